What follows belongs to an exercise in optimizing a design on an open flow for a short achievable clock period and few clock cycles; a production flow would make more cautious choices. At most, simulation tests tie the RTL to the original design; equivalence was not proved. Runs are listed by start time; runs that overlapped did not see each other's results, and the first one shown may already differ from the original design. Not every run is shown, and edits may drop behaviour that the tests do not exercise. Only the layout flow was run in runs 1 to 3, 5, 7, 14 to 17, 19 to 23, 29, 31, 32, 34 to 36, 38 and 40 to 46; the RTL was not checked for function there. No activity file was given, so power comes from the tool's default toggle rates.

==> design.v <==
module mul_pipe (
    input clk,
    input [31:0] a, b,
    output [31:0] p
);
wire pp0_0 = b[0] & a[0];
wire pp0_1 = b[0] & a[1];
wire pp0_2 = b[0] & a[2];
wire pp0_3 = b[0] & a[3];
wire pp0_4 = b[0] & a[4];
wire pp0_5 = b[0] & a[5];
wire pp0_6 = b[0] & a[6];
wire pp0_7 = b[0] & a[7];
wire pp0_8 = b[0] & a[8];
wire pp0_9 = b[0] & a[9];
wire pp0_10 = b[0] & a[10];
wire pp0_11 = b[0] & a[11];
wire pp0_12 = b[0] & a[12];
wire pp0_13 = b[0] & a[13];
wire pp0_14 = b[0] & a[14];
wire pp0_15 = b[0] & a[15];
wire pp0_16 = b[0] & a[16];
wire pp0_17 = b[0] & a[17];
wire pp0_18 = b[0] & a[18];
wire pp0_19 = b[0] & a[19];
wire pp0_20 = b[0] & a[20];
wire pp0_21 = b[0] & a[21];
wire pp0_22 = b[0] & a[22];
wire pp0_23 = b[0] & a[23];
wire pp0_24 = b[0] & a[24];
wire pp0_25 = b[0] & a[25];
wire pp0_26 = b[0] & a[26];
wire pp0_27 = b[0] & a[27];
wire pp0_28 = b[0] & a[28];
wire pp0_29 = b[0] & a[29];
wire pp0_30 = b[0] & a[30];
wire pp0_31 = b[0] & a[31];
wire pp1_0 = b[1] & a[0];
wire pp1_1 = b[1] & a[1];
wire pp1_2 = b[1] & a[2];
wire pp1_3 = b[1] & a[3];
wire pp1_4 = b[1] & a[4];
wire pp1_5 = b[1] & a[5];
wire pp1_6 = b[1] & a[6];
wire pp1_7 = b[1] & a[7];
wire pp1_8 = b[1] & a[8];
wire pp1_9 = b[1] & a[9];
wire pp1_10 = b[1] & a[10];
wire pp1_11 = b[1] & a[11];
wire pp1_12 = b[1] & a[12];
wire pp1_13 = b[1] & a[13];
wire pp1_14 = b[1] & a[14];
wire pp1_15 = b[1] & a[15];
wire pp1_16 = b[1] & a[16];
wire pp1_17 = b[1] & a[17];
wire pp1_18 = b[1] & a[18];
wire pp1_19 = b[1] & a[19];
wire pp1_20 = b[1] & a[20];
wire pp1_21 = b[1] & a[21];
wire pp1_22 = b[1] & a[22];
wire pp1_23 = b[1] & a[23];
wire pp1_24 = b[1] & a[24];
wire pp1_25 = b[1] & a[25];
wire pp1_26 = b[1] & a[26];
wire pp1_27 = b[1] & a[27];
wire pp1_28 = b[1] & a[28];
wire pp1_29 = b[1] & a[29];
wire pp1_30 = b[1] & a[30];
wire pp2_0 = b[2] & a[0];
wire pp2_1 = b[2] & a[1];
wire pp2_2 = b[2] & a[2];
wire pp2_3 = b[2] & a[3];
wire pp2_4 = b[2] & a[4];
wire pp2_5 = b[2] & a[5];
wire pp2_6 = b[2] & a[6];
wire pp2_7 = b[2] & a[7];
wire pp2_8 = b[2] & a[8];
wire pp2_9 = b[2] & a[9];
wire pp2_10 = b[2] & a[10];
wire pp2_11 = b[2] & a[11];
wire pp2_12 = b[2] & a[12];
wire pp2_13 = b[2] & a[13];
wire pp2_14 = b[2] & a[14];
wire pp2_15 = b[2] & a[15];
wire pp2_16 = b[2] & a[16];
wire pp2_17 = b[2] & a[17];
wire pp2_18 = b[2] & a[18];
wire pp2_19 = b[2] & a[19];
wire pp2_20 = b[2] & a[20];
wire pp2_21 = b[2] & a[21];
wire pp2_22 = b[2] & a[22];
wire pp2_23 = b[2] & a[23];
wire pp2_24 = b[2] & a[24];
wire pp2_25 = b[2] & a[25];
wire pp2_26 = b[2] & a[26];
wire pp2_27 = b[2] & a[27];
wire pp2_28 = b[2] & a[28];
wire pp2_29 = b[2] & a[29];
wire pp3_0 = b[3] & a[0];
wire pp3_1 = b[3] & a[1];
wire pp3_2 = b[3] & a[2];
wire pp3_3 = b[3] & a[3];
wire pp3_4 = b[3] & a[4];
wire pp3_5 = b[3] & a[5];
wire pp3_6 = b[3] & a[6];
wire pp3_7 = b[3] & a[7];
wire pp3_8 = b[3] & a[8];
wire pp3_9 = b[3] & a[9];
wire pp3_10 = b[3] & a[10];
wire pp3_11 = b[3] & a[11];
wire pp3_12 = b[3] & a[12];
wire pp3_13 = b[3] & a[13];
wire pp3_14 = b[3] & a[14];
wire pp3_15 = b[3] & a[15];
wire pp3_16 = b[3] & a[16];
wire pp3_17 = b[3] & a[17];
wire pp3_18 = b[3] & a[18];
wire pp3_19 = b[3] & a[19];
wire pp3_20 = b[3] & a[20];
wire pp3_21 = b[3] & a[21];
wire pp3_22 = b[3] & a[22];
wire pp3_23 = b[3] & a[23];
wire pp3_24 = b[3] & a[24];
wire pp3_25 = b[3] & a[25];
wire pp3_26 = b[3] & a[26];
wire pp3_27 = b[3] & a[27];
wire pp3_28 = b[3] & a[28];
wire pp4_0 = b[4] & a[0];
wire pp4_1 = b[4] & a[1];
wire pp4_2 = b[4] & a[2];
wire pp4_3 = b[4] & a[3];
wire pp4_4 = b[4] & a[4];
wire pp4_5 = b[4] & a[5];
wire pp4_6 = b[4] & a[6];
wire pp4_7 = b[4] & a[7];
wire pp4_8 = b[4] & a[8];
wire pp4_9 = b[4] & a[9];
wire pp4_10 = b[4] & a[10];
wire pp4_11 = b[4] & a[11];
wire pp4_12 = b[4] & a[12];
wire pp4_13 = b[4] & a[13];
wire pp4_14 = b[4] & a[14];
wire pp4_15 = b[4] & a[15];
wire pp4_16 = b[4] & a[16];
wire pp4_17 = b[4] & a[17];
wire pp4_18 = b[4] & a[18];
wire pp4_19 = b[4] & a[19];
wire pp4_20 = b[4] & a[20];
wire pp4_21 = b[4] & a[21];
wire pp4_22 = b[4] & a[22];
wire pp4_23 = b[4] & a[23];
wire pp4_24 = b[4] & a[24];
wire pp4_25 = b[4] & a[25];
wire pp4_26 = b[4] & a[26];
wire pp4_27 = b[4] & a[27];
wire pp5_0 = b[5] & a[0];
wire pp5_1 = b[5] & a[1];
wire pp5_2 = b[5] & a[2];
wire pp5_3 = b[5] & a[3];
wire pp5_4 = b[5] & a[4];
wire pp5_5 = b[5] & a[5];
wire pp5_6 = b[5] & a[6];
wire pp5_7 = b[5] & a[7];
wire pp5_8 = b[5] & a[8];
wire pp5_9 = b[5] & a[9];
wire pp5_10 = b[5] & a[10];
wire pp5_11 = b[5] & a[11];
wire pp5_12 = b[5] & a[12];
wire pp5_13 = b[5] & a[13];
wire pp5_14 = b[5] & a[14];
wire pp5_15 = b[5] & a[15];
wire pp5_16 = b[5] & a[16];
wire pp5_17 = b[5] & a[17];
wire pp5_18 = b[5] & a[18];
wire pp5_19 = b[5] & a[19];
wire pp5_20 = b[5] & a[20];
wire pp5_21 = b[5] & a[21];
wire pp5_22 = b[5] & a[22];
wire pp5_23 = b[5] & a[23];
wire pp5_24 = b[5] & a[24];
wire pp5_25 = b[5] & a[25];
wire pp5_26 = b[5] & a[26];
wire pp6_0 = b[6] & a[0];
wire pp6_1 = b[6] & a[1];
wire pp6_2 = b[6] & a[2];
wire pp6_3 = b[6] & a[3];
wire pp6_4 = b[6] & a[4];
wire pp6_5 = b[6] & a[5];
wire pp6_6 = b[6] & a[6];
wire pp6_7 = b[6] & a[7];
wire pp6_8 = b[6] & a[8];
wire pp6_9 = b[6] & a[9];
wire pp6_10 = b[6] & a[10];
wire pp6_11 = b[6] & a[11];
wire pp6_12 = b[6] & a[12];
wire pp6_13 = b[6] & a[13];
wire pp6_14 = b[6] & a[14];
wire pp6_15 = b[6] & a[15];
wire pp6_16 = b[6] & a[16];
wire pp6_17 = b[6] & a[17];
wire pp6_18 = b[6] & a[18];
wire pp6_19 = b[6] & a[19];
wire pp6_20 = b[6] & a[20];
wire pp6_21 = b[6] & a[21];
wire pp6_22 = b[6] & a[22];
wire pp6_23 = b[6] & a[23];
wire pp6_24 = b[6] & a[24];
wire pp6_25 = b[6] & a[25];
wire pp7_0 = b[7] & a[0];
wire pp7_1 = b[7] & a[1];
wire pp7_2 = b[7] & a[2];
wire pp7_3 = b[7] & a[3];
wire pp7_4 = b[7] & a[4];
wire pp7_5 = b[7] & a[5];
wire pp7_6 = b[7] & a[6];
wire pp7_7 = b[7] & a[7];
wire pp7_8 = b[7] & a[8];
wire pp7_9 = b[7] & a[9];
wire pp7_10 = b[7] & a[10];
wire pp7_11 = b[7] & a[11];
wire pp7_12 = b[7] & a[12];
wire pp7_13 = b[7] & a[13];
wire pp7_14 = b[7] & a[14];
wire pp7_15 = b[7] & a[15];
wire pp7_16 = b[7] & a[16];
wire pp7_17 = b[7] & a[17];
wire pp7_18 = b[7] & a[18];
wire pp7_19 = b[7] & a[19];
wire pp7_20 = b[7] & a[20];
wire pp7_21 = b[7] & a[21];
wire pp7_22 = b[7] & a[22];
wire pp7_23 = b[7] & a[23];
wire pp7_24 = b[7] & a[24];
wire pp8_0 = b[8] & a[0];
wire pp8_1 = b[8] & a[1];
wire pp8_2 = b[8] & a[2];
wire pp8_3 = b[8] & a[3];
wire pp8_4 = b[8] & a[4];
wire pp8_5 = b[8] & a[5];
wire pp8_6 = b[8] & a[6];
wire pp8_7 = b[8] & a[7];
wire pp8_8 = b[8] & a[8];
wire pp8_9 = b[8] & a[9];
wire pp8_10 = b[8] & a[10];
wire pp8_11 = b[8] & a[11];
wire pp8_12 = b[8] & a[12];
wire pp8_13 = b[8] & a[13];
wire pp8_14 = b[8] & a[14];
wire pp8_15 = b[8] & a[15];
wire pp8_16 = b[8] & a[16];
wire pp8_17 = b[8] & a[17];
wire pp8_18 = b[8] & a[18];
wire pp8_19 = b[8] & a[19];
wire pp8_20 = b[8] & a[20];
wire pp8_21 = b[8] & a[21];
wire pp8_22 = b[8] & a[22];
wire pp8_23 = b[8] & a[23];
wire pp9_0 = b[9] & a[0];
wire pp9_1 = b[9] & a[1];
wire pp9_2 = b[9] & a[2];
wire pp9_3 = b[9] & a[3];
wire pp9_4 = b[9] & a[4];
wire pp9_5 = b[9] & a[5];
wire pp9_6 = b[9] & a[6];
wire pp9_7 = b[9] & a[7];
wire pp9_8 = b[9] & a[8];
wire pp9_9 = b[9] & a[9];
wire pp9_10 = b[9] & a[10];
wire pp9_11 = b[9] & a[11];
wire pp9_12 = b[9] & a[12];
wire pp9_13 = b[9] & a[13];
wire pp9_14 = b[9] & a[14];
wire pp9_15 = b[9] & a[15];
wire pp9_16 = b[9] & a[16];
wire pp9_17 = b[9] & a[17];
wire pp9_18 = b[9] & a[18];
wire pp9_19 = b[9] & a[19];
wire pp9_20 = b[9] & a[20];
wire pp9_21 = b[9] & a[21];
wire pp9_22 = b[9] & a[22];
wire pp10_0 = b[10] & a[0];
wire pp10_1 = b[10] & a[1];
wire pp10_2 = b[10] & a[2];
wire pp10_3 = b[10] & a[3];
wire pp10_4 = b[10] & a[4];
wire pp10_5 = b[10] & a[5];
wire pp10_6 = b[10] & a[6];
wire pp10_7 = b[10] & a[7];
wire pp10_8 = b[10] & a[8];
wire pp10_9 = b[10] & a[9];
wire pp10_10 = b[10] & a[10];
wire pp10_11 = b[10] & a[11];
wire pp10_12 = b[10] & a[12];
wire pp10_13 = b[10] & a[13];
wire pp10_14 = b[10] & a[14];
wire pp10_15 = b[10] & a[15];
wire pp10_16 = b[10] & a[16];
wire pp10_17 = b[10] & a[17];
wire pp10_18 = b[10] & a[18];
wire pp10_19 = b[10] & a[19];
wire pp10_20 = b[10] & a[20];
wire pp10_21 = b[10] & a[21];
wire pp11_0 = b[11] & a[0];
wire pp11_1 = b[11] & a[1];
wire pp11_2 = b[11] & a[2];
wire pp11_3 = b[11] & a[3];
wire pp11_4 = b[11] & a[4];
wire pp11_5 = b[11] & a[5];
wire pp11_6 = b[11] & a[6];
wire pp11_7 = b[11] & a[7];
wire pp11_8 = b[11] & a[8];
wire pp11_9 = b[11] & a[9];
wire pp11_10 = b[11] & a[10];
wire pp11_11 = b[11] & a[11];
wire pp11_12 = b[11] & a[12];
wire pp11_13 = b[11] & a[13];
wire pp11_14 = b[11] & a[14];
wire pp11_15 = b[11] & a[15];
wire pp11_16 = b[11] & a[16];
wire pp11_17 = b[11] & a[17];
wire pp11_18 = b[11] & a[18];
wire pp11_19 = b[11] & a[19];
wire pp11_20 = b[11] & a[20];
wire pp12_0 = b[12] & a[0];
wire pp12_1 = b[12] & a[1];
wire pp12_2 = b[12] & a[2];
wire pp12_3 = b[12] & a[3];
wire pp12_4 = b[12] & a[4];
wire pp12_5 = b[12] & a[5];
wire pp12_6 = b[12] & a[6];
wire pp12_7 = b[12] & a[7];
wire pp12_8 = b[12] & a[8];
wire pp12_9 = b[12] & a[9];
wire pp12_10 = b[12] & a[10];
wire pp12_11 = b[12] & a[11];
wire pp12_12 = b[12] & a[12];
wire pp12_13 = b[12] & a[13];
wire pp12_14 = b[12] & a[14];
wire pp12_15 = b[12] & a[15];
wire pp12_16 = b[12] & a[16];
wire pp12_17 = b[12] & a[17];
wire pp12_18 = b[12] & a[18];
wire pp12_19 = b[12] & a[19];
wire pp13_0 = b[13] & a[0];
wire pp13_1 = b[13] & a[1];
wire pp13_2 = b[13] & a[2];
wire pp13_3 = b[13] & a[3];
wire pp13_4 = b[13] & a[4];
wire pp13_5 = b[13] & a[5];
wire pp13_6 = b[13] & a[6];
wire pp13_7 = b[13] & a[7];
wire pp13_8 = b[13] & a[8];
wire pp13_9 = b[13] & a[9];
wire pp13_10 = b[13] & a[10];
wire pp13_11 = b[13] & a[11];
wire pp13_12 = b[13] & a[12];
wire pp13_13 = b[13] & a[13];
wire pp13_14 = b[13] & a[14];
wire pp13_15 = b[13] & a[15];
wire pp13_16 = b[13] & a[16];
wire pp13_17 = b[13] & a[17];
wire pp13_18 = b[13] & a[18];
wire pp14_0 = b[14] & a[0];
wire pp14_1 = b[14] & a[1];
wire pp14_2 = b[14] & a[2];
wire pp14_3 = b[14] & a[3];
wire pp14_4 = b[14] & a[4];
wire pp14_5 = b[14] & a[5];
wire pp14_6 = b[14] & a[6];
wire pp14_7 = b[14] & a[7];
wire pp14_8 = b[14] & a[8];
wire pp14_9 = b[14] & a[9];
wire pp14_10 = b[14] & a[10];
wire pp14_11 = b[14] & a[11];
wire pp14_12 = b[14] & a[12];
wire pp14_13 = b[14] & a[13];
wire pp14_14 = b[14] & a[14];
wire pp14_15 = b[14] & a[15];
wire pp14_16 = b[14] & a[16];
wire pp14_17 = b[14] & a[17];
wire pp15_0 = b[15] & a[0];
wire pp15_1 = b[15] & a[1];
wire pp15_2 = b[15] & a[2];
wire pp15_3 = b[15] & a[3];
wire pp15_4 = b[15] & a[4];
wire pp15_5 = b[15] & a[5];
wire pp15_6 = b[15] & a[6];
wire pp15_7 = b[15] & a[7];
wire pp15_8 = b[15] & a[8];
wire pp15_9 = b[15] & a[9];
wire pp15_10 = b[15] & a[10];
wire pp15_11 = b[15] & a[11];
wire pp15_12 = b[15] & a[12];
wire pp15_13 = b[15] & a[13];
wire pp15_14 = b[15] & a[14];
wire pp15_15 = b[15] & a[15];
wire pp15_16 = b[15] & a[16];
wire pp16_0 = b[16] & a[0];
wire pp16_1 = b[16] & a[1];
wire pp16_2 = b[16] & a[2];
wire pp16_3 = b[16] & a[3];
wire pp16_4 = b[16] & a[4];
wire pp16_5 = b[16] & a[5];
wire pp16_6 = b[16] & a[6];
wire pp16_7 = b[16] & a[7];
wire pp16_8 = b[16] & a[8];
wire pp16_9 = b[16] & a[9];
wire pp16_10 = b[16] & a[10];
wire pp16_11 = b[16] & a[11];
wire pp16_12 = b[16] & a[12];
wire pp16_13 = b[16] & a[13];
wire pp16_14 = b[16] & a[14];
wire pp16_15 = b[16] & a[15];
wire pp17_0 = b[17] & a[0];
wire pp17_1 = b[17] & a[1];
wire pp17_2 = b[17] & a[2];
wire pp17_3 = b[17] & a[3];
wire pp17_4 = b[17] & a[4];
wire pp17_5 = b[17] & a[5];
wire pp17_6 = b[17] & a[6];
wire pp17_7 = b[17] & a[7];
wire pp17_8 = b[17] & a[8];
wire pp17_9 = b[17] & a[9];
wire pp17_10 = b[17] & a[10];
wire pp17_11 = b[17] & a[11];
wire pp17_12 = b[17] & a[12];
wire pp17_13 = b[17] & a[13];
wire pp17_14 = b[17] & a[14];
wire pp18_0 = b[18] & a[0];
wire pp18_1 = b[18] & a[1];
wire pp18_2 = b[18] & a[2];
wire pp18_3 = b[18] & a[3];
wire pp18_4 = b[18] & a[4];
wire pp18_5 = b[18] & a[5];
wire pp18_6 = b[18] & a[6];
wire pp18_7 = b[18] & a[7];
wire pp18_8 = b[18] & a[8];
wire pp18_9 = b[18] & a[9];
wire pp18_10 = b[18] & a[10];
wire pp18_11 = b[18] & a[11];
wire pp18_12 = b[18] & a[12];
wire pp18_13 = b[18] & a[13];
wire pp19_0 = b[19] & a[0];
wire pp19_1 = b[19] & a[1];
wire pp19_2 = b[19] & a[2];
wire pp19_3 = b[19] & a[3];
wire pp19_4 = b[19] & a[4];
wire pp19_5 = b[19] & a[5];
wire pp19_6 = b[19] & a[6];
wire pp19_7 = b[19] & a[7];
wire pp19_8 = b[19] & a[8];
wire pp19_9 = b[19] & a[9];
wire pp19_10 = b[19] & a[10];
wire pp19_11 = b[19] & a[11];
wire pp19_12 = b[19] & a[12];
wire pp20_0 = b[20] & a[0];
wire pp20_1 = b[20] & a[1];
wire pp20_2 = b[20] & a[2];
wire pp20_3 = b[20] & a[3];
wire pp20_4 = b[20] & a[4];
wire pp20_5 = b[20] & a[5];
wire pp20_6 = b[20] & a[6];
wire pp20_7 = b[20] & a[7];
wire pp20_8 = b[20] & a[8];
wire pp20_9 = b[20] & a[9];
wire pp20_10 = b[20] & a[10];
wire pp20_11 = b[20] & a[11];
wire pp21_0 = b[21] & a[0];
wire pp21_1 = b[21] & a[1];
wire pp21_2 = b[21] & a[2];
wire pp21_3 = b[21] & a[3];
wire pp21_4 = b[21] & a[4];
wire pp21_5 = b[21] & a[5];
wire pp21_6 = b[21] & a[6];
wire pp21_7 = b[21] & a[7];
wire pp21_8 = b[21] & a[8];
wire pp21_9 = b[21] & a[9];
wire pp21_10 = b[21] & a[10];
wire pp22_0 = b[22] & a[0];
wire pp22_1 = b[22] & a[1];
wire pp22_2 = b[22] & a[2];
wire pp22_3 = b[22] & a[3];
wire pp22_4 = b[22] & a[4];
wire pp22_5 = b[22] & a[5];
wire pp22_6 = b[22] & a[6];
wire pp22_7 = b[22] & a[7];
wire pp22_8 = b[22] & a[8];
wire pp22_9 = b[22] & a[9];
wire pp23_0 = b[23] & a[0];
wire pp23_1 = b[23] & a[1];
wire pp23_2 = b[23] & a[2];
wire pp23_3 = b[23] & a[3];
wire pp23_4 = b[23] & a[4];
wire pp23_5 = b[23] & a[5];
wire pp23_6 = b[23] & a[6];
wire pp23_7 = b[23] & a[7];
wire pp23_8 = b[23] & a[8];
wire pp24_0 = b[24] & a[0];
wire pp24_1 = b[24] & a[1];
wire pp24_2 = b[24] & a[2];
wire pp24_3 = b[24] & a[3];
wire pp24_4 = b[24] & a[4];
wire pp24_5 = b[24] & a[5];
wire pp24_6 = b[24] & a[6];
wire pp24_7 = b[24] & a[7];
wire pp25_0 = b[25] & a[0];
wire pp25_1 = b[25] & a[1];
wire pp25_2 = b[25] & a[2];
wire pp25_3 = b[25] & a[3];
wire pp25_4 = b[25] & a[4];
wire pp25_5 = b[25] & a[5];
wire pp25_6 = b[25] & a[6];
wire pp26_0 = b[26] & a[0];
wire pp26_1 = b[26] & a[1];
wire pp26_2 = b[26] & a[2];
wire pp26_3 = b[26] & a[3];
wire pp26_4 = b[26] & a[4];
wire pp26_5 = b[26] & a[5];
wire pp27_0 = b[27] & a[0];
wire pp27_1 = b[27] & a[1];
wire pp27_2 = b[27] & a[2];
wire pp27_3 = b[27] & a[3];
wire pp27_4 = b[27] & a[4];
wire pp28_0 = b[28] & a[0];
wire pp28_1 = b[28] & a[1];
wire pp28_2 = b[28] & a[2];
wire pp28_3 = b[28] & a[3];
wire pp29_0 = b[29] & a[0];
wire pp29_1 = b[29] & a[1];
wire pp29_2 = b[29] & a[2];
wire pp30_0 = b[30] & a[0];
wire pp30_1 = b[30] & a[1];
wire pp31_0 = b[31] & a[0];
wire s1;
wire c2;
wire s3;
wire c4;
wire s5;
wire c6;
wire s7;
wire c8;
wire s9;
wire c10;
wire s11;
wire c12;
wire s13;
wire c14;
wire s15;
wire c16;
wire s17;
wire c18;
wire s19;
wire c20;
wire s21;
wire c22;
wire s23;
wire c24;
wire s25;
wire c26;
wire s27;
wire c28;
wire s29;
wire c30;
wire s31;
wire c32;
wire s33;
wire c34;
wire s35;
wire c36;
wire s37;
wire c38;
wire s39;
wire c40;
wire s41;
wire c42;
wire s43;
wire c44;
wire s45;
wire c46;
wire s47;
wire c48;
wire s49;
wire c50;
wire s51;
wire c52;
wire s53;
wire c54;
wire s55;
wire c56;
wire s57;
wire c58;
wire s59;
wire c60;
wire s61;
wire c62;
wire s63;
wire c64;
wire s65;
wire c66;
wire s67;
wire c68;
wire s69;
wire c70;
wire s71;
wire c72;
wire s73;
wire c74;
wire s75;
wire c76;
wire s77;
wire c78;
wire s79;
wire c80;
wire s81;
wire c82;
wire s83;
wire c84;
wire s85;
wire c86;
wire s87;
wire c88;
wire s89;
wire c90;
wire s91;
wire c92;
wire s93;
wire c94;
wire s95;
wire c96;
wire s97;
wire c98;
wire s99;
wire c100;
wire s101;
wire c102;
wire s103;
wire c104;
wire s105;
wire c106;
wire s107;
wire c108;
wire s109;
wire c110;
wire s111;
wire c112;
wire s113;
wire c114;
wire s115;
wire c116;
wire s117;
wire c118;
wire s119;
wire c120;
wire s121;
wire c122;
wire s123;
wire c124;
wire s125;
wire c126;
wire s127;
wire c128;
wire s129;
wire c130;
wire s131;
wire c132;
wire s133;
wire c134;
wire s135;
wire c136;
wire s137;
wire c138;
wire s139;
wire c140;
wire s141;
wire c142;
wire s143;
wire c144;
wire s145;
wire c146;
wire s147;
wire c148;
wire s149;
wire c150;
wire s151;
wire c152;
wire s153;
wire c154;
wire s155;
wire c156;
wire s157;
wire c158;
wire s159;
wire c160;
wire s161;
wire c162;
wire s163;
wire c164;
wire s165;
wire c166;
wire s167;
wire c168;
wire s169;
wire c170;
wire s171;
wire c172;
wire s173;
wire c174;
wire s175;
wire c176;
wire s177;
wire c178;
wire s179;
wire c180;
wire s181;
wire c182;
wire s183;
wire c184;
wire s185;
wire c186;
wire s187;
wire c188;
wire s189;
wire c190;
wire s191;
wire c192;
wire s193;
wire c194;
wire s195;
wire c196;
wire s197;
wire c198;
wire s199;
wire c200;
wire s201;
wire c202;
wire s203;
wire c204;
wire s205;
wire c206;
wire s207;
wire c208;
wire s209;
wire c210;
wire s211;
wire c212;
wire s213;
wire c214;
wire s215;
wire c216;
wire s217;
wire c218;
wire s219;
wire c220;
wire s221;
wire c222;
wire s223;
wire c224;
wire s225;
wire c226;
wire s227;
wire c228;
wire s229;
wire c230;
wire s231;
wire c232;
wire s233;
wire c234;
wire s235;
wire c236;
wire s237;
wire c238;
wire s239;
wire c240;
wire s241;
wire c242;
wire s243;
wire c244;
wire s245;
wire c246;
wire s247;
wire c248;
wire s249;
wire c250;
wire s251;
wire c252;
wire s253;
wire c254;
wire s255;
wire c256;
wire s257;
wire c258;
wire s259;
wire c260;
wire s261;
wire c262;
wire s263;
wire c264;
wire s265;
wire c266;
wire s267;
wire c268;
wire s269;
wire c270;
wire s271;
wire c272;
wire s273;
wire c274;
wire s275;
wire c276;
wire s277;
wire c278;
wire s279;
wire c280;
wire s281;
wire c282;
wire s283;
wire c284;
wire s285;
wire c286;
wire s287;
wire c288;
wire s289;
wire c290;
wire s291;
wire c292;
wire s293;
wire c294;
wire s295;
wire c296;
wire s297;
wire c298;
wire s299;
wire c300;
wire s301;
wire c302;
wire s303;
wire c304;
wire s305;
wire c306;
wire s307;
wire c308;
wire s309;
wire c310;
wire s311;
wire c312;
wire s313;
wire c314;
wire s315;
wire c316;
wire s317;
wire c318;
wire s319;
wire c320;
wire s321;
wire c322;
wire s323;
wire c324;
wire s325;
wire c326;
wire s327;
wire c328;
wire s329;
wire c330;
wire s331;
wire c332;
wire s333;
wire c334;
wire s335;
wire c336;
wire s337;
wire c338;
wire s339;
wire c340;
wire s341;
wire c342;
wire s343;
wire c344;
wire s345;
wire c346;
wire s347;
wire c348;
wire s349;
wire c350;
wire s351;
wire c352;
wire s353;
wire c354;
wire s355;
wire c356;
wire s357;
wire c358;
wire s359;
wire c360;
wire s361;
wire c362;
wire s363;
wire c364;
wire s365;
wire c366;
wire s367;
wire c368;
wire s369;
wire c370;
wire s371;
wire c372;
wire s373;
wire c374;
wire s375;
wire c376;
wire s377;
wire c378;
wire s379;
wire c380;
wire s381;
wire c382;
wire s383;
wire c384;
wire s385;
wire c386;
wire s387;
wire c388;
wire s389;
wire c390;
wire s391;
wire c392;
wire s393;
wire c394;
wire s395;
wire c396;
wire s397;
wire c398;
wire s399;
wire c400;
wire s401;
wire c402;
wire s403;
wire c404;
wire s405;
wire c406;
wire s407;
wire c408;
wire s409;
wire c410;
wire s411;
wire c412;
wire s413;
wire c414;
wire s415;
wire c416;
wire s417;
wire c418;
wire s419;
wire c420;
wire s421;
wire c422;
wire s423;
wire c424;
wire s425;
wire c426;
wire s427;
wire c428;
wire s429;
wire c430;
wire s431;
wire c432;
wire s433;
wire c434;
wire s435;
wire c436;
wire s437;
wire c438;
wire s439;
wire c440;
wire s441;
wire c442;
wire s443;
wire c444;
wire s445;
wire c446;
wire s447;
wire c448;
wire s449;
wire c450;
wire s451;
wire c452;
wire s453;
wire c454;
wire s455;
wire c456;
wire s457;
wire c458;
wire s459;
wire c460;
wire s461;
wire c462;
wire s463;
wire c464;
wire s465;
wire c466;
wire s467;
wire c468;
wire s469;
wire c470;
wire s471;
wire c472;
wire s473;
wire c474;
wire s475;
wire c476;
wire s477;
wire c478;
wire s479;
wire c480;
wire s481;
wire c482;
wire s483;
wire c484;
wire s485;
wire c486;
wire s487;
wire c488;
wire s489;
wire c490;
wire s491;
wire c492;
wire s493;
wire c494;
wire s495;
wire c496;
wire s497;
wire c498;
wire s499;
wire c500;
wire s501;
wire c502;
wire s503;
wire c504;
wire s505;
wire c506;
wire s507;
wire c508;
wire s509;
wire c510;
wire s511;
wire c512;
wire s513;
wire c514;
wire s515;
wire c516;
wire s517;
wire c518;
wire s519;
wire c520;
wire s521;
wire c522;
wire s523;
wire c524;
wire s525;
wire c526;
wire s527;
wire c528;
wire s529;
wire c530;
wire s531;
wire c532;
wire s533;
wire c534;
wire s535;
wire c536;
wire s537;
wire c538;
wire s539;
wire c540;
wire s541;
wire c542;
wire s543;
wire c544;
wire s545;
wire c546;
wire s547;
wire c548;
wire s549;
wire c550;
wire s551;
wire c552;
wire s553;
wire c554;
wire s555;
wire c556;
wire s557;
wire c558;
wire s559;
wire c560;
wire s561;
wire c562;
wire s563;
wire c564;
wire s565;
wire c566;
wire s567;
wire c568;
wire s569;
wire c570;
wire s571;
wire c572;
wire s573;
wire c574;
wire s575;
wire c576;
wire s577;
wire c578;
wire s579;
wire c580;
wire s581;
wire c582;
wire s583;
wire c584;
wire s585;
wire c586;
wire s587;
wire c588;
wire s589;
wire c590;
wire s591;
wire c592;
wire s593;
wire c594;
wire s595;
wire c596;
wire s597;
wire c598;
wire s599;
wire c600;
wire s601;
wire c602;
wire s603;
wire c604;
wire s605;
wire c606;
wire s607;
wire c608;
wire s609;
wire c610;
wire s611;
wire c612;
wire s613;
wire c614;
wire s615;
wire c616;
wire s617;
wire c618;
wire s619;
wire c620;
wire s621;
wire c622;
wire s623;
wire c624;
wire s625;
wire c626;
wire s627;
wire c628;
wire s629;
wire c630;
wire s631;
wire c632;
wire s633;
wire c634;
wire s635;
wire c636;
wire s637;
wire c638;
wire s639;
wire c640;
wire s641;
wire c642;
wire s643;
wire c644;
wire s645;
wire c646;
wire s647;
wire c648;
wire s649;
wire c650;
wire s651;
wire c652;
wire s653;
wire c654;
wire s655;
wire c656;
wire s657;
wire c658;
wire s659;
wire c660;
wire s661;
wire c662;
wire s663;
wire c664;
wire s665;
wire c666;
wire s667;
wire c668;
wire s669;
wire c670;
wire s671;
wire c672;
wire s673;
wire c674;
wire s675;
wire c676;
wire s677;
wire c678;
wire s679;
wire c680;
wire s681;
wire c682;
wire s683;
wire c684;
wire s685;
wire c686;
wire s687;
wire c688;
wire s689;
wire c690;
wire s691;
wire c692;
wire s693;
wire c694;
wire s695;
wire c696;
wire s697;
wire c698;
wire s699;
wire c700;
wire s701;
wire c702;
wire s703;
wire c704;
wire s705;
wire c706;
wire s707;
wire c708;
wire s709;
wire c710;
wire s711;
wire c712;
wire s713;
wire c714;
wire s715;
wire c716;
wire s717;
wire c718;
wire s719;
wire c720;
wire s721;
wire c722;
wire s723;
wire c724;
wire s725;
wire c726;
wire s727;
wire c728;
wire s729;
wire c730;
wire s731;
wire c732;
wire s733;
wire c734;
wire s735;
wire c736;
wire s737;
wire c738;
wire s739;
wire c740;
wire s741;
wire c742;
wire s743;
wire c744;
wire s745;
wire c746;
wire s747;
wire c748;
wire s749;
wire c750;
wire s751;
wire c752;
wire s753;
wire c754;
wire s755;
wire c756;
wire s757;
wire c758;
wire s759;
wire c760;
wire s761;
wire c762;
wire s763;
wire c764;
wire s765;
wire c766;
wire s767;
wire c768;
wire s769;
wire c770;
wire s771;
wire c772;
wire s773;
wire c774;
wire s775;
wire c776;
wire s777;
wire c778;
wire s779;
wire c780;
wire s781;
wire c782;
wire s783;
wire c784;
wire s785;
wire c786;
wire s787;
wire c788;
wire s789;
wire c790;
wire s791;
wire c792;
wire s793;
wire c794;
wire s795;
wire c796;
wire s797;
wire c798;
wire s799;
wire c800;
wire s801;
wire c802;
wire s803;
wire c804;
wire s805;
wire c806;
wire s807;
wire c808;
wire s809;
wire c810;
wire s811;
wire c812;
wire s813;
wire c814;
wire s815;
wire c816;
wire s817;
wire c818;
wire s819;
wire c820;
wire s821;
wire c822;
wire s823;
wire c824;
wire s825;
wire c826;
wire s827;
wire c828;
wire s829;
wire c830;
wire s831;
wire c832;
wire s833;
wire c834;
wire s835;
wire c836;
wire s837;
wire c838;
wire s839;
wire c840;
wire s841;
wire c842;
wire s843;
wire c844;
wire s845;
wire c846;
wire s847;
wire c848;
wire s849;
wire c850;
wire s851;
wire c852;
wire s853;
wire c854;
wire s855;
wire c856;
wire s857;
wire c858;
wire s859;
wire c860;
wire s861;
wire c862;
wire s863;
wire c864;
wire s865;
wire c866;
wire s867;
wire c868;
wire s869;
wire c870;
wire s871;
wire c872;
wire s873;
wire c874;
wire s875;
wire c876;
wire s877;
wire c878;
wire s879;
wire c880;
wire s881;
wire c882;
wire s883;
wire c884;
wire s885;
wire c886;
wire s887;
wire c888;
wire s889;
wire c890;
wire s891;
wire c892;
wire s893;
wire c894;
wire s895;
wire c896;
wire s897;
wire c898;
wire s899;
wire c900;
wire s901;
wire c902;
wire s903;
wire c904;
wire s905;
wire c906;
wire s907;
wire c908;
wire s909;
wire c910;
wire s911;
wire c912;
wire s913;
wire c914;
wire s915;
wire c916;
wire s917;
wire c918;
wire s919;
wire c920;
wire s921;
wire c922;
wire s923;
wire c924;
wire s925;
wire c926;
wire s927;
wire c928;
wire s929;
wire c930;
reg r1_0_0;
reg r1_1_0;
reg r1_1_1;
reg r1_2_0;
reg r1_2_1;
reg r1_2_2;
reg r1_3_0;
reg r1_3_1;
reg r1_3_2;
reg r1_3_3;
reg r1_4_0;
reg r1_4_1;
reg r1_4_2;
reg r1_4_3;
reg r1_4_4;
reg r1_5_0;
reg r1_5_1;
reg r1_5_2;
reg r1_5_3;
reg r1_5_4;
reg r1_5_5;
reg r1_6_0;
reg r1_6_1;
reg r1_6_2;
reg r1_6_3;
reg r1_6_4;
reg r1_6_5;
reg r1_6_6;
reg r1_7_0;
reg r1_7_1;
reg r1_7_2;
reg r1_7_3;
reg r1_7_4;
reg r1_7_5;
reg r1_7_6;
reg r1_7_7;
reg r1_8_0;
reg r1_8_1;
reg r1_8_2;
reg r1_8_3;
reg r1_8_4;
reg r1_8_5;
reg r1_8_6;
reg r1_8_7;
reg r1_8_8;
reg r1_9_0;
reg r1_9_1;
reg r1_9_2;
reg r1_9_3;
reg r1_9_4;
reg r1_9_5;
reg r1_9_6;
reg r1_9_7;
reg r1_9_8;
reg r1_10_0;
reg r1_10_1;
reg r1_10_2;
reg r1_10_3;
reg r1_10_4;
reg r1_10_5;
reg r1_10_6;
reg r1_10_7;
reg r1_10_8;
reg r1_11_0;
reg r1_11_1;
reg r1_11_2;
reg r1_11_3;
reg r1_11_4;
reg r1_11_5;
reg r1_11_6;
reg r1_11_7;
reg r1_11_8;
reg r1_12_0;
reg r1_12_1;
reg r1_12_2;
reg r1_12_3;
reg r1_12_4;
reg r1_12_5;
reg r1_12_6;
reg r1_12_7;
reg r1_12_8;
reg r1_13_0;
reg r1_13_1;
reg r1_13_2;
reg r1_13_3;
reg r1_13_4;
reg r1_13_5;
reg r1_13_6;
reg r1_13_7;
reg r1_13_8;
reg r1_14_0;
reg r1_14_1;
reg r1_14_2;
reg r1_14_3;
reg r1_14_4;
reg r1_14_5;
reg r1_14_6;
reg r1_14_7;
reg r1_14_8;
reg r1_15_0;
reg r1_15_1;
reg r1_15_2;
reg r1_15_3;
reg r1_15_4;
reg r1_15_5;
reg r1_15_6;
reg r1_15_7;
reg r1_15_8;
reg r1_16_0;
reg r1_16_1;
reg r1_16_2;
reg r1_16_3;
reg r1_16_4;
reg r1_16_5;
reg r1_16_6;
reg r1_16_7;
reg r1_16_8;
reg r1_17_0;
reg r1_17_1;
reg r1_17_2;
reg r1_17_3;
reg r1_17_4;
reg r1_17_5;
reg r1_17_6;
reg r1_17_7;
reg r1_17_8;
reg r1_18_0;
reg r1_18_1;
reg r1_18_2;
reg r1_18_3;
reg r1_18_4;
reg r1_18_5;
reg r1_18_6;
reg r1_18_7;
reg r1_18_8;
reg r1_19_0;
reg r1_19_1;
reg r1_19_2;
reg r1_19_3;
reg r1_19_4;
reg r1_19_5;
reg r1_19_6;
reg r1_19_7;
reg r1_19_8;
reg r1_20_0;
reg r1_20_1;
reg r1_20_2;
reg r1_20_3;
reg r1_20_4;
reg r1_20_5;
reg r1_20_6;
reg r1_20_7;
reg r1_20_8;
reg r1_21_0;
reg r1_21_1;
reg r1_21_2;
reg r1_21_3;
reg r1_21_4;
reg r1_21_5;
reg r1_21_6;
reg r1_21_7;
reg r1_21_8;
reg r1_22_0;
reg r1_22_1;
reg r1_22_2;
reg r1_22_3;
reg r1_22_4;
reg r1_22_5;
reg r1_22_6;
reg r1_22_7;
reg r1_22_8;
reg r1_23_0;
reg r1_23_1;
reg r1_23_2;
reg r1_23_3;
reg r1_23_4;
reg r1_23_5;
reg r1_23_6;
reg r1_23_7;
reg r1_23_8;
reg r1_24_0;
reg r1_24_1;
reg r1_24_2;
reg r1_24_3;
reg r1_24_4;
reg r1_24_5;
reg r1_24_6;
reg r1_24_7;
reg r1_24_8;
reg r1_25_0;
reg r1_25_1;
reg r1_25_2;
reg r1_25_3;
reg r1_25_4;
reg r1_25_5;
reg r1_25_6;
reg r1_25_7;
reg r1_25_8;
reg r1_26_0;
reg r1_26_1;
reg r1_26_2;
reg r1_26_3;
reg r1_26_4;
reg r1_26_5;
reg r1_26_6;
reg r1_26_7;
reg r1_26_8;
reg r1_27_0;
reg r1_27_1;
reg r1_27_2;
reg r1_27_3;
reg r1_27_4;
reg r1_27_5;
reg r1_27_6;
reg r1_27_7;
reg r1_27_8;
reg r1_28_0;
reg r1_28_1;
reg r1_28_2;
reg r1_28_3;
reg r1_28_4;
reg r1_28_5;
reg r1_28_6;
reg r1_28_7;
reg r1_28_8;
reg r1_29_0;
reg r1_29_1;
reg r1_29_2;
reg r1_29_3;
reg r1_29_4;
reg r1_29_5;
reg r1_29_6;
reg r1_29_7;
reg r1_29_8;
reg r1_30_0;
reg r1_30_1;
reg r1_30_2;
reg r1_30_3;
reg r1_30_4;
reg r1_30_5;
reg r1_30_6;
reg r1_30_7;
reg r1_30_8;
reg r1_31_0;
reg r1_31_1;
reg r1_31_2;
reg r1_31_3;
reg r1_31_4;
reg r1_31_5;
reg r1_31_6;
reg r1_31_7;
reg r1_31_8;
reg r2_0_0;
reg r2_1_0;
reg r2_1_1;
reg r2_2_0;
reg r2_2_1;
reg r2_3_0;
reg r2_3_1;
reg r2_4_0;
reg r2_4_1;
reg r2_5_0;
reg r2_5_1;
reg r2_6_0;
reg r2_6_1;
reg r2_7_0;
reg r2_7_1;
reg r2_8_0;
reg r2_8_1;
reg r2_9_0;
reg r2_9_1;
reg r2_10_0;
reg r2_10_1;
reg r2_11_0;
reg r2_11_1;
reg r2_12_0;
reg r2_12_1;
reg r2_13_0;
reg r2_13_1;
reg r2_14_0;
reg r2_14_1;
reg r2_15_0;
reg r2_15_1;
reg r2_16_0;
reg r2_16_1;
reg r2_17_0;
reg r2_17_1;
reg r2_18_0;
reg r2_18_1;
reg r2_19_0;
reg r2_19_1;
reg r2_20_0;
reg r2_20_1;
reg r2_21_0;
reg r2_21_1;
reg r2_22_0;
reg r2_22_1;
reg r2_23_0;
reg r2_23_1;
reg r2_24_0;
reg r2_24_1;
reg r2_25_0;
reg r2_25_1;
reg r2_26_0;
reg r2_26_1;
reg r2_27_0;
reg r2_27_1;
reg r2_28_0;
reg r2_28_1;
reg r2_29_0;
reg r2_29_1;
reg r2_30_0;
reg r2_30_1;
reg r2_31_0;
reg r2_31_1;
assign s1 = pp0_28 ^ pp1_27;
assign c2 = pp0_28 & pp1_27;
assign s3 = pp0_29 ^ pp1_28 ^ pp2_27;
assign c4 = (pp0_29 & pp1_28) | (pp0_29 & pp2_27) | (pp1_28 & pp2_27);
assign s5 = pp3_26 ^ pp4_25;
assign c6 = pp3_26 & pp4_25;
assign s7 = pp0_30 ^ pp1_29 ^ pp2_28;
assign c8 = (pp0_30 & pp1_29) | (pp0_30 & pp2_28) | (pp1_29 & pp2_28);
assign s9 = pp3_27 ^ pp4_26 ^ pp5_25;
assign c10 = (pp3_27 & pp4_26) | (pp3_27 & pp5_25) | (pp4_26 & pp5_25);
assign s11 = pp6_24 ^ pp7_23;
assign c12 = pp6_24 & pp7_23;
assign s13 = pp0_31 ^ pp1_30 ^ pp2_29;
assign c14 = (pp0_31 & pp1_30) | (pp0_31 & pp2_29) | (pp1_30 & pp2_29);
assign s15 = pp3_28 ^ pp4_27 ^ pp5_26;
assign c16 = (pp3_28 & pp4_27) | (pp3_28 & pp5_26) | (pp4_27 & pp5_26);
assign s17 = pp6_25 ^ pp7_24 ^ pp8_23;
assign c18 = (pp6_25 & pp7_24) | (pp6_25 & pp8_23) | (pp7_24 & pp8_23);
assign s19 = pp9_22 ^ pp10_21;
assign c20 = pp9_22 & pp10_21;
assign s21 = pp0_19 ^ pp1_18;
assign c22 = pp0_19 & pp1_18;
assign s23 = pp0_20 ^ pp1_19 ^ pp2_18;
assign c24 = (pp0_20 & pp1_19) | (pp0_20 & pp2_18) | (pp1_19 & pp2_18);
assign s25 = pp3_17 ^ pp4_16;
assign c26 = pp3_17 & pp4_16;
assign s27 = pp0_21 ^ pp1_20 ^ pp2_19;
assign c28 = (pp0_21 & pp1_20) | (pp0_21 & pp2_19) | (pp1_20 & pp2_19);
assign s29 = pp3_18 ^ pp4_17 ^ pp5_16;
assign c30 = (pp3_18 & pp4_17) | (pp3_18 & pp5_16) | (pp4_17 & pp5_16);
assign s31 = pp6_15 ^ pp7_14;
assign c32 = pp6_15 & pp7_14;
assign s33 = pp0_22 ^ pp1_21 ^ pp2_20;
assign c34 = (pp0_22 & pp1_21) | (pp0_22 & pp2_20) | (pp1_21 & pp2_20);
assign s35 = pp3_19 ^ pp4_18 ^ pp5_17;
assign c36 = (pp3_19 & pp4_18) | (pp3_19 & pp5_17) | (pp4_18 & pp5_17);
assign s37 = pp6_16 ^ pp7_15 ^ pp8_14;
assign c38 = (pp6_16 & pp7_15) | (pp6_16 & pp8_14) | (pp7_15 & pp8_14);
assign s39 = pp9_13 ^ pp10_12;
assign c40 = pp9_13 & pp10_12;
assign s41 = pp0_23 ^ pp1_22 ^ pp2_21;
assign c42 = (pp0_23 & pp1_22) | (pp0_23 & pp2_21) | (pp1_22 & pp2_21);
assign s43 = pp3_20 ^ pp4_19 ^ pp5_18;
assign c44 = (pp3_20 & pp4_19) | (pp3_20 & pp5_18) | (pp4_19 & pp5_18);
assign s45 = pp6_17 ^ pp7_16 ^ pp8_15;
assign c46 = (pp6_17 & pp7_16) | (pp6_17 & pp8_15) | (pp7_16 & pp8_15);
assign s47 = pp9_14 ^ pp10_13 ^ pp11_12;
assign c48 = (pp9_14 & pp10_13) | (pp9_14 & pp11_12) | (pp10_13 & pp11_12);
assign s49 = pp12_11 ^ pp13_10;
assign c50 = pp12_11 & pp13_10;
assign s51 = pp0_24 ^ pp1_23 ^ pp2_22;
assign c52 = (pp0_24 & pp1_23) | (pp0_24 & pp2_22) | (pp1_23 & pp2_22);
assign s53 = pp3_21 ^ pp4_20 ^ pp5_19;
assign c54 = (pp3_21 & pp4_20) | (pp3_21 & pp5_19) | (pp4_20 & pp5_19);
assign s55 = pp6_18 ^ pp7_17 ^ pp8_16;
assign c56 = (pp6_18 & pp7_17) | (pp6_18 & pp8_16) | (pp7_17 & pp8_16);
assign s57 = pp9_15 ^ pp10_14 ^ pp11_13;
assign c58 = (pp9_15 & pp10_14) | (pp9_15 & pp11_13) | (pp10_14 & pp11_13);
assign s59 = pp12_12 ^ pp13_11 ^ pp14_10;
assign c60 = (pp12_12 & pp13_11) | (pp12_12 & pp14_10) | (pp13_11 & pp14_10);
assign s61 = pp15_9 ^ pp16_8;
assign c62 = pp15_9 & pp16_8;
assign s63 = pp0_25 ^ pp1_24 ^ pp2_23;
assign c64 = (pp0_25 & pp1_24) | (pp0_25 & pp2_23) | (pp1_24 & pp2_23);
assign s65 = pp3_22 ^ pp4_21 ^ pp5_20;
assign c66 = (pp3_22 & pp4_21) | (pp3_22 & pp5_20) | (pp4_21 & pp5_20);
assign s67 = pp6_19 ^ pp7_18 ^ pp8_17;
assign c68 = (pp6_19 & pp7_18) | (pp6_19 & pp8_17) | (pp7_18 & pp8_17);
assign s69 = pp9_16 ^ pp10_15 ^ pp11_14;
assign c70 = (pp9_16 & pp10_15) | (pp9_16 & pp11_14) | (pp10_15 & pp11_14);
assign s71 = pp12_13 ^ pp13_12 ^ pp14_11;
assign c72 = (pp12_13 & pp13_12) | (pp12_13 & pp14_11) | (pp13_12 & pp14_11);
assign s73 = pp15_10 ^ pp16_9 ^ pp17_8;
assign c74 = (pp15_10 & pp16_9) | (pp15_10 & pp17_8) | (pp16_9 & pp17_8);
assign s75 = pp18_7 ^ pp19_6;
assign c76 = pp18_7 & pp19_6;
assign s77 = pp0_26 ^ pp1_25 ^ pp2_24;
assign c78 = (pp0_26 & pp1_25) | (pp0_26 & pp2_24) | (pp1_25 & pp2_24);
assign s79 = pp3_23 ^ pp4_22 ^ pp5_21;
assign c80 = (pp3_23 & pp4_22) | (pp3_23 & pp5_21) | (pp4_22 & pp5_21);
assign s81 = pp6_20 ^ pp7_19 ^ pp8_18;
assign c82 = (pp6_20 & pp7_19) | (pp6_20 & pp8_18) | (pp7_19 & pp8_18);
assign s83 = pp9_17 ^ pp10_16 ^ pp11_15;
assign c84 = (pp9_17 & pp10_16) | (pp9_17 & pp11_15) | (pp10_16 & pp11_15);
assign s85 = pp12_14 ^ pp13_13 ^ pp14_12;
assign c86 = (pp12_14 & pp13_13) | (pp12_14 & pp14_12) | (pp13_13 & pp14_12);
assign s87 = pp15_11 ^ pp16_10 ^ pp17_9;
assign c88 = (pp15_11 & pp16_10) | (pp15_11 & pp17_9) | (pp16_10 & pp17_9);
assign s89 = pp18_8 ^ pp19_7 ^ pp20_6;
assign c90 = (pp18_8 & pp19_7) | (pp18_8 & pp20_6) | (pp19_7 & pp20_6);
assign s91 = pp21_5 ^ pp22_4;
assign c92 = pp21_5 & pp22_4;
assign s93 = pp0_27 ^ pp1_26 ^ pp2_25;
assign c94 = (pp0_27 & pp1_26) | (pp0_27 & pp2_25) | (pp1_26 & pp2_25);
assign s95 = pp3_24 ^ pp4_23 ^ pp5_22;
assign c96 = (pp3_24 & pp4_23) | (pp3_24 & pp5_22) | (pp4_23 & pp5_22);
assign s97 = pp6_21 ^ pp7_20 ^ pp8_19;
assign c98 = (pp6_21 & pp7_20) | (pp6_21 & pp8_19) | (pp7_20 & pp8_19);
assign s99 = pp9_18 ^ pp10_17 ^ pp11_16;
assign c100 = (pp9_18 & pp10_17) | (pp9_18 & pp11_16) | (pp10_17 & pp11_16);
assign s101 = pp12_15 ^ pp13_14 ^ pp14_13;
assign c102 = (pp12_15 & pp13_14) | (pp12_15 & pp14_13) | (pp13_14 & pp14_13);
assign s103 = pp15_12 ^ pp16_11 ^ pp17_10;
assign c104 = (pp15_12 & pp16_11) | (pp15_12 & pp17_10) | (pp16_11 & pp17_10);
assign s105 = pp18_9 ^ pp19_8 ^ pp20_7;
assign c106 = (pp18_9 & pp19_8) | (pp18_9 & pp20_7) | (pp19_8 & pp20_7);
assign s107 = pp21_6 ^ pp22_5 ^ pp23_4;
assign c108 = (pp21_6 & pp22_5) | (pp21_6 & pp23_4) | (pp22_5 & pp23_4);
assign s109 = pp24_3 ^ pp25_2;
assign c110 = pp24_3 & pp25_2;
assign s111 = s1 ^ pp2_26 ^ pp3_25;
assign c112 = (s1 & pp2_26) | (s1 & pp3_25) | (pp2_26 & pp3_25);
assign s113 = pp4_24 ^ pp5_23 ^ pp6_22;
assign c114 = (pp4_24 & pp5_23) | (pp4_24 & pp6_22) | (pp5_23 & pp6_22);
assign s115 = pp7_21 ^ pp8_20 ^ pp9_19;
assign c116 = (pp7_21 & pp8_20) | (pp7_21 & pp9_19) | (pp8_20 & pp9_19);
assign s117 = pp10_18 ^ pp11_17 ^ pp12_16;
assign c118 = (pp10_18 & pp11_17) | (pp10_18 & pp12_16) | (pp11_17 & pp12_16);
assign s119 = pp13_15 ^ pp14_14 ^ pp15_13;
assign c120 = (pp13_15 & pp14_14) | (pp13_15 & pp15_13) | (pp14_14 & pp15_13);
assign s121 = pp16_12 ^ pp17_11 ^ pp18_10;
assign c122 = (pp16_12 & pp17_11) | (pp16_12 & pp18_10) | (pp17_11 & pp18_10);
assign s123 = pp19_9 ^ pp20_8 ^ pp21_7;
assign c124 = (pp19_9 & pp20_8) | (pp19_9 & pp21_7) | (pp20_8 & pp21_7);
assign s125 = pp22_6 ^ pp23_5 ^ pp24_4;
assign c126 = (pp22_6 & pp23_5) | (pp22_6 & pp24_4) | (pp23_5 & pp24_4);
assign s127 = pp25_3 ^ pp26_2 ^ pp27_1;
assign c128 = (pp25_3 & pp26_2) | (pp25_3 & pp27_1) | (pp26_2 & pp27_1);
assign s129 = s3 ^ s5 ^ pp5_24;
assign c130 = (s3 & s5) | (s3 & pp5_24) | (s5 & pp5_24);
assign s131 = pp6_23 ^ pp7_22 ^ pp8_21;
assign c132 = (pp6_23 & pp7_22) | (pp6_23 & pp8_21) | (pp7_22 & pp8_21);
assign s133 = pp9_20 ^ pp10_19 ^ pp11_18;
assign c134 = (pp9_20 & pp10_19) | (pp9_20 & pp11_18) | (pp10_19 & pp11_18);
assign s135 = pp12_17 ^ pp13_16 ^ pp14_15;
assign c136 = (pp12_17 & pp13_16) | (pp12_17 & pp14_15) | (pp13_16 & pp14_15);
assign s137 = pp15_14 ^ pp16_13 ^ pp17_12;
assign c138 = (pp15_14 & pp16_13) | (pp15_14 & pp17_12) | (pp16_13 & pp17_12);
assign s139 = pp18_11 ^ pp19_10 ^ pp20_9;
assign c140 = (pp18_11 & pp19_10) | (pp18_11 & pp20_9) | (pp19_10 & pp20_9);
assign s141 = pp21_8 ^ pp22_7 ^ pp23_6;
assign c142 = (pp21_8 & pp22_7) | (pp21_8 & pp23_6) | (pp22_7 & pp23_6);
assign s143 = pp24_5 ^ pp25_4 ^ pp26_3;
assign c144 = (pp24_5 & pp25_4) | (pp24_5 & pp26_3) | (pp25_4 & pp26_3);
assign s145 = pp27_2 ^ pp28_1 ^ pp29_0;
assign c146 = (pp27_2 & pp28_1) | (pp27_2 & pp29_0) | (pp28_1 & pp29_0);
assign s147 = s7 ^ s9 ^ s11;
assign c148 = (s7 & s9) | (s7 & s11) | (s9 & s11);
assign s149 = pp8_22 ^ pp9_21 ^ pp10_20;
assign c150 = (pp8_22 & pp9_21) | (pp8_22 & pp10_20) | (pp9_21 & pp10_20);
assign s151 = pp11_19 ^ pp12_18 ^ pp13_17;
assign c152 = (pp11_19 & pp12_18) | (pp11_19 & pp13_17) | (pp12_18 & pp13_17);
assign s153 = pp14_16 ^ pp15_15 ^ pp16_14;
assign c154 = (pp14_16 & pp15_15) | (pp14_16 & pp16_14) | (pp15_15 & pp16_14);
assign s155 = pp17_13 ^ pp18_12 ^ pp19_11;
assign c156 = (pp17_13 & pp18_12) | (pp17_13 & pp19_11) | (pp18_12 & pp19_11);
assign s157 = pp20_10 ^ pp21_9 ^ pp22_8;
assign c158 = (pp20_10 & pp21_9) | (pp20_10 & pp22_8) | (pp21_9 & pp22_8);
assign s159 = pp23_7 ^ pp24_6 ^ pp25_5;
assign c160 = (pp23_7 & pp24_6) | (pp23_7 & pp25_5) | (pp24_6 & pp25_5);
assign s161 = pp26_4 ^ pp27_3 ^ pp28_2;
assign c162 = (pp26_4 & pp27_3) | (pp26_4 & pp28_2) | (pp27_3 & pp28_2);
assign s163 = pp29_1 ^ pp30_0 ^ c4;
assign c164 = (pp29_1 & pp30_0) | (pp29_1 & c4) | (pp30_0 & c4);
assign s165 = s13 ^ s15 ^ s17;
assign c166 = (s13 & s15) | (s13 & s17) | (s15 & s17);
assign s167 = s19 ^ pp11_20 ^ pp12_19;
assign c168 = (s19 & pp11_20) | (s19 & pp12_19) | (pp11_20 & pp12_19);
assign s169 = pp13_18 ^ pp14_17 ^ pp15_16;
assign c170 = (pp13_18 & pp14_17) | (pp13_18 & pp15_16) | (pp14_17 & pp15_16);
assign s171 = pp16_15 ^ pp17_14 ^ pp18_13;
assign c172 = (pp16_15 & pp17_14) | (pp16_15 & pp18_13) | (pp17_14 & pp18_13);
assign s173 = pp19_12 ^ pp20_11 ^ pp21_10;
assign c174 = (pp19_12 & pp20_11) | (pp19_12 & pp21_10) | (pp20_11 & pp21_10);
assign s175 = pp22_9 ^ pp23_8 ^ pp24_7;
assign c176 = (pp22_9 & pp23_8) | (pp22_9 & pp24_7) | (pp23_8 & pp24_7);
assign s177 = pp25_6 ^ pp26_5 ^ pp27_4;
assign c178 = (pp25_6 & pp26_5) | (pp25_6 & pp27_4) | (pp26_5 & pp27_4);
assign s179 = pp28_3 ^ pp29_2 ^ pp30_1;
assign c180 = (pp28_3 & pp29_2) | (pp28_3 & pp30_1) | (pp29_2 & pp30_1);
assign s181 = pp31_0 ^ c8 ^ c10;
assign c182 = (pp31_0 & c8) | (pp31_0 & c10) | (c8 & c10);
assign s183 = pp0_13 ^ pp1_12;
assign c184 = pp0_13 & pp1_12;
assign s185 = pp0_14 ^ pp1_13 ^ pp2_12;
assign c186 = (pp0_14 & pp1_13) | (pp0_14 & pp2_12) | (pp1_13 & pp2_12);
assign s187 = pp3_11 ^ pp4_10;
assign c188 = pp3_11 & pp4_10;
assign s189 = pp0_15 ^ pp1_14 ^ pp2_13;
assign c190 = (pp0_15 & pp1_14) | (pp0_15 & pp2_13) | (pp1_14 & pp2_13);
assign s191 = pp3_12 ^ pp4_11 ^ pp5_10;
assign c192 = (pp3_12 & pp4_11) | (pp3_12 & pp5_10) | (pp4_11 & pp5_10);
assign s193 = pp6_9 ^ pp7_8;
assign c194 = pp6_9 & pp7_8;
assign s195 = pp0_16 ^ pp1_15 ^ pp2_14;
assign c196 = (pp0_16 & pp1_15) | (pp0_16 & pp2_14) | (pp1_15 & pp2_14);
assign s197 = pp3_13 ^ pp4_12 ^ pp5_11;
assign c198 = (pp3_13 & pp4_12) | (pp3_13 & pp5_11) | (pp4_12 & pp5_11);
assign s199 = pp6_10 ^ pp7_9 ^ pp8_8;
assign c200 = (pp6_10 & pp7_9) | (pp6_10 & pp8_8) | (pp7_9 & pp8_8);
assign s201 = pp9_7 ^ pp10_6;
assign c202 = pp9_7 & pp10_6;
assign s203 = pp0_17 ^ pp1_16 ^ pp2_15;
assign c204 = (pp0_17 & pp1_16) | (pp0_17 & pp2_15) | (pp1_16 & pp2_15);
assign s205 = pp3_14 ^ pp4_13 ^ pp5_12;
assign c206 = (pp3_14 & pp4_13) | (pp3_14 & pp5_12) | (pp4_13 & pp5_12);
assign s207 = pp6_11 ^ pp7_10 ^ pp8_9;
assign c208 = (pp6_11 & pp7_10) | (pp6_11 & pp8_9) | (pp7_10 & pp8_9);
assign s209 = pp9_8 ^ pp10_7 ^ pp11_6;
assign c210 = (pp9_8 & pp10_7) | (pp9_8 & pp11_6) | (pp10_7 & pp11_6);
assign s211 = pp12_5 ^ pp13_4;
assign c212 = pp12_5 & pp13_4;
assign s213 = pp0_18 ^ pp1_17 ^ pp2_16;
assign c214 = (pp0_18 & pp1_17) | (pp0_18 & pp2_16) | (pp1_17 & pp2_16);
assign s215 = pp3_15 ^ pp4_14 ^ pp5_13;
assign c216 = (pp3_15 & pp4_14) | (pp3_15 & pp5_13) | (pp4_14 & pp5_13);
assign s217 = pp6_12 ^ pp7_11 ^ pp8_10;
assign c218 = (pp6_12 & pp7_11) | (pp6_12 & pp8_10) | (pp7_11 & pp8_10);
assign s219 = pp9_9 ^ pp10_8 ^ pp11_7;
assign c220 = (pp9_9 & pp10_8) | (pp9_9 & pp11_7) | (pp10_8 & pp11_7);
assign s221 = pp12_6 ^ pp13_5 ^ pp14_4;
assign c222 = (pp12_6 & pp13_5) | (pp12_6 & pp14_4) | (pp13_5 & pp14_4);
assign s223 = pp15_3 ^ pp16_2;
assign c224 = pp15_3 & pp16_2;
assign s225 = s21 ^ pp2_17 ^ pp3_16;
assign c226 = (s21 & pp2_17) | (s21 & pp3_16) | (pp2_17 & pp3_16);
assign s227 = pp4_15 ^ pp5_14 ^ pp6_13;
assign c228 = (pp4_15 & pp5_14) | (pp4_15 & pp6_13) | (pp5_14 & pp6_13);
assign s229 = pp7_12 ^ pp8_11 ^ pp9_10;
assign c230 = (pp7_12 & pp8_11) | (pp7_12 & pp9_10) | (pp8_11 & pp9_10);
assign s231 = pp10_9 ^ pp11_8 ^ pp12_7;
assign c232 = (pp10_9 & pp11_8) | (pp10_9 & pp12_7) | (pp11_8 & pp12_7);
assign s233 = pp13_6 ^ pp14_5 ^ pp15_4;
assign c234 = (pp13_6 & pp14_5) | (pp13_6 & pp15_4) | (pp14_5 & pp15_4);
assign s235 = pp16_3 ^ pp17_2 ^ pp18_1;
assign c236 = (pp16_3 & pp17_2) | (pp16_3 & pp18_1) | (pp17_2 & pp18_1);
assign s237 = s23 ^ s25 ^ pp5_15;
assign c238 = (s23 & s25) | (s23 & pp5_15) | (s25 & pp5_15);
assign s239 = pp6_14 ^ pp7_13 ^ pp8_12;
assign c240 = (pp6_14 & pp7_13) | (pp6_14 & pp8_12) | (pp7_13 & pp8_12);
assign s241 = pp9_11 ^ pp10_10 ^ pp11_9;
assign c242 = (pp9_11 & pp10_10) | (pp9_11 & pp11_9) | (pp10_10 & pp11_9);
assign s243 = pp12_8 ^ pp13_7 ^ pp14_6;
assign c244 = (pp12_8 & pp13_7) | (pp12_8 & pp14_6) | (pp13_7 & pp14_6);
assign s245 = pp15_5 ^ pp16_4 ^ pp17_3;
assign c246 = (pp15_5 & pp16_4) | (pp15_5 & pp17_3) | (pp16_4 & pp17_3);
assign s247 = pp18_2 ^ pp19_1 ^ pp20_0;
assign c248 = (pp18_2 & pp19_1) | (pp18_2 & pp20_0) | (pp19_1 & pp20_0);
assign s249 = s27 ^ s29 ^ s31;
assign c250 = (s27 & s29) | (s27 & s31) | (s29 & s31);
assign s251 = pp8_13 ^ pp9_12 ^ pp10_11;
assign c252 = (pp8_13 & pp9_12) | (pp8_13 & pp10_11) | (pp9_12 & pp10_11);
assign s253 = pp11_10 ^ pp12_9 ^ pp13_8;
assign c254 = (pp11_10 & pp12_9) | (pp11_10 & pp13_8) | (pp12_9 & pp13_8);
assign s255 = pp14_7 ^ pp15_6 ^ pp16_5;
assign c256 = (pp14_7 & pp15_6) | (pp14_7 & pp16_5) | (pp15_6 & pp16_5);
assign s257 = pp17_4 ^ pp18_3 ^ pp19_2;
assign c258 = (pp17_4 & pp18_3) | (pp17_4 & pp19_2) | (pp18_3 & pp19_2);
assign s259 = pp20_1 ^ pp21_0 ^ c24;
assign c260 = (pp20_1 & pp21_0) | (pp20_1 & c24) | (pp21_0 & c24);
assign s261 = s33 ^ s35 ^ s37;
assign c262 = (s33 & s35) | (s33 & s37) | (s35 & s37);
assign s263 = s39 ^ pp11_11 ^ pp12_10;
assign c264 = (s39 & pp11_11) | (s39 & pp12_10) | (pp11_11 & pp12_10);
assign s265 = pp13_9 ^ pp14_8 ^ pp15_7;
assign c266 = (pp13_9 & pp14_8) | (pp13_9 & pp15_7) | (pp14_8 & pp15_7);
assign s267 = pp16_6 ^ pp17_5 ^ pp18_4;
assign c268 = (pp16_6 & pp17_5) | (pp16_6 & pp18_4) | (pp17_5 & pp18_4);
assign s269 = pp19_3 ^ pp20_2 ^ pp21_1;
assign c270 = (pp19_3 & pp20_2) | (pp19_3 & pp21_1) | (pp20_2 & pp21_1);
assign s271 = pp22_0 ^ c28 ^ c30;
assign c272 = (pp22_0 & c28) | (pp22_0 & c30) | (c28 & c30);
assign s273 = s41 ^ s43 ^ s45;
assign c274 = (s41 & s43) | (s41 & s45) | (s43 & s45);
assign s275 = s47 ^ s49 ^ pp14_9;
assign c276 = (s47 & s49) | (s47 & pp14_9) | (s49 & pp14_9);
assign s277 = pp15_8 ^ pp16_7 ^ pp17_6;
assign c278 = (pp15_8 & pp16_7) | (pp15_8 & pp17_6) | (pp16_7 & pp17_6);
assign s279 = pp18_5 ^ pp19_4 ^ pp20_3;
assign c280 = (pp18_5 & pp19_4) | (pp18_5 & pp20_3) | (pp19_4 & pp20_3);
assign s281 = pp21_2 ^ pp22_1 ^ pp23_0;
assign c282 = (pp21_2 & pp22_1) | (pp21_2 & pp23_0) | (pp22_1 & pp23_0);
assign s283 = c34 ^ c36 ^ c38;
assign c284 = (c34 & c36) | (c34 & c38) | (c36 & c38);
assign s285 = s51 ^ s53 ^ s55;
assign c286 = (s51 & s53) | (s51 & s55) | (s53 & s55);
assign s287 = s57 ^ s59 ^ s61;
assign c288 = (s57 & s59) | (s57 & s61) | (s59 & s61);
assign s289 = pp17_7 ^ pp18_6 ^ pp19_5;
assign c290 = (pp17_7 & pp18_6) | (pp17_7 & pp19_5) | (pp18_6 & pp19_5);
assign s291 = pp20_4 ^ pp21_3 ^ pp22_2;
assign c292 = (pp20_4 & pp21_3) | (pp20_4 & pp22_2) | (pp21_3 & pp22_2);
assign s293 = pp23_1 ^ pp24_0 ^ c42;
assign c294 = (pp23_1 & pp24_0) | (pp23_1 & c42) | (pp24_0 & c42);
assign s295 = c44 ^ c46 ^ c48;
assign c296 = (c44 & c46) | (c44 & c48) | (c46 & c48);
assign s297 = s63 ^ s65 ^ s67;
assign c298 = (s63 & s65) | (s63 & s67) | (s65 & s67);
assign s299 = s69 ^ s71 ^ s73;
assign c300 = (s69 & s71) | (s69 & s73) | (s71 & s73);
assign s301 = s75 ^ pp20_5 ^ pp21_4;
assign c302 = (s75 & pp20_5) | (s75 & pp21_4) | (pp20_5 & pp21_4);
assign s303 = pp22_3 ^ pp23_2 ^ pp24_1;
assign c304 = (pp22_3 & pp23_2) | (pp22_3 & pp24_1) | (pp23_2 & pp24_1);
assign s305 = pp25_0 ^ c52 ^ c54;
assign c306 = (pp25_0 & c52) | (pp25_0 & c54) | (c52 & c54);
assign s307 = c56 ^ c58 ^ c60;
assign c308 = (c56 & c58) | (c56 & c60) | (c58 & c60);
assign s309 = s77 ^ s79 ^ s81;
assign c310 = (s77 & s79) | (s77 & s81) | (s79 & s81);
assign s311 = s83 ^ s85 ^ s87;
assign c312 = (s83 & s85) | (s83 & s87) | (s85 & s87);
assign s313 = s89 ^ s91 ^ pp23_3;
assign c314 = (s89 & s91) | (s89 & pp23_3) | (s91 & pp23_3);
assign s315 = pp24_2 ^ pp25_1 ^ pp26_0;
assign c316 = (pp24_2 & pp25_1) | (pp24_2 & pp26_0) | (pp25_1 & pp26_0);
assign s317 = c64 ^ c66 ^ c68;
assign c318 = (c64 & c66) | (c64 & c68) | (c66 & c68);
assign s319 = c70 ^ c72 ^ c74;
assign c320 = (c70 & c72) | (c70 & c74) | (c72 & c74);
assign s321 = s93 ^ s95 ^ s97;
assign c322 = (s93 & s95) | (s93 & s97) | (s95 & s97);
assign s323 = s99 ^ s101 ^ s103;
assign c324 = (s99 & s101) | (s99 & s103) | (s101 & s103);
assign s325 = s105 ^ s107 ^ s109;
assign c326 = (s105 & s107) | (s105 & s109) | (s107 & s109);
assign s327 = pp26_1 ^ pp27_0 ^ c78;
assign c328 = (pp26_1 & pp27_0) | (pp26_1 & c78) | (pp27_0 & c78);
assign s329 = c80 ^ c82 ^ c84;
assign c330 = (c80 & c82) | (c80 & c84) | (c82 & c84);
assign s331 = c86 ^ c88 ^ c90;
assign c332 = (c86 & c88) | (c86 & c90) | (c88 & c90);
assign s333 = s111 ^ s113 ^ s115;
assign c334 = (s111 & s113) | (s111 & s115) | (s113 & s115);
assign s335 = s117 ^ s119 ^ s121;
assign c336 = (s117 & s119) | (s117 & s121) | (s119 & s121);
assign s337 = s123 ^ s125 ^ s127;
assign c338 = (s123 & s125) | (s123 & s127) | (s125 & s127);
assign s339 = pp28_0 ^ c94 ^ c96;
assign c340 = (pp28_0 & c94) | (pp28_0 & c96) | (c94 & c96);
assign s341 = c98 ^ c100 ^ c102;
assign c342 = (c98 & c100) | (c98 & c102) | (c100 & c102);
assign s343 = c104 ^ c106 ^ c108;
assign c344 = (c104 & c106) | (c104 & c108) | (c106 & c108);
assign s345 = s129 ^ s131 ^ s133;
assign c346 = (s129 & s131) | (s129 & s133) | (s131 & s133);
assign s347 = s135 ^ s137 ^ s139;
assign c348 = (s135 & s137) | (s135 & s139) | (s137 & s139);
assign s349 = s141 ^ s143 ^ s145;
assign c350 = (s141 & s143) | (s141 & s145) | (s143 & s145);
assign s351 = c2 ^ c112 ^ c114;
assign c352 = (c2 & c112) | (c2 & c114) | (c112 & c114);
assign s353 = c116 ^ c118 ^ c120;
assign c354 = (c116 & c118) | (c116 & c120) | (c118 & c120);
assign s355 = c122 ^ c124 ^ c126;
assign c356 = (c122 & c124) | (c122 & c126) | (c124 & c126);
assign s357 = s147 ^ s149 ^ s151;
assign c358 = (s147 & s149) | (s147 & s151) | (s149 & s151);
assign s359 = s153 ^ s155 ^ s157;
assign c360 = (s153 & s155) | (s153 & s157) | (s155 & s157);
assign s361 = s159 ^ s161 ^ s163;
assign c362 = (s159 & s161) | (s159 & s163) | (s161 & s163);
assign s363 = c6 ^ c130 ^ c132;
assign c364 = (c6 & c130) | (c6 & c132) | (c130 & c132);
assign s365 = c134 ^ c136 ^ c138;
assign c366 = (c134 & c136) | (c134 & c138) | (c136 & c138);
assign s367 = c140 ^ c142 ^ c144;
assign c368 = (c140 & c142) | (c140 & c144) | (c142 & c144);
assign s369 = s165 ^ s167 ^ s169;
assign c370 = (s165 & s167) | (s165 & s169) | (s167 & s169);
assign s371 = s171 ^ s173 ^ s175;
assign c372 = (s171 & s173) | (s171 & s175) | (s173 & s175);
assign s373 = s177 ^ s179 ^ s181;
assign c374 = (s177 & s179) | (s177 & s181) | (s179 & s181);
assign s375 = c12 ^ c148 ^ c150;
assign c376 = (c12 & c148) | (c12 & c150) | (c148 & c150);
assign s377 = c152 ^ c154 ^ c156;
assign c378 = (c152 & c154) | (c152 & c156) | (c154 & c156);
assign s379 = c158 ^ c160 ^ c162;
assign c380 = (c158 & c160) | (c158 & c162) | (c160 & c162);
assign s381 = pp0_9 ^ pp1_8;
assign c382 = pp0_9 & pp1_8;
assign s383 = pp0_10 ^ pp1_9 ^ pp2_8;
assign c384 = (pp0_10 & pp1_9) | (pp0_10 & pp2_8) | (pp1_9 & pp2_8);
assign s385 = pp3_7 ^ pp4_6;
assign c386 = pp3_7 & pp4_6;
assign s387 = pp0_11 ^ pp1_10 ^ pp2_9;
assign c388 = (pp0_11 & pp1_10) | (pp0_11 & pp2_9) | (pp1_10 & pp2_9);
assign s389 = pp3_8 ^ pp4_7 ^ pp5_6;
assign c390 = (pp3_8 & pp4_7) | (pp3_8 & pp5_6) | (pp4_7 & pp5_6);
assign s391 = pp6_5 ^ pp7_4;
assign c392 = pp6_5 & pp7_4;
assign s393 = pp0_12 ^ pp1_11 ^ pp2_10;
assign c394 = (pp0_12 & pp1_11) | (pp0_12 & pp2_10) | (pp1_11 & pp2_10);
assign s395 = pp3_9 ^ pp4_8 ^ pp5_7;
assign c396 = (pp3_9 & pp4_8) | (pp3_9 & pp5_7) | (pp4_8 & pp5_7);
assign s397 = pp6_6 ^ pp7_5 ^ pp8_4;
assign c398 = (pp6_6 & pp7_5) | (pp6_6 & pp8_4) | (pp7_5 & pp8_4);
assign s399 = pp9_3 ^ pp10_2;
assign c400 = pp9_3 & pp10_2;
assign s401 = s183 ^ pp2_11 ^ pp3_10;
assign c402 = (s183 & pp2_11) | (s183 & pp3_10) | (pp2_11 & pp3_10);
assign s403 = pp4_9 ^ pp5_8 ^ pp6_7;
assign c404 = (pp4_9 & pp5_8) | (pp4_9 & pp6_7) | (pp5_8 & pp6_7);
assign s405 = pp7_6 ^ pp8_5 ^ pp9_4;
assign c406 = (pp7_6 & pp8_5) | (pp7_6 & pp9_4) | (pp8_5 & pp9_4);
assign s407 = pp10_3 ^ pp11_2 ^ pp12_1;
assign c408 = (pp10_3 & pp11_2) | (pp10_3 & pp12_1) | (pp11_2 & pp12_1);
assign s409 = s185 ^ s187 ^ pp5_9;
assign c410 = (s185 & s187) | (s185 & pp5_9) | (s187 & pp5_9);
assign s411 = pp6_8 ^ pp7_7 ^ pp8_6;
assign c412 = (pp6_8 & pp7_7) | (pp6_8 & pp8_6) | (pp7_7 & pp8_6);
assign s413 = pp9_5 ^ pp10_4 ^ pp11_3;
assign c414 = (pp9_5 & pp10_4) | (pp9_5 & pp11_3) | (pp10_4 & pp11_3);
assign s415 = pp12_2 ^ pp13_1 ^ pp14_0;
assign c416 = (pp12_2 & pp13_1) | (pp12_2 & pp14_0) | (pp13_1 & pp14_0);
assign s417 = s189 ^ s191 ^ s193;
assign c418 = (s189 & s191) | (s189 & s193) | (s191 & s193);
assign s419 = pp8_7 ^ pp9_6 ^ pp10_5;
assign c420 = (pp8_7 & pp9_6) | (pp8_7 & pp10_5) | (pp9_6 & pp10_5);
assign s421 = pp11_4 ^ pp12_3 ^ pp13_2;
assign c422 = (pp11_4 & pp12_3) | (pp11_4 & pp13_2) | (pp12_3 & pp13_2);
assign s423 = pp14_1 ^ pp15_0 ^ c186;
assign c424 = (pp14_1 & pp15_0) | (pp14_1 & c186) | (pp15_0 & c186);
assign s425 = s195 ^ s197 ^ s199;
assign c426 = (s195 & s197) | (s195 & s199) | (s197 & s199);
assign s427 = s201 ^ pp11_5 ^ pp12_4;
assign c428 = (s201 & pp11_5) | (s201 & pp12_4) | (pp11_5 & pp12_4);
assign s429 = pp13_3 ^ pp14_2 ^ pp15_1;
assign c430 = (pp13_3 & pp14_2) | (pp13_3 & pp15_1) | (pp14_2 & pp15_1);
assign s431 = pp16_0 ^ c190 ^ c192;
assign c432 = (pp16_0 & c190) | (pp16_0 & c192) | (c190 & c192);
assign s433 = s203 ^ s205 ^ s207;
assign c434 = (s203 & s205) | (s203 & s207) | (s205 & s207);
assign s435 = s209 ^ s211 ^ pp14_3;
assign c436 = (s209 & s211) | (s209 & pp14_3) | (s211 & pp14_3);
assign s437 = pp15_2 ^ pp16_1 ^ pp17_0;
assign c438 = (pp15_2 & pp16_1) | (pp15_2 & pp17_0) | (pp16_1 & pp17_0);
assign s439 = c196 ^ c198 ^ c200;
assign c440 = (c196 & c198) | (c196 & c200) | (c198 & c200);
assign s441 = s213 ^ s215 ^ s217;
assign c442 = (s213 & s215) | (s213 & s217) | (s215 & s217);
assign s443 = s219 ^ s221 ^ s223;
assign c444 = (s219 & s221) | (s219 & s223) | (s221 & s223);
assign s445 = pp17_1 ^ pp18_0 ^ c204;
assign c446 = (pp17_1 & pp18_0) | (pp17_1 & c204) | (pp18_0 & c204);
assign s447 = c206 ^ c208 ^ c210;
assign c448 = (c206 & c208) | (c206 & c210) | (c208 & c210);
assign s449 = s225 ^ s227 ^ s229;
assign c450 = (s225 & s227) | (s225 & s229) | (s227 & s229);
assign s451 = s231 ^ s233 ^ s235;
assign c452 = (s231 & s233) | (s231 & s235) | (s233 & s235);
assign s453 = pp19_0 ^ c214 ^ c216;
assign c454 = (pp19_0 & c214) | (pp19_0 & c216) | (c214 & c216);
assign s455 = c218 ^ c220 ^ c222;
assign c456 = (c218 & c220) | (c218 & c222) | (c220 & c222);
assign s457 = s237 ^ s239 ^ s241;
assign c458 = (s237 & s239) | (s237 & s241) | (s239 & s241);
assign s459 = s243 ^ s245 ^ s247;
assign c460 = (s243 & s245) | (s243 & s247) | (s245 & s247);
assign s461 = c22 ^ c226 ^ c228;
assign c462 = (c22 & c226) | (c22 & c228) | (c226 & c228);
assign s463 = c230 ^ c232 ^ c234;
assign c464 = (c230 & c232) | (c230 & c234) | (c232 & c234);
assign s465 = s249 ^ s251 ^ s253;
assign c466 = (s249 & s251) | (s249 & s253) | (s251 & s253);
assign s467 = s255 ^ s257 ^ s259;
assign c468 = (s255 & s257) | (s255 & s259) | (s257 & s259);
assign s469 = c26 ^ c238 ^ c240;
assign c470 = (c26 & c238) | (c26 & c240) | (c238 & c240);
assign s471 = c242 ^ c244 ^ c246;
assign c472 = (c242 & c244) | (c242 & c246) | (c244 & c246);
assign s473 = s261 ^ s263 ^ s265;
assign c474 = (s261 & s263) | (s261 & s265) | (s263 & s265);
assign s475 = s267 ^ s269 ^ s271;
assign c476 = (s267 & s269) | (s267 & s271) | (s269 & s271);
assign s477 = c32 ^ c250 ^ c252;
assign c478 = (c32 & c250) | (c32 & c252) | (c250 & c252);
assign s479 = c254 ^ c256 ^ c258;
assign c480 = (c254 & c256) | (c254 & c258) | (c256 & c258);
assign s481 = s273 ^ s275 ^ s277;
assign c482 = (s273 & s275) | (s273 & s277) | (s275 & s277);
assign s483 = s279 ^ s281 ^ s283;
assign c484 = (s279 & s281) | (s279 & s283) | (s281 & s283);
assign s485 = c40 ^ c262 ^ c264;
assign c486 = (c40 & c262) | (c40 & c264) | (c262 & c264);
assign s487 = c266 ^ c268 ^ c270;
assign c488 = (c266 & c268) | (c266 & c270) | (c268 & c270);
assign s489 = s285 ^ s287 ^ s289;
assign c490 = (s285 & s287) | (s285 & s289) | (s287 & s289);
assign s491 = s291 ^ s293 ^ s295;
assign c492 = (s291 & s293) | (s291 & s295) | (s293 & s295);
assign s493 = c50 ^ c274 ^ c276;
assign c494 = (c50 & c274) | (c50 & c276) | (c274 & c276);
assign s495 = c278 ^ c280 ^ c282;
assign c496 = (c278 & c280) | (c278 & c282) | (c280 & c282);
assign s497 = s297 ^ s299 ^ s301;
assign c498 = (s297 & s299) | (s297 & s301) | (s299 & s301);
assign s499 = s303 ^ s305 ^ s307;
assign c500 = (s303 & s305) | (s303 & s307) | (s305 & s307);
assign s501 = c62 ^ c286 ^ c288;
assign c502 = (c62 & c286) | (c62 & c288) | (c286 & c288);
assign s503 = c290 ^ c292 ^ c294;
assign c504 = (c290 & c292) | (c290 & c294) | (c292 & c294);
assign s505 = s309 ^ s311 ^ s313;
assign c506 = (s309 & s311) | (s309 & s313) | (s311 & s313);
assign s507 = s315 ^ s317 ^ s319;
assign c508 = (s315 & s317) | (s315 & s319) | (s317 & s319);
assign s509 = c76 ^ c298 ^ c300;
assign c510 = (c76 & c298) | (c76 & c300) | (c298 & c300);
assign s511 = c302 ^ c304 ^ c306;
assign c512 = (c302 & c304) | (c302 & c306) | (c304 & c306);
assign s513 = s321 ^ s323 ^ s325;
assign c514 = (s321 & s323) | (s321 & s325) | (s323 & s325);
assign s515 = s327 ^ s329 ^ s331;
assign c516 = (s327 & s329) | (s327 & s331) | (s329 & s331);
assign s517 = c92 ^ c310 ^ c312;
assign c518 = (c92 & c310) | (c92 & c312) | (c310 & c312);
assign s519 = c314 ^ c316 ^ c318;
assign c520 = (c314 & c316) | (c314 & c318) | (c316 & c318);
assign s521 = s333 ^ s335 ^ s337;
assign c522 = (s333 & s335) | (s333 & s337) | (s335 & s337);
assign s523 = s339 ^ s341 ^ s343;
assign c524 = (s339 & s341) | (s339 & s343) | (s341 & s343);
assign s525 = c110 ^ c322 ^ c324;
assign c526 = (c110 & c322) | (c110 & c324) | (c322 & c324);
assign s527 = c326 ^ c328 ^ c330;
assign c528 = (c326 & c328) | (c326 & c330) | (c328 & c330);
assign s529 = s345 ^ s347 ^ s349;
assign c530 = (s345 & s347) | (s345 & s349) | (s347 & s349);
assign s531 = s351 ^ s353 ^ s355;
assign c532 = (s351 & s353) | (s351 & s355) | (s353 & s355);
assign s533 = c128 ^ c334 ^ c336;
assign c534 = (c128 & c334) | (c128 & c336) | (c334 & c336);
assign s535 = c338 ^ c340 ^ c342;
assign c536 = (c338 & c340) | (c338 & c342) | (c340 & c342);
assign s537 = s357 ^ s359 ^ s361;
assign c538 = (s357 & s359) | (s357 & s361) | (s359 & s361);
assign s539 = s363 ^ s365 ^ s367;
assign c540 = (s363 & s365) | (s363 & s367) | (s365 & s367);
assign s541 = c146 ^ c346 ^ c348;
assign c542 = (c146 & c346) | (c146 & c348) | (c346 & c348);
assign s543 = c350 ^ c352 ^ c354;
assign c544 = (c350 & c352) | (c350 & c354) | (c352 & c354);
assign s545 = s369 ^ s371 ^ s373;
assign c546 = (s369 & s371) | (s369 & s373) | (s371 & s373);
assign s547 = s375 ^ s377 ^ s379;
assign c548 = (s375 & s377) | (s375 & s379) | (s377 & s379);
assign s549 = c164 ^ c358 ^ c360;
assign c550 = (c164 & c358) | (c164 & c360) | (c358 & c360);
assign s551 = c362 ^ c364 ^ c366;
assign c552 = (c362 & c364) | (c362 & c366) | (c364 & c366);
assign s553 = r1_6_0 ^ r1_6_1;
assign c554 = r1_6_0 & r1_6_1;
assign s555 = r1_7_0 ^ r1_7_1 ^ r1_7_2;
assign c556 = (r1_7_0 & r1_7_1) | (r1_7_0 & r1_7_2) | (r1_7_1 & r1_7_2);
assign s557 = r1_7_3 ^ r1_7_4;
assign c558 = r1_7_3 & r1_7_4;
assign s559 = r1_8_0 ^ r1_8_1 ^ r1_8_2;
assign c560 = (r1_8_0 & r1_8_1) | (r1_8_0 & r1_8_2) | (r1_8_1 & r1_8_2);
assign s561 = r1_8_3 ^ r1_8_4 ^ r1_8_5;
assign c562 = (r1_8_3 & r1_8_4) | (r1_8_3 & r1_8_5) | (r1_8_4 & r1_8_5);
assign s563 = r1_8_6 ^ r1_8_7;
assign c564 = r1_8_6 & r1_8_7;
assign s565 = r1_9_0 ^ r1_9_1 ^ r1_9_2;
assign c566 = (r1_9_0 & r1_9_1) | (r1_9_0 & r1_9_2) | (r1_9_1 & r1_9_2);
assign s567 = r1_9_3 ^ r1_9_4 ^ r1_9_5;
assign c568 = (r1_9_3 & r1_9_4) | (r1_9_3 & r1_9_5) | (r1_9_4 & r1_9_5);
assign s569 = r1_9_6 ^ r1_9_7 ^ r1_9_8;
assign c570 = (r1_9_6 & r1_9_7) | (r1_9_6 & r1_9_8) | (r1_9_7 & r1_9_8);
assign s571 = r1_10_0 ^ r1_10_1 ^ r1_10_2;
assign c572 = (r1_10_0 & r1_10_1) | (r1_10_0 & r1_10_2) | (r1_10_1 & r1_10_2);
assign s573 = r1_10_3 ^ r1_10_4 ^ r1_10_5;
assign c574 = (r1_10_3 & r1_10_4) | (r1_10_3 & r1_10_5) | (r1_10_4 & r1_10_5);
assign s575 = r1_10_6 ^ r1_10_7 ^ r1_10_8;
assign c576 = (r1_10_6 & r1_10_7) | (r1_10_6 & r1_10_8) | (r1_10_7 & r1_10_8);
assign s577 = r1_11_0 ^ r1_11_1 ^ r1_11_2;
assign c578 = (r1_11_0 & r1_11_1) | (r1_11_0 & r1_11_2) | (r1_11_1 & r1_11_2);
assign s579 = r1_11_3 ^ r1_11_4 ^ r1_11_5;
assign c580 = (r1_11_3 & r1_11_4) | (r1_11_3 & r1_11_5) | (r1_11_4 & r1_11_5);
assign s581 = r1_11_6 ^ r1_11_7 ^ r1_11_8;
assign c582 = (r1_11_6 & r1_11_7) | (r1_11_6 & r1_11_8) | (r1_11_7 & r1_11_8);
assign s583 = r1_12_0 ^ r1_12_1 ^ r1_12_2;
assign c584 = (r1_12_0 & r1_12_1) | (r1_12_0 & r1_12_2) | (r1_12_1 & r1_12_2);
assign s585 = r1_12_3 ^ r1_12_4 ^ r1_12_5;
assign c586 = (r1_12_3 & r1_12_4) | (r1_12_3 & r1_12_5) | (r1_12_4 & r1_12_5);
assign s587 = r1_12_6 ^ r1_12_7 ^ r1_12_8;
assign c588 = (r1_12_6 & r1_12_7) | (r1_12_6 & r1_12_8) | (r1_12_7 & r1_12_8);
assign s589 = r1_13_0 ^ r1_13_1 ^ r1_13_2;
assign c590 = (r1_13_0 & r1_13_1) | (r1_13_0 & r1_13_2) | (r1_13_1 & r1_13_2);
assign s591 = r1_13_3 ^ r1_13_4 ^ r1_13_5;
assign c592 = (r1_13_3 & r1_13_4) | (r1_13_3 & r1_13_5) | (r1_13_4 & r1_13_5);
assign s593 = r1_13_6 ^ r1_13_7 ^ r1_13_8;
assign c594 = (r1_13_6 & r1_13_7) | (r1_13_6 & r1_13_8) | (r1_13_7 & r1_13_8);
assign s595 = r1_14_0 ^ r1_14_1 ^ r1_14_2;
assign c596 = (r1_14_0 & r1_14_1) | (r1_14_0 & r1_14_2) | (r1_14_1 & r1_14_2);
assign s597 = r1_14_3 ^ r1_14_4 ^ r1_14_5;
assign c598 = (r1_14_3 & r1_14_4) | (r1_14_3 & r1_14_5) | (r1_14_4 & r1_14_5);
assign s599 = r1_14_6 ^ r1_14_7 ^ r1_14_8;
assign c600 = (r1_14_6 & r1_14_7) | (r1_14_6 & r1_14_8) | (r1_14_7 & r1_14_8);
assign s601 = r1_15_0 ^ r1_15_1 ^ r1_15_2;
assign c602 = (r1_15_0 & r1_15_1) | (r1_15_0 & r1_15_2) | (r1_15_1 & r1_15_2);
assign s603 = r1_15_3 ^ r1_15_4 ^ r1_15_5;
assign c604 = (r1_15_3 & r1_15_4) | (r1_15_3 & r1_15_5) | (r1_15_4 & r1_15_5);
assign s605 = r1_15_6 ^ r1_15_7 ^ r1_15_8;
assign c606 = (r1_15_6 & r1_15_7) | (r1_15_6 & r1_15_8) | (r1_15_7 & r1_15_8);
assign s607 = r1_16_0 ^ r1_16_1 ^ r1_16_2;
assign c608 = (r1_16_0 & r1_16_1) | (r1_16_0 & r1_16_2) | (r1_16_1 & r1_16_2);
assign s609 = r1_16_3 ^ r1_16_4 ^ r1_16_5;
assign c610 = (r1_16_3 & r1_16_4) | (r1_16_3 & r1_16_5) | (r1_16_4 & r1_16_5);
assign s611 = r1_16_6 ^ r1_16_7 ^ r1_16_8;
assign c612 = (r1_16_6 & r1_16_7) | (r1_16_6 & r1_16_8) | (r1_16_7 & r1_16_8);
assign s613 = r1_17_0 ^ r1_17_1 ^ r1_17_2;
assign c614 = (r1_17_0 & r1_17_1) | (r1_17_0 & r1_17_2) | (r1_17_1 & r1_17_2);
assign s615 = r1_17_3 ^ r1_17_4 ^ r1_17_5;
assign c616 = (r1_17_3 & r1_17_4) | (r1_17_3 & r1_17_5) | (r1_17_4 & r1_17_5);
assign s617 = r1_17_6 ^ r1_17_7 ^ r1_17_8;
assign c618 = (r1_17_6 & r1_17_7) | (r1_17_6 & r1_17_8) | (r1_17_7 & r1_17_8);
assign s619 = r1_18_0 ^ r1_18_1 ^ r1_18_2;
assign c620 = (r1_18_0 & r1_18_1) | (r1_18_0 & r1_18_2) | (r1_18_1 & r1_18_2);
assign s621 = r1_18_3 ^ r1_18_4 ^ r1_18_5;
assign c622 = (r1_18_3 & r1_18_4) | (r1_18_3 & r1_18_5) | (r1_18_4 & r1_18_5);
assign s623 = r1_18_6 ^ r1_18_7 ^ r1_18_8;
assign c624 = (r1_18_6 & r1_18_7) | (r1_18_6 & r1_18_8) | (r1_18_7 & r1_18_8);
assign s625 = r1_19_0 ^ r1_19_1 ^ r1_19_2;
assign c626 = (r1_19_0 & r1_19_1) | (r1_19_0 & r1_19_2) | (r1_19_1 & r1_19_2);
assign s627 = r1_19_3 ^ r1_19_4 ^ r1_19_5;
assign c628 = (r1_19_3 & r1_19_4) | (r1_19_3 & r1_19_5) | (r1_19_4 & r1_19_5);
assign s629 = r1_19_6 ^ r1_19_7 ^ r1_19_8;
assign c630 = (r1_19_6 & r1_19_7) | (r1_19_6 & r1_19_8) | (r1_19_7 & r1_19_8);
assign s631 = r1_20_0 ^ r1_20_1 ^ r1_20_2;
assign c632 = (r1_20_0 & r1_20_1) | (r1_20_0 & r1_20_2) | (r1_20_1 & r1_20_2);
assign s633 = r1_20_3 ^ r1_20_4 ^ r1_20_5;
assign c634 = (r1_20_3 & r1_20_4) | (r1_20_3 & r1_20_5) | (r1_20_4 & r1_20_5);
assign s635 = r1_20_6 ^ r1_20_7 ^ r1_20_8;
assign c636 = (r1_20_6 & r1_20_7) | (r1_20_6 & r1_20_8) | (r1_20_7 & r1_20_8);
assign s637 = r1_21_0 ^ r1_21_1 ^ r1_21_2;
assign c638 = (r1_21_0 & r1_21_1) | (r1_21_0 & r1_21_2) | (r1_21_1 & r1_21_2);
assign s639 = r1_21_3 ^ r1_21_4 ^ r1_21_5;
assign c640 = (r1_21_3 & r1_21_4) | (r1_21_3 & r1_21_5) | (r1_21_4 & r1_21_5);
assign s641 = r1_21_6 ^ r1_21_7 ^ r1_21_8;
assign c642 = (r1_21_6 & r1_21_7) | (r1_21_6 & r1_21_8) | (r1_21_7 & r1_21_8);
assign s643 = r1_22_0 ^ r1_22_1 ^ r1_22_2;
assign c644 = (r1_22_0 & r1_22_1) | (r1_22_0 & r1_22_2) | (r1_22_1 & r1_22_2);
assign s645 = r1_22_3 ^ r1_22_4 ^ r1_22_5;
assign c646 = (r1_22_3 & r1_22_4) | (r1_22_3 & r1_22_5) | (r1_22_4 & r1_22_5);
assign s647 = r1_22_6 ^ r1_22_7 ^ r1_22_8;
assign c648 = (r1_22_6 & r1_22_7) | (r1_22_6 & r1_22_8) | (r1_22_7 & r1_22_8);
assign s649 = r1_23_0 ^ r1_23_1 ^ r1_23_2;
assign c650 = (r1_23_0 & r1_23_1) | (r1_23_0 & r1_23_2) | (r1_23_1 & r1_23_2);
assign s651 = r1_23_3 ^ r1_23_4 ^ r1_23_5;
assign c652 = (r1_23_3 & r1_23_4) | (r1_23_3 & r1_23_5) | (r1_23_4 & r1_23_5);
assign s653 = r1_23_6 ^ r1_23_7 ^ r1_23_8;
assign c654 = (r1_23_6 & r1_23_7) | (r1_23_6 & r1_23_8) | (r1_23_7 & r1_23_8);
assign s655 = r1_24_0 ^ r1_24_1 ^ r1_24_2;
assign c656 = (r1_24_0 & r1_24_1) | (r1_24_0 & r1_24_2) | (r1_24_1 & r1_24_2);
assign s657 = r1_24_3 ^ r1_24_4 ^ r1_24_5;
assign c658 = (r1_24_3 & r1_24_4) | (r1_24_3 & r1_24_5) | (r1_24_4 & r1_24_5);
assign s659 = r1_24_6 ^ r1_24_7 ^ r1_24_8;
assign c660 = (r1_24_6 & r1_24_7) | (r1_24_6 & r1_24_8) | (r1_24_7 & r1_24_8);
assign s661 = r1_25_0 ^ r1_25_1 ^ r1_25_2;
assign c662 = (r1_25_0 & r1_25_1) | (r1_25_0 & r1_25_2) | (r1_25_1 & r1_25_2);
assign s663 = r1_25_3 ^ r1_25_4 ^ r1_25_5;
assign c664 = (r1_25_3 & r1_25_4) | (r1_25_3 & r1_25_5) | (r1_25_4 & r1_25_5);
assign s665 = r1_25_6 ^ r1_25_7 ^ r1_25_8;
assign c666 = (r1_25_6 & r1_25_7) | (r1_25_6 & r1_25_8) | (r1_25_7 & r1_25_8);
assign s667 = r1_26_0 ^ r1_26_1 ^ r1_26_2;
assign c668 = (r1_26_0 & r1_26_1) | (r1_26_0 & r1_26_2) | (r1_26_1 & r1_26_2);
assign s669 = r1_26_3 ^ r1_26_4 ^ r1_26_5;
assign c670 = (r1_26_3 & r1_26_4) | (r1_26_3 & r1_26_5) | (r1_26_4 & r1_26_5);
assign s671 = r1_26_6 ^ r1_26_7 ^ r1_26_8;
assign c672 = (r1_26_6 & r1_26_7) | (r1_26_6 & r1_26_8) | (r1_26_7 & r1_26_8);
assign s673 = r1_27_0 ^ r1_27_1 ^ r1_27_2;
assign c674 = (r1_27_0 & r1_27_1) | (r1_27_0 & r1_27_2) | (r1_27_1 & r1_27_2);
assign s675 = r1_27_3 ^ r1_27_4 ^ r1_27_5;
assign c676 = (r1_27_3 & r1_27_4) | (r1_27_3 & r1_27_5) | (r1_27_4 & r1_27_5);
assign s677 = r1_27_6 ^ r1_27_7 ^ r1_27_8;
assign c678 = (r1_27_6 & r1_27_7) | (r1_27_6 & r1_27_8) | (r1_27_7 & r1_27_8);
assign s679 = r1_28_0 ^ r1_28_1 ^ r1_28_2;
assign c680 = (r1_28_0 & r1_28_1) | (r1_28_0 & r1_28_2) | (r1_28_1 & r1_28_2);
assign s681 = r1_28_3 ^ r1_28_4 ^ r1_28_5;
assign c682 = (r1_28_3 & r1_28_4) | (r1_28_3 & r1_28_5) | (r1_28_4 & r1_28_5);
assign s683 = r1_28_6 ^ r1_28_7 ^ r1_28_8;
assign c684 = (r1_28_6 & r1_28_7) | (r1_28_6 & r1_28_8) | (r1_28_7 & r1_28_8);
assign s685 = r1_29_0 ^ r1_29_1 ^ r1_29_2;
assign c686 = (r1_29_0 & r1_29_1) | (r1_29_0 & r1_29_2) | (r1_29_1 & r1_29_2);
assign s687 = r1_29_3 ^ r1_29_4 ^ r1_29_5;
assign c688 = (r1_29_3 & r1_29_4) | (r1_29_3 & r1_29_5) | (r1_29_4 & r1_29_5);
assign s689 = r1_29_6 ^ r1_29_7 ^ r1_29_8;
assign c690 = (r1_29_6 & r1_29_7) | (r1_29_6 & r1_29_8) | (r1_29_7 & r1_29_8);
assign s691 = r1_30_0 ^ r1_30_1 ^ r1_30_2;
assign c692 = (r1_30_0 & r1_30_1) | (r1_30_0 & r1_30_2) | (r1_30_1 & r1_30_2);
assign s693 = r1_30_3 ^ r1_30_4 ^ r1_30_5;
assign c694 = (r1_30_3 & r1_30_4) | (r1_30_3 & r1_30_5) | (r1_30_4 & r1_30_5);
assign s695 = r1_30_6 ^ r1_30_7 ^ r1_30_8;
assign c696 = (r1_30_6 & r1_30_7) | (r1_30_6 & r1_30_8) | (r1_30_7 & r1_30_8);
assign s697 = r1_31_0 ^ r1_31_1 ^ r1_31_2;
assign c698 = (r1_31_0 & r1_31_1) | (r1_31_0 & r1_31_2) | (r1_31_1 & r1_31_2);
assign s699 = r1_31_3 ^ r1_31_4 ^ r1_31_5;
assign c700 = (r1_31_3 & r1_31_4) | (r1_31_3 & r1_31_5) | (r1_31_4 & r1_31_5);
assign s701 = r1_31_6 ^ r1_31_7 ^ r1_31_8;
assign c702 = (r1_31_6 & r1_31_7) | (r1_31_6 & r1_31_8) | (r1_31_7 & r1_31_8);
assign s703 = r1_4_0 ^ r1_4_1;
assign c704 = r1_4_0 & r1_4_1;
assign s705 = r1_5_0 ^ r1_5_1 ^ r1_5_2;
assign c706 = (r1_5_0 & r1_5_1) | (r1_5_0 & r1_5_2) | (r1_5_1 & r1_5_2);
assign s707 = r1_5_3 ^ r1_5_4;
assign c708 = r1_5_3 & r1_5_4;
assign s709 = s553 ^ r1_6_2 ^ r1_6_3;
assign c710 = (s553 & r1_6_2) | (s553 & r1_6_3) | (r1_6_2 & r1_6_3);
assign s711 = r1_6_4 ^ r1_6_5 ^ r1_6_6;
assign c712 = (r1_6_4 & r1_6_5) | (r1_6_4 & r1_6_6) | (r1_6_5 & r1_6_6);
assign s713 = s555 ^ s557 ^ r1_7_5;
assign c714 = (s555 & s557) | (s555 & r1_7_5) | (s557 & r1_7_5);
assign s715 = r1_7_6 ^ r1_7_7 ^ c554;
assign c716 = (r1_7_6 & r1_7_7) | (r1_7_6 & c554) | (r1_7_7 & c554);
assign s717 = s559 ^ s561 ^ s563;
assign c718 = (s559 & s561) | (s559 & s563) | (s561 & s563);
assign s719 = r1_8_8 ^ c556 ^ c558;
assign c720 = (r1_8_8 & c556) | (r1_8_8 & c558) | (c556 & c558);
assign s721 = s565 ^ s567 ^ s569;
assign c722 = (s565 & s567) | (s565 & s569) | (s567 & s569);
assign s723 = c560 ^ c562 ^ c564;
assign c724 = (c560 & c562) | (c560 & c564) | (c562 & c564);
assign s725 = s571 ^ s573 ^ s575;
assign c726 = (s571 & s573) | (s571 & s575) | (s573 & s575);
assign s727 = c566 ^ c568 ^ c570;
assign c728 = (c566 & c568) | (c566 & c570) | (c568 & c570);
assign s729 = s577 ^ s579 ^ s581;
assign c730 = (s577 & s579) | (s577 & s581) | (s579 & s581);
assign s731 = c572 ^ c574 ^ c576;
assign c732 = (c572 & c574) | (c572 & c576) | (c574 & c576);
assign s733 = s583 ^ s585 ^ s587;
assign c734 = (s583 & s585) | (s583 & s587) | (s585 & s587);
assign s735 = c578 ^ c580 ^ c582;
assign c736 = (c578 & c580) | (c578 & c582) | (c580 & c582);
assign s737 = s589 ^ s591 ^ s593;
assign c738 = (s589 & s591) | (s589 & s593) | (s591 & s593);
assign s739 = c584 ^ c586 ^ c588;
assign c740 = (c584 & c586) | (c584 & c588) | (c586 & c588);
assign s741 = s595 ^ s597 ^ s599;
assign c742 = (s595 & s597) | (s595 & s599) | (s597 & s599);
assign s743 = c590 ^ c592 ^ c594;
assign c744 = (c590 & c592) | (c590 & c594) | (c592 & c594);
assign s745 = s601 ^ s603 ^ s605;
assign c746 = (s601 & s603) | (s601 & s605) | (s603 & s605);
assign s747 = c596 ^ c598 ^ c600;
assign c748 = (c596 & c598) | (c596 & c600) | (c598 & c600);
assign s749 = s607 ^ s609 ^ s611;
assign c750 = (s607 & s609) | (s607 & s611) | (s609 & s611);
assign s751 = c602 ^ c604 ^ c606;
assign c752 = (c602 & c604) | (c602 & c606) | (c604 & c606);
assign s753 = s613 ^ s615 ^ s617;
assign c754 = (s613 & s615) | (s613 & s617) | (s615 & s617);
assign s755 = c608 ^ c610 ^ c612;
assign c756 = (c608 & c610) | (c608 & c612) | (c610 & c612);
assign s757 = s619 ^ s621 ^ s623;
assign c758 = (s619 & s621) | (s619 & s623) | (s621 & s623);
assign s759 = c614 ^ c616 ^ c618;
assign c760 = (c614 & c616) | (c614 & c618) | (c616 & c618);
assign s761 = s625 ^ s627 ^ s629;
assign c762 = (s625 & s627) | (s625 & s629) | (s627 & s629);
assign s763 = c620 ^ c622 ^ c624;
assign c764 = (c620 & c622) | (c620 & c624) | (c622 & c624);
assign s765 = s631 ^ s633 ^ s635;
assign c766 = (s631 & s633) | (s631 & s635) | (s633 & s635);
assign s767 = c626 ^ c628 ^ c630;
assign c768 = (c626 & c628) | (c626 & c630) | (c628 & c630);
assign s769 = s637 ^ s639 ^ s641;
assign c770 = (s637 & s639) | (s637 & s641) | (s639 & s641);
assign s771 = c632 ^ c634 ^ c636;
assign c772 = (c632 & c634) | (c632 & c636) | (c634 & c636);
assign s773 = s643 ^ s645 ^ s647;
assign c774 = (s643 & s645) | (s643 & s647) | (s645 & s647);
assign s775 = c638 ^ c640 ^ c642;
assign c776 = (c638 & c640) | (c638 & c642) | (c640 & c642);
assign s777 = s649 ^ s651 ^ s653;
assign c778 = (s649 & s651) | (s649 & s653) | (s651 & s653);
assign s779 = c644 ^ c646 ^ c648;
assign c780 = (c644 & c646) | (c644 & c648) | (c646 & c648);
assign s781 = s655 ^ s657 ^ s659;
assign c782 = (s655 & s657) | (s655 & s659) | (s657 & s659);
assign s783 = c650 ^ c652 ^ c654;
assign c784 = (c650 & c652) | (c650 & c654) | (c652 & c654);
assign s785 = s661 ^ s663 ^ s665;
assign c786 = (s661 & s663) | (s661 & s665) | (s663 & s665);
assign s787 = c656 ^ c658 ^ c660;
assign c788 = (c656 & c658) | (c656 & c660) | (c658 & c660);
assign s789 = s667 ^ s669 ^ s671;
assign c790 = (s667 & s669) | (s667 & s671) | (s669 & s671);
assign s791 = c662 ^ c664 ^ c666;
assign c792 = (c662 & c664) | (c662 & c666) | (c664 & c666);
assign s793 = s673 ^ s675 ^ s677;
assign c794 = (s673 & s675) | (s673 & s677) | (s675 & s677);
assign s795 = c668 ^ c670 ^ c672;
assign c796 = (c668 & c670) | (c668 & c672) | (c670 & c672);
assign s797 = s679 ^ s681 ^ s683;
assign c798 = (s679 & s681) | (s679 & s683) | (s681 & s683);
assign s799 = c674 ^ c676 ^ c678;
assign c800 = (c674 & c676) | (c674 & c678) | (c676 & c678);
assign s801 = s685 ^ s687 ^ s689;
assign c802 = (s685 & s687) | (s685 & s689) | (s687 & s689);
assign s803 = c680 ^ c682 ^ c684;
assign c804 = (c680 & c682) | (c680 & c684) | (c682 & c684);
assign s805 = s691 ^ s693 ^ s695;
assign c806 = (s691 & s693) | (s691 & s695) | (s693 & s695);
assign s807 = c686 ^ c688 ^ c690;
assign c808 = (c686 & c688) | (c686 & c690) | (c688 & c690);
assign s809 = s697 ^ s699 ^ s701;
assign c810 = (s697 & s699) | (s697 & s701) | (s699 & s701);
assign s811 = c692 ^ c694 ^ c696;
assign c812 = (c692 & c694) | (c692 & c696) | (c694 & c696);
assign s813 = r1_3_0 ^ r1_3_1;
assign c814 = r1_3_0 & r1_3_1;
assign s815 = s703 ^ r1_4_2 ^ r1_4_3;
assign c816 = (s703 & r1_4_2) | (s703 & r1_4_3) | (r1_4_2 & r1_4_3);
assign s817 = s705 ^ s707 ^ r1_5_5;
assign c818 = (s705 & s707) | (s705 & r1_5_5) | (s707 & r1_5_5);
assign s819 = s709 ^ s711 ^ c706;
assign c820 = (s709 & s711) | (s709 & c706) | (s711 & c706);
assign s821 = s713 ^ s715 ^ c710;
assign c822 = (s713 & s715) | (s713 & c710) | (s715 & c710);
assign s823 = s717 ^ s719 ^ c714;
assign c824 = (s717 & s719) | (s717 & c714) | (s719 & c714);
assign s825 = s721 ^ s723 ^ c718;
assign c826 = (s721 & s723) | (s721 & c718) | (s723 & c718);
assign s827 = s725 ^ s727 ^ c722;
assign c828 = (s725 & s727) | (s725 & c722) | (s727 & c722);
assign s829 = s729 ^ s731 ^ c726;
assign c830 = (s729 & s731) | (s729 & c726) | (s731 & c726);
assign s831 = s733 ^ s735 ^ c730;
assign c832 = (s733 & s735) | (s733 & c730) | (s735 & c730);
assign s833 = s737 ^ s739 ^ c734;
assign c834 = (s737 & s739) | (s737 & c734) | (s739 & c734);
assign s835 = s741 ^ s743 ^ c738;
assign c836 = (s741 & s743) | (s741 & c738) | (s743 & c738);
assign s837 = s745 ^ s747 ^ c742;
assign c838 = (s745 & s747) | (s745 & c742) | (s747 & c742);
assign s839 = s749 ^ s751 ^ c746;
assign c840 = (s749 & s751) | (s749 & c746) | (s751 & c746);
assign s841 = s753 ^ s755 ^ c750;
assign c842 = (s753 & s755) | (s753 & c750) | (s755 & c750);
assign s843 = s757 ^ s759 ^ c754;
assign c844 = (s757 & s759) | (s757 & c754) | (s759 & c754);
assign s845 = s761 ^ s763 ^ c758;
assign c846 = (s761 & s763) | (s761 & c758) | (s763 & c758);
assign s847 = s765 ^ s767 ^ c762;
assign c848 = (s765 & s767) | (s765 & c762) | (s767 & c762);
assign s849 = s769 ^ s771 ^ c766;
assign c850 = (s769 & s771) | (s769 & c766) | (s771 & c766);
assign s851 = s773 ^ s775 ^ c770;
assign c852 = (s773 & s775) | (s773 & c770) | (s775 & c770);
assign s853 = s777 ^ s779 ^ c774;
assign c854 = (s777 & s779) | (s777 & c774) | (s779 & c774);
assign s855 = s781 ^ s783 ^ c778;
assign c856 = (s781 & s783) | (s781 & c778) | (s783 & c778);
assign s857 = s785 ^ s787 ^ c782;
assign c858 = (s785 & s787) | (s785 & c782) | (s787 & c782);
assign s859 = s789 ^ s791 ^ c786;
assign c860 = (s789 & s791) | (s789 & c786) | (s791 & c786);
assign s861 = s793 ^ s795 ^ c790;
assign c862 = (s793 & s795) | (s793 & c790) | (s795 & c790);
assign s863 = s797 ^ s799 ^ c794;
assign c864 = (s797 & s799) | (s797 & c794) | (s799 & c794);
assign s865 = s801 ^ s803 ^ c798;
assign c866 = (s801 & s803) | (s801 & c798) | (s803 & c798);
assign s867 = s805 ^ s807 ^ c802;
assign c868 = (s805 & s807) | (s805 & c802) | (s807 & c802);
assign s869 = s809 ^ s811 ^ c806;
assign c870 = (s809 & s811) | (s809 & c806) | (s811 & c806);
assign s871 = r1_2_0 ^ r1_2_1;
assign c872 = r1_2_0 & r1_2_1;
assign s873 = s813 ^ r1_3_2 ^ r1_3_3;
assign c874 = (s813 & r1_3_2) | (s813 & r1_3_3) | (r1_3_2 & r1_3_3);
assign s875 = s815 ^ r1_4_4 ^ c814;
assign c876 = (s815 & r1_4_4) | (s815 & c814) | (r1_4_4 & c814);
assign s877 = s817 ^ c704 ^ c816;
assign c878 = (s817 & c704) | (s817 & c816) | (c704 & c816);
assign s879 = s819 ^ c708 ^ c818;
assign c880 = (s819 & c708) | (s819 & c818) | (c708 & c818);
assign s881 = s821 ^ c712 ^ c820;
assign c882 = (s821 & c712) | (s821 & c820) | (c712 & c820);
assign s883 = s823 ^ c716 ^ c822;
assign c884 = (s823 & c716) | (s823 & c822) | (c716 & c822);
assign s885 = s825 ^ c720 ^ c824;
assign c886 = (s825 & c720) | (s825 & c824) | (c720 & c824);
assign s887 = s827 ^ c724 ^ c826;
assign c888 = (s827 & c724) | (s827 & c826) | (c724 & c826);
assign s889 = s829 ^ c728 ^ c828;
assign c890 = (s829 & c728) | (s829 & c828) | (c728 & c828);
assign s891 = s831 ^ c732 ^ c830;
assign c892 = (s831 & c732) | (s831 & c830) | (c732 & c830);
assign s893 = s833 ^ c736 ^ c832;
assign c894 = (s833 & c736) | (s833 & c832) | (c736 & c832);
assign s895 = s835 ^ c740 ^ c834;
assign c896 = (s835 & c740) | (s835 & c834) | (c740 & c834);
assign s897 = s837 ^ c744 ^ c836;
assign c898 = (s837 & c744) | (s837 & c836) | (c744 & c836);
assign s899 = s839 ^ c748 ^ c838;
assign c900 = (s839 & c748) | (s839 & c838) | (c748 & c838);
assign s901 = s841 ^ c752 ^ c840;
assign c902 = (s841 & c752) | (s841 & c840) | (c752 & c840);
assign s903 = s843 ^ c756 ^ c842;
assign c904 = (s843 & c756) | (s843 & c842) | (c756 & c842);
assign s905 = s845 ^ c760 ^ c844;
assign c906 = (s845 & c760) | (s845 & c844) | (c760 & c844);
assign s907 = s847 ^ c764 ^ c846;
assign c908 = (s847 & c764) | (s847 & c846) | (c764 & c846);
assign s909 = s849 ^ c768 ^ c848;
assign c910 = (s849 & c768) | (s849 & c848) | (c768 & c848);
assign s911 = s851 ^ c772 ^ c850;
assign c912 = (s851 & c772) | (s851 & c850) | (c772 & c850);
assign s913 = s853 ^ c776 ^ c852;
assign c914 = (s853 & c776) | (s853 & c852) | (c776 & c852);
assign s915 = s855 ^ c780 ^ c854;
assign c916 = (s855 & c780) | (s855 & c854) | (c780 & c854);
assign s917 = s857 ^ c784 ^ c856;
assign c918 = (s857 & c784) | (s857 & c856) | (c784 & c856);
assign s919 = s859 ^ c788 ^ c858;
assign c920 = (s859 & c788) | (s859 & c858) | (c788 & c858);
assign s921 = s861 ^ c792 ^ c860;
assign c922 = (s861 & c792) | (s861 & c860) | (c792 & c860);
assign s923 = s863 ^ c796 ^ c862;
assign c924 = (s863 & c796) | (s863 & c862) | (c796 & c862);
assign s925 = s865 ^ c800 ^ c864;
assign c926 = (s865 & c800) | (s865 & c864) | (c800 & c864);
assign s927 = s867 ^ c804 ^ c866;
assign c928 = (s867 & c804) | (s867 & c866) | (c804 & c866);
assign s929 = s869 ^ c808 ^ c868;
assign c930 = (s869 & c808) | (s869 & c868) | (c808 & c868);
always @(posedge clk) begin
  r1_0_0 <= pp0_0;
  r1_1_0 <= pp0_1;
  r1_1_1 <= pp1_0;
  r1_2_0 <= pp0_2;
  r1_2_1 <= pp1_1;
  r1_2_2 <= pp2_0;
  r1_3_0 <= pp0_3;
  r1_3_1 <= pp1_2;
  r1_3_2 <= pp2_1;
  r1_3_3 <= pp3_0;
  r1_4_0 <= pp0_4;
  r1_4_1 <= pp1_3;
  r1_4_2 <= pp2_2;
  r1_4_3 <= pp3_1;
  r1_4_4 <= pp4_0;
  r1_5_0 <= pp0_5;
  r1_5_1 <= pp1_4;
  r1_5_2 <= pp2_3;
  r1_5_3 <= pp3_2;
  r1_5_4 <= pp4_1;
  r1_5_5 <= pp5_0;
  r1_6_0 <= pp0_6;
  r1_6_1 <= pp1_5;
  r1_6_2 <= pp2_4;
  r1_6_3 <= pp3_3;
  r1_6_4 <= pp4_2;
  r1_6_5 <= pp5_1;
  r1_6_6 <= pp6_0;
  r1_7_0 <= pp0_7;
  r1_7_1 <= pp1_6;
  r1_7_2 <= pp2_5;
  r1_7_3 <= pp3_4;
  r1_7_4 <= pp4_3;
  r1_7_5 <= pp5_2;
  r1_7_6 <= pp6_1;
  r1_7_7 <= pp7_0;
  r1_8_0 <= pp0_8;
  r1_8_1 <= pp1_7;
  r1_8_2 <= pp2_6;
  r1_8_3 <= pp3_5;
  r1_8_4 <= pp4_4;
  r1_8_5 <= pp5_3;
  r1_8_6 <= pp6_2;
  r1_8_7 <= pp7_1;
  r1_8_8 <= pp8_0;
  r1_9_0 <= s381;
  r1_9_1 <= pp2_7;
  r1_9_2 <= pp3_6;
  r1_9_3 <= pp4_5;
  r1_9_4 <= pp5_4;
  r1_9_5 <= pp6_3;
  r1_9_6 <= pp7_2;
  r1_9_7 <= pp8_1;
  r1_9_8 <= pp9_0;
  r1_10_0 <= s383;
  r1_10_1 <= s385;
  r1_10_2 <= pp5_5;
  r1_10_3 <= pp6_4;
  r1_10_4 <= pp7_3;
  r1_10_5 <= pp8_2;
  r1_10_6 <= pp9_1;
  r1_10_7 <= pp10_0;
  r1_10_8 <= c382;
  r1_11_0 <= s387;
  r1_11_1 <= s389;
  r1_11_2 <= s391;
  r1_11_3 <= pp8_3;
  r1_11_4 <= pp9_2;
  r1_11_5 <= pp10_1;
  r1_11_6 <= pp11_0;
  r1_11_7 <= c384;
  r1_11_8 <= c386;
  r1_12_0 <= s393;
  r1_12_1 <= s395;
  r1_12_2 <= s397;
  r1_12_3 <= s399;
  r1_12_4 <= pp11_1;
  r1_12_5 <= pp12_0;
  r1_12_6 <= c388;
  r1_12_7 <= c390;
  r1_12_8 <= c392;
  r1_13_0 <= s401;
  r1_13_1 <= s403;
  r1_13_2 <= s405;
  r1_13_3 <= s407;
  r1_13_4 <= pp13_0;
  r1_13_5 <= c394;
  r1_13_6 <= c396;
  r1_13_7 <= c398;
  r1_13_8 <= c400;
  r1_14_0 <= s409;
  r1_14_1 <= s411;
  r1_14_2 <= s413;
  r1_14_3 <= s415;
  r1_14_4 <= c184;
  r1_14_5 <= c402;
  r1_14_6 <= c404;
  r1_14_7 <= c406;
  r1_14_8 <= c408;
  r1_15_0 <= s417;
  r1_15_1 <= s419;
  r1_15_2 <= s421;
  r1_15_3 <= s423;
  r1_15_4 <= c188;
  r1_15_5 <= c410;
  r1_15_6 <= c412;
  r1_15_7 <= c414;
  r1_15_8 <= c416;
  r1_16_0 <= s425;
  r1_16_1 <= s427;
  r1_16_2 <= s429;
  r1_16_3 <= s431;
  r1_16_4 <= c194;
  r1_16_5 <= c418;
  r1_16_6 <= c420;
  r1_16_7 <= c422;
  r1_16_8 <= c424;
  r1_17_0 <= s433;
  r1_17_1 <= s435;
  r1_17_2 <= s437;
  r1_17_3 <= s439;
  r1_17_4 <= c202;
  r1_17_5 <= c426;
  r1_17_6 <= c428;
  r1_17_7 <= c430;
  r1_17_8 <= c432;
  r1_18_0 <= s441;
  r1_18_1 <= s443;
  r1_18_2 <= s445;
  r1_18_3 <= s447;
  r1_18_4 <= c212;
  r1_18_5 <= c434;
  r1_18_6 <= c436;
  r1_18_7 <= c438;
  r1_18_8 <= c440;
  r1_19_0 <= s449;
  r1_19_1 <= s451;
  r1_19_2 <= s453;
  r1_19_3 <= s455;
  r1_19_4 <= c224;
  r1_19_5 <= c442;
  r1_19_6 <= c444;
  r1_19_7 <= c446;
  r1_19_8 <= c448;
  r1_20_0 <= s457;
  r1_20_1 <= s459;
  r1_20_2 <= s461;
  r1_20_3 <= s463;
  r1_20_4 <= c236;
  r1_20_5 <= c450;
  r1_20_6 <= c452;
  r1_20_7 <= c454;
  r1_20_8 <= c456;
  r1_21_0 <= s465;
  r1_21_1 <= s467;
  r1_21_2 <= s469;
  r1_21_3 <= s471;
  r1_21_4 <= c248;
  r1_21_5 <= c458;
  r1_21_6 <= c460;
  r1_21_7 <= c462;
  r1_21_8 <= c464;
  r1_22_0 <= s473;
  r1_22_1 <= s475;
  r1_22_2 <= s477;
  r1_22_3 <= s479;
  r1_22_4 <= c260;
  r1_22_5 <= c466;
  r1_22_6 <= c468;
  r1_22_7 <= c470;
  r1_22_8 <= c472;
  r1_23_0 <= s481;
  r1_23_1 <= s483;
  r1_23_2 <= s485;
  r1_23_3 <= s487;
  r1_23_4 <= c272;
  r1_23_5 <= c474;
  r1_23_6 <= c476;
  r1_23_7 <= c478;
  r1_23_8 <= c480;
  r1_24_0 <= s489;
  r1_24_1 <= s491;
  r1_24_2 <= s493;
  r1_24_3 <= s495;
  r1_24_4 <= c284;
  r1_24_5 <= c482;
  r1_24_6 <= c484;
  r1_24_7 <= c486;
  r1_24_8 <= c488;
  r1_25_0 <= s497;
  r1_25_1 <= s499;
  r1_25_2 <= s501;
  r1_25_3 <= s503;
  r1_25_4 <= c296;
  r1_25_5 <= c490;
  r1_25_6 <= c492;
  r1_25_7 <= c494;
  r1_25_8 <= c496;
  r1_26_0 <= s505;
  r1_26_1 <= s507;
  r1_26_2 <= s509;
  r1_26_3 <= s511;
  r1_26_4 <= c308;
  r1_26_5 <= c498;
  r1_26_6 <= c500;
  r1_26_7 <= c502;
  r1_26_8 <= c504;
  r1_27_0 <= s513;
  r1_27_1 <= s515;
  r1_27_2 <= s517;
  r1_27_3 <= s519;
  r1_27_4 <= c320;
  r1_27_5 <= c506;
  r1_27_6 <= c508;
  r1_27_7 <= c510;
  r1_27_8 <= c512;
  r1_28_0 <= s521;
  r1_28_1 <= s523;
  r1_28_2 <= s525;
  r1_28_3 <= s527;
  r1_28_4 <= c332;
  r1_28_5 <= c514;
  r1_28_6 <= c516;
  r1_28_7 <= c518;
  r1_28_8 <= c520;
  r1_29_0 <= s529;
  r1_29_1 <= s531;
  r1_29_2 <= s533;
  r1_29_3 <= s535;
  r1_29_4 <= c344;
  r1_29_5 <= c522;
  r1_29_6 <= c524;
  r1_29_7 <= c526;
  r1_29_8 <= c528;
  r1_30_0 <= s537;
  r1_30_1 <= s539;
  r1_30_2 <= s541;
  r1_30_3 <= s543;
  r1_30_4 <= c356;
  r1_30_5 <= c530;
  r1_30_6 <= c532;
  r1_30_7 <= c534;
  r1_30_8 <= c536;
  r1_31_0 <= s545;
  r1_31_1 <= s547;
  r1_31_2 <= s549;
  r1_31_3 <= s551;
  r1_31_4 <= c368;
  r1_31_5 <= c538;
  r1_31_6 <= c540;
  r1_31_7 <= c542;
  r1_31_8 <= c544;
  r2_0_0 <= r1_0_0;
  r2_1_0 <= r1_1_0;
  r2_1_1 <= r1_1_1;
  r2_2_0 <= s871;
  r2_2_1 <= r1_2_2;
  r2_3_0 <= s873;
  r2_3_1 <= c872;
  r2_4_0 <= s875;
  r2_4_1 <= c874;
  r2_5_0 <= s877;
  r2_5_1 <= c876;
  r2_6_0 <= s879;
  r2_6_1 <= c878;
  r2_7_0 <= s881;
  r2_7_1 <= c880;
  r2_8_0 <= s883;
  r2_8_1 <= c882;
  r2_9_0 <= s885;
  r2_9_1 <= c884;
  r2_10_0 <= s887;
  r2_10_1 <= c886;
  r2_11_0 <= s889;
  r2_11_1 <= c888;
  r2_12_0 <= s891;
  r2_12_1 <= c890;
  r2_13_0 <= s893;
  r2_13_1 <= c892;
  r2_14_0 <= s895;
  r2_14_1 <= c894;
  r2_15_0 <= s897;
  r2_15_1 <= c896;
  r2_16_0 <= s899;
  r2_16_1 <= c898;
  r2_17_0 <= s901;
  r2_17_1 <= c900;
  r2_18_0 <= s903;
  r2_18_1 <= c902;
  r2_19_0 <= s905;
  r2_19_1 <= c904;
  r2_20_0 <= s907;
  r2_20_1 <= c906;
  r2_21_0 <= s909;
  r2_21_1 <= c908;
  r2_22_0 <= s911;
  r2_22_1 <= c910;
  r2_23_0 <= s913;
  r2_23_1 <= c912;
  r2_24_0 <= s915;
  r2_24_1 <= c914;
  r2_25_0 <= s917;
  r2_25_1 <= c916;
  r2_26_0 <= s919;
  r2_26_1 <= c918;
  r2_27_0 <= s921;
  r2_27_1 <= c920;
  r2_28_0 <= s923;
  r2_28_1 <= c922;
  r2_29_0 <= s925;
  r2_29_1 <= c924;
  r2_30_0 <= s927;
  r2_30_1 <= c926;
  r2_31_0 <= s929;
  r2_31_1 <= c928;
end
wire [31:0] ra = {r2_31_0, r2_30_0, r2_29_0, r2_28_0, r2_27_0, r2_26_0, r2_25_0, r2_24_0, r2_23_0, r2_22_0, r2_21_0, r2_20_0, r2_19_0, r2_18_0, r2_17_0, r2_16_0, r2_15_0, r2_14_0, r2_13_0, r2_12_0, r2_11_0, r2_10_0, r2_9_0, r2_8_0, r2_7_0, r2_6_0, r2_5_0, r2_4_0, r2_3_0, r2_2_0, r2_1_0, r2_0_0};
wire [31:0] rb = {r2_31_1, r2_30_1, r2_29_1, r2_28_1, r2_27_1, r2_26_1, r2_25_1, r2_24_1, r2_23_1, r2_22_1, r2_21_1, r2_20_1, r2_19_1, r2_18_1, r2_17_1, r2_16_1, r2_15_1, r2_14_1, r2_13_1, r2_12_1, r2_11_1, r2_10_1, r2_9_1, r2_8_1, r2_7_1, r2_6_1, r2_5_1, r2_4_1, r2_3_1, r2_2_1, r2_1_1, 1'b0};
assign p = ra + rb;
endmodule
module MIPS_Pipe (
    input  clk, reset,
    input  [31:0] imem_rdata,
    input  [31:0] dmem_rdata,
    output [31:0] imem_addr,
    output [31:0] dmem_addr,
    output [31:0] dmem_wdata,
    output dmem_we
);
reg  [31:0] pc_f;
assign imem_addr = pc_f;
reg        btb_v   [0:15];
reg  [5:0] btb_tag [0:15];
reg [29:0] btb_tgt [0:15];
reg        btb_t   [0:15];
wire [3:0]  f_idx  = pc_f[5:2];
wire        f_hit  = btb_v[f_idx] & btb_t[f_idx] & (btb_tag[f_idx] == pc_f[11:6]);
wire [31:0] pcp4_f = pc_f + 32'd4;
wire [31:0] pred_f = f_hit ? {btb_tgt[f_idx], 2'b00} : pcp4_f;
reg         valid_d;
reg  [31:0] instr_d, pc_d, pcp4_d, pred_d;
reg         predt_d;
wire [5:0]  op_d  = instr_d[31:26];
wire [5:0]  fn_d  = instr_d[5:0];
wire [4:0]  rs_d  = instr_d[25:21];
wire [4:0]  rt_d  = instr_d[20:16];
wire [4:0]  rd_d  = instr_d[15:11];
wire [31:0] imm_d = {{16{instr_d[15]}}, instr_d[15:0]};
wire is_r_d    = (op_d == 6'b000000);
wire is_addi_d = (op_d == 6'b001000);
wire is_lw_d   = (op_d == 6'b100011);
wire is_sw_d   = (op_d == 6'b101011);
wire is_beq_d  = (op_d == 6'b000100);
wire is_j_d    = (op_d == 6'b000010);
wire f_add_d = (fn_d == 6'b100000);
wire f_sub_d = (fn_d == 6'b100010);
wire f_slt_d = (fn_d == 6'b101010);
wire f_mul_d = (fn_d == 6'b011100);
wire f_and_d = (fn_d == 6'b100100);
wire f_or_d  = (fn_d == 6'b100101);
wire use_imm_d = is_addi_d | is_lw_d | is_sw_d;
wire uses_rs_d = is_r_d | use_imm_d | is_beq_d;
wire uses_rt_d = is_r_d | is_sw_d | is_beq_d;
wire [4:0] dst_d = is_r_d ? rd_d : rt_d;
wire wr_d = (is_r_d | is_addi_d | is_lw_d) & (dst_d != 5'd0);
reg        wr_e, lw_e, mul_e;
reg  [4:0] dst_e;
reg        wr_m, lw_m, mul_m;
reg  [4:0] dst_m;
reg        wr_w, mul_w;
reg  [4:0] dst_w;
reg [31:0] res_m, res_w;
wire [31:0] mul_p;
wire [31:0] wdata_w = mul_w ? mul_p : res_w;
reg [31:0] rf [1:31];
wire [31:0] rf_rs = (rs_d == 5'd0) ? 32'd0 :
                    (wr_w && dst_w == rs_d) ? wdata_w : rf[rs_d];
wire [31:0] rf_rt = (rt_d == 5'd0) ? 32'd0 :
                    (wr_w && dst_w == rt_d) ? wdata_w : rf[rt_d];
wire rs_e_hit = wr_e && dst_e == rs_d;
wire rt_e_hit = wr_e && dst_e == rt_d;
wire rs_m_hit = wr_m && dst_m == rs_d;
wire rt_m_hit = wr_m && dst_m == rt_d;
wire long_e = lw_e | mul_e;
wire stall_d = valid_d & (
      (uses_rs_d & ((rs_e_hit & long_e) | (rs_m_hit & mul_m))) |
      (uses_rt_d & ((rt_e_hit & long_e) | (rt_m_hit & mul_m))));
wire [31:0] jt_d = {pcp4_d[31:28], instr_d[25:0], 2'b00};
wire [31:0] bt_d = pcp4_d + {imm_d[29:0], 2'b00};
wire j_ok_d  = predt_d & (pred_d == jt_d);
wire redir_d = valid_d & ~stall_d &
               ((is_j_d & ~j_ok_d) | (~is_j_d & ~is_beq_d & predt_d));
wire [31:0] redir_d_tgt = is_j_d ? jt_d : pcp4_d;
reg  [31:0] opa_e, opb_e, sd_e, bt_e, pcp4_e, pred_e;
reg         fa_m_e, fa_w_e, fb_m_e, fb_w_e, fs_m_e, fs_w_e;
reg         add_e, sub_e, and_e, or_e, slt_e, sw_e, beq_e, predt_e;
reg   [9:0] bpc_e;
wire [31:0] a_e = fa_m_e ? res_m : fa_w_e ? res_w : opa_e;
wire [31:0] b_e = fb_m_e ? res_m : fb_w_e ? res_w : opb_e;
wire [31:0] s_e = fs_m_e ? res_m : fs_w_e ? res_w : sd_e;
wire [31:0] sum_e  = a_e + b_e;
wire [31:0] diff_e = a_e - b_e;
wire        lt_e   = a_e < b_e;
wire [31:0] alu_e  = ({32{add_e}} & sum_e) | ({32{sub_e}} & diff_e) |
                     ({32{and_e}} & (a_e & b_e)) | ({32{or_e}} & (a_e | b_e)) |
                     {31'd0, slt_e & lt_e};
wire taken_e  = (a_e == b_e);
wire tmatch_e = (pred_e == bt_e);
wire redir_e  = beq_e & (taken_e ? ~(predt_e & tmatch_e) : predt_e);
wire [31:0] redir_e_tgt = taken_e ? bt_e : pcp4_e;
mul_pipe mul_u (.clk(clk), .a(a_e), .b(b_e), .p(mul_p));
reg  [31:0] sd_m;
reg         we_m;
assign dmem_addr  = res_m;
assign dmem_wdata = sd_m;
assign dmem_we    = we_m;
integer i;
always @(posedge clk or negedge reset) begin
    if (!reset) begin
        pc_f <= 32'd0;
        valid_d <= 1'b0;
        predt_d <= 1'b0;
        wr_e <= 1'b0; lw_e <= 1'b0; mul_e <= 1'b0; dst_e <= 5'd0;
        add_e <= 1'b0; sub_e <= 1'b0; and_e <= 1'b0; or_e <= 1'b0; slt_e <= 1'b0;
        sw_e <= 1'b0; beq_e <= 1'b0; predt_e <= 1'b0;
        fa_m_e <= 1'b0; fa_w_e <= 1'b0; fb_m_e <= 1'b0; fb_w_e <= 1'b0;
        fs_m_e <= 1'b0; fs_w_e <= 1'b0;
        wr_m <= 1'b0; lw_m <= 1'b0; mul_m <= 1'b0; dst_m <= 5'd0; we_m <= 1'b0;
        wr_w <= 1'b0; mul_w <= 1'b0; dst_w <= 5'd0;
        for (i = 0; i < 16; i = i + 1) btb_v[i] <= 1'b0;
        for (i = 1; i < 32; i = i + 1) rf[i] <= 32'd0;
    end else begin
        if (redir_e) begin
            pc_f <= redir_e_tgt;
            valid_d <= 1'b0;
            predt_d <= 1'b0;
        end else if (stall_d) begin
        end else if (redir_d) begin
            pc_f <= redir_d_tgt;
            valid_d <= 1'b0;
            predt_d <= 1'b0;
        end else begin
            pc_f <= pred_f;
            valid_d <= 1'b1;
            predt_d <= f_hit;
        end
        if (redir_e || stall_d || !valid_d) begin
            wr_e <= 1'b0; lw_e <= 1'b0; mul_e <= 1'b0;
            add_e <= 1'b0; sub_e <= 1'b0; and_e <= 1'b0; or_e <= 1'b0; slt_e <= 1'b0;
            sw_e <= 1'b0; beq_e <= 1'b0;
            fa_m_e <= 1'b0; fa_w_e <= 1'b0; fb_m_e <= 1'b0; fb_w_e <= 1'b0;
            fs_m_e <= 1'b0; fs_w_e <= 1'b0;
        end else begin
            wr_e  <= wr_d;
            lw_e  <= is_lw_d;
            mul_e <= is_r_d & f_mul_d;
            add_e <= use_imm_d | (is_r_d & f_add_d);
            sub_e <= is_r_d & f_sub_d;
            and_e <= is_r_d & f_and_d;
            or_e  <= is_r_d & f_or_d;
            slt_e <= is_r_d & f_slt_d;
            sw_e  <= is_sw_d;
            beq_e <= is_beq_d;
            fa_m_e <= rs_e_hit;
            fa_w_e <= ~rs_e_hit & rs_m_hit;
            fb_m_e <= ~use_imm_d & rt_e_hit;
            fb_w_e <= ~use_imm_d & ~rt_e_hit & rt_m_hit;
            fs_m_e <= rt_e_hit;
            fs_w_e <= ~rt_e_hit & rt_m_hit;
        end
        dst_e <= dst_d;
        predt_e <= predt_d;
        wr_m  <= wr_e;
        lw_m  <= lw_e;
        mul_m <= mul_e;
        dst_m <= dst_e;
        we_m  <= sw_e;
        wr_w  <= wr_m;
        mul_w <= mul_m;
        dst_w <= dst_m;
        if (wr_w) rf[dst_w] <= wdata_w;
        if (valid_d && !stall_d && is_j_d) begin
            btb_v[pc_d[5:2]] <= 1'b1;
        end
        if (beq_e && (taken_e || predt_e)) begin
            btb_v[bpc_e[3:0]] <= 1'b1;
        end
    end
end
always @(posedge clk) begin
    if (!redir_e && !stall_d && !redir_d) begin
        instr_d <= imem_rdata;
        pc_d    <= pc_f;
        pcp4_d  <= pcp4_f;
        pred_d  <= pred_f;
    end
    opa_e  <= rf_rs;
    opb_e  <= use_imm_d ? imm_d : rf_rt;
    sd_e   <= rf_rt;
    bt_e   <= bt_d;
    pcp4_e <= pcp4_d;
    pred_e <= pred_d;
    bpc_e  <= pc_d[11:2];
    res_m  <= alu_e;
    sd_m   <= s_e;
    res_w  <= lw_m ? dmem_rdata : res_m;
    if (valid_d && !stall_d && is_j_d) begin
        btb_tag[pc_d[5:2]] <= pc_d[11:6];
        btb_tgt[pc_d[5:2]] <= jt_d[31:2];
        btb_t[pc_d[5:2]]   <= 1'b1;
    end
    if (beq_e && (taken_e || predt_e)) begin
        btb_tag[bpc_e[3:0]] <= bpc_e[9:4];
        btb_tgt[bpc_e[3:0]] <= bt_e[31:2];
        btb_t[bpc_e[3:0]]   <= taken_e;
    end
end
endmodule
==> run.sh <==
#!/bin/bash
# synth_recipe.tcl (not shown) runs the flow's synth.tcl, then flattens the netlist and writes it again
# the make line also repeats each setting of config.mk as NAME=value (left out here)
make -C /OpenROAD-flow-scripts/flow DESIGN_CONFIG=/design/flow/config.mk WORK_HOME=/design/flow/orfs CLKGATE_MAP_FILE= SYNTH_SCRIPT=/design/flow/synth_recipe.tcl finish
==> config.mk <==
export PLATFORM = sky130hd
export DESIGN_NAME = MIPS_Pipe
export DESIGN_NICKNAME = MIPS_Pipe
export VERILOG_FILES = /design/flow/design.v
export SDC_FILE = /design/flow/constraint.sdc
export NUM_CORES = 8
export LEC_CHECK = 0
export ABC_CLOCK_PERIOD_IN_PS = 3000
export CAP_MARGIN = 20
export CORE_MARGIN = 2
export CORE_UTILIZATION = 40
export SETUP_SLACK_MARGIN = 5
export SLEW_MARGIN = 20
==> constraint.sdc <==
create_clock -name core_clock -period 12.0 [get_ports {clk}]
set_input_delay 2.4000 -clock core_clock [delete_from_list [all_inputs] [get_ports {clk}]]
set_output_delay 2.4000 -clock core_clock [all_outputs]
set_load 0.01 [all_outputs]
==> results of run 1 <==
==> state kept, by name, indices dropped and copies added (netlist names), 10 cells and up <==
name,count
pred_e,32
btb_tag,96
res_w,32
pc_d,12
pc_f,32
pred_d,32
pcp4_d,30
sd_e,32
bt_e,30
opa_e,32
btb_v,16
rf,992
pcp4_e,32
bpc_e,10
instr_d,32
res_m,32
opb_e,32
btb_t,16
sd_m,32
btb_tgt,480
==> cell usage after synthesis (66+ instances only) <==
cell type                     n  area share [%]
sky130_fd_sc_hd__mux4_2     184             3.4
sky130_fd_sc_hd__inv_1      537             1.6
sky130_fd_sc_hd__a21oi_1    309             1.3
sky130_fd_sc_hd__o21ai_0   1245             5.1
sky130_fd_sc_hd__ha_1       207             2.1
sky130_fd_sc_hd__edfxtp_1   682              17
sky130_fd_sc_hd__dfxtp_1    627              10
sky130_fd_sc_hd__buf_1       92            0.28
sky130_fd_sc_hd__nand2_1   1651             5.1
sky130_fd_sc_hd__fa_1       403             6.6
sky130_fd_sc_hd__dfrtp_1   1080              22
sky130_fd_sc_hd__xnor2_1    208             1.5
sky130_fd_sc_hd__mux2i_1    143             1.2
sky130_fd_sc_hd__a22o_1     101            0.72
sky130_fd_sc_hd__nand3_1    122            0.50
sky130_fd_sc_hd__clkbuf_1   773             2.4
sky130_fd_sc_hd__nor3_1      74            0.30
sky130_fd_sc_hd__xor2_1      72            0.52
sky130_fd_sc_hd__a221oi_1   119            0.85
sky130_fd_sc_hd__o21a_1      66            0.41
sky130_fd_sc_hd__a22oi_1    669             4.1
sky130_fd_sc_hd__nor2_1     655             2.0
sky130_fd_sc_hd__nand4_1    139            0.71
sky130_fd_sc_hd__buf_2       76            0.31
sky130_fd_sc_hd__mux2_2     580             5.3
==> report_power, final <==
part / switching (mW) / internal, mW / total (mW)
Combinational: 2.63 / 1.77 / 4.40
Sequential: 0.934 / 8.94 / 9.87
Clock: 3.65 / 4.95 / 8.60
Total: 7.21 / 15.7 / 22.9
==> logic make-up (layout without fill, tap and decap cells) <==
group / after synthesis / count (layout) / synth area share (%)
XOR/XNOR: 280 / 280 / 2.006
buffers and inverters: 1527 / 1513 / 4.863
AND/OR/NAND/NOR: 2939 / 2940 / 10.33
other: 0 / 38 / 0
adder cells (fa/ha/maj): 612 / 612 / 8.735
multiplexers: 910 / 910 / 9.931
AO/OA/AOI/OAI: 2893 / 2893 / 15.01
flip-flops: 2389 / 2389 / 49.13
==> stage by stage <==
| stage | worst slack [ns] | utilization, % | instance area, um2 |
|---|---|---|---|
| 3_3_place_gp | 4.757 | 42.31 | 128400 |
| 3_5_place_dp | 4.728 | 42.32 | 128500 |
| 4_1_cts | 5.005 | 45.32 | 137600 |
| 2_1_floorplan | 5.559 | - | 122200 |
| 6_report | 5.206 | 45.39 | 137800 |
| 5_1_grt | 5.050 | 45.37 | 137700 |
==> area by class of cell <==
type / instances / area [um2] / area share (%)
Antenna cell: 38 / 95.09 / 0.06901
Clock buffer: 381 / 7830 / 5.682
Clock inverter: 107 / 1252 / 0.9089
Inverter: 554 / 2082 / 1.511
Multi-Input combinational cell: 7635 / 57290 / 41.58
Sequential cell: 2389 / 60080 / 43.60
Tap cell: 4080 / 5105 / 3.705
Timing Repair Buffer: 471 / 4058 / 2.945
==> layer usage <==
metal | routed length [um] | vias up | global-route usage (%)
met4 | 42980 | 22 | 21.83
met2 | 223200 | 7943 | 48.67
met1 | 196700 | 49650 | 42.85
met3 | 71850 | 2176 | 11.78
li1 | - | 40480 | -
met5 | 145 | - | 0.1235
==> path summary, 6_finish.rpt <==
path                               from              to  cells after the start
max                              fa_w_e  btb_tgt[4][25]                     15
min                        mul_u.r1_1_1    mul_u.r2_1_1                      0
max reg2reg                      fa_w_e  btb_tgt[4][25]                     15
min reg2reg                mul_u.r1_1_1    mul_u.r2_1_1                      0
max in group asynchronous         reset      rf[23][13]                      3
min in group asynchronous         reset       rf[25][0]                      1
==> worst register-to-register path: cells and delay by family, from the launching register on <==
family                   cells  cell delay (ns)
buffers and inverters        5             2.48
flip-flops                   1             0.35
AND/OR/NAND/NOR              6             1.76
adder cells (fa/ha/maj)      1             0.48
AO/OA/AOI/OAI                2             0.91
multiplexers                 1             0.33
==> timing repair <==
item,4_1_cts,5_1_grt
endpoints found under the setup margin,60,109
gates resized for setup,4,8
cloned,1,0
hold buffers,0,0
==> impl_table.tex, run 1 <==
\begin{tabular}{lr}
\hline
Metric & Value \\
\hline
\multicolumn{2}{l}{\textbf{Status}} \\
\quad Result of the run & finished clean \\
\multicolumn{2}{l}{\textbf{Worst setup path}} \\
\quad Nature of the critical path startpoint & flip-flop \\
\quad Slowest cell on the critical path & sky130\_fd\_sc\_hd\_\_o21a\_1 \\
\quad Kind of cell adding the most delay to the critical path & buffers and inverters \\
\quad CP required & 12.48 ns \\
\quad Cells along the critical path & buf\_4 > mux2i\_1 > o21a\_1 > ha\_1 > clkinv\_1 > nand4\_1 > nor4\_4 > buf\_4 > o21ai\_1 > nor2\_1 > nand2\_2 > nor3\_4 > buf\_4 > or2\_2 > buf\_4 \\
\quad Biggest fanout along the worst timing path & 46 \\
\quad Delay contributed by the slowest stage of the critical path & 0.69 ns \\
\quad Setup slack of the most critical reg-to-reg path & 5.21 ns \\
\quad Critical path buffers and inverters & 5 \\
\quad Data arrival time of the worst path & 7.28 ns \\
\quad Cell occurring most often along the worst timing path & sky130\_fd\_sc\_hd\_\_buf\_4 \\
\quad Element type at the critical path end & flip-flop \\
\quad Classification of the worst setup path & reg -> reg \\
\multicolumn{2}{l}{\textbf{Clock network}} \\
\quad H-tree depth reported by CTS & 5 \\
\quad Sink Count & 2,389 \\
\quad Number of buffers inserted during clock tree synthesis & 271 \\
\quad Clock slew at reported path FFs & 0.06 ns \\
\quad Clock tree from TritonCTS & built \\
\quad Root buffer selected by CTS & sky130\_fd\_sc\_hd\_\_clkbuf\_16 \\
\quad Source-to-sink clock delay at the later pin of the worst-skew pair & 0.93 ns \\
\quad Maximum clock insertion buffer count & 4 \\
\quad Post-CTS repair timing setup buffer count & 0 \\
\multicolumn{2}{l}{\textbf{Final layout}} \\
\quad Area growth from synthesis to final layout & 12.72\% \\
\quad Commonest cells after routing, fill and taps aside & 1,617 x sky130\_fd\_sc\_hd\_\_nand2\_1, 1,239 x sky130\_fd\_sc\_hd\_\_o21ai\_0, 1,068 x sky130\_fd\_sc\_hd\_\_dfrtp\_1 \\
\quad FILL cells & 27,980 \\
\quad Post-layout instance count excluding filler cells & 15,660 \\
\quad Most common cell after layout, fill and taps aside & sky130\_fd\_sc\_hd\_\_nand2\_1 \\
\quad Layout cells sized above 1 & 15.30\% \\
\quad Final \#Nets & 12,000 \\
\multicolumn{2}{l}{\textbf{Floorplanning}} \\
\quad Horizontal extent of the die & 556.8 um \\
\quad Effective utilization at floorplan & 40.27\% \\
\quad Floorplan die height & 556.8 um \\
\quad Std-Cell Core Area & 303,500 um2 \\
\quad Total number of placement rows & 202 \\
\quad Total I/O pin count & 163 \\
\quad Area of the die & 310,000 um2 \\
\multicolumn{2}{l}{\textbf{Synth}} \\
\quad Flip-flop and latch count after synthesis & 2,389 \\
\quad Synthesized instance count & 11,550 \\
\quad Proportion of synthesized flip-flops having asynchronous set or reset & 45.21\% \\
\quad Synth warn & 4 \\
\quad Distinct cell type count of the synthesized netlist & 99 \\
\quad Syn avg cell area & 10.58 um2 \\
\quad Seq/Total Area, Yosys & 49.13\% \\
\quad Combined area of all synthesized cells & 122,200 um2 \\
\quad Prevailing post-synth register cell & sky130\_fd\_sc\_hd\_\_dfrtp\_1 \\
\quad Number of flops mapped to enable cells by yosys & 682 \\
\multicolumn{2}{l}{\textbf{Timing}} \\
\quad Final TNS setup & 0 ns \\
\quad Slew at the pin closest to its max-slew limit & 1.409 ns \\
\quad Headroom to the max-slew limit & 5.061\% \\
\quad Worst hold slack & 0.3272 ns \\
\quad Final Cycle Share & 56.62\% \\
\quad Time the final worst path needs with I/O delays and setup & 6.794 ns \\
\quad Final Hold Fails & 0 \\
\quad Highest clock rate & 147.2 MHz \\
\quad Total setup violations reported at the end of the flow & 0 \\
\quad Post-route clock skew & 0.08612 ns \\
\quad Setup repair after global routing missed its margin & no \\
\quad Number of pins with negative max-slew slack in the final report & 0 \\
\multicolumn{2}{l}{\textbf{Global routing}} \\
\quad Remaining global-route overflow & 0 \\
\quad Number of antenna violations at the first check in global routing & 48 \\
\quad Wire length of the first global-routing pass & 743.4 mm \\
\quad Largest net degree at the start of global routing & 166 \\
\quad Overall global routing resource usage & 33.73\% \\
\quad Number of global-route vias before repair & 97,630 \\
\multicolumn{2}{l}{\textbf{Detailed routing}} \\
\quad First-pass iteration count of the detailed router & 14 \\
\quad Antenna Nets Post-Route & 0 \\
\quad Detail-routed via count per cell & 6.405 \\
\quad Count of unresolved DRC violations after routing & 0 \\
\quad Total wirelength of the detailed-routed design & 534.9 mm \\
\quad Total via count after detailed routing & 100,300 \\
\quad Drt initial violations & 17,950 \\
\quad Routed wire per std cell & 34.16 um \\
\multicolumn{2}{l}{\textbf{Power}} \\
\quad Leak pwr & 54.92 nW \\
\quad Power consumption & 22.87 mW \\
\quad Largest voltage drop on the vdd net & 0.1680 mV \\
\quad Power Dens Cells & 165.9 nW/um2 \\
\multicolumn{2}{l}{\textbf{Place}} \\
\quad Global placement routability congestion & 1.015 \\
\quad I/O Buffers & 162 \\
\quad Post-DP HPWL & 338.4 mm \\
\quad \# placed instances & 15,120 \\
\multicolumn{2}{l}{\textbf{Job}} \\
\quad Number of max-cap violations & 0 \\
\multicolumn{2}{l}{\textbf{Worst hold path}} \\
\quad Worst hold-check path type & reg -> reg \\
\hline
\end{tabular}
--- run 2: outline of the changes from run 1 ---
design.v: 3227 -> 3236 lines; modules unchanged: 1
  MIPS_Pipe: edited, 198 -> 207 lines, shown in part
==> module MIPS_Pipe, changes in run 2, first 9 of 118 lines <==
@@ -13,6 +13,10 @@
 reg  [5:0] btb_tag [0:15];
 reg [29:0] btb_tgt [0:15];
 reg        btb_t   [0:15];
+reg        upd_v, upd_t, updj_v;
+reg  [3:0] upd_idx, updj_idx;
+reg  [5:0] upd_tag, updj_tag;
+reg [29:0] upd_tgt, updj_tgt;
 wire [3:0]  f_idx  = pc_f[5:2];
removed: run.sh
==> flow/run.sh (new file) <==
#!/bin/bash
set -euo pipefail
MARGIN=$(cat flow/setup_margin)
bash standard.sh SETUP_SLACK_MARGIN="$MARGIN" finish > flow_make.log 2>&1
==> flow/setup_margin (new file) <==
8.5
==> standard.sh (new file) <==
#!/bin/bash
# synth_recipe.tcl (not shown) runs the flow's synth.tcl, then flattens the netlist and writes it again
# the make line also repeats each setting of config.mk as NAME=value (left out here)
make -C /OpenROAD-flow-scripts/flow DESIGN_CONFIG=/design/flow/config.mk WORK_HOME=/design/flow/orfs CLKGATE_MAP_FILE= SYNTH_SCRIPT=/design/flow/synth_recipe.tcl "${@:-finish}"
--- a/config.mk
+++ b/config.mk
@@ -9,5 +9,4 @@
 export CAP_MARGIN = 20
 export CORE_MARGIN = 2
 export CORE_UTILIZATION = 40
-export SETUP_SLACK_MARGIN = 5
 export SLEW_MARGIN = 20
==> run 2 against run 1 <==
Compared with the run above:
- still clean on timing, DRC and antenna
- wire length is 11% higher
- critical endpoint is now imem_addr[5]
- largest power group unchanged
- clock power is 5.6% higher
- core utilization is 4.4 points higher
- largest cell class is now multi-input gates
- sequential cell count is 69 higher
- critical path type is now reg -> out
- critical path depth is 12 lower
- first-iteration DRC count is 12% higher
==> impl_table.tex, run 2 <==
\begin{tabular}{lr}
\hline
Metric & Value \\
\hline
\multicolumn{2}{l}{\textbf{Worst setup path}} \\
\quad Critical path buffers and inverters & 3 (-2) \\
\quad Setup slack of the most critical reg-to-reg path & 7.92 ns (+2.71 ns) \\
\quad Kind of cell adding the most delay to the critical path & flip-flops \\
\quad Crit. path cell count & 3 (-12) \\
\quad Source of the worst register-to-register timing path & fb\_w\_e \\
\quad Slowest cell on the critical path & sky130\_fd\_sc\_hd\_\_dfrtp\_2 \\
\quad Cells along the critical path & buf\_12 > buf\_16 > buf\_6 \\
\quad Data arrival time of the worst path & 1.75 ns (-5.53 ns) \\
\quad Cell depth of the worst flop-to-flop path & 18 (+3) \\
\quad CP required & 9.60 ns (-2.88 ns) \\
\multicolumn{2}{l}{\textbf{Floorplanning}} \\
\quad Std-Cell Core Area & 309,100 um2 (+1.8\%) \\
\quad Total I/O pin count & 163 (unchanged) \\
\multicolumn{2}{l}{\textbf{Synth}} \\
\quad Most repeated cell in the gate-level netlist after synthesis & sky130\_fd\_sc\_hd\_\_nand2\_1 \\
\quad Prevailing post-synth register cell & sky130\_fd\_sc\_hd\_\_dfrtp\_1 \\
\quad Seq/Total Area, Yosys & 49.42\% (+0.29 points) \\
\quad Synthesized instance count & 11,570 (+0.17\%) \\
\quad Xor and xnor area share after synthesis & 2.634\% (+0.63 points) \\
\quad Distinct cell type count of the synthesized netlist & 95 (-4.0\%) \\
\multicolumn{2}{l}{\textbf{Clock network}} \\
\quad Source-to-sink clock delay at the later pin of the worst-skew pair & 0.94 ns (about the same) \\
\quad H-tree depth reported by CTS & 5 (unchanged) \\
\quad Maximum clock insertion buffer count & 4 (unchanged) \\
\quad Clock slew at reported path FFs & 0.06 ns (about the same) \\
\multicolumn{2}{l}{\textbf{Final layout}} \\
\quad Flip-flop count of the largest register, all copies and words added & 992 (unchanged) \\
\quad Final \#Nets & 12,650 (+5.4\%) \\
\quad Area growth from synthesis to final layout & 23.83\% \\
\multicolumn{2}{l}{\textbf{Power}} \\
\quad Leak pwr & 61.95 nW (+13\%) \\
\quad Internal power & 16.87 mW (+7.7\%) \\
\quad Share of power burned in combinational logic & 20.2\% (+1.0 points) \\
\multicolumn{2}{l}{\textbf{Timing}} \\
\quad Headroom to the max-slew limit & 9.860\% (+4.8 points) \\
\quad Highest clock rate & 240.7 MHz (+64\%) \\
\quad Post-route clock skew & 0.09411 ns (+0.007991 ns) \\
\multicolumn{2}{l}{\textbf{Status}} \\
\quad Result of the run & finished clean \\
\multicolumn{2}{l}{\textbf{Place}} \\
\quad \# placed instances & 15,210 (+0.57\%) \\
\quad Post-DP HPWL & 343.6 mm (+1.6\%) \\
\hline
\end{tabular}
run 2: cell types whose count changed after synthesis, moves of 46 or more:
cell,before,now
sky130_fd_sc_hd__dfxtp_1,627,694
sky130_fd_sc_hd__mux2_2,580,658
sky130_fd_sc_hd__mux2i_1,143,189
sky130_fd_sc_hd__nand2_1,1651,1511
sky130_fd_sc_hd__nor2_1,655,704
sky130_fd_sc_hd__o21ai_0,1245,1083
sky130_fd_sc_hd__o21ai_1,6,93
sky130_fd_sc_hd__xnor2_1,208,270
run 2: layout make-up:
cell class,count,area (um2)
Clock buffer,399,8102
Multi-Input combinational cell,7619,62520
Tap cell,4120,5155
Fill cell,27010,155100
Antenna cell,40,100.1
Clock inverter,101,1434
Sequential cell,2458,61640
Timing Repair Buffer,1068,12710
Inverter,558,2328
run 2: stage by stage:
stage          util, %  setup WS, ns  cell area, um2  total power, mW
2_1_floorplan        -         8.009          124700            12.40
3_3_place_gp     42.42         6.508          131100            14.01
3_5_place_dp     42.46         6.479          131300            14.08
4_1_cts          48.28         7.820          149200            23.76
5_1_grt          49.79         7.828          153900            24.64
6_report         49.82         7.845          154000            24.07
run 2: routing by layer:
metal,vias to the layer above,global-route usage [%],wire length (um)
met5,-,0.6325,290
met4,24,26.02,56300
met3,2863,13.49,86180
met2,9365,50.97,240500
met1,53170,46.29,211400
li1,42090,-,-
run 2: how the worst min path moves through the flow:
stage / start / to / cells after the start
6_report: mul_u.r1_2_2 / mul_u.r2_2_1 / 0
5_1_grt: mul_u.r1_2_2 / mul_u.r2_2_1 / 0
4_1_cts: mul_u.r1_2_2 / mul_u.r2_2_1 / 0
3_5_place_dp: mul_u.r1_2_2 / mul_u.r2_2_1 / 0
3_3_place_gp: mul_u.r1_2_2 / mul_u.r2_2_1 / 0
2_1_floorplan: mul_u.r1_0_0 / mul_u.r2_0_0 / 0
run 2: repair_timing:
item | in CTS | in global routing
pin swaps | 268 | 280
resized for setup | 1587 | 701
buffers inserted | 336 | 197
gates cloned | 61 | 14
setup endpoints to repair | 1478 | 897
--- run 3: outline of the changes from run 2 ---
design.v: 3236 -> 3741 lines; modules unchanged: 0
  mul_pipe: edited, 3029 -> 3207 lines, shown in part
  gcell: new, 4 lines
  gcell_g: new, 3 lines
  ks_add32: new, 298 lines, not shown
  MIPS_Pipe: edited, 207 -> 198 lines, not shown
  dff_r: new, 9 lines, not shown
  dff: new, 7 lines, not shown
  beq_cmp: new, 15 lines, not shown
==> module mul_pipe, changes in run 3, first 8 of 1411 lines <==
@@ -1,8 +1,13 @@
 module mul_pipe (
     input clk,
-    input [31:0] a, b,
+    input [31:0] res_m, res_w, opa, opb,
+    input [3:0] sel_d,
     output [31:0] p
 );
==> module gcell as of run 3 <==
module gcell (input gh, ph, gl, pl, output g, p);
assign g = gh | (ph & gl);
assign p = ph & pl;
endmodule
==> module gcell_g as of run 3 <==
module gcell_g (input gh, ph, gl, output g);
assign g = gh | (ph & gl);
endmodule
--- a/config.mk
+++ b/config.mk
@@ -5,8 +5,9 @@
 export SDC_FILE = /design/flow/constraint.sdc
 export NUM_CORES = 8
 export LEC_CHECK = 0
-export ABC_CLOCK_PERIOD_IN_PS = 3000
 export CAP_MARGIN = 20
 export CORE_MARGIN = 2
-export CORE_UTILIZATION = 40
+export CORE_UTILIZATION = 55
+export PLACE_DENSITY = 0.65
 export SLEW_MARGIN = 20
+export SYNTH_HIERARCHICAL = 1
==> run 3 against run 2 <==
Compared with the run above:
- hold slack got worse by 0.0079 ns
- via count decreased by 30%
- combinational power increased by 3%
- clock power shrank 19%
- largest cell class is now flip-flops and latches
- largest power group unchanged
==> impl_table.tex, run 3 <==
\begin{tabular}{lr}
\hline
Metric & Value \\
\hline
\multicolumn{2}{l}{\textbf{Status}} \\
\quad Result of the run & finished clean \\
\multicolumn{2}{l}{\textbf{Worst setup path}} \\
\quad Biggest fanout along the worst timing path & 9 \\
\quad Cell occurring most often along the worst timing path & sky130\_fd\_sc\_hd\_\_buf\_12 \\
\quad CP required & 12.78 ns (+3.18 ns) \\
\quad Setup slack of the most critical reg-to-reg path & 7.65 ns (-0.27 ns) \\
\quad Source of the worst register-to-register timing path & res\_m[24] \\
\quad Slowest cell on the critical path & sky130\_fd\_sc\_hd\_\_dfxtp\_1 \\
\quad Cell depth of the worst flop-to-flop path & 16 (-2) \\
\quad Cells along the critical path & xor2\_1 > nor4\_1 > nand4\_1 > nor4\_1 > a22oi\_1 > a31oi\_4 > buf\_12 > nand4\_1 > nor4\_4 > a21boi\_4 > buf\_12 > nor2\_4 > buf\_12 > buf\_12 > a22oi\_1 > and3\_1 \\
\quad Data arrival time of the worst path & 5.12 ns (+3.37 ns) \\
\quad Worst setup path startpoint & res\_m[24] \\
\multicolumn{2}{l}{\textbf{Power}} \\
\quad Power consumption & 21.99 mW (-8.6\%) \\
\quad Internal power & 15.31 mW (-9.2\%) \\
\quad Fraction of power spent switching nets & 30.36\% \\
\quad Share of power burned in combinational logic & 22.7\% (+2.5 points) \\
\quad Leak pwr & 53.17 nW (-14\%) \\
\multicolumn{2}{l}{\textbf{Clock network}} \\
\quad Clock slew at reported path FFs & 0.06 ns (about the same) \\
\quad Sink Count & 2,271 \\
\quad H-tree depth reported by CTS & 4 (-1) \\
\quad Maximum clock insertion buffer count & 3 (-1) \\
\quad Source-to-sink clock delay at the later pin of the worst-skew pair & 0.94 ns (about the same) \\
\multicolumn{2}{l}{\textbf{Final layout}} \\
\quad Flip-flop count of the largest register, all copies and words added & 992 (unchanged) \\
\quad Post-route core utilization & 64.41\% (+15 points) \\
\quad Final std cell area, no fill & 133,100 um2 (-14\%) \\
\quad Final \#Nets & 9,419 (-26\%) \\
\quad Layout cells sized above 1 & 24.96\% \\
\quad Area growth from synthesis to final layout & 16.57\% \\
\quad Post-layout instance count excluding filler cells & 11,690 \\
\multicolumn{2}{l}{\textbf{Synth}} \\
\quad Synth warn & 11 \\
\quad Synthesized instance count & 8,432 (-27\%) \\
\quad Combined area of all synthesized cells & 114,200 um2 \\
\multicolumn{2}{l}{\textbf{Timing}} \\
\quad Highest clock rate & 230.1 MHz (-4.4\%) \\
\quad Final Hold Fails & 0 \\
\quad Headroom to the max-slew limit & 17.18\% (+7.3 points) \\
\quad Slack of the critical path & 7.654 ns (-0.1910 ns) \\
\multicolumn{2}{l}{\textbf{Place}} \\
\quad Placed cell areas & 119,300 um2 (-9.1\%) \\
\quad Post-DP HPWL & 249.2 mm (-27\%) \\
\quad I/O Buffers & 162 \\
\quad \# placed instances & 11,030 (-27\%) \\
\quad Placement Setup Slack & 5.186 ns (-1.293 ns) \\
\multicolumn{2}{l}{\textbf{Worst hold path}} \\
\quad Worst-case hold path end point & upd\_idx[2] \\
\quad WHS Path Cells & 0 (unchanged) \\
\quad Min-delay src & bpc\_e[2] \\
\multicolumn{2}{l}{\textbf{Detailed routing}} \\
\quad Count of unresolved DRC violations after routing & 0 \\
\quad Antenna Nets Post-Route & 0 \\
\multicolumn{2}{l}{\textbf{Floorplanning}} \\
\quad Std-Cell Core Area & 206,700 um2 (-33\%) \\
\quad Total I/O pin count & 163 (unchanged) \\
\quad Floorplan die height & 459.6 um \\
\multicolumn{2}{l}{\textbf{Global routing}} \\
\quad Overall global routing resource usage & 36.40\% \\
\hline
\end{tabular}
## run 3: cell types whose count changed in the layout (fill, tap and decap cells not counted), moves of 191 or more
cell	delta
sky130_fd_sc_hd__nand2_1	-928
sky130_fd_sc_hd__dfrtp_1	-914
sky130_fd_sc_hd__o21ai_0	-725
sky130_fd_sc_hd__edfxtp_1	+672
sky130_fd_sc_hd__a22oi_1	-655
sky130_fd_sc_hd__mux2_2	-568
sky130_fd_sc_hd__mux4_2	+470
sky130_fd_sc_hd__a21o_1	+365
sky130_fd_sc_hd__and2_1	+290
sky130_fd_sc_hd__buf_4	-281
sky130_fd_sc_hd__mux2i_1	+191
## run 3: power by group through the flow
| stage | sequential, mW | combinational, mW | clock, mW |
|---|---|---|---|
| after detailed placement | 9.79 | 4.25 | 0 |
| after global routing | 9.70 | 5.24 | 7.72 |
| after floorplan | 9.50 | 2.72 | 0 |
| final | 9.65 | 5.00 | 7.34 |
| after CTS | 9.62 | 4.70 | 7.42 |
| after global placement | 9.77 | 4.23 | 0 |
## run 3: timing repair
item / CTS / global route
pin swaps: 146 / 141
cloned: 24 / 12
buffers inserted: 132 / 45
setup endpoints to repair: 1113 / 877
gates resized for setup: 1037 / 264
## run 3: area by class of cell
type                    instances  area [um2]
fillers                     15030       73550
flip-flops and latches       2271       59920
multi-input cells            5105       53760
clock buffers                 313        6424
repair buffers                535        5844
well taps                    2704        3383
inverters                     621        2419
clock inverters               118        1270
repair inverters                8       57.56
diodes                         10       25.02
## run 3: layer usage
| layer | global-route usage, % | vias to the layer above | part of all wire, % |
|---|---|---|---|
| li1 | - | 31280 | - |
| met1 | 49.29 | 38810 | 38 |
| met2 | 55.79 | 4189 | 46 |
| met3 | 7.873 | 982 | 9.9 |
| met4 | 18.61 | 16 | 5.9 |
| met5 | 0 | - | 0.031 |
## run 3: worst max-delay path: cells and delay by family, from the launching register on
family,cells,cell delay [ns]
AND/OR/NAND/NOR,7,1.94
AO/OA/AOI/OAI,4,0.81
flip-flops,1,0.67
buffers and inverters,4,0.65
XOR/XNOR,1,0.14
## Run 4: large edit since run 3, in outline
design.v: 3741 -> 3224 lines; modules unchanged: 0
  mul_pipe: edited, 3207 -> 3029 lines, not shown
  MIPS_Pipe: edited, 198 -> 195 lines, not shown
  removed: gcell, gcell_g, ks_add32, dff_r, dff, beq_cmp
--- a/config.mk
+++ b/config.mk
@@ -7,7 +7,5 @@
 export LEC_CHECK = 0
 export CAP_MARGIN = 20
 export CORE_MARGIN = 2
-export CORE_UTILIZATION = 55
-export PLACE_DENSITY = 0.65
+export CORE_UTILIZATION = 40
 export SLEW_MARGIN = 20
-export SYNTH_HIERARCHICAL = 1
==> run 4 against run 3 <==
Compared with the run above:
- clock power hardly changed
- sequential cell count is 195 lower
- largest cell class is now multi-input gates
- critical path depth is 14 lower
- final area is 3.2% lower
- hold slack worse by 0.039 ns
- critical path type is now reg -> out
- synthesized area is 8.9% lower
==> impl_table.tex, run 4 <==
\begin{tabular}{lr}
\hline
Metric & Value \\
\hline
\multicolumn{2}{l}{\textbf{Worst setup path}} \\
\quad Cells along the critical path & buf\_16 > buf\_6 \\
\quad Kind of cell adding the most delay to the critical path & flip-flops \\
\quad Critical path buffers and inverters & 2 (-2) \\
\quad CP required & 9.60 ns (-3.18 ns) \\
\quad Data arrival time of the worst path & 1.72 ns (-3.40 ns) \\
\quad Slowest cell on the critical path & sky130\_fd\_sc\_hd\_\_dfrtp\_4 \\
\quad Biggest fanout along the worst timing path & 2 (-7) \\
\multicolumn{2}{l}{\textbf{Synth}} \\
\quad Seq/Total Area, Yosys & 48.63\% \\
\quad Proportion of synthesized area in mux cells & 4.124\% \\
\quad Proportion of synthesized flip-flops having asynchronous set or reset & 52.12\% \\
\quad Synth warn & 4 (-7) \\
\quad Synthesized instance count & 10,320 (+22\%) \\
\quad Xor and xnor area share after synthesis & 3.097\% \\
\quad Combined area of all synthesized cells & 104,100 um2 (-8.9\%) \\
\multicolumn{2}{l}{\textbf{Detailed routing}} \\
\quad Antenna Nets Post-Route & 0 (unchanged) \\
\quad Count of unresolved DRC violations after routing & 0 (unchanged) \\
\quad Drt initial violations & 15,550 \\
\multicolumn{2}{l}{\textbf{Final layout}} \\
\quad Post-layout instance count excluding filler cells & 14,350 (+23\%) \\
\quad Area growth from synthesis to final layout & 23.77\% \\
\quad Flip-flop count of the largest register, all copies and words added & 992 (unchanged) \\
\quad FILL cells & 23,100 (+54\%) \\
\quad Final \#Nets & 11,390 (+21\%) \\
\quad Biggest register & rf \\
\quad Layout cells sized above 1 & 20.88\% (-4.1 points) \\
\multicolumn{2}{l}{\textbf{Global routing}} \\
\quad GR Util met3 & 15.38\% (+7.5 points) \\
\quad Number of global-route vias before repair & 89,370 \\
\quad Met1 GRT Util & 46.40\% (-2.9 points) \\
\quad Met2 track demand over resource & 51.97\% (-3.8 points) \\
\quad Most Used Layer, Global Route & met2 \\
\multicolumn{2}{l}{\textbf{Place}} \\
\quad \# placed instances & 13,350 (+21\%) \\
\quad Post-DP HPWL & 297.8 mm (+20\%) \\
\quad I/O Buffers & 162 (unchanged) \\
\quad Placement Setup Slack & 6.157 ns (+0.9712 ns) \\
\multicolumn{2}{l}{\textbf{Floorplanning}} \\
\quad Std-Cell Core Area & 259,200 um2 (+25\%) \\
\quad Floorplan die height & 514.0 um (+12\%) \\
\quad Area of the die & 264,200 um2 \\
\multicolumn{2}{l}{\textbf{Power}} \\
\quad Power Dens Cells & 141.1 nW/um2 \\
\quad Leak pwr & 53.72 nW (+1.0\%) \\
\multicolumn{2}{l}{\textbf{Timing}} \\
\quad Headroom to the max-slew limit & 11.10\% (-6.1 points) \\
\quad Final Hold Fails & 0 (unchanged) \\
\quad Highest clock rate & 242.7 MHz (+5.5\%) \\
\quad Slack of the critical path & 7.880 ns (+0.2253 ns) \\
\quad Time the final worst path needs with I/O delays and setup & 4.120 ns \\
\multicolumn{2}{l}{\textbf{Clock network}} \\
\quad H-tree depth reported by CTS & 4 (unchanged) \\
\quad Maximum clock insertion buffer count & 3 (unchanged) \\
\quad Number of buffers inserted during clock tree synthesis & 217 \\
\quad Sink Count & 2,076 (-8.6\%) \\
\quad Source-to-sink clock delay at the later pin of the worst-skew pair & 0.96 ns (+0.02 ns) \\
\multicolumn{2}{l}{\textbf{Status}} \\
\quad Result of the run & finished clean \\
\hline
\end{tabular}
[run 4: cell type report]
class	instances	area [um2]	area share, %
timing repair buffer	970	10840	8.420
sequential	2076	50790	39.43
antenna	31	77.57	0.06023
clock inverter	108	1540	1.196
tap	3402	4257	3.305
multi-input combinational	6918	52740	40.95
clock buffer	301	6294	4.887
inverter	542	2248	1.746
[run 4: path summary, 6_finish.rpt]
path / start / end / slack [ns] / cells past startpoint
min in group asynchronous: reset / rf[31][12] / 1.46 / 1
worst min-delay path: mul_u.r1_1_0 / mul_u.r2_1_0 / 0.29 / 0
worst max-delay path: pc_f[3] / imem_addr[3] / 7.88 / 2
worst max register to register: fa_w_e / res_m[29] / 7.89 / 15
max in group asynchronous: reset / rf[21][22] / 8.76 / 3
worst min register to register: mul_u.r1_1_0 / mul_u.r2_1_0 / 0.29 / 0
[run 4: per-layer routing]
| metal | routed length (um) | vias up | share of wire, % |
|---|---|---|---|
| met5 | 492 | - | 0.097 |
| met4 | 47870 | 54 | 9.4 |
| met3 | 73530 | 2574 | 14 |
| met2 | 205200 | 7740 | 40 |
| met1 | 181900 | 45630 | 36 |
| li1 | - | 37080 | - |
[run 4: repair_timing]
item	CTS	global route
endpoints found under the hold margin	0	0
gates cloned	34	19
setup buffers	396	110
setup endpoints to repair	1522	535
pin swaps	130	176
resized for setup	1284	458
[run 4: cells by family after synthesis]
family	count (synthesis)
AO/OA/AOI/OAI	2734
XOR/XNOR	368
adder cells (fa/ha/maj)	598
buffers and inverters	1334
flip-flops	2076
multiplexers	333
AND/OR/NAND/NOR	2878
[run 4: per-stage QoR]
stage	utilization (%)	cell area, um2	total power [mW]	hold slack (ns)
finish	49.68	128800	18.18	0.2855
global route	49.65	128700	18.61	0.2902
CTS	48.38	125400	17.91	0.2705
detailed placement	42.50	110200	10.23	0.3128
global placement	42.49	110200	10.19	0.3108
floorplan	-	104800	9.271	0.3096
[run 4: power by group]
part | total, mW | switching [mW] | internal, mW
Sequential | 8.06 | 0.406 | 7.65
Clock | 7.35 | 3.17 | 4.18
Combinational | 2.76 | 1.58 | 1.18
Testbench counts for the RTL of run 4, summed over its fixed seeds: cycles 116,867.
==> run 5: too many edits to list; what changed since run 4 <==
design.v: 3224 -> 3332 lines; modules unchanged: 0
  mul_pipe: edited, 3029 -> 2763 lines, not shown
  gcell: new, 4 lines, not shown
  gcell_g: new, 3 lines
  ks_add32: new, 298 lines, not shown
  MIPS_Pipe: edited, 195 -> 202 lines, not shown
  dff_r: new, 9 lines, not shown
  dff: new, 7 lines, not shown
  beq_cmp: new, 16 lines, not shown
  eq32: new, 3 lines
  late_sel: new, 7 lines, not shown
  fwd3: new, 7 lines, not shown
  fwd_slice: new, 13 lines, not shown
==> module gcell_g as of run 5 <==
module gcell_g (input gh, ph, gl, output g);
assign g = gh | (ph & gl);
endmodule
==> module eq32 as of run 5 <==
module eq32 (input [31:0] a, b, output eq);
assign eq = (a == b);
endmodule
--- a/config.mk
+++ b/config.mk
@@ -7,5 +7,6 @@
 export LEC_CHECK = 0
 export CAP_MARGIN = 20
 export CORE_MARGIN = 2
-export CORE_UTILIZATION = 40
+export CORE_UTILIZATION = 50
 export SLEW_MARGIN = 20
+export SYNTH_HIERARCHICAL = 1
==> run 5 against run 4 <==
Compared with the run above:
- setup slack better by 0.11 ns
- global-route usage down 3.1 points
- clock skew down 0.020 ns
- final area up 3.2%
- non-clock buffer count down 346
- largest power group unchanged
==> impl_table.tex, run 5 <==
\begin{tabular}{lr}
\hline
Metric & Value \\
\hline
\multicolumn{2}{l}{\textbf{Status}} \\
\quad Result of the run & finished clean \\
\multicolumn{2}{l}{\textbf{Global routing}} \\
\quad Remaining global-route overflow & 0 \\
\quad Number of global-route vias before repair & 74,570 (-17\%) \\
\quad Overall global routing resource usage & 34.08\% \\
\multicolumn{2}{l}{\textbf{Floorplanning}} \\
\quad Area of the die & 227,800 um2 (-14\%) \\
\quad Floorplan die height & 477.2 um (-7.2\%) \\
\quad Std-Cell Core Area & 222,500 um2 (-14\%) \\
\multicolumn{2}{l}{\textbf{Synth}} \\
\quad Syn avg cell area & 13.76 um2 \\
\quad Combined area of all synthesized cells & 112,000 um2 (+7.6\%) \\
\quad Synthesized instance count & 8,139 (-21\%) \\
\multicolumn{2}{l}{\textbf{Final layout}} \\
\quad Area growth from synthesis to final layout & 18.73\% \\
\quad Area used by sequential logic in the layout & 57,560 um2 (+13\%) \\
\quad FILL cells & 17,390 (-25\%) \\
\quad Final \#Nets & 9,190 (-19\%) \\
\quad Flip-flop count of the largest register, all copies and words added & 992 (unchanged) \\
\quad Layout cells sized above 1 & 30.28\% (+9.4 points) \\
\quad Post-route core utilization & 59.75\% (+10 points) \\
\quad Biggest register & rf \\
\quad Footprint of the multi-input gates & 56,110 um2 (+6.4\%) \\
\multicolumn{2}{l}{\textbf{Clock network}} \\
\quad H-tree depth reported by CTS & 4 (unchanged) \\
\quad Sink Count & 2,138 (+3.0\%) \\
\quad Maximum clock insertion buffer count & 3 (unchanged) \\
\quad Number of buffers inserted during clock tree synthesis & 222 (+2.3\%) \\
\quad Source-to-sink clock delay at the later pin of the worst-skew pair & 0.92 ns (-0.04 ns) \\
\multicolumn{2}{l}{\textbf{Timing}} \\
\quad Highest clock rate & 249.7 MHz (+2.9\%) \\
\quad Final Hold Fails & 0 (unchanged) \\
\quad Time the final worst path needs with I/O delays and setup & 4.005 ns (-0.1148 ns) \\
\quad Headroom to the max-slew limit & 22.24\% (+11 points) \\
\quad Final TNS setup & 0 ns \\
\multicolumn{2}{l}{\textbf{Detailed routing}} \\
\quad Count of unresolved DRC violations after routing & 0 (unchanged) \\
\quad Antenna Nets Post-Route & 0 (unchanged) \\
\quad First-pass iteration count of the detailed router & 6 \\
\multicolumn{2}{l}{\textbf{Worst setup path}} \\
\quad Biggest fanout along the worst timing path & 8 (+6) \\
\quad Critical path buffers and inverters & 6 (+4) \\
\quad CP required & 12.86 ns (+3.26 ns) \\
\quad Slowest cell on the critical path & sky130\_fd\_sc\_hd\_\_fa\_1 \\
\quad Data arrival time of the worst path & 4.86 ns (+3.14 ns) \\
\quad Source of the worst register-to-register timing path & mul\_u.fwd[0].fb.sw \\
\quad Worst setup path startpoint & mul\_u.fwd[0].fb.sw \\
\quad Cells along the critical path & buf\_6 > mux2i\_4 > o21ai\_4 > buf\_12 > and2\_4 > fa\_1 > inv\_2 > fa\_1 > inv\_1 > fa\_2 > inv\_2 > fa\_2 > inv\_2 > fa\_2 \\
\quad Kind of cell adding the most delay to the critical path & adder cells \\
\multicolumn{2}{l}{\textbf{Power}} \\
\quad Psw & 6.718 mW (+30\%) \\
\quad Clock network fraction of total power & 32.5\% (-8.0 points) \\
\quad Leak pwr & 51.86 nW (-3.5\%) \\
\quad Share of power burned in combinational logic & 24.6\% (+9.4 points) \\
\quad Power Dens Cells & 163.2 nW/um2 (+16\%) \\
\quad Fraction of power spent switching nets & 30.96\% (+2.6 points) \\
\multicolumn{2}{l}{\textbf{Place}} \\
\quad Post-DP HPWL & 247.9 mm (-17\%) \\
\quad I/O Buffers & 162 (unchanged) \\
\hline
\end{tabular}
## run 5: worst paths after layout
kind / slack (ns) / cells past startpoint / to
worst min-delay path: 0.33 / 0 / upd_idx[3]
max in group asynchronous: 8.97 / 2 / rf_ok[14]
worst max register to register: 7.99 / 14 / mul_u.r1_30_0
min in group asynchronous: 1.55 / 1 / pc_out.q[0]
worst max-delay path: 7.99 / 14 / mul_u.r1_30_0
worst min register to register: 0.33 / 0 / upd_idx[3]
## run 5: cell type report
type,instances,share of cell area (%)
flip-flops and latches,2138,43.29
well taps,2975,2.800
inverters,371,1.052
clock buffers,317,4.689
diodes,8,0.01506
clock inverters,102,0.9835
multi-input cells,5185,42.21
repair buffers,624,4.962
## run 5: power groups by stage
| stage | clock network (mW) | logic [mW] | registers, mW |
|---|---|---|---|
| floorplan | 0 | 2.92 | 9.02 |
| global placement | 0 | 4.32 | 9.40 |
| detailed placement | 0 | 4.34 | 9.41 |
| CTS | 7.14 | 4.93 | 9.26 |
| global route | 7.43 | 5.63 | 9.34 |
| finish | 7.06 | 5.34 | 9.29 |
## run 5: stage by stage
step | setup slack, ns | hold slack [ns] | instances | instance area, um2 | power (mW)
global placement | 6.715 | 0.3110 | 11010 | 117400 | 13.73
detailed placement | 6.610 | 0.3121 | 11010 | 117400 | 13.75
finish | 7.995 | 0.3271 | 11720 | 133000 | 21.70
CTS | 8.020 | 0.3258 | 11600 | 129500 | 21.34
floorplan | 7.891 | 0.3096 | 8140 | 112300 | 11.94
global route | 7.933 | 0.3326 | 11710 | 132900 | 22.40
## run 5: routing by layer
metal	global-route usage (%)	wire, um
met2	52.01	178600
met4	13.33	18590
met5	0	39
met3	6.955	36790
met1	48.19	160200
## run 5: repair_timing
| item | 4_1_cts | 5_1_grt |
|---|---|---|
| resized for setup | 1281 | 473 |
| setup endpoints to repair | 588 | 400 |
| pin swaps | 197 | 220 |
| gates cloned | 21 | 4 |
| buffers inserted | 148 | 109 |
==> run 6: too many edits to list; what changed since run 5 <==
design.v: 3332 -> 4215 lines; modules unchanged: 10
  x2: new, 3 lines
  mj3: new, 3 lines
  mul_pipe: edited, 2763 -> 3633 lines, not shown
  kx2: new, 3 lines
  ks_add32: edited, 298 -> 302 lines, not shown
==> module x2 as of run 6 <==
module x2 (input a, b, output y);
assign y = a ^ b;
endmodule
==> module mj3 as of run 6 <==
module mj3 (input a, b, c, output y);
assign y = (a & b) | (a & c) | (b & c);
endmodule
==> module kx2 as of run 6 <==
module kx2 (input a, b, output y);
assign y = a ^ b;
endmodule
==> run 6 against run 5 <==
Compared with the run above:
- first-iteration DRC count down 7.0%
- largest power group unchanged
- register-to-register slack better by 0.19 ns
- setup slack better by 0.051 ns
==> impl_table.tex, run 6 <==
\begin{tabular}{lr}
\hline
Metric & Value \\
\hline
\multicolumn{2}{l}{\textbf{Timing}} \\
\quad Total setup violations reported at the end of the flow & 0 \\
\quad Highest clock rate & 252.9 MHz (+1.3\%) \\
\quad Final TNS setup & 0 ns (unchanged) \\
\quad Headroom to the max-slew limit & 20.77\% (-1.5 points) \\
\quad Final Hold Fails & 0 (unchanged) \\
\quad Worst hold slack & 0.3135 ns (-0.01358 ns) \\
\quad Time the final worst path needs with I/O delays and setup & 3.954 ns (-0.05123 ns) \\
\multicolumn{2}{l}{\textbf{Synth}} \\
\quad Synth warn & 12 \\
\quad Combined area of all synthesized cells & 115,100 um2 (+2.8\%) \\
\multicolumn{2}{l}{\textbf{Detailed routing}} \\
\quad Total wirelength of the detailed-routed design & 394.8 mm \\
\quad Count of unresolved DRC violations after routing & 0 (unchanged) \\
\quad First-pass iteration count of the detailed router & 7 (+1) \\
\quad Antenna Nets Post-Route & 0 (unchanged) \\
\multicolumn{2}{l}{\textbf{Worst setup path}} \\
\quad Cells along the critical path & buf\_6 \\
\quad CP required & 9.60 ns (-3.26 ns) \\
\quad Reg2reg end & pc\_f[28] \\
\quad Classification of the worst setup path & reg -> out \\
\quad Cell depth of the worst flop-to-flop path & 14 (unchanged) \\
\quad Kind of cell adding the most delay to the critical path & flip-flops \\
\quad Crit. path cell count & 1 (-13) \\
\quad Critical path buffers and inverters & 1 (-5) \\
\quad Worst setup path startpoint & pc\_out.q[7] \\
\quad Biggest fanout along the worst timing path & 1 (-7) \\
\quad Setup slack of the most critical reg-to-reg path & 8.18 ns (+0.19 ns) \\
\quad Data arrival time of the worst path & 1.55 ns (-3.31 ns) \\
\multicolumn{2}{l}{\textbf{Clock network}} \\
\quad Maximum clock insertion buffer count & 3 (unchanged) \\
\quad H-tree depth reported by CTS & 4 (unchanged) \\
\quad Sink Count & 2,138 (unchanged) \\
\quad Source-to-sink clock delay at the later pin of the worst-skew pair & 0.92 ns (about the same) \\
\quad Number of buffers inserted during clock tree synthesis & 221 (-0.45\%) \\
\multicolumn{2}{l}{\textbf{Floorplanning}} \\
\quad Area of the die & 234,100 um2 (+2.8\%) \\
\quad Std-Cell Core Area & 229,500 um2 (+3.1\%) \\
\quad Floorplan die height & 483.8 um (+1.4\%) \\
\multicolumn{2}{l}{\textbf{Global routing}} \\
\quad Wire length of the first global-routing pass & 560.1 mm \\
\quad Remaining global-route overflow & 0 (unchanged) \\
\quad Overall global routing resource usage & 33.20\% (-0.88 points) \\
\quad Number of global-route vias before repair & 76,820 (+3.0\%) \\
\multicolumn{2}{l}{\textbf{Worst hold path}} \\
\quad WHS Path Cells & 0 (unchanged) \\
\quad Worst-case hold path end point & upd\_tag[0] \\
\multicolumn{2}{l}{\textbf{Final layout}} \\
\quad Final \#Nets & 9,170 (-0.22\%) \\
\quad Biggest register & rf \\
\quad Footprint of the multi-input gates & 59,040 um2 (+5.2\%) \\
\quad Area used by sequential logic in the layout & 57,470 um2 (-0.15\%) \\
\quad Flip-flop count of the largest register, all copies and words added & 992 (unchanged) \\
\multicolumn{2}{l}{\textbf{Status}} \\
\quad Result of the run & finished clean \\
\multicolumn{2}{l}{\textbf{Power}} \\
\quad Power Dens Cells & 157.5 nW/um2 (-3.5\%) \\
\quad Leak pwr & 56.84 nW (+9.6\%) \\
\multicolumn{2}{l}{\textbf{Place}} \\
\quad Post-DP HPWL & 256.1 mm (+3.3\%) \\
\quad I/O Buffers & 162 (unchanged) \\
\hline
\end{tabular}
## run 6: timing repair
| action | in CTS | in global routing |
|---|---|---|
| endpoints found under the setup margin | 624 | 406 |
| gates cloned | 12 | 0 |
| gates resized for setup | 1075 | 319 |
| buffers inserted | 136 | 100 |
| pin swaps | 194 | 213 |
## run 6: cell type report
cell class	count	area share [%]
multi-input combinational	6045	44.10
sequential	2138	42.93
clock buffer	305	4.670
timing repair buffer	574	4.211
tap	3026	2.828
clock inverter	115	1.041
inverter	71	0.2103
antenna	6	0.01121
## run 6: per-stage QoR
| step | instances | power, mW | util, % | worst slack (ns) | area (um2) |
|---|---|---|---|---|---|
| finish | 12280 | 21.09 | 58.35 | 8.046 | 133900 |
| floorplan | 8706 | 11.63 | - | 7.980 | 115300 |
| global placement | 11600 | 13.10 | 52.41 | 6.722 | 120300 |
| global route | 12280 | 21.77 | 58.34 | 8.018 | 133900 |
| CTS | 12170 | 20.90 | 57.39 | 8.001 | 131700 |
| detailed placement | 11610 | 13.14 | 52.43 | 6.758 | 120300 |
## run 6: routing by layer
| layer | up-vias | track usage (%) | wire length (um) |
|---|---|---|---|
| met1 | 39550 | 43.69 | 155200 |
| met2 | 3684 | 53.03 | 184200 |
| li1 | 32950 | - | - |
| met4 | 2 | 16.33 | 23080 |
| met3 | 870 | 6.117 | 32300 |
| met5 | - | 0 | 9 |
## run 6: power by group
| group | internal [mW] | switching (mW) | total, mW |
|---|---|---|---|
| Clock | 4.12 | 3.06 | 7.18 |
| Sequential | 8.49 | 0.712 | 9.20 |
| Combinational | 2.12 | 2.58 | 4.70 |
## run 6: how the worst max path moves through the flow
stage                    to  slack, ns
3_3_place_gp       pc_f[14]       6.72
6_report       imem_addr[7]       8.05
5_1_grt        imem_addr[7]       8.02
2_1_floorplan      pc_f[12]       7.98
3_5_place_dp       pc_f[24]       6.76
4_1_cts        imem_addr[7]       8.00
Testbench counts for the RTL of run 6, summed over its fixed seeds: cycles 115,533.
--- run 7: outline of the changes from run 6 ---
design.v: 4215 -> 4263 lines; modules unchanged: 14
  MIPS_Pipe: edited, 202 -> 237 lines, not shown
  stall_calc: new, 13 lines
==> module stall_calc as of run 7 <==
module stall_calc (
    input valid, uses_rs, uses_rt, is_sw,
    input [4:0] rs, rt,
    input wr_e, lw_e, mul_e,
    input [4:0] dst_e,
    output stall
);
wire rs_hit = wr_e && dst_e == rs;
wire rt_hit = wr_e && dst_e == rt;
assign stall = valid & ((uses_rs & rs_hit & (lw_e | mul_e)) |
                        (uses_rt & rt_hit & (lw_e | mul_e)) |
                        (is_sw & rt_hit & mul_e));
endmodule
--- a/config.mk
+++ b/config.mk
@@ -8,5 +8,7 @@
 export CAP_MARGIN = 20
 export CORE_MARGIN = 2
 export CORE_UTILIZATION = 50
+export CTS_CLUSTER_DIAMETER = 60
+export CTS_CLUSTER_SIZE = 20
 export SLEW_MARGIN = 20
 export SYNTH_HIERARCHICAL = 1
==> run 7 against run 6 <==
Compared with the run above:
- still clean on timing, DRC and antenna
- clock power down 15%
- synthesized area is 0.30% higher
- combinational power rose by 22%
- setup slack improved by 0.082 ns
- register-to-register slack improved by 0.03 ns
- largest cell class unchanged
- largest power group unchanged
==> impl_table.tex, run 7 <==
\begin{tabular}{lr}
\hline
Metric & Value \\
\hline
\multicolumn{2}{l}{\textbf{Global routing}} \\
\quad Largest net degree at the start of global routing & 105 \\
\quad Overall global routing resource usage & 33.85\% (+0.66 points) \\
\quad Remaining global-route overflow & 0 (unchanged) \\
\quad Number of global-route vias before repair & 77,120 (+0.39\%) \\
\quad Wire length of the first global-routing pass & 569.1 mm (+1.6\%) \\
\multicolumn{2}{l}{\textbf{Worst setup path}} \\
\quad Classification of the worst setup path & reg -> out \\
\quad Data arrival time of the worst path & 1.47 ns (-0.08 ns) \\
\quad Critical path buffers and inverters & 1 (unchanged) \\
\quad Cell depth of the worst flop-to-flop path & 11 (-3) \\
\quad Kind of cell adding the most delay to the critical path & flip-flops \\
\quad Crit. path cell count & 1 (unchanged) \\
\quad Biggest fanout along the worst timing path & 1 (unchanged) \\
\quad CP required & 9.60 ns (about the same) \\
\multicolumn{2}{l}{\textbf{Floorplanning}} \\
\quad Area of the die & 234,800 um2 (+0.29\%) \\
\quad Std-Cell Core Area & 229,700 um2 (about the same) \\
\quad Floorplan die height & 484.5 um (+0.15\%) \\
\multicolumn{2}{l}{\textbf{Detailed routing}} \\
\quad Count of unresolved DRC violations after routing & 0 (unchanged) \\
\quad First-pass iteration count of the detailed router & 7 (unchanged) \\
\quad Total wirelength of the detailed-routed design & 405.0 mm (+2.6\%) \\
\multicolumn{2}{l}{\textbf{Clock network}} \\
\quad Number of buffers inserted during clock tree synthesis & 170 (-23\%) \\
\quad H-tree depth reported by CTS & 4 (unchanged) \\
\quad Maximum clock insertion buffer count & 3 (unchanged) \\
\quad Sink Count & 2,117 (-0.98\%) \\
\multicolumn{2}{l}{\textbf{Final layout}} \\
\quad Final \#Nets & 9,217 (+0.51\%) \\
\quad Footprint of the multi-input gates & 59,830 um2 (+1.3\%) \\
\quad Area used by sequential logic in the layout & 56,820 um2 (-1.1\%) \\
\quad Most common cell after layout, fill and taps aside & sky130\_fd\_sc\_hd\_\_edfxtp\_1 \\
\quad Post-route core utilization & 57.68\% (-0.67 points) \\
\quad Biggest register & rf \\
\quad Flip-flop count of the largest register, all copies and words added & 992 (unchanged) \\
\multicolumn{2}{l}{\textbf{Timing}} \\
\quad Worst hold slack & 0.3457 ns (+0.03216 ns) \\
\quad Headroom to the max-slew limit & 22.62\% (+1.8 points) \\
\quad Final Hold Fails & 0 (unchanged) \\
\quad Highest clock rate & 258.2 MHz (+2.1\%) \\
\quad Slack of the critical path & 8.128 ns (+0.08189 ns) \\
\quad Time the final worst path needs with I/O delays and setup & 3.872 ns (-0.08189 ns) \\
\quad Total setup violations reported at the end of the flow & 0 (unchanged) \\
\quad Final TNS setup & 0 ns (unchanged) \\
\multicolumn{2}{l}{\textbf{Place}} \\
\quad Post-DP HPWL & 255.2 mm (-0.38\%) \\
\quad Global placement routability congestion & 0.9462 \\
\quad I/O Buffers & 162 (unchanged) \\
\quad Placement Setup Slack & 6.992 ns (+0.2345 ns) \\
\multicolumn{2}{l}{\textbf{Power}} \\
\quad Power Dens Cells & 157.7 nW/um2 (+0.11\%) \\
\quad Power consumption & 20.89 mW (-0.94\%) \\
\quad Leak pwr & 56.69 nW (-0.26\%) \\
\multicolumn{2}{l}{\textbf{Status}} \\
\quad Result of the run & finished clean \\
\multicolumn{2}{l}{\textbf{Worst hold path}} \\
\quad WHS Path Cells & 0 (unchanged) \\
\multicolumn{2}{l}{\textbf{Synth}} \\
\quad Synth warn & 12 (unchanged) \\
\quad Combined area of all synthesized cells & 115,500 um2 (+0.30\%) \\
\hline
\end{tabular}
==> run 7: per-stage QoR <==
stage / instances / area, um2
after global routing: 12260 / 132500
after detailed placement: 11700 / 121000
final: 12270 / 132500
after floorplan: 8764 / 115700
after CTS: 12170 / 130100
after global placement: 11690 / 120900
==> run 7: path summary, 6_finish.rpt <==
path / startpoint / endpoint / slack (ns)
setup / recovery: pc_out.q[19] / imem_addr[19] / 8.13
hold / removal: dec_d[14] / sub_e / 0.35
setup reg to reg: pc_f[10] / pc_out.q[30] / 8.21
hold reg to reg: dec_d[14] / sub_e / 0.35
max in group asynchronous: reset / pc_f[2] / 8.88
min in group asynchronous: reset / pc_f[23] / 1.57
==> run 7: power by group <==
part / internal, mW / switching, mW / total (mW)
Sequential: 8.36 / 0.713 / 9.07
Combinational: 2.61 / 3.13 / 5.74
Clock: 3.09 / 2.99 / 6.08
Total: 14.1 / 6.83 / 20.9
==> run 7: per-layer routing <==
metal  GRT usage [%]  wire length [um]
met1           45.83            161200
met2           53.55            186600
met3           5.811             35100
met4           15.31             22010
met5               0                77
==> run 7: cell type report <==
| class | instances | share of cell area (%) |
|---|---|---|
| multi-input combinational | 6130 | 45.16 |
| sequential | 2117 | 42.89 |
| timing repair buffer | 604 | 4.321 |
| clock buffer | 197 | 3.396 |
| tap | 3026 | 2.858 |
| clock inverter | 112 | 1.125 |
| inverter | 74 | 0.2201 |
| antenna | 13 | 0.02456 |
==> run 7: timing repair <==
item                       4_1_cts  5_1_grt
buffers inserted               154       86
pin swaps                      154      176
gates resized for setup        958      359
setup endpoints to repair      478      368
gates cloned                    14        2
## Run 8: large edit since run 7, in outline
design.v: 4263 -> 4187 lines; modules unchanged: 14
  mul_pipe: edited, 3633 -> 3523 lines, not shown
  MIPS_Pipe: edited, 237 -> 252 lines, not shown
  inc4: new, 16 lines, not shown
  and2m: new, 3 lines
==> module and2m as of run 8 <==
module and2m (input a, b, output y);
assign y = a & b;
endmodule
==> run 8 against run 7 <==
Compared with the run above:
- still clean on timing, DRC and antenna
- clock skew increased by 0.018 ns
- synthesized area rose by 1.1%
- register-to-register slack better by 0.02 ns
- sequential power is 2% lower
- wire length is 0.93% higher
- final cell count grew 1.4%
- count of clock-buffer cells in the layout grew 3
- maximum frequency is 1.6% higher
- die area grew 1.1%
- synthesized cell count up 2.2%
- largest power group unchanged
==> impl_table.tex, run 8 <==
\begin{tabular}{lr}
\hline
Metric & Value \\
\hline
\multicolumn{2}{l}{\textbf{Synth}} \\
\quad Synthesized instance count & 8,952 \\
\quad Combined area of all synthesized cells & 116,700 um2 (+1.1\%) \\
\quad Synth warn & 11 (-1) \\
\multicolumn{2}{l}{\textbf{Timing}} \\
\quad Total setup violations reported at the end of the flow & 0 (unchanged) \\
\quad Final Hold Fails & 0 (unchanged) \\
\quad Headroom to the max-slew limit & 16.50\% (-6.1 points) \\
\quad Slack of the critical path & 8.188 ns (+0.06055 ns) \\
\quad Highest clock rate & 262.3 MHz (+1.6\%) \\
\quad Worst hold slack & 0.3357 ns (-0.009926 ns) \\
\quad Time the final worst path needs with I/O delays and setup & 3.812 ns (-0.06055 ns) \\
\quad Final TNS setup & 0 ns (unchanged) \\
\multicolumn{2}{l}{\textbf{Global routing}} \\
\quad Number of global-route vias before repair & 77,410 (+0.38\%) \\
\quad Met2 track demand over resource & 50.15\% (-3.4 points) \\
\quad Wire length of the first global-routing pass & 570.2 mm (+0.20\%) \\
\quad Remaining global-route overflow & 0 (unchanged) \\
\quad Met1 GRT Util & 48.42\% (+2.6 points) \\
\quad Largest net degree at the start of global routing & 126 (+20\%) \\
\quad Overall global routing resource usage & 33.56\% (-0.29 points) \\
\multicolumn{2}{l}{\textbf{Final layout}} \\
\quad Final std cell area, no fill & 134,900 um2 (+1.8\%) \\
\quad Post-route core utilization & 58.08\% (+0.40 points) \\
\quad Biggest register & rf \\
\quad Most common cell after layout, fill and taps aside & sky130\_fd\_sc\_hd\_\_edfxtp\_1 \\
\quad Final \#Nets & 9,345 (+1.4\%) \\
\multicolumn{2}{l}{\textbf{Detailed routing}} \\
\quad Top Layer Used & met5 \\
\quad Detail Route met2 WL & 180.4 mm (-3.3\%) \\
\quad M1 WL & 171.9 mm (+6.6\%) \\
\quad First-pass iteration count of the detailed router & 7 (unchanged) \\
\quad Total wirelength of the detailed-routed design & 408.8 mm (+0.93\%) \\
\quad Count of unresolved DRC violations after routing & 0 (unchanged) \\
\quad Met3 wire len & 38.49 mm (+9.7\%) \\
\multicolumn{2}{l}{\textbf{Worst setup path}} \\
\quad Classification of the worst setup path & in -> reg \\
\quad CP required & 12.68 ns (+3.08 ns) \\
\quad Biggest fanout along the worst timing path & 5 (+4) \\
\quad Data arrival time of the worst path & 4.49 ns (+3.02 ns) \\
\multicolumn{2}{l}{\textbf{Clock network}} \\
\quad Sink Count & 2,083 (-1.6\%) \\
\quad Number of buffers inserted during clock tree synthesis & 169 (-0.59\%) \\
\quad Maximum clock insertion buffer count & 3 (unchanged) \\
\quad H-tree depth reported by CTS & 4 (unchanged) \\
\multicolumn{2}{l}{\textbf{Place}} \\
\quad I/O Buffers & 162 (unchanged) \\
\quad Placement Setup Slack & 6.367 ns (-0.6247 ns) \\
\quad \# placed instances & 11,890 (+1.7\%) \\
\quad Global placement routability congestion & 0.9871 (+4.3\%) \\
\multicolumn{2}{l}{\textbf{Floorplanning}} \\
\quad Floorplan die height & 487.1 um (+0.53\%) \\
\quad Area of the die & 237,200 um2 (+1.1\%) \\
\quad Std-Cell Core Area & 232,300 um2 (+1.1\%) \\
\multicolumn{2}{l}{\textbf{Power}} \\
\quad Power consumption & 19.10 mW (-8.6\%) \\
\quad Power Dens Cells & 141.5 nW/um2 (-10\%) \\
\quad Largest voltage drop on the vdd net & 0.1468 mV \\
\multicolumn{2}{l}{\textbf{Status}} \\
\quad Result of the run & finished clean \\
\hline
\end{tabular}
==> run 8: path summary, 6_finish.rpt <==
check,start,to,slack [ns],cells past startpoint
worst min register to register,bpc_e[2],upd_idx[2],0.34,0
max in group asynchronous,reset,pc_f[3],9.18,2
worst min-delay path,bpc_e[2],upd_idx[2],0.34,0
min in group asynchronous,reset,pc_f[4],1.42,1
worst max register to register,pc_f[4],pc_out.q[27],8.23,11
worst max-delay path,imem_rdata[30],pc_out.q[27],8.19,11
==> run 8: area by class of cell <==
class	instances	area, um2	share of cell area [%]
Timing Repair inverter	2	12.51	0.009274
Inverter	85	330.3	0.2448
Clock buffer	200	4533	3.360
Sequential cell	2083	56360	41.77
Clock inverter	109	1573	1.166
Timing Repair Buffer	559	6050	4.484
Tap cell	3043	3807	2.822
Antenna cell	14	35.03	0.02597
Multi-Input combinational cell	6355	62220	46.11
==> run 8: timing repair <==
action | CTS | global route
gates cloned | 19 | 13
gates resized for setup | 1157 | 463
hold endpoints to repair | 0 | 0
pin swaps | 77 | 153
setup endpoints to repair | 542 | 481
buffers inserted | 103 | 101
==> run 8: report_power, final <==
group | internal [mW] | leakage, nW | switching (mW) | total [mW]
sequential | 8.10 | 19.6 | 0.797 | 8.90
combinational | 1.72 | 35.6 | 2.31 | 4.03
clock | 3.18 | 2.96 | 2.99 | 6.17
==> run 8: worst max-delay path, stage by stage <==
cell                       delay (ns)
sky130_fd_sc_hd__buf_8           0.10
sky130_fd_sc_hd__nor4_4          0.28
sky130_fd_sc_hd__nand3b_1        0.12
sky130_fd_sc_hd__buf_6           0.15
sky130_fd_sc_hd__nand2b_4        0.22
sky130_fd_sc_hd__o221a_4         0.26
sky130_fd_sc_hd__o21ai_0         0.16
sky130_fd_sc_hd__a31oi_4         0.05
sky130_fd_sc_hd__a21o_1          0.20
sky130_fd_sc_hd__mux2_4          0.27
sky130_fd_sc_hd__mux2_4          0.27
Testbench counts for the RTL of run 8, summed over its fixed seeds: cycles 115,533.
==> inputs of run 9 (changes only) <==
--- a/design.v
+++ b/design.v
@@ -3873,7 +3873,7 @@
 inc4 inc_f (.a(pc_f), .y(pcp4_f));
 wire [31:0] jt_f   = {pcp4_f[31:28], imem_rdata[25:0], 2'b00};
 wire [9:0]  btgt_f = btb_tgt[f_idx];
-wire [31:0] pred_f = j_f ? jt_f : f_hit ? {pc_f[31:12], btgt_f, 2'b00} : pcp4_f;
+wire [31:0] pred_f = f_hit ? {pc_f[31:12], btgt_f, 2'b00} : pcp4_f;
 wire        predt_f = f_hit & ~j_f;
 wire [29:0] immp1_f = {{14{imem_rdata[15]}}, imem_rdata[15:0]} + 30'd1;
 wire [31:0] immx_f  = {immp1_f, 2'b00};
@@ -3998,8 +3998,12 @@
 wire tmatch_e = (pch_e == bt_e[31:12]) & (btgt_e == bt_e[11:2]);
 wire redir_t = beq_e & ~(predt_e & tmatch_e);    
 wire redir_n = beq_e & predt_e;                  
-wire [31:0] pc_t = redir_t ? bt_e   : pc_next_f;
-wire [31:0] pc_n = redir_n ? pcp4_e : pc_next_f;
+wire [31:0] pc_t0 = redir_t ? bt_e   : pc_next_f;
+wire [31:0] pc_n0 = redir_n ? pcp4_e : pc_next_f;
+wire j_ok = j_f & ~hold_pc & ~redir_pc;
+wire [31:0] pc_t, pc_n;
+late_sel #(.W(32)) jsel_t (.s(j_ok & ~redir_t), .x1(jt_f), .x0(pc_t0), .y(pc_t));
+late_sel #(.W(32)) jsel_n (.s(j_ok & ~redir_n), .x1(jt_f), .x0(pc_n0), .y(pc_n));
 wire vd = stall_d ? valid_d : ~redir_d;
 wire b0 = stall_d | ~valid_d;
 wire valid_d_next, bubble_d;
--- a/config.mk
+++ b/config.mk
@@ -7,7 +7,7 @@
 export LEC_CHECK = 0
 export CAP_MARGIN = 20
 export CORE_MARGIN = 2
-export CORE_UTILIZATION = 50
+export CORE_UTILIZATION = 35
 export CTS_CLUSTER_DIAMETER = 60
 export CTS_CLUSTER_SIZE = 20
 export SLEW_MARGIN = 20
==> run 9 against run 8 <==
Compared with the run above:
- hold slack got worse by 0.0083 ns
- critical path depth fell by 10
- setup slack got worse by 0.18 ns
- clock power fell by 0.8%
- largest cell class unchanged
- still clean on timing, DRC and antenna
- synthesized cell count rose by 1.8%
==> impl_table.tex, run 9 <==
\begin{tabular}{lr}
\hline
Metric & Value \\
\hline
\multicolumn{2}{l}{\textbf{Floorplanning}} \\
\quad Area of the die & 341,400 um2 (+44\%) \\
\quad Std-Cell Core Area & 335,800 um2 (+45\%) \\
\quad Floorplan die height & 584.3 um (+20\%) \\
\multicolumn{2}{l}{\textbf{Place}} \\
\quad Global placement routability congestion & 0.9314 (-5.6\%) \\
\quad Placement Setup Slack & 6.040 ns (-0.3277 ns) \\
\multicolumn{2}{l}{\textbf{Power}} \\
\quad Power Dens Cells & 138.2 nW/um2 (-2.4\%) \\
\quad Largest voltage drop on the vdd net & 0.1321 mV (-10\%) \\
\quad Power consumption & 19.06 mW (-0.17\%) \\
\multicolumn{2}{l}{\textbf{Clock network}} \\
\quad Clock tree from TritonCTS & built \\
\quad Sink Count & 2,083 (unchanged) \\
\quad H-tree depth reported by CTS & 4 (unchanged) \\
\quad Maximum clock insertion buffer count & 4 (+1) \\
\multicolumn{2}{l}{\textbf{Worst setup path}} \\
\quad Classification of the worst setup path & reg -> out \\
\quad Kind of cell adding the most delay to the critical path & flip-flops \\
\quad Slowest cell on the critical path & sky130\_fd\_sc\_hd\_\_dfrtp\_2 \\
\quad Delay contributed by the slowest stage of the critical path & 0.48 ns (+0.20 ns) \\
\quad Critical path buffers and inverters & 1 (-1) \\
\quad Nature of the critical path startpoint & flip-flop \\
\quad Data arrival time of the worst path & 1.59 ns (-2.90 ns) \\
\quad Biggest fanout along the worst timing path & 1 (-4) \\
\quad CP required & 9.60 ns (-3.08 ns) \\
\multicolumn{2}{l}{\textbf{Global routing}} \\
\quad Remaining global-route overflow & 0 (unchanged) \\
\quad Most Used Layer, Global Route & met2 \\
\quad Wire length of the first global-routing pass & 587.8 mm (+3.1\%) \\
\quad Met1 GRT Util & 30.22\% (-18 points) \\
\quad Largest net degree at the start of global routing & 95 (-25\%) \\
\quad Number of global-route vias before repair & 79,730 (+3.0\%) \\
\quad Met2 track demand over resource & 38.92\% (-11 points) \\
\multicolumn{2}{l}{\textbf{Timing}} \\
\quad Final TNS setup & 0 ns (unchanged) \\
\quad Total setup violations reported at the end of the flow & 0 (unchanged) \\
\quad Highest clock rate & 250.5 MHz (-4.5\%) \\
\quad Worst hold slack & 0.3274 ns (-0.008338 ns) \\
\quad Slack of the critical path & 8.009 ns (-0.1796 ns) \\
\quad Time the final worst path needs with I/O delays and setup & 3.991 ns (+0.1796 ns) \\
\multicolumn{2}{l}{\textbf{Detailed routing}} \\
\quad Count of unresolved DRC violations after routing & 0 (unchanged) \\
\quad Total wirelength of the detailed-routed design & 423.6 mm (+3.6\%) \\
\quad First-pass iteration count of the detailed router & 8 (+1) \\
\quad Met3 wire len & 33.47 mm (-13\%) \\
\quad Detail Route met2 WL & 199.3 mm (+10\%) \\
\quad M1 WL & 164.2 mm (-4.5\%) \\
\quad Top Layer Used & met5 \\
\multicolumn{2}{l}{\textbf{Final layout}} \\
\quad Post-route core utilization & 41.09\% (-17 points) \\
\quad Biggest register & rf \\
\quad Final \#Nets & 9,593 (+2.7\%) \\
\quad Final std cell area, no fill & 138,000 um2 (+2.3\%) \\
\multicolumn{2}{l}{\textbf{Status}} \\
\quad Result of the run & finished clean \\
\multicolumn{2}{l}{\textbf{Synth}} \\
\quad Synthesized instance count & 9,116 (+1.8\%) \\
\quad Combined area of all synthesized cells & 117,800 um2 (+0.99\%) \\
\quad Synth warn & 11 (unchanged) \\
\hline
\end{tabular}
-- run 9: timing repair --
| item | CTS | global route |
|---|---|---|
| hold buffers | 0 | 0 |
| endpoints found under the setup margin | 536 | 452 |
| pin swaps | 94 | 150 |
| gates resized for setup | 1039 | 410 |
| setup buffers | 117 | 150 |
| gates cloned | 27 | 22 |
-- run 9: layout make-up --
cell class	instances	area [um2]	area share (%)
multi-input cells	6523	62570	45.34
flip-flops and latches	2083	56400	40.87
repair inverters	2	12.51	0.009068
well taps	4407	5514	3.996
diodes	41	102.6	0.07435
inverters	75	285.3	0.2067
clock inverters	117	1265	0.9167
clock buffers	207	4726	3.425
repair buffers	641	7113	5.155
-- run 9: power by group --
group,internal (mW),switching (mW)
combinational,1.87,2.26
sequential,8.13,0.675
clock,3.07,3.05
-- run 9: final timing paths --
path                            startpoint   endpoint  depth (start not counted)
max in group asynchronous            reset   dst_w[3]                          3
worst min register to register   btgt_d[4]  btgt_e[4]                          0
worst min-delay path             btgt_d[4]  btgt_e[4]                          0
worst max-delay path                  we_m    dmem_we                          1
worst max register to register     pc_f[3]    pc_f[7]                         15
min in group asynchronous            reset    pc_f[4]                          2
-- run 9: worst register-to-register path: stages (launching register included) --
cell and delay (ns):
sky130_fd_sc_hd__dfrtp_4 0.51, sky130_fd_sc_hd__buf_6 0.15, sky130_fd_sc_hd__buf_16 0.13, sky130_fd_sc_hd__mux4_2 0.40, sky130_fd_sc_hd__mux2i_1 0.19, sky130_fd_sc_hd__xor2_1 0.18, sky130_fd_sc_hd__o211ai_1 0.10, sky130_fd_sc_hd__or4_4 0.51
sky130_fd_sc_hd__buf_8 0.17, sky130_fd_sc_hd__buf_12 0.13, sky130_fd_sc_hd__a21oi_4 0.21, sky130_fd_sc_hd__buf_6 0.17, sky130_fd_sc_hd__mux2_4 0.19, sky130_fd_sc_hd__a31oi_4 0.08, sky130_fd_sc_hd__mux2_4 0.31, sky130_fd_sc_hd__mux2_4 0.26
Testbench counts for the RTL of run 9, summed over its fixed seeds: cycles 115,533.
==> inputs of run 10 (changes only) <==
--- a/config.mk
+++ b/config.mk
@@ -7,7 +7,7 @@
 export LEC_CHECK = 0
 export CAP_MARGIN = 20
 export CORE_MARGIN = 2
-export CORE_UTILIZATION = 35
+export CORE_UTILIZATION = 42
 export CTS_CLUSTER_DIAMETER = 60
 export CTS_CLUSTER_SIZE = 20
 export SLEW_MARGIN = 20
==> run 10 against run 9 <==
Compared with the run above:
- still clean
- first-iteration DRC count shrank 2.2%
- sequential cell count is the same
- critical path depth is the same
- setup slack gained 0.017 ns
- via count shrank 0.84%
- largest power group unchanged
==> impl_table.tex, run 10 <==
\begin{tabular}{lr}
\hline
Metric & Value \\
\hline
\multicolumn{2}{l}{\textbf{Status}} \\
\quad Result of the run & finished clean \\
\multicolumn{2}{l}{\textbf{Worst setup path}} \\
\quad Slowest cell on the critical path & sky130\_fd\_sc\_hd\_\_dfrtp\_2 \\
\quad Source of the worst register-to-register timing path & pc\_f[3] \\
\quad Worst setup path startpoint & we\_m \\
\quad Biggest fanout along the worst timing path & 1 (unchanged) \\
\quad Data arrival time of the worst path & 1.57 ns (-0.02 ns) \\
\quad Reg2reg end & pc\_out.q[26] \\
\quad Nature of the critical path startpoint & flip-flop \\
\quad Kind of cell adding the most delay to the critical path & flip-flops \\
\quad Cell depth of the worst flop-to-flop path & 15 (unchanged) \\
\quad Classification of the worst setup path & reg -> out \\
\quad CP required & 9.60 ns (about the same) \\
\quad Critical path buffers and inverters & 1 (unchanged) \\
\multicolumn{2}{l}{\textbf{Synth}} \\
\quad Synth warn & 11 (unchanged) \\
\quad Combined area of all synthesized cells & 117,800 um2 (unchanged) \\
\quad Synthesized instance count & 9,116 (unchanged) \\
\multicolumn{2}{l}{\textbf{Power}} \\
\quad Seq pwr share & 46.2\% (about the same) \\
\quad Power consumption & 19.04 mW (-0.14\%) \\
\quad Power Dens Cells & 139.6 nW/um2 (+1.0\%) \\
\quad Clock network fraction of total power & 32.1\% (about the same) \\
\quad Internal power & 13.15 mW (+0.53\%) \\
\quad Largest voltage drop on the vdd net & 0.1296 mV (-1.9\%) \\
\quad Share of power burned in combinational logic & 21.6\% (about the same) \\
\quad Fraction of power spent switching nets & 30.93\% (-0.46 points) \\
\quad Psw & 5.888 mW (-1.6\%) \\
\multicolumn{2}{l}{\textbf{Clock network}} \\
\quad Clock tree from TritonCTS & built \\
\quad H-tree depth reported by CTS & 4 (unchanged) \\
\quad Maximum clock insertion buffer count & 4 (unchanged) \\
\quad Sink Count & 2,083 (unchanged) \\
\multicolumn{2}{l}{\textbf{Worst hold path}} \\
\quad Min-delay src & bpc\_e[4] \\
\quad Worst-case hold path end point & upd\_tag[0] \\
\quad WHS Path Cells & 0 (unchanged) \\
\multicolumn{2}{l}{\textbf{Place}} \\
\quad Global placement routability congestion & 0.9402 (+0.94\%) \\
\quad Placement Setup Slack & 6.181 ns (+0.1417 ns) \\
\multicolumn{2}{l}{\textbf{Floorplanning}} \\
\quad Floorplan die height & 533.7 um (-8.7\%) \\
\quad Area of the die & 284,800 um2 (-17\%) \\
\multicolumn{2}{l}{\textbf{Final layout}} \\
\quad Post-route core utilization & 48.87\% (+7.8 points) \\
\quad Final std cell area, no fill & 136,400 um2 (-1.1\%) \\
\quad Final \#Nets & 9,561 (-0.33\%) \\
\quad Most common cell after layout, fill and taps aside & sky130\_fd\_sc\_hd\_\_xor2\_1 \\
\multicolumn{2}{l}{\textbf{Detailed routing}} \\
\quad First-pass iteration count of the detailed router & 6 (-2) \\
\quad Count of unresolved DRC violations after routing & 0 (unchanged) \\
\multicolumn{2}{l}{\textbf{Global routing}} \\
\quad Largest net degree at the start of global routing & 70 (-26\%) \\
\quad Remaining global-route overflow & 0 (unchanged) \\
\quad Number of global-route vias before repair & 79,330 (-0.51\%) \\
\multicolumn{2}{l}{\textbf{Timing}} \\
\quad Slack of the critical path & 8.026 ns (+0.01746 ns) \\
\quad Time the final worst path needs with I/O delays and setup & 3.974 ns (-0.01746 ns) \\
\quad Final TNS setup & 0 ns (unchanged) \\
\quad Highest clock rate & 251.6 MHz (+0.44\%) \\
\hline
\end{tabular}
[run 10: power by group through the flow]
stage | Sequential, mW | Clock, mW | Combinational (mW)
3_3_place_gp | 8.96 | 0 | 3.54
3_5_place_dp | 8.96 | 0 | 3.57
6_report | 8.80 | 6.11 | 4.12
2_1_floorplan | 8.57 | 0 | 2.50
4_1_cts | 8.80 | 6.19 | 3.88
5_1_grt | 8.84 | 6.48 | 4.34
[run 10: cell type report]
cell class	instances	area (um2)
fill	24200	142700
multi-input combinational	6517	62290
sequential	2083	56400
timing repair buffer	624	6721
clock buffer	207	4666
tap	3724	4659
clock inverter	105	1349
inverter	75	285.3
antenna	15	37.54
[run 10: metal layers]
layer	vias to the layer above	track usage, %	share of wire, %
li1	34240	-	-
met1	41050	35.26	38
met2	3760	46.45	47
met3	1016	4.718	7.8
met4	16	14.88	6.3
met5	-	0	0.030
[run 10: worst max path at each step]
stage,end,slack [ns],cells after the start
2_1_floorplan,pc_f[0],7.86,11
3_3_place_gp,pc_f[31],6.20,9
3_5_place_dp,pc_f[29],6.18,9
4_1_cts,dmem_we,8.01,1
5_1_grt,dmem_we,8.01,1
6_report,dmem_we,8.03,1
[run 10: timing repair]
action,in CTS,in global routing
hold buffers,0,0
pin swaps,63,144
endpoints found under the setup margin,490,389
setup buffers,100,142
gates cloned,17,16
resized for setup,1084,391
==> inputs of run 11 (changes only) <==
--- a/design.v
+++ b/design.v
@@ -3873,7 +3873,7 @@
 inc4 inc_f (.a(pc_f), .y(pcp4_f));
 wire [31:0] jt_f   = {pcp4_f[31:28], imem_rdata[25:0], 2'b00};
 wire [9:0]  btgt_f = btb_tgt[f_idx];
-wire [31:0] pred_f = f_hit ? {pc_f[31:12], btgt_f, 2'b00} : pcp4_f;
+wire [31:0] pred_f = j_f ? jt_f : f_hit ? {pc_f[31:12], btgt_f, 2'b00} : pcp4_f;
 wire        predt_f = f_hit & ~j_f;
 wire [29:0] immp1_f = {{14{imem_rdata[15]}}, imem_rdata[15:0]} + 30'd1;
 wire [31:0] immx_f  = {immp1_f, 2'b00};
@@ -3998,12 +3998,8 @@
 wire tmatch_e = (pch_e == bt_e[31:12]) & (btgt_e == bt_e[11:2]);
 wire redir_t = beq_e & ~(predt_e & tmatch_e);    
 wire redir_n = beq_e & predt_e;                  
-wire [31:0] pc_t0 = redir_t ? bt_e   : pc_next_f;
-wire [31:0] pc_n0 = redir_n ? pcp4_e : pc_next_f;
-wire j_ok = j_f & ~hold_pc & ~redir_pc;
-wire [31:0] pc_t, pc_n;
-late_sel #(.W(32)) jsel_t (.s(j_ok & ~redir_t), .x1(jt_f), .x0(pc_t0), .y(pc_t));
-late_sel #(.W(32)) jsel_n (.s(j_ok & ~redir_n), .x1(jt_f), .x0(pc_n0), .y(pc_n));
+wire [31:0] pc_t = redir_t ? bt_e   : pc_next_f;
+wire [31:0] pc_n = redir_n ? pcp4_e : pc_next_f;
 wire vd = stall_d ? valid_d : ~redir_d;
 wire b0 = stall_d | ~valid_d;
 wire valid_d_next, bubble_d;
==> run 11 against run 10 <==
Compared with the run above:
- sequential power rose by 0.5%
- clock power fell by 3.6%
- largest cell class unchanged
- highest routed layer unchanged
- wire length fell by 0.79%
- non-clock buffer count fell by 31
- largest power group unchanged
- first-iteration DRC count fell by 1.7%
- critical path type unchanged
- global-route usage rose by 0.15 points
==> impl_table.tex, run 11 <==
\begin{tabular}{lr}
\hline
Metric & Value \\
\hline
\multicolumn{2}{l}{\textbf{Timing}} \\
\quad Slack of the critical path & 8.182 ns (+0.1556 ns) \\
\quad Final TNS setup & 0 ns (unchanged) \\
\quad Time the final worst path needs with I/O delays and setup & 3.818 ns (-0.1556 ns) \\
\multicolumn{2}{l}{\textbf{Status}} \\
\quad Result of the run & finished clean \\
\multicolumn{2}{l}{\textbf{Final layout}} \\
\quad Final \#Nets & 9,385 (-1.8\%) \\
\quad Most common cell after layout, fill and taps aside & sky130\_fd\_sc\_hd\_\_xor2\_1 \\
\quad Area growth from synthesis to final layout & 16.37\% \\
\quad Final std cell area, no fill & 135,800 um2 (-0.46\%) \\
\quad FILL cells & 23,830 (-1.5\%) \\
\multicolumn{2}{l}{\textbf{Worst setup path}} \\
\quad CP required & 9.60 ns (about the same) \\
\quad Kind of cell adding the most delay to the critical path & flip-flops \\
\quad Cell depth of the worst flop-to-flop path & 13 (-2) \\
\quad Nature of the critical path startpoint & flip-flop \\
\quad Data arrival time of the worst path & 1.42 ns (-0.15 ns) \\
\quad Reg2reg end & pc\_f[16] \\
\quad Biggest fanout along the worst timing path & 1 (unchanged) \\
\quad Critical path buffers and inverters & 1 (unchanged) \\
\quad Source of the worst register-to-register timing path & pc\_f[3] \\
\quad Slowest cell on the critical path & sky130\_fd\_sc\_hd\_\_dfxtp\_4 \\
\quad Classification of the worst setup path & reg -> out \\
\multicolumn{2}{l}{\textbf{Floorplanning}} \\
\quad Area of the die & 282,100 um2 (-0.98\%) \\
\quad Floorplan die height & 531.1 um (-0.49\%) \\
\quad Horizontal extent of the die & 531.1 um \\
\multicolumn{2}{l}{\textbf{Detailed routing}} \\
\quad Count of unresolved DRC violations after routing & 0 (unchanged) \\
\quad Top Layer Used & met5 \\
\quad First-pass iteration count of the detailed router & 7 (+1) \\
\quad M1 WL & 168.1 mm (+5.1\%) \\
\quad Met3 wire len & 33.12 mm (+2.5\%) \\
\quad Detail Route met2 WL & 190.2 mm (-3.7\%) \\
\multicolumn{2}{l}{\textbf{Global routing}} \\
\quad Met2 track demand over resource & 44.94\% (-1.5 points) \\
\quad Remaining global-route overflow & 0 (unchanged) \\
\quad Largest net degree at the start of global routing & 80 (+14\%) \\
\quad Most Used Layer, Global Route & met2 \\
\quad GR Util met3 & 4.443\% (-0.27 points) \\
\quad Met1 GRT Util & 38.19\% (+2.9 points) \\
\multicolumn{2}{l}{\textbf{Worst hold path}} \\
\quad Worst-case hold path end point & upd\_idx[2] \\
\quad Min-delay src & bpc\_e[2] \\
\quad WHS Path Cells & 0 (unchanged) \\
\multicolumn{2}{l}{\textbf{Clock network}} \\
\quad Maximum clock insertion buffer count & 4 (unchanged) \\
\quad Clock tree from TritonCTS & built \\
\quad H-tree depth reported by CTS & 4 (unchanged) \\
\quad CTS Hold Bufs & 0 (unchanged) \\
\quad Sink Count & 2,083 (unchanged) \\
\multicolumn{2}{l}{\textbf{Power}} \\
\quad Power consumption & 18.76 mW (-1.5\%) \\
\quad Largest voltage drop on the vdd net & 0.1162 mV (-10\%) \\
\quad Power Dens Cells & 138.1 nW/um2 (-1.0\%) \\
\multicolumn{2}{l}{\textbf{Synth}} \\
\quad Synth warn & 11 (unchanged) \\
\quad Synthesized instance count & 8,952 (-1.8\%) \\
\quad Combined area of all synthesized cells & 116,700 um2 (-0.98\%) \\
\hline
\end{tabular}
run 11: cell count changes in the layout (fill, tap and decap cells not counted), moves of 20 or more:
cell                       change
sky130_fd_sc_hd__nand2_1      -95
sky130_fd_sc_hd__o211ai_1     -20
sky130_fd_sc_hd__a22o_1       +23
sky130_fd_sc_hd__dfxtp_2      +48
sky130_fd_sc_hd__o31ai_1      -62
sky130_fd_sc_hd__mux2i_1      -50
sky130_fd_sc_hd__buf_4        -27
sky130_fd_sc_hd__o21ai_1      +32
sky130_fd_sc_hd__mux2_4       -53
sky130_fd_sc_hd__o21bai_1     -20
sky130_fd_sc_hd__a31oi_1      -26
sky130_fd_sc_hd__o21ai_2      -26
sky130_fd_sc_hd__dfxtp_1      -35
run 11: area by class of cell:
| class | instances | area [um2] | share of cell area, % |
|---|---|---|---|
| inverters | 85 | 326.6 | 0.2405 |
| repair buffers | 593 | 6571 | 4.840 |
| clock buffers | 204 | 4539 | 3.343 |
| well taps | 3705 | 4636 | 3.414 |
| multi-input cells | 6358 | 62110 | 45.74 |
| flip-flops and latches | 2083 | 56410 | 41.54 |
| clock inverters | 94 | 1142 | 0.8413 |
| repair inverters | 2 | 12.51 | 0.009215 |
| diodes | 16 | 40.04 | 0.02949 |
run 11: how the worst max path moves through the flow:
stage | start | end | slack, ns | depth (start not counted)
2_1_floorplan | imem_rdata[30] | pc_f[21] | 7.71 | 9
3_3_place_gp | imem_rdata[29] | pc_f[13] | 6.26 | 10
3_5_place_dp | imem_rdata[29] | pc_f[13] | 6.18 | 10
4_1_cts | pc_out.q[15] | imem_addr[15] | 8.15 | 1
5_1_grt | pc_out.q[15] | imem_addr[15] | 8.16 | 1
6_report | sd_m[6] | dmem_wdata[6] | 8.18 | 1
run 11: report_power, final:
part | internal (mW) | total [mW] | leakage, nW | switching (mW)
Clock | 2.94 | 5.89 | 2.75 | 2.94
Combinational | 1.74 | 4.03 | 35.8 | 2.29
Sequential | 8.11 | 8.84 | 19.6 | 0.730
Testbench counts for the RTL of run 11, summed over its fixed seeds: cycles 115,533.
==> inputs of run 12 (changes only) <==
--- a/design.v
+++ b/design.v
@@ -3873,7 +3873,7 @@
 inc4 inc_f (.a(pc_f), .y(pcp4_f));
 wire [31:0] jt_f   = {pcp4_f[31:28], imem_rdata[25:0], 2'b00};
 wire [9:0]  btgt_f = btb_tgt[f_idx];
-wire [31:0] pred_f = j_f ? jt_f : f_hit ? {pc_f[31:12], btgt_f, 2'b00} : pcp4_f;
+wire [31:0] pred_f = f_hit ? {pc_f[31:12], btgt_f, 2'b00} : pcp4_f;
 wire        predt_f = f_hit & ~j_f;
 wire [29:0] immp1_f = {{14{imem_rdata[15]}}, imem_rdata[15:0]} + 30'd1;
 wire [31:0] immx_f  = {immp1_f, 2'b00};
@@ -3998,8 +3998,12 @@
 wire tmatch_e = (pch_e == bt_e[31:12]) & (btgt_e == bt_e[11:2]);
 wire redir_t = beq_e & ~(predt_e & tmatch_e);    
 wire redir_n = beq_e & predt_e;                  
-wire [31:0] pc_t = redir_t ? bt_e   : pc_next_f;
-wire [31:0] pc_n = redir_n ? pcp4_e : pc_next_f;
+wire [31:0] pc_t0 = redir_t ? bt_e   : pc_next_f;
+wire [31:0] pc_n0 = redir_n ? pcp4_e : pc_next_f;
+wire j_ok = j_f & ~hold_pc & ~redir_pc;
+wire [31:0] pc_t, pc_n;
+late_sel #(.W(32)) jsel_t (.s(j_ok & ~redir_t), .x1(jt_f), .x0(pc_t0), .y(pc_t));
+late_sel #(.W(32)) jsel_n (.s(j_ok & ~redir_n), .x1(jt_f), .x0(pc_n0), .y(pc_n));
 wire vd = stall_d ? valid_d : ~redir_d;
 wire b0 = stall_d | ~valid_d;
 wire valid_d_next, bubble_d;
==> flow/run.sh (replaced) <==
#!/bin/bash
set -euo pipefail
MARGIN=$(cat flow/setup_margin)
RES=orfs/results/${FLOW_PLATFORM}/MIPS_Pipe/base
bash standard.sh SETUP_SLACK_MARGIN="$MARGIN" 3_3_place_gp > flow_make_place.log 2>&1
openroad -no_init -exit -threads "${NUM_CORES:-8}" flow/move_out_regs.tcl > flow_move_out_regs.log 2>&1
bash standard.sh SETUP_SLACK_MARGIN="$MARGIN" > flow_make_rest.log 2>&1
==> flow/move_out_regs.tcl (new file) <==
# Move each flip-flop that drives an output port's buffer next to that buffer.
set odb orfs/results/$::env(FLOW_PLATFORM)/MIPS_Pipe/base/3_3_place_gp.odb
read_db $odb
set block [ord::get_db_block]
set core [$block getCoreArea]
set cx [expr {([$core xMin] + [$core xMax]) / 2}]
set cy [expr {([$core yMin] + [$core yMax]) / 2}]
set moved 0
foreach bt [$block getBTerms] {
  if {[$bt getIoType] ne "OUTPUT"} { continue }
  set net [$bt getNet]
  set buf ""
  foreach it [$net getITerms] { if {[$it isOutputSignal]} { set buf [$it getInst] } }
  if {$buf eq ""} { continue }
  set innet ""
  foreach it [$buf getITerms] { if {[$it isInputSignal]} { set innet [$it getNet] } }
  if {$innet eq ""} { continue }
  set ff ""
  set nload 0
  foreach it [$innet getITerms] {
    if {[$it isOutputSignal]} { set ff [$it getInst] } else { incr nload }
  }
  if {$ff eq "" || $nload != 1} { continue }
  if {![string match "*df*" [[$ff getMaster] getName]]} { continue }
  set loc [$buf getLocation]
  set x [lindex $loc 0]
  set y [lindex $loc 1]
  # a few microns from the buffer, towards the core centre
  set dx [expr {$cx > $x ? 3000 : -3000}]
  set dy [expr {$cy > $y ? 3000 : -3000}]
  $ff setLocation [expr {$x + $dx}] [expr {$y + $dy}]
  $ff setPlacementStatus PLACED
  incr moved
  puts "moved [$ff getName] next to [$buf getName] for [$bt getName]"
}
puts "moved $moved flip-flops"
write_db $odb
==> run 12 against run 11 <==
Compared with the run above:
- still clean on timing, DRC and antenna
- sequential share of layout area down 0.22 points
- sequential power down 1%
- wire length up 0.95%
- sequential cell count unchanged
- maximum frequency down 0.50%
- synthesized area up 0.99%
- first-iteration DRC count up 5.5%
- clock power up 5.1%
- via count up 1.8%
- combinational power up 2%
- largest cell class unchanged
- largest power group unchanged
==> impl_table.tex, run 12 <==
\begin{tabular}{lr}
\hline
Metric & Value \\
\hline
\multicolumn{2}{l}{\textbf{Timing}} \\
\quad Number of pins with negative max-slew slack in the final report & 0 \\
\quad Time the final worst path needs with I/O delays and setup & 3.838 ns (+0.01923 ns) \\
\quad Final TNS setup & 0 ns (unchanged) \\
\quad Slew at the pin closest to its max-slew limit & 1.129 ns \\
\multicolumn{2}{l}{\textbf{Detailed routing}} \\
\quad Drt initial violations & 8,924 \\
\quad Count of unresolved DRC violations after routing & 0 (unchanged) \\
\quad First-pass iteration count of the detailed router & 8 (+1) \\
\multicolumn{2}{l}{\textbf{Floorplanning}} \\
\quad Horizontal extent of the die & 533.7 um (+0.49\%) \\
\quad Area of the die & 284,800 um2 (+0.99\%) \\
\quad Std-Cell Core Area & 279,100 um2 \\
\quad Floorplan die height & 533.7 um (+0.49\%) \\
\multicolumn{2}{l}{\textbf{Power}} \\
\quad Power consumption & 19.06 mW (+1.6\%) \\
\quad Largest voltage drop on the vdd net & 0.1434 mV (+23\%) \\
\quad Leak pwr & 58.91 nW \\
\quad Power Dens Cells & 139.8 nW/um2 (+1.2\%) \\
\multicolumn{2}{l}{\textbf{Final layout}} \\
\quad Final \#Nets & 9,546 (+1.7\%) \\
\quad Area growth from synthesis to final layout & 15.68\% \\
\quad Most common cell after layout, fill and taps aside & sky130\_fd\_sc\_hd\_\_xor2\_1 \\
\quad Commonest cells after routing, fill and taps aside & 1,363 x sky130\_fd\_sc\_hd\_\_xor2\_1, 1,352 x sky130\_fd\_sc\_hd\_\_edfxtp\_1, 1,235 x sky130\_fd\_sc\_hd\_\_and2\_1 \\
\quad Flip-flop count of the largest register, all copies and words added & 992 \\
\multicolumn{2}{l}{\textbf{Place}} \\
\quad Global placement routability congestion & 0.9402 \\
\quad Post-DP HPWL & 265.9 mm \\
\multicolumn{2}{l}{\textbf{Status}} \\
\quad Result of the run & finished clean \\
\multicolumn{2}{l}{\textbf{Worst setup path}} \\
\quad Data arrival time of the worst path & 1.44 ns (+0.02 ns) \\
\quad Kind of cell adding the most delay to the critical path & flip-flops \\
\quad Critical path buffers and inverters & 1 (unchanged) \\
\quad Cell depth of the worst flop-to-flop path & 13 (unchanged) \\
\quad Slowest cell on the critical path & sky130\_fd\_sc\_hd\_\_dfrtp\_1 \\
\quad Reg2reg end & pc\_out.q[19] \\
\quad Classification of the worst setup path & reg -> out \\
\quad Biggest fanout along the worst timing path & 1 (unchanged) \\
\quad Source of the worst register-to-register timing path & pc\_f[4] \\
\quad CP required & 9.60 ns (about the same) \\
\quad Nature of the critical path startpoint & flip-flop \\
\multicolumn{2}{l}{\textbf{Synth}} \\
\quad Synthesized instance count & 9,116 (+1.8\%) \\
\quad Syn avg cell area & 12.93 um2 \\
\quad Combined area of all synthesized cells & 117,800 um2 (+0.99\%) \\
\quad Synth warn & 11 (unchanged) \\
\multicolumn{2}{l}{\textbf{Job}} \\
\quad Number of max-cap violations & 0 \\
\multicolumn{2}{l}{\textbf{Worst hold path}} \\
\quad WHS Path Cells & 0 (unchanged) \\
\quad Worst-case hold path end point & upd\_tag[0] \\
\quad Min-delay src & bpc\_e[4] \\
\multicolumn{2}{l}{\textbf{Global routing}} \\
\quad Number of antenna violations at the first check in global routing & 45 \\
\quad Remaining global-route overflow & 0 (unchanged) \\
\quad Largest net degree at the start of global routing & 70 (-13\%) \\
\multicolumn{2}{l}{\textbf{Clock network}} \\
\quad Maximum clock insertion buffer count & 4 (unchanged) \\
\quad Clock tree from TritonCTS & built \\
\quad H-tree depth reported by CTS & 4 (unchanged) \\
\quad Sink Count & 2,083 (unchanged) \\
\hline
\end{tabular}
[run 12: cell count changes in the layout (fill, tap and decap cells not counted), moves of 39 or more]
cell and delta:
sky130_fd_sc_hd__buf_6 -46, sky130_fd_sc_hd__dfxtp_1 +63, sky130_fd_sc_hd__o31ai_1 +62, sky130_fd_sc_hd__mux2_4 +53, sky130_fd_sc_hd__mux2i_1 +53, sky130_fd_sc_hd__dfxtp_2 -60, sky130_fd_sc_hd__nand2_1 +95, sky130_fd_sc_hd__buf_2 +39
[run 12: final cells by class]
cell class	count	area, um2
fillers	24220	142800
multi-input cells	6517	62430
flip-flops and latches	2083	56320
repair buffers	605	6440
clock buffers	212	4682
well taps	3724	4659
clock inverters	111	1454
inverters	75	285.3
diodes	19	47.55
[run 12: metrics by stage]
step	setup slack (ns)	utilization [%]	cell area, um2	cells	hold slack [ns]
finish	8.162	48.83	136300	13350	0.2940
global route	8.115	48.82	136300	13330	0.3057
CTS	8.115	47.58	132800	13190	0.3047
detailed placement	6.023	44.37	123900	12750	0.3121
global placement	6.203	44.37	123900	12750	0.3131
floorplan	7.863	-	118000	9128	0.3096
[run 12: what timing repair did]
item / in CTS / in global routing
setup buffers: 99 / 122
cloned: 18 / 17
pin swaps: 40 / 150
hold endpoints to repair: 0 / 0
endpoints found under the setup margin: 481 / 365
hold buffers: 0 / 0
gates resized for setup: 967 / 424
[run 12: worst max-delay path by stage]
stage	end	slack, ns	depth (start not counted)	from
detailed placement	pc_out.q[31]	6.02	9	imem_rdata[28]
finish	dmem_we	8.16	1	we_m
global placement	pc_f[31]	6.20	9	imem_rdata[28]
floorplan	pc_f[0]	7.86	11	reset
global route	dmem_we	8.11	1	we_m
CTS	dmem_we	8.12	1	we_m
[run 12: power breakdown]
group,internal [mW],switching [mW]
combinational,1.84,2.29
clock,3.12,3.07
sequential,8.12,0.624
[run 12: metal layers]
metal	global-route usage, %	vias to the layer above	part of all wire, %
met3	4.652	966	7.8
met5	0	-	0.034
met1	35.18	40930	38
li1	-	34200	-
met2	46.77	3729	48
met4	14.66	20	6.1
Testbench counts for the RTL of run 12, summed over its fixed seeds: cycles 115,533.
==> inputs of run 13 (changes only) <==
--- a/config.mk
+++ b/config.mk
@@ -7,7 +7,7 @@
 export LEC_CHECK = 0
 export CAP_MARGIN = 20
 export CORE_MARGIN = 2
-export CORE_UTILIZATION = 42
+export CORE_UTILIZATION = 50
 export CTS_CLUSTER_DIAMETER = 60
 export CTS_CLUSTER_SIZE = 20
 export SLEW_MARGIN = 20
==> run 13 against run 12 <==
Compared with the run above:
- still clean on timing, DRC and antenna
- wire length decreased by 1.4%
- first-iteration DRC count increased by 6.3%
- synthesized area unchanged
- register-to-register slack got worse by 0.08 ns
- combinational power increased by 4%
- die area decreased by 16%
- critical path depth unchanged
- critical endpoint unchanged
==> impl_table.tex, run 13 <==
\begin{tabular}{lr}
\hline
Metric & Value \\
\hline
\multicolumn{2}{l}{\textbf{Detailed routing}} \\
\quad M1 WL & 165.5 mm (+3.8\%) \\
\quad Drt initial violations & 9,490 (+6.3\%) \\
\quad Detail Route met2 WL & 187.6 mm (-5.7\%) \\
\quad Top Layer Used & met5 \\
\quad Met3 wire len & 38.32 mm (+17\%) \\
\quad Count of unresolved DRC violations after routing & 0 (unchanged) \\
\multicolumn{2}{l}{\textbf{Worst setup path}} \\
\quad Classification of the worst setup path & reg -> out \\
\quad Slowest cell on the critical path & sky130\_fd\_sc\_hd\_\_dfrtp\_1 \\
\quad CP required & 9.60 ns (about the same) \\
\quad Nature of the critical path startpoint & flip-flop \\
\quad Kind of cell adding the most delay to the critical path & flip-flops \\
\multicolumn{2}{l}{\textbf{Global routing}} \\
\quad Number of antenna violations at the first check in global routing & 48 (+6.7\%) \\
\quad Largest net degree at the start of global routing & 118 (+69\%) \\
\quad GR Util met3 & 6.934\% (+2.3 points) \\
\quad Met1 GRT Util & 45.87\% (+11 points) \\
\quad Met2 track demand over resource & 52.35\% (+5.6 points) \\
\multicolumn{2}{l}{\textbf{Floorplanning}} \\
\quad Horizontal extent of the die & 489.5 um (-8.3\%) \\
\quad Std-Cell Core Area & 234,700 um2 (-16\%) \\
\quad Floorplan die height & 489.5 um (-8.3\%) \\
\quad Area of the die & 239,600 um2 (-16\%) \\
\multicolumn{2}{l}{\textbf{Status}} \\
\quad Result of the run & finished clean \\
\multicolumn{2}{l}{\textbf{Power}} \\
\quad Seq pwr share & 46.0\% (about the same) \\
\quad Psw & 6.030 mW (+0.76\%) \\
\quad Largest voltage drop on the vdd net & 0.1636 mV (+14\%) \\
\quad Power Dens Cells & 140.6 nW/um2 (+0.54\%) \\
\quad Internal power & 13.00 mW (-0.56\%) \\
\quad Leak pwr & 58.74 nW (-0.28\%) \\
\quad Clock network fraction of total power & 31.5\% (-1.0 points) \\
\quad Fraction of power spent switching nets & 31.68\% (+0.28 points) \\
\multicolumn{2}{l}{\textbf{Final layout}} \\
\quad Area growth from synthesis to final layout & 14.89\% \\
\quad FILL cells & 18,940 (-22\%) \\
\quad Commonest cells after routing, fill and taps aside & 1,394 x sky130\_fd\_sc\_hd\_\_xor2\_1, 1,352 x sky130\_fd\_sc\_hd\_\_edfxtp\_1, 1,233 x sky130\_fd\_sc\_hd\_\_and2\_1 \\
\quad Final \#Nets & 9,526 (-0.21\%) \\
\quad Flip-flop count of the largest register, all copies and words added & 992 (unchanged) \\
\quad Most common cell after layout, fill and taps aside & sky130\_fd\_sc\_hd\_\_xor2\_1 \\
\multicolumn{2}{l}{\textbf{Clock network}} \\
\quad Clock tree from TritonCTS & built \\
\quad Sink Count & 2,083 (unchanged) \\
\quad H-tree depth reported by CTS & 4 (unchanged) \\
\multicolumn{2}{l}{\textbf{Synth}} \\
\quad Synthesized instance count & 9,116 (unchanged) \\
\quad Syn avg cell area & 12.93 um2 (unchanged) \\
\quad Synth warn & 11 (unchanged) \\
\multicolumn{2}{l}{\textbf{Timing}} \\
\quad Final TNS setup & 0 ns (unchanged) \\
\quad Slew at the pin closest to its max-slew limit & 1.169 ns (+0.03935 ns) \\
\quad Time the final worst path needs with I/O delays and setup & 3.795 ns (-0.04259 ns) \\
\quad Number of pins with negative max-slew slack in the final report & 0 (unchanged) \\
\multicolumn{2}{l}{\textbf{Job}} \\
\quad Number of max-cap violations & 0 (unchanged) \\
\multicolumn{2}{l}{\textbf{Place}} \\
\quad \# placed instances & 12,170 (-4.6\%) \\
\quad Post-DP HPWL & 269.5 mm (+1.4\%) \\
\quad Global placement routability congestion & 1.001 (+6.5\%) \\
\hline
\end{tabular}
[run 13: power by group through the flow]
stage,sequential [mW],combinational (mW),clock [mW]
6_report,8.75,4.28,6.00
5_1_grt,8.78,4.49,6.35
4_1_cts,8.73,4.06,6.09
3_5_place_dp,8.92,3.70,0
3_3_place_gp,8.95,3.65,0
2_1_floorplan,8.57,2.50,0
[run 13: cell type report]
class / count / area [um2] / share of cell area (%)
multi-input cells: 6519 / 62630 / 46.26
flip-flops and latches: 2083 / 56290 / 41.57
repair buffers: 590 / 6284 / 4.641
clock buffers: 200 / 4403 / 3.252
well taps: 3150 / 3941 / 2.911
clock inverters: 105 / 1528 / 1.128
inverters: 75 / 289.0 / 0.2135
diodes: 9 / 22.52 / 0.01663
repair inverters: 1 / 7.507 / 0.005545
[run 13: final timing paths]
path / end / cells past startpoint / startpoint
min: upd_idx[3] / 0 / bpc_e[3]
max: dmem_we / 1 / we_m
min in group asynchronous: pc_f[9] / 1 / reset
max in group asynchronous: dst_w[0] / 2 / reset
max reg2reg: pc_out.q[30] / 14 / pc_f[3]
min reg2reg: upd_idx[3] / 0 / bpc_e[3]
[run 13: timing repair]
| action | CTS | global route |
|---|---|---|
| gates resized for setup | 1032 | 424 |
| gates cloned | 23 | 12 |
| endpoints found under the setup margin | 639 | 436 |
| hold endpoints to repair | 0 | 0 |
| setup buffers | 96 | 119 |
| pin swaps | 71 | 156 |
[run 13: metrics by stage]
| step | hold slack (ns) | cell area (um2) | setup WS, ns | power (mW) | utilization (%) |
|---|---|---|---|---|---|
| final | 0.3321 | 135400 | 8.205 | 19.03 | 57.68 |
| after global routing | 0.3384 | 135400 | 8.139 | 19.63 | 57.67 |
| after detailed placement | 0.3132 | 123100 | 5.779 | 12.62 | 52.46 |
| after global placement | 0.3114 | 123100 | 5.928 | 12.60 | 52.45 |
| after floorplan | 0.3096 | 118000 | 7.863 | 11.07 | - |
| after CTS | 0.3211 | 132300 | 8.152 | 18.88 | 56.34 |
==> inputs of run 14 (changes only) <==
--- a/design.v
+++ b/design.v
@@ -3929,7 +3929,7 @@
 wire is_sw_d   = dec_d[2];
 wire is_lw_d   = dec_d[1];
 wire fix_d     = dec_d[0];
-reg        wr_e, lw_e, mul_e;
+reg        wr_e, lw_e, mul_e, sw_e;
 reg  [4:0] dst_e;
 reg        wr_m, lw_m, mul_m;
 reg  [4:0] dst_m;
@@ -3947,6 +3947,9 @@
                     (wr_w && dst_w == rs_d) ? wdata_w : (rf[rs_d] & {32{rf_ok[rs_d]}});
 wire [31:0] rf_rt = (rt_d == 5'd0) ? 32'd0 :
                     (wr_w && dst_w == rt_d) ? wdata_w : (rf[rt_d] & {32{rf_ok[rt_d]}});
+wire [4:0] rs_f = imem_rdata[25:21];
+wire [9:0] base10_f = (rs_f == 5'd0) ? 10'd0 :
+                      (wr_w && dst_w == rs_f) ? wdata_w[9:0] : (rf[rs_f][9:0] & {10{rf_ok[rs_f]}});
 wire rs_e_hit = wr_e && dst_e == rs_d;
 wire rt_e_hit = wr_e && dst_e == rt_d;
 wire rs_m_hit = wr_m && dst_m == rs_d;
@@ -3967,13 +3970,20 @@
 wire redir_pc = valid_d & ~stall_pc & fix_d;
 wire hold_pc = stall_pc | ~fetch_ok | ~reset;
 wire [31:0] pc_next_f = hold_pc ? pc_f : redir_pc ? pcp4_d : pred_f;
+reg  [9:0] base10_d;
+reg        el_e;
+wire rs_w_hit  = wr_w && dst_w == rs_d;
+wire [9:0] base10 = (rs_d == 5'd0) ? 10'd0 : rs_m_hit ? res_m[9:0] :
+                    rs_w_hit ? res_w[9:0] : base10_d;
+wire [9:0] addr10_d = base10 + instr_d[9:0];
+wire el_d = valid_d & is_lw_d & ~rs_e_hit & ~(rs_m_hit & (lw_m | mul_m)) & ~sw_e & ~lw_e;
 wire [3:0] sel_next = {rs_e_hit, ~rs_e_hit & rs_m_hit,
                        ~use_imm_d & rt_e_hit, ~use_imm_d & ~rt_e_hit & rt_m_hit};
 reg  [31:0] opa_e, opb_e, sd_e, bt_e, pcp4_e;
 reg   [9:0] btgt_e;
 reg  [19:0] pch_e;
 reg         fa_m_e, fa_w_e, fb_m_e, fb_w_e, fs_m_e, fs_w_e, fs_l_e;
-reg         add_e, sub_e, and_e, or_e, slt_e, sw_e, beq_e, predt_e;
+reg         add_e, sub_e, and_e, or_e, slt_e, beq_e, predt_e;
 reg   [9:0] bpc_e;
 wire [31:0] a_e, b_e, s_e;
 generate for (k = 0; k < 4; k = k + 1) begin : fwd
@@ -3990,7 +4000,7 @@
 wire        lt_e   = ~c_diff_e;    
 wire [31:0] alu_e  = ({32{add_e}} & sum_e) | ({32{sub_e}} & diff_e) |
                      ({32{and_e}} & (a_e & b_e)) | ({32{or_e}} & (a_e | b_e)) |
-                     {31'd0, slt_e & lt_e};
+                     {31'd0, slt_e & lt_e} | ({32{el_e}} & dmem_rdata);
 wire taken_e;
 beq_cmp cmp_u (.res_m(res_mc), .res_w(res_w), .opa(opa_e), .opb(opb_e),
                .fa_m(fa_m_e), .fa_w(fa_w_e), .fb_m(fb_m_e), .fb_w(fb_w_e),
@@ -4016,7 +4026,7 @@
                 .opa(opa_e), .opb(opb_e), .sel_d(sel_next), .p(mul_p));
 reg  [31:0] sd_m;
 reg         we_m;
-dff #(.W(32)) addr_out (.clk(clk), .d(alu_e), .q(dmem_addr));
+dff #(.W(32)) addr_out (.clk(clk), .d(el_d ? {22'd0, addr10_d} : alu_e), .q(dmem_addr));
 dff #(.W(32)) res_mc_u (.clk(clk), .d(alu_e),   .q(res_mc));
 assign dmem_wdata = sd_m;
 assign dmem_we    = we_m;
@@ -4026,7 +4036,7 @@
         pc_f <= 32'd0;
         valid_d <= 1'b0;
         predt_d <= 1'b0;
-        wr_e <= 1'b0; lw_e <= 1'b0; mul_e <= 1'b0; dst_e <= 5'd0;
+        wr_e <= 1'b0; lw_e <= 1'b0; mul_e <= 1'b0; dst_e <= 5'd0; el_e <= 1'b0;
         sw_e <= 1'b0; beq_e <= 1'b0; predt_e <= 1'b0;
         wr_m <= 1'b0; lw_m <= 1'b0; mul_m <= 1'b0; dst_m <= 5'd0; we_m <= 1'b0;
         wr_w <= 1'b0; dst_w <= 5'd0;
@@ -4038,7 +4048,8 @@
         valid_d <= valid_d_next & fetch_ok;
         if (!stall_dr) predt_d <= predt_f;
         wr_e  <= wr_d & ~bubble_d;
-        lw_e  <= is_lw_d & ~bubble_d;
+        lw_e  <= is_lw_d & ~el_d & ~bubble_d;
+        el_e  <= el_d & ~bubble_d;
         mul_e <= mul_d & ~bubble_d;
         sw_e  <= is_sw_d & ~bubble_d;
         beq_e <= is_beq_d & ~bubble_d;
@@ -4057,6 +4068,8 @@
     end
 end
 always @(posedge clk) begin
+    if (!stall_dr) base10_d <= base10_f;
+    else if (rs_w_hit) base10_d <= wdata_w[9:0];
     if (!stall_dr) begin
         instr_d <= imem_rdata;
         dec_d   <= dec_f;
@@ -4064,7 +4077,7 @@
         btgt_d  <= btgt_f;
         immx_d  <= immx_f;
     end
-    add_e <= add_d;
+    add_e <= add_d & ~el_d;
     sub_e <= sub_d;
     and_e <= and_d;
     or_e  <= or_d;
--- a/config.mk
+++ b/config.mk
@@ -7,7 +7,7 @@
 export LEC_CHECK = 0
 export CAP_MARGIN = 20
 export CORE_MARGIN = 2
-export CORE_UTILIZATION = 50
+export CORE_UTILIZATION = 42
 export CTS_CLUSTER_DIAMETER = 60
 export CTS_CLUSTER_SIZE = 20
 export SLEW_MARGIN = 20
==> run 14 against run 13 <==
Compared with the run above:
- sequential share of layout area decreased by 2.0 points
- critical endpoint is now base10_d[7]
- clock power barely moved
- combinational power is 7.0% higher
- global-route usage fell by 4.4 points
- die area grew 23%
- critical path type is now in -> reg
- final area rose by 5.7%
- critical path depth rose by 8
- wire length rose by 8.6%
- largest power group unchanged
- sequential power grew 2%
- still clean
==> impl_table.tex, run 14 <==
\begin{tabular}{lr}
\hline
Metric & Value \\
\hline
\multicolumn{2}{l}{\textbf{Detailed routing}} \\
\quad Drt initial violations & 11,350 (+20\%) \\
\quad Count of unresolved DRC violations after routing & 0 (unchanged) \\
\quad Total via count after detailed routing & 84,720 \\
\multicolumn{2}{l}{\textbf{Floorplanning}} \\
\quad Floorplan die height & 542.1 um (+11\%) \\
\quad Horizontal extent of the die & 542.1 um (+11\%) \\
\quad Area of the die & 293,900 um2 (+23\%) \\
\multicolumn{2}{l}{\textbf{Worst setup path}} \\
\quad CP required & 12.67 ns (+3.07 ns) \\
\quad Classification of the worst setup path & in -> reg \\
\quad Nature of the critical path startpoint & primary input \\
\multicolumn{2}{l}{\textbf{Timing}} \\
\quad Worst hold slack & 0.3291 ns (-0.002987 ns) \\
\quad Slack of the critical path & 8.049 ns (-0.1556 ns) \\
\quad Time the final worst path needs with I/O delays and setup & 3.951 ns (+0.1556 ns) \\
\quad Number of pins with negative max-slew slack in the final report & 0 (unchanged) \\
\quad Final TNS setup & 0 ns (unchanged) \\
\quad Slew at the pin closest to its max-slew limit & 1.043 ns (-0.1258 ns) \\
\multicolumn{2}{l}{\textbf{Power}} \\
\quad Largest voltage drop on the vdd net & 0.1318 mV (-19\%) \\
\quad Comb group & 4.58 mW (+7.0\%) \\
\quad Internal power & 13.27 mW (+2.1\%) \\
\quad Clock network fraction of total power & 30.9\% (-0.6 points) \\
\quad Power Dens Cells & 136.4 nW/um2 (-3.0\%) \\
\quad Leading power group & registers \\
\quad Seq pwr share & 45.7\% (-0.3 points) \\
\quad Power consumption & 19.51 mW (+2.5\%) \\
\quad Fraction of power spent switching nets & 31.98\% (+0.30 points) \\
\quad Clock-net power & 6.02 mW (about the same) \\
\quad Leak pwr & 61.86 nW (+5.3\%) \\
\quad Psw & 6.240 mW (+3.5\%) \\
\quad Sequential-cell power consumption & 8.91 mW (+2\%) \\
\multicolumn{2}{l}{\textbf{Final layout}} \\
\quad Most common cell after layout, fill and taps aside & sky130\_fd\_sc\_hd\_\_edfxtp\_1 \\
\quad FILL cells & 24,640 (+30\%) \\
\quad Flip-flop count of the largest register, all copies and words added & 992 (unchanged) \\
\quad Final std cell area, no fill & 143,100 um2 (+5.7\%) \\
\quad Post-route core utilization & 49.65\% (-8.0 points) \\
\quad Final \#Nets & 9,986 (+4.8\%) \\
\multicolumn{2}{l}{\textbf{Global routing}} \\
\quad Largest net degree at the start of global routing & 120 (+1.7\%) \\
\quad Number of antenna violations at the first check in global routing & 40 (-17\%) \\
\multicolumn{2}{l}{\textbf{Status}} \\
\quad Result of the run & finished clean \\
\multicolumn{2}{l}{\textbf{Synth}} \\
\quad Synthesized instance count & 9,399 (+3.1\%) \\
\quad Syn avg cell area & 12.94 um2 (about the same) \\
\quad Synth warn & 11 (unchanged) \\
\multicolumn{2}{l}{\textbf{Clock network}} \\
\quad Sink Count & 2,094 (+0.53\%) \\
\quad H-tree depth reported by CTS & 4 (unchanged) \\
\quad Clock tree from TritonCTS & built \\
\multicolumn{2}{l}{\textbf{Place}} \\
\quad Post-DP HPWL & 285.4 mm (+5.9\%) \\
\quad Placement Setup Slack & 5.722 ns (-0.05618 ns) \\
\quad Placed cell areas & 127,800 um2 (+3.8\%) \\
\quad Global placement routability congestion & 1.004 (+0.32\%) \\
\quad \# placed instances & 13,050 (+7.3\%) \\
\multicolumn{2}{l}{\textbf{Job}} \\
\quad Number of max-cap violations & 0 (unchanged) \\
\hline
\end{tabular}
==> run 14: cell count changes in the layout (fill, tap and decap cells not counted), sizes merged, moves of 29 or more <==
cell and delta:
buf +173, mux4 +101, nand2 -91, nor2 +74
o31ai -61, nand3 +59, a21oi +42, o21ai +38
a2bb2oi +32, nor2b +31, mux2i +29
==> run 14: repair_timing <==
action	in CTS	in global routing
setup endpoints to repair	554	458
gates resized for setup	1253	515
setup buffers	192	194
pin swaps	154	248
cloned	27	23
==> run 14: worst paths after layout <==
| kind | startpoint | to | slack [ns] | depth (start not counted) |
|---|---|---|---|---|
| min | bpc_e[9] | upd_tag[5] | 0.33 | 0 |
| min in group asynchronous | reset | btb_v[3] | 1.26 | 1 |
| min reg2reg | bpc_e[9] | upd_tag[5] | 0.33 | 0 |
| max in group asynchronous | reset | dst_w[3] | 8.94 | 4 |
| max reg2reg | instr_d[24] | addr_out.q[8] | 8.15 | 17 |
| max | imem_rdata[21] | base10_d[7] | 8.05 | 9 |
==> run 14: critical path, cell delays in order <==
cell and delay (ns):
sky130_fd_sc_hd__buf_16 0.12, sky130_fd_sc_hd__clkinvlp_4 0.16, sky130_fd_sc_hd__ha_4 0.34, sky130_fd_sc_hd__mux4_2 0.30, sky130_fd_sc_hd__mux4_2 0.53, sky130_fd_sc_hd__mux2i_4 0.24, sky130_fd_sc_hd__or4_4 0.25, sky130_fd_sc_hd__buf_12 0.15
sky130_fd_sc_hd__o21ai_2 0.06
==> run 14: final cells by class <==
cell class | instances | area, um2 | share of cell area [%]
Clock buffer | 194 | 4523 | 3.162
Inverter | 62 | 254.0 | 0.1776
Multi-Input combinational cell | 6781 | 67570 | 47.23
Tap cell | 3781 | 4731 | 3.307
Timing Repair Buffer | 772 | 8059 | 5.634
Antenna cell | 17 | 42.54 | 0.02974
Clock inverter | 104 | 1255 | 0.8773
Sequential cell | 2094 | 56620 | 39.58
==> run 14: metal layers <==
metal  track usage [%]  share of wire (%)
met1             39.87                 40
met2             45.21                 45
met3             6.096                 10
met4             12.28                5.0
met5                 0              0.023
==> inputs of run 15 (changes only) <==
--- a/design.v
+++ b/design.v
@@ -3948,8 +3948,7 @@
 wire [31:0] rf_rt = (rt_d == 5'd0) ? 32'd0 :
                     (wr_w && dst_w == rt_d) ? wdata_w : (rf[rt_d] & {32{rf_ok[rt_d]}});
 wire [4:0] rs_f = imem_rdata[25:21];
-wire [9:0] base10_f = (rs_f == 5'd0) ? 10'd0 :
-                      (wr_w && dst_w == rs_f) ? wdata_w[9:0] : (rf[rs_f][9:0] & {10{rf_ok[rs_f]}});
+wire [9:0] base10_f = rf[rs_f][9:0] & {10{rf_ok[rs_f]}};
 wire rs_e_hit = wr_e && dst_e == rs_d;
 wire rt_e_hit = wr_e && dst_e == rt_d;
 wire rs_m_hit = wr_m && dst_m == rs_d;
@@ -3972,10 +3971,18 @@
 wire [31:0] pc_next_f = hold_pc ? pc_f : redir_pc ? pcp4_d : pred_f;
 reg  [9:0] base10_d;
 reg        el_e;
+reg        wl_v;
+reg  [4:0] wl_dst;
+reg  [9:0] wl_val;
 wire rs_w_hit  = wr_w && dst_w == rs_d;
-wire [9:0] base10 = (rs_d == 5'd0) ? 10'd0 : rs_m_hit ? res_m[9:0] :
-                    rs_w_hit ? res_w[9:0] : base10_d;
-wire [9:0] addr10_d = base10 + instr_d[9:0];
+wire rs_l_hit  = wl_v && wl_dst == rs_d;
+wire [9:0] imm10 = instr_d[9:0];
+wire [9:0] a10_m = res_m[9:0] + imm10;
+wire [9:0] a10_w = res_w[9:0] + imm10;
+wire [9:0] a10_l = wl_val + imm10;
+wire [9:0] a10_r = base10_d + imm10;
+wire [9:0] addr10_d = (rs_d == 5'd0) ? imm10 : rs_m_hit ? a10_m :
+                      rs_w_hit ? a10_w : rs_l_hit ? a10_l : a10_r;
 wire el_d = valid_d & is_lw_d & ~rs_e_hit & ~(rs_m_hit & (lw_m | mul_m)) & ~sw_e & ~lw_e;
 wire [3:0] sel_next = {rs_e_hit, ~rs_e_hit & rs_m_hit,
                        ~use_imm_d & rt_e_hit, ~use_imm_d & ~rt_e_hit & rt_m_hit};
@@ -4043,6 +4050,7 @@
         for (i = 0; i < 16; i = i + 1) btb_v[i] <= 1'b0;
         upd_v <= 1'b0;
         rf_ok <= 31'd0;
+        wl_v  <= 1'b0;
     end else begin
         pc_f    <= pc_in;
         valid_d <= valid_d_next & fetch_ok;
@@ -4063,13 +4071,15 @@
         wr_w  <= wr_m;
         dst_w <= dst_m;
         if (wr_w) rf_ok[dst_w] <= 1'b1;
+        wl_v  <= wr_w;
         upd_v  <= redir_n | (beq_e & taken_e);
         if (upd_v) btb_v[upd_idx] <= upd_t;
     end
 end
 always @(posedge clk) begin
-    if (!stall_dr) base10_d <= base10_f;
-    else if (rs_w_hit) base10_d <= wdata_w[9:0];
+    base10_d <= stall_dr ? (rs_w_hit ? wdata_w[9:0] : rs_l_hit ? wl_val : base10_d) : base10_f;
+    wl_dst   <= dst_w;
+    wl_val   <= wdata_w[9:0];
     if (!stall_dr) begin
         instr_d <= imem_rdata;
         dec_d   <= dec_f;
==> run 15 against run 14 <==
Compared with the run above:
- still clean
- clock power increased by 2%
- maximum frequency down 5.6%
- via count is 1.8% higher
- hold slack improved by 0.0063 ns
- core utilization down 0.25 points
- critical endpoint is now base10_d[3]
- largest cell class unchanged
==> impl_table.tex, run 15 <==
\begin{tabular}{lr}
\hline
Metric & Value \\
\hline
\multicolumn{2}{l}{\textbf{Final layout}} \\
\quad Footprint of the multi-input gates & 67,690 um2 (+0.19\%) \\
\quad Area used by sequential logic in the layout & 57,020 um2 (+0.71\%) \\
\quad Most common cell after layout, fill and taps aside & sky130\_fd\_sc\_hd\_\_edfxtp\_1 \\
\quad Flip-flop count of the largest register, all copies and words added & 992 (unchanged) \\
\quad Final \#Nets & 10,190 (+2.0\%) \\
\quad FILL cells & 25,130 (+2.0\%) \\
\quad Post-route core utilization & 49.40\% (-0.25 points) \\
\multicolumn{2}{l}{\textbf{Power}} \\
\quad Clock network fraction of total power & 30.8\% (about the same) \\
\quad Leak pwr & 60.90 nW (-1.6\%) \\
\quad Seq pwr share & 45.0\% (-0.7 points) \\
\quad Power Dens Cells & 138.6 nW/um2 (+1.6\%) \\
\quad Fraction of power spent switching nets & 31.80\% (-0.19 points) \\
\quad Largest voltage drop on the vdd net & 0.1306 mV (-0.91\%) \\
\quad Internal power & 13.59 mW (+2.4\%) \\
\quad Psw & 6.338 mW (+1.6\%) \\
\multicolumn{2}{l}{\textbf{Place}} \\
\quad Post-DP HPWL & 295.9 mm (+3.7\%) \\
\quad Global placement routability congestion & 0.9614 (-4.3\%) \\
\quad \# placed instances & 13,460 (+3.1\%) \\
\multicolumn{2}{l}{\textbf{Floorplanning}} \\
\quad Floorplan die height & 545.0 um (+0.52\%) \\
\quad Horizontal extent of the die & 545.0 um (+0.52\%) \\
\quad Area of the die & 297,000 um2 (+1.1\%) \\
\multicolumn{2}{l}{\textbf{Synth}} \\
\quad Syn avg cell area & 12.69 um2 (-1.9\%) \\
\quad Synthesized instance count & 9,686 (+3.1\%) \\
\quad Synth warn & 11 (unchanged) \\
\multicolumn{2}{l}{\textbf{Worst setup path}} \\
\quad Critical path buffers and inverters & 4 (+1) \\
\quad Cell occurring most often along the worst timing path & sky130\_fd\_sc\_hd\_\_buf\_12 \\
\quad Slowest cell on the critical path & sky130\_fd\_sc\_hd\_\_mux4\_2 \\
\quad Delay contributed by the slowest stage of the critical path & 0.54 ns (about the same) \\
\quad Kind of cell adding the most delay to the critical path & compound AO/OA/AOI/OAI gates \\
\quad Biggest fanout along the worst timing path & 5 \\
\quad Nature of the critical path startpoint & primary input \\
\quad Classification of the worst setup path & in -> reg \\
\quad Cells along the critical path & buf\_16 > inv\_8 > ha\_4 > xor2\_4 > buf\_12 > mux4\_2 > a211oi\_4 > a311oi\_2 > nor3\_2 > a41oi\_4 > buf\_12 > a22o\_1 \\
\multicolumn{2}{l}{\textbf{Timing}} \\
\quad Final TNS setup & 0 ns (unchanged) \\
\quad Highest clock rate & 238.9 MHz \\
\quad Number of pins with negative max-slew slack in the final report & 0 (unchanged) \\
\quad Slew at the pin closest to its max-slew limit & 1.273 ns (+0.2301 ns) \\
\quad Time the final worst path needs with I/O delays and setup & 4.186 ns (+0.2350 ns) \\
\multicolumn{2}{l}{\textbf{Clock network}} \\
\quad Sink Count & 2,110 (+0.76\%) \\
\quad Root buffer selected by CTS & sky130\_fd\_sc\_hd\_\_clkbuf\_16 \\
\quad H-tree depth reported by CTS & 4 (unchanged) \\
\quad Clock tree from TritonCTS & built \\
\multicolumn{2}{l}{\textbf{Detailed routing}} \\
\quad Count of unresolved DRC violations after routing & 0 (unchanged) \\
\quad Drt initial violations & 10,080 (-11\%) \\
\quad Total via count after detailed routing & 86,260 (+1.8\%) \\
\multicolumn{2}{l}{\textbf{Job}} \\
\quad Number of max-cap violations & 0 (unchanged) \\
\multicolumn{2}{l}{\textbf{Global routing}} \\
\quad Number of antenna violations at the first check in global routing & 45 (+13\%) \\
\quad Largest net degree at the start of global routing & 83 (-31\%) \\
\multicolumn{2}{l}{\textbf{Status}} \\
\quad Result of the run & finished clean \\
\hline
\end{tabular}
run 15: worst paths after layout:
kind,startpoint,to,slack [ns],cells after the start
setup / recovery,imem_rdata[21],base10_d[3],7.81,12
hold / removal,bpc_e[5],upd_tag[1],0.34,0
setup reg to reg,dst_w[4],addr_out.q[8],8.04,18
hold reg to reg,bpc_e[5],upd_tag[1],0.34,0
max in group asynchronous,reset,pc_f[2],8.76,3
min in group asynchronous,reset,pc_f[31],1.79,2
run 15: metal layers:
metal / GRT usage, % / part of all wire [%] / vias up / routed length [um]
met2: 49.14 / 47 / 4437 / 216400
met3: 5.878 / 8.9 / 1111 / 40620
met5: 0 / 0.030 / - / 138
met1: 37.79 / 38 / 44110 / 174800
met4: 13.97 / 5.5 / 20 / 25370
li1: - / - / 36580 / -
run 15: area by class of cell:
type | instances | share of cell area, %
multi-input cells | 7011 | 47.08
flip-flops and latches | 2110 | 39.65
repair buffers | 715 | 5.475
well taps | 3900 | 3.393
clock buffers | 206 | 3.260
clock inverters | 102 | 0.9040
inverters | 73 | 0.2001
diodes | 22 | 0.03828
run 15: power groups by stage:
stage | clock (mW) | sequential (mW) | combinational [mW]
5_1_grt | 6.47 | 9.01 | 5.05
4_1_cts | 6.20 | 8.95 | 4.53
2_1_floorplan | 0 | 8.75 | 2.84
3_5_place_dp | 0 | 9.12 | 4.19
3_3_place_gp | 0 | 9.15 | 4.11
6_report | 6.14 | 8.98 | 4.81
run 15: what timing repair did:
action	4_1_cts	5_1_grt
cloned	26	19
endpoints found under the setup margin	494	402
setup buffers	133	175
pin swaps	71	172
gates resized for setup	1157	524
run 15: through the flow:
step / setup slack, ns / hold slack [ns] / cell area (um2) / power [mW]
final: 7.814 / 0.3353 / 143800 / 19.93
after global routing: 7.769 / 0.3403 / 143700 / 20.53
after CTS: 7.875 / 0.3378 / 139400 / 19.68
after detailed placement: 5.740 / 0.3178 / 129200 / 13.31
after global placement: 5.775 / 0.3145 / 129200 / 13.26
after floorplan: 7.029 / 0.3096 / 123300 / 11.59
==> inputs of run 16 (changes only) <==
--- a/config.mk
+++ b/config.mk
@@ -7,7 +7,7 @@
 export LEC_CHECK = 0
 export CAP_MARGIN = 20
 export CORE_MARGIN = 2
-export CORE_UTILIZATION = 42
+export CORE_UTILIZATION = 50
 export CTS_CLUSTER_DIAMETER = 60
 export CTS_CLUSTER_SIZE = 20
 export SLEW_MARGIN = 20
==> run 16 against run 15 <==
Compared with the run above:
- still clean on timing, DRC and antenna
- via count down 0.37%
- critical path type unchanged
- global-route usage up 5.4 points
- synthesized area unchanged
- register-to-register slack worse by 0.17 ns
- final area down 1.3%
- critical endpoint is now base10_d[8]
- sequential cell count unchanged
- clock skew down 0.022 ns
==> impl_table.tex, run 16 <==
\begin{tabular}{lr}
\hline
Metric & Value \\
\hline
\multicolumn{2}{l}{\textbf{Global routing}} \\
\quad GR Util met3 & 7.406\% (+1.5 points) \\
\quad Met2 track demand over resource & 55.98\% (+6.8 points) \\
\quad Largest net degree at the start of global routing & 97 (+17\%) \\
\multicolumn{2}{l}{\textbf{Worst setup path}} \\
\quad Nature of the critical path startpoint & primary input \\
\quad Slowest cell on the critical path & sky130\_fd\_sc\_hd\_\_buf\_6 \\
\quad Cells along the critical path & buf\_8 > buf\_6 > mux4\_2 > mux4\_2 > mux2i\_1 > nor2\_1 > a22o\_1 \\
\quad Delay contributed by the slowest stage of the critical path & 0.49 ns (-0.05 ns) \\
\multicolumn{2}{l}{\textbf{Floorplanning}} \\
\quad Horizontal extent of the die & 499.8 um (-8.3\%) \\
\quad Area of the die & 249,800 um2 (-16\%) \\
\quad Floorplan die height & 499.8 um (-8.3\%) \\
\multicolumn{2}{l}{\textbf{Final layout}} \\
\quad Final \#Nets & 10,110 (-0.75\%) \\
\quad FILL cells & 19,680 (-22\%) \\
\quad Flip-flop count of the largest register, all copies and words added & 992 (unchanged) \\
\quad Post-route core utilization & 57.87\% (+8.5 points) \\
\quad Footprint of the multi-input gates & 67,700 um2 (about the same) \\
\multicolumn{2}{l}{\textbf{Power}} \\
\quad Internal power & 13.34 mW (-1.9\%) \\
\quad Largest voltage drop on the vdd net & 0.1390 mV (+6.4\%) \\
\quad Psw & 6.377 mW (+0.62\%) \\
\quad Fraction of power spent switching nets & 32.34\% (+0.54 points) \\
\quad Power consumption & 19.72 mW (-1.1\%) \\
\quad Clock network fraction of total power & 30.5\% (-0.3 points) \\
\quad Power Dens Cells & 138.9 nW/um2 (+0.23\%) \\
\multicolumn{2}{l}{\textbf{Clock network}} \\
\quad Root buffer selected by CTS & sky130\_fd\_sc\_hd\_\_clkbuf\_16 \\
\quad Sink Count & 2,110 (unchanged) \\
\multicolumn{2}{l}{\textbf{Synth}} \\
\quad Syn avg cell area & 12.69 um2 (unchanged) \\
\multicolumn{2}{l}{\textbf{Timing}} \\
\quad Final TNS setup & 0 ns (unchanged) \\
\quad Time the final worst path needs with I/O delays and setup & 4.150 ns (-0.03568 ns) \\
\quad Highest clock rate & 241.0 MHz (+0.86\%) \\
\quad Slew at the pin closest to its max-slew limit & 1.099 ns (-0.1738 ns) \\
\quad Number of pins with negative max-slew slack in the final report & 0 (unchanged) \\
\multicolumn{2}{l}{\textbf{Status}} \\
\quad Result of the run & finished clean \\
\multicolumn{2}{l}{\textbf{Place}} \\
\quad Global placement routability congestion & 0.9983 (+3.8\%) \\
\quad Post-DP HPWL & 297.8 mm (+0.62\%) \\
\multicolumn{2}{l}{\textbf{Detailed routing}} \\
\quad Total via count after detailed routing & 85,940 (-0.37\%) \\
\hline
\end{tabular}
## run 16: layer usage
layer  share of wire [%]  vias to the layer above
li1                    -                    36430
met1                  39                    44040
met2                  46                     4507
met3                 9.5                      952
met4                 5.0                        8
met5               0.011                        -
## run 16: cell type report
type,instances,share of cell area [%]
timing repair buffer,647,4.905
clock buffer,195,3.082
clock inverter,108,1.088
antenna,16,0.02821
tap,3220,2.839
multi-input combinational,7012,47.70
inverter,73,0.2028
sequential,2110,40.15
timing repair inverter,1,0.003526
## run 16: timing repair
action                                   CTS  global route
setup buffers                            120           128
cloned                                    27            14
resized for setup                       1168           470
endpoints found under the setup margin   685           512
pin swaps                                 80           135
endpoints found under the hold margin      0             0
## run 16: critical path: cells and delay by family
| family | cells | cell delay [ns] |
|---|---|---|
| AOI/OAI and AO/OA | 1 | 0.25 |
| and+or+nand+nor | 1 | 0.11 |
| muxes | 3 | 1.35 |
| buffers and inverters | 2 | 0.59 |
## run 16: per-stage QoR
stage	cell area, um2	std cells	hold slack, ns
2_1_floorplan	123300	9698	0.3096
3_3_place_gp	128300	12770	0.3140
3_5_place_dp	128400	12770	0.3121
4_1_cts	138400	13220	0.3328
5_1_grt	141900	13370	0.3416
6_report	141900	13380	0.3308
## run 16: path summary, 6_finish.rpt
kind | start | endpoint | slack, ns | cells after the start
max | imem_rdata[22] | base10_d[8] | 7.85 | 7
min reg2reg | bpc_e[2] | upd_idx[2] | 0.33 | 0
min in group asynchronous | reset | pc_f[15] | 1.37 | 1
min | bpc_e[2] | upd_idx[2] | 0.33 | 0
max in group asynchronous | reset | lw_m | 9.92 | 3
max reg2reg | instr_d[25] | addr_out.q[9] | 7.87 | 16
## run 16: power groups by stage
| stage | clock network (mW) | registers (mW) | logic (mW) |
|---|---|---|---|
| 2_1_floorplan | 0 | 8.75 | 2.84 |
| 3_3_place_gp | 0 | 9.13 | 4.17 |
| 3_5_place_dp | 0 | 9.11 | 4.20 |
| 4_1_cts | 6.09 | 8.94 | 4.49 |
| 5_1_grt | 6.36 | 9.00 | 4.97 |
| 6_report | 6.02 | 8.97 | 4.73 |
==> inputs of run 17 (changes only) <==
--- a/design.v
+++ b/design.v
@@ -3868,11 +3868,21 @@
 reg  [9:0] upd_tgt;
 wire [3:0]  f_idx  = pc_f[5:2];
 wire        j_f    = (imem_rdata[31:26] == 6'b000010);
-wire        f_hit  = btb_v[f_idx] & (btb_tag[f_idx] == pc_f[11:6]);
+wire        f_hit;
+wire [9:0]  btgt_f;
+wire [15:0] btb_vv;
+wire [95:0] btb_tags;
+wire [159:0] btb_tgts;
+generate for (k = 0; k < 16; k = k + 1) begin : btbw
+    assign btb_vv[k] = btb_v[k];
+    assign btb_tags[6*k+5:6*k] = btb_tag[k];
+    assign btb_tgts[10*k+9:10*k] = btb_tgt[k];
+end endgenerate
+btb_lookup btb_lk (.pc(pc_f[11:2]), .v(btb_vv), .tags(btb_tags), .tgts(btb_tgts),
+                   .hit(f_hit), .tgt(btgt_f));
 wire [31:0] pcp4_f;
 inc4 inc_f (.a(pc_f), .y(pcp4_f));
 wire [31:0] jt_f   = {pcp4_f[31:28], imem_rdata[25:0], 2'b00};
-wire [9:0]  btgt_f = btb_tgt[f_idx];
 wire [31:0] pred_f = f_hit ? {pc_f[31:12], btgt_f, 2'b00} : pcp4_f;
 wire        predt_f = f_hit & ~j_f;
 wire [29:0] immp1_f = {{14{imem_rdata[15]}}, imem_rdata[15:0]} + 30'd1;
@@ -3948,7 +3958,14 @@
 wire [31:0] rf_rt = (rt_d == 5'd0) ? 32'd0 :
                     (wr_w && dst_w == rt_d) ? wdata_w : (rf[rt_d] & {32{rf_ok[rt_d]}});
 wire [4:0] rs_f = imem_rdata[25:21];
-wire [9:0] base10_f = rf[rs_f][9:0] & {10{rf_ok[rs_f]}};
+wire [31:1] rs_f_hot;
+wire [309:0] rf_lo10;
+generate for (k = 1; k < 32; k = k + 1) begin : rflo
+    assign rf_lo10[10*(k-1)+9:10*(k-1)] = rf[k][9:0];
+end endgenerate
+dec5 rs_f_dec (.a(rs_f), .y(rs_f_hot));
+wire [9:0] base10_f;
+rd10 rs_f_rd (.sel(rs_f_hot & rf_ok), .d(rf_lo10), .y(base10_f));
 wire rs_e_hit = wr_e && dst_e == rs_d;
 wire rt_e_hit = wr_e && dst_e == rt_d;
 wire rs_m_hit = wr_m && dst_m == rs_d;
@@ -3977,10 +3994,11 @@
 wire rs_w_hit  = wr_w && dst_w == rs_d;
 wire rs_l_hit  = wl_v && wl_dst == rs_d;
 wire [9:0] imm10 = instr_d[9:0];
-wire [9:0] a10_m = res_m[9:0] + imm10;
-wire [9:0] a10_w = res_w[9:0] + imm10;
-wire [9:0] a10_l = wl_val + imm10;
-wire [9:0] a10_r = base10_d + imm10;
+wire [9:0] a10_m, a10_w, a10_l, a10_r;
+add10 ad_m (.a(res_m[9:0]), .b(imm10), .y(a10_m));
+add10 ad_w (.a(res_w[9:0]), .b(imm10), .y(a10_w));
+add10 ad_l (.a(wl_val),     .b(imm10), .y(a10_l));
+add10 ad_r (.a(base10_d),   .b(imm10), .y(a10_r));
 wire [9:0] addr10_d = (rs_d == 5'd0) ? imm10 : rs_m_hit ? a10_m :
                       rs_w_hit ? a10_w : rs_l_hit ? a10_l : a10_r;
 wire el_d = valid_d & is_lw_d & ~rs_e_hit & ~(rs_m_hit & (lw_m | mul_m)) & ~sw_e & ~lw_e;
@@ -4212,3 +4230,51 @@
 module and2m (input a, b, output y);
 assign y = a & b;
 endmodule
+module btb_lookup (
+    input [9:0] pc,
+    input [15:0] v,
+    input [95:0] tags,
+    input [159:0] tgts,
+    output hit,
+    output [9:0] tgt
+);
+wire [15:0] m;
+genvar i;
+generate for (i = 0; i < 16; i = i + 1) begin : e
+    btb_match #(.I(i)) u (.pc(pc), .v(v[i]), .tag(tags[6*i+5:6*i]), .m(m[i]));
+end endgenerate
+assign hit = |m;
+reg [9:0] t;
+integer j;
+always @(*) begin
+    t = 10'd0;
+    for (j = 0; j < 16; j = j + 1) t = t | ({10{m[j]}} & tgts[10*j +: 10]);
+end
+assign tgt = t;
+endmodule
+module btb_match #(parameter I = 0) (
+    input [9:0] pc,
+    input v,
+    input [5:0] tag,
+    output m
+);
+assign m = v & (pc[9:4] == tag) & (pc[3:0] == I);
+endmodule
+module add10 (input [9:0] a, b, output [9:0] y);
+assign y = a + b;
+endmodule
+module dec5 (input [4:0] a, output [31:1] y);
+genvar i;
+generate for (i = 1; i < 32; i = i + 1) begin : d
+    assign y[i] = (a == i);
+end endgenerate
+endmodule
+module rd10 (input [31:1] sel, input [309:0] d, output [9:0] y);
+reg [9:0] t;
+integer i;
+always @(*) begin
+    t = 10'd0;
+    for (i = 1; i < 32; i = i + 1) t = t | ({10{sel[i]}} & d[10*(i-1) +: 10]);
+end
+assign y = t;
+endmodule
==> run 17 against run 16 <==
Compared with the run above:
- still clean on timing, DRC and antenna
- first-iteration DRC count up 22%
- die area up 2.0%
- hold slack worse by 0.00082 ns
- final area up 2.1%
- maximum frequency up 9.3%
- global-route usage up 3.4 points
- count of clock-buffer cells in the layout up 4
- critical path type is now reg -> out
==> impl_table.tex, run 17 <==
\begin{tabular}{lr}
\hline
Metric & Value \\
\hline
\multicolumn{2}{l}{\textbf{Power}} \\
\quad Fraction of power spent switching nets & 33.22\% (+0.88 points) \\
\quad Clock network fraction of total power & 31.5\% (+1.0 points) \\
\quad Power Dens Cells & 135.0 nW/um2 (-2.8\%) \\
\quad Largest voltage drop on the vdd net & 0.1604 mV (+15\%) \\
\quad Internal power & 13.07 mW (-2.1\%) \\
\quad Psw & 6.498 mW (+1.9\%) \\
\multicolumn{2}{l}{\textbf{Detailed routing}} \\
\quad Total via count after detailed routing & 96,290 (+12\%) \\
\quad Antenna Nets Post-Route & 0 \\
\multicolumn{2}{l}{\textbf{Floorplanning}} \\
\quad Floorplan die height & 504.9 um (+1.0\%) \\
\quad Horizontal extent of the die & 504.9 um (+1.0\%) \\
\quad Area of the die & 254,900 um2 (+2.0\%) \\
\quad Total number of placement rows & 183 \\
\multicolumn{2}{l}{\textbf{Timing}} \\
\quad Worst hold slack & 0.3300 ns (-0.0008170 ns) \\
\quad Setup repair after global routing missed its margin & yes \\
\quad Highest clock rate & 263.4 MHz (+9.3\%) \\
\quad Slew at the pin closest to its max-slew limit & 1.178 ns (+0.07884 ns) \\
\quad Post-route clock skew & 0.06833 ns \\
\quad Number of pins with negative max-slew slack in the final report & 0 (unchanged) \\
\quad Final Hold Fails & 0 \\
\quad Final TNS setup & 0 ns (unchanged) \\
\quad Time the final worst path needs with I/O delays and setup & 3.797 ns (-0.3533 ns) \\
\multicolumn{2}{l}{\textbf{Worst setup path}} \\
\quad Cells along the critical path & buf\_2 \\
\quad Cell depth of the worst flop-to-flop path & 18 (+2) \\
\quad Crit. path cell count & 1 (-6) \\
\quad Delay contributed by the slowest stage of the critical path & 0.38 ns (-0.11 ns) \\
\quad Nature of the critical path startpoint & flip-flop \\
\quad Kind of cell adding the most delay to the critical path & flip-flops \\
\quad Slowest cell on the critical path & sky130\_fd\_sc\_hd\_\_dfrtp\_1 \\
\quad Critical path buffers and inverters & 1 (-1) \\
\multicolumn{2}{l}{\textbf{Final layout}} \\
\quad Flip-flop count of the largest register, all copies and words added & 1,024 (+3.2\%) \\
\quad Footprint of the multi-input gates & 69,160 um2 (+2.2\%) \\
\quad Final std cell area, no fill & 144,900 um2 (+2.1\%) \\
\quad Post-route core utilization & 58.17\% (+0.30 points) \\
\quad Final \#Nets & 11,430 (+13\%) \\
\quad FILL cells & 20,590 (+4.6\%) \\
\quad Area growth from synthesis to final layout & 15.53\% \\
\multicolumn{2}{l}{\textbf{Place}} \\
\quad I/O Buffers & 162 \\
\quad Placed cell areas & 130,800 um2 (+1.9\%) \\
\quad Global placement routability congestion & 0.9791 (-1.9\%) \\
\quad Post-DP HPWL & 337.9 mm (+13\%) \\
\multicolumn{2}{l}{\textbf{Status}} \\
\quad Result of the run & finished clean \\
\multicolumn{2}{l}{\textbf{Synth}} \\
\quad Syn avg cell area & 11.44 um2 (-9.8\%) \\
\multicolumn{2}{l}{\textbf{Global routing}} \\
\quad Met2 track demand over resource & 58.77\% (+2.8 points) \\
\quad Remaining global-route overflow & 0 \\
\quad GR Util met3 & 8.469\% (+1.1 points) \\
\quad Largest net degree at the start of global routing & 127 (+31\%) \\
\multicolumn{2}{l}{\textbf{Worst hold path}} \\
\quad WHS Path Cells & 0 (unchanged) \\
\multicolumn{2}{l}{\textbf{Clock network}} \\
\quad Root buffer selected by CTS & sky130\_fd\_sc\_hd\_\_clkbuf\_16 \\
\quad Sink Count & 2,142 (+1.5\%) \\
\hline
\end{tabular}
-- run 17: layer usage --
| metal | routed length (um) | share of wire (%) |
|---|---|---|
| met1 | 206900 | 40 |
| met2 | 226200 | 44 |
| met3 | 53230 | 10 |
| met4 | 32890 | 6.3 |
| met5 | 119 | 0.023 |
-- run 17: layout make-up --
class	instances	area share (%)
clock inverters	117	0.9920
flip-flops and latches	2142	39.95
inverters	108	0.2910
well taps	3330	2.875
clock buffers	199	3.155
repair buffers	693	4.975
multi-input cells	8177	47.73
diodes	20	0.03454
-- run 17: power by group through the flow --
stage / sequential, mW / combinational, mW / clock (mW)
floorplan: 8.77 / 2.44 / 0
global placement: 9.05 / 3.83 / 0
detailed placement: 9.01 / 3.91 / 0
CTS: 8.85 / 4.12 / 6.20
global route: 8.90 / 4.73 / 6.46
finish: 8.88 / 4.53 / 6.15
-- run 17: path summary, 6_finish.rpt --
| check | start | end | slack, ns |
|---|---|---|---|
| worst max-delay path | we_m | dmem_we | 8.20 |
| worst min-delay path | bpc_e[5] | upd_tag[1] | 0.33 |
| worst max register to register | pc_f[9] | pc_out.q[11] | 8.21 |
| worst min register to register | bpc_e[5] | upd_tag[1] | 0.33 |
| max in group asynchronous | reset | dst_w[0] | 9.49 |
| min in group asynchronous | reset | pc_f[9] | 1.34 |
-- run 17: metrics by stage --
| step | setup WS [ns] | power (mW) | cells |
|---|---|---|---|
| 6_report | 8.203 | 19.56 | 14790 |
| 5_1_grt | 8.139 | 20.09 | 14770 |
| 4_1_cts | 8.171 | 19.17 | 14590 |
| 3_5_place_dp | 6.053 | 12.92 | 14110 |
| 3_3_place_gp | 6.273 | 12.89 | 14110 |
| 2_1_floorplan | 7.770 | 11.21 | 10980 |
-- run 17: timing repair --
item | 4_1_cts | 5_1_grt
pin swaps | 110 | 208
buffers inserted | 142 | 149
cloned | 22 | 23
endpoints found under the setup margin | 653 | 447
gates resized for setup | 1146 | 637
==> inputs of run 18 (changes only) <==
--- a/design.v
+++ b/design.v
@@ -3957,15 +3957,6 @@
                     (wr_w && dst_w == rs_d) ? wdata_w : (rf[rs_d] & {32{rf_ok[rs_d]}});
 wire [31:0] rf_rt = (rt_d == 5'd0) ? 32'd0 :
                     (wr_w && dst_w == rt_d) ? wdata_w : (rf[rt_d] & {32{rf_ok[rt_d]}});
-wire [4:0] rs_f = imem_rdata[25:21];
-wire [31:1] rs_f_hot;
-wire [309:0] rf_lo10;
-generate for (k = 1; k < 32; k = k + 1) begin : rflo
-    assign rf_lo10[10*(k-1)+9:10*(k-1)] = rf[k][9:0];
-end endgenerate
-dec5 rs_f_dec (.a(rs_f), .y(rs_f_hot));
-wire [9:0] base10_f;
-rd10 rs_f_rd (.sel(rs_f_hot & rf_ok), .d(rf_lo10), .y(base10_f));
 wire rs_e_hit = wr_e && dst_e == rs_d;
 wire rt_e_hit = wr_e && dst_e == rt_d;
 wire rs_m_hit = wr_m && dst_m == rs_d;
@@ -3986,7 +3977,6 @@
 wire redir_pc = valid_d & ~stall_pc & fix_d;
 wire hold_pc = stall_pc | ~fetch_ok | ~reset;
 wire [31:0] pc_next_f = hold_pc ? pc_f : redir_pc ? pcp4_d : pred_f;
-reg  [9:0] base10_d;
 reg        el_e;
 reg        wl_v;
 reg  [4:0] wl_dst;
@@ -3994,14 +3984,14 @@
 wire rs_w_hit  = wr_w && dst_w == rs_d;
 wire rs_l_hit  = wl_v && wl_dst == rs_d;
 wire [9:0] imm10 = instr_d[9:0];
-wire [9:0] a10_m, a10_w, a10_l, a10_r;
+wire [9:0] a10_m, a10_w, a10_l;
 add10 ad_m (.a(res_m[9:0]), .b(imm10), .y(a10_m));
 add10 ad_w (.a(res_w[9:0]), .b(imm10), .y(a10_w));
 add10 ad_l (.a(wl_val),     .b(imm10), .y(a10_l));
-add10 ad_r (.a(base10_d),   .b(imm10), .y(a10_r));
 wire [9:0] addr10_d = (rs_d == 5'd0) ? imm10 : rs_m_hit ? a10_m :
-                      rs_w_hit ? a10_w : rs_l_hit ? a10_l : a10_r;
-wire el_d = valid_d & is_lw_d & ~rs_e_hit & ~(rs_m_hit & (lw_m | mul_m)) & ~sw_e & ~lw_e;
+                      rs_w_hit ? a10_w : a10_l;
+wire el_d = valid_d & is_lw_d & ~rs_e_hit & ~(rs_m_hit & (lw_m | mul_m)) & ~sw_e & ~lw_e &
+            ((rs_d == 5'd0) | rs_m_hit | rs_w_hit | rs_l_hit);
 wire [3:0] sel_next = {rs_e_hit, ~rs_e_hit & rs_m_hit,
                        ~use_imm_d & rt_e_hit, ~use_imm_d & ~rt_e_hit & rt_m_hit};
 reg  [31:0] opa_e, opb_e, sd_e, bt_e, pcp4_e;
@@ -4095,7 +4085,6 @@
     end
 end
 always @(posedge clk) begin
-    base10_d <= stall_dr ? (rs_w_hit ? wdata_w[9:0] : rs_l_hit ? wl_val : base10_d) : base10_f;
     wl_dst   <= dst_w;
     wl_val   <= wdata_w[9:0];
     if (!stall_dr) begin
@@ -4263,18 +4252,3 @@
 module add10 (input [9:0] a, b, output [9:0] y);
 assign y = a + b;
 endmodule
-module dec5 (input [4:0] a, output [31:1] y);
-genvar i;
-generate for (i = 1; i < 32; i = i + 1) begin : d
-    assign y[i] = (a == i);
-end endgenerate
-endmodule
-module rd10 (input [31:1] sel, input [309:0] d, output [9:0] y);
-reg [9:0] t;
-integer i;
-always @(*) begin
-    t = 10'd0;
-    for (i = 1; i < 32; i = i + 1) t = t | ({10{sel[i]}} & d[10*(i-1) +: 10]);
-end
-assign y = t;
-endmodule
==> run 18 against run 17 <==
Compared with the run above:
- still clean
- maximum frequency rose by 0.39%
- global-route usage is 4.2 points lower
- sequential power fell by 1%
- synthesized cell count fell by 9.6%
- combinational power down 4.4%
- register-to-register slack improved by 0.09 ns
- sequential share of layout area grew 0.31 points
- critical endpoint unchanged
- largest cell class unchanged
==> impl_table.tex, run 18 <==
\begin{tabular}{lr}
\hline
Metric & Value \\
\hline
\multicolumn{2}{l}{\textbf{Power}} \\
\quad Internal power & 12.95 mW (-0.87\%) \\
\quad Clock network fraction of total power & 31.6\% (about the same) \\
\quad Clock-net power & 6.03 mW (-2\%) \\
\quad Leading power group & registers \\
\quad Fraction of power spent switching nets & 32.21\% (-1.0 points) \\
\quad Leak pwr & 61.09 nW \\
\quad Sequential-cell power consumption & 8.75 mW (-1\%) \\
\quad Largest voltage drop on the vdd net & 0.1784 mV (+11\%) \\
\quad Power Dens Cells & 135.7 nW/um2 (+0.51\%) \\
\quad Psw & 6.155 mW (-5.3\%) \\
\multicolumn{2}{l}{\textbf{Worst setup path}} \\
\quad Delay contributed by the slowest stage of the critical path & 0.38 ns (about the same) \\
\quad Critical path buffers and inverters & 1 (unchanged) \\
\quad Slowest cell on the critical path & sky130\_fd\_sc\_hd\_\_dfrtp\_1 \\
\quad Crit. path cell count & 1 (unchanged) \\
\quad Cells along the critical path & buf\_2 \\
\multicolumn{2}{l}{\textbf{Final layout}} \\
\quad Footprint of the multi-input gates & 66,250 um2 (-4.2\%) \\
\quad Layout inverter count without the clock tree & 96 (-11\%) \\
\quad Biggest area consumer among cell classes & multi-input gates \\
\quad Seq/total area & 40.26\% (+0.31 points) \\
\quad FILL cells & 19,510 (-5.3\%) \\
\quad Number of antenna repair diodes & 23 (+15\%) \\
\quad Number of multi-input logic gates & 7,266 (-11\%) \\
\quad Area growth from synthesis to final layout & 16.98\% \\
\quad Non-clock buffer area fraction after layout & 5.356\% (+0.38 points) \\
\quad Total of clock buffers placed in the layout & 191 (-4.0\%) \\
\quad Clock buffer and inverter area fraction after layout & 4.195\% (+0.048 points) \\
\quad Final \#Nets & 10,470 (-8.3\%) \\
\multicolumn{2}{l}{\textbf{Timing}} \\
\quad Highest clock rate & 264.4 MHz (+0.39\%) \\
\quad Post-route clock skew & 0.06980 ns (+0.001468 ns) \\
\quad Slew at the pin closest to its max-slew limit & 1.155 ns (-0.02338 ns) \\
\quad Time the final worst path needs with I/O delays and setup & 3.782 ns (-0.01485 ns) \\
\quad Final TNS setup & 0 ns (unchanged) \\
\quad Number of pins with negative max-slew slack in the final report & 0 (unchanged) \\
\quad Worst hold slack & 0.3323 ns (+0.002230 ns) \\
\quad Setup repair after global routing missed its margin & yes \\
\quad Final Hold Fails & 0 (unchanged) \\
\multicolumn{2}{l}{\textbf{Floorplanning}} \\
\quad Horizontal extent of the die & 494.7 um (-2.0\%) \\
\quad Tapcell count & 3,185 (-4.4\%) \\
\quad Total number of placement rows & 180 (-1.6\%) \\
\quad Floorplan die height & 494.7 um (-2.0\%) \\
\quad Area of the die & 244,700 um2 (-4.0\%) \\
\multicolumn{2}{l}{\textbf{Synth}} \\
\quad Syn avg cell area & 12.14 um2 (+6.1\%) \\
\multicolumn{2}{l}{\textbf{Global routing}} \\
\quad Remaining global-route overflow & 0 (unchanged) \\
\multicolumn{2}{l}{\textbf{Clock network}} \\
\quad Root buffer selected by CTS & sky130\_fd\_sc\_hd\_\_clkbuf\_16 \\
\quad Sink Count & 2,100 (-2.0\%) \\
\multicolumn{2}{l}{\textbf{Place}} \\
\quad Post-DP HPWL & 288.8 mm (-15\%) \\
\quad I/O Buffers & 162 (unchanged) \\
\multicolumn{2}{l}{\textbf{Status}} \\
\quad Result of the run & finished clean \\
\multicolumn{2}{l}{\textbf{Detailed routing}} \\
\quad Total via count after detailed routing & 85,710 (-11\%) \\
\hline
\end{tabular}
## run 18: cell types whose count changed in the layout (fill, tap and decap cells not counted), moves of 22 or more
cell,previous run,this run
sky130_fd_sc_hd__mux2i_1,926,388
sky130_fd_sc_hd__mux4_2,137,408
sky130_fd_sc_hd__a22oi_1,387,152
sky130_fd_sc_hd__nand3_1,298,106
sky130_fd_sc_hd__mux2_2,66,122
sky130_fd_sc_hd__nand4_1,140,84
sky130_fd_sc_hd__edfxtp_1,1394,1352
sky130_fd_sc_hd__a22o_1,81,44
sky130_fd_sc_hd__nor2b_1,57,21
sky130_fd_sc_hd__a21oi_1,202,168
sky130_fd_sc_hd__a31o_2,35,3
sky130_fd_sc_hd__nand2_1,529,500
sky130_fd_sc_hd__inv_1,97,75
## run 18: what timing repair did
item / CTS / global route
setup buffers: 157 / 174
gates resized for setup: 1169 / 684
endpoints found under the setup margin: 432 / 358
gates cloned: 17 / 21
pin swaps: 121 / 239
endpoints found under the hold margin: 0 / 0
## run 18: path summary, 6_finish.rpt
check,startpoint,end,slack [ns]
worst max-delay path,we_m,dmem_we,8.22
worst min-delay path,bpc_e[5],upd_tag[1],0.33
worst max register to register,pc_f[7],pc_out.q[31],8.30
worst min register to register,bpc_e[5],upd_tag[1],0.33
max in group asynchronous,reset,pc_f[7],9.36
min in group asynchronous,reset,pc_f[20],1.46
## run 18: routing by layer
| layer | vias up | part of all wire, % | GRT usage [%] |
|---|---|---|---|
| met2 | 4064 | 47 | 55.77 |
| met5 | - | 0.023 | 0 |
| met1 | 43680 | 39 | 45.09 |
| li1 | 36990 | - | - |
| met4 | 14 | 6.1 | 17.43 |
| met3 | 958 | 7.9 | 5.064 |
## run 18: metrics by stage
step                      cells  instance area (um2)  setup slack (ns)  power (mW)  utilization, %
final                     13700               140800             8.218       19.11           58.66
after global placement    13000               125700             6.056       12.48           52.34
after global routing      13690               140800             8.173       19.66           58.65
after CTS                 13480               135700             8.176       18.74           56.54
after floorplan            9928               120700             7.861       10.91               -
after detailed placement  13000               125700             6.013       12.51           52.35
Testbench counts for the RTL of run 18, summed over its fixed seeds: cycles 114,082.
==> inputs of run 19 (changes only) <==
--- a/design.v
+++ b/design.v
@@ -3883,7 +3883,7 @@
 wire [31:0] pcp4_f;
 inc4 inc_f (.a(pc_f), .y(pcp4_f));
 wire [31:0] jt_f   = {pcp4_f[31:28], imem_rdata[25:0], 2'b00};
-wire [31:0] pred_f = f_hit ? {pc_f[31:12], btgt_f, 2'b00} : pcp4_f;
+wire [31:0] btb_pc_f = {pc_f[31:12], btgt_f, 2'b00};
 wire        predt_f = f_hit & ~j_f;
 wire [29:0] immp1_f = {{14{imem_rdata[15]}}, imem_rdata[15:0]} + 30'd1;
 wire [31:0] immx_f  = {immp1_f, 2'b00};
@@ -3957,6 +3957,15 @@
                     (wr_w && dst_w == rs_d) ? wdata_w : (rf[rs_d] & {32{rf_ok[rs_d]}});
 wire [31:0] rf_rt = (rt_d == 5'd0) ? 32'd0 :
                     (wr_w && dst_w == rt_d) ? wdata_w : (rf[rt_d] & {32{rf_ok[rt_d]}});
+wire [4:0] rs_f = imem_rdata[25:21];
+wire [31:1] rs_f_hot;
+wire [309:0] rf_lo10;
+generate for (k = 1; k < 32; k = k + 1) begin : rflo
+    assign rf_lo10[10*(k-1)+9:10*(k-1)] = rf[k][9:0];
+end endgenerate
+dec5 rs_f_dec (.a(rs_f), .y(rs_f_hot));
+wire [9:0] base10_f;
+rd10 rs_f_rd (.sel(rs_f_hot & rf_ok), .d(rf_lo10), .y(base10_f));
 wire rs_e_hit = wr_e && dst_e == rs_d;
 wire rt_e_hit = wr_e && dst_e == rt_d;
 wire rs_m_hit = wr_m && dst_m == rs_d;
@@ -3976,7 +3985,12 @@
 wire redir_d  = valid_d & ~stall_d  & fix_d;
 wire redir_pc = valid_d & ~stall_pc & fix_d;
 wire hold_pc = stall_pc | ~fetch_ok | ~reset;
-wire [31:0] pc_next_f = hold_pc ? pc_f : redir_pc ? pcp4_d : pred_f;
+wire s_hold = hold_pc;
+wire s_rd   = ~hold_pc & redir_pc;
+wire s_j    = ~hold_pc & ~redir_pc & j_f;
+wire s_b    = ~hold_pc & ~redir_pc & ~j_f & f_hit;
+wire s_p    = ~hold_pc & ~redir_pc & ~j_f & ~f_hit;
+reg  [9:0] base10_d;
 reg        el_e;
 reg        wl_v;
 reg  [4:0] wl_dst;
@@ -3984,14 +3998,14 @@
 wire rs_w_hit  = wr_w && dst_w == rs_d;
 wire rs_l_hit  = wl_v && wl_dst == rs_d;
 wire [9:0] imm10 = instr_d[9:0];
-wire [9:0] a10_m, a10_w, a10_l;
+wire [9:0] a10_m, a10_w, a10_l, a10_r;
 add10 ad_m (.a(res_m[9:0]), .b(imm10), .y(a10_m));
 add10 ad_w (.a(res_w[9:0]), .b(imm10), .y(a10_w));
 add10 ad_l (.a(wl_val),     .b(imm10), .y(a10_l));
+add10 ad_r (.a(base10_d),   .b(imm10), .y(a10_r));
 wire [9:0] addr10_d = (rs_d == 5'd0) ? imm10 : rs_m_hit ? a10_m :
-                      rs_w_hit ? a10_w : a10_l;
-wire el_d = valid_d & is_lw_d & ~rs_e_hit & ~(rs_m_hit & (lw_m | mul_m)) & ~sw_e & ~lw_e &
-            ((rs_d == 5'd0) | rs_m_hit | rs_w_hit | rs_l_hit);
+                      rs_w_hit ? a10_w : rs_l_hit ? a10_l : a10_r;
+wire el_d = valid_d & is_lw_d & ~rs_e_hit & ~(rs_m_hit & (lw_m | mul_m)) & ~sw_e & ~lw_e;
 wire [3:0] sel_next = {rs_e_hit, ~rs_e_hit & rs_m_hit,
                        ~use_imm_d & rt_e_hit, ~use_imm_d & ~rt_e_hit & rt_m_hit};
 reg  [31:0] opa_e, opb_e, sd_e, bt_e, pcp4_e;
@@ -4023,12 +4037,11 @@
 wire tmatch_e = (pch_e == bt_e[31:12]) & (btgt_e == bt_e[11:2]);
 wire redir_t = beq_e & ~(predt_e & tmatch_e);    
 wire redir_n = beq_e & predt_e;                  
-wire [31:0] pc_t0 = redir_t ? bt_e   : pc_next_f;
-wire [31:0] pc_n0 = redir_n ? pcp4_e : pc_next_f;
-wire j_ok = j_f & ~hold_pc & ~redir_pc;
 wire [31:0] pc_t, pc_n;
-late_sel #(.W(32)) jsel_t (.s(j_ok & ~redir_t), .x1(jt_f), .x0(pc_t0), .y(pc_t));
-late_sel #(.W(32)) jsel_n (.s(j_ok & ~redir_n), .x1(jt_f), .x0(pc_n0), .y(pc_n));
+ao7 pcsel_t (.s({redir_t, {5{~redir_t}} & {s_hold, s_rd, s_j, s_b, s_p}}),
+             .x6(bt_e), .x5(pc_f), .x4(pcp4_d), .x3(jt_f), .x2(btb_pc_f), .x1(pcp4_f), .y(pc_t));
+ao7 pcsel_n (.s({redir_n, {5{~redir_n}} & {s_hold, s_rd, s_j, s_b, s_p}}),
+             .x6(pcp4_e), .x5(pc_f), .x4(pcp4_d), .x3(jt_f), .x2(btb_pc_f), .x1(pcp4_f), .y(pc_n));
 wire vd = stall_d ? valid_d : ~redir_d;
 wire b0 = stall_d | ~valid_d;
 wire valid_d_next, bubble_d;
@@ -4085,6 +4098,7 @@
     end
 end
 always @(posedge clk) begin
+    base10_d <= stall_dr ? (rs_w_hit ? wdata_w[9:0] : rs_l_hit ? wl_val : base10_d) : base10_f;
     wl_dst   <= dst_w;
     wl_val   <= wdata_w[9:0];
     if (!stall_dr) begin
@@ -4252,3 +4266,26 @@
 module add10 (input [9:0] a, b, output [9:0] y);
 assign y = a + b;
 endmodule
+module dec5 (input [4:0] a, output [31:1] y);
+genvar i;
+generate for (i = 1; i < 32; i = i + 1) begin : d
+    assign y[i] = (a == i);
+end endgenerate
+endmodule
+module rd10 (input [31:1] sel, input [309:0] d, output [9:0] y);
+reg [9:0] t;
+integer i;
+always @(*) begin
+    t = 10'd0;
+    for (i = 1; i < 32; i = i + 1) t = t | ({10{sel[i]}} & d[10*(i-1) +: 10]);
+end
+assign y = t;
+endmodule
+module ao7 (
+    input [5:0] s,
+    input [31:0] x6, x5, x4, x3, x2, x1,
+    output [31:0] y
+);
+assign y = ({32{s[5]}} & x6) | ({32{s[4]}} & x5) | ({32{s[3]}} & x4) |
+           ({32{s[2]}} & x3) | ({32{s[1]}} & x2) | ({32{s[0]}} & x1);
+endmodule
==> run 19 against run 18 <==
Compared with the run above:
- critical endpoint is now base10_d[0]
- global-route usage increased by 4.2 points
- synthesized cell count increased by 6.1%
- sequential cell count increased by 42
- non-clock buffer count decreased by 67
- synthesized area increased by 3.0%
- combinational power decreased by 21%
- sequential share of layout area increased by 0.37 points
- final area increased by 1.2%
- register-to-register slack improved by 0.11 ns
==> impl_table.tex, run 19 <==
\begin{tabular}{lr}
\hline
Metric & Value \\
\hline
\multicolumn{2}{l}{\textbf{Final layout}} \\
\quad Most common cell after layout, fill and taps aside & sky130\_fd\_sc\_hd\_\_edfxtp\_1 \\
\quad Flip-flop count of the largest register, all copies and words added & 1,024 \\
\quad Post-route core utilization & 57.85\% (-0.81 points) \\
\quad Final std cell area, no fill & 142,500 um2 (+1.2\%) \\
\quad Area growth from synthesis to final layout & 14.92\% \\
\quad Post-layout instance count excluding filler cells & 14,310 (+4.5\%) \\
\quad Final \#Nets & 10,970 (+4.7\%) \\
\multicolumn{2}{l}{\textbf{Place}} \\
\quad \# placed instances & 13,680 (+5.2\%) \\
\quad Placed cell areas & 129,800 um2 (+3.3\%) \\
\quad Post-DP HPWL & 331.2 mm (+15\%) \\
\quad I/O Buffers & 162 (unchanged) \\
\multicolumn{2}{l}{\textbf{Global routing}} \\
\quad Number of antenna violations at the first check in global routing & 42 \\
\quad Remaining global-route overflow & 0 (unchanged) \\
\multicolumn{2}{l}{\textbf{Power}} \\
\quad Power Dens Cells & 130.5 nW/um2 (-3.8\%) \\
\quad Largest voltage drop on the vdd net & 0.1520 mV (-15\%) \\
\quad Leak pwr & 62.73 nW (+2.7\%) \\
\multicolumn{2}{l}{\textbf{Timing}} \\
\quad Time the final worst path needs with I/O delays and setup & 3.894 ns (+0.1126 ns) \\
\quad Slew at the pin closest to its max-slew limit & 1.186 ns (+0.03118 ns) \\
\quad Highest clock rate & 256.8 MHz (-2.9\%) \\
\quad Final TNS setup & 0 ns (unchanged) \\
\quad Number of pins with negative max-slew slack in the final report & 0 (unchanged) \\
\quad Final Hold Fails & 0 (unchanged) \\
\quad Setup repair after global routing missed its margin & yes \\
\quad Post-route clock skew & 0.08227 ns (+0.01247 ns) \\
\multicolumn{2}{l}{\textbf{Worst setup path}} \\
\quad Reg2reg end & pc\_out.q[27] \\
\quad Delay contributed by the slowest stage of the critical path & 0.56 ns (+0.18 ns) \\
\quad Slowest cell on the critical path & sky130\_fd\_sc\_hd\_\_or4\_1 \\
\quad Source of the worst register-to-register timing path & bt\_e[3] \\
\quad Setup slack of the most critical reg-to-reg path & 8.41 ns (+0.11 ns) \\
\quad Critical path buffers and inverters & 4 (+3) \\
\quad Cells along the critical path & buf\_6 > buf\_8 > buf\_4 > nand3b\_1 > buf\_6 > nor2\_2 > and2\_4 > a22oi\_2 > nand4\_1 > or4\_1 > nor2\_1 > a31oi\_1 \\
\quad Crit. path cell count & 12 (+11) \\
\quad Crit path capture & base10\_d[0] \\
\quad Worst setup path startpoint & imem\_rdata[22] \\
\quad Biggest fanout along the worst timing path & 5 \\
\multicolumn{2}{l}{\textbf{Clock network}} \\
\quad Number of buffers inserted during clock tree synthesis & 171 \\
\quad Sink Count & 2,142 (+2.0\%) \\
\quad Maximum clock insertion buffer count & 3 \\
\quad Root buffer selected by CTS & sky130\_fd\_sc\_hd\_\_clkbuf\_16 \\
\multicolumn{2}{l}{\textbf{Floorplanning}} \\
\quad Floorplan die height & 502.1 um (+1.5\%) \\
\quad Total number of placement rows & 182 (+1.1\%) \\
\quad Effective utilization at floorplan & 50.34\% \\
\quad Area of the die & 252,100 um2 (+3.0\%) \\
\quad Horizontal extent of the die & 502.1 um (+1.5\%) \\
\multicolumn{2}{l}{\textbf{Synth}} \\
\quad Synthesized instance count & 10,520 \\
\quad Syn avg cell area & 11.79 um2 (-2.9\%) \\
\multicolumn{2}{l}{\textbf{Status}} \\
\quad Result of the run & finished clean \\
\multicolumn{2}{l}{\textbf{Detailed routing}} \\
\quad Count of unresolved DRC violations after routing & 0 \\
\quad Total via count after detailed routing & 94,050 (+9.7\%) \\
\hline
\end{tabular}
==> run 19: changes by cell type in the layout (fill, tap and decap cells not counted), moves of 105 or more <==
cell,change
sky130_fd_sc_hd__a22oi_2,+105
sky130_fd_sc_hd__a22oi_1,+308
sky130_fd_sc_hd__mux2i_1,+284
sky130_fd_sc_hd__mux4_2,-141
sky130_fd_sc_hd__o22ai_1,+163
sky130_fd_sc_hd__a21oi_1,-113
==> run 19: worst min path at each step <==
stage             start          to  slack (ns)  cells after the start
2_1_floorplan  bpc_e[0]  upd_idx[0]        0.31                      0
3_3_place_gp   bpc_e[3]  upd_idx[3]        0.32                      0
3_5_place_dp   bpc_e[8]  upd_tag[4]        0.31                      0
4_1_cts        bpc_e[9]  upd_tag[5]        0.34                      0
5_1_grt        bpc_e[1]  upd_idx[1]        0.34                      0
6_report       bpc_e[9]  upd_tag[5]        0.33                      0
==> run 19: final cells by class <==
cell class	count	area [um2]
fillers	20370	103900
multi-input cells	7778	67570
flip-flops and latches	2142	57910
repair buffers	657	6464
clock buffers	212	4608
well taps	3312	4144
clock inverters	106	1451
inverters	87	337.8
diodes	20	50.05
==> run 19: per-layer routing <==
metal	vias to the layer above	GRT usage, %	routed length [um]
met3	1130	8.418	50760
met2	5622	59.12	223000
met5	-	0	127
li1	39600	-	-
met4	18	19.55	31370
met1	47690	51.76	199800
==> run 19: power by group <==
group	leakage, nW	switching [mW]	internal [mW]
Clock	2.91	3.12	3.08
Sequential	19.5	0.706	8.29
Combinational	40.4	2.07	1.34
==> run 19: stage by stage <==
step	hold slack, ns	total power, mW	worst slack, ns
6_report	0.3331	18.61	8.106
4_1_cts	0.3362	18.44	8.157
3_5_place_dp	0.3121	12.24	6.269
2_1_floorplan	0.3096	10.77	7.770
3_3_place_gp	0.3159	12.22	6.310
5_1_grt	0.3409	19.09	8.061
==> run 19: timing repair <==
item	in CTS	in global routing
buffers inserted	108	149
pin swaps	76	144
hold buffers	0	0
setup endpoints to repair	648	380
gates cloned	21	13
gates resized for setup	1060	471
==> inputs of run 20 (changes only) <==
--- a/design.v
+++ b/design.v
@@ -3961,11 +3961,11 @@
 wire [31:1] rs_f_hot;
 wire [309:0] rf_lo10;
 generate for (k = 1; k < 32; k = k + 1) begin : rflo
-    assign rf_lo10[10*(k-1)+9:10*(k-1)] = rf[k][9:0];
+    assign rf_lo10[10*(k-1)+9:10*(k-1)] = rf[k][9:0] & {10{rf_ok[k]}};
 end endgenerate
 dec5 rs_f_dec (.a(rs_f), .y(rs_f_hot));
 wire [9:0] base10_f;
-rd10 rs_f_rd (.sel(rs_f_hot & rf_ok), .d(rf_lo10), .y(base10_f));
+rd10 rs_f_rd (.sel(rs_f_hot), .d(rf_lo10), .y(base10_f));
 wire rs_e_hit = wr_e && dst_e == rs_d;
 wire rt_e_hit = wr_e && dst_e == rt_d;
 wire rs_m_hit = wr_m && dst_m == rs_d;
@@ -3990,7 +3990,9 @@
 wire s_j    = ~hold_pc & ~redir_pc & j_f;
 wire s_b    = ~hold_pc & ~redir_pc & ~j_f & f_hit;
 wire s_p    = ~hold_pc & ~redir_pc & ~j_f & ~f_hit;
-reg  [9:0] base10_d;
+reg  [9:0] raw10, base10_d;
+reg        fresh_d;
+wire [9:0] base10_e = fresh_d ? raw10 : base10_d;
 reg        el_e;
 reg        wl_v;
 reg  [4:0] wl_dst;
@@ -4002,7 +4004,7 @@
 add10 ad_m (.a(res_m[9:0]), .b(imm10), .y(a10_m));
 add10 ad_w (.a(res_w[9:0]), .b(imm10), .y(a10_w));
 add10 ad_l (.a(wl_val),     .b(imm10), .y(a10_l));
-add10 ad_r (.a(base10_d),   .b(imm10), .y(a10_r));
+add10 ad_r (.a(base10_e),   .b(imm10), .y(a10_r));
 wire [9:0] addr10_d = (rs_d == 5'd0) ? imm10 : rs_m_hit ? a10_m :
                       rs_w_hit ? a10_w : rs_l_hit ? a10_l : a10_r;
 wire el_d = valid_d & is_lw_d & ~rs_e_hit & ~(rs_m_hit & (lw_m | mul_m)) & ~sw_e & ~lw_e;
@@ -4098,7 +4100,9 @@
     end
 end
 always @(posedge clk) begin
-    base10_d <= stall_dr ? (rs_w_hit ? wdata_w[9:0] : rs_l_hit ? wl_val : base10_d) : base10_f;
+    raw10    <= base10_f;
+    fresh_d  <= ~stall_dr;
+    base10_d <= rs_w_hit ? wdata_w[9:0] : rs_l_hit ? wl_val : base10_e;
     wl_dst   <= dst_w;
     wl_val   <= wdata_w[9:0];
     if (!stall_dr) begin
==> run 20 against run 19 <==
Compared with the run above:
- largest power group unchanged
- register-to-register slack worse by 0.04 ns
- power grew 5.0%
- global-route usage up 0.28 points
- largest cell class unchanged
- final cell count is 2.8% higher
- clock skew up 0.0083 ns
- maximum frequency up 1.2%
- sequential power fell by 0.4%
- clock power barely moved
- die area is 2.0% higher
- sequential share of layout area shrank 0.38 points
- critical endpoint is now dmem_we
- count of clock-buffer cells in the layout up 6
==> impl_table.tex, run 20 <==
\begin{tabular}{lr}
\hline
Metric & Value \\
\hline
\multicolumn{2}{l}{\textbf{Global routing}} \\
\quad Number of antenna violations at the first check in global routing & 57 (+36\%) \\
\quad Remaining global-route overflow & 0 (unchanged) \\
\multicolumn{2}{l}{\textbf{Worst hold path}} \\
\quad Worst-case hold path end point & upd\_tag[4] \\
\quad Worst hold-check path type & reg -> reg \\
\quad WHS Path Cells & 0 (unchanged) \\
\quad Min-delay src & bpc\_e[8] \\
\multicolumn{2}{l}{\textbf{Final layout}} \\
\quad Area growth from synthesis to final layout & 14.03\% \\
\quad FILL cells & 20,910 (+2.7\%) \\
\quad Final \#Nets & 11,330 (+3.3\%) \\
\multicolumn{2}{l}{\textbf{Timing}} \\
\quad Final Hold Fails & 0 (unchanged) \\
\quad Setup repair after global routing missed its margin & yes \\
\quad Time the final worst path needs with I/O delays and setup & 3.848 ns (-0.04665 ns) \\
\quad Number of pins with negative max-slew slack in the final report & 0 (unchanged) \\
\quad Slew at the pin closest to its max-slew limit & 1.386 ns (+0.2003 ns) \\
\quad Post-route clock skew & 0.09053 ns (+0.008265 ns) \\
\multicolumn{2}{l}{\textbf{Job}} \\
\quad Number of max-cap violations & 0 \\
\multicolumn{2}{l}{\textbf{Power}} \\
\quad Largest voltage drop on the vdd net & 0.1678 mV (+10\%) \\
\quad Power Dens Cells & 135.4 nW/um2 (+3.7\%) \\
\quad Power consumption & 19.53 mW (+5.0\%) \\
\quad Leak pwr & 63.42 nW (+1.1\%) \\
\multicolumn{2}{l}{\textbf{Worst setup path}} \\
\quad Crit. path cell count & 1 (-11) \\
\quad Delay contributed by the slowest stage of the critical path & 0.40 ns (-0.16 ns) \\
\quad Setup slack of the most critical reg-to-reg path & 8.37 ns (-0.04 ns) \\
\quad Source of the worst register-to-register timing path & bt\_e[2] \\
\quad Reg2reg end & pc\_out.q[29] \\
\quad Critical path buffers and inverters & 1 (-3) \\
\quad Slowest cell on the critical path & sky130\_fd\_sc\_hd\_\_dfrtp\_1 \\
\quad Biggest fanout along the worst timing path & 1 (-4) \\
\quad Cells along the critical path & buf\_2 \\
\quad CP required & 9.60 ns \\
\multicolumn{2}{l}{\textbf{Clock network}} \\
\quad CTS Hold Bufs & 0 (unchanged) \\
\quad Maximum clock insertion buffer count & 3 (unchanged) \\
\quad Number of buffers inserted during clock tree synthesis & 172 (+0.58\%) \\
\quad Root buffer selected by CTS & sky130\_fd\_sc\_hd\_\_clkbuf\_16 \\
\multicolumn{2}{l}{\textbf{Floorplanning}} \\
\quad Floorplan die height & 507.0 um (+0.99\%) \\
\quad Horizontal extent of the die & 507.0 um (+0.99\%) \\
\quad Total number of placement rows & 184 (+1.1\%) \\
\quad Std-Cell Core Area & 251,400 um2 \\
\quad Area of the die & 257,100 um2 (+2.0\%) \\
\quad Effective utilization at floorplan & 50.32\% (about the same) \\
\multicolumn{2}{l}{\textbf{Place}} \\
\quad I/O Buffers & 162 (unchanged) \\
\multicolumn{2}{l}{\textbf{Detailed routing}} \\
\quad Total via count after detailed routing & 96,030 (+2.1\%) \\
\quad Top Layer Used & met5 \\
\quad M1 WL & 204.7 mm (+2.5\%) \\
\quad Met3 wire len & 50.71 mm (about the same) \\
\quad Count of unresolved DRC violations after routing & 0 (unchanged) \\
\multicolumn{2}{l}{\textbf{Synth}} \\
\quad Syn avg cell area & 11.57 um2 (-1.9\%) \\
\quad Synthesized instance count & 10,940 (+4.0\%) \\
\multicolumn{2}{l}{\textbf{Status}} \\
\quad Result of the run & finished clean \\
\hline
\end{tabular}
## run 20: what timing repair did
item,4_1_cts,5_1_grt
gates resized for setup,999,522
pin swaps,63,173
setup endpoints to repair,613,483
cloned,17,12
buffers inserted,94,150
## run 20: layout make-up
type / instances / area, um2 / share of cell area, %
multi-input cells: 8139 / 69220 / 47.99
flip-flops and latches: 2153 / 58060 / 40.25
repair buffers: 644 / 6286 / 4.358
clock buffers: 218 / 4708 / 3.264
well taps: 3348 / 4189 / 2.904
clock inverters: 101 / 1380 / 0.9567
inverters: 87 / 330.3 / 0.2290
diodes: 30 / 75.07 / 0.05204
repair inverters: 1 / 5.005 / 0.003469
## run 20: how the worst max path moves through the flow
stage                   start        to  slack [ns]
2_1_floorplan  imem_rdata[28]   pc_f[8]        8.15
3_3_place_gp   imem_rdata[24]  raw10[0]        6.80
3_5_place_dp   imem_rdata[24]  raw10[0]        6.83
4_1_cts                  we_m   dmem_we        8.12
5_1_grt                  we_m   dmem_we        8.12
6_report                 we_m   dmem_we        8.15
## run 20: routing by layer
layer	up-vias	track usage [%]
met1	48740	51.39
met5	-	0.5185
met2	5423	59.58
li1	40650	-
met3	1206	8.566
met4	12	21.34
## run 20: through the flow
stage	std cells	hold WS, ns	setup WS [ns]	util, %	instance area [um2]
after global routing	14700	0.3475	8.121	57.36	144200
after floorplan	10950	0.3096	8.147	-	126700
after detailed placement	14100	0.3121	6.825	52.43	131800
final	14720	0.3326	8.152	57.38	144300
after CTS	14530	0.3344	8.122	55.86	140400
after global placement	14090	0.3167	6.797	52.40	131700
## run 20: power by group
part | internal, mW | switching, mW
Combinational | 1.60 | 2.74
Clock | 3.08 | 3.14
Sequential | 8.30 | 0.662
==> inputs of run 21 (changes only) <==
--- a/config.mk
+++ b/config.mk
@@ -7,7 +7,7 @@
 export LEC_CHECK = 0
 export CAP_MARGIN = 20
 export CORE_MARGIN = 2
-export CORE_UTILIZATION = 50
+export CORE_UTILIZATION = 46
 export CTS_CLUSTER_DIAMETER = 60
 export CTS_CLUSTER_SIZE = 20
 export SLEW_MARGIN = 20
==> run 21 against run 20 <==
Compared with the run above:
- core utilization is 3.9 points lower
- still clean
- final cell count rose by 2.1%
- combinational power down 1%
- global-route usage decreased by 2.4 points
- critical path depth is the same
- critical path type unchanged
- wire length up 2.2%
- non-clock buffer count is 35 higher
- setup slack gained 0.0045 ns
- largest cell class unchanged
- final area rose by 1.5%
- register-to-register slack got worse by 0.07 ns
- highest routed layer unchanged
- sequential power is 1% higher
==> impl_table.tex, run 21 <==
\begin{tabular}{lr}
\hline
Metric & Value \\
\hline
\multicolumn{2}{l}{\textbf{Status}} \\
\quad Result of the run & finished clean \\
\multicolumn{2}{l}{\textbf{Timing}} \\
\quad Post-route clock skew & 0.06982 ns (-0.02072 ns) \\
\quad Worst hold slack & 0.3301 ns (-0.002519 ns) \\
\quad Setup repair after global routing missed its margin & yes \\
\quad Final Hold Fails & 0 (unchanged) \\
\quad Total setup violations reported at the end of the flow & 0 \\
\quad Slew at the pin closest to its max-slew limit & 1.277 ns (-0.1097 ns) \\
\quad Number of pins with negative max-slew slack in the final report & 0 (unchanged) \\
\quad Slack of the critical path & 8.157 ns (+0.004450 ns) \\
\quad Time the final worst path needs with I/O delays and setup & 3.843 ns (-0.004450 ns) \\
\multicolumn{2}{l}{\textbf{Power}} \\
\quad Leak pwr & 64.16 nW (+1.2\%) \\
\quad Largest voltage drop on the vdd net & 0.1964 mV (+17\%) \\
\quad Psw & 6.732 mW (+2.9\%) \\
\quad Power Dens Cells & 136.6 nW/um2 (+0.89\%) \\
\quad Fraction of power spent switching nets & 33.68\% (+0.16 points) \\
\quad Share of power burned in combinational logic & 21.5\% (-0.8 points) \\
\quad Seq pwr share & 45.3\% (-0.6 points) \\
\quad Internal power & 13.26 mW (+2.1\%) \\
\quad Clock network fraction of total power & 33.2\% (+1.3 points) \\
\multicolumn{2}{l}{\textbf{Worst setup path}} \\
\quad Setup slack of the most critical reg-to-reg path & 8.30 ns (-0.07 ns) \\
\quad Biggest fanout along the worst timing path & 1 (unchanged) \\
\quad Delay contributed by the slowest stage of the critical path & 0.39 ns (about the same) \\
\quad Cells along the critical path & buf\_2 \\
\quad Crit. path cell count & 1 (unchanged) \\
\quad CP required & 9.60 ns (about the same) \\
\quad Critical path buffers and inverters & 1 (unchanged) \\
\multicolumn{2}{l}{\textbf{Place}} \\
\quad Placement Setup Slack & 6.746 ns (-0.07868 ns) \\
\quad Placed cell areas & 132,000 um2 (+0.10\%) \\
\quad I/O Buffers & 162 (unchanged) \\
\multicolumn{2}{l}{\textbf{Global routing}} \\
\quad Remaining global-route overflow & 0 (unchanged) \\
\quad Number of antenna violations at the first check in global routing & 32 (-44\%) \\
\multicolumn{2}{l}{\textbf{Synth}} \\
\quad Synthesized instance count & 10,940 (unchanged) \\
\quad Syn avg cell area & 11.57 um2 (unchanged) \\
\multicolumn{2}{l}{\textbf{Detailed routing}} \\
\quad Count of unresolved DRC violations after routing & 0 (unchanged) \\
\quad Total via count after detailed routing & 96,380 (+0.36\%) \\
\multicolumn{2}{l}{\textbf{Final layout}} \\
\quad Biggest register & rf \\
\quad Final \#Nets & 11,390 (+0.53\%) \\
\quad Final std cell area, no fill & 146,400 um2 (+1.5\%) \\
\multicolumn{2}{l}{\textbf{Clock network}} \\
\quad Number of buffers inserted during clock tree synthesis & 188 (+9.3\%) \\
\quad CTS Hold Bufs & 0 (unchanged) \\
\multicolumn{2}{l}{\textbf{Floorplanning}} \\
\quad Total number of placement rows & 192 (+4.3\%) \\
\quad Floorplan die height & 528.4 um (+4.2\%) \\
\quad Std-Cell Core Area & 273,600 um2 (+8.8\%) \\
\quad Area of the die & 279,200 um2 (+8.6\%) \\
\quad Horizontal extent of the die & 528.4 um (+4.2\%) \\
\quad Effective utilization at floorplan & 46.24\% (-4.1 points) \\
\multicolumn{2}{l}{\textbf{Worst hold path}} \\
\quad Worst hold-check path type & reg -> reg \\
\quad WHS Path Cells & 0 (unchanged) \\
\multicolumn{2}{l}{\textbf{Job}} \\
\quad Number of max-cap violations & 0 (unchanged) \\
\hline
\end{tabular}
run 21: layout make-up:
type | count | area (um2)
clock buffer | 215 | 4906
tap | 3589 | 4491
sequential | 2153 | 58060
timing repair buffer | 679 | 6759
inverter | 87 | 330.3
clock inverter | 131 | 1689
antenna | 33 | 82.58
fill | 23390 | 127200
multi-input combinational | 8147 | 70040
timing repair inverter | 2 | 12.51
run 21: layer usage:
metal  GRT usage [%]  up-vias  part of all wire (%)
met1           48.35    48920                    40
met5               0        -                 0.017
met4           20.45       12                   6.6
met2           56.54     5330                    45
li1                -    40860                     -
met3           6.386     1257                   8.9
run 21: worst paths after layout:
path,from,to
max,we_m,dmem_we
max in group asynchronous,reset,rf_ok[29]
max reg2reg,fwd[2].b.sw,addr_out.q[24]
min in group asynchronous,reset,pc_f[6]
min reg2reg,bpc_e[6],upd_tag[2]
min,bpc_e[6],upd_tag[2]
run 21: power by group through the flow:
stage	registers (mW)	logic, mW	clock network (mW)
after global routing	9.07	4.50	6.95
final	9.06	4.30	6.63
after CTS	9.04	3.98	6.69
after detailed placement	9.19	3.77	0
after floorplan	8.81	2.38	0
after global placement	9.20	3.73	0
run 21: repair_timing:
item / CTS / global route
setup endpoints to repair: 600 / 380
pin swaps: 102 / 230
setup buffers: 127 / 154
cloned: 27 / 22
gates resized for setup: 1212 / 470
run 21: metrics by stage:
| stage | instances | util [%] | total power, mW |
|---|---|---|---|
| final | 15040 | 53.49 | 19.99 |
| after detailed placement | 14330 | 48.22 | 12.96 |
| after global routing | 15020 | 53.48 | 20.52 |
| after global placement | 14330 | 48.21 | 12.93 |
| after floorplan | 10950 | - | 11.19 |
| after CTS | 14830 | 52.05 | 19.70 |
==> inputs of run 22 (changes only) <==
==> flow/run.sh (replaced) <==
#!/bin/bash
set -euo pipefail
MARGIN=$(cat flow/setup_margin)
CTSD=$(cat flow/cts_buf_distance)
RES=orfs/results/${FLOW_PLATFORM}/MIPS_Pipe/base
bash standard.sh SETUP_SLACK_MARGIN="$MARGIN" CTS_BUF_DISTANCE="$CTSD" 3_3_place_gp > flow_make_place.log 2>&1
openroad -no_init -exit -threads "${NUM_CORES:-8}" flow/move_out_regs.tcl > flow_move_out_regs.log 2>&1
bash standard.sh SETUP_SLACK_MARGIN="$MARGIN" CTS_BUF_DISTANCE="$CTSD" > flow_make_rest.log 2>&1
==> flow/cts_buf_distance (new file) <==
150
==> run 22 against run 21 <==
Compared with the run above:
- still clean
- final cell count increased by 0.36%
- register-to-register slack got worse by 0.06 ns
- die area unchanged
- combinational power increased by 1%
- clock skew increased by 0.022 ns
- wire length increased by 0.30%
- count of clock-buffer cells in the layout increased by 8
- synthesized area unchanged
- via count increased by 0.70%
- hold slack about the same
- sequential power about the same
- global-route usage increased by 0.097 points
- critical path type unchanged
- largest power group unchanged
- highest routed layer unchanged
==> impl_table.tex, run 22 <==
\begin{tabular}{lr}
\hline
Metric & Value \\
\hline
\multicolumn{2}{l}{\textbf{Worst hold path}} \\
\quad Worst hold-check path type & reg -> reg \\
\multicolumn{2}{l}{\textbf{Clock network}} \\
\quad Number of buffers inserted during clock tree synthesis & 196 (+4.3\%) \\
\quad CTS Hold Bufs & 0 (unchanged) \\
\quad Clock slew at reported path FFs & 0.08 ns \\
\quad Source-to-sink clock delay at the later pin of the worst-skew pair & 0.97 ns \\
\quad Maximum clock insertion buffer count & 5 \\
\multicolumn{2}{l}{\textbf{Power}} \\
\quad Psw & 6.716 mW (-0.24\%) \\
\quad Share of power burned in combinational logic & 21.7\% (+0.2 points) \\
\quad Clock network fraction of total power & 33.4\% (+0.2 points) \\
\quad Leak pwr & 64.45 nW (+0.44\%) \\
\quad Largest voltage drop on the vdd net & 0.1901 mV (-3.2\%) \\
\quad Power Dens Cells & 137.2 nW/um2 (+0.44\%) \\
\quad Internal power & 13.38 mW (+0.92\%) \\
\quad Seq pwr share & 45.0\% (-0.3 points) \\
\quad Fraction of power spent switching nets & 33.42\% (-0.26 points) \\
\multicolumn{2}{l}{\textbf{Worst setup path}} \\
\quad CP required & 9.60 ns (about the same) \\
\quad Critical path buffers and inverters & 1 (unchanged) \\
\quad Delay contributed by the slowest stage of the critical path & 0.39 ns (about the same) \\
\quad Biggest fanout along the worst timing path & 1 (unchanged) \\
\quad Cells along the critical path & buf\_2 \\
\multicolumn{2}{l}{\textbf{Final layout}} \\
\quad Layout cells sized above 1 & 23.94\% \\
\quad Final std cell area, no fill & 146,500 um2 (about the same) \\
\quad FILL cells & 23,460 (+0.30\%) \\
\quad Biggest register & rf \\
\quad Final \#Nets & 11,440 (+0.49\%) \\
\multicolumn{2}{l}{\textbf{Global routing}} \\
\quad Number of antenna violations at the first check in global routing & 42 (+31\%) \\
\quad Remaining global-route overflow & 0 (unchanged) \\
\multicolumn{2}{l}{\textbf{Job}} \\
\quad Number of max-cap violations & 0 (unchanged) \\
\multicolumn{2}{l}{\textbf{Detailed routing}} \\
\quad Detail-routed via count per cell & 6.432 \\
\quad Total via count after detailed routing & 97,050 (+0.70\%) \\
\quad Count of unresolved DRC violations after routing & 0 (unchanged) \\
\multicolumn{2}{l}{\textbf{Timing}} \\
\quad Post-route clock skew & 0.09169 ns (+0.02188 ns) \\
\quad Total setup violations reported at the end of the flow & 0 (unchanged) \\
\quad Number of pins with negative max-slew slack in the final report & 0 (unchanged) \\
\quad Worst hold slack & 0.3299 ns (-0.0001390 ns) \\
\quad Time the final worst path needs with I/O delays and setup & 3.863 ns (+0.01989 ns) \\
\quad Slew at the pin closest to its max-slew limit & 1.331 ns (+0.05427 ns) \\
\quad Final Hold Fails & 0 (unchanged) \\
\multicolumn{2}{l}{\textbf{Synth}} \\
\quad Synthesized instance count & 10,940 (unchanged) \\
\quad Syn avg cell area & 11.57 um2 (unchanged) \\
\multicolumn{2}{l}{\textbf{Place}} \\
\quad I/O Buffers & 162 (unchanged) \\
\quad Placed cell areas & 132,000 um2 (unchanged) \\
\multicolumn{2}{l}{\textbf{Floorplanning}} \\
\quad Horizontal extent of the die & 528.4 um (unchanged) \\
\quad Area of the die & 279,200 um2 (unchanged) \\
\quad Effective utilization at floorplan & 46.24\% (unchanged) \\
\quad Floorplan die height & 528.4 um (unchanged) \\
\quad Total number of placement rows & 192 (unchanged) \\
\quad Std-Cell Core Area & 273,600 um2 (unchanged) \\
\multicolumn{2}{l}{\textbf{Status}} \\
\quad Result of the run & finished clean \\
\hline
\end{tabular}
[run 22: layer usage]
| metal | wire (um) | vias to the layer above | global-route usage [%] |
|---|---|---|---|
| li1 | - | 40950 | - |
| met1 | 211700 | 49320 | 48.17 |
| met2 | 237100 | 5403 | 56.47 |
| met3 | 47630 | 1359 | 6.810 |
| met4 | 36620 | 22 | 21.09 |
| met5 | 147 | - | 0 |
[run 22: final cells by class]
class                      instances  area, um2  area share, %
sequential                      2153      58040          39.62
clock buffer                     223       5106          3.485
tap                             3589       4491          3.065
clock inverter                   126       1590          1.085
multi-input combinational       8146      69680          47.56
timing repair buffer             728       7169          4.894
timing repair inverter             2      12.51       0.008540
inverter                          87      330.3         0.2255
antenna                           36      90.09        0.06149
[run 22: what timing repair did]
item | CTS | global route
setup buffers | 141 | 192
gates resized for setup | 1217 | 401
gates cloned | 26 | 20
pin swaps | 119 | 213
setup endpoints to repair | 602 | 390
[run 22: stage by stage]
step	power, mW	setup WS, ns	utilization (%)	cells
finish	20.10	8.137	53.54	15090
global route	20.64	8.103	53.52	15070
detailed placement	12.96	6.746	48.22	14330
floorplan	11.19	8.147	-	10950
CTS	19.79	8.108	52.12	14840
global placement	12.93	6.798	48.21	14330
[run 22: path summary, 6_finish.rpt]
path / from / end / depth (start not counted) / slack [ns]
max: we_m / dmem_we / 1 / 8.14
min: bpc_e[6] / upd_tag[2] / 0 / 0.33
max reg2reg: fwd[3].b.sw / addr_out.q[29] / 13 / 8.24
min reg2reg: bpc_e[6] / upd_tag[2] / 0 / 0.33
max in group asynchronous: reset / rf_ok[29] / 2 / 9.47
min in group asynchronous: reset / pc_f[6] / 1 / 1.26
[run 22: power groups by stage]
stage	sequential [mW]	combinational [mW]	clock [mW]
finish	9.04	4.35	6.71
CTS	9.04	3.98	6.78
global placement	9.20	3.73	0
floorplan	8.81	2.38	0
detailed placement	9.19	3.77	0
global route	9.05	4.55	7.04
==> inputs of run 23 (changes only) <==
--- a/config.mk
+++ b/config.mk
@@ -7,7 +7,7 @@
 export LEC_CHECK = 0
 export CAP_MARGIN = 20
 export CORE_MARGIN = 2
-export CORE_UTILIZATION = 46
+export CORE_UTILIZATION = 50
 export CTS_CLUSTER_DIAMETER = 60
 export CTS_CLUSTER_SIZE = 20
 export SLEW_MARGIN = 20
==> run 23 against run 22 <==
Compared with the run above:
- sequential share of layout area up 0.33 points
- highest routed layer unchanged
- still clean on timing, DRC and antenna
- wire length decreased by 1.7%
- critical path type unchanged
- critical endpoint unchanged
- die area decreased by 7.9%
==> impl_table.tex, run 23 <==
\begin{tabular}{lr}
\hline
Metric & Value \\
\hline
\multicolumn{2}{l}{\textbf{Status}} \\
\quad Result of the run & finished clean \\
\multicolumn{2}{l}{\textbf{Timing}} \\
\quad Total setup violations reported at the end of the flow & 0 (unchanged) \\
\quad Highest clock rate & 264.3 MHz \\
\quad Post-route clock skew & 0.1326 ns (+0.04086 ns) \\
\quad Final Hold Fails & 0 (unchanged) \\
\quad Time the final worst path needs with I/O delays and setup & 3.784 ns (-0.07942 ns) \\
\quad Slew at the pin closest to its max-slew limit & 1.241 ns (-0.08978 ns) \\
\quad Number of pins with negative max-slew slack in the final report & 0 (unchanged) \\
\quad Worst hold slack & 0.3333 ns (+0.003348 ns) \\
\multicolumn{2}{l}{\textbf{Worst setup path}} \\
\quad Crit path capture & dmem\_we \\
\quad Delay contributed by the slowest stage of the critical path & 0.40 ns (about the same) \\
\quad Worst setup path startpoint & we\_m \\
\quad Setup slack of the most critical reg-to-reg path & 8.44 ns (+0.20 ns) \\
\quad Cells along the critical path & buf\_2 \\
\quad Crit. path cell count & 1 (unchanged) \\
\quad Biggest fanout along the worst timing path & 1 (unchanged) \\
\quad CP required & 9.60 ns (about the same) \\
\quad Critical path buffers and inverters & 1 (unchanged) \\
\multicolumn{2}{l}{\textbf{Clock network}} \\
\quad Clock slew at reported path FFs & 0.08 ns (about the same) \\
\quad Maximum clock insertion buffer count & 4 (-1) \\
\quad CTS Hold Bufs & 0 (unchanged) \\
\quad Number of buffers inserted during clock tree synthesis & 176 (-10\%) \\
\quad Source-to-sink clock delay at the later pin of the worst-skew pair & 0.87 ns (-0.10 ns) \\
\multicolumn{2}{l}{\textbf{Job}} \\
\quad Number of max-cap violations & 0 (unchanged) \\
\multicolumn{2}{l}{\textbf{Detailed routing}} \\
\quad Detail-routed via count per cell & 6.559 (+2.0\%) \\
\quad Total via count after detailed routing & 96,940 (-0.12\%) \\
\quad Total wirelength of the detailed-routed design & 524.2 mm \\
\quad Antenna Nets Post-Route & 0 \\
\quad Count of unresolved DRC violations after routing & 0 (unchanged) \\
\multicolumn{2}{l}{\textbf{Power}} \\
\quad Leak pwr & 63.94 nW (-0.79\%) \\
\quad Power Dens Cells & 135.0 nW/um2 (-1.6\%) \\
\quad Largest voltage drop on the vdd net & 0.1488 mV (-22\%) \\
\multicolumn{2}{l}{\textbf{Global routing}} \\
\quad Remaining global-route overflow & 0 (unchanged) \\
\multicolumn{2}{l}{\textbf{Floorplanning}} \\
\quad Std-Cell Core Area & 251,400 um2 (-8.1\%) \\
\quad Area of the die & 257,100 um2 (-7.9\%) \\
\quad Horizontal extent of the die & 507.0 um (-4.1\%) \\
\quad Effective utilization at floorplan & 50.32\% (+4.1 points) \\
\multicolumn{2}{l}{\textbf{Place}} \\
\quad Placed cell areas & 131,800 um2 (-0.10\%) \\
\quad I/O Buffers & 162 (unchanged) \\
\multicolumn{2}{l}{\textbf{Final layout}} \\
\quad FILL cells & 20,780 (-11\%) \\
\quad Biggest register & rf \\
\quad Footprint of the multi-input gates & 69,570 um2 (-0.16\%) \\
\quad Final \#Nets & 11,380 (-0.52\%) \\
\quad Layout cells sized above 1 & 23.74\% (-0.20 points) \\
\quad Final std cell area, no fill & 145,400 um2 (-0.74\%) \\
\quad Area used by sequential logic in the layout & 58,080 um2 (about the same) \\
\quad Post-route core utilization & 57.84\% (+4.3 points) \\
\multicolumn{2}{l}{\textbf{Synth}} \\
\quad Syn avg cell area & 11.57 um2 (unchanged) \\
\multicolumn{2}{l}{\textbf{Worst hold path}} \\
\quad Worst hold-check path type & reg -> reg \\
\hline
\end{tabular}
[run 23: worst min path at each step]
stage	start	to	slack, ns	depth (start not counted)
2_1_floorplan	bpc_e[0]	upd_idx[0]	0.31	0
3_3_place_gp	bpc_e[6]	upd_tag[2]	0.32	0
3_5_place_dp	bpc_e[6]	upd_tag[2]	0.31	0
4_1_cts	bpc_e[8]	upd_tag[4]	0.33	0
5_1_grt	bpc_e[5]	upd_tag[1]	0.35	0
6_report	bpc_e[8]	upd_tag[4]	0.33	0
[run 23: cell type report]
class / count / share of cell area, %
Multi-Input combinational cell: 8140 / 47.84
Sequential cell: 2153 / 39.94
Timing Repair Buffer: 696 / 4.839
Clock buffer: 225 / 3.358
Tap cell: 3348 / 2.881
Clock inverter: 96 / 0.8553
Inverter: 87 / 0.2272
Antenna cell: 33 / 0.05679
Timing Repair inverter: 1 / 0.003442
[run 23: power breakdown]
part	leakage (nW)	internal, mW	switching, mW
combinational	40.6	1.62	2.77
clock	2.97	3.16	3.12
sequential	20.3	8.30	0.666
[run 23: timing repair]
action                                  in CTS  in global routing
gates resized for setup                   1054                563
hold endpoints to repair                     0                  0
setup buffers                              125                165
gates cloned                                22                 14
endpoints found under the setup margin     618                458
pin swaps                                   83                213
[run 23: stage by stage]
step | setup WS (ns) | cells | total power [mW]
after floorplan | 8.147 | 10950 | 11.19
after global placement | 6.797 | 14090 | 12.93
after detailed placement | 6.825 | 14100 | 12.96
after CTS | 8.205 | 14570 | 19.29
after global routing | 8.195 | 14750 | 20.11
final | 8.216 | 14780 | 19.63
[run 23: per-layer routing]
metal | track usage, % | vias up | share of wire, %
met5 | 0.5185 | - | 0.0090
li1 | - | 40790 | -
met4 | 20.22 | 6 | 6.6
met3 | 8.104 | 1329 | 10
met2 | 60.17 | 5888 | 44
met1 | 51.58 | 48930 | 39
==> inputs of run 24 (changes only) <==
--- a/design.v
+++ b/design.v
@@ -3917,6 +3917,7 @@
 reg  [31:0] instr_d, pc_d;
 reg  [18:0] dec_d;
 reg   [9:0] btgt_d;
+reg         same_d;    
 reg         predt_d;
 reg  [31:0] immx_d;
 wire [31:0] pcp4_d;
@@ -4012,6 +4013,7 @@
                        ~use_imm_d & rt_e_hit, ~use_imm_d & ~rt_e_hit & rt_m_hit};
 reg  [31:0] opa_e, opb_e, sd_e, bt_e, pcp4_e;
 reg   [9:0] btgt_e;
+reg         same_e;
 reg  [19:0] pch_e;
 reg         fa_m_e, fa_w_e, fb_m_e, fb_w_e, fs_m_e, fs_w_e, fs_l_e;
 reg         add_e, sub_e, and_e, or_e, slt_e, beq_e, predt_e;
@@ -4037,8 +4039,8 @@
                .fa_m(fa_m_e), .fa_w(fa_w_e), .fb_m(fb_m_e), .fb_w(fb_w_e),
                .taken(taken_e));
 wire tmatch_e = (pch_e == bt_e[31:12]) & (btgt_e == bt_e[11:2]);
-wire redir_t = beq_e & ~(predt_e & tmatch_e);    
-wire redir_n = beq_e & predt_e;                  
+wire redir_t = beq_e & (predt_e ? ~tmatch_e : ~same_e);
+wire redir_n = beq_e & predt_e & ~(same_e & tmatch_e);
 wire [31:0] pc_t, pc_n;
 ao7 pcsel_t (.s({redir_t, {5{~redir_t}} & {s_hold, s_rd, s_j, s_b, s_p}}),
              .x6(bt_e), .x5(pc_f), .x4(pcp4_d), .x3(jt_f), .x2(btb_pc_f), .x1(pcp4_f), .y(pc_t));
@@ -4110,6 +4112,7 @@
         dec_d   <= dec_f;
         pc_d    <= pc_f;
         btgt_d  <= btgt_f;
+        same_d  <= (imem_rdata[15:0] == 16'd0);
         immx_d  <= immx_f;
     end
     add_e <= add_d & ~el_d;
@@ -4127,6 +4130,7 @@
     bt_e   <= bt_d;
     pcp4_e <= pcp4_d;
     btgt_e <= btgt_d;
+    same_e <= same_d;
     pch_e  <= pc_d[31:12];
     bpc_e  <= pc_d[11:2];
     res_m  <= alu_e;
==> flow/cts_buf_distance (replaced) <==
200
==> run 24 against run 23 <==
Compared with the run above:
- global-route usage grew 0.56 points
- critical path depth is the same
- critical endpoint is now imem_addr[2]
- still clean
- hold slack lost 0.035 ns
==> impl_table.tex, run 24 <==
\begin{tabular}{lr}
\hline
Metric & Value \\
\hline
\multicolumn{2}{l}{\textbf{Detailed routing}} \\
\quad Top Layer Used & met5 \\
\quad Total wirelength of the detailed-routed design & 526.2 mm (+0.38\%) \\
\quad Met3 wire len & 56.93 mm (+7.8\%) \\
\quad Count of unresolved DRC violations after routing & 0 (unchanged) \\
\quad Antenna Nets Post-Route & 0 (unchanged) \\
\quad Total via count after detailed routing & 95,800 (-1.2\%) \\
\quad M1 WL & 206.4 mm (+0.99\%) \\
\quad Detail Route met2 WL & 226.2 mm (-2.7\%) \\
\quad Detail-routed via count per cell & 6.647 (+1.3\%) \\
\multicolumn{2}{l}{\textbf{Timing}} \\
\quad Post-route clock skew & 0.1354 ns (+0.002822 ns) \\
\quad Time the final worst path needs with I/O delays and setup & 3.758 ns (-0.02547 ns) \\
\quad Highest clock rate & 266.1 MHz (+0.68\%) \\
\quad Final Hold Fails & 0 (unchanged) \\
\quad Slew at the pin closest to its max-slew limit & 1.235 ns (-0.005654 ns) \\
\quad Total setup violations reported at the end of the flow & 0 (unchanged) \\
\quad Worst hold slack & 0.2987 ns (-0.03458 ns) \\
\multicolumn{2}{l}{\textbf{Worst setup path}} \\
\quad CP required & 9.60 ns (about the same) \\
\quad Critical path buffers and inverters & 1 (unchanged) \\
\quad Biggest fanout along the worst timing path & 1 (unchanged) \\
\quad Delay contributed by the slowest stage of the critical path & 0.33 ns (-0.07 ns) \\
\quad Cells along the critical path & buf\_6 \\
\quad Element type at the critical path end & output port \\
\multicolumn{2}{l}{\textbf{Power}} \\
\quad Psw & 6.112 mW (-6.7\%) \\
\quad Internal power & 12.99 mW (-0.70\%) \\
\quad Share of power burned in combinational logic & 19.4\% (-2.9 points) \\
\quad Power consumption & 19.10 mW (-2.7\%) \\
\quad Leak pwr & 63.25 nW (-1.1\%) \\
\quad Power Dens Cells & 131.4 nW/um2 (-2.7\%) \\
\quad Largest voltage drop on the vdd net & 0.1416 mV (-4.8\%) \\
\quad Fraction of power spent switching nets & 32.00\% (-1.4 points) \\
\quad Clock network fraction of total power & 34.1\% (+2.1 points) \\
\multicolumn{2}{l}{\textbf{Clock network}} \\
\quad Clock slew at reported path FFs & 0.09 ns (about the same) \\
\quad Number of buffers inserted during clock tree synthesis & 180 (+2.3\%) \\
\quad Source-to-sink clock delay at the later pin of the worst-skew pair & 0.91 ns (+0.04 ns) \\
\quad Maximum clock insertion buffer count & 4 (unchanged) \\
\multicolumn{2}{l}{\textbf{Final layout}} \\
\quad Commonest cells after routing, fill and taps aside & 1,536 x sky130\_fd\_sc\_hd\_\_and2\_1, 1,389 x sky130\_fd\_sc\_hd\_\_xor2\_1, 1,385 x sky130\_fd\_sc\_hd\_\_edfxtp\_1 \\
\quad Layout cells sized above 1 & 25.98\% (+2.2 points) \\
\quad Post-route core utilization & 57.99\% (+0.14 points) \\
\quad Final \#Nets & 10,990 (-3.5\%) \\
\quad Biggest register & rf \\
\multicolumn{2}{l}{\textbf{Place}} \\
\quad I/O Buffers & 162 (unchanged) \\
\multicolumn{2}{l}{\textbf{Status}} \\
\quad Result of the run & finished clean \\
\multicolumn{2}{l}{\textbf{Floorplanning}} \\
\quad Total I/O pin count & 163 \\
\quad Horizontal extent of the die & 505.3 um (-0.35\%) \\
\quad Std-Cell Core Area & 250,700 um2 (-0.27\%) \\
\quad Effective utilization at floorplan & 50.11\% (-0.21 points) \\
\multicolumn{2}{l}{\textbf{Global routing}} \\
\quad Number of antenna violations at the first check in global routing & 59 \\
\quad Remaining global-route overflow & 0 (unchanged) \\
\multicolumn{2}{l}{\textbf{Synth}} \\
\quad Syn avg cell area & 11.96 um2 (+3.4\%) \\
\hline
\end{tabular}
[run 24: area by class of cell]
type,count,area (um2)
Inverter,81,307.8
Tap cell,3348,4189
Antenna cell,53,132.6
Multi-Input combinational cell,7736,69110
Clock buffer,222,4901
Sequential cell,2155,58080
Fill cell,20490,105300
Timing Repair Buffer,706,7133
Timing Repair inverter,2,12.51
Clock inverter,110,1520
[run 24: path summary, 6_finish.rpt]
path / startpoint / endpoint / slack [ns] / cells after the start
min in group asynchronous: reset / dst_w[0] / 1.39 / 1
min reg2reg: btgt_d[8] / btgt_e[8] / 0.30 / 0
max: pc_out.q[2] / imem_addr[2] / 8.24 / 1
max reg2reg: flip-flop / opb_e[9] / 8.46 / 5
max in group asynchronous: reset / mul_m / 9.44 / 2
min: btgt_d[8] / btgt_e[8] / 0.30 / 0
[run 24: what timing repair did]
action | 4_1_cts | 5_1_grt
pin swaps | 75 | 272
hold buffers | 0 | 0
endpoints found under the hold margin | 0 | 0
gates resized for setup | 1042 | 582
setup buffers | 88 | 176
setup endpoints to repair | 640 | 454
gates cloned | 20 | 15
[run 24: layer usage]
metal | vias to the layer above | GRT usage [%]
met5 | - | 0
met4 | 24 | 22.13
met3 | 1433 | 10.19
met2 | 6167 | 58.56
met1 | 48530 | 52.61
li1 | 39650 | -
[run 24: power groups by stage]
stage	clock [mW]	sequential (mW)	combinational [mW]
after floorplan	0	8.78	1.94
after global placement	0	9.07	3.17
after detailed placement	0	9.03	3.23
after CTS	6.55	8.87	3.39
after global routing	6.82	8.92	3.85
final	6.51	8.89	3.70
[run 24: per-stage QoR]
stage | std cells | setup slack, ns | instance area [um2]
2_1_floorplan | 10520 | 8.139 | 125800
3_3_place_gp | 13720 | 6.648 | 131300
3_5_place_dp | 13730 | 6.570 | 131500
4_1_cts | 14170 | 8.196 | 140700
5_1_grt | 14380 | 8.202 | 145300
6_report | 14410 | 8.242 | 145400
Testbench counts for the RTL of run 24, summed over its fixed seeds: cycles 112,410.
==> inputs of run 25 (changes only) <==
==> flow/cts_buf_distance (replaced) <==
150
==> run 25 against run 24 <==
Compared with the run above:
- core utilization rose by 0.17 points
- clock power is essentially flat
- synthesized cell count unchanged
- first-iteration DRC count grew 0.79%
- wire length hardly changed
- combinational power up 1%
- final area increased by 0.30%
- power is 0.19% higher
- die area unchanged
- largest power group unchanged
- register-to-register slack worse by 0.08 ns
- sequential share of layout area decreased by 0.13 points
- via count barely moved
==> impl_table.tex, run 25 <==
\begin{tabular}{lr}
\hline
Metric & Value \\
\hline
\multicolumn{2}{l}{\textbf{Worst setup path}} \\
\quad Setup slack of the most critical reg-to-reg path & 8.38 ns (-0.08 ns) \\
\quad Cell depth of the worst flop-to-flop path & 14 (+9) \\
\quad CP required & 9.60 ns (about the same) \\
\quad Biggest fanout along the worst timing path & 1 (unchanged) \\
\quad Element type at the critical path end & output port \\
\quad Delay contributed by the slowest stage of the critical path & 0.33 ns (about the same) \\
\multicolumn{2}{l}{\textbf{Place}} \\
\quad Placement Setup Slack & 6.570 ns (unchanged) \\
\quad Placed cell areas & 131,500 um2 (unchanged) \\
\quad \# placed instances & 13,730 (unchanged) \\
\multicolumn{2}{l}{\textbf{Detailed routing}} \\
\quad Met3 wire len & 58.01 mm (+1.9\%) \\
\quad Total wirelength of the detailed-routed design & 526.7 mm (about the same) \\
\quad Total via count after detailed routing & 95,720 (-0.090\%) \\
\quad Count of unresolved DRC violations after routing & 0 (unchanged) \\
\quad Antenna Nets Post-Route & 0 (unchanged) \\
\quad Detail Route met2 WL & 226.6 mm (+0.18\%) \\
\quad M1 WL & 205.8 mm (-0.30\%) \\
\multicolumn{2}{l}{\textbf{Final layout}} \\
\quad FILL cells & 20,380 (-0.55\%) \\
\quad Layout cells sized above 1 & 26.44\% (+0.46 points) \\
\quad Commonest cells after routing, fill and taps aside & 1,527 x sky130\_fd\_sc\_hd\_\_and2\_1, 1,385 x sky130\_fd\_sc\_hd\_\_edfxtp\_1, 1,380 x sky130\_fd\_sc\_hd\_\_xor2\_1 \\
\quad Final \#Nets & 11,000 (+0.10\%) \\
\quad Biggest register & rf \\
\quad Post-route core utilization & 58.16\% (+0.17 points) \\
\quad Post-layout instance count excluding filler cells & 14,430 (+0.090\%) \\
\multicolumn{2}{l}{\textbf{Power}} \\
\quad Fraction of power spent switching nets & 32.02\% (about the same) \\
\quad Clock network fraction of total power & 34.0\% (about the same) \\
\quad Power Dens Cells & 131.2 nW/um2 (-0.11\%) \\
\quad Power consumption & 19.14 mW (+0.19\%) \\
\quad Largest voltage drop on the vdd net & 0.1485 mV (+4.8\%) \\
\quad Internal power & 13.01 mW (+0.16\%) \\
\quad Psw & 6.127 mW (+0.25\%) \\
\quad Share of power burned in combinational logic & 19.5\% (about the same) \\
\multicolumn{2}{l}{\textbf{Timing}} \\
\quad Worst hold slack & 0.3046 ns (+0.005919 ns) \\
\quad Slew at the pin closest to its max-slew limit & 1.235 ns (-0.0007267 ns) \\
\quad Final Hold Fails & 0 (unchanged) \\
\quad Slack of the critical path & 8.264 ns (+0.02258 ns) \\
\quad Highest clock rate & 267.7 MHz (+0.60\%) \\
\quad Total setup violations reported at the end of the flow & 0 (unchanged) \\
\multicolumn{2}{l}{\textbf{Worst hold path}} \\
\quad Worst-case hold path end point & btgt\_e[4] \\
\quad WHS Path Cells & 0 (unchanged) \\
\quad Min-delay src & btgt\_d[4] \\
\multicolumn{2}{l}{\textbf{Floorplanning}} \\
\quad Total I/O pin count & 163 (unchanged) \\
\quad Effective utilization at floorplan & 50.11\% (unchanged) \\
\quad Std-Cell Core Area & 250,700 um2 (unchanged) \\
\multicolumn{2}{l}{\textbf{Clock network}} \\
\quad Number of buffers inserted during clock tree synthesis & 180 (unchanged) \\
\quad Source-to-sink clock delay at the later pin of the worst-skew pair & 0.89 ns (-0.02 ns) \\
\quad Maximum clock insertion buffer count & 4 (unchanged) \\
\multicolumn{2}{l}{\textbf{Status}} \\
\quad Result of the run & finished clean \\
\multicolumn{2}{l}{\textbf{Synth}} \\
\quad Combined area of all synthesized cells & 125,600 um2 \\
\quad Syn avg cell area & 11.96 um2 (unchanged) \\
\hline
\end{tabular}
run 25: cell types whose count changed in the layout (fill, tap and decap cells not counted), sizes merged:
cell | previous run | this run
diode | 53 | 55
nand2b | 29 | 28
bufbuf | 6 | 7
clkdlybuf4s50 | 39 | 36
clkdlybuf4s15 | 1 | 0
buf | 630 | 644
dlygate4sd2 | 10 | 14
clkbuf | 239 | 236
run 25: worst max path at each step:
| stage | startpoint | endpoint | slack [ns] | cells past startpoint |
|---|---|---|---|---|
| 2_1_floorplan | imem_rdata[28] | pc_f[8] | 8.14 | 8 |
| 3_3_place_gp | imem_rdata[21] | raw10[0] | 6.65 | 6 |
| 3_5_place_dp | imem_rdata[21] | raw10[0] | 6.57 | 6 |
| 4_1_cts | pc_out.q[8] | imem_addr[8] | 8.23 | 1 |
| 5_1_grt | pc_out.q[2] | imem_addr[2] | 8.22 | 1 |
| 6_report | pc_out.q[2] | imem_addr[2] | 8.26 | 1 |
run 25: layout make-up:
cell class / count / area (um2) / share of cell area, %
timing repair buffer: 718 / 7338 / 5.033
tap: 3348 / 4189 / 2.873
clock inverter: 110 / 1520 / 1.043
clock buffer: 222 / 4901 / 3.361
inverter: 81 / 307.8 / 0.2111
antenna: 55 / 137.6 / 0.09439
sequential: 2155 / 58060 / 39.82
timing repair inverter: 2 / 12.51 / 0.008581
multi-input combinational: 7735 / 69350 / 47.56
run 25: timing repair:
action                     4_1_cts  5_1_grt
pin swaps                      114      305
resized for setup             1096      583
gates cloned                    21       11
setup endpoints to repair      644      388
setup buffers                  109      168
hold buffers                     0        0
run 25: power by group through the flow:
stage	clock, mW	combinational (mW)	sequential (mW)
final	6.50	3.74	8.89
after global routing	6.81	3.89	8.92
after CTS	6.55	3.41	8.87
after detailed placement	0	3.23	9.03
after global placement	0	3.17	9.07
after floorplan	0	1.94	8.78
run 25: metal layers:
| metal | vias up | track usage (%) |
|---|---|---|
| li1 | 39670 | - |
| met2 | 6214 | 58.64 |
| met3 | 1414 | 10.29 |
| met5 | - | 0 |
| met1 | 48390 | 52.67 |
| met4 | 30 | 21.90 |
==> inputs of run 26 (changes only) <==
--- a/config.mk
+++ b/config.mk
@@ -7,7 +7,7 @@
 export LEC_CHECK = 0
 export CAP_MARGIN = 20
 export CORE_MARGIN = 2
-export CORE_UTILIZATION = 50
+export CORE_UTILIZATION = 58
 export CTS_CLUSTER_DIAMETER = 60
 export CTS_CLUSTER_SIZE = 20
 export SLEW_MARGIN = 20
==> run 26 against run 25 <==
Compared with the run above:
- maximum frequency barely moved
- wire length fell by 3.0%
- critical path depth did not move
- hold slack improved by 0.025 ns
- largest cell class unchanged
==> impl_table.tex, run 26 <==
\begin{tabular}{lr}
\hline
Metric & Value \\
\hline
\multicolumn{2}{l}{\textbf{Status}} \\
\quad Result of the run & finished clean \\
\multicolumn{2}{l}{\textbf{Floorplanning}} \\
\quad Effective utilization at floorplan & 58.42\% (+8.3 points) \\
\quad Total I/O pin count & 163 (unchanged) \\
\quad Total number of placement rows & 170 \\
\quad Std-Cell Core Area & 215,000 um2 (-14\%) \\
\multicolumn{2}{l}{\textbf{Worst setup path}} \\
\quad Nature of the critical path startpoint & flip-flop \\
\quad Setup slack of the most critical reg-to-reg path & 8.27 ns (-0.11 ns) \\
\quad Worst setup path startpoint & we\_m \\
\quad Delay contributed by the slowest stage of the critical path & 0.39 ns (+0.06 ns) \\
\quad Crit path capture & dmem\_we \\
\quad Slowest cell on the critical path & sky130\_fd\_sc\_hd\_\_dfrtp\_1 \\
\quad CP required & 9.60 ns (about the same) \\
\quad Crit. path cell count & 1 (unchanged) \\
\quad Cell depth of the worst flop-to-flop path & 7 (-7) \\
\quad Biggest fanout along the worst timing path & 1 (unchanged) \\
\quad Element type at the critical path end & output port \\
\multicolumn{2}{l}{\textbf{Timing}} \\
\quad Total setup violations reported at the end of the flow & 0 (unchanged) \\
\quad Slack of the critical path & 8.268 ns (+0.003590 ns) \\
\quad Highest clock rate & 267.9 MHz (about the same) \\
\quad Slew at the pin closest to its max-slew limit & 1.290 ns (+0.05521 ns) \\
\quad Final Hold Fails & 0 (unchanged) \\
\quad Worst hold slack & 0.3293 ns (+0.02471 ns) \\
\quad Number of pins with negative max-slew slack in the final report & 0 \\
\multicolumn{2}{l}{\textbf{Global routing}} \\
\quad Wire length of the first global-routing pass & 700.3 mm \\
\quad Number of antenna violations at the first check in global routing & 61 \\
\multicolumn{2}{l}{\textbf{Final layout}} \\
\quad Post-layout instance count excluding filler cells & 13,840 (-4.0\%) \\
\quad Biggest register & rf \\
\quad Layout cells sized above 1 & 25.94\% (-0.50 points) \\
\quad Final \#Nets & 10,930 (-0.64\%) \\
\quad Area used by sequential logic in the layout & 58,020 um2 (about the same) \\
\quad Most common cell after layout, fill and taps aside & sky130\_fd\_sc\_hd\_\_and2\_1 \\
\quad FILL cells & 15,800 (-22\%) \\
\quad Footprint of the multi-input gates & 69,250 um2 (-0.14\%) \\
\multicolumn{2}{l}{\textbf{Power}} \\
\quad Largest voltage drop on the vdd net & 0.1610 mV (+8.4\%) \\
\quad Power Dens Cells & 129.5 nW/um2 (-1.4\%) \\
\quad Power consumption & 18.61 mW (-2.8\%) \\
\multicolumn{2}{l}{\textbf{Synth}} \\
\quad Combined area of all synthesized cells & 125,600 um2 (unchanged) \\
\quad Syn avg cell area & 11.96 um2 (unchanged) \\
\multicolumn{2}{l}{\textbf{Place}} \\
\quad Placement Setup Slack & 6.731 ns (+0.1605 ns) \\
\quad \# placed instances & 13,230 (-3.6\%) \\
\multicolumn{2}{l}{\textbf{Detailed routing}} \\
\quad Total via count after detailed routing & 96,990 (+1.3\%) \\
\quad Detail-routed via count per cell & 7.007 \\
\quad Count of unresolved DRC violations after routing & 0 (unchanged) \\
\quad Total wirelength of the detailed-routed design & 510.7 mm (-3.0\%) \\
\quad Antenna Nets Post-Route & 0 (unchanged) \\
\multicolumn{2}{l}{\textbf{Clock network}} \\
\quad Clock slew at reported path FFs & 0.08 ns \\
\quad Source-to-sink clock delay at the later pin of the worst-skew pair & 0.84 ns (-0.05 ns) \\
\quad Number of buffers inserted during clock tree synthesis & 171 (-5.0\%) \\
\quad Maximum clock insertion buffer count & 4 (unchanged) \\
\hline
\end{tabular}
## run 26: per-stage QoR
| step | util [%] | instance area [um2] |
|---|---|---|
| after detailed placement | 60.85 | 130900 |
| after CTS | 64.86 | 139500 |
| after global routing | 66.81 | 143700 |
| final | 66.84 | 143700 |
| after global placement | 60.80 | 130700 |
| after floorplan | - | 125800 |
## run 26: worst min-delay path by stage
stage	slack, ns	cells past startpoint	start	endpoint
5_1_grt	0.34	0	bpc_e[8]	upd_tag[4]
4_1_cts	0.33	0	bpc_e[9]	upd_tag[5]
6_report	0.33	0	bpc_e[9]	upd_tag[5]
3_5_place_dp	0.32	0	bpc_e[9]	upd_tag[5]
2_1_floorplan	0.31	0	bpc_e[0]	upd_idx[0]
3_3_place_gp	0.31	0	bpc_e[0]	upd_idx[0]
## run 26: routing by layer
layer	GRT usage, %	share of wire (%)	up-vias
met5	0.8220	0.064	-
met4	33.96	9.7	38
met3	13.42	12	2011
met2	66.90	43	7330
met1	53.77	35	48090
li1	-	-	39530
## run 26: repair_timing
action	CTS	global route
pin swaps	65	233
cloned	19	12
endpoints found under the setup margin	645	473
hold endpoints to repair	0	0
hold buffers	0	0
resized for setup	1106	595
buffers inserted	62	141
## run 26: power breakdown
part / switching, mW / total, mW / internal, mW
registers: 0.630 / 8.91 / 8.28
clock network: 3.09 / 6.03 / 2.94
logic: 2.28 / 3.67 / 1.39
total: 6.00 / 18.6 / 12.6
## run 26: cell type report
| type | count | area share, % |
|---|---|---|
| Antenna cell | 64 | 0.1114 |
| Clock buffer | 217 | 3.220 |
| Clock inverter | 93 | 0.8105 |
| Inverter | 81 | 0.2168 |
| Multi-Input combinational cell | 7734 | 48.18 |
| Sequential cell | 2155 | 40.37 |
| Tap cell | 2838 | 2.471 |
| Timing Repair Buffer | 658 | 4.615 |
| Timing Repair inverter | 2 | 0.008705 |
==> inputs of run 27 (changes only) <==
--- a/config.mk
+++ b/config.mk
@@ -7,8 +7,8 @@
 export LEC_CHECK = 0
 export CAP_MARGIN = 20
 export CORE_MARGIN = 2
-export CORE_UTILIZATION = 58
-export CTS_CLUSTER_DIAMETER = 60
+export CORE_UTILIZATION = 50
+export CTS_CLUSTER_DIAMETER = 100
 export CTS_CLUSTER_SIZE = 20
 export SLEW_MARGIN = 20
 export SYNTH_HIERARCHICAL = 1
==> run 27 against run 26 <==
Compared with the run above:
- die area increased by 16%
- synthesized area unchanged
- count of clock-buffer cells in the layout decreased by 5
- sequential share of layout area increased by 0.35 points
==> impl_table.tex, run 27 <==
\begin{tabular}{lr}
\hline
Metric & Value \\
\hline
\multicolumn{2}{l}{\textbf{Status}} \\
\quad Result of the run & finished clean \\
\multicolumn{2}{l}{\textbf{Floorplanning}} \\
\quad Std-Cell Core Area & 250,700 um2 (+17\%) \\
\quad Total I/O pin count & 163 (unchanged) \\
\quad Total number of placement rows & 184 (+8.2\%) \\
\quad Effective utilization at floorplan & 50.11\% (-8.3 points) \\
\multicolumn{2}{l}{\textbf{Final layout}} \\
\quad Final std cell area, no fill & 142,600 um2 (-0.82\%) \\
\quad Final \#Nets & 10,910 (-0.19\%) \\
\quad Most common cell after layout, fill and taps aside & sky130\_fd\_sc\_hd\_\_and2\_1 \\
\quad Biggest register & rf \\
\quad Post-layout instance count excluding filler cells & 14,280 (+3.1\%) \\
\quad Layout cells sized above 1 & 24.72\% (-1.2 points) \\
\multicolumn{2}{l}{\textbf{Timing}} \\
\quad Worst hold slack & 0.3351 ns (+0.005728 ns) \\
\quad Final Hold Fails & 0 (unchanged) \\
\quad Total setup violations reported at the end of the flow & 0 (unchanged) \\
\quad Highest clock rate & 269.6 MHz (+0.63\%) \\
\quad Time the final worst path needs with I/O delays and setup & 3.709 ns \\
\quad Slew at the pin closest to its max-slew limit & 1.303 ns (+0.01307 ns) \\
\quad Setup repair after global routing missed its margin & yes \\
\quad Slack of the critical path & 8.291 ns (+0.02334 ns) \\
\multicolumn{2}{l}{\textbf{Detailed routing}} \\
\quad Antenna Nets Post-Route & 0 (unchanged) \\
\quad Detail Route met2 WL & 226.5 mm (+2.3\%) \\
\quad M1 WL & 206.8 mm (+17\%) \\
\quad Met3 wire len & 56.05 mm (-11\%) \\
\quad Detail-routed via count per cell & 6.672 (-4.8\%) \\
\quad Count of unresolved DRC violations after routing & 0 (unchanged) \\
\quad Top Layer Used & met5 \\
\multicolumn{2}{l}{\textbf{Power}} \\
\quad Psw & 5.657 mW (-5.7\%) \\
\quad Clock network fraction of total power & 28.7\% (-3.7 points) \\
\quad Seq pwr share & 50.5\% (+2.6 points) \\
\quad Power consumption & 17.62 mW (-5.3\%) \\
\quad Largest voltage drop on the vdd net & 0.1628 mV (+1.1\%) \\
\quad Power Dens Cells & 123.6 nW/um2 (-4.5\%) \\
\quad Share of power burned in combinational logic & 20.8\% (+1.1 points) \\
\quad Fraction of power spent switching nets & 32.11\% (-0.13 points) \\
\multicolumn{2}{l}{\textbf{Clock network}} \\
\quad Source-to-sink clock delay at the later pin of the worst-skew pair & 0.84 ns (about the same) \\
\quad CTS Hold Bufs & 0 (unchanged) \\
\quad Maximum clock insertion buffer count & 4 (unchanged) \\
\quad Number of buffers inserted during clock tree synthesis & 139 (-19\%) \\
\quad Clock slew at reported path FFs & 0.08 ns (about the same) \\
\multicolumn{2}{l}{\textbf{Place}} \\
\quad Placed cell areas & 131,500 um2 (+0.46\%) \\
\quad Placement Setup Slack & 6.570 ns (-0.1605 ns) \\
\multicolumn{2}{l}{\textbf{Global routing}} \\
\quad Wire length of the first global-routing pass & 711.6 mm (+1.6\%) \\
\quad Remaining global-route overflow & 0 \\
\multicolumn{2}{l}{\textbf{Worst setup path}} \\
\quad Delay contributed by the slowest stage of the critical path & 0.36 ns (-0.03 ns) \\
\quad Setup slack of the most critical reg-to-reg path & 8.38 ns (+0.11 ns) \\
\quad Nature of the critical path startpoint & flip-flop \\
\quad CP required & 9.60 ns (about the same) \\
\quad Element type at the critical path end & output port \\
\multicolumn{2}{l}{\textbf{Synth}} \\
\quad Syn avg cell area & 11.96 um2 (unchanged) \\
\hline
\end{tabular}
-- run 27: final cells by class --
class | count | area [um2]
Timing Repair Buffer | 669 | 6655
Sequential cell | 2155 | 58050
Clock buffer | 212 | 3805
Fill cell | 20770 | 108200
Antenna cell | 44 | 110.1
Clock inverter | 31 | 430.4
Multi-Input combinational cell | 7734 | 68990
Timing Repair inverter | 2 | 12.51
Tap cell | 3348 | 4189
Inverter | 81 | 307.8
-- run 27: worst paths after layout --
path | from | to | cells past startpoint
hold / removal | bpc_e[5] | upd_tag[1] | 0
max in group asynchronous | reset | mul_m | 2
setup / recovery | we_m | dmem_we | 1
setup reg to reg | bt_e[22] | pc_out.q[12] | 12
min in group asynchronous | reset | rf_ok[20] | 1
hold reg to reg | bpc_e[5] | upd_tag[1] | 0
-- run 27: layer usage --
metal | track usage, % | up-vias
met5 | 0.3378 | -
met4 | 20.97 | 42
met3 | 9.845 | 1347
met2 | 58.55 | 5992
met1 | 52.56 | 48420
li1 | - | 39450
-- run 27: power groups by stage --
stage	Clock (mW)	Combinational, mW	Sequential [mW]
final	5.05	3.67	8.89
after global routing	5.33	3.82	8.92
after global placement	0	3.17	9.07
after detailed placement	0	3.23	9.03
after CTS	5.08	3.38	8.87
after floorplan	0	1.94	8.78
-- run 27: timing repair --
action / 4_1_cts / 5_1_grt
endpoints found under the hold margin: 0 / 0
resized for setup: 1050 / 545
cloned: 14 / 18
buffers inserted: 82 / 147
endpoints found under the setup margin: 656 / 439
pin swaps: 74 / 244
==> inputs of run 28 (changes only) <==
--- a/config.mk
+++ b/config.mk
@@ -8,7 +8,7 @@
 export CAP_MARGIN = 20
 export CORE_MARGIN = 2
 export CORE_UTILIZATION = 50
-export CTS_CLUSTER_DIAMETER = 100
-export CTS_CLUSTER_SIZE = 20
+export CTS_CLUSTER_DIAMETER = 60
+export CTS_CLUSTER_SIZE = 15
 export SLEW_MARGIN = 20
 export SYNTH_HIERARCHICAL = 1
==> run 28 against run 27 <==
Compared with the run above:
- still clean
- maximum frequency decreased by 0.29%
- synthesized cell count unchanged
- power increased by 7.3%
==> impl_table.tex, run 28 <==
\begin{tabular}{lr}
\hline
Metric & Value \\
\hline
\multicolumn{2}{l}{\textbf{Timing}} \\
\quad Time the final worst path needs with I/O delays and setup & 3.720 ns (+0.01089 ns) \\
\quad Slew at the pin closest to its max-slew limit & 1.273 ns (-0.03008 ns) \\
\quad Final Hold Fails & 0 (unchanged) \\
\quad Total setup violations reported at the end of the flow & 0 (unchanged) \\
\quad Setup repair after global routing missed its margin & yes \\
\quad Highest clock rate & 268.8 MHz (-0.29\%) \\
\quad Number of pins with negative max-slew slack in the final report & 0 \\
\multicolumn{2}{l}{\textbf{Global routing}} \\
\quad GR Util met3 & 9.599\% (-0.25 points) \\
\quad Remaining global-route overflow & 0 (unchanged) \\
\quad Most Used Layer, Global Route & met2 \\
\quad Met2 track demand over resource & 58.37\% (-0.19 points) \\
\quad Met1 GRT Util & 53.11\% (+0.55 points) \\
\multicolumn{2}{l}{\textbf{Worst setup path}} \\
\quad CP required & 9.60 ns (about the same) \\
\quad Reg2reg end & pc\_out.q[27] \\
\quad Source of the worst register-to-register timing path & bt\_e[22] \\
\quad Crit path capture & dmem\_addr[7] \\
\quad Classification of the worst setup path & reg -> out \\
\quad Nature of the critical path startpoint & flip-flop \\
\quad Crit. path cell count & 1 (unchanged) \\
\quad Worst setup path startpoint & addr\_out.q[7] \\
\quad Delay contributed by the slowest stage of the critical path & 0.34 ns (-0.02 ns) \\
\quad Element type at the critical path end & output port \\
\quad Cell depth of the worst flop-to-flop path & 12 (unchanged) \\
\multicolumn{2}{l}{\textbf{Floorplanning}} \\
\quad Effective utilization at floorplan & 50.11\% (unchanged) \\
\quad Std-Cell Core Area & 250,700 um2 (unchanged) \\
\quad Total number of placement rows & 184 (unchanged) \\
\quad Total I/O pin count & 163 (unchanged) \\
\multicolumn{2}{l}{\textbf{Power}} \\
\quad Power consumption & 18.90 mW (+7.3\%) \\
\quad Fraction of power spent switching nets & 31.61\% (-0.50 points) \\
\quad Power Dens Cells & 130.3 nW/um2 (+5.4\%) \\
\quad Psw & 5.976 mW (+5.6\%) \\
\quad Seq pwr share & 47.1\% (-3.4 points) \\
\quad Clock network fraction of total power & 33.4\% (+4.7 points) \\
\quad Largest voltage drop on the vdd net & 0.1718 mV (+5.5\%) \\
\multicolumn{2}{l}{\textbf{Clock network}} \\
\quad Number of buffers inserted during clock tree synthesis & 198 (+42\%) \\
\quad Clock slew at reported path FFs & 0.07 ns (about the same) \\
\quad Source-to-sink clock delay at the later pin of the worst-skew pair & 0.86 ns (+0.02 ns) \\
\multicolumn{2}{l}{\textbf{Detailed routing}} \\
\quad Antenna Nets Post-Route & 0 (unchanged) \\
\quad Detail-routed via count per cell & 6.643 (-0.43\%) \\
\quad Count of unresolved DRC violations after routing & 0 (unchanged) \\
\quad M1 WL & 207.2 mm (+0.20\%) \\
\quad Detail Route met2 WL & 226.5 mm (about the same) \\
\quad Top Layer Used & met5 \\
\multicolumn{2}{l}{\textbf{Final layout}} \\
\quad FILL cells & 20,580 (-0.91\%) \\
\quad Most common cell after layout, fill and taps aside & sky130\_fd\_sc\_hd\_\_and2\_1 \\
\quad Layout cells sized above 1 & 25.88\% (+1.2 points) \\
\quad Final \#Nets & 11,020 (+0.95\%) \\
\multicolumn{2}{l}{\textbf{Status}} \\
\quad Result of the run & finished clean \\
\multicolumn{2}{l}{\textbf{Synth}} \\
\quad Syn avg cell area & 11.96 um2 (unchanged) \\
\hline
\end{tabular}
run 28: metrics by stage:
stage          hold WS, ns  instance area (um2)  setup slack [ns]  util [%]
2_1_floorplan       0.3096               125800             8.139         -
3_3_place_gp        0.3129               131300             6.648     52.38
3_5_place_dp        0.3121               131500             6.570     52.43
4_1_cts             0.3050               140400             8.258     56.01
5_1_grt             0.3253               145000             8.257     57.84
6_report            0.3126               145100             8.280     57.88
run 28: power groups by stage:
stage | Combinational, mW | Clock [mW] | Sequential (mW)
3_5_place_dp | 3.23 | 0 | 9.03
4_1_cts | 3.37 | 6.36 | 8.88
6_report | 3.69 | 6.31 | 8.90
5_1_grt | 3.84 | 6.64 | 8.91
2_1_floorplan | 1.94 | 0 | 8.78
3_3_place_gp | 3.17 | 0 | 9.07
run 28: what timing repair did:
| action | 4_1_cts | 5_1_grt |
|---|---|---|
| resized for setup | 1051 | 595 |
| gates cloned | 17 | 11 |
| endpoints found under the setup margin | 640 | 376 |
| hold buffers | 0 | 0 |
| buffers inserted | 96 | 182 |
| pin swaps | 76 | 314 |
run 28: cell type report:
| cell class | count | area [um2] | area share, % |
|---|---|---|---|
| inverter | 81 | 311.5 | 0.2147 |
| timing repair buffer | 714 | 7056 | 4.862 |
| clock inverter | 76 | 838.3 | 0.5777 |
| antenna | 56 | 140.1 | 0.09657 |
| timing repair inverter | 2 | 12.51 | 0.008622 |
| sequential | 2155 | 58070 | 40.02 |
| clock buffer | 288 | 5375 | 3.704 |
| multi-input combinational | 7734 | 69120 | 47.63 |
| tap | 3348 | 4189 | 2.887 |
run 28: worst min-delay path by stage:
stage | startpoint | end | depth (start not counted)
floorplan | bpc_e[0] | upd_idx[0] | 0
global placement | bpc_e[8] | upd_tag[4] | 0
detailed placement | bpc_e[4] | upd_tag[0] | 0
CTS | btgt_d[4] | btgt_e[4] | 0
global route | btgt_d[4] | btgt_e[4] | 0
finish | btgt_d[4] | btgt_e[4] | 0
--- run 29: outline of the changes from run 28 ---
design.v: 4299 -> 4365 lines; modules unchanged: 21
  MIPS_Pipe: edited, 308 -> 296 lines, not shown
  btb: new, 99 lines, not shown
  ao8: new, 9 lines
  removed: btb_lookup, ao7
==> module ao8 as of run 29 <==
module ao8 (
    input [6:0] s,
    input [31:0] x7, x6, x5, x4, x3, x2, x1,
    output [31:0] y
);
assign y = ({32{s[6]}} & x7) | ({32{s[5]}} & x6) | ({32{s[4]}} & x5) |
           ({32{s[3]}} & x4) | ({32{s[2]}} & x3) | ({32{s[1]}} & x2) |
           ({32{s[0]}} & x1);
endmodule
--- a/config.mk
+++ b/config.mk
@@ -9,6 +9,6 @@
 export CORE_MARGIN = 2
 export CORE_UTILIZATION = 50
 export CTS_CLUSTER_DIAMETER = 60
-export CTS_CLUSTER_SIZE = 15
+export CTS_CLUSTER_SIZE = 20
 export SLEW_MARGIN = 20
 export SYNTH_HIERARCHICAL = 1
==> run 29 against run 28 <==
Compared with the run above:
- count of clock-buffer cells in the layout shrank 15
- register-to-register slack lost 0.44 ns
- sequential power grew 22%
- maximum frequency shrank 7.8%
- final cell count grew 16%
- setup slack lost 0.32 ns
- combinational power grew 33%
- critical endpoint is now pc_out.q[9]
- highest routed layer unchanged
- first-iteration DRC count grew 29%
==> impl_table.tex, run 29 <==
\begin{tabular}{lr}
\hline
Metric & Value \\
\hline
\multicolumn{2}{l}{\textbf{Status}} \\
\quad Result of the run & finished clean \\
\multicolumn{2}{l}{\textbf{Power}} \\
\quad Power Dens Cells & 137.3 nW/um2 (+5.4\%) \\
\quad Fraction of power spent switching nets & 32.34\% (+0.72 points) \\
\quad Clock network fraction of total power & 33.8\% (+0.4 points) \\
\quad Sequential-cell power consumption & 10.9 mW (+22\%) \\
\quad Seq pwr share & 45.6\% (-1.5 points) \\
\quad Clock-net power & 8.04 mW (+27\%) \\
\quad Leading power group & registers \\
\quad Psw & 7.691 mW (+29\%) \\
\quad Largest voltage drop on the vdd net & 0.1427 mV (-17\%) \\
\quad Power consumption & 23.78 mW (+26\%) \\
\multicolumn{2}{l}{\textbf{Floorplanning}} \\
\quad Std-Cell Core Area & 294,300 um2 (+17\%) \\
\quad Total number of placement rows & 199 (+8.2\%) \\
\quad Effective utilization at floorplan & 50.35\% (+0.25 points) \\
\multicolumn{2}{l}{\textbf{Detailed routing}} \\
\quad Detail-routed via count per cell & 6.836 (+2.9\%) \\
\quad Detail Route met2 WL & 280.0 mm (+24\%) \\
\quad Top Layer Used & met5 \\
\quad Count of unresolved DRC violations after routing & 0 (unchanged) \\
\quad Antenna Nets Post-Route & 0 (unchanged) \\
\quad M1 WL & 255.2 mm (+23\%) \\
\multicolumn{2}{l}{\textbf{Place}} \\
\quad Placement Setup Slack & 6.561 ns (-0.009200 ns) \\
\quad Placed cell areas & 155,100 um2 (+18\%) \\
\multicolumn{2}{l}{\textbf{Final layout}} \\
\quad Final std cell area, no fill & 173,300 um2 (+19\%) \\
\quad Layout cells sized above 1 & 26.38\% (+0.49 points) \\
\quad Footprint of the multi-input gates & 77,670 um2 (+12\%) \\
\quad FILL cells & 23,650 (+15\%) \\
\quad Area used by sequential logic in the layout & 72,220 um2 (+24\%) \\
\quad Final \#Nets & 12,770 (+16\%) \\
\quad Most common cell after layout, fill and taps aside & sky130\_fd\_sc\_hd\_\_edfxtp\_1 \\
\multicolumn{2}{l}{\textbf{Worst setup path}} \\
\quad Cell depth of the worst flop-to-flop path & 20 (+8) \\
\quad Source of the worst register-to-register timing path & pc\_f[6] \\
\quad CP required & 12.83 ns (+3.23 ns) \\
\quad Element type at the critical path end & flip-flop \\
\quad Reg2reg end & pc\_out.q[9] \\
\quad Nature of the critical path startpoint & flip-flop \\
\quad Classification of the worst setup path & reg -> reg \\
\quad Setup slack of the most critical reg-to-reg path & 7.97 ns \\
\multicolumn{2}{l}{\textbf{Clock network}} \\
\quad Source-to-sink clock delay at the later pin of the worst-skew pair & 1.02 ns (+0.16 ns) \\
\quad Number of buffers inserted during clock tree synthesis & 230 (+16\%) \\
\multicolumn{2}{l}{\textbf{Timing}} \\
\quad Worst hold slack & 0.2870 ns (-0.02569 ns) \\
\quad Number of pins with negative max-slew slack in the final report & 0 (unchanged) \\
\quad Total setup violations reported at the end of the flow & 0 (unchanged) \\
\quad Time the final worst path needs with I/O delays and setup & 4.035 ns (+0.3151 ns) \\
\quad Setup repair after global routing missed its margin & yes \\
\quad Final Hold Fails & 0 (unchanged) \\
\quad Slew at the pin closest to its max-slew limit & 1.231 ns (-0.04150 ns) \\
\multicolumn{2}{l}{\textbf{Worst hold path}} \\
\quad Worst-case hold path end point & btgt\_e[4] \\
\multicolumn{2}{l}{\textbf{Synth}} \\
\quad Syn avg cell area & 12.25 um2 (+2.4\%) \\
\multicolumn{2}{l}{\textbf{Global routing}} \\
\quad Remaining global-route overflow & 0 (unchanged) \\
\hline
\end{tabular}
run 29: worst max-delay path by stage:
stage | start | to | cells after the start
2_1_floorplan | imem_rdata[28] | pc_f[10] | 9
3_3_place_gp | imem_rdata[23] | raw10[3] | 6
3_5_place_dp | imem_rdata[23] | raw10[5] | 6
4_1_cts | we_m | dmem_we | 1
5_1_grt | pc_f[6] | pc_out.q[25] | 20
6_report | pc_f[6] | pc_out.q[9] | 20
run 29: critical path, cell delays in order, from the launching register on:
cell and delay (ns):
sky130_fd_sc_hd__dfrtp_2 0.43, sky130_fd_sc_hd__buf_6 0.13, sky130_fd_sc_hd__buf_12 0.13, sky130_fd_sc_hd__buf_16 0.15, sky130_fd_sc_hd__xnor2_2 0.13, sky130_fd_sc_hd__nand4_1 0.13
sky130_fd_sc_hd__nor4_4 0.05, sky130_fd_sc_hd__buf_4 0.15, sky130_fd_sc_hd__buf_12 0.12, sky130_fd_sc_hd__nand3b_1 0.09, sky130_fd_sc_hd__nand4_1 0.09, sky130_fd_sc_hd__or4_4 0.65
sky130_fd_sc_hd__o41ai_4 0.11, sky130_fd_sc_hd__nand2b_4 0.21, sky130_fd_sc_hd__buf_6 0.10, sky130_fd_sc_hd__nor2_4 0.07, sky130_fd_sc_hd__buf_12 0.18, sky130_fd_sc_hd__buf_16 0.13
sky130_fd_sc_hd__a222oi_1 0.31, sky130_fd_sc_hd__nand3_1 0.18, sky130_fd_sc_hd__mux2_4 0.33
run 29: routing by layer:
layer / GRT usage [%] / vias up
li1: - / 46420
met1: 57.75 / 58300
met2: 62.10 / 8259
met3: 12.05 / 1808
met4: 22.24 / 22
met5: 0 / -
run 29: area by class of cell:
cell class,count,share of cell area [%]
repair buffers,959,5.752
flip-flops and latches,2641,41.68
inverters,105,0.2354
diodes,54,0.07798
multi-input cells,8701,44.82
well taps,3919,2.830
clock inverters,143,1.111
clock buffers,273,3.497
run 29: what timing repair did:
item	CTS	global route
hold endpoints to repair	0	0
setup buffers	219	200
gates resized for setup	1345	551
cloned	28	9
pin swaps	202	246
hold buffers	0	0
setup endpoints to repair	978	457
==> inputs of run 30 (changes only) <==
--- a/design.v
+++ b/design.v
@@ -3865,9 +3865,10 @@
 wire [25:0] bjf_f;
 wire        ue_v, ud_v;
 wire [9:0]  ud_pc;
+wire [25:0] ud_jf;
 btb btb_u (.clk(clk), .rst(reset), .pc(pc_f[11:2]),
            .ue_v(ue_v), .ue_pc(bpc_e), .ue_taken(taken_e), .ue_tgt(bt_e[11:2]),
-           .ud_v(ud_v), .ud_pc(ud_pc), .ud_jf(instr_d[25:0]),
+           .ud_v(ud_v), .ud_pc(ud_pc), .ud_jf(ud_jf),
            .hit_t(hit_t_f), .hit_f(hit_f_f), .tgt(btgt_f), .jf(bjf_f));
 wire [31:0] pcp4_f;
 inc4 inc_f (.a(pc_f), .y(pcp4_f));
@@ -4043,9 +4044,11 @@
 ao8 pcsel_n (.s({redir_n, {6{~redir_n}} & {s_hold, s_rd, s_j, s_b, s_fd, s_p}}),
              .x7(pcp4_e), .x6(pc_f), .x5(pcp4_d), .x4(jt_f), .x3(btb_pc_f), .x2(fold_pc_f),
              .x1(pcp4_f), .y(pc_n));
+wire is_nop_d = ~wr_d & ~is_sw_d & ~is_beq_d & ~is_j_d;
 assign ue_v  = beq_e & (taken_e | predt_e);
-assign ud_v  = valid_d & is_j_d;
+assign ud_v  = valid_d & (is_j_d | is_nop_d);
 assign ud_pc = pc_d[11:2] - 10'd1;
+assign ud_jf = is_j_d ? instr_d[25:0] : pcp4_d[27:2];
 wire vd = stall_d ? valid_d : ~redir_d;
 wire b0 = stall_d | ~valid_d;
 wire valid_d_next, bubble_d;
==> run 30 against run 29 <==
Compared with the run above:
- still clean
- highest routed layer unchanged
- sequential cell count unchanged
- critical path depth down 19
- core utilization decreased by 0.61 points
- setup slack better by 0.15 ns
- clock skew shrank 0.0062 ns
- count of clock-buffer cells in the layout fell by 15
- clock power fell by 3.5%
- sequential share of layout area is 0.48 points higher
- global-route usage fell by 1.6 points
- largest power group unchanged
==> impl_table.tex, run 30 <==
\begin{tabular}{lr}
\hline
Metric & Value \\
\hline
\multicolumn{2}{l}{\textbf{Worst setup path}} \\
\quad Slowest cell on the critical path & sky130\_fd\_sc\_hd\_\_dfxtp\_2 \\
\quad Element type at the critical path end & output port \\
\quad Cells along the critical path & buf\_8 \\
\quad Critical path buffers and inverters & 1 (-7) \\
\quad Kind of cell adding the most delay to the critical path & flip-flops \\
\quad CP required & 9.60 ns (-3.23 ns) \\
\quad Nature of the critical path startpoint & flip-flop \\
\quad Classification of the worst setup path & reg -> out \\
\quad Delay contributed by the slowest stage of the critical path & 0.36 ns (-0.29 ns) \\
\multicolumn{2}{l}{\textbf{Timing}} \\
\quad Number of pins with negative max-slew slack in the final report & 0 (unchanged) \\
\quad Setup repair after global routing missed its margin & yes \\
\quad Slack of the critical path & 8.119 ns \\
\quad Total setup violations reported at the end of the flow & 0 (unchanged) \\
\quad Slew at the pin closest to its max-slew limit & 1.230 ns (-0.001481 ns) \\
\quad Final Hold Fails & 0 (unchanged) \\
\quad Time the final worst path needs with I/O delays and setup & 3.881 ns (-0.1534 ns) \\
\multicolumn{2}{l}{\textbf{Global routing}} \\
\quad Met1 GRT Util & 54.65\% (-3.1 points) \\
\quad GR Util met3 & 9.583\% (-2.5 points) \\
\quad Most Used Layer, Global Route & met2 \\
\quad Met2 track demand over resource & 60.14\% (-2.0 points) \\
\quad Remaining global-route overflow & 0 (unchanged) \\
\multicolumn{2}{l}{\textbf{Clock network}} \\
\quad Clock slew at reported path FFs & 0.09 ns \\
\quad Post-CTS repair timing setup buffer count & 183 (-16\%) \\
\quad CTS Hold Bufs & 0 (unchanged) \\
\quad Number of buffers inserted during clock tree synthesis & 223 (-3.0\%) \\
\quad Post-cts resize count & 1,378 (+2.5\%) \\
\quad Root buffer selected by CTS & sky130\_fd\_sc\_hd\_\_clkbuf\_16 \\
\quad Source-to-sink clock delay at the later pin of the worst-skew pair & 0.98 ns (-0.04 ns) \\
\quad Sink Count & 2,641 \\
\multicolumn{2}{l}{\textbf{Place}} \\
\quad Placed cell areas & 154,400 um2 (-0.42\%) \\
\quad Post-DP HPWL & 415.5 mm \\
\quad Placement Setup Slack & 6.325 ns (-0.2366 ns) \\
\multicolumn{2}{l}{\textbf{Detailed routing}} \\
\quad Antenna Nets Post-Route & 0 (unchanged) \\
\quad Detail-routed via count per cell & 6.749 (-1.3\%) \\
\quad Count of unresolved DRC violations after routing & 0 (unchanged) \\
\quad First-pass iteration count of the detailed router & 11 \\
\multicolumn{2}{l}{\textbf{Power}} \\
\quad Power consumption & 25.48 mW (+7.1\%) \\
\quad Power Dens Cells & 148.6 nW/um2 (+8.3\%) \\
\quad Largest voltage drop on the vdd net & 0.1643 mV (+15\%) \\
\multicolumn{2}{l}{\textbf{Floorplanning}} \\
\quad Std-Cell Core Area & 294,300 um2 (unchanged) \\
\quad Total number of placement rows & 199 (unchanged) \\
\quad Effective utilization at floorplan & 50.33\% (about the same) \\
\multicolumn{2}{l}{\textbf{Synth}} \\
\quad Syn avg cell area & 12.43 um2 (+1.5\%) \\
\quad Combined area of all synthesized cells & 148,100 um2 \\
\multicolumn{2}{l}{\textbf{Status}} \\
\quad Result of the run & finished clean \\
\multicolumn{2}{l}{\textbf{Final layout}} \\
\quad Layout cells sized above 1 & 26.24\% (-0.13 points) \\
\quad Final std cell area, no fill & 171,500 um2 (-1.0\%) \\
\quad Final \#Nets & 12,480 (-2.3\%) \\
\quad Most common cell after layout, fill and taps aside & sky130\_fd\_sc\_hd\_\_edfxtp\_1 \\
\hline
\end{tabular}
## run 30: cell types whose count changed in the layout (fill, tap and decap cells not counted), moves of 26 or more
cell | before | now
sky130_fd_sc_hd__buf_4 | 567 | 474
sky130_fd_sc_hd__dfxtp_1 | 452 | 420
sky130_fd_sc_hd__mux2i_1 | 437 | 377
sky130_fd_sc_hd__mux4_2 | 419 | 499
sky130_fd_sc_hd__nand2_1 | 417 | 447
sky130_fd_sc_hd__nor2_1 | 143 | 105
sky130_fd_sc_hd__nor2_4 | 71 | 45
sky130_fd_sc_hd__o211ai_1 | 40 | 13
sky130_fd_sc_hd__o21ai_1 | 77 | 130
sky130_fd_sc_hd__o22ai_1 | 107 | 58
## run 30: final cells by class
class	instances	area, um2
Sequential cell	2641	72290
Timing Repair Buffer	840	9150
Multi-Input combinational cell	8543	77020
Tap cell	3919	4903
Inverter	95	362.8
Clock inverter	136	1805
Fill cell	23650	122800
Clock buffer	258	5804
Antenna cell	63	157.7
## run 30: path summary, 6_finish.rpt
check / end / cells after the start / slack, ns / start
max in group asynchronous: pc_f[10] / 3 / 8.94 / reset
max reg2reg: pc_out.q[16] / 16 / 8.30 / pc_f[10]
max: imem_addr[24] / 1 / 8.12 / pc_out.q[24]
min reg2reg: btb_u.re_pc[1] / 0 / 0.32 / bpc_e[1]
min: btb_u.re_pc[1] / 0 / 0.32 / bpc_e[1]
min in group asynchronous: predt_d / 1 / 1.29 / reset
## run 30: report_power, final
group	leakage [nW]	switching, mW	internal, mW
logic	43.7	3.65	2.21
registers	24.8	1.15	10.7
clock network	3.68	3.85	3.91
## run 30: per-layer routing
metal  share of wire, %  wire (um)
met2                 43     272900
met5              0.022        139
met1                 38     244500
met4                7.5      47890
met3                 11      69570
## run 30: per-stage QoR
step,hold WS (ns),std cells
after floorplan,0.3096,11930
after global placement,0.3112,15650
after detailed placement,0.3120,15650
after CTS,0.3217,16260
after global routing,0.3234,16470
final,0.3198,16500
Testbench counts for the RTL of run 30, summed over its fixed seeds: cycles 105,474.
==> inputs of run 31 (changes only) <==
--- a/design.v
+++ b/design.v
@@ -3862,22 +3862,21 @@
 wire        j_f    = (imem_rdata[31:26] == 6'b000010);
 wire        hit_t_f, hit_f_f;
 wire [9:0]  btgt_f;
-wire [25:0] bjf_f;
+wire [25:0] blow_f;
 wire        ue_v, ud_v;
 wire [9:0]  ud_pc;
 wire [25:0] ud_jf;
 btb btb_u (.clk(clk), .rst(reset), .pc(pc_f[11:2]),
            .ue_v(ue_v), .ue_pc(bpc_e), .ue_taken(taken_e), .ue_tgt(bt_e[11:2]),
            .ud_v(ud_v), .ud_pc(ud_pc), .ud_jf(ud_jf),
-           .hit_t(hit_t_f), .hit_f(hit_f_f), .tgt(btgt_f), .jf(bjf_f));
+           .hit_t(hit_t_f), .hit_f(hit_f_f), .tgt(btgt_f), .nlow(blow_f));
 wire [31:0] pcp4_f;
 inc4 inc_f (.a(pc_f), .y(pcp4_f));
 wire [31:0] jt_f   = {pcp4_f[31:28], imem_rdata[25:0], 2'b00};
-wire [31:0] btb_pc_f  = {pc_f[31:12], btgt_f, 2'b00};
-wire [31:0] fold_pc_f = {pc_f[31:28], bjf_f, 2'b00};
 wire        fold_ok = ~&pc_f[27:12];
+wire [31:0] btb_pc_f = {pc_f[31:28], blow_f[25:10] | ({16{hit_t_f}} & pc_f[27:12]), blow_f[9:0], 2'b00};
 wire        predt_f = hit_t_f & ~j_f;
-wire        fold_f  = hit_f_f & fold_ok;
+wire        bhit_f  = hit_t_f | (hit_f_f & fold_ok);
 wire [29:0] immp1_f = {{14{imem_rdata[15]}}, imem_rdata[15:0]} + 30'd1;
 wire [31:0] immx_f  = {immp1_f, 2'b00};
 wire [5:0]  op_f  = imem_rdata[31:26];
@@ -3984,9 +3983,8 @@
 wire s_hold = hold_pc;
 wire s_rd   = ~hold_pc & redir_pc;
 wire s_j    = ~hold_pc & ~redir_pc & j_f;
-wire s_b    = ~hold_pc & ~redir_pc & ~j_f & hit_t_f;
-wire s_fd   = ~hold_pc & ~redir_pc & ~j_f & ~hit_t_f & fold_f;
-wire s_p    = ~hold_pc & ~redir_pc & ~j_f & ~hit_t_f & ~fold_f;
+wire s_b    = ~hold_pc & ~redir_pc & ~j_f & bhit_f;
+wire s_p    = ~hold_pc & ~redir_pc & ~j_f & ~bhit_f;
 reg  [9:0] raw10, base10_d;
 reg        fresh_d;
 wire [9:0] base10_e = fresh_d ? raw10 : base10_d;
@@ -4038,12 +4036,10 @@
 wire redir_t = beq_e & (predt_e ? ~tmatch_e : ~same_e);
 wire redir_n = beq_e & predt_e & ~(same_e & tmatch_e);
 wire [31:0] pc_t, pc_n;
-ao8 pcsel_t (.s({redir_t, {6{~redir_t}} & {s_hold, s_rd, s_j, s_b, s_fd, s_p}}),
-             .x7(bt_e), .x6(pc_f), .x5(pcp4_d), .x4(jt_f), .x3(btb_pc_f), .x2(fold_pc_f),
-             .x1(pcp4_f), .y(pc_t));
-ao8 pcsel_n (.s({redir_n, {6{~redir_n}} & {s_hold, s_rd, s_j, s_b, s_fd, s_p}}),
-             .x7(pcp4_e), .x6(pc_f), .x5(pcp4_d), .x4(jt_f), .x3(btb_pc_f), .x2(fold_pc_f),
-             .x1(pcp4_f), .y(pc_n));
+ao7 pcsel_t (.s({redir_t, {5{~redir_t}} & {s_hold, s_rd, s_j, s_b, s_p}}),
+             .x6(bt_e), .x5(pc_f), .x4(pcp4_d), .x3(jt_f), .x2(btb_pc_f), .x1(pcp4_f), .y(pc_t));
+ao7 pcsel_n (.s({redir_n, {5{~redir_n}} & {s_hold, s_rd, s_j, s_b, s_p}}),
+             .x6(pcp4_e), .x5(pc_f), .x4(pcp4_d), .x3(jt_f), .x2(btb_pc_f), .x1(pcp4_f), .y(pc_n));
 wire is_nop_d = ~wr_d & ~is_sw_d & ~is_beq_d & ~is_j_d;
 assign ue_v  = beq_e & (taken_e | predt_e);
 assign ud_v  = valid_d & (is_j_d | is_nop_d);
@@ -4242,7 +4238,7 @@
     input [25:0] ud_jf,
     output hit_t, hit_f,
     output [9:0] tgt,
-    output [25:0] jf
+    output [25:0] nlow      
 );
 reg        v   [0:15];
 reg        t   [0:15];
@@ -4267,21 +4263,21 @@
 end endgenerate
 reg ht, hf;
 reg [9:0] tsel;
-reg [25:0] jsel;
+reg [25:0] nsel;
 integer j;
 always @(*) begin
-    ht = 1'b0; hf = 1'b0; tsel = 10'd0; jsel = 26'd0;
+    ht = 1'b0; hf = 1'b0; tsel = 10'd0; nsel = 26'd0;
     for (j = 0; j < 16; j = j + 1) begin
         ht = ht | (m[j] & t[j]);
         hf = hf | (m[j] & ~t[j] & fv[j]);
         tsel = tsel | ({10{m[j]}} & tg[j]);
-        jsel = jsel | ({26{m[j]}} & jt[j]);
+        nsel = nsel | ({26{m[j]}} & (t[j] ? {16'd0, tg[j]} : jt[j]));
     end
 end
 assign hit_t = ht;
 assign hit_f = hf;
 assign tgt = tsel;
-assign jf = jsel;
+assign nlow = nsel;
 integer n;
 always @(posedge clk or negedge rst) begin
     if (!rst) begin
@@ -4357,12 +4353,11 @@
 end
 assign y = t;
 endmodule
-module ao8 (
-    input [6:0] s,
-    input [31:0] x7, x6, x5, x4, x3, x2, x1,
+module ao7 (
+    input [5:0] s,
+    input [31:0] x6, x5, x4, x3, x2, x1,
     output [31:0] y
 );
-assign y = ({32{s[6]}} & x7) | ({32{s[5]}} & x6) | ({32{s[4]}} & x5) |
-           ({32{s[3]}} & x4) | ({32{s[2]}} & x3) | ({32{s[1]}} & x2) |
-           ({32{s[0]}} & x1);
+assign y = ({32{s[5]}} & x6) | ({32{s[4]}} & x5) | ({32{s[3]}} & x4) |
+           ({32{s[2]}} & x3) | ({32{s[1]}} & x2) | ({32{s[0]}} & x1);
 endmodule
==> run 31 against run 30 <==
Compared with the run above:
- still clean on timing, DRC and antenna
- die area increased by 0.80%
- first-iteration DRC count increased by 3.2%
- final cell count increased by 2.1%
- critical path type is now reg -> reg
- largest cell class unchanged
- largest power group unchanged
- highest routed layer unchanged
==> impl_table.tex, run 31 <==
\begin{tabular}{lr}
\hline
Metric & Value \\
\hline
\multicolumn{2}{l}{\textbf{Detailed routing}} \\
\quad Antenna Nets Post-Route & 0 (unchanged) \\
\quad Drt initial violations & 17,560 \\
\quad Count of unresolved DRC violations after routing & 0 (unchanged) \\
\quad Detail-routed via count per cell & 6.827 (+1.2\%) \\
\quad First-pass iteration count of the detailed router & 9 (-2) \\
\multicolumn{2}{l}{\textbf{Worst setup path}} \\
\quad Setup slack of the most critical reg-to-reg path & 7.94 ns (-0.36 ns) \\
\quad Kind of cell adding the most delay to the critical path & simple AND/OR/NAND/NOR gates \\
\quad CP required & 12.84 ns (+3.24 ns) \\
\quad Slowest cell on the critical path & sky130\_fd\_sc\_hd\_\_dfrtp\_4 \\
\quad Crit path capture & pc\_out.q[11] \\
\quad Element type at the critical path end & flip-flop \\
\quad Reg2reg end & pc\_out.q[11] \\
\quad Cell depth of the worst flop-to-flop path & 20 (+4) \\
\quad Critical path buffers and inverters & 6 (+5) \\
\quad Cells along the critical path & buf\_12 > buf\_16 > xnor2\_4 > nand4\_1 > nor4\_2 > buf\_6 > nor2b\_4 > a22o\_1 > a221oi\_4 > nand4\_1 > o41ai\_4 > nand2b\_4 > buf\_12 > nand2\_8 > buf\_8 > nor2\_4 > buf\_12 > a22oi\_2 > nand3\_2 > mux2\_4 \\
\quad Crit. path cell count & 20 (+19) \\
\quad Source of the worst register-to-register timing path & pc\_f[8] \\
\quad Worst setup path startpoint & pc\_f[8] \\
\quad Nature of the critical path startpoint & flip-flop \\
\quad Delay contributed by the slowest stage of the critical path & 0.51 ns (+0.15 ns) \\
\multicolumn{2}{l}{\textbf{Final layout}} \\
\quad Non-clock buffer total of the final layout & 898 (+6.9\%) \\
\quad Most common cell after layout, fill and taps aside & sky130\_fd\_sc\_hd\_\_edfxtp\_1 \\
\quad Seq/total area & 41.35\% (-0.80 points) \\
\quad Clock buffer and inverter area fraction after layout & 4.570\% (+0.13 points) \\
\quad Number of antenna repair diodes & 60 (-4.8\%) \\
\quad Layout cells sized above 1 & 27.85\% (+1.6 points) \\
\quad Multi-input gate share of the layout cell area & 45.55\% (+0.63 points) \\
\quad FILL cells & 23,740 (+0.36\%) \\
\quad Sequential cell count & 2,641 (unchanged) \\
\quad Total of clock buffers placed in the layout & 276 (+7.0\%) \\
\quad Number of multi-input logic gates & 8,776 (+2.7\%) \\
\multicolumn{2}{l}{\textbf{Clock network}} \\
\quad Number of buffers inserted during clock tree synthesis & 232 (+4.0\%) \\
\quad Sink Count & 2,641 (unchanged) \\
\quad CTS Hold Bufs & 0 (unchanged) \\
\quad Source-to-sink clock delay at the later pin of the worst-skew pair & 1.01 ns (+0.03 ns) \\
\quad Maximum clock insertion buffer count & 5 \\
\quad Root buffer selected by CTS & sky130\_fd\_sc\_hd\_\_clkbuf\_16 \\
\quad Clock slew at reported path FFs & 0.08 ns (about the same) \\
\multicolumn{2}{l}{\textbf{Floorplanning}} \\
\quad Std-Cell Core Area & 297,000 um2 (+0.93\%) \\
\multicolumn{2}{l}{\textbf{Status}} \\
\quad Result of the run & finished clean \\
\multicolumn{2}{l}{\textbf{Place}} \\
\quad Post-DP HPWL & 429.9 mm (+3.5\%) \\
\multicolumn{2}{l}{\textbf{Timing}} \\
\quad Setup repair after global routing missed its margin & yes \\
\quad Total setup violations reported at the end of the flow & 0 (unchanged) \\
\quad Time the final worst path needs with I/O delays and setup & 4.058 ns (+0.1772 ns) \\
\quad Final Hold Fails & 0 (unchanged) \\
\multicolumn{2}{l}{\textbf{Synth}} \\
\quad Combined area of all synthesized cells & 149,300 um2 (+0.80\%) \\
\multicolumn{2}{l}{\textbf{Power}} \\
\quad Power Dens Cells & 145.6 nW/um2 (-2.0\%) \\
\quad Largest voltage drop on the vdd net & 0.1666 mV (+1.4\%) \\
\multicolumn{2}{l}{\textbf{Global routing}} \\
\quad Remaining global-route overflow & 0 (unchanged) \\
\hline
\end{tabular}
## run 31: worst min-delay path by stage
| stage | to | slack, ns | cells after the start | from |
|---|---|---|---|---|
| after floorplan | btb_u.re_pc[0] | 0.31 | 0 | bpc_e[0] |
| after global placement | btb_u.re_pc[4] | 0.31 | 0 | bpc_e[4] |
| after detailed placement | btb_u.re_pc[4] | 0.32 | 0 | bpc_e[4] |
| after CTS | btb_u.re_pc[4] | 0.33 | 0 | bpc_e[4] |
| after global routing | btb_u.re_pc[4] | 0.34 | 0 | bpc_e[4] |
| final | btb_u.re_pc[4] | 0.32 | 0 | bpc_e[4] |
## run 31: report_power, final
group	internal, mW	switching, mW	total (mW)
Clock	4.05	3.97	8.02
Combinational	2.10	3.50	5.61
Sequential	10.7	1.13	11.8
Total	16.8	8.60	25.4
## run 31: stage by stage
stage	power, mW	hold WS (ns)	cells	worst slack, ns	cell area (um2)
2_1_floorplan	14.33	0.3096	12200	7.873	150000
5_1_grt	25.99	0.3398	16810	7.951	174700
3_3_place_gp	16.71	0.3107	15930	6.448	156300
4_1_cts	24.94	0.3251	16510	8.071	169200
6_report	25.45	0.3227	16840	7.942	174700
3_5_place_dp	16.76	0.3153	15940	6.302	156400
## run 31: what timing repair did
item,CTS,global route
buffers inserted,135,249
gates resized for setup,1397,580
pin swaps,164,355
hold endpoints to repair,0,0
gates cloned,17,17
endpoints found under the setup margin,1201,524
## run 31: per-layer routing
metal | share of wire [%] | vias up | GRT usage (%)
met5 | 0.045 | - | 0
met4 | 6.8 | 44 | 24.29
met3 | 12 | 1770 | 9.881
met2 | 43 | 8019 | 61.75
met1 | 39 | 58690 | 57.58
li1 | - | 46430 | -
==> inputs of run 32 (changes only) <==
--- a/design.v
+++ b/design.v
@@ -3860,23 +3860,22 @@
     else boot <= 1'b0;
 wire fetch_ok = ~boot | z;
 wire        j_f    = (imem_rdata[31:26] == 6'b000010);
-wire        hit_t_f, hit_f_f;
+wire        hit_t_f, bhit_f;
 wire [9:0]  btgt_f;
 wire [25:0] blow_f;
 wire        ue_v, ud_v;
 wire [9:0]  ud_pc;
 wire [25:0] ud_jf;
+wire        fold_ok = ~&pc_f[27:12];
 btb btb_u (.clk(clk), .rst(reset), .pc(pc_f[11:2]),
            .ue_v(ue_v), .ue_pc(bpc_e), .ue_taken(taken_e), .ue_tgt(bt_e[11:2]),
-           .ud_v(ud_v), .ud_pc(ud_pc), .ud_jf(ud_jf),
-           .hit_t(hit_t_f), .hit_f(hit_f_f), .tgt(btgt_f), .nlow(blow_f));
+           .ud_v(ud_v), .ud_pc(ud_pc), .ud_jf(ud_jf), .fold_ok(fold_ok),
+           .hit_t(hit_t_f), .hit(bhit_f), .tgt(btgt_f), .nlow(blow_f));
 wire [31:0] pcp4_f;
 inc4 inc_f (.a(pc_f), .y(pcp4_f));
 wire [31:0] jt_f   = {pcp4_f[31:28], imem_rdata[25:0], 2'b00};
-wire        fold_ok = ~&pc_f[27:12];
 wire [31:0] btb_pc_f = {pc_f[31:28], blow_f[25:10] | ({16{hit_t_f}} & pc_f[27:12]), blow_f[9:0], 2'b00};
 wire        predt_f = hit_t_f & ~j_f;
-wire        bhit_f  = hit_t_f | (hit_f_f & fold_ok);
 wire [29:0] immp1_f = {{14{imem_rdata[15]}}, imem_rdata[15:0]} + 30'd1;
 wire [31:0] immx_f  = {immp1_f, 2'b00};
 wire [5:0]  op_f  = imem_rdata[31:26];
@@ -3983,8 +3982,7 @@
 wire s_hold = hold_pc;
 wire s_rd   = ~hold_pc & redir_pc;
 wire s_j    = ~hold_pc & ~redir_pc & j_f;
-wire s_b    = ~hold_pc & ~redir_pc & ~j_f & bhit_f;
-wire s_p    = ~hold_pc & ~redir_pc & ~j_f & ~bhit_f;
+wire s_p    = ~hold_pc & ~redir_pc & ~j_f;    
 reg  [9:0] raw10, base10_d;
 reg        fresh_d;
 wire [9:0] base10_e = fresh_d ? raw10 : base10_d;
@@ -4036,10 +4034,13 @@
 wire redir_t = beq_e & (predt_e ? ~tmatch_e : ~same_e);
 wire redir_n = beq_e & predt_e & ~(same_e & tmatch_e);
 wire [31:0] pc_t, pc_n;
-ao7 pcsel_t (.s({redir_t, {5{~redir_t}} & {s_hold, s_rd, s_j, s_b, s_p}}),
-             .x6(bt_e), .x5(pc_f), .x4(pcp4_d), .x3(jt_f), .x2(btb_pc_f), .x1(pcp4_f), .y(pc_t));
-ao7 pcsel_n (.s({redir_n, {5{~redir_n}} & {s_hold, s_rd, s_j, s_b, s_p}}),
-             .x6(pcp4_e), .x5(pc_f), .x4(pcp4_d), .x3(jt_f), .x2(btb_pc_f), .x1(pcp4_f), .y(pc_n));
+wire [31:0] pc_t0, pc_n0;
+ao6 pcsel_t (.s({redir_t, {4{~redir_t}} & {s_hold, s_rd, s_j, s_p}}),
+             .x5(bt_e), .x4(pc_f), .x3(pcp4_d), .x2(jt_f), .x1(pcp4_f), .y(pc_t0));
+ao6 pcsel_n (.s({redir_n, {4{~redir_n}} & {s_hold, s_rd, s_j, s_p}}),
+             .x5(pcp4_e), .x4(pc_f), .x3(pcp4_d), .x2(jt_f), .x1(pcp4_f), .y(pc_n0));
+late_sel #(.W(32)) bsel_t (.s(bhit_f & s_p & ~redir_t), .x1(btb_pc_f), .x0(pc_t0), .y(pc_t));
+late_sel #(.W(32)) bsel_n (.s(bhit_f & s_p & ~redir_n), .x1(btb_pc_f), .x0(pc_n0), .y(pc_n));
 wire is_nop_d = ~wr_d & ~is_sw_d & ~is_beq_d & ~is_j_d;
 assign ue_v  = beq_e & (taken_e | predt_e);
 assign ud_v  = valid_d & (is_j_d | is_nop_d);
@@ -4236,7 +4237,9 @@
     input ud_v,                         
     input [9:0] ud_pc,
     input [25:0] ud_jf,
-    output hit_t, hit_f,
+    input fold_ok,                      
+    output hit_t,                       
+    output hit,                         
     output [9:0] tgt,
     output [25:0] nlow      
 );
@@ -4269,13 +4272,13 @@
     ht = 1'b0; hf = 1'b0; tsel = 10'd0; nsel = 26'd0;
     for (j = 0; j < 16; j = j + 1) begin
         ht = ht | (m[j] & t[j]);
-        hf = hf | (m[j] & ~t[j] & fv[j]);
+        hf = hf | (m[j] & (t[j] | (fv[j] & fold_ok)));
         tsel = tsel | ({10{m[j]}} & tg[j]);
         nsel = nsel | ({26{m[j]}} & (t[j] ? {16'd0, tg[j]} : jt[j]));
     end
 end
 assign hit_t = ht;
-assign hit_f = hf;
+assign hit = hf;
 assign tgt = tsel;
 assign nlow = nsel;
 integer n;
@@ -4353,11 +4356,11 @@
 end
 assign y = t;
 endmodule
-module ao7 (
-    input [5:0] s,
-    input [31:0] x6, x5, x4, x3, x2, x1,
+module ao6 (
+    input [4:0] s,
+    input [31:0] x5, x4, x3, x2, x1,
     output [31:0] y
 );
-assign y = ({32{s[5]}} & x6) | ({32{s[4]}} & x5) | ({32{s[3]}} & x4) |
-           ({32{s[2]}} & x3) | ({32{s[1]}} & x2) | ({32{s[0]}} & x1);
+assign y = ({32{s[4]}} & x5) | ({32{s[3]}} & x4) | ({32{s[2]}} & x3) |
+           ({32{s[1]}} & x2) | ({32{s[0]}} & x1);
 endmodule
==> run 32 against run 31 <==
Compared with the run above:
- die area grew 0.52%
- final area shrank 1.4%
- global-route usage shrank 0.49 points
- synthesized cell count grew 0.92%
- setup slack gained 0.060 ns
- count of clock-buffer cells in the layout shrank 15
- sequential cell count is the same
- largest cell class unchanged
- sequential share of layout area grew 0.56 points
- clock power grew 1%
- sequential power is essentially flat
- combinational power grew 7.0%
- wire length shrank 1.3%
==> impl_table.tex, run 32 <==
\begin{tabular}{lr}
\hline
Metric & Value \\
\hline
\multicolumn{2}{l}{\textbf{Timing}} \\
\quad Slew at the pin closest to its max-slew limit & 1.351 ns \\
\quad Final Hold Fails & 0 (unchanged) \\
\quad Slack of the critical path & 8.002 ns (+0.06030 ns) \\
\quad Time the final worst path needs with I/O delays and setup & 3.998 ns (-0.06030 ns) \\
\quad Setup repair after global routing missed its margin & yes \\
\quad Total setup violations reported at the end of the flow & 0 (unchanged) \\
\multicolumn{2}{l}{\textbf{Clock network}} \\
\quad Sink Count & 2,641 (unchanged) \\
\quad H-tree depth reported by CTS & 4 \\
\quad Source-to-sink clock delay at the later pin of the worst-skew pair & 1.04 ns (+0.03 ns) \\
\quad CTS Hold Bufs & 0 (unchanged) \\
\quad Maximum clock insertion buffer count & 5 (unchanged) \\
\quad Post-CTS repair timing setup buffer count & 138 (+2.2\%) \\
\quad Number of buffers inserted during clock tree synthesis & 234 (+0.86\%) \\
\quad Root buffer selected by CTS & sky130\_fd\_sc\_hd\_\_clkbuf\_16 \\
\quad Clock slew at reported path FFs & 0.08 ns (about the same) \\
\quad Post-cts resize count & 1,210 (-13\%) \\
\multicolumn{2}{l}{\textbf{Detailed routing}} \\
\quad Total via count after detailed routing & 115,100 \\
\quad Drt initial violations & 18,040 (+2.7\%) \\
\quad Detail-routed via count per cell & 6.839 (+0.18\%) \\
\quad Antenna Nets Post-Route & 0 (unchanged) \\
\quad First-pass iteration count of the detailed router & 12 (+3) \\
\quad Count of unresolved DRC violations after routing & 0 (unchanged) \\
\multicolumn{2}{l}{\textbf{Floorplanning}} \\
\quad Area of the die & 304,600 um2 \\
\quad Std-Cell Core Area & 299,300 um2 (+0.75\%) \\
\multicolumn{2}{l}{\textbf{Place}} \\
\quad Placement Setup Slack & 6.298 ns (-0.004040 ns) \\
\quad \# placed instances & 16,040 (+0.64\%) \\
\multicolumn{2}{l}{\textbf{Synth}} \\
\quad Combined area of all synthesized cells & 150,100 um2 (+0.52\%) \\
\quad Synth warn & 24 \\
\multicolumn{2}{l}{\textbf{Worst setup path}} \\
\quad Source of the worst register-to-register timing path & pc\_f[8] \\
\quad Nature of the critical path startpoint & primary input \\
\quad Reg2reg end & pc\_out.q[28] \\
\quad Setup slack of the most critical reg-to-reg path & 8.00 ns (+0.06 ns) \\
\quad CP required & 12.84 ns (about the same) \\
\quad Element type at the critical path end & flip-flop \\
\multicolumn{2}{l}{\textbf{Global routing}} \\
\quad Remaining global-route overflow & 0 (unchanged) \\
\quad Met1 GRT Util & 57.02\% (-0.56 points) \\
\quad Most Used Layer, Global Route & met2 \\
\quad Met2 track demand over resource & 60.40\% (-1.3 points) \\
\multicolumn{2}{l}{\textbf{Final layout}} \\
\quad Post-layout instance count excluding filler cells & 16,830 (-0.065\%) \\
\quad Most common cell after layout, fill and taps aside & sky130\_fd\_sc\_hd\_\_edfxtp\_1 \\
\quad Layout cells sized above 1 & 25.42\% (-2.4 points) \\
\quad FILL cells & 24,470 (+3.1\%) \\
\multicolumn{2}{l}{\textbf{Worst hold path}} \\
\quad WHS Path Cells & 0 (unchanged) \\
\quad Min-delay src & bpc\_e[0] \\
\quad Worst-case hold path end point & btb\_u.re\_pc[0] \\
\multicolumn{2}{l}{\textbf{Power}} \\
\quad Power Dens Cells & 150.7 nW/um2 (+3.4\%) \\
\quad Largest voltage drop on the vdd net & 0.1376 mV (-17\%) \\
\quad Leak pwr & 72.77 nW \\
\multicolumn{2}{l}{\textbf{Status}} \\
\quad Result of the run & finished clean \\
\hline
\end{tabular}
==> run 32: final cells by class <==
cell class	count	area, um2	share of cell area (%)
Clock buffer	261	6130	3.559
Sequential cell	2641	72200	41.92
Antenna cell	52	130.1	0.07554
Clock inverter	153	1958	1.137
Multi-Input combinational cell	8881	78460	45.55
Tap cell	3958	4952	2.875
Inverter	94	370.4	0.2150
Timing Repair Buffer	786	8050	4.674
==> run 32: power by group <==
part,total [mW],internal [mW],switching [mW]
clock,8.14,4.06,4.08
sequential,11.8,10.6,1.19
combinational,6.00,2.24,3.75
==> run 32: worst max path at each step <==
stage                   start             to  cells after the start
2_1_floorplan  imem_rdata[29]       pc_f[30]                      9
3_3_place_gp   imem_rdata[24]       raw10[9]                      6
3_5_place_dp   imem_rdata[25]       raw10[9]                      6
4_1_cts          pc_out.q[21]  imem_addr[21]                      1
5_1_grt               pc_f[8]   pc_out.q[12]                     17
6_report       imem_rdata[31]   pc_out.q[28]                     11
==> run 32: worst max-delay path: stages <==
cell                              delay, ns
sky130_fd_sc_hd__clkdlybuf4s50_1       0.52
sky130_fd_sc_hd__nor2_1                0.07
sky130_fd_sc_hd__nand3_2               0.17
sky130_fd_sc_hd__inv_1                 0.10
sky130_fd_sc_hd__nand3_2               0.14
sky130_fd_sc_hd__nor2_4                0.10
sky130_fd_sc_hd__buf_8                 0.19
sky130_fd_sc_hd__a222oi_1              0.33
sky130_fd_sc_hd__nand2_1               0.08
sky130_fd_sc_hd__mux2_4                0.28
sky130_fd_sc_hd__mux2_4                0.39
==> run 32: metrics by stage <==
step	hold WS, ns	power, mW	area (um2)
after floorplan	0.3096	14.63	150300
after global placement	0.3108	17.13	156400
after detailed placement	0.3121	17.19	156500
after CTS	0.3305	25.47	168400
after global routing	0.3377	26.55	172100
final	0.3308	25.95	172200
==> run 32: metal layers <==
layer	wire length [um]	share of wire (%)
met4	36750	5.6
met1	255200	39
met5	301	0.046
met3	86970	13
met2	276200	42
==> inputs of run 33 (changes only) <==
==> design.v: back to that of run 30 <==
==> flow/run.sh (replaced) <==
#!/bin/bash
set -euo pipefail
MARGIN=$(cat flow/setup_margin)
CTSD=$(cat flow/cts_buf_distance)
RES=orfs/results/${FLOW_PLATFORM}/MIPS_Pipe/base
bash standard.sh SETUP_SLACK_MARGIN="$MARGIN" CTS_BUF_DISTANCE="$CTSD" \
    BUFFER_PORTS_ARGS="-buffer_cell sky130_fd_sc_hd__buf_4" 3_3_place_gp > flow_make_place.log 2>&1
openroad -no_init -exit -threads "${NUM_CORES:-8}" flow/move_out_regs.tcl > flow_move_out_regs.log 2>&1
bash standard.sh SETUP_SLACK_MARGIN="$MARGIN" CTS_BUF_DISTANCE="$CTSD" \
    BUFFER_PORTS_ARGS="-buffer_cell sky130_fd_sc_hd__buf_4" > flow_make_rest.log 2>&1
==> run 33 against run 32 <==
Compared with the run above:
- combinational power hardly changed
- largest cell class unchanged
- final area is 0.51% higher
- still clean on timing, DRC and antenna
- count of clock-buffer cells in the layout is 14 higher
- hold slack worse by 0.038 ns
- final cell count is 1.2% lower
==> impl_table.tex, run 33 <==
\begin{tabular}{lr}
\hline
Metric & Value \\
\hline
\multicolumn{2}{l}{\textbf{Worst setup path}} \\
\quad Critical path buffers and inverters & 1 (-2) \\
\quad Nature of the critical path startpoint & flip-flop \\
\quad Slowest cell on the critical path & sky130\_fd\_sc\_hd\_\_dfxtp\_2 \\
\quad Source of the worst register-to-register timing path & fwd[1].b.sw \\
\quad Element type at the critical path end & output port \\
\quad Kind of cell adding the most delay to the critical path & flip-flops \\
\quad Cells along the critical path & buf\_12 \\
\quad Worst setup path startpoint & pc\_out.q[23] \\
\quad Delay contributed by the slowest stage of the critical path & 0.36 ns (-0.16 ns) \\
\quad CP required & 9.60 ns (-3.24 ns) \\
\multicolumn{2}{l}{\textbf{Timing}} \\
\quad Setup repair after global routing missed its margin & yes \\
\quad Total setup violations reported at the end of the flow & 0 (unchanged) \\
\quad Slack of the critical path & 8.061 ns (+0.05939 ns) \\
\quad Time the final worst path needs with I/O delays and setup & 3.939 ns (-0.05939 ns) \\
\quad Final Hold Fails & 0 (unchanged) \\
\quad Slew at the pin closest to its max-slew limit & 1.359 ns (+0.008405 ns) \\
\quad Worst hold slack & 0.2923 ns (-0.03848 ns) \\
\quad Final Cycle Share & 32.82\% \\
\multicolumn{2}{l}{\textbf{Power}} \\
\quad Power Dens Cells & 149.1 nW/um2 (-1.0\%) \\
\quad Power consumption & 25.82 mW (-0.51\%) \\
\quad Leak pwr & 72.84 nW (+0.10\%) \\
\quad Largest voltage drop on the vdd net & 0.1386 mV (+0.74\%) \\
\multicolumn{2}{l}{\textbf{Final layout}} \\
\quad Biggest register & rf \\
\quad Layout cells sized above 1 & 27.89\% (+2.5 points) \\
\quad Post-route core utilization & 58.83\% \\
\quad Post-layout instance count excluding filler cells & 16,630 (-1.2\%) \\
\multicolumn{2}{l}{\textbf{Synth}} \\
\quad Synth warn & 24 (unchanged) \\
\quad Combined area of all synthesized cells & 148,100 um2 (-1.3\%) \\
\multicolumn{2}{l}{\textbf{Global routing}} \\
\quad Remaining global-route overflow & 0 (unchanged) \\
\quad Number of global-route vias before repair & 107,800 \\
\multicolumn{2}{l}{\textbf{Floorplanning}} \\
\quad Area of the die & 300,600 um2 (-1.3\%) \\
\quad Std-Cell Core Area & 294,300 um2 (-1.7\%) \\
\multicolumn{2}{l}{\textbf{Detailed routing}} \\
\quad Antenna Nets Post-Route & 0 (unchanged) \\
\quad First-pass iteration count of the detailed router & 10 (-2) \\
\quad Total via count after detailed routing & 112,900 (-1.9\%) \\
\quad Count of unresolved DRC violations after routing & 0 (unchanged) \\
\quad Drt initial violations & 16,280 (-9.7\%) \\
\quad Detail-routed via count per cell & 6.788 (-0.75\%) \\
\multicolumn{2}{l}{\textbf{Clock network}} \\
\quad Clock slew at reported path FFs & 0.08 ns (about the same) \\
\quad Root buffer selected by CTS & sky130\_fd\_sc\_hd\_\_clkbuf\_16 \\
\quad H-tree depth reported by CTS & 4 (unchanged) \\
\quad Source-to-sink clock delay at the later pin of the worst-skew pair & 1.02 ns (-0.02 ns) \\
\quad CTS Hold Bufs & 0 (unchanged) \\
\quad Sink Count & 2,641 (unchanged) \\
\multicolumn{2}{l}{\textbf{Place}} \\
\quad Placed cell areas & 154,100 um2 (-1.5\%) \\
\quad Placement Setup Slack & 6.360 ns (+0.06184 ns) \\
\quad \# placed instances & 15,650 (-2.4\%) \\
\multicolumn{2}{l}{\textbf{Status}} \\
\quad Result of the run & finished clean \\
\multicolumn{2}{l}{\textbf{Worst hold path}} \\
\quad Min-delay src & dec\_d[11] \\
\hline
\end{tabular}
## run 33: power by group
part,switching [mW],internal [mW]
combinational,3.70,2.27
sequential,1.17,10.7
clock,3.95,4.00
total,8.82,17.0
## run 33: metal layers
| metal | share of wire [%] | wire length (um) | vias up | track usage, % |
|---|---|---|---|---|
| met5 | 0.037 | 239 | - | 0 |
| met4 | 8.5 | 55030 | 34 | 29.31 |
| met3 | 11 | 72810 | 1918 | 10.64 |
| met2 | 43 | 280400 | 7711 | 62.13 |
| met1 | 37 | 242500 | 57610 | 53.87 |
| li1 | - | - | 45620 | - |
## run 33: final timing paths
kind                       slack (ns)  cells past startpoint        endpoint
hold reg to reg                  0.29                      0        dst_e[3]
hold / removal                   0.29                      0        dst_e[3]
setup reg to reg                 8.13                     14  addr_out.q[26]
setup / recovery                 8.06                      1   imem_addr[23]
min in group asynchronous        1.22                      1       rf_ok[12]
max in group asynchronous        9.71                      2        pc_f[10]
## run 33: timing repair
action | 4_1_cts | 5_1_grt
resized for setup | 1051 | 412
setup endpoints to repair | 722 | 413
pin swaps | 197 | 252
buffers inserted | 242 | 206
gates cloned | 28 | 14
## run 33: final cells by class
| class | count | area (um2) |
|---|---|---|
| timing repair buffer | 939 | 10050 |
| multi-input combinational | 8545 | 77460 |
| clock buffer | 275 | 6105 |
| inverter | 95 | 360.3 |
| fill | 23500 | 121200 |
| antenna | 70 | 175.2 |
| sequential | 2641 | 72280 |
| tap | 3919 | 4903 |
| clock inverter | 148 | 1782 |
Testbench counts for the RTL of run 33, summed over its fixed seeds: cycles 105,474.
==> inputs of run 34 (changes only) <==
==> design.v: back to that of run 32 <==
==> run 34 against run 33 <==
Compared with the run above:
- combinational power grew 1%
- first-iteration DRC count increased by 14%
- wire length is 0.53% higher
- non-clock buffer count is 167 lower
- clock skew grew 0.0088 ns
- power increased by 1.3%
- still clean
- count of clock-buffer cells in the layout decreased by 5
- largest power group unchanged
- critical endpoint is now pc_out.q[28]
- synthesized area grew 1.3%
- final cell count is 1.2% higher
- critical path depth increased by 14
- maximum frequency shrank 4.0%
==> impl_table.tex, run 34 <==
\begin{tabular}{lr}
\hline
Metric & Value \\
\hline
\multicolumn{2}{l}{\textbf{Power}} \\
\quad Power consumption & 26.16 mW (+1.3\%) \\
\quad Largest voltage drop on the vdd net & 0.1475 mV (+6.4\%) \\
\quad Leak pwr & 72.76 nW (-0.12\%) \\
\quad Clock network fraction of total power & 31.7\% (+0.9 points) \\
\quad Power Dens Cells & 151.6 nW/um2 (+1.7\%) \\
\quad Seq pwr share & 45.3\% (-0.8 points) \\
\quad Share of power burned in combinational logic & 23.0\% (about the same) \\
\quad Fraction of power spent switching nets & 34.79\% (+0.61 points) \\
\quad Psw & 9.101 mW (+3.1\%) \\
\quad Internal power & 17.06 mW (+0.38\%) \\
\multicolumn{2}{l}{\textbf{Worst setup path}} \\
\quad Biggest fanout along the worst timing path & 11 \\
\quad Element type at the critical path end & flip-flop \\
\quad Setup slack of the most critical reg-to-reg path & 7.90 ns (-0.23 ns) \\
\quad Delay contributed by the slowest stage of the critical path & 0.59 ns (+0.23 ns) \\
\quad Slowest cell on the critical path & sky130\_fd\_sc\_hd\_\_dfrtp\_4 \\
\quad Nature of the critical path startpoint & flip-flop \\
\quad Source of the worst register-to-register timing path & pc\_f[9] \\
\quad Critical path buffers and inverters & 5 (+4) \\
\quad Kind of cell adding the most delay to the critical path & compound AO/OA/AOI/OAI gates \\
\quad CP required & 12.85 ns (+3.25 ns) \\
\quad Cells along the critical path & buf\_16 > xor2\_1 > nor4\_4 > buf\_6 > a22o\_4 > a221oi\_1 > nand4\_1 > a21o\_1 > nand4\_1 > buf\_6 > nor2\_4 > buf\_6 > buf\_12 > mux2\_4 > mux2\_4 \\
\quad Worst setup path startpoint & pc\_f[9] \\
\multicolumn{2}{l}{\textbf{Clock network}} \\
\quad Root buffer selected by CTS & sky130\_fd\_sc\_hd\_\_clkbuf\_16 \\
\quad H-tree depth reported by CTS & 4 (unchanged) \\
\quad Sink Count & 2,641 (unchanged) \\
\quad Source-to-sink clock delay at the later pin of the worst-skew pair & 1.02 ns (about the same) \\
\quad Clock slew at reported path FFs & 0.08 ns (about the same) \\
\multicolumn{2}{l}{\textbf{Timing}} \\
\quad Setup repair after global routing missed its margin & yes \\
\quad Final Hold Fails & 0 (unchanged) \\
\quad Final Cycle Share & 34.20\% (+1.4 points) \\
\quad Total setup violations reported at the end of the flow & 0 (unchanged) \\
\quad Worst hold slack & 0.3278 ns (+0.03551 ns) \\
\multicolumn{2}{l}{\textbf{Detailed routing}} \\
\quad Count of unresolved DRC violations after routing & 0 (unchanged) \\
\quad Detail-routed via count per cell & 6.829 (+0.60\%) \\
\quad Drt initial violations & 18,560 (+14\%) \\
\quad First-pass iteration count of the detailed router & 10 (unchanged) \\
\quad Antenna Nets Post-Route & 0 (unchanged) \\
\quad Total via count after detailed routing & 114,900 (+1.8\%) \\
\multicolumn{2}{l}{\textbf{Synth}} \\
\quad Combined area of all synthesized cells & 150,100 um2 (+1.3\%) \\
\quad Synth warn & 24 (unchanged) \\
\quad Syn avg cell area & 12.21 um2 \\
\multicolumn{2}{l}{\textbf{Global routing}} \\
\quad Remaining global-route overflow & 0 (unchanged) \\
\quad Number of global-route vias before repair & 108,900 (+1.0\%) \\
\multicolumn{2}{l}{\textbf{Floorplanning}} \\
\quad Total number of placement rows & 201 \\
\quad Area of the die & 304,600 um2 (+1.3\%) \\
\quad Std-Cell Core Area & 299,300 um2 (+1.7\%) \\
\multicolumn{2}{l}{\textbf{Status}} \\
\quad Result of the run & finished clean \\
\multicolumn{2}{l}{\textbf{Final layout}} \\
\quad Post-route core utilization & 57.66\% (-1.2 points) \\
\multicolumn{2}{l}{\textbf{Worst hold path}} \\
\quad Min-delay src & bpc\_e[3] \\
\hline
\end{tabular}
[run 34: worst paths after layout]
check | depth (start not counted) | to
worst max-delay path | 15 | pc_out.q[28]
worst min-delay path | 0 | btb_u.re_pc[3]
worst max register to register | 15 | pc_out.q[28]
worst min register to register | 0 | btb_u.re_pc[3]
max in group asynchronous | 2 | dst_w[2]
min in group asynchronous | 1 | pc_f[22]
[run 34: stage by stage]
step | area, um2 | worst slack [ns] | cells
2_1_floorplan | 150300 | 8.004 | 12310
3_3_place_gp | 155900 | 6.653 | 16020
3_5_place_dp | 156000 | 6.503 | 16030
4_1_cts | 168600 | 8.099 | 16620
5_1_grt | 172500 | 7.920 | 16790
6_report | 172600 | 7.897 | 16830
[run 34: what timing repair did]
action,CTS,global route
gates resized for setup,755,483
buffers inserted,145,154
cloned,12,8
hold buffers,0,0
setup endpoints to repair,796,466
pin swaps,54,223
[run 34: area by class of cell]
class / count / area, um2
sequential: 2641 / 72220
timing repair buffer: 772 / 7801
antenna: 50 / 125.1
clock buffer: 270 / 6222
clock inverter: 167 / 2126
inverter: 94 / 375.4
tap: 3958 / 4952
fill: 24370 / 126700
multi-input combinational: 8880 / 78740
[run 34: power by group through the flow]
stage	Clock [mW]	Combinational [mW]	Sequential (mW)
floorplan	0	3.30	11.3
global placement	0	5.11	12.0
detailed placement	0	5.19	12.0
CTS	8.32	5.61	11.8
global route	8.65	6.26	11.9
finish	8.29	6.03	11.8
[run 34: layer usage]
| layer | vias to the layer above | share of wire, % | track usage, % | wire length, um |
|---|---|---|---|---|
| met5 | - | 0.043 | 0.1563 | 283 |
| met4 | 34 | 5.6 | 18.87 | 36740 |
| met3 | 1860 | 13 | 14.02 | 88080 |
| met2 | 8225 | 42 | 59.55 | 272200 |
| met1 | 58280 | 39 | 57.25 | 257100 |
| li1 | 46540 | - | - | - |
==> inputs of run 35 (changes only) <==
--- a/design.v
+++ b/design.v
@@ -4033,14 +4033,11 @@
 wire tmatch_e = (pch_e == bt_e[31:12]) & (btgt_e == bt_e[11:2]);
 wire redir_t = beq_e & (predt_e ? ~tmatch_e : ~same_e);
 wire redir_n = beq_e & predt_e & ~(same_e & tmatch_e);
-wire [31:0] pc_t, pc_n;
 wire [31:0] pc_t0, pc_n0;
 ao6 pcsel_t (.s({redir_t, {4{~redir_t}} & {s_hold, s_rd, s_j, s_p}}),
              .x5(bt_e), .x4(pc_f), .x3(pcp4_d), .x2(jt_f), .x1(pcp4_f), .y(pc_t0));
 ao6 pcsel_n (.s({redir_n, {4{~redir_n}} & {s_hold, s_rd, s_j, s_p}}),
              .x5(pcp4_e), .x4(pc_f), .x3(pcp4_d), .x2(jt_f), .x1(pcp4_f), .y(pc_n0));
-late_sel #(.W(32)) bsel_t (.s(bhit_f & s_p & ~redir_t), .x1(btb_pc_f), .x0(pc_t0), .y(pc_t));
-late_sel #(.W(32)) bsel_n (.s(bhit_f & s_p & ~redir_n), .x1(btb_pc_f), .x0(pc_n0), .y(pc_n));
 wire is_nop_d = ~wr_d & ~is_sw_d & ~is_beq_d & ~is_j_d;
 assign ue_v  = beq_e & (taken_e | predt_e);
 assign ud_v  = valid_d & (is_j_d | is_nop_d);
@@ -4049,11 +4046,15 @@
 wire vd = stall_d ? valid_d : ~redir_d;
 wire b0 = stall_d | ~valid_d;
 wire valid_d_next, bubble_d;
-late_sel #(.W(34)) tsel_u (.s(taken_e),
-    .x1({pc_t, ~redir_t & vd, redir_t | b0}),
-    .x0({pc_n, ~redir_n & vd, redir_n | b0}),
-    .y({pc_in, valid_d_next, bubble_d}));
-late_sel #(.W(32)) tsel_o (.s(taken_e), .x1(pc_t), .x0(pc_n), .y(pc_in_o));
+wire [31:0] pc_tn, pc_tn_o;
+wire bsel;
+late_sel #(.W(35)) tsel_u (.s(taken_e),
+    .x1({pc_t0, ~redir_t & vd, redir_t | b0, s_p & ~redir_t}),
+    .x0({pc_n0, ~redir_n & vd, redir_n | b0, s_p & ~redir_n}),
+    .y({pc_tn, valid_d_next, bubble_d, bsel}));
+late_sel #(.W(32)) tsel_o (.s(taken_e), .x1(pc_t0), .x0(pc_n0), .y(pc_tn_o));
+late_sel #(.W(32)) bsel_u (.s(bhit_f & bsel), .x1(btb_pc_f), .x0(pc_tn),   .y(pc_in));
+late_sel #(.W(32)) bsel_o (.s(bhit_f & bsel), .x1(btb_pc_f), .x0(pc_tn_o), .y(pc_in_o));
 mul_pipe mul_u (.clk(clk), .res_m(res_mc), .res_w(res_w),
                 .opa(opa_e), .opb(opb_e), .sel_d(sel_next), .p(mul_p));
 reg  [31:0] sd_m;
==> run 35 against run 34 <==
Compared with the run above:
- sequential share of layout area fell by 0.51 points
- first-iteration DRC count down 5.3%
- clock power barely moved
- via count is 2.0% higher
- count of clock-buffer cells in the layout increased by 1
- synthesized area up 0.56%
- final cell count increased by 3.5%
- synthesized cell count grew 4.5%
- power is 1.9% lower
- non-clock buffer count up 82
- critical path depth is 2 lower
- critical endpoint is now pc_out.q[24]
- largest cell class unchanged
- highest routed layer unchanged
==> impl_table.tex, run 35 <==
\begin{tabular}{lr}
\hline
Metric & Value \\
\hline
\multicolumn{2}{l}{\textbf{Power}} \\
\quad Power Dens Cells & 147.0 nW/um2 (-3.1\%) \\
\quad Power consumption & 25.66 mW (-1.9\%) \\
\quad Leak pwr & 75.74 nW (+4.1\%) \\
\quad Seq pwr share & 45.7\% (+0.4 points) \\
\quad Largest voltage drop on the vdd net & 0.1601 mV (+8.6\%) \\
\quad Internal power & 17.17 mW (+0.64\%) \\
\quad Share of power burned in combinational logic & 22.0\% (-1.0 points) \\
\quad Psw & 8.494 mW (-6.7\%) \\
\quad Clock network fraction of total power & 32.3\% (+0.6 points) \\
\multicolumn{2}{l}{\textbf{Detailed routing}} \\
\quad Drt initial violations & 17,580 (-5.3\%) \\
\quad Antenna Nets Post-Route & 0 (unchanged) \\
\quad Count of unresolved DRC violations after routing & 0 (unchanged) \\
\quad Detail-routed via count per cell & 6.728 (-1.5\%) \\
\multicolumn{2}{l}{\textbf{Worst setup path}} \\
\quad Reg2reg end & pc\_out.q[24] \\
\quad Source of the worst register-to-register timing path & pc\_f[4] \\
\quad Nature of the critical path startpoint & flip-flop \\
\quad Slowest cell on the critical path & sky130\_fd\_sc\_hd\_\_nand4\_1 \\
\quad Setup slack of the most critical reg-to-reg path & 8.05 ns (+0.15 ns) \\
\quad Element type at the critical path end & flip-flop \\
\quad Delay contributed by the slowest stage of the critical path & 0.69 ns (+0.10 ns) \\
\quad Data arrival time of the worst path & 4.79 ns \\
\quad Biggest fanout along the worst timing path & 18 (+7) \\
\multicolumn{2}{l}{\textbf{Global routing}} \\
\quad Number of global-route vias before repair & 111,500 (+2.4\%) \\
\multicolumn{2}{l}{\textbf{Final layout}} \\
\quad FILL cells & 24,440 (+0.32\%) \\
\quad Post-layout instance count excluding filler cells & 17,430 (+3.5\%) \\
\quad Final std cell area, no fill & 174,600 um2 (+1.2\%) \\
\multicolumn{2}{l}{\textbf{Timing}} \\
\quad Total setup violations reported at the end of the flow & 0 (unchanged) \\
\quad Worst hold slack & 0.3022 ns (-0.02560 ns) \\
\quad Final Cycle Share & 32.92\% (-1.3 points) \\
\quad Final Hold Fails & 0 (unchanged) \\
\quad Slack of the critical path & 8.049 ns (+0.1528 ns) \\
\multicolumn{2}{l}{\textbf{Clock network}} \\
\quad Clock slew at reported path FFs & 0.09 ns (about the same) \\
\quad Source-to-sink clock delay at the later pin of the worst-skew pair & 1.00 ns (-0.02 ns) \\
\quad H-tree depth reported by CTS & 4 (unchanged) \\
\quad Root buffer selected by CTS & sky130\_fd\_sc\_hd\_\_clkbuf\_16 \\
\quad CTS Hold Bufs & 0 (unchanged) \\
\quad Sink Count & 2,641 (unchanged) \\
\multicolumn{2}{l}{\textbf{Floorplanning}} \\
\quad Std-Cell Core Area & 300,000 um2 (+0.25\%) \\
\quad Floorplan die height & 553.4 um \\
\quad Total number of placement rows & 201 (unchanged) \\
\multicolumn{2}{l}{\textbf{Synth}} \\
\quad Synthesized instance count & 12,850 \\
\quad Combined area of all synthesized cells & 150,900 um2 (+0.56\%) \\
\quad Syn avg cell area & 11.74 um2 (-3.8\%) \\
\quad Synth warn & 24 (unchanged) \\
\multicolumn{2}{l}{\textbf{Status}} \\
\quad Result of the run & finished clean \\
\multicolumn{2}{l}{\textbf{Worst hold path}} \\
\quad WHS Path Cells & 0 (unchanged) \\
\multicolumn{2}{l}{\textbf{Place}} \\
\quad Placed cell areas & 156,800 um2 (+0.49\%) \\
\quad Placement Setup Slack & 5.515 ns (-0.9889 ns) \\
\quad \# placed instances & 16,540 (+3.2\%) \\
\hline
\end{tabular}
run 35: power by group through the flow:
stage | clock network (mW) | registers [mW] | logic, mW
2_1_floorplan | 0 | 11.4 | 2.98
3_3_place_gp | 0 | 11.9 | 4.68
3_5_place_dp | 0 | 11.9 | 4.77
4_1_cts | 8.31 | 11.7 | 5.29
5_1_grt | 8.66 | 11.8 | 5.81
6_report | 8.29 | 11.7 | 5.63
run 35: final cells by class:
class	count	area, um2	area share [%]
Multi-Input combinational cell	9408	79700	45.64
Sequential cell	2641	72200	41.34
Timing Repair Buffer	854	9046	5.180
Clock buffer	271	6183	3.541
Tap cell	3958	4952	2.836
Clock inverter	159	2066	1.183
Inverter	100	405.4	0.2321
Antenna cell	35	87.58	0.05015
run 35: how the worst max path moves through the flow:
stage | startpoint | to | slack [ns] | cells after the start
final | pc_f[4] | pc_out.q[24] | 8.05 | 13
after global routing | pc_f[10] | pc_out.q[24] | 8.06 | 15
after CTS | we_m | dmem_we | 8.08 | 1
after detailed placement | reset | pc_out.q[31] | 5.51 | 9
after global placement | reset | pc_f[29] | 5.60 | 9
after floorplan | imem_rdata[29] | pc_f[30] | 7.95 | 9
run 35: repair_timing:
| action | in CTS | in global routing |
|---|---|---|
| pin swaps | 51 | 254 |
| endpoints found under the setup margin | 666 | 523 |
| setup buffers | 161 | 204 |
| resized for setup | 851 | 459 |
| gates cloned | 31 | 26 |
run 35: metal layers:
layer	global-route usage, %	vias up	wire length (um)
met3	13.61	1841	87470
met4	18.87	36	36180
met5	0.1250	-	264
met1	54.39	59120	252400
met2	57.59	7988	269700
li1	-	48250	-
run 35: worst max-delay path: cells and delay by family (launching register included):
family	cells	cell delay, ns
multiplexers	1	0.31
buffers and inverters	5	0.83
AND/OR/NAND/NOR	4	1.14
AO/OA/AOI/OAI	3	0.89
flip-flops	1	0.61
==> inputs of run 36 (changes only) <==
==> flow/run.sh (replaced) <==
#!/bin/bash
set -euo pipefail
MARGIN=$(cat flow/setup_margin)
CTSD=$(cat flow/cts_buf_distance)
RES=orfs/results/${FLOW_PLATFORM}/MIPS_Pipe/base
bash standard.sh SETUP_SLACK_MARGIN="$MARGIN" CTS_BUF_DISTANCE="$CTSD" 3_3_place_gp > flow_make_place.log 2>&1
openroad -no_init -exit -threads "${NUM_CORES:-8}" flow/move_out_regs.tcl > flow_move_out_regs.log 2>&1
bash standard.sh SETUP_SLACK_MARGIN="$MARGIN" CTS_BUF_DISTANCE="$CTSD" > flow_make_rest.log 2>&1
==> run 36 against run 35 <==
Compared with the run above:
- critical path depth increased by 1
- power down 0.30%
- setup slack better by 0.048 ns
- register-to-register slack improved by 0.05 ns
- maximum frequency increased by 1.2%
- synthesized cell count did not move
- via count up 0.15%
- synthesized area did not move
- final cell count fell by 0.25%
- global-route usage up 0.51 points
- combinational power decreased by 1%
- clock skew grew 0.029 ns
- critical endpoint is now pc_out.q[12]
- highest routed layer unchanged
==> impl_table.tex, run 36 <==
\begin{tabular}{lr}
\hline
Metric & Value \\
\hline
\multicolumn{2}{l}{\textbf{Power}} \\
\quad Leak pwr & 75.45 nW (-0.39\%) \\
\quad Largest voltage drop on the vdd net & 0.1384 mV (-14\%) \\
\quad Power Dens Cells & 147.3 nW/um2 (+0.24\%) \\
\multicolumn{2}{l}{\textbf{Timing}} \\
\quad Worst hold slack & 0.3292 ns (+0.02701 ns) \\
\quad Final Hold Fails & 0 (unchanged) \\
\quad Number of pins with negative max-slew slack in the final report & 0 \\
\quad Final Cycle Share & 32.52\% (-0.40 points) \\
\quad Headroom to the max-slew limit & 9.075\% \\
\quad Post-route clock skew & 0.1206 ns \\
\quad Total setup violations reported at the end of the flow & 0 (unchanged) \\
\quad Final TNS setup & 0 ns \\
\multicolumn{2}{l}{\textbf{Clock network}} \\
\quad CTS Hold Bufs & 0 (unchanged) \\
\quad Clock slew at reported path FFs & 0.08 ns (about the same) \\
\quad H-tree depth reported by CTS & 4 (unchanged) \\
\quad Sink Count & 2,641 (unchanged) \\
\quad Root buffer selected by CTS & sky130\_fd\_sc\_hd\_\_clkbuf\_16 \\
\quad Source-to-sink clock delay at the later pin of the worst-skew pair & 1.02 ns (+0.02 ns) \\
\multicolumn{2}{l}{\textbf{Detailed routing}} \\
\quad Drt initial violations & 18,200 (+3.5\%) \\
\quad Antenna Nets Post-Route & 0 (unchanged) \\
\quad Count of unresolved DRC violations after routing & 0 (unchanged) \\
\quad Detail-routed via count per cell & 6.754 (+0.39\%) \\
\multicolumn{2}{l}{\textbf{Floorplanning}} \\
\quad Horizontal extent of the die & 553.4 um \\
\quad Effective utilization at floorplan & 50.30\% \\
\quad Floorplan die height & 553.4 um (unchanged) \\
\quad Total number of placement rows & 201 (unchanged) \\
\quad Std-Cell Core Area & 300,000 um2 (unchanged) \\
\multicolumn{2}{l}{\textbf{Place}} \\
\quad \# placed instances & 16,550 (+0.097\%) \\
\quad Placed cell areas & 157,300 um2 (+0.29\%) \\
\quad Post-DP HPWL & 410.8 mm \\
\multicolumn{2}{l}{\textbf{Synth}} \\
\quad Synth warn & 24 (unchanged) \\
\quad Combined area of all synthesized cells & 150,900 um2 (unchanged) \\
\quad Synthesized instance count & 12,850 (unchanged) \\
\quad Syn avg cell area & 11.74 um2 (unchanged) \\
\multicolumn{2}{l}{\textbf{Worst setup path}} \\
\quad CP required & 12.84 ns \\
\quad Classification of the worst setup path & reg -> reg \\
\quad Biggest fanout along the worst timing path & 19 (+1) \\
\quad Slowest cell on the critical path & sky130\_fd\_sc\_hd\_\_dfrtp\_4 \\
\quad Nature of the critical path startpoint & flip-flop \\
\quad Setup slack of the most critical reg-to-reg path & 8.10 ns (+0.05 ns) \\
\quad Delay contributed by the slowest stage of the critical path & 0.55 ns (-0.14 ns) \\
\quad Element type at the critical path end & flip-flop \\
\quad Cell occurring most often along the worst timing path & sky130\_fd\_sc\_hd\_\_buf\_12 \\
\quad Data arrival time of the worst path & 4.75 ns (-0.04 ns) \\
\multicolumn{2}{l}{\textbf{Global routing}} \\
\quad Remaining global-route overflow & 0 \\
\quad Overall global routing resource usage & 40.67\% \\
\quad Number of global-route vias before repair & 111,000 (-0.50\%) \\
\multicolumn{2}{l}{\textbf{Final layout}} \\
\quad Post-layout instance count excluding filler cells & 17,380 (-0.25\%) \\
\quad Final std cell area, no fill & 173,700 um2 (-0.54\%) \\
\multicolumn{2}{l}{\textbf{Status}} \\
\quad Result of the run & finished clean \\
\hline
\end{tabular}
-- run 36: metrics by stage --
stage | setup WS, ns | util [%] | power (mW)
after floorplan | 7.946 | - | 14.42
after global placement | 5.768 | 52.40 | 16.66
after detailed placement | 5.684 | 52.41 | 16.76
after CTS | 8.122 | 56.41 | 25.13
after global routing | 8.062 | 57.87 | 26.16
final | 8.098 | 57.89 | 25.59
-- run 36: area by class of cell --
cell class | count | area (um2)
Antenna cell | 44 | 110.1
Clock buffer | 260 | 6101
Clock inverter | 172 | 2186
Fill cell | 24470 | 126300
Inverter | 100 | 394.1
Multi-Input combinational cell | 9413 | 79540
Sequential cell | 2641 | 72120
Tap cell | 3958 | 4952
Timing Repair Buffer | 795 | 8295
-- run 36: path summary, 6_finish.rpt --
path | to | cells after the start | start
worst max-delay path | pc_out.q[12] | 14 | pc_f[5]
worst min-delay path | btb_u.re_pc[4] | 0 | bpc_e[4]
worst max register to register | pc_out.q[12] | 14 | pc_f[5]
worst min register to register | btb_u.re_pc[4] | 0 | bpc_e[4]
max in group asynchronous | btb_u.fv[9] | 3 | reset
min in group asynchronous | pc_f[4] | 1 | reset
-- run 36: where the power goes --
part           switching (mW)  internal (mW)  leakage [nW]
combinational            3.46           2.09          47.5
sequential               1.07           10.7          24.0
clock                    4.09           4.18          4.02
total                    8.62           17.0          75.5
-- run 36: critical path: cells and delay by family (launching register included) --
family,cells,cell delay [ns]
buf+inv,5,1.02
compound gates,1,0.23
flops,1,0.55
mux,1,0.36
simple gates,7,1.59
-- run 36: what timing repair did --
item / in CTS / in global routing
cloned: 31 / 26
setup endpoints to repair: 738 / 524
gates resized for setup: 1207 / 525
buffers inserted: 114 / 182
pin swaps: 126 / 193
-- run 36: metal layers --
layer	track usage (%)	vias to the layer above	part of all wire, %
met3	12.03	1545	13
met1	55.84	59630	40
met4	17.80	14	5.0
met5	0	-	0.014
li1	-	48180	-
met2	59.38	8035	42
==> inputs of run 37 (changes only) <==
--- a/design.v
+++ b/design.v
@@ -4260,10 +4260,11 @@
     rd_pc    <= ud_pc;
     rd_jf    <= ud_jf;
 end
-wire [15:0] m;
+wire [15:0] m, mh;
 genvar i;
 generate for (i = 0; i < 16; i = i + 1) begin : e
-    btb_match #(.I(i)) u (.pc(pc), .v(v[i]), .tag(tag[i]), .m(m[i]));
+    btb_match #(.I(i)) u  (.pc(pc), .v(v[i]), .tag(tag[i]), .m(m[i]));
+    btb_match #(.I(i)) uh (.pc(pc), .v(v[i]), .tag(tag[i]), .m(mh[i]));
 end endgenerate
 reg ht, hf;
 reg [9:0] tsel;
@@ -4272,8 +4273,8 @@
 always @(*) begin
     ht = 1'b0; hf = 1'b0; tsel = 10'd0; nsel = 26'd0;
     for (j = 0; j < 16; j = j + 1) begin
-        ht = ht | (m[j] & t[j]);
-        hf = hf | (m[j] & (t[j] | (fv[j] & fold_ok)));
+        ht = ht | (mh[j] & t[j]);
+        hf = hf | (mh[j] & (t[j] | (fv[j] & fold_ok)));
         tsel = tsel | ({10{m[j]}} & tg[j]);
         nsel = nsel | ({26{m[j]}} & (t[j] ? {16'd0, tg[j]} : jt[j]));
     end
==> run 37 against run 36 <==
Compared with the run above:
- sequential power barely moved
- via count fell by 2.1%
- core utilization barely moved
- critical path depth down 13
- largest power group unchanged
- global-route usage shrank 1.0 points
==> impl_table.tex, run 37 <==
\begin{tabular}{lr}
\hline
Metric & Value \\
\hline
\multicolumn{2}{l}{\textbf{Worst setup path}} \\
\quad CP required & 9.60 ns (-3.24 ns) \\
\quad Slowest cell on the critical path & sky130\_fd\_sc\_hd\_\_dfrtp\_1 \\
\quad Biggest fanout along the worst timing path & 1 (-18) \\
\quad Source of the worst register-to-register timing path & fwd[0].a.sw \\
\quad Element type at the critical path end & output port \\
\quad Delay contributed by the slowest stage of the critical path & 0.37 ns (-0.18 ns) \\
\quad Classification of the worst setup path & reg -> out \\
\quad Kind of cell adding the most delay to the critical path & flip-flops \\
\quad Worst setup path startpoint & we\_m \\
\quad Nature of the critical path startpoint & flip-flop \\
\multicolumn{2}{l}{\textbf{Global routing}} \\
\quad Met1 GRT Util & 48.69\% (-7.1 points) \\
\quad Number of global-route vias before repair & 112,400 (+1.3\%) \\
\quad Most Used Layer, Global Route & met2 \\
\quad GR Util met3 & 8.171\% (-3.9 points) \\
\quad Met2 track demand over resource & 62.80\% (+3.4 points) \\
\quad Remaining global-route overflow & 0 (unchanged) \\
\quad Overall global routing resource usage & 39.68\% (-1.0 points) \\
\multicolumn{2}{l}{\textbf{Clock network}} \\
\quad Clock slew at reported path FFs & 0.08 ns (about the same) \\
\quad Sink Count & 2,641 (unchanged) \\
\quad H-tree depth reported by CTS & 4 (unchanged) \\
\quad Root buffer selected by CTS & sky130\_fd\_sc\_hd\_\_clkbuf\_16 \\
\multicolumn{2}{l}{\textbf{Detailed routing}} \\
\quad Top Layer Used & met5 \\
\quad Detail Route met2 WL & 290.2 mm (+5.0\%) \\
\quad Antenna Nets Post-Route & 0 (unchanged) \\
\quad Detail-routed via count per cell & 6.616 (-2.0\%) \\
\quad Met3 wire len & 60.49 mm (-29\%) \\
\multicolumn{2}{l}{\textbf{Status}} \\
\quad Result of the run & finished clean \\
\multicolumn{2}{l}{\textbf{Synth}} \\
\quad Combined area of all synthesized cells & 152,400 um2 (+0.97\%) \\
\quad Syn avg cell area & 11.91 um2 (+1.4\%) \\
\multicolumn{2}{l}{\textbf{Floorplanning}} \\
\quad Std-Cell Core Area & 303,000 um2 (+1.0\%) \\
\quad Total number of placement rows & 202 (+0.50\%) \\
\quad Effective utilization at floorplan & 50.29\% (about the same) \\
\multicolumn{2}{l}{\textbf{Power}} \\
\quad Leak pwr & 75.43 nW (about the same) \\
\quad Power Dens Cells & 150.1 nW/um2 (+1.9\%) \\
\quad Largest voltage drop on the vdd net & 0.1349 mV (-2.5\%) \\
\multicolumn{2}{l}{\textbf{Final layout}} \\
\quad Post-layout instance count excluding filler cells & 17,370 (-0.086\%) \\
\quad Area used by sequential logic in the layout & 72,110 um2 (about the same) \\
\quad FILL cells & 24,660 (+0.80\%) \\
\quad Footprint of the multi-input gates & 81,070 um2 (+1.9\%) \\
\quad Post-route core utilization & 57.84\% (about the same) \\
\multicolumn{2}{l}{\textbf{Timing}} \\
\quad Post-route clock skew & 0.1016 ns (-0.01894 ns) \\
\quad Final Cycle Share & 32.38\% (-0.14 points) \\
\quad Final TNS setup & 0 ns (unchanged) \\
\quad Number of pins with negative max-slew slack in the final report & 0 (unchanged) \\
\quad Total setup violations reported at the end of the flow & 0 (unchanged) \\
\quad Worst hold slack & 0.2975 ns (-0.03165 ns) \\
\multicolumn{2}{l}{\textbf{Place}} \\
\quad \# placed instances & 16,560 (+0.030\%) \\
\quad Post-DP HPWL & 412.9 mm (+0.51\%) \\
\quad Placement Setup Slack & 6.070 ns (+0.3858 ns) \\
\hline
\end{tabular}
[run 37: worst paths after layout]
path                                       end  slack (ns)  depth (start not counted)
min in group asynchronous             pc_f[18]        1.35                          1
worst max register to register  addr_out.q[24]        8.36                         14
worst max-delay path                   dmem_we        8.11                          1
max in group asynchronous          btb_u.fv[5]        9.12                          3
worst min-delay path            btb_u.re_pc[8]        0.30                          0
worst min register to register  btb_u.re_pc[8]        0.30                          0
[run 37: cell type report]
cell class	count	share of cell area, %
clock buffers	276	3.585
well taps	3978	2.839
flip-flops and latches	2641	41.14
inverters	99	0.2263
multi-input cells	9367	46.25
repair buffers	780	4.707
diodes	66	0.09422
repair inverters	2	0.007138
clock inverters	159	1.158
[run 37: stage by stage]
stage / instance area (um2) / power (mW)
after global routing: 175200 / 27.00
after detailed placement: 158900 / 17.56
after floorplan: 152600 / 15.11
after global placement: 158800 / 17.45
after CTS: 171100 / 25.99
final: 175300 / 26.31
[run 37: report_power, final]
group	switching [mW]	internal (mW)	leakage (nW)
combinational	3.79	2.40	46.6
clock	4.08	4.12	4.01
sequential	1.12	10.8	24.8
[run 37: what timing repair did]
action	4_1_cts	5_1_grt
gates resized for setup	1179	509
cloned	24	19
hold buffers	0	0
buffers inserted	127	138
pin swaps	116	270
endpoints found under the setup margin	1209	635
[run 37: worst register-to-register path, cell delays in order, from the launching register on]
cell	delay [ns]
sky130_fd_sc_hd__dfxtp_4	0.41
sky130_fd_sc_hd__buf_6	0.12
sky130_fd_sc_hd__mux2i_4	0.30
sky130_fd_sc_hd__o21ai_4	0.10
sky130_fd_sc_hd__xor2_1	0.16
sky130_fd_sc_hd__ha_2	0.18
sky130_fd_sc_hd__a21o_4	0.20
sky130_fd_sc_hd__a21o_1	0.21
sky130_fd_sc_hd__a21o_1	0.23
sky130_fd_sc_hd__a21o_1	0.24
sky130_fd_sc_hd__a21o_1	0.23
sky130_fd_sc_hd__xor2_2	0.20
sky130_fd_sc_hd__a222oi_1	0.40
sky130_fd_sc_hd__nand3_2	0.24
sky130_fd_sc_hd__nor2b_4	0.23
Testbench counts for the RTL of run 37, summed over its fixed seeds: cycles 105,474.
==> inputs of run 38 (changes only) <==
--- a/design.v
+++ b/design.v
@@ -3862,11 +3862,11 @@
 wire        j_f    = (imem_rdata[31:26] == 6'b000010);
 wire        hit_t_f, bhit_f;
 wire [9:0]  btgt_f;
-wire [25:0] blow_f;
+wire [9:0]  blow_f;
 wire        ue_v, ud_v;
 wire [9:0]  ud_pc;
-wire [25:0] ud_jf;
-wire        fold_ok = ~&pc_f[27:12];
+wire [9:0]  ud_jf;
+wire        fold_ok = (pc_f[31:12] == 20'd0);
 btb btb_u (.clk(clk), .rst(reset), .pc(pc_f[11:2]),
            .ue_v(ue_v), .ue_pc(bpc_e), .ue_taken(taken_e), .ue_tgt(bt_e[11:2]),
            .ud_v(ud_v), .ud_pc(ud_pc), .ud_jf(ud_jf), .fold_ok(fold_ok),
@@ -3874,7 +3874,7 @@
 wire [31:0] pcp4_f;
 inc4 inc_f (.a(pc_f), .y(pcp4_f));
 wire [31:0] jt_f   = {pcp4_f[31:28], imem_rdata[25:0], 2'b00};
-wire [31:0] btb_pc_f = {pc_f[31:28], blow_f[25:10] | ({16{hit_t_f}} & pc_f[27:12]), blow_f[9:0], 2'b00};
+wire [31:0] btb_pc_f = {pc_f[31:12], blow_f, 2'b00};
 wire        predt_f = hit_t_f & ~j_f;
 wire [29:0] immp1_f = {{14{imem_rdata[15]}}, imem_rdata[15:0]} + 30'd1;
 wire [31:0] immx_f  = {immp1_f, 2'b00};
@@ -4040,9 +4040,10 @@
              .x5(pcp4_e), .x4(pc_f), .x3(pcp4_d), .x2(jt_f), .x1(pcp4_f), .y(pc_n0));
 wire is_nop_d = ~wr_d & ~is_sw_d & ~is_beq_d & ~is_j_d;
 assign ue_v  = beq_e & (taken_e | predt_e);
-assign ud_v  = valid_d & (is_j_d | is_nop_d);
+assign ud_v  = valid_d & (is_j_d | is_nop_d) & (pc_d[31:12] == 20'd0) & (pc_d[11:2] != 10'd0) &
+               (is_j_d ? (instr_d[25:10] == 16'd0) : (pcp4_d[31:12] == 20'd0));
 assign ud_pc = pc_d[11:2] - 10'd1;
-assign ud_jf = is_j_d ? instr_d[25:0] : pcp4_d[27:2];
+assign ud_jf = is_j_d ? instr_d[9:0] : pcp4_d[11:2];
 wire vd = stall_d ? valid_d : ~redir_d;
 wire b0 = stall_d | ~valid_d;
 wire valid_d_next, bubble_d;
@@ -4237,22 +4238,22 @@
     input [9:0] ue_pc, ue_tgt,
     input ud_v,                         
     input [9:0] ud_pc,
-    input [25:0] ud_jf,
+    input [9:0] ud_jf,
     input fold_ok,                      
     output hit_t,                       
     output hit,                         
     output [9:0] tgt,
-    output [25:0] nlow      
+    output [9:0] nlow       
 );
 reg        v   [0:15];
 reg        t   [0:15];
 reg        fv  [0:15];
 reg  [5:0] tag [0:15];
 reg  [9:0] tg  [0:15];
-reg [25:0] jt  [0:15];
+reg  [9:0] jt  [0:15];
 reg        re_v, re_taken, rd_v;
 reg  [9:0] re_pc, re_tgt, rd_pc;
-reg [25:0] rd_jf;
+reg  [9:0] rd_jf;
 always @(posedge clk) begin
     re_taken <= ue_taken;
     re_pc    <= ue_pc;
@@ -4268,15 +4269,15 @@
 end endgenerate
 reg ht, hf;
 reg [9:0] tsel;
-reg [25:0] nsel;
+reg [9:0] nsel;
 integer j;
 always @(*) begin
-    ht = 1'b0; hf = 1'b0; tsel = 10'd0; nsel = 26'd0;
+    ht = 1'b0; hf = 1'b0; tsel = 10'd0; nsel = 10'd0;
     for (j = 0; j < 16; j = j + 1) begin
         ht = ht | (mh[j] & t[j]);
         hf = hf | (mh[j] & (t[j] | (fv[j] & fold_ok)));
         tsel = tsel | ({10{m[j]}} & tg[j]);
-        nsel = nsel | ({26{m[j]}} & (t[j] ? {16'd0, tg[j]} : jt[j]));
+        nsel = nsel | ({10{m[j]}} & (t[j] ? tg[j] : jt[j]));
     end
 end
 assign hit_t = ht;
==> flow/cts_buf_distance (replaced) <==
200
--- a/config.mk
+++ b/config.mk
@@ -8,7 +8,7 @@
 export CAP_MARGIN = 20
 export CORE_MARGIN = 2
 export CORE_UTILIZATION = 50
-export CTS_CLUSTER_DIAMETER = 60
-export CTS_CLUSTER_SIZE = 20
+export CTS_CLUSTER_DIAMETER = 80
+export CTS_CLUSTER_SIZE = 24
 export SLEW_MARGIN = 20
 export SYNTH_HIERARCHICAL = 1
==> run 38 against run 37 <==
Compared with the run above:
- global-route usage increased by 0.32 points
- non-clock buffer count is 55 higher
- clock skew shrank 0.041 ns
- maximum frequency increased by 3.3%
==> impl_table.tex, run 38 <==
\begin{tabular}{lr}
\hline
Metric & Value \\
\hline
\multicolumn{2}{l}{\textbf{Worst setup path}} \\
\quad Slowest cell on the critical path & sky130\_fd\_sc\_hd\_\_dfrtp\_1 \\
\quad Biggest fanout along the worst timing path & 1 (unchanged) \\
\quad Classification of the worst setup path & reg -> out \\
\quad Delay contributed by the slowest stage of the critical path & 0.38 ns (about the same) \\
\quad Reg2reg end & pc\_out.q[31] \\
\quad CP required & 9.60 ns (about the same) \\
\quad Cell depth of the worst flop-to-flop path & 12 (-2) \\
\quad Element type at the critical path end & output port \\
\quad Critical path buffers and inverters & 1 \\
\quad Worst setup path startpoint & we\_m \\
\quad Source of the worst register-to-register timing path & pc\_f[5] \\
\quad Setup slack of the most critical reg-to-reg path & 8.28 ns (-0.08 ns) \\
\quad Kind of cell adding the most delay to the critical path & flip-flops \\
\quad Nature of the critical path startpoint & flip-flop \\
\multicolumn{2}{l}{\textbf{Synth}} \\
\quad Combined area of all synthesized cells & 142,500 um2 (-6.5\%) \\
\quad Syn avg cell area & 11.63 um2 (-2.4\%) \\
\multicolumn{2}{l}{\textbf{Worst hold path}} \\
\quad Worst hold-check path type & reg -> reg \\
\quad WHS Path Cells & 0 (unchanged) \\
\quad Worst-case hold path end point & btb\_u.re\_pc[1] \\
\multicolumn{2}{l}{\textbf{Job}} \\
\quad Number of max-cap violations & 0 \\
\multicolumn{2}{l}{\textbf{Detailed routing}} \\
\quad Total via count after detailed routing & 110,000 \\
\quad Detail-routed via count per cell & 6.664 (+0.72\%) \\
\quad Antenna Nets Post-Route & 0 (unchanged) \\
\multicolumn{2}{l}{\textbf{Floorplanning}} \\
\quad Floorplan die height & 537.9 um \\
\quad Std-Cell Core Area & 284,500 um2 (-6.1\%) \\
\quad Effective utilization at floorplan & 50.11\% (-0.18 points) \\
\quad Total number of placement rows & 196 (-3.0\%) \\
\multicolumn{2}{l}{\textbf{Clock network}} \\
\quad Sink Count & 2,369 (-10\%) \\
\quad Maximum clock insertion buffer count & 4 \\
\quad Root buffer selected by CTS & sky130\_fd\_sc\_hd\_\_clkbuf\_16 \\
\quad Clock slew at reported path FFs & 0.10 ns (+0.02 ns) \\
\quad CTS Hold Bufs & 0 (unchanged) \\
\quad H-tree depth reported by CTS & 4 (unchanged) \\
\multicolumn{2}{l}{\textbf{Timing}} \\
\quad Final TNS setup & 0 ns (unchanged) \\
\quad Post-route clock skew & 0.06049 ns (-0.04114 ns) \\
\quad Final Cycle Share & 31.34\% (-1.0 points) \\
\quad Total setup violations reported at the end of the flow & 0 (unchanged) \\
\quad Number of pins with negative max-slew slack in the final report & 0 (unchanged) \\
\multicolumn{2}{l}{\textbf{Power}} \\
\quad Leak pwr & 70.35 nW (-6.7\%) \\
\quad Largest voltage drop on the vdd net & 0.1558 mV (+15\%) \\
\quad Power Dens Cells & 133.6 nW/um2 (-11\%) \\
\multicolumn{2}{l}{\textbf{Global routing}} \\
\quad Overall global routing resource usage & 39.99\% (+0.32 points) \\
\quad Remaining global-route overflow & 0 (unchanged) \\
\quad Number of global-route vias before repair & 104,800 (-6.8\%) \\
\multicolumn{2}{l}{\textbf{Status}} \\
\quad Result of the run & finished clean \\
\multicolumn{2}{l}{\textbf{Final layout}} \\
\quad Post-route core utilization & 56.77\% (-1.1 points) \\
\quad Area growth from synthesis to final layout & 13.30\% \\
\multicolumn{2}{l}{\textbf{Place}} \\
\quad Global placement routability congestion & 1.002 \\
\quad Post-DP HPWL & 388.3 mm (-6.0\%) \\
\hline
\end{tabular}
[run 38: worst max-delay path by stage]
stage	endpoint	slack [ns]	cells past startpoint
after detailed placement	pc_out.q[31]	5.59	9
final	dmem_we	8.24	1
after floorplan	pc_f[30]	7.93	9
after CTS	dmem_we	8.22	1
after global routing	dmem_we	8.23	1
after global placement	pc_out.q[29]	5.69	9
[run 38: per-stage QoR]
stage | power, mW | std cells | setup WS, ns | cell area (um2) | hold WS, ns
6_report | 21.58 | 16500 | 8.239 | 161500 | 0.3304
5_1_grt | 22.12 | 16480 | 8.226 | 161400 | 0.3368
4_1_cts | 21.09 | 16240 | 8.223 | 157000 | 0.3332
3_5_place_dp | 15.20 | 15830 | 5.587 | 148600 | 0.3121
3_3_place_gp | 15.15 | 15830 | 5.691 | 148600 | 0.3109
2_1_floorplan | 13.02 | 12280 | 7.933 | 142700 | 0.3096
[run 38: metal layers]
layer  share of wire (%)  GRT usage (%)  wire length [um]
met2                  43          59.02            256800
met4                 5.9          18.97             35360
met5               0.019              0               114
met3                  12          9.890             70950
met1                  40          55.09            239600
[run 38: final cells by class]
cell class | count | area, um2
fill | 23950 | 123000
multi-input combinational | 9149 | 78870
sequential | 2369 | 64140
timing repair inverter | 2 | 10.01
timing repair buffer | 835 | 8328
tap | 3762 | 4707
antenna | 31 | 77.57
inverter | 90 | 364.1
clock buffer | 192 | 4143
clock inverter | 71 | 854.6
[run 38: what timing repair did]
item	4_1_cts	5_1_grt
resized for setup	1117	469
setup endpoints to repair	626	510
setup buffers	126	205
gates cloned	21	18
pin swaps	150	178
[run 38: power by group]
| part | internal, mW | switching [mW] | total, mW |
|---|---|---|---|
| Sequential | 9.33 | 0.870 | 10.2 |
| Clock | 2.66 | 3.15 | 5.81 |
| Combinational | 2.15 | 3.42 | 5.57 |
==> inputs of run 39 (changes only) <==
==> design.v: back to that of run 37 <==
==> run 39 against run 38 <==
Compared with the run above:
- first-iteration DRC count fell by 7.5%
- sequential cell count up 272
- sequential share of layout area up 2.1 points
- final area increased by 6.7%
- non-clock buffer count is 50 lower
- critical path type unchanged
- setup slack worse by 0.030 ns
- largest power group unchanged
- synthesized area increased by 6.9%
- register-to-register slack is essentially flat
- synthesized cell count grew 4.4%
- via count grew 4.3%
- clock skew grew 0.0057 ns
==> impl_table.tex, run 39 <==
\begin{tabular}{lr}
\hline
Metric & Value \\
\hline
\multicolumn{2}{l}{\textbf{Job}} \\
\quad Number of max-cap violations & 0 (unchanged) \\
\multicolumn{2}{l}{\textbf{Power}} \\
\quad Seq pwr share & 48.6\% (+1.3 points) \\
\quad Fraction of power spent switching nets & 34.40\% (-0.090 points) \\
\quad Psw & 8.417 mW (+13\%) \\
\quad Power Dens Cells & 142.0 nW/um2 (+6.3\%) \\
\quad Largest voltage drop on the vdd net & 0.1408 mV (-9.6\%) \\
\quad Leak pwr & 74.13 nW (+5.4\%) \\
\quad Clock network fraction of total power & 26.2\% (-0.7 points) \\
\multicolumn{2}{l}{\textbf{Detailed routing}} \\
\quad M1 WL & 233.1 mm (-2.7\%) \\
\quad Detail Route met2 WL & 290.3 mm (+13\%) \\
\quad Detail-routed via count per cell & 6.655 (-0.14\%) \\
\quad Top Layer Used & met5 \\
\quad Antenna Nets Post-Route & 0 (unchanged) \\
\multicolumn{2}{l}{\textbf{Clock network}} \\
\quad H-tree depth reported by CTS & 4 (unchanged) \\
\quad Root buffer selected by CTS & sky130\_fd\_sc\_hd\_\_clkbuf\_16 \\
\quad Clock slew at reported path FFs & 0.10 ns (about the same) \\
\multicolumn{2}{l}{\textbf{Global routing}} \\
\quad GR Util met3 & 7.667\% (-2.2 points) \\
\quad Remaining global-route overflow & 0 (unchanged) \\
\quad Met1 GRT Util & 48.76\% (-6.3 points) \\
\multicolumn{2}{l}{\textbf{Worst setup path}} \\
\quad Classification of the worst setup path & reg -> out \\
\quad Element type at the critical path end & output port \\
\quad Delay contributed by the slowest stage of the critical path & 0.38 ns (about the same) \\
\quad Nature of the critical path startpoint & flip-flop \\
\quad Cell depth of the worst flop-to-flop path & 14 (+2) \\
\quad Biggest fanout along the worst timing path & 1 (unchanged) \\
\quad Critical path buffers and inverters & 1 (unchanged) \\
\quad Setup slack of the most critical reg-to-reg path & 8.29 ns (about the same) \\
\quad Crit. path cell count & 1 (unchanged) \\
\quad Kind of cell adding the most delay to the critical path & flip-flops \\
\quad CP required & 9.60 ns (about the same) \\
\multicolumn{2}{l}{\textbf{Timing}} \\
\quad Worst hold slack & 0.2961 ns (-0.03421 ns) \\
\quad Number of pins with negative max-slew slack in the final report & 0 (unchanged) \\
\quad Final TNS setup & 0 ns (unchanged) \\
\quad Post-route clock skew & 0.06616 ns (+0.005672 ns) \\
\quad Final Cycle Share & 31.59\% (+0.25 points) \\
\quad Total setup violations reported at the end of the flow & 0 (unchanged) \\
\multicolumn{2}{l}{\textbf{Synth}} \\
\quad Syn avg cell area & 11.91 um2 (+2.4\%) \\
\quad Combined area of all synthesized cells & 152,400 um2 (+6.9\%) \\
\multicolumn{2}{l}{\textbf{Floorplanning}} \\
\quad Effective utilization at floorplan & 50.29\% (+0.18 points) \\
\quad Std-Cell Core Area & 303,000 um2 (+6.5\%) \\
\multicolumn{2}{l}{\textbf{Place}} \\
\quad Placed cell areas & 158,900 um2 (+6.9\%) \\
\quad Global placement routability congestion & 1.029 (+2.7\%) \\
\multicolumn{2}{l}{\textbf{Final layout}} \\
\quad Post-route core utilization & 56.88\% (+0.11 points) \\
\quad FILL cells & 24,940 (+4.1\%) \\
\quad Area used by sequential logic in the layout & 72,130 um2 (+12\%) \\
\quad Final std cell area, no fill & 172,400 um2 (+6.7\%) \\
\multicolumn{2}{l}{\textbf{Worst hold path}} \\
\quad WHS Path Cells & 0 (unchanged) \\
\quad Worst hold-check path type & reg -> reg \\
\multicolumn{2}{l}{\textbf{Status}} \\
\quad Result of the run & finished clean \\
\hline
\end{tabular}
-- run 39: cell types whose count changed in the layout (fill, tap and decap cells not counted), sizes merged, moves of 49 or more --
cell,before,now
buf,758,708
mux2i,822,723
o21ai,308,364
edfxtp,1546,1802
a221oi,106,155
nand2,568,646
-- run 39: layout make-up --
cell class              instances  share of cell area, %
repair inverters                2               0.007259
well taps                    3978                  2.888
flip-flops and latches       2641                  41.85
clock buffers                 210                  2.604
repair buffers                785                  4.782
inverters                      99                 0.2301
clock inverters                80                 0.6337
diodes                         70                 0.1016
multi-input cells            9368                  46.91
-- run 39: path summary, 6_finish.rpt --
check / startpoint / to
setup / recovery: we_m / dmem_we
hold / removal: bpc_e[2] / btb_u.re_pc[2]
setup reg to reg: res_w[9] / pc_out.q[9]
hold reg to reg: bpc_e[2] / btb_u.re_pc[2]
max in group asynchronous: reset / btb_u.v[12]
min in group asynchronous: reset / pc_f[28]
-- run 39: repair_timing --
item | in CTS | in global routing
buffers inserted | 113 | 157
pin swaps | 112 | 233
cloned | 27 | 17
endpoints found under the setup margin | 1221 | 552
hold buffers | 0 | 0
resized for setup | 1204 | 476
-- run 39: power groups by stage --
| stage | clock (mW) | sequential [mW] | combinational, mW |
|---|---|---|---|
| floorplan | 0 | 11.7 | 3.44 |
| global route | 6.76 | 12.0 | 6.38 |
| global placement | 0 | 12.2 | 5.26 |
| detailed placement | 0 | 12.1 | 5.45 |
| CTS | 6.47 | 11.9 | 5.84 |
| finish | 6.42 | 11.9 | 6.15 |
-- run 39: through the flow --
stage / std cells / setup slack [ns] / power [mW]
6_report: 17230 / 8.209 / 24.47
5_1_grt: 17200 / 8.182 / 25.12
4_1_cts: 16990 / 8.182 / 24.17
3_5_place_dp: 16560 / 6.070 / 17.56
3_3_place_gp: 16560 / 6.218 / 17.45
2_1_floorplan: 12810 / 7.977 / 15.11
Testbench counts for the RTL of run 39, summed over its fixed seeds: cycles 105,474.
--- run 40: outline of the changes from run 39 ---
design.v: 4368 -> 4370 lines; modules unchanged: 21
  MIPS_Pipe: edited, 297 -> 300 lines, not shown
  btb: edited, 102 -> 102 lines, not shown
  ao5: new, 7 lines
  removed: ao6
==> module ao5 as of run 40 <==
module ao5 (
    input [3:0] s,
    input [31:0] x4, x3, x2, x1,
    output [31:0] y
);
assign y = ({32{s[3]}} & x4) | ({32{s[2]}} & x3) | ({32{s[1]}} & x2) | ({32{s[0]}} & x1);
endmodule
==> run 40 against run 39 <==
Compared with the run above:
- still clean
- wire length down 8.2%
- sequential cell count down 272
- sequential share of layout area down 2.4 points
- die area down 6.0%
- setup slack worse by 0.010 ns
- clock skew down 0.0093 ns
- first-iteration DRC count down 6.1%
- register-to-register slack worse by 0.08 ns
- global-route usage down 1.0 points
- critical endpoint is now pc_out.q[10]
==> impl_table.tex, run 40 <==
\begin{tabular}{lr}
\hline
Metric & Value \\
\hline
\multicolumn{2}{l}{\textbf{Job}} \\
\quad Number of max-cap violations & 0 (unchanged) \\
\multicolumn{2}{l}{\textbf{Timing}} \\
\quad Slew at the pin closest to its max-slew limit & 1.190 ns \\
\quad Time the final worst path needs with I/O delays and setup & 3.801 ns \\
\quad Worst hold slack & 0.3308 ns (+0.03463 ns) \\
\quad Setup repair after global routing missed its margin & yes \\
\quad Final TNS setup & 0 ns (unchanged) \\
\quad Highest clock rate & 263.1 MHz \\
\quad Post-route clock skew & 0.05681 ns (-0.009350 ns) \\
\quad Final Cycle Share & 31.68\% (+0.083 points) \\
\quad Total setup violations reported at the end of the flow & 0 (unchanged) \\
\quad Number of pins with negative max-slew slack in the final report & 0 (unchanged) \\
\multicolumn{2}{l}{\textbf{Worst setup path}} \\
\quad Setup slack of the most critical reg-to-reg path & 8.21 ns (-0.08 ns) \\
\quad Biggest fanout along the worst timing path & 6 (+5) \\
\quad CP required & 12.74 ns (+3.14 ns) \\
\quad Cells along the critical path & buf\_8 > nor3\_4 > nand3\_4 > inv\_4 > nand3\_4 > nor2\_4 > buf\_6 > buf\_12 > mux2\_4 > mux2\_4 > mux2\_4 \\
\quad Delay contributed by the slowest stage of the critical path & 0.35 ns (-0.03 ns) \\
\quad Classification of the worst setup path & in -> reg \\
\quad Data arrival time of the worst path & 4.54 ns \\
\quad Nature of the critical path startpoint & primary input \\
\quad Element type at the critical path end & flip-flop \\
\quad Cell occurring most often along the worst timing path & sky130\_fd\_sc\_hd\_\_mux2\_4 \\
\multicolumn{2}{l}{\textbf{Worst hold path}} \\
\quad Worst hold-check path type & reg -> reg \\
\multicolumn{2}{l}{\textbf{Floorplanning}} \\
\quad Effective utilization at floorplan & 50.24\% (about the same) \\
\quad Horizontal extent of the die & 539.1 um \\
\quad Floorplan die height & 539.1 um \\
\quad Std-Cell Core Area & 285,000 um2 (-6.0\%) \\
\multicolumn{2}{l}{\textbf{Clock network}} \\
\quad Root buffer selected by CTS & sky130\_fd\_sc\_hd\_\_clkbuf\_16 \\
\quad CTS Hold Bufs & 0 (unchanged) \\
\quad Clock slew at reported path FFs & 0.10 ns (about the same) \\
\quad Number of buffers inserted during clock tree synthesis & 152 \\
\quad H-tree depth reported by CTS & 4 (unchanged) \\
\multicolumn{2}{l}{\textbf{Global routing}} \\
\quad Remaining global-route overflow & 0 (unchanged) \\
\quad Overall global routing resource usage & 38.44\% \\
\quad Number of antenna violations at the first check in global routing & 69 \\
\quad Wire length of the first global-routing pass & 795.7 mm \\
\multicolumn{2}{l}{\textbf{Place}} \\
\quad Global placement routability congestion & 1.023 (-0.60\%) \\
\multicolumn{2}{l}{\textbf{Detailed routing}} \\
\quad Detail-routed via count per cell & 6.641 (-0.21\%) \\
\quad Antenna Nets Post-Route & 0 (unchanged) \\
\quad Drt initial violations & 13,870 \\
\multicolumn{2}{l}{\textbf{Final layout}} \\
\quad Most common cell after layout, fill and taps aside & sky130\_fd\_sc\_hd\_\_edfxtp\_1 \\
\quad Area growth from synthesis to final layout & 13.75\% \\
\quad Final \#Nets & 12,120 \\
\multicolumn{2}{l}{\textbf{Status}} \\
\quad Result of the run & finished clean \\
\multicolumn{2}{l}{\textbf{Power}} \\
\quad Largest voltage drop on the vdd net & 0.1551 mV (+10\%) \\
\quad Power Dens Cells & 125.2 nW/um2 (-12\%) \\
\quad Leak pwr & 70.14 nW (-5.4\%) \\
\quad Power consumption & 20.39 mW (-17\%) \\
\multicolumn{2}{l}{\textbf{Synth}} \\
\quad Syn avg cell area & 12.29 um2 (+3.2\%) \\
\quad Combined area of all synthesized cells & 143,200 um2 (-6.0\%) \\
\hline
\end{tabular}
## run 40: through the flow
step                setup WS, ns  utilization [%]  instance area (um2)  instances
floorplan                  7.798                -               143400      11660
global placement           6.116            52.34               149100      15230
detailed placement         6.024            52.37               149200      15230
CTS                        8.177            55.46               158000      15660
global route               8.157            57.12               162800      15890
finish                     8.199            57.15               162900      15920
## run 40: what timing repair did
item | CTS | global route
resized for setup | 1226 | 528
pin swaps | 77 | 299
setup endpoints to repair | 645 | 447
buffers inserted | 134 | 188
gates cloned | 15 | 21
## run 40: per-layer routing
layer | GRT usage [%] | share of wire [%]
met5 | 0.1973 | 0.030
met4 | 22.44 | 7.0
met3 | 7.409 | 9.6
met2 | 60.23 | 45
met1 | 49.71 | 38
## run 40: critical path, delay by kind of cell
| kind | cells | cell delay, ns |
|---|---|---|
| buffers and inverters | 4 | 0.52 |
| multiplexers | 3 | 0.90 |
| AND/OR/NAND/NOR | 4 | 0.69 |
## run 40: power by group
group | internal, mW | switching (mW) | total (mW)
Clock | 2.69 | 3.20 | 5.90
Combinational | 1.86 | 2.66 | 4.53
Sequential | 9.22 | 0.751 | 9.97
Total | 13.8 | 6.62 | 20.4
## run 40: final cells by class
cell class              instances  area (um2)
fillers                     23290      122100
repair inverters                2       12.51
clock inverters                82        1087
clock buffers                 192        4090
repair buffers                792        8379
multi-input cells            8568       79850
inverters                      99       390.4
flip-flops and latches       2369       64220
diodes                         52       130.1
well taps                    3762        4707
## run 40: worst paths after layout
| kind | from | end | cells after the start |
|---|---|---|---|
| setup / recovery | imem_rdata[29] | pc_out.q[10] | 11 |
| hold / removal | bpc_e[7] | btb_u.re_pc[7] | 0 |
| setup reg to reg | pc_f[8] | pc_out.q[11] | 12 |
| hold reg to reg | bpc_e[7] | btb_u.re_pc[7] | 0 |
| max in group asynchronous | reset | pc_f[13] | 2 |
| min in group asynchronous | reset | dst_w[1] | 1 |
==> inputs of run 41 (changes only) <==
--- a/design.v
+++ b/design.v
@@ -3859,7 +3859,8 @@
     if (!reset) boot <= 1'b1;
     else boot <= 1'b0;
 wire fetch_ok = ~boot | z;
-wire        j_f    = (imem_rdata[31:26] == 6'b000010);
+wire        j_f;
+opdec #(.OP(6'b000010)) jdec_f (.op(imem_rdata[31:26]), .y(j_f));
 wire        hit_t_f, bhit_f;
 wire [9:0]  btgt_f;
 wire [9:0]  blow_f;
@@ -4368,3 +4369,6 @@
 );
 assign y = ({32{s[3]}} & x4) | ({32{s[2]}} & x3) | ({32{s[1]}} & x2) | ({32{s[0]}} & x1);
 endmodule
+module opdec #(parameter [5:0] OP = 6'd0) (input [5:0] op, output y);
+assign y = (op == OP);
+endmodule
==> run 41 against run 40 <==
Compared with the run above:
- largest power group unchanged
- sequential share of layout area down 0.17 points
- clock power down 3.7%
- synthesized area up 0.27%
- non-clock buffer count up 56
- hold slack worse by 0.0013 ns
==> impl_table.tex, run 41 <==
\begin{tabular}{lr}
\hline
Metric & Value \\
\hline
\multicolumn{2}{l}{\textbf{Status}} \\
\quad Result of the run & finished clean \\
\multicolumn{2}{l}{\textbf{Final layout}} \\
\quad Total of clock buffers placed in the layout & 182 (-5.2\%) \\
\quad Layout inverter count without the clock tree & 106 (+5.0\%) \\
\quad Area used by sequential logic in the layout & 64,170 um2 (about the same) \\
\quad Most common cell after layout, fill and taps aside & sky130\_fd\_sc\_hd\_\_edfxtp\_1 \\
\quad Non-clock buffer total of the final layout & 848 (+7.1\%) \\
\quad Multi-input gate share of the layout cell area & 49.27\% (+0.24 points) \\
\quad Final \#Nets & 12,950 (+6.9\%) \\
\quad Area growth from synthesis to final layout & 13.84\% (about the same) \\
\quad Footprint of the multi-input gates & 80,520 um2 (+0.83\%) \\
\quad Biggest area consumer among cell classes & multi-input gates \\
\multicolumn{2}{l}{\textbf{Clock network}} \\
\quad Post-cts resize count & 1,220 (-0.49\%) \\
\quad Post-CTS repair timing setup buffer count & 142 (+6.0\%) \\
\quad Number of buffers inserted during clock tree synthesis & 146 (-3.9\%) \\
\quad H-tree depth reported by CTS & 4 (unchanged) \\
\quad CTS Hold Bufs & 0 (unchanged) \\
\quad Clock slew at reported path FFs & 0.09 ns (about the same) \\
\multicolumn{2}{l}{\textbf{Place}} \\
\quad Global placement routability congestion & 1.021 (-0.17\%) \\
\quad Placed cell areas & 149,600 um2 (+0.27\%) \\
\quad \# placed instances & 16,030 (+5.2\%) \\
\multicolumn{2}{l}{\textbf{Worst setup path}} \\
\quad Nature of the critical path startpoint & primary input \\
\quad Kind of cell adding the most delay to the critical path & simple AND/OR/NAND/NOR gates \\
\quad Delay contributed by the slowest stage of the critical path & 0.54 ns (+0.19 ns) \\
\quad Element type at the critical path end & flip-flop \\
\quad Worst setup path startpoint & imem\_rdata[31] \\
\quad Cell depth of the worst flop-to-flop path & 12 (unchanged) \\
\quad Critical path buffers and inverters & 5 (+1) \\
\quad CP required & 12.73 ns (about the same) \\
\quad Biggest fanout along the worst timing path & 8 (+2) \\
\quad Cells along the critical path & buf\_8 > or4b\_4 > nor3\_4 > buf\_12 > nand3\_4 > nor2\_4 > buf\_6 > buf\_12 > buf\_16 > mux2\_4 > mux2\_4 > mux2\_4 \\
\quad Reg2reg end & pc\_out.q[19] \\
\quad Setup slack of the most critical reg-to-reg path & 7.91 ns (-0.30 ns) \\
\multicolumn{2}{l}{\textbf{Power}} \\
\quad Power consumption & 21.38 mW (+4.9\%) \\
\quad Power Dens Cells & 130.9 nW/um2 (+4.5\%) \\
\quad Largest voltage drop on the vdd net & 0.1470 mV (-5.2\%) \\
\multicolumn{2}{l}{\textbf{Global routing}} \\
\quad Number of antenna violations at the first check in global routing & 62 (-10\%) \\
\quad Wire length of the first global-routing pass & 820.1 mm (+3.1\%) \\
\multicolumn{2}{l}{\textbf{Floorplanning}} \\
\quad Std-Cell Core Area & 285,500 um2 (+0.17\%) \\
\quad Horizontal extent of the die & 539.8 um (+0.13\%) \\
\quad Tapcell count & 3,762 (unchanged) \\
\multicolumn{2}{l}{\textbf{Worst hold path}} \\
\quad Worst hold-check path type & reg -> reg \\
\quad WHS Path Cells & 0 (unchanged) \\
\multicolumn{2}{l}{\textbf{Timing}} \\
\quad Time the final worst path needs with I/O delays and setup & 4.115 ns (+0.3144 ns) \\
\quad Final Cycle Share & 34.30\% (+2.6 points) \\
\quad Number of pins with negative max-slew slack in the final report & 0 (unchanged) \\
\quad Slack of the critical path & 7.885 ns (-0.3144 ns) \\
\quad Setup repair after global routing missed its margin & yes \\
\quad Slew at the pin closest to its max-slew limit & 1.250 ns (+0.05984 ns) \\
\multicolumn{2}{l}{\textbf{Detailed routing}} \\
\quad Detail-routed via count per cell & 6.624 (-0.25\%) \\
\hline
\end{tabular}
[run 41: cell count changes in the layout (fill, tap and decap cells not counted), moves of 27 or more]
| cell | before | now |
|---|---|---|
| sky130_fd_sc_hd__mux2i_1 | 223 | 837 |
| sky130_fd_sc_hd__mux4_2 | 560 | 183 |
| sky130_fd_sc_hd__a22oi_1 | 276 | 592 |
| sky130_fd_sc_hd__nand2_1 | 405 | 582 |
| sky130_fd_sc_hd__mux2_2 | 387 | 296 |
| sky130_fd_sc_hd__a22o_1 | 112 | 160 |
| sky130_fd_sc_hd__a21oi_1 | 62 | 108 |
| sky130_fd_sc_hd__buf_4 | 446 | 486 |
| sky130_fd_sc_hd__nand3_1 | 129 | 169 |
| sky130_fd_sc_hd__o22ai_1 | 33 | 67 |
| sky130_fd_sc_hd__a32o_1 | 32 | 0 |
| sky130_fd_sc_hd__o21ai_0 | 80 | 107 |
[run 41: metal layers]
metal	up-vias	wire length [um]	track usage (%)	part of all wire, %
met5	-	43	0	0.0071
met4	8	47190	24.61	7.8
met3	1797	59860	7.397	9.9
met2	6914	270700	61.50	45
met1	55760	229900	50.43	38
li1	46380	-	-	-
[run 41: worst reg2reg max path: stages (launching register included)]
cell	delay [ns]
sky130_fd_sc_hd__dfrtp_2	0.42
sky130_fd_sc_hd__buf_4	0.20
sky130_fd_sc_hd__nor3b_2	0.60
sky130_fd_sc_hd__nand3_1	0.19
sky130_fd_sc_hd__nor4_2	0.59
sky130_fd_sc_hd__a221oi_1	0.16
sky130_fd_sc_hd__nand4_1	0.48
sky130_fd_sc_hd__a21o_1	0.23
sky130_fd_sc_hd__nand2_2	0.13
sky130_fd_sc_hd__nor2_4	0.26
sky130_fd_sc_hd__buf_12	0.16
sky130_fd_sc_hd__buf_16	0.21
sky130_fd_sc_hd__mux2_4	0.35
[run 41: power breakdown]
group	total, mW	switching [mW]	internal [mW]	leakage (nW)
Combinational	5.60	3.43	2.17	46.7
Sequential	10.1	0.838	9.26	22.3
Clock	5.68	3.12	2.57	2.36
==> inputs of run 42 (changes only) <==
==> flow/cts_buf_distance (replaced) <==
150
--- a/config.mk
+++ b/config.mk
@@ -8,7 +8,7 @@
 export CAP_MARGIN = 20
 export CORE_MARGIN = 2
 export CORE_UTILIZATION = 50
-export CTS_CLUSTER_DIAMETER = 80
-export CTS_CLUSTER_SIZE = 24
+export CTS_CLUSTER_DIAMETER = 60
+export CTS_CLUSTER_SIZE = 20
 export SLEW_MARGIN = 20
 export SYNTH_HIERARCHICAL = 1
==> run 42 against run 41 <==
Compared with the run above:
- critical path depth is the same
- hold slack lost 0.0060 ns
- critical path type is now reg -> reg
- sequential power is essentially flat
- largest cell class unchanged
==> impl_table.tex, run 42 <==
\begin{tabular}{lr}
\hline
Metric & Value \\
\hline
\multicolumn{2}{l}{\textbf{Power}} \\
\quad Largest voltage drop on the vdd net & 0.1578 mV (+7.3\%) \\
\quad Power Dens Cells & 140.0 nW/um2 (+7.0\%) \\
\quad Power consumption & 23.03 mW (+7.7\%) \\
\multicolumn{2}{l}{\textbf{Timing}} \\
\quad Setup repair after global routing missed its margin & yes \\
\quad Headroom to the max-slew limit & 6.575\% \\
\quad Slew at the pin closest to its max-slew limit & 1.401 ns (+0.1514 ns) \\
\quad Time the final worst path needs with I/O delays and setup & 4.078 ns (-0.03728 ns) \\
\quad Final Cycle Share & 33.98\% (-0.31 points) \\
\quad Number of pins with negative max-slew slack in the final report & 0 (unchanged) \\
\multicolumn{2}{l}{\textbf{Final layout}} \\
\quad Biggest register & rf \\
\quad Final \#Nets & 12,920 (-0.23\%) \\
\quad Most common cell after layout, fill and taps aside & sky130\_fd\_sc\_hd\_\_edfxtp\_1 \\
\quad Area used by sequential logic in the layout & 64,160 um2 (about the same) \\
\quad Footprint of the multi-input gates & 80,110 um2 (-0.50\%) \\
\quad Area growth from synthesis to final layout & 14.59\% \\
\multicolumn{2}{l}{\textbf{Global routing}} \\
\quad Number of antenna violations at the first check in global routing & 60 (-3.2\%) \\
\quad Wire length of the first global-routing pass & 821.3 mm (+0.15\%) \\
\quad Number of global-route vias before repair & 107,300 \\
\multicolumn{2}{l}{\textbf{Worst setup path}} \\
\quad Nature of the critical path startpoint & flip-flop \\
\quad Worst setup path startpoint & pc\_f[2] \\
\quad Biggest fanout along the worst timing path & 21 (+13) \\
\quad Source of the worst register-to-register timing path & pc\_f[2] \\
\quad Delay contributed by the slowest stage of the critical path & 0.63 ns (+0.09 ns) \\
\quad Element type at the critical path end & flip-flop \\
\quad CP required & 12.82 ns (+0.09 ns) \\
\quad Cells along the critical path & buf\_4 > nor3b\_2 > nand3\_1 > nor4\_2 > a221oi\_1 > nand4\_1 > a21o\_1 > nand2\_2 > nor2\_4 > buf\_12 > buf\_16 > mux2\_4 \\
\multicolumn{2}{l}{\textbf{Detailed routing}} \\
\quad Detail-routed via count per cell & 6.594 (-0.45\%) \\
\quad Routed wire per std cell & 35.96 um \\
\quad First-pass iteration count of the detailed router & 7 \\
\quad Drt initial violations & 14,490 \\
\multicolumn{2}{l}{\textbf{Floorplanning}} \\
\quad Horizontal extent of the die & 539.8 um (unchanged) \\
\quad Floorplan die height & 539.8 um \\
\quad Std-Cell Core Area & 285,500 um2 (unchanged) \\
\quad Area of the die & 291,400 um2 \\
\quad Effective utilization at floorplan & 50.29\% \\
\quad Total I/O pin count & 163 \\
\multicolumn{2}{l}{\textbf{Status}} \\
\quad Result of the run & finished clean \\
\multicolumn{2}{l}{\textbf{Worst hold path}} \\
\quad Worst hold-check path type & reg -> reg \\
\multicolumn{2}{l}{\textbf{Clock network}} \\
\quad Root buffer selected by CTS & sky130\_fd\_sc\_hd\_\_clkbuf\_16 \\
\quad Number of buffers inserted during clock tree synthesis & 214 (+47\%) \\
\quad H-tree depth reported by CTS & 4 (unchanged) \\
\quad Clock slew at reported path FFs & 0.09 ns (about the same) \\
\quad Clock tree from TritonCTS & built \\
\quad CTS Hold Bufs & 0 (unchanged) \\
\multicolumn{2}{l}{\textbf{Place}} \\
\quad Global placement routability congestion & 1.021 (unchanged) \\
\quad I/O Buffers & 162 \\
\quad \# placed instances & 16,030 (unchanged) \\
\multicolumn{2}{l}{\textbf{Synth}} \\
\quad Synthesized instance count & 12,490 \\
\quad Combined area of all synthesized cells & 143,600 um2 \\
\hline
\end{tabular}
==> run 42: worst paths after layout <==
path | endpoint | slack, ns | cells past startpoint
max in group asynchronous | dst_w[2] | 9.71 | 2
min in group asynchronous | pc_f[2] | 1.26 | 1
min | btb_u.re_pc[6] | 0.32 | 0
min reg2reg | btb_u.re_pc[6] | 0.32 | 0
max reg2reg | pc_f[20] | 7.92 | 12
max | pc_f[20] | 7.92 | 12
==> run 42: through the flow <==
stage / worst slack (ns) / area [um2]
2_1_floorplan: 7.464 / 143800
3_3_place_gp: 5.372 / 149600
3_5_place_dp: 5.245 / 149600
4_1_cts: 7.976 / 160100
5_1_grt: 7.941 / 164400
6_report: 7.922 / 164500
==> run 42: worst max-delay path: cells and delay by family (launching register included) <==
| kind | cells | cell delay [ns] |
|---|---|---|
| AOI/OAI and AO/OA | 2 | 0.39 |
| buffers and inverters | 3 | 0.56 |
| DFF | 1 | 0.42 |
| muxes | 1 | 0.31 |
| and+or+nand+nor | 6 | 2.25 |
==> run 42: routing by layer <==
layer	GRT usage (%)	part of all wire, %	vias to the layer above
met5	0.1808	0.037	-
met4	24.68	7.5	14
met3	7.859	9.9	1753
met2	61.77	45	6694
met1	50.17	38	55640
li1	-	-	46420
==> run 42: timing repair <==
item / 4_1_cts / 5_1_grt
setup buffers: 105 / 161
endpoints found under the setup margin: 696 / 505
pin swaps: 82 / 207
gates cloned: 10 / 25
resized for setup: 1143 / 516
==> run 42: area by class of cell <==
class | instances | share of cell area, %
well taps | 3762 | 2.861
clock inverters | 150 | 1.116
inverters | 105 | 0.2487
flip-flops and latches | 2369 | 39.00
clock buffers | 235 | 3.375
multi-input cells | 9348 | 48.70
repair inverters | 1 | 0.003042
repair buffers | 748 | 4.630
diodes | 44 | 0.06693
==> run 42: power by group <==
part	leakage (nW)	internal (mW)	switching, mW	total [mW]
Clock	3.57	3.76	3.64	7.40
Combinational	46.0	2.15	3.40	5.54
Sequential	22.3	9.27	0.826	10.1
Total	71.9	15.2	7.86	23.0
==> inputs of run 43 (changes only) <==
--- a/design.v
+++ b/design.v
@@ -4033,14 +4033,11 @@
 wire tmatch_e = (pch_e == bt_e[31:12]) & (btgt_e == bt_e[11:2]);
 wire redir_t = beq_e & (predt_e ? ~tmatch_e : ~same_e);
 wire redir_n = beq_e & predt_e & ~(same_e & tmatch_e);
-wire [31:0] pc_t0, pc_n0;
 wire [31:0] pc_t1, pc_n1;
 ao5 pcsel_t (.s({redir_t, {3{~redir_t}} & {s_hold, s_rd, s_p}}),
              .x4(bt_e), .x3(pc_f), .x2(pcp4_d), .x1(pcp4_f), .y(pc_t1));
 ao5 pcsel_n (.s({redir_n, {3{~redir_n}} & {s_hold, s_rd, s_p}}),
              .x4(pcp4_e), .x3(pc_f), .x2(pcp4_d), .x1(pcp4_f), .y(pc_n1));
-late_sel #(.W(32)) jsel_t (.s(j_f & s_p & ~redir_t), .x1(jt_f), .x0(pc_t1), .y(pc_t0));
-late_sel #(.W(32)) jsel_n (.s(j_f & s_p & ~redir_n), .x1(jt_f), .x0(pc_n1), .y(pc_n0));
 wire is_nop_d = ~wr_d & ~is_sw_d & ~is_beq_d & ~is_j_d;
 assign ue_v  = beq_e & (taken_e | predt_e);
 assign ud_v  = valid_d & (is_j_d | is_nop_d) & (pc_d[31:12] == 20'd0) & (pc_d[11:2] != 10'd0) &
@@ -4053,12 +4050,15 @@
 wire [31:0] pc_tn, pc_tn_o;
 wire bsel;
 late_sel #(.W(35)) tsel_u (.s(taken_e),
-    .x1({pc_t0, ~redir_t & vd, redir_t | b0, s_p & ~redir_t}),
-    .x0({pc_n0, ~redir_n & vd, redir_n | b0, s_p & ~redir_n}),    
+    .x1({pc_t1, ~redir_t & vd, redir_t | b0, s_p & ~redir_t}),
+    .x0({pc_n1, ~redir_n & vd, redir_n | b0, s_p & ~redir_n}),    
     .y({pc_tn, valid_d_next, bubble_d, bsel}));
-late_sel #(.W(32)) tsel_o (.s(taken_e), .x1(pc_t0), .x0(pc_n0), .y(pc_tn_o));
-late_sel #(.W(32)) bsel_u (.s(bhit_f & bsel & ~j_f), .x1(btb_pc_f), .x0(pc_tn),   .y(pc_in));
-late_sel #(.W(32)) bsel_o (.s(bhit_f & bsel & ~j_f), .x1(btb_pc_f), .x0(pc_tn_o), .y(pc_in_o));
+late_sel #(.W(32)) tsel_o (.s(taken_e), .x1(pc_t1), .x0(pc_n1), .y(pc_tn_o));
+wire [31:0] pc_j, pc_j_o;
+late_sel #(.W(32)) jsel_u (.s(j_f & bsel), .x1(jt_f), .x0(pc_tn),   .y(pc_j));
+late_sel #(.W(32)) jsel_o (.s(j_f & bsel), .x1(jt_f), .x0(pc_tn_o), .y(pc_j_o));
+late_sel #(.W(32)) bsel_u (.s(bhit_f & bsel & ~j_f), .x1(btb_pc_f), .x0(pc_j),   .y(pc_in));
+late_sel #(.W(32)) bsel_o (.s(bhit_f & bsel & ~j_f), .x1(btb_pc_f), .x0(pc_j_o), .y(pc_in_o));
 mul_pipe mul_u (.clk(clk), .res_m(res_mc), .res_w(res_w),
                 .opa(opa_e), .opb(opb_e), .sel_d(sel_next), .p(mul_p));
 reg  [31:0] sd_m;
==> flow/cts_buf_distance (replaced) <==
200
--- a/config.mk
+++ b/config.mk
@@ -8,7 +8,7 @@
 export CAP_MARGIN = 20
 export CORE_MARGIN = 2
 export CORE_UTILIZATION = 50
-export CTS_CLUSTER_DIAMETER = 60
-export CTS_CLUSTER_SIZE = 20
+export CTS_CLUSTER_DIAMETER = 80
+export CTS_CLUSTER_SIZE = 24
 export SLEW_MARGIN = 20
 export SYNTH_HIERARCHICAL = 1
==> run 43 against run 42 <==
Compared with the run above:
- clock power is 21% lower
- critical path depth decreased by 2
- register-to-register slack better by 0.34 ns
- non-clock buffer count increased by 30
- global-route usage rose by 0.10 points
- wire length rose by 0.11%
- setup slack better by 0.24 ns
- core utilization shrank 0.96 points
==> impl_table.tex, run 43 <==
\begin{tabular}{lr}
\hline
Metric & Value \\
\hline
\multicolumn{2}{l}{\textbf{Status}} \\
\quad Result of the run & finished clean \\
\multicolumn{2}{l}{\textbf{Floorplanning}} \\
\quad Area of the die & 292,900 um2 (+0.51\%) \\
\quad Horizontal extent of the die & 541.2 um (+0.25\%) \\
\quad Effective utilization at floorplan & 50.16\% (-0.13 points) \\
\quad Std-Cell Core Area & 287,700 um2 (+0.77\%) \\
\quad Total I/O pin count & 163 (unchanged) \\
\multicolumn{2}{l}{\textbf{Clock network}} \\
\quad Number of buffers inserted during clock tree synthesis & 153 (-29\%) \\
\quad H-tree depth reported by CTS & 4 (unchanged) \\
\quad Clock tree from TritonCTS & built \\
\quad Post-cts resize count & 1,205 (+5.4\%) \\
\quad Clock slew at reported path FFs & 0.10 ns (about the same) \\
\multicolumn{2}{l}{\textbf{Power}} \\
\quad Largest voltage drop on the vdd net & 0.3143 mV (+99\%) \\
\quad Power Dens Cells & 130.1 nW/um2 (-7.1\%) \\
\multicolumn{2}{l}{\textbf{Worst setup path}} \\
\quad Source of the worst register-to-register timing path & res\_w[31] \\
\quad Nature of the critical path startpoint & primary input \\
\quad Worst setup path startpoint & imem\_rdata[31] \\
\quad Element type at the critical path end & flip-flop \\
\quad CP required & 12.73 ns (-0.09 ns) \\
\quad Biggest fanout along the worst timing path & 6 (-71\%) \\
\quad Reg2reg end & pc\_out.q[5] \\
\multicolumn{2}{l}{\textbf{Timing}} \\
\quad Setup repair after global routing missed its margin & yes \\
\quad Slew at the pin closest to its max-slew limit & 1.294 ns (-0.1071 ns) \\
\quad Final Cycle Share & 32.02\% (-2.0 points) \\
\quad Time the final worst path needs with I/O delays and setup & 3.842 ns (-0.2359 ns) \\
\quad Headroom to the max-slew limit & 13.71\% (+7.1 points) \\
\multicolumn{2}{l}{\textbf{Final layout}} \\
\quad Final \#Nets & 12,940 (+0.16\%) \\
\quad Biggest register & rf \\
\quad Most common cell after layout, fill and taps aside & sky130\_fd\_sc\_hd\_\_edfxtp\_1 \\
\quad Area used by sequential logic in the layout & 64,130 um2 (about the same) \\
\quad Footprint of the multi-input gates & 80,630 um2 (+0.65\%) \\
\quad Final std cell area, no fill & 163,000 um2 (-0.91\%) \\
\multicolumn{2}{l}{\textbf{Global routing}} \\
\quad Met1 GRT Util & 48.99\% (-1.2 points) \\
\quad Number of global-route vias before repair & 106,400 (-0.80\%) \\
\quad Wire length of the first global-routing pass & 823.2 mm (+0.23\%) \\
\quad Number of antenna violations at the first check in global routing & 72 (+20\%) \\
\quad Met2 track demand over resource & 62.63\% (+0.87 points) \\
\multicolumn{2}{l}{\textbf{Place}} \\
\quad Global placement routability congestion & 0.9933 (-2.7\%) \\
\quad I/O Buffers & 162 (unchanged) \\
\quad \# placed instances & 16,080 (+0.33\%) \\
\quad Placed cell areas & 150,000 um2 (+0.27\%) \\
\multicolumn{2}{l}{\textbf{Worst hold path}} \\
\quad Worst hold-check path type & reg -> reg \\
\quad WHS Path Cells & 0 (unchanged) \\
\quad Worst-case hold path end point & btb\_u.re\_pc[5] \\
\multicolumn{2}{l}{\textbf{Detailed routing}} \\
\quad Detail-routed via count per cell & 6.561 (-0.50\%) \\
\quad Drt initial violations & 12,580 (-13\%) \\
\quad Routed wire per std cell & 36.04 um (+0.23\%) \\
\quad First-pass iteration count of the detailed router & 9 (+2) \\
\multicolumn{2}{l}{\textbf{Synth}} \\
\quad Synthesized instance count & 12,550 (+0.48\%) \\
\quad Combined area of all synthesized cells & 144,300 um2 (+0.51\%) \\
\hline
\end{tabular}
## run 43: how the worst max path moves through the flow
stage,to,cells after the start
detailed placement,pc_out.q[15],7
CTS,pc_out.q[5],10
global route,pc_out.q[5],14
global placement,pc_f[31],7
floorplan,pc_f[0],7
finish,pc_out.q[5],10
## run 43: worst max-delay path: stages
cell and delay [ns]:
sky130_fd_sc_hd__buf_8 0.10, sky130_fd_sc_hd__or4b_4 0.54, sky130_fd_sc_hd__nor3_4 0.16, sky130_fd_sc_hd__buf_12 0.16, sky130_fd_sc_hd__and2_4 0.18, sky130_fd_sc_hd__buf_12 0.12, sky130_fd_sc_hd__buf_12 0.13, sky130_fd_sc_hd__buf_16 0.16
sky130_fd_sc_hd__mux2_4 0.31, sky130_fd_sc_hd__mux2_4 0.31
## run 43: final cells by class
type | count | share of cell area (%)
multi-input cells | 9421 | 49.46
flip-flops and latches | 2369 | 39.34
repair buffers | 778 | 4.871
well taps | 3781 | 2.902
clock buffers | 184 | 2.498
clock inverters | 80 | 0.6540
inverters | 84 | 0.2003
diodes | 45 | 0.06908
## run 43: per-layer routing
layer	part of all wire, %	vias to the layer above
li1	-	46460
met2	45	6166
met4	7.7	20
met5	0.021	-
met1	38	55560
met3	9.1	1644
## run 43: metrics by stage
| stage | setup WS (ns) | util, % | hold slack, ns |
|---|---|---|---|
| after floorplan | 7.809 | - | 0.3096 |
| final | 8.158 | 56.67 | 0.3351 |
| after CTS | 8.150 | 55.25 | 0.3337 |
| after detailed placement | 5.609 | 52.15 | 0.3121 |
| after global placement | 5.667 | 52.13 | 0.3103 |
| after global routing | 8.163 | 56.66 | 0.3391 |
## run 43: where the power goes
| group | leakage, nW | switching [mW] | total (mW) | internal [mW] |
|---|---|---|---|---|
| Sequential | 22.3 | 0.846 | 10.1 | 9.26 |
| Clock | 2.47 | 3.20 | 5.87 | 2.67 |
| Combinational | 46.4 | 3.17 | 5.23 | 2.06 |
==> inputs of run 44 (changes only) <==
==> flow/cts_buf_distance (replaced) <==
150
--- a/config.mk
+++ b/config.mk
@@ -8,7 +8,7 @@
 export CAP_MARGIN = 20
 export CORE_MARGIN = 2
 export CORE_UTILIZATION = 50
-export CTS_CLUSTER_DIAMETER = 80
-export CTS_CLUSTER_SIZE = 24
+export CTS_CLUSTER_DIAMETER = 60
+export CTS_CLUSTER_SIZE = 20
 export SLEW_MARGIN = 20
 export SYNTH_HIERARCHICAL = 1
==> run 44 against run 43 <==
Compared with the run above:
- first-iteration DRC count fell by 0.27%
- synthesized cell count is the same
- critical path depth fell by 9
- sequential share of layout area shrank 0.73 points
- hold slack got worse by 0.0050 ns
- count of clock-buffer cells in the layout increased by 62
- synthesized area is the same
==> impl_table.tex, run 44 <==
\begin{tabular}{lr}
\hline
Metric & Value \\
\hline
\multicolumn{2}{l}{\textbf{Status}} \\
\quad Result of the run & finished clean \\
\multicolumn{2}{l}{\textbf{Place}} \\
\quad Placement Setup Slack & 5.609 ns (unchanged) \\
\quad Global placement routability congestion & 0.9933 (unchanged) \\
\quad Placed cell areas & 150,000 um2 (unchanged) \\
\quad \# placed instances & 16,080 (unchanged) \\
\quad I/O Buffers & 162 (unchanged) \\
\multicolumn{2}{l}{\textbf{Timing}} \\
\quad Slack of the critical path & 8.090 ns (-0.06768 ns) \\
\quad Setup repair after global routing missed its margin & yes \\
\quad Slew at the pin closest to its max-slew limit & 1.264 ns (-0.03068 ns) \\
\quad Time the final worst path needs with I/O delays and setup & 3.910 ns (+0.06768 ns) \\
\quad Total setup violations reported at the end of the flow & 0 \\
\quad Worst hold slack & 0.3301 ns (-0.004981 ns) \\
\quad Headroom to the max-slew limit & 15.76\% (+2.0 points) \\
\quad Final Cycle Share & 32.58\% (+0.56 points) \\
\multicolumn{2}{l}{\textbf{Global routing}} \\
\quad Number of global-route vias before repair & 107,000 (+0.51\%) \\
\quad Wire length of the first global-routing pass & 824.6 mm (+0.18\%) \\
\quad Number of antenna violations at the first check in global routing & 68 (-5.6\%) \\
\multicolumn{2}{l}{\textbf{Floorplanning}} \\
\quad Horizontal extent of the die & 541.2 um (unchanged) \\
\quad Effective utilization at floorplan & 50.16\% (unchanged) \\
\quad Total I/O pin count & 163 (unchanged) \\
\quad Area of the die & 292,900 um2 (unchanged) \\
\quad Std-Cell Core Area & 287,700 um2 (unchanged) \\
\multicolumn{2}{l}{\textbf{Worst setup path}} \\
\quad Slowest cell on the critical path & sky130\_fd\_sc\_hd\_\_dfrtp\_1 \\
\quad CP required & 9.60 ns (-3.13 ns) \\
\quad Kind of cell adding the most delay to the critical path & flip-flops \\
\quad Element type at the critical path end & output port \\
\quad Nature of the critical path startpoint & flip-flop \\
\quad Source of the worst register-to-register timing path & rf\_ok[19] \\
\quad Critical path buffers and inverters & 1 (-4) \\
\quad Delay contributed by the slowest stage of the critical path & 0.39 ns (-0.15 ns) \\
\quad Biggest fanout along the worst timing path & 1 (-5) \\
\multicolumn{2}{l}{\textbf{Detailed routing}} \\
\quad Routed wire per std cell & 35.90 um (-0.40\%) \\
\quad Drt initial violations & 12,550 (-0.27\%) \\
\quad Detail-routed via count per cell & 6.534 (-0.41\%) \\
\multicolumn{2}{l}{\textbf{Power}} \\
\quad Largest voltage drop on the vdd net & 0.3022 mV (-3.9\%) \\
\quad Power Dens Cells & 137.6 nW/um2 (+5.8\%) \\
\multicolumn{2}{l}{\textbf{Synth}} \\
\quad Combined area of all synthesized cells & 144,300 um2 (unchanged) \\
\quad Synthesized instance count & 12,550 (unchanged) \\
\multicolumn{2}{l}{\textbf{Final layout}} \\
\quad Final \#Nets & 13,050 (+0.86\%) \\
\quad Biggest register & rf \\
\quad Commonest cells after routing, fill and taps aside & 1,546 x sky130\_fd\_sc\_hd\_\_edfxtp\_1, 1,521 x sky130\_fd\_sc\_hd\_\_xor2\_1, 1,518 x sky130\_fd\_sc\_hd\_\_and2\_1 \\
\quad Final std cell area, no fill & 166,200 um2 (+2.0\%) \\
\quad Post-route core utilization & 57.79\% (+1.1 points) \\
\quad Most common cell after layout, fill and taps aside & sky130\_fd\_sc\_hd\_\_edfxtp\_1 \\
\multicolumn{2}{l}{\textbf{Worst hold path}} \\
\quad Worst hold-check path type & reg -> reg \\
\multicolumn{2}{l}{\textbf{Clock network}} \\
\quad Clock tree from TritonCTS & built \\
\quad H-tree depth reported by CTS & 4 (unchanged) \\
\quad Number of buffers inserted during clock tree synthesis & 215 (+41\%) \\
\quad Clock slew at reported path FFs & 0.08 ns (-0.02 ns) \\
\hline
\end{tabular}
[run 44: worst paths after layout]
kind / to / slack [ns] / cells past startpoint
max: dmem_we / 8.09 / 1
min: btb_u.re_pc[5] / 0.33 / 0
max reg2reg: opb_e[13] / 8.29 / 6
min reg2reg: btb_u.re_pc[5] / 0.33 / 0
max in group asynchronous: pc_f[3] / 9.31 / 3
min in group asynchronous: pc_f[30] / 1.27 / 1
[run 44: area by class of cell]
class                           count  area (um2)  share of cell area [%]
Multi-Input combinational cell   9421       80780                   48.60
Sequential cell                  2369       64170                   38.61
Timing Repair Buffer              827        8627                   5.190
Clock buffer                      246        5715                   3.438
Tap cell                         3781        4731                   2.846
Clock inverter                    143        1733                   1.043
Inverter                           84       326.6                  0.1965
Antenna cell                       54       135.1                 0.08129
[run 44: where the power goes]
| part | internal (mW) | switching (mW) | leakage, nW |
|---|---|---|---|
| clock | 3.79 | 3.63 | 3.60 |
| sequential | 9.26 | 0.847 | 22.3 |
| combinational | 2.12 | 3.23 | 46.8 |
| total | 15.2 | 7.70 | 72.7 |
[run 44: metal layers]
metal / vias up / global-route usage (%) / wire length (um)
li1: 46790 / - / -
met1: 55870 / 49.23 / 230600
met2: 6261 / 62.39 / 274100
met3: 1647 / 8.532 / 56350
met4: 18 / 26.15 / 46400
met5: - / 0.4603 / 118
[run 44: timing repair]
action,CTS,global route
cloned,22,18
hold buffers,0,0
endpoints found under the setup margin,679,426
hold endpoints to repair,0,0
gates resized for setup,1230,525
setup buffers,156,201
pin swaps,61,241
==> inputs of run 45 (changes only) <==
--- a/design.v
+++ b/design.v
@@ -3860,7 +3860,7 @@
     else boot <= 1'b0;
 wire fetch_ok = ~boot | z;
 wire        j_f;
-opdec #(.OP(6'b000010)) jdec_f (.op(imem_rdata[31:26]), .y(j_f));
+opdec_j jdec_f (.op(imem_rdata[31:26]), .y(j_f));
 wire        hit_t_f, bhit_f;
 wire [9:0]  btgt_f;
 wire [9:0]  blow_f;
@@ -4369,6 +4369,18 @@
 );
 assign y = ({32{s[3]}} & x4) | ({32{s[2]}} & x3) | ({32{s[1]}} & x2) | ({32{s[0]}} & x1);
 endmodule
-module opdec #(parameter [5:0] OP = 6'd0) (input [5:0] op, output y);
-assign y = (op == OP);
+module opdec_j (input [5:0] op, output y);
+wire a, b;
+nor3m g1 (.a(op[5]), .b(op[4]), .c(op[3]), .y(a));
+nor2m g2 (.a(op[2]), .b(op[0]), .y(b));
+and3m g3 (.a(a), .b(b), .c(op[1]), .y(y));
+endmodule
+module nor3m (input a, b, c, output y);
+assign y = ~(a | b | c);
+endmodule
+module nor2m (input a, b, output y);
+assign y = ~(a | b);
+endmodule
+module and3m (input a, b, c, output y);
+assign y = a & b & c;
 endmodule
==> run 45 against run 44 <==
Compared with the run above:
- global-route usage grew 0.62 points
- first-iteration DRC count grew 11%
- count of clock-buffer cells in the layout unchanged
- power barely moved
- register-to-register slack lost 0.08 ns
- core utilization up 0.12 points
- critical path type unchanged
- largest power group unchanged
==> impl_table.tex, run 45 <==
\begin{tabular}{lr}
\hline
Metric & Value \\
\hline
\multicolumn{2}{l}{\textbf{Status}} \\
\quad Result of the run & finished clean \\
\multicolumn{2}{l}{\textbf{Place}} \\
\quad Global placement routability congestion & 0.9995 (+0.62\%) \\
\quad Placement Setup Slack & 5.689 ns (+0.07907 ns) \\
\quad Placed cell areas & 150,000 um2 (about the same) \\
\quad \# placed instances & 16,150 (+0.43\%) \\
\quad I/O Buffers & 162 (unchanged) \\
\multicolumn{2}{l}{\textbf{Synth}} \\
\quad Synthesized instance count & 12,590 (+0.37\%) \\
\quad Combined area of all synthesized cells & 144,100 um2 (-0.14\%) \\
\multicolumn{2}{l}{\textbf{Final layout}} \\
\quad Final \#Nets & 13,120 (+0.56\%) \\
\quad Most common cell after layout, fill and taps aside & sky130\_fd\_sc\_hd\_\_edfxtp\_1 \\
\quad Biggest register & rf \\
\quad Final std cell area, no fill & 166,400 um2 (+0.12\%) \\
\quad Commonest cells after routing, fill and taps aside & 1,546 x sky130\_fd\_sc\_hd\_\_edfxtp\_1, 1,518 x sky130\_fd\_sc\_hd\_\_and2\_1, 1,499 x sky130\_fd\_sc\_hd\_\_xor2\_1 \\
\quad Post-route core utilization & 57.91\% (+0.12 points) \\
\multicolumn{2}{l}{\textbf{Timing}} \\
\quad Final Cycle Share & 32.28\% (-0.30 points) \\
\quad Headroom to the max-slew limit & 13.62\% (-2.1 points) \\
\quad Worst hold slack & 0.3268 ns (-0.003373 ns) \\
\quad Total setup violations reported at the end of the flow & 0 (unchanged) \\
\quad Setup repair after global routing missed its margin & yes \\
\quad Slack of the critical path & 8.126 ns (+0.03589 ns) \\
\quad Time the final worst path needs with I/O delays and setup & 3.874 ns (-0.03589 ns) \\
\quad Slew at the pin closest to its max-slew limit & 1.296 ns (+0.03211 ns) \\
\multicolumn{2}{l}{\textbf{Clock network}} \\
\quad Clock slew at reported path FFs & 0.08 ns (about the same) \\
\quad CTS Hold Bufs & 0 (unchanged) \\
\quad Number of buffers inserted during clock tree synthesis & 214 (-0.47\%) \\
\quad Clock tree from TritonCTS & built \\
\quad H-tree depth reported by CTS & 4 (unchanged) \\
\multicolumn{2}{l}{\textbf{Floorplanning}} \\
\quad Horizontal extent of the die & 540.8 um (about the same) \\
\quad Std-Cell Core Area & 287,400 um2 (about the same) \\
\quad Effective utilization at floorplan & 50.14\% (about the same) \\
\quad Area of the die & 292,500 um2 (-0.14\%) \\
\quad Total I/O pin count & 163 (unchanged) \\
\multicolumn{2}{l}{\textbf{Worst setup path}} \\
\quad Kind of cell adding the most delay to the critical path & flip-flops \\
\quad Biggest fanout along the worst timing path & 1 (unchanged) \\
\quad CP required & 9.60 ns (about the same) \\
\quad Nature of the critical path startpoint & flip-flop \\
\quad Delay contributed by the slowest stage of the critical path & 0.39 ns (about the same) \\
\quad Element type at the critical path end & output port \\
\multicolumn{2}{l}{\textbf{Detailed routing}} \\
\quad Antenna Nets Post-Route & 0 \\
\quad Routed wire per std cell & 36.12 um (+0.62\%) \\
\quad Drt initial violations & 13,900 (+11\%) \\
\quad Detail-routed via count per cell & 6.583 (+0.75\%) \\
\quad Total via count after detailed routing & 111,900 \\
\multicolumn{2}{l}{\textbf{Global routing}} \\
\quad Wire length of the first global-routing pass & 836.4 mm (+1.4\%) \\
\quad Number of global-route vias before repair & 107,900 (+0.90\%) \\
\quad Number of antenna violations at the first check in global routing & 71 (+4.4\%) \\
\multicolumn{2}{l}{\textbf{Power}} \\
\quad Largest voltage drop on the vdd net & 0.1662 mV (-45\%) \\
\quad Power Dens Cells & 137.4 nW/um2 (-0.20\%) \\
\multicolumn{2}{l}{\textbf{Worst hold path}} \\
\quad Worst hold-check path type & reg -> reg \\
\hline
\end{tabular}
[run 45: cell types whose count changed in the layout (fill, tap and decap cells not counted), sizes merged, moves of 7 or more]
cell	before	now
or3	24	17
mux2	567	549
inv	148	157
nand2	662	725
buf	742	765
nand3	165	172
[run 45: worst paths after layout]
| path | from | slack, ns | end | depth (start not counted) |
|---|---|---|---|---|
| setup reg to reg | res_w[31] | 8.21 | pc_f[25] | 15 |
| min in group asynchronous | reset | 1.27 | mul_m | 1 |
| setup / recovery | we_m | 8.13 | dmem_we | 1 |
| max in group asynchronous | reset | 8.99 | btb_u.t[4] | 4 |
| hold reg to reg | bpc_e[5] | 0.33 | btb_u.re_pc[5] | 0 |
| hold / removal | bpc_e[5] | 0.33 | btb_u.re_pc[5] | 0 |
[run 45: layout make-up]
type	instances	area, um2	area share [%]
diodes	56	140.1	0.08420
clock buffers	246	5622	3.378
clock inverters	141	1662	0.9984
inverters	87	360.3	0.2165
multi-input cells	9465	80880	48.60
flip-flops and latches	2369	64200	38.57
well taps	3781	4731	2.843
repair buffers	853	8831	5.306
repair inverters	1	5.005	0.003007
[run 45: where the power goes]
group,switching [mW],internal (mW),total (mW)
Clock,3.64,3.68,7.32
Combinational,3.30,2.11,5.41
Sequential,0.855,9.28,10.1
Total,7.79,15.1,22.9
[run 45: per-layer routing]
| layer | GRT usage (%) | share of wire [%] |
|---|---|---|
| met1 | 51.16 | 38 |
| met4 | 26.20 | 7.9 |
| met2 | 61.69 | 44 |
| met3 | 9.256 | 10 |
| met5 | 0.4439 | 0.049 |
[run 45: timing repair]
item                       in CTS  in global routing
setup endpoints to repair     733                466
gates cloned                   29                 13
setup buffers                 125                236
gates resized for setup      1223                570
pin swaps                      77                261
==> inputs of run 46 (changes only) <==
==> flow/cts_buf_distance (replaced) <==
200
--- a/config.mk
+++ b/config.mk
@@ -8,7 +8,7 @@
 export CAP_MARGIN = 20
 export CORE_MARGIN = 2
 export CORE_UTILIZATION = 50
-export CTS_CLUSTER_DIAMETER = 60
-export CTS_CLUSTER_SIZE = 20
+export CTS_CLUSTER_DIAMETER = 80
+export CTS_CLUSTER_SIZE = 24
 export SLEW_MARGIN = 20
 export SYNTH_HIERARCHICAL = 1
==> run 46 against run 45 <==
Compared with the run above:
- clock power decreased by 18%
- largest power group unchanged
- register-to-register slack improved by 0.06 ns
- critical path type unchanged
- die area did not move
- maximum frequency up 1.9%
- power is 5.4% lower
- combinational power barely moved
- global-route usage shrank 0.064 points
- via count decreased by 0.48%
==> impl_table.tex, run 46 <==
\begin{tabular}{lr}
\hline
Metric & Value \\
\hline
\multicolumn{2}{l}{\textbf{Status}} \\
\quad Result of the run & finished clean \\
\multicolumn{2}{l}{\textbf{Power}} \\
\quad Fraction of power spent switching nets & 34.15\% (+0.062 points) \\
\quad Psw & 7.384 mW (-5.2\%) \\
\quad Seq pwr share & 47.0\% (+2.7 points) \\
\quad Power Dens Cells & 131.1 nW/um2 (-4.5\%) \\
\quad Clock network fraction of total power & 27.9\% (-4.1 points) \\
\quad Share of power burned in combinational logic & 25.1\% (+1.4 points) \\
\multicolumn{2}{l}{\textbf{Worst setup path}} \\
\quad Source of the worst register-to-register timing path & bt\_e[20] \\
\quad Element type at the critical path end & output port \\
\quad Nature of the critical path startpoint & flip-flop \\
\quad Kind of cell adding the most delay to the critical path & flip-flops \\
\quad CP required & 9.60 ns (about the same) \\
\quad Worst setup path startpoint & we\_m \\
\quad Delay contributed by the slowest stage of the critical path & 0.39 ns (about the same) \\
\quad Biggest fanout along the worst timing path & 1 (unchanged) \\
\multicolumn{2}{l}{\textbf{Detailed routing}} \\
\quad Total via count after detailed routing & 111,400 (-0.48\%) \\
\quad Detail-routed via count per cell & 6.600 (+0.25\%) \\
\quad Antenna Nets Post-Route & 0 (unchanged) \\
\quad Drt initial violations & 14,710 (+5.8\%) \\
\quad Routed wire per std cell & 36.38 um (+0.71\%) \\
\multicolumn{2}{l}{\textbf{Timing}} \\
\quad Final Cycle Share & 31.68\% (-0.61 points) \\
\quad Slack of the critical path & 8.199 ns (+0.07283 ns) \\
\quad Slew at the pin closest to its max-slew limit & 1.336 ns (+0.04073 ns) \\
\quad Time the final worst path needs with I/O delays and setup & 3.801 ns (-0.07283 ns) \\
\quad Total setup violations reported at the end of the flow & 0 (unchanged) \\
\quad Worst hold slack & 0.3311 ns (+0.004341 ns) \\
\quad Headroom to the max-slew limit & 10.72\% (-2.9 points) \\
\quad Setup repair after global routing missed its margin & yes \\
\multicolumn{2}{l}{\textbf{Place}} \\
\quad I/O Buffers & 162 (unchanged) \\
\quad Global placement routability congestion & 0.9995 (unchanged) \\
\quad Post-DP HPWL & 399.3 mm \\
\quad Placement Setup Slack & 5.689 ns (unchanged) \\
\multicolumn{2}{l}{\textbf{Worst hold path}} \\
\quad Worst hold-check path type & reg -> reg \\
\multicolumn{2}{l}{\textbf{Global routing}} \\
\quad Number of antenna violations at the first check in global routing & 76 (+7.0\%) \\
\multicolumn{2}{l}{\textbf{Floorplanning}} \\
\quad Effective utilization at floorplan & 50.14\% (unchanged) \\
\quad Horizontal extent of the die & 540.8 um (unchanged) \\
\quad Area of the die & 292,500 um2 (unchanged) \\
\quad Total I/O pin count & 163 (unchanged) \\
\quad Std-Cell Core Area & 287,400 um2 (unchanged) \\
\multicolumn{2}{l}{\textbf{Clock network}} \\
\quad Clock tree from TritonCTS & built \\
\quad H-tree depth reported by CTS & 4 (unchanged) \\
\quad Maximum clock insertion buffer count & 4 \\
\quad Clock slew at reported path FFs & 0.09 ns (about the same) \\
\quad Number of buffers inserted during clock tree synthesis & 153 (-29\%) \\
\multicolumn{2}{l}{\textbf{Final layout}} \\
\quad Most common cell after layout, fill and taps aside & sky130\_fd\_sc\_hd\_\_edfxtp\_1 \\
\quad Post-route core utilization & 57.38\% (-0.53 points) \\
\quad Biggest register & rf \\
\multicolumn{2}{l}{\textbf{Synth}} \\
\quad Combined area of all synthesized cells & 144,100 um2 (unchanged) \\
\quad Synthesized instance count & 12,590 (unchanged) \\
\hline
\end{tabular}
run 46: final cells by class:
| class | instances | area [um2] | share of cell area, % |
|---|---|---|---|
| multi-input combinational | 9466 | 81240 | 49.26 |
| sequential | 2369 | 64180 | 38.92 |
| timing repair buffer | 849 | 8960 | 5.433 |
| tap | 3781 | 4731 | 2.869 |
| clock buffer | 187 | 4209 | 2.552 |
| clock inverter | 82 | 1086 | 0.6586 |
| inverter | 87 | 360.3 | 0.2185 |
| antenna | 53 | 132.6 | 0.08043 |
| timing repair inverter | 1 | 5.005 | 0.003035 |
run 46: timing repair:
item / in CTS / in global routing
hold buffers: 0 / 0
cloned: 36 / 13
setup endpoints to repair: 736 / 427
endpoints found under the hold margin: 0 / 0
pin swaps: 121 / 285
setup buffers: 130 / 221
resized for setup: 1266 / 603
run 46: worst paths after layout:
check / end / slack [ns] / depth (start not counted)
worst max register to register: pc_out.q[11] / 8.27 / 14
min in group asynchronous: pc_f[22] / 1.36 / 1
worst min register to register: btb_u.re_pc[8] / 0.33 / 0
worst max-delay path: dmem_we / 8.20 / 1
max in group asynchronous: pc_f[9] / 9.23 / 3
worst min-delay path: btb_u.re_pc[8] / 0.33 / 0
run 46: through the flow:
stage | total power [mW] | cells | cell area (um2)
after global placement | 15.04 | 16150 | 150000
after detailed placement | 15.09 | 16150 | 150000
after CTS | 21.23 | 16590 | 159700
after global routing | 22.18 | 16850 | 164800
final | 21.62 | 16880 | 164900
after floorplan | 12.98 | 12610 | 144300
run 46: power groups by stage:
stage / logic (mW) / clock network, mW / registers (mW)
after floorplan: 3.04 / 0 / 9.94
after global placement: 4.72 / 0 / 10.3
after detailed placement: 4.80 / 0 / 10.3
after CTS: 5.05 / 6.06 / 10.1
after global routing: 5.66 / 6.33 / 10.2
final: 5.43 / 6.03 / 10.2
run 46: metal layers:
layer	part of all wire (%)	vias up	wire, um	track usage, %
li1	-	46730	-	-
met3	9.8	1728	60140	8.582
met4	7.7	20	47050	25.20
met5	0.073	-	446	0
met2	44	6720	271300	62.03
met1	38	56170	235000	51.54

-- separate check: timing with driven ports --
The results above use ideal ports. As a check the final layouts listed here were re-extracted and re-timed, cells and wires unchanged.
Step 1 sets driving cells, clkbuf_16 on the clock port and buf_2 on the other inputs (assumed; they add their load-dependent delay and slew).
Step 2 times the ports against the registers' clock, not the clock port: input delays grow and output delays shrink by t, the midpoint of the rising clock arrivals with the driver on.
a / b / c = ideal ports / drivers / drivers and shift; a / b = the first two.
run	t (ns)	slack for setup (ns)	worst setup path after step 2	worst data-port slew with drivers (ns)	cell pins on the clock port's net
run 1	1.001	5.206 / 5.206 / 5.206	register to register	0.07	1
run 2	1.004	7.845 / 7.733 / 7.670	input, reset recovery	0.17	1
run 3	0.996	7.654 / 7.654 / 7.185	input to register	0.18	1
run 4	1.006	7.880 / 7.770 / 7.369	input to register	0.16	1
run 5	0.960	7.995 / 7.948 / 7.501	input to register	0.05	1
run 6	0.977	8.046 / 7.940 / 7.386	input to register	0.25	1
run 7	0.955	8.128 / 8.037 / 7.409	input to register	0.14	1
run 8	0.914	8.188 / 8.141 / 7.321	input to register	0.15	1
run 9	1.005	8.009 / 7.899 / 7.345	input to register	0.28	1
run 10	0.977	8.026 / 7.933 / 7.319	input to register	0.19	1
run 11	0.971	8.182 / 8.078 / 7.370	input to register	0.28	1
run 12	0.983	8.162 / 8.063 / 7.367	input to register	0.19	1
run 13	0.943	8.205 / 8.115 / 7.275	input to register	0.19	1
run 14	0.961	8.049 / 7.856 / 6.895	input to register	0.30	1
run 15	0.962	7.814 / 7.709 / 6.747	input to register	0.22	1
run 16	0.953	7.850 / 7.685 / 6.733	input to register	0.30	1
run 17	0.964	8.203 / 8.102 / 7.253	input to register	0.31	1
run 18	0.953	8.218 / 8.106 / 7.154	input to register	0.42	1
run 19	0.954	8.106 / 8.113 / 7.185	input to register	0.28	1
run 20	0.980	8.152 / 8.054 / 7.282	input to register	0.29	1
run 21	1.012	8.157 / 8.050 / 7.332	input to register	0.29	1
run 22	1.026	8.137 / 8.031 / 7.283	input to register	0.28	1
run 23	0.904	8.216 / 8.115 / 7.466	input to register	0.26	1
run 24	0.952	8.242 / 8.130 / 7.475	input to register	0.18	1
run 25	0.928	8.264 / 8.156 / 7.504	input to register	0.18	1
run 26	0.912	8.268 / 8.163 / 7.268	input to register	0.33	1
run 27	0.909	8.291 / 8.178 / 7.308	input to register	0.31	1
run 28	0.905	8.280 / 8.179 / 7.483	input to register	0.18	1
run 29	1.083	7.965 / 7.965 / 6.972	input to register	0.17	1
run 30	1.043	8.119 / 8.015 / 7.245	input to register	0.27	1
run 31	1.058	7.942 / 7.942 / 7.145	input to register	0.33	1
run 32	1.093	8.002 / 8.003 / 6.994	input to register	0.38	1
run 33	1.080	8.061 / 7.958 / 6.970	input to register	0.29	1
run 34	1.086	7.897 / 7.897 / 7.015	input to register	0.41	1
run 35	1.048	8.049 / 7.985 / 7.215	input to register	0.26	1
run 36	1.066	8.098 / 8.043 / 7.050	input to register	0.28	1
run 37	1.068	8.115 / 8.018 / 7.307	input to register	0.22	1
run 38	0.942	8.239 / 8.050 / 7.108	input to register	0.42	1
run 39	0.960	8.209 / 8.103 / 7.355	input to register	0.21	1
run 40	0.955	8.199 / 8.059 / 7.104	input to register	0.34	1
run 41	0.934	7.885 / 7.858 / 6.924	input to register	0.26	1
run 42	1.035	7.922 / 7.922 / 6.969	input to register	0.29	1
run 43	0.961	8.158 / 8.095 / 7.275	input to register	0.22	1
run 44	1.050	8.090 / 7.971 / 7.283	input to register	0.22	1
run 45	1.031	8.126 / 8.027 / 7.135	input to register	0.25	1
run 46	0.942	8.199 / 8.056 / 7.114	input to register	0.25	1
After both steps every run listed still meets setup and hold. The setup slack of run 14, which loses most, moves by -0.193 ns with the drivers and by -1.154 ns with both steps. The worst setup slack also covers recovery checks on asynchronous resets.
